Background: an optimization exercise with open tools, aiming at small area, a short achievable clock period and few clock cycles per item. Do not read the settings as production practice. At most, simulation tests tie the RTL to the original design; equivalence was not proved. The runs stand in the order in which they began. Some may have run side by side, so a run need not build on the results above it, and the first need not be the original design. The series may have gaps, and a smaller design here may also do less where the tests do not look. The RTL of run 2 was laid out without a check of its function. Power and IR drop assume default switching activity.

## flow/run.sh

```bash
#!/bin/bash
# synth_recipe.tcl (not shown) runs the flow's synth.tcl, then flattens the netlist and writes it again
# the make line also repeats each setting of config.mk as NAME=value (left out here)
make -C /OpenROAD-flow-scripts/flow DESIGN_CONFIG=/design/flow/config.mk WORK_HOME=/design/flow/orfs CLKGATE_MAP_FILE= SYNTH_SCRIPT=/design/flow/synth_recipe.tcl finish
```

## flow/config.mk

```make
export PLATFORM = sky130hd
export DESIGN_NAME = seqpolar
export DESIGN_NICKNAME = seqpolar
export VERILOG_FILES = /design/flow/design.v
export SDC_FILE = /design/flow/constraint.sdc
export NUM_CORES = 4
export LEC_CHECK = 0
export CAP_MARGIN = 20
export CORE_MARGIN = 2
export CORE_UTILIZATION = 40
export SLEW_MARGIN = 20
```

## flow/constraint.sdc

```tcl
create_clock -name core_clock -period 7.0 [get_ports {i_clk}]
set_input_delay 1.4000 -clock core_clock [delete_from_list [all_inputs] [get_ports {i_clk}]]
set_output_delay 1.4000 -clock core_clock [all_outputs]
set_load 0.01 [all_outputs]
```

## flow/design.v

```verilog
`default_nettype	none
module	seqpolar(i_clk, i_reset, i_stb, i_xval, i_yval, i_aux, o_busy,
		o_done, o_mag, o_phase, o_aux);
	localparam	IW=29,	 
			OW=26, 
			NSTAGES=33,
			XTRA= 3, 
			WW=35,	 
			PW=36;	 
	input	wire	i_clk, i_reset, i_stb;
	input	wire	signed	[(IW-1):0]	i_xval, i_yval;
	output	wire				o_busy;
	output	reg				o_done;
	output	reg	signed	[(OW-1):0]	o_mag;
	output	reg		[(OW-1):0]	o_phase;
	input	wire				i_aux;
	output	reg				o_aux;
	wire	signed [(WW-1):0]	e_xval, e_yval;
	assign	e_xval = { {(2){i_xval[(IW-1)]}}, i_xval, {(WW-IW-2){1'b0}} };
	assign	e_yval = { {(2){i_yval[(IW-1)]}}, i_yval, {(WW-IW-2){1'b0}} };
	reg	signed	[(WW-1):0]	xv, yv, prex, prey;
	reg		[(PW-1):0]	ph, preph;
	reg		aux;
	always @(posedge i_clk)
	if (i_reset)
		aux <= 0;
	else if ((i_stb)&&(!o_busy))
		aux <= i_aux;
	always @(posedge i_clk)
		case({i_xval[IW-1], i_yval[IW-1]})
		2'b01: begin  
			prex <=  e_xval - e_yval;
			prey <=  e_xval + e_yval;
			preph <= 36'he00000000;
			end
		2'b10: begin  
			prex <= -e_xval + e_yval;
			prey <= -e_xval - e_yval;
			preph <= 36'h600000000;
			end
		2'b11: begin  
			prex <= -e_xval - e_yval;
			prey <=  e_xval - e_yval;
			preph <= 36'ha00000000;
			end
		default: begin  
			prex <=  e_xval + e_yval;
			prey <= -e_xval + e_yval;
			preph <= 36'h200000000;
			end
		endcase
	reg	[35:0]	cangle;
	always @(posedge i_clk)
		case(state)
		6'd0: cangle <= 36'h12e40_51da;  
		6'd1: cangle <= 36'h09fb3_85b5;  
		6'd2: cangle <= 36'h05111_1d41;  
		6'd3: cangle <= 36'h028b0_d430;  
		6'd4: cangle <= 36'h0145d_7e15;  
		6'd5: cangle <= 36'h00a2f_61e5;  
		6'd6: cangle <= 36'h00517_c551;  
		6'd7: cangle <= 36'h0028b_e534;  
		6'd8: cangle <= 36'h00145_f2eb;  
		6'd9: cangle <= 36'h000a2_f980;  
		6'd10: cangle <= 36'h00051_7cc1;  
		6'd11: cangle <= 36'h00028_be60;  
		6'd12: cangle <= 36'h00014_5f30;  
		6'd13: cangle <= 36'h0000a_2f98;  
		6'd14: cangle <= 36'h00005_17cc;  
		6'd15: cangle <= 36'h00002_8be6;  
		6'd16: cangle <= 36'h00001_45f3;  
		6'd17: cangle <= 36'h00000_a2f9;  
		6'd18: cangle <= 36'h00000_517c;  
		6'd19: cangle <= 36'h00000_28be;  
		6'd20: cangle <= 36'h00000_145f;  
		6'd21: cangle <= 36'h00000_0a2f;  
		6'd22: cangle <= 36'h00000_0517;  
		6'd23: cangle <= 36'h00000_028b;  
		6'd24: cangle <= 36'h00000_0145;  
		6'd25: cangle <= 36'h00000_00a2;  
		6'd26: cangle <= 36'h00000_0051;  
		6'd27: cangle <= 36'h00000_0028;  
		6'd28: cangle <= 36'h00000_0014;  
		6'd29: cangle <= 36'h00000_000a;  
		6'd30: cangle <= 36'h00000_0005;  
		6'd31: cangle <= 36'h00000_0002;  
		6'd32: cangle <= 36'h00000_0001;  
		6'd33: cangle <= 36'h00000_0000;  
		6'd34: cangle <= 36'h00000_0000;  
		6'd35: cangle <= 36'h00000_0000;  
		6'd36: cangle <= 36'h00000_0000;  
		default: cangle <= 36'h0;
		endcase
	reg		idle, pre_valid;
	reg	[5:0]	state;
	wire	last_state;
	assign	last_state = (state >= 34);
	always @(posedge i_clk)
	if (i_reset)
		idle <= 1'b1;
	else if (i_stb)
		idle <= 1'b0;
	else if (last_state)
		idle <= 1'b1;
	always @(posedge i_clk)
	if (i_reset)
		pre_valid <= 1'b0;
	else
		pre_valid <= (i_stb)&&(idle);
	always @(posedge i_clk)
	if (i_reset)
		state <= 0;
	else if (idle)
		state <= 0;
	else if (last_state)
		state <= 0;
	else
		state <= state + 1;
	always @(posedge i_clk)
	if (pre_valid)
	begin
		xv <= prex;
		yv <= prey;
		ph <= preph;
	end else if (yv[(WW-1)])  
	begin
		xv <= xv - (yv>>>state);
		yv <= yv + (xv>>>state);
		ph <= ph - cangle;
	end else begin
		xv <= xv + (yv>>>state);
		yv <= yv - (xv>>>state);
		ph <= ph + cangle;
	end
	always @(posedge i_clk)
	if (i_reset)
		o_done <= 1'b0;
	else
		o_done <= (last_state);
	wire	[(WW-1):0]	final_mag;
	assign	final_mag = xv + $signed({{(OW){1'b0}},
				xv[(WW-OW)],
				{(WW-OW-1){!xv[WW-OW]}}});
	always @(posedge i_clk)
	if (last_state)
	begin
		o_mag   <= final_mag[(WW-2):(WW-OW-1)];   
		o_phase <= ph[(PW-1):(PW-OW)];
		o_aux <= aux;
	end
	assign	o_busy = !idle;
	/*verilator lint_off UNUSED*/
	wire	[(WW-OW):0] unused_val;
	assign	unused_val = { final_mag[WW-1], final_mag[(WW-OW-1):0] };
	/*verilator lint_on UNUSED*/
endmodule
```

==> flow_summary.ini, run 1 <==
[yosys]
synth_area_per_cell_um2 = 7.953
synthTopCellsByArea = dfxtp_1, ha_1, xnor2_1, a21oi_1, edfxtp_1
ys_warn_count = 1
syn-num-nets = 3925
syn_area_mm2 = 0.02874
synthCells = 3614
synthArstFlopShare = 0
ys_types = 97
synth_edf_count = 53
synth_largest_area_cell = dfxtp_1
synth_flop_cell = dfxtp_1
synth_top_cell_area_share = 0.1477
synth_seq_area_share = 0.2030
ys_ff_latch = 265

[clock_network]
cts_tree = built
clk_pin_slew_ns = 0.07
cts_buffers = 31
clock-sinks = 265
cts-root-buf = clkbuf_16
h-tree-depth = 1
clock_path_buffers = 3
clock_latency_ns = 0.60
postCtsHoldBufs = 0

[final_layout]
syn2layout_area_growth_pct = 13.66
fill_cells = 7204
drive_gt1_frac = 0.1035
finish.utilization = 0.4578
final_cell_area_mm2 = 0.03267
nets = 4033

[drt]
wl_per_cell_um = 22.13
remaining_drc_errors = 0
dr.pass1.iters = 6
via_per_inst = 6.105
drt_iter0_drc = 3147
vias = 28680
drt_wl_total_mm = 104.0
antenna_left = 0

[critical_path]
crit_required_ns = 7.48
critPathMaxFanout = 75
crit_slowest_cell = or4_1
worstPathCellList = buf_16 -> mux2_2 -> mux4_2 -> mux2i_1 -> mux4_2 -> o21ai_0 -> nor3_2 -> buf_4 -> nor2_1 -> xnor2_1 -> ha_1 -> a2111o_1 -> a21oi_1 -> o21a_1 -> a21oi_1 -> a21o_1 -> or4_1 -> a2111oi_1 -> or3_1 -> o21ai_0 -> xnor2_1 -> mux2_2
cpPeakStageDelay_ns = 0.58
cp-end-kind = register
critical_path_arrival_ns = 7.15
startpoint_type = register
reg2reg_from = state[1]$_SDFF_PP0_
critPathKind = register to register
startpoint = state[1]$_SDFF_PP0_

[global_route]
grt_pass1_wl_mm = 158.3
antenna_found_initial = 1
grt_max_degree = 93
grtUsageTotal = 0.2701
grt_overflow_total = 0
grt_pass1_vias = 26660

[sta]
max-slew-margin-rel = 0.3031
worst_pin_slew_ns = 1.045
min_period_ns = 6.669
final-hold-violation-count = 0
setup_viol_count_final = 0
slew_viol_final = 0
fin_crit_sh = 0.9528
final.setup.tns_ns = 0
rsz0062_at_grt = false
setup_ws_ns = 0.3306
finClkSkew_ns = 0.01698
fmax_ghz = 0.1499

[place]
port_buffers = 116
place_area_mm2 = 0.03152
post-dp-hpwl_mm = 80.78
dp_slack_ns = 0.1340
gp_congestion = 1.081

[floorplan]
start_util = 0.4028
die_area_mm2 = 0.07402
ios = 117
num_rows = 98
core_mm2 = 0.07136
die-height_um = 272.1
die-width_um = 272.1

[pwr]
power_mw = 15.94
leakagePower_nw = 13.23
powerDensity_mw_per_mm2 = 487.8
ir_drop_v = 0.0002768

[hold_path]
hold_start = prex[12]$_DFF_P_
hold_class = register to register

[job]
max_cap_viol_count = 0

[status]
outcome = timing/DRC/antenna clean
## report_power, final
part           leakage [nW]  internal, mW  switching (mW)  total (mW)
Sequential             2.26          2.15           0.784        2.93
Clock                 0.543          1.02           0.685        1.71
Combinational          10.4          5.16            6.15        11.3
Total                  13.2          8.32            7.62        15.9
## through the flow
step | instances | hold slack [ns]
global route | 4697 | 0.4571
floorplan | 3614 | 0.4014
finish | 4698 | 0.4257
detailed placement | 4637 | 0.4162
CTS | 4695 | 0.4302
global placement | 4637 | 0.4103
## layout make-up
cell class | count | area (um2) | area share
diodes | 1 | 2.502 | 0.00007659
repair buffers | 290 | 2519 | 0.07709
well taps | 950 | 1189 | 0.03638
multi-input cells | 2975 | 21410 | 0.6552
flip-flops and latches | 265 | 5857 | 0.1793
clock buffers | 42 | 942.2 | 0.02884
inverters | 159 | 596.8 | 0.01827
clock inverters | 16 | 160.2 | 0.004902
## repair_timing
item	4_1_cts	5_1_grt
gates resized for setup	0	6
endpoints found under the setup margin	0	7
buffers inserted	0	2
## flip-flops by register name (all words and copies together) (netlist names)
signal,cells
aux,1
yv,35
idle,1
o_phase,26
o_done,1
xv,35
prex,31
o_aux,1
preph,2
pre_valid,1
ph,36
cangle,33
prey,30
state,6
o_mag,26
## final timing paths
kind	to	slack, ns	depth (start not counted)
max	yv[34]$_DFF_P_	0.33	22
min	xv[12]$_DFF_P_	0.43	2
max reg2reg	yv[34]$_DFF_P_	0.33	22
min reg2reg	xv[12]$_DFF_P_	0.43	2
## Yosys cell counts (55+ instances only)
master and instances:
o21ai_0 222, mux2i_1 55, inv_1 151, nand2_1 319, nor2_1 354, ha_1 242
nor3_1 77, xor2_1 98, mux4_2 69, a21oi_1 326, a21o_1 76, xnor2_1 208
clkbuf_1 152, dfxtp_1 212
## critical path: cells and delay by family (launching register included)
family                   cells  cell delay, ns
adder cells (fa/ha/maj)      1            0.27
XOR/XNOR                     2            0.31
flip-flops                   1            0.51
AND/OR/NAND/NOR              4            1.18
buffers and inverters        2            0.54
AO/OA/AOI/OAI                8            1.77
multiplexers                 5            1.88
## logic make-up after synthesis
group	count (synthesis)	share of synthesized area
buffers and inverters	374	0.05324
DFF	265	0.2030
and+or+nand+nor	1089	0.1779
adders and majority gates	249	0.1102
muxes	170	0.09659
AOI/OAI and AO/OA	1161	0.2658
xor gates and xnor gates	306	0.09324
## per-layer routing
metal / part of all wire / up-vias / wire (um) / GRT usage
li1: - / 13580 / - / -
met1: 0.43 / 13550 / 44910 / 0.3651
met2: 0.45 / 1310 / 46670 / 0.4377
met3: 0.079 / 233 / 8229 / 0.03782
met4: 0.040 / 2 / 4143 / 0.09933
met5: 0.00013 / - / 13 / 0
## layout by cell type, fill, tap and decap left out, types with 29 or more instances in the layout
master / count
a211oi_1: 39
a21o_1: 76
a21oi_1: 326
a221oi_1: 50
a31oi_1: 44
and3_1: 29
buf_4: 169
clkbuf_16: 35
clkdlybuf4s50_1: 116
dfxtp_1: 205
edfxtp_1: 53
ha_1: 239
inv_1: 151
mux2_2: 35
mux2i_1: 55
mux4_2: 69
nand2_1: 319
nand2b_1: 43
nand3_1: 50
nor2_1: 354
nor2b_1: 43
nor3_1: 76
o211ai_1: 32
o21a_1: 41
o21ai_0: 221
o21bai_1: 33
o22ai_1: 39
o31ai_1: 31
or3_1: 34
xnor2_1: 208
xor2_1: 98
Testbench counts, summed over its fixed seeds: cycles 18,432, items 512.
==> inputs of run 2 (changes only) <==
==> flow/design.v (replaced) <==
`default_nettype none
module seqpolar(i_clk, i_reset, i_stb, i_xval, i_yval, i_aux, o_busy,
		o_done, o_mag, o_phase, o_aux);
	input	wire		i_clk, i_reset, i_stb;
	input	wire	[28:0]	i_xval, i_yval;
	input	wire		i_aux;
	output	wire		o_busy;
	output	reg		o_done;
	output	wire	[25:0]	o_mag;
	output	wire	[25:0]	o_phase;
	output	reg		o_aux;
	reg		busy;
	reg	[5:0]	k;		 
	reg	[33:0]	xv;		 
	reg	[33:0]	yv;		 
	reg	[35:1]	ph;		 
	wire	sx = i_xval[28], sy = i_yval[28];
	wire	[33:0]	ex = { {1{sx}}, i_xval, 4'b0 };
	wire	[33:0]	ey = { {1{sy}}, i_yval, 4'b0 };
	wire	[33:0]	nsel = sy ? ey : ex;
	wire	[33:0]	neg  = -nsel;
	wire	[33:0]	ld_x = !sx ? ex : (sy ? neg : ey);
	wire	[33:0]	ld_y = !sx ? ey : (sy ? ex : neg);
	wire	[35:1]	ld_p = { !sx, !(sx^sy), 33'h1c7c6e34f };
	wire		d = yv[33];			 
	wire	[33:0]	ysh = $signed(yv) >>> k;
	wire	[33:0]	xsh = xv >> k;
	wire		last = (k == 6'd33);
	wire	[9:0]	x34 = xv[9:0] + {9'b0, d};
	wire		rnd = last && (x34[9] || (x34[7:0] != 8'd0));
	wire	[33:0]	xop = (ysh ^ {34{d}}) | {25'b0, rnd, 8'b0};
	wire	[33:0]	xn = xv + xop + {33'b0, d};
	wire	[33:0]	yn = yv + (xsh ^ {34{!d}}) + {33'b0, !d};
	reg	[34:0]	ang;
	always @(*)
		case (k)
		6'd1: ang = 35'h12e4051da;
		6'd2: ang = 35'h09fb385b5;
		6'd3: ang = 35'h051111d41;
		6'd4: ang = 35'h028b0d430;
		6'd5: ang = 35'h0145d7e15;
		6'd6: ang = 35'h00a2f61e5;
		6'd7: ang = 35'h00517c551;
		6'd8: ang = 35'h0028be534;
		6'd9: ang = 35'h00145f2eb;
		6'd10: ang = 35'h000a2f980;
		6'd11: ang = 35'h000517cc1;
		6'd12: ang = 35'h00028be60;
		6'd13: ang = 35'h000145f30;
		6'd14: ang = 35'h0000a2f98;
		6'd15: ang = 35'h0000517cc;
		6'd16: ang = 35'h000028be6;
		6'd17: ang = 35'h0000145f3;
		6'd18: ang = 35'h00000a2f9;
		6'd19: ang = 35'h00000517c;
		6'd20: ang = 35'h0000028be;
		6'd21: ang = 35'h00000145f;
		6'd22: ang = 35'h000000a2f;
		6'd23: ang = 35'h000000517;
		6'd24: ang = 35'h00000028b;
		6'd25: ang = 35'h000000145;
		6'd26: ang = 35'h0000000a2;
		6'd27: ang = 35'h000000051;
		6'd28: ang = 35'h000000028;
		6'd29: ang = 35'h000000014;
		6'd30: ang = 35'h00000000a;
		6'd31: ang = 35'h000000005;
		6'd32: ang = 35'h000000002;
		6'd33: ang = 35'h000000001;
		default: ang = 35'h0;
		endcase
	wire	[35:1]	pn = ph + (ang & {35{!d}});
	wire	load = i_stb && !busy;
	always @(posedge i_clk)
	begin
		if (load) begin
			xv <= ld_x;
			yv <= ld_y;
			ph <= ld_p;
			k  <= 6'd0;
		end else begin
			xv <= xn;
			yv <= yn;
			ph <= pn;
			k  <= k + 6'd1;
		end
	end
	always @(posedge i_clk)
	if (load)
		o_aux <= i_aux;
	always @(posedge i_clk)
	if (i_reset) begin
		busy   <= 1'b0;
		o_done <= 1'b0;
	end else begin
		o_done <= busy && last;
		if (load)
			busy <= 1'b1;
		else if (last)
			busy <= 1'b0;
	end
	assign	o_busy  = busy;
	assign	o_mag   = xv[33:8];
	assign	o_phase = ph[35:10];
endmodule
==> run 2 against run 1 <==
  * Still clean on timing, DRC and antenna
  * Design area down 44%
  * Global-route usage down 0.68 points
  * Non-clock buffer count down 151
  * Critical path type unchanged
  * Critical endpoint is now xv[18]$_DFF_P_
  * Largest cell class unchanged
==> flow_summary.ini, run 2 <==
[status]
outcome = timing/DRC/antenna clean

[floorplan]
die-height_um = 207.9
num_rows = 74
ios = 117
start_util = 0.4062
die_area_mm2 = 0.04320
core_mm2 = 0.04092
die-width_um = 207.9

[final_layout]
mostFrequentLayoutCell = nand2_1
finish.utilization = 0.4462
syn2layout_area_growth_pct = 9.846
num_antenna_cells = 0
largestRegisters = ph x35, xv x34, yv x34
largest_register = ph
drive_gt1_frac = 0.06399
largest_reg_flops = 35
final_cell_area_mm2 = 0.01826
nets = 2381
fill_cells = 4173
final_cell_mix = nand2_1, nor2_1, a21oi_1

[clock_network]
post_cts_buffers = 0
post_cts_resized = 0
clk_pin_slew_ns = 0.07
cts_tree = built
clock-sinks = 145
clock_path_buffers = 2
postCtsHoldBufs = 0
cts-root-buf = clkbuf_16
cts_buffers = 17
h-tree-depth = 4
clock_latency_ns = 0.47

[sta]
final-hold-violation-count = 0
fin_crit_sh = 0.8967
worst_pin_slew_ns = 1.156
max-slew-margin-rel = 0.2265
rsz0062_at_grt = false
final.setup.tns_ns = 0
setup_viol_count_final = 0
fmax_ghz = 0.1593
slew_viol_final = 0
finClkSkew_ns = 0.01073
min_period_ns = 6.277

[place]
post-dp-hpwl_mm = 45.36
port_buffers = 116
place_area_mm2 = 0.01771
gp_congestion = 0.9617

[yosys]
synth_largest_area_cell = dfxtp_1
synth_flop_cell = dfxtp_1
synthArstFlopShare = 0
synth_edf_count = 1
yosysMostFrequentCell = nand2_1
syn_area_mm2 = 0.01662
ys_warn_count = 1
synth_top_cell_area_share = 0.1734
syn-num-nets = 2418
synthCells = 2243
synth_seq_area_share = 0.1752
synthTopCellsByArea = dfxtp_1, ha_1, a21oi_1, nand2_1, mux4_2
synth_area_per_cell_um2 = 7.411
netlist_top_cells_count = nand2_1, nor2_1, a21oi_1
ys_types = 78
ys_ff_latch = 145

[global_route]
grt_max_degree = 89
grtUsageTotal = 0.2633
grt_pass1_wl_mm = 89.69
grt_overflow_total = 0
antenna_found_initial = 0
grt_pass1_vias = 15470

[critical_path]
r2r_cells = 17
r2r_slack_ns = 0.72
critical_path_arrival_ns = 6.60
cp-end-kind = register
startpoint_type = register
critPathMaxFanout = 27
critPathKind = register to register
crit_required_ns = 7.33

[drt]
drt_iter0_drc = 1413
drt_wl_total_mm = 58.19
antenna_left = 0
remaining_drc_errors = 0
vias = 16470
dr.pass1.iters = 7
via_per_inst = 5.987
wl_per_cell_um = 21.15

[job]
max_cap_viol_count = 0

[hold_path]
whs_path_depth = 1
hold_class = register to register
[run 2: cells by family after synthesis]
family	Yosys count	share of synthesized area
adder cells (fa/ha/maj)	113	0.08641
AND/OR/NAND/NOR	732	0.1995
XOR/XNOR	196	0.1033
buffers and inverters	242	0.06744
AO/OA/AOI/OAI	693	0.2630
flip-flops	145	0.1752
multiplexers	122	0.1051
[run 2: final timing paths]
path	start	to
worst max register to register	k[4]$_SDFF_PP0_	xv[18]$_DFF_P_
worst min-delay path	busy$_SDFFE_PP0P_	o_done$_SDFF_PP0_
worst max-delay path	k[4]$_SDFF_PP0_	xv[18]$_DFF_P_
worst min register to register	busy$_SDFFE_PP0P_	o_done$_SDFF_PP0_
[run 2: per-stage QoR]
stage          cells  hold WS (ns)  setup slack (ns)
2_1_floorplan   2243        0.5091             1.573
3_3_place_gp    2719        0.4935            0.8285
3_5_place_dp    2719        0.4958            0.8940
4_1_cts         2751        0.5056            0.8593
5_1_grt         2751        0.5249            0.3576
6_report        2751        0.5020            0.7231
[run 2: routing by layer]
layer,GRT usage,wire [um],part of all wire
met5,0,0,0
met4,0.09269,1904,0.033
met3,0.03797,3098,0.053
met2,0.4482,28040,0.48
met1,0.3389,25140,0.43
[run 2: area by class of cell]
class / count / area (um2) / area share
Timing Repair Buffer: 139 / 1351 / 0.07401
Sequential cell: 145 / 2925 / 0.1602
Clock buffer: 19 / 442.9 / 0.02426
Multi-Input combinational cell: 1856 / 12590 / 0.6896
Inverter: 47 / 178.9 / 0.009799
Clock inverter: 13 / 103.9 / 0.005688
Tap cell: 532 / 665.6 / 0.03646
[run 2: critical path, stage by stage, from the launching register on]
cell and delay (ns):
dfxtp_2 0.51, nor2_1 0.96, nand2_1 0.60, a211oi_1 0.71
or3_1 0.26, mux2_2 0.35, fa_1 0.41, a21o_1 0.21
a21oi_1 0.31, o21ai_0 0.19, a41o_1 0.34, a211oi_1 0.36
o21ai_0 0.19, a21oi_1 0.19, o21ai_0 0.12, a21oi_1 0.19
xor2_1 0.16, o21ai_0 0.08
Power of run 2 is not shown: the default activity estimate is doubtful for this run.
==> inputs of run 3 (changes only) <==
==> flow/design.v (replaced) <==
`default_nettype none
module seqpolar(i_clk, i_reset, i_stb, i_xval, i_yval, i_aux, o_busy,
		o_done, o_mag, o_phase, o_aux);
	input	wire		i_clk, i_reset, i_stb;
	input	wire	[28:0]	i_xval, i_yval;
	input	wire		i_aux;
	output	wire		o_busy;
	output	reg		o_done;
	output	wire	[25:0]	o_mag;
	output	wire	[25:0]	o_phase;
	output	reg		o_aux;
	reg		busy;
	reg		rot;		 
	reg	[5:0]	k;		 
	reg	[5:0]	kn;		 
	reg	[33:0]	xv;		 
	reg	[39:1]	yn;		 
	reg	[35:1]	ph;		 
	wire	sx = i_xval[28], sy = i_yval[28];
	wire	[33:0]	ex = { {1{sx}}, i_xval, 4'b0 };
	wire	[39:1]	ey = { {7{sy}}, i_yval, 3'b0 };
	wire	[33:0]	ld_x = sx ? { {2{sx}}, i_xval, 3'b0 } : ex;
	wire	[35:1]	ld_p = { !sx, !(sx^sy), 33'h1c7c6e34f };
	wire		d = yn[39];			 
	wire	[39:0]	y0 = { yn, 1'b0 };
	wire	[39:0]	ys0 = kn[0] ? y0  : { {2{y0[39]}},  y0[39:2] };
	wire	[39:0]	ys1 = kn[1] ? ys0 : { {4{ys0[39]}}, ys0[39:4] };
	wire	[39:0]	ys2 = kn[2] ? ys1 : { {8{ys1[39]}}, ys1[39:8] };
	wire	[39:0]	ys3 = kn[3] ? ys2 : { {16{ys2[39]}}, ys2[39:16] };
	wire	[39:0]	ys4 = kn[4] ? ys3 : { {32{ys3[39]}}, ys3[39:32] };
	wire	[33:0]	ysh = kn[5] ? ys4[33:0] : {34{ys4[39]}};
	wire	[33:0]	xmask = {34{1'b1}} << k;
	wire	[33:0]	xm = xv & xmask;
	wire		last = (k == 6'd33);
	wire	[9:0]	x34 = xv[9:0] + {9'b0, d};
	wire		rnd = last && (x34[9] || (x34[7:0] != 8'd0));
	wire	[33:0]	xop = (ysh ^ {34{d}}) | {25'b0, rnd, 8'b0};
	wire	[33:0]	xa = xv & {34{!rot}};
	wire	[33:0]	xn_s_a = xa;
	wire	[33:0]	xn_s_b = xop;
	wire	[33:0]	xn_s_p = xn_s_a ^ xn_s_b;
	wire	[33:0]	xn_s_g = xn_s_a & xn_s_b;
	wire	xn_s_ci = d;
	wire xn_s_g0c = xn_s_g[0] | (xn_s_p[0] & xn_s_ci);
	wire xn_s_g0 = xn_s_g[1] | (xn_s_p[1] & xn_s_g0c);
	wire xn_s_p0 = xn_s_p[1] & xn_s_p[0];
	wire xn_s_g1 = xn_s_g[3] | (xn_s_p[3] & xn_s_g[2]);
	wire xn_s_p1 = xn_s_p[3] & xn_s_p[2];
	wire xn_s_g2 = xn_s_g[5] | (xn_s_p[5] & xn_s_g[4]);
	wire xn_s_p2 = xn_s_p[5] & xn_s_p[4];
	wire xn_s_g3 = xn_s_g[7] | (xn_s_p[7] & xn_s_g[6]);
	wire xn_s_p3 = xn_s_p[7] & xn_s_p[6];
	wire xn_s_g4 = xn_s_g[9] | (xn_s_p[9] & xn_s_g[8]);
	wire xn_s_p4 = xn_s_p[9] & xn_s_p[8];
	wire xn_s_g5 = xn_s_g[11] | (xn_s_p[11] & xn_s_g[10]);
	wire xn_s_p5 = xn_s_p[11] & xn_s_p[10];
	wire xn_s_g6 = xn_s_g[13] | (xn_s_p[13] & xn_s_g[12]);
	wire xn_s_p6 = xn_s_p[13] & xn_s_p[12];
	wire xn_s_g7 = xn_s_g[15] | (xn_s_p[15] & xn_s_g[14]);
	wire xn_s_p7 = xn_s_p[15] & xn_s_p[14];
	wire xn_s_g8 = xn_s_g[17] | (xn_s_p[17] & xn_s_g[16]);
	wire xn_s_p8 = xn_s_p[17] & xn_s_p[16];
	wire xn_s_g9 = xn_s_g[19] | (xn_s_p[19] & xn_s_g[18]);
	wire xn_s_p9 = xn_s_p[19] & xn_s_p[18];
	wire xn_s_g10 = xn_s_g[21] | (xn_s_p[21] & xn_s_g[20]);
	wire xn_s_p10 = xn_s_p[21] & xn_s_p[20];
	wire xn_s_g11 = xn_s_g[23] | (xn_s_p[23] & xn_s_g[22]);
	wire xn_s_p11 = xn_s_p[23] & xn_s_p[22];
	wire xn_s_g12 = xn_s_g[25] | (xn_s_p[25] & xn_s_g[24]);
	wire xn_s_p12 = xn_s_p[25] & xn_s_p[24];
	wire xn_s_g13 = xn_s_g[27] | (xn_s_p[27] & xn_s_g[26]);
	wire xn_s_p13 = xn_s_p[27] & xn_s_p[26];
	wire xn_s_g14 = xn_s_g[29] | (xn_s_p[29] & xn_s_g[28]);
	wire xn_s_p14 = xn_s_p[29] & xn_s_p[28];
	wire xn_s_g15 = xn_s_g[31] | (xn_s_p[31] & xn_s_g[30]);
	wire xn_s_p15 = xn_s_p[31] & xn_s_p[30];
	wire xn_s_g16 = xn_s_g[2] | (xn_s_p[2] & xn_s_g0);
	wire xn_s_p16 = xn_s_p[2] & xn_s_p0;
	wire xn_s_g17 = xn_s_g1 | (xn_s_p1 & xn_s_g0);
	wire xn_s_p17 = xn_s_p1 & xn_s_p0;
	wire xn_s_g18 = xn_s_g[6] | (xn_s_p[6] & xn_s_g2);
	wire xn_s_p18 = xn_s_p[6] & xn_s_p2;
	wire xn_s_g19 = xn_s_g3 | (xn_s_p3 & xn_s_g2);
	wire xn_s_p19 = xn_s_p3 & xn_s_p2;
	wire xn_s_g20 = xn_s_g[10] | (xn_s_p[10] & xn_s_g4);
	wire xn_s_p20 = xn_s_p[10] & xn_s_p4;
	wire xn_s_g21 = xn_s_g5 | (xn_s_p5 & xn_s_g4);
	wire xn_s_p21 = xn_s_p5 & xn_s_p4;
	wire xn_s_g22 = xn_s_g[14] | (xn_s_p[14] & xn_s_g6);
	wire xn_s_p22 = xn_s_p[14] & xn_s_p6;
	wire xn_s_g23 = xn_s_g7 | (xn_s_p7 & xn_s_g6);
	wire xn_s_p23 = xn_s_p7 & xn_s_p6;
	wire xn_s_g24 = xn_s_g[18] | (xn_s_p[18] & xn_s_g8);
	wire xn_s_p24 = xn_s_p[18] & xn_s_p8;
	wire xn_s_g25 = xn_s_g9 | (xn_s_p9 & xn_s_g8);
	wire xn_s_p25 = xn_s_p9 & xn_s_p8;
	wire xn_s_g26 = xn_s_g[22] | (xn_s_p[22] & xn_s_g10);
	wire xn_s_p26 = xn_s_p[22] & xn_s_p10;
	wire xn_s_g27 = xn_s_g11 | (xn_s_p11 & xn_s_g10);
	wire xn_s_p27 = xn_s_p11 & xn_s_p10;
	wire xn_s_g28 = xn_s_g[26] | (xn_s_p[26] & xn_s_g12);
	wire xn_s_p28 = xn_s_p[26] & xn_s_p12;
	wire xn_s_g29 = xn_s_g13 | (xn_s_p13 & xn_s_g12);
	wire xn_s_p29 = xn_s_p13 & xn_s_p12;
	wire xn_s_g30 = xn_s_g[30] | (xn_s_p[30] & xn_s_g14);
	wire xn_s_p30 = xn_s_p[30] & xn_s_p14;
	wire xn_s_g31 = xn_s_g15 | (xn_s_p15 & xn_s_g14);
	wire xn_s_p31 = xn_s_p15 & xn_s_p14;
	wire xn_s_g32 = xn_s_g[4] | (xn_s_p[4] & xn_s_g17);
	wire xn_s_p32 = xn_s_p[4] & xn_s_p17;
	wire xn_s_g33 = xn_s_g2 | (xn_s_p2 & xn_s_g17);
	wire xn_s_p33 = xn_s_p2 & xn_s_p17;
	wire xn_s_g34 = xn_s_g18 | (xn_s_p18 & xn_s_g17);
	wire xn_s_p34 = xn_s_p18 & xn_s_p17;
	wire xn_s_g35 = xn_s_g19 | (xn_s_p19 & xn_s_g17);
	wire xn_s_p35 = xn_s_p19 & xn_s_p17;
	wire xn_s_g36 = xn_s_g[12] | (xn_s_p[12] & xn_s_g21);
	wire xn_s_p36 = xn_s_p[12] & xn_s_p21;
	wire xn_s_g37 = xn_s_g6 | (xn_s_p6 & xn_s_g21);
	wire xn_s_p37 = xn_s_p6 & xn_s_p21;
	wire xn_s_g38 = xn_s_g22 | (xn_s_p22 & xn_s_g21);
	wire xn_s_p38 = xn_s_p22 & xn_s_p21;
	wire xn_s_g39 = xn_s_g23 | (xn_s_p23 & xn_s_g21);
	wire xn_s_p39 = xn_s_p23 & xn_s_p21;
	wire xn_s_g40 = xn_s_g[20] | (xn_s_p[20] & xn_s_g25);
	wire xn_s_p40 = xn_s_p[20] & xn_s_p25;
	wire xn_s_g41 = xn_s_g10 | (xn_s_p10 & xn_s_g25);
	wire xn_s_p41 = xn_s_p10 & xn_s_p25;
	wire xn_s_g42 = xn_s_g26 | (xn_s_p26 & xn_s_g25);
	wire xn_s_p42 = xn_s_p26 & xn_s_p25;
	wire xn_s_g43 = xn_s_g27 | (xn_s_p27 & xn_s_g25);
	wire xn_s_p43 = xn_s_p27 & xn_s_p25;
	wire xn_s_g44 = xn_s_g[28] | (xn_s_p[28] & xn_s_g29);
	wire xn_s_p44 = xn_s_p[28] & xn_s_p29;
	wire xn_s_g45 = xn_s_g14 | (xn_s_p14 & xn_s_g29);
	wire xn_s_p45 = xn_s_p14 & xn_s_p29;
	wire xn_s_g46 = xn_s_g30 | (xn_s_p30 & xn_s_g29);
	wire xn_s_p46 = xn_s_p30 & xn_s_p29;
	wire xn_s_g47 = xn_s_g31 | (xn_s_p31 & xn_s_g29);
	wire xn_s_p47 = xn_s_p31 & xn_s_p29;
	wire xn_s_g48 = xn_s_g[8] | (xn_s_p[8] & xn_s_g35);
	wire xn_s_p48 = xn_s_p[8] & xn_s_p35;
	wire xn_s_g49 = xn_s_g4 | (xn_s_p4 & xn_s_g35);
	wire xn_s_p49 = xn_s_p4 & xn_s_p35;
	wire xn_s_g50 = xn_s_g20 | (xn_s_p20 & xn_s_g35);
	wire xn_s_p50 = xn_s_p20 & xn_s_p35;
	wire xn_s_g51 = xn_s_g21 | (xn_s_p21 & xn_s_g35);
	wire xn_s_p51 = xn_s_p21 & xn_s_p35;
	wire xn_s_g52 = xn_s_g36 | (xn_s_p36 & xn_s_g35);
	wire xn_s_p52 = xn_s_p36 & xn_s_p35;
	wire xn_s_g53 = xn_s_g37 | (xn_s_p37 & xn_s_g35);
	wire xn_s_p53 = xn_s_p37 & xn_s_p35;
	wire xn_s_g54 = xn_s_g38 | (xn_s_p38 & xn_s_g35);
	wire xn_s_p54 = xn_s_p38 & xn_s_p35;
	wire xn_s_g55 = xn_s_g39 | (xn_s_p39 & xn_s_g35);
	wire xn_s_p55 = xn_s_p39 & xn_s_p35;
	wire xn_s_g56 = xn_s_g[24] | (xn_s_p[24] & xn_s_g43);
	wire xn_s_p56 = xn_s_p[24] & xn_s_p43;
	wire xn_s_g57 = xn_s_g12 | (xn_s_p12 & xn_s_g43);
	wire xn_s_p57 = xn_s_p12 & xn_s_p43;
	wire xn_s_g58 = xn_s_g28 | (xn_s_p28 & xn_s_g43);
	wire xn_s_p58 = xn_s_p28 & xn_s_p43;
	wire xn_s_g59 = xn_s_g29 | (xn_s_p29 & xn_s_g43);
	wire xn_s_p59 = xn_s_p29 & xn_s_p43;
	wire xn_s_g60 = xn_s_g44 | (xn_s_p44 & xn_s_g43);
	wire xn_s_p60 = xn_s_p44 & xn_s_p43;
	wire xn_s_g61 = xn_s_g45 | (xn_s_p45 & xn_s_g43);
	wire xn_s_p61 = xn_s_p45 & xn_s_p43;
	wire xn_s_g62 = xn_s_g46 | (xn_s_p46 & xn_s_g43);
	wire xn_s_p62 = xn_s_p46 & xn_s_p43;
	wire xn_s_g63 = xn_s_g47 | (xn_s_p47 & xn_s_g43);
	wire xn_s_p63 = xn_s_p47 & xn_s_p43;
	wire xn_s_g64 = xn_s_g[16] | (xn_s_p[16] & xn_s_g55);
	wire xn_s_p64 = xn_s_p[16] & xn_s_p55;
	wire xn_s_g65 = xn_s_g8 | (xn_s_p8 & xn_s_g55);
	wire xn_s_p65 = xn_s_p8 & xn_s_p55;
	wire xn_s_g66 = xn_s_g24 | (xn_s_p24 & xn_s_g55);
	wire xn_s_p66 = xn_s_p24 & xn_s_p55;
	wire xn_s_g67 = xn_s_g25 | (xn_s_p25 & xn_s_g55);
	wire xn_s_p67 = xn_s_p25 & xn_s_p55;
	wire xn_s_g68 = xn_s_g40 | (xn_s_p40 & xn_s_g55);
	wire xn_s_p68 = xn_s_p40 & xn_s_p55;
	wire xn_s_g69 = xn_s_g41 | (xn_s_p41 & xn_s_g55);
	wire xn_s_p69 = xn_s_p41 & xn_s_p55;
	wire xn_s_g70 = xn_s_g42 | (xn_s_p42 & xn_s_g55);
	wire xn_s_p70 = xn_s_p42 & xn_s_p55;
	wire xn_s_g71 = xn_s_g43 | (xn_s_p43 & xn_s_g55);
	wire xn_s_p71 = xn_s_p43 & xn_s_p55;
	wire xn_s_g72 = xn_s_g56 | (xn_s_p56 & xn_s_g55);
	wire xn_s_p72 = xn_s_p56 & xn_s_p55;
	wire xn_s_g73 = xn_s_g57 | (xn_s_p57 & xn_s_g55);
	wire xn_s_p73 = xn_s_p57 & xn_s_p55;
	wire xn_s_g74 = xn_s_g58 | (xn_s_p58 & xn_s_g55);
	wire xn_s_p74 = xn_s_p58 & xn_s_p55;
	wire xn_s_g75 = xn_s_g59 | (xn_s_p59 & xn_s_g55);
	wire xn_s_p75 = xn_s_p59 & xn_s_p55;
	wire xn_s_g76 = xn_s_g60 | (xn_s_p60 & xn_s_g55);
	wire xn_s_p76 = xn_s_p60 & xn_s_p55;
	wire xn_s_g77 = xn_s_g61 | (xn_s_p61 & xn_s_g55);
	wire xn_s_p77 = xn_s_p61 & xn_s_p55;
	wire xn_s_g78 = xn_s_g62 | (xn_s_p62 & xn_s_g55);
	wire xn_s_p78 = xn_s_p62 & xn_s_p55;
	wire xn_s_g79 = xn_s_g63 | (xn_s_p63 & xn_s_g55);
	wire xn_s_p79 = xn_s_p63 & xn_s_p55;
	wire xn_s_g80 = xn_s_g[32] | (xn_s_p[32] & xn_s_g79);
	wire xn_s_p80 = xn_s_p[32] & xn_s_p79;
	wire	[33:0]	xn_s_c = {xn_s_g80, xn_s_g79, xn_s_g78, xn_s_g77, xn_s_g76, xn_s_g75, xn_s_g74, xn_s_g73, xn_s_g72, xn_s_g71, xn_s_g70, xn_s_g69, xn_s_g68, xn_s_g67, xn_s_g66, xn_s_g65, xn_s_g64, xn_s_g55, xn_s_g54, xn_s_g53, xn_s_g52, xn_s_g51, xn_s_g50, xn_s_g49, xn_s_g48, xn_s_g35, xn_s_g34, xn_s_g33, xn_s_g32, xn_s_g17, xn_s_g16, xn_s_g0, xn_s_g0c, xn_s_ci};
	wire	[33:0]	xn_s = xn_s_p ^ xn_s_c;
	wire	[33:0]	xn = xn_s;
	wire	[38:0]	ya = { yn[38:1], 1'b0 } & {39{!rot}};
	wire	[38:0]	yop = { {5{rot & xv[33]}}, xm } ^ {39{!d}};
	wire	[38:0]	ynn_s_a = ya;
	wire	[38:0]	ynn_s_b = yop;
	wire	[38:0]	ynn_s_p = ynn_s_a ^ ynn_s_b;
	wire	[38:0]	ynn_s_g = ynn_s_a & ynn_s_b;
	wire	ynn_s_ci = !d;
	wire ynn_s_g0c = ynn_s_g[0] | (ynn_s_p[0] & ynn_s_ci);
	wire ynn_s_g0 = ynn_s_g[1] | (ynn_s_p[1] & ynn_s_g0c);
	wire ynn_s_p0 = ynn_s_p[1] & ynn_s_p[0];
	wire ynn_s_g1 = ynn_s_g[3] | (ynn_s_p[3] & ynn_s_g[2]);
	wire ynn_s_p1 = ynn_s_p[3] & ynn_s_p[2];
	wire ynn_s_g2 = ynn_s_g[5] | (ynn_s_p[5] & ynn_s_g[4]);
	wire ynn_s_p2 = ynn_s_p[5] & ynn_s_p[4];
	wire ynn_s_g3 = ynn_s_g[7] | (ynn_s_p[7] & ynn_s_g[6]);
	wire ynn_s_p3 = ynn_s_p[7] & ynn_s_p[6];
	wire ynn_s_g4 = ynn_s_g[9] | (ynn_s_p[9] & ynn_s_g[8]);
	wire ynn_s_p4 = ynn_s_p[9] & ynn_s_p[8];
	wire ynn_s_g5 = ynn_s_g[11] | (ynn_s_p[11] & ynn_s_g[10]);
	wire ynn_s_p5 = ynn_s_p[11] & ynn_s_p[10];
	wire ynn_s_g6 = ynn_s_g[13] | (ynn_s_p[13] & ynn_s_g[12]);
	wire ynn_s_p6 = ynn_s_p[13] & ynn_s_p[12];
	wire ynn_s_g7 = ynn_s_g[15] | (ynn_s_p[15] & ynn_s_g[14]);
	wire ynn_s_p7 = ynn_s_p[15] & ynn_s_p[14];
	wire ynn_s_g8 = ynn_s_g[17] | (ynn_s_p[17] & ynn_s_g[16]);
	wire ynn_s_p8 = ynn_s_p[17] & ynn_s_p[16];
	wire ynn_s_g9 = ynn_s_g[19] | (ynn_s_p[19] & ynn_s_g[18]);
	wire ynn_s_p9 = ynn_s_p[19] & ynn_s_p[18];
	wire ynn_s_g10 = ynn_s_g[21] | (ynn_s_p[21] & ynn_s_g[20]);
	wire ynn_s_p10 = ynn_s_p[21] & ynn_s_p[20];
	wire ynn_s_g11 = ynn_s_g[23] | (ynn_s_p[23] & ynn_s_g[22]);
	wire ynn_s_p11 = ynn_s_p[23] & ynn_s_p[22];
	wire ynn_s_g12 = ynn_s_g[25] | (ynn_s_p[25] & ynn_s_g[24]);
	wire ynn_s_p12 = ynn_s_p[25] & ynn_s_p[24];
	wire ynn_s_g13 = ynn_s_g[27] | (ynn_s_p[27] & ynn_s_g[26]);
	wire ynn_s_p13 = ynn_s_p[27] & ynn_s_p[26];
	wire ynn_s_g14 = ynn_s_g[29] | (ynn_s_p[29] & ynn_s_g[28]);
	wire ynn_s_p14 = ynn_s_p[29] & ynn_s_p[28];
	wire ynn_s_g15 = ynn_s_g[31] | (ynn_s_p[31] & ynn_s_g[30]);
	wire ynn_s_p15 = ynn_s_p[31] & ynn_s_p[30];
	wire ynn_s_g16 = ynn_s_g[33] | (ynn_s_p[33] & ynn_s_g[32]);
	wire ynn_s_p16 = ynn_s_p[33] & ynn_s_p[32];
	wire ynn_s_g17 = ynn_s_g[35] | (ynn_s_p[35] & ynn_s_g[34]);
	wire ynn_s_p17 = ynn_s_p[35] & ynn_s_p[34];
	wire ynn_s_g18 = ynn_s_g[37] | (ynn_s_p[37] & ynn_s_g[36]);
	wire ynn_s_p18 = ynn_s_p[37] & ynn_s_p[36];
	wire ynn_s_g19 = ynn_s_g[2] | (ynn_s_p[2] & ynn_s_g0);
	wire ynn_s_p19 = ynn_s_p[2] & ynn_s_p0;
	wire ynn_s_g20 = ynn_s_g1 | (ynn_s_p1 & ynn_s_g0);
	wire ynn_s_p20 = ynn_s_p1 & ynn_s_p0;
	wire ynn_s_g21 = ynn_s_g[6] | (ynn_s_p[6] & ynn_s_g2);
	wire ynn_s_p21 = ynn_s_p[6] & ynn_s_p2;
	wire ynn_s_g22 = ynn_s_g3 | (ynn_s_p3 & ynn_s_g2);
	wire ynn_s_p22 = ynn_s_p3 & ynn_s_p2;
	wire ynn_s_g23 = ynn_s_g[10] | (ynn_s_p[10] & ynn_s_g4);
	wire ynn_s_p23 = ynn_s_p[10] & ynn_s_p4;
	wire ynn_s_g24 = ynn_s_g5 | (ynn_s_p5 & ynn_s_g4);
	wire ynn_s_p24 = ynn_s_p5 & ynn_s_p4;
	wire ynn_s_g25 = ynn_s_g[14] | (ynn_s_p[14] & ynn_s_g6);
	wire ynn_s_p25 = ynn_s_p[14] & ynn_s_p6;
	wire ynn_s_g26 = ynn_s_g7 | (ynn_s_p7 & ynn_s_g6);
	wire ynn_s_p26 = ynn_s_p7 & ynn_s_p6;
	wire ynn_s_g27 = ynn_s_g[18] | (ynn_s_p[18] & ynn_s_g8);
	wire ynn_s_p27 = ynn_s_p[18] & ynn_s_p8;
	wire ynn_s_g28 = ynn_s_g9 | (ynn_s_p9 & ynn_s_g8);
	wire ynn_s_p28 = ynn_s_p9 & ynn_s_p8;
	wire ynn_s_g29 = ynn_s_g[22] | (ynn_s_p[22] & ynn_s_g10);
	wire ynn_s_p29 = ynn_s_p[22] & ynn_s_p10;
	wire ynn_s_g30 = ynn_s_g11 | (ynn_s_p11 & ynn_s_g10);
	wire ynn_s_p30 = ynn_s_p11 & ynn_s_p10;
	wire ynn_s_g31 = ynn_s_g[26] | (ynn_s_p[26] & ynn_s_g12);
	wire ynn_s_p31 = ynn_s_p[26] & ynn_s_p12;
	wire ynn_s_g32 = ynn_s_g13 | (ynn_s_p13 & ynn_s_g12);
	wire ynn_s_p32 = ynn_s_p13 & ynn_s_p12;
	wire ynn_s_g33 = ynn_s_g[30] | (ynn_s_p[30] & ynn_s_g14);
	wire ynn_s_p33 = ynn_s_p[30] & ynn_s_p14;
	wire ynn_s_g34 = ynn_s_g15 | (ynn_s_p15 & ynn_s_g14);
	wire ynn_s_p34 = ynn_s_p15 & ynn_s_p14;
	wire ynn_s_g35 = ynn_s_g[34] | (ynn_s_p[34] & ynn_s_g16);
	wire ynn_s_p35 = ynn_s_p[34] & ynn_s_p16;
	wire ynn_s_g36 = ynn_s_g17 | (ynn_s_p17 & ynn_s_g16);
	wire ynn_s_p36 = ynn_s_p17 & ynn_s_p16;
	wire ynn_s_g37 = ynn_s_g[4] | (ynn_s_p[4] & ynn_s_g20);
	wire ynn_s_p37 = ynn_s_p[4] & ynn_s_p20;
	wire ynn_s_g38 = ynn_s_g2 | (ynn_s_p2 & ynn_s_g20);
	wire ynn_s_p38 = ynn_s_p2 & ynn_s_p20;
	wire ynn_s_g39 = ynn_s_g21 | (ynn_s_p21 & ynn_s_g20);
	wire ynn_s_p39 = ynn_s_p21 & ynn_s_p20;
	wire ynn_s_g40 = ynn_s_g22 | (ynn_s_p22 & ynn_s_g20);
	wire ynn_s_p40 = ynn_s_p22 & ynn_s_p20;
	wire ynn_s_g41 = ynn_s_g[12] | (ynn_s_p[12] & ynn_s_g24);
	wire ynn_s_p41 = ynn_s_p[12] & ynn_s_p24;
	wire ynn_s_g42 = ynn_s_g6 | (ynn_s_p6 & ynn_s_g24);
	wire ynn_s_p42 = ynn_s_p6 & ynn_s_p24;
	wire ynn_s_g43 = ynn_s_g25 | (ynn_s_p25 & ynn_s_g24);
	wire ynn_s_p43 = ynn_s_p25 & ynn_s_p24;
	wire ynn_s_g44 = ynn_s_g26 | (ynn_s_p26 & ynn_s_g24);
	wire ynn_s_p44 = ynn_s_p26 & ynn_s_p24;
	wire ynn_s_g45 = ynn_s_g[20] | (ynn_s_p[20] & ynn_s_g28);
	wire ynn_s_p45 = ynn_s_p[20] & ynn_s_p28;
	wire ynn_s_g46 = ynn_s_g10 | (ynn_s_p10 & ynn_s_g28);
	wire ynn_s_p46 = ynn_s_p10 & ynn_s_p28;
	wire ynn_s_g47 = ynn_s_g29 | (ynn_s_p29 & ynn_s_g28);
	wire ynn_s_p47 = ynn_s_p29 & ynn_s_p28;
	wire ynn_s_g48 = ynn_s_g30 | (ynn_s_p30 & ynn_s_g28);
	wire ynn_s_p48 = ynn_s_p30 & ynn_s_p28;
	wire ynn_s_g49 = ynn_s_g[28] | (ynn_s_p[28] & ynn_s_g32);
	wire ynn_s_p49 = ynn_s_p[28] & ynn_s_p32;
	wire ynn_s_g50 = ynn_s_g14 | (ynn_s_p14 & ynn_s_g32);
	wire ynn_s_p50 = ynn_s_p14 & ynn_s_p32;
	wire ynn_s_g51 = ynn_s_g33 | (ynn_s_p33 & ynn_s_g32);
	wire ynn_s_p51 = ynn_s_p33 & ynn_s_p32;
	wire ynn_s_g52 = ynn_s_g34 | (ynn_s_p34 & ynn_s_g32);
	wire ynn_s_p52 = ynn_s_p34 & ynn_s_p32;
	wire ynn_s_g53 = ynn_s_g[36] | (ynn_s_p[36] & ynn_s_g36);
	wire ynn_s_p53 = ynn_s_p[36] & ynn_s_p36;
	wire ynn_s_g54 = ynn_s_g18 | (ynn_s_p18 & ynn_s_g36);
	wire ynn_s_p54 = ynn_s_p18 & ynn_s_p36;
	wire ynn_s_g55 = ynn_s_g[8] | (ynn_s_p[8] & ynn_s_g40);
	wire ynn_s_p55 = ynn_s_p[8] & ynn_s_p40;
	wire ynn_s_g56 = ynn_s_g4 | (ynn_s_p4 & ynn_s_g40);
	wire ynn_s_p56 = ynn_s_p4 & ynn_s_p40;
	wire ynn_s_g57 = ynn_s_g23 | (ynn_s_p23 & ynn_s_g40);
	wire ynn_s_p57 = ynn_s_p23 & ynn_s_p40;
	wire ynn_s_g58 = ynn_s_g24 | (ynn_s_p24 & ynn_s_g40);
	wire ynn_s_p58 = ynn_s_p24 & ynn_s_p40;
	wire ynn_s_g59 = ynn_s_g41 | (ynn_s_p41 & ynn_s_g40);
	wire ynn_s_p59 = ynn_s_p41 & ynn_s_p40;
	wire ynn_s_g60 = ynn_s_g42 | (ynn_s_p42 & ynn_s_g40);
	wire ynn_s_p60 = ynn_s_p42 & ynn_s_p40;
	wire ynn_s_g61 = ynn_s_g43 | (ynn_s_p43 & ynn_s_g40);
	wire ynn_s_p61 = ynn_s_p43 & ynn_s_p40;
	wire ynn_s_g62 = ynn_s_g44 | (ynn_s_p44 & ynn_s_g40);
	wire ynn_s_p62 = ynn_s_p44 & ynn_s_p40;
	wire ynn_s_g63 = ynn_s_g[24] | (ynn_s_p[24] & ynn_s_g48);
	wire ynn_s_p63 = ynn_s_p[24] & ynn_s_p48;
	wire ynn_s_g64 = ynn_s_g12 | (ynn_s_p12 & ynn_s_g48);
	wire ynn_s_p64 = ynn_s_p12 & ynn_s_p48;
	wire ynn_s_g65 = ynn_s_g31 | (ynn_s_p31 & ynn_s_g48);
	wire ynn_s_p65 = ynn_s_p31 & ynn_s_p48;
	wire ynn_s_g66 = ynn_s_g32 | (ynn_s_p32 & ynn_s_g48);
	wire ynn_s_p66 = ynn_s_p32 & ynn_s_p48;
	wire ynn_s_g67 = ynn_s_g49 | (ynn_s_p49 & ynn_s_g48);
	wire ynn_s_p67 = ynn_s_p49 & ynn_s_p48;
	wire ynn_s_g68 = ynn_s_g50 | (ynn_s_p50 & ynn_s_g48);
	wire ynn_s_p68 = ynn_s_p50 & ynn_s_p48;
	wire ynn_s_g69 = ynn_s_g51 | (ynn_s_p51 & ynn_s_g48);
	wire ynn_s_p69 = ynn_s_p51 & ynn_s_p48;
	wire ynn_s_g70 = ynn_s_g52 | (ynn_s_p52 & ynn_s_g48);
	wire ynn_s_p70 = ynn_s_p52 & ynn_s_p48;
	wire ynn_s_g71 = ynn_s_g[16] | (ynn_s_p[16] & ynn_s_g62);
	wire ynn_s_p71 = ynn_s_p[16] & ynn_s_p62;
	wire ynn_s_g72 = ynn_s_g8 | (ynn_s_p8 & ynn_s_g62);
	wire ynn_s_p72 = ynn_s_p8 & ynn_s_p62;
	wire ynn_s_g73 = ynn_s_g27 | (ynn_s_p27 & ynn_s_g62);
	wire ynn_s_p73 = ynn_s_p27 & ynn_s_p62;
	wire ynn_s_g74 = ynn_s_g28 | (ynn_s_p28 & ynn_s_g62);
	wire ynn_s_p74 = ynn_s_p28 & ynn_s_p62;
	wire ynn_s_g75 = ynn_s_g45 | (ynn_s_p45 & ynn_s_g62);
	wire ynn_s_p75 = ynn_s_p45 & ynn_s_p62;
	wire ynn_s_g76 = ynn_s_g46 | (ynn_s_p46 & ynn_s_g62);
	wire ynn_s_p76 = ynn_s_p46 & ynn_s_p62;
	wire ynn_s_g77 = ynn_s_g47 | (ynn_s_p47 & ynn_s_g62);
	wire ynn_s_p77 = ynn_s_p47 & ynn_s_p62;
	wire ynn_s_g78 = ynn_s_g48 | (ynn_s_p48 & ynn_s_g62);
	wire ynn_s_p78 = ynn_s_p48 & ynn_s_p62;
	wire ynn_s_g79 = ynn_s_g63 | (ynn_s_p63 & ynn_s_g62);
	wire ynn_s_p79 = ynn_s_p63 & ynn_s_p62;
	wire ynn_s_g80 = ynn_s_g64 | (ynn_s_p64 & ynn_s_g62);
	wire ynn_s_p80 = ynn_s_p64 & ynn_s_p62;
	wire ynn_s_g81 = ynn_s_g65 | (ynn_s_p65 & ynn_s_g62);
	wire ynn_s_p81 = ynn_s_p65 & ynn_s_p62;
	wire ynn_s_g82 = ynn_s_g66 | (ynn_s_p66 & ynn_s_g62);
	wire ynn_s_p82 = ynn_s_p66 & ynn_s_p62;
	wire ynn_s_g83 = ynn_s_g67 | (ynn_s_p67 & ynn_s_g62);
	wire ynn_s_p83 = ynn_s_p67 & ynn_s_p62;
	wire ynn_s_g84 = ynn_s_g68 | (ynn_s_p68 & ynn_s_g62);
	wire ynn_s_p84 = ynn_s_p68 & ynn_s_p62;
	wire ynn_s_g85 = ynn_s_g69 | (ynn_s_p69 & ynn_s_g62);
	wire ynn_s_p85 = ynn_s_p69 & ynn_s_p62;
	wire ynn_s_g86 = ynn_s_g70 | (ynn_s_p70 & ynn_s_g62);
	wire ynn_s_p86 = ynn_s_p70 & ynn_s_p62;
	wire ynn_s_g87 = ynn_s_g[32] | (ynn_s_p[32] & ynn_s_g86);
	wire ynn_s_p87 = ynn_s_p[32] & ynn_s_p86;
	wire ynn_s_g88 = ynn_s_g16 | (ynn_s_p16 & ynn_s_g86);
	wire ynn_s_p88 = ynn_s_p16 & ynn_s_p86;
	wire ynn_s_g89 = ynn_s_g35 | (ynn_s_p35 & ynn_s_g86);
	wire ynn_s_p89 = ynn_s_p35 & ynn_s_p86;
	wire ynn_s_g90 = ynn_s_g36 | (ynn_s_p36 & ynn_s_g86);
	wire ynn_s_p90 = ynn_s_p36 & ynn_s_p86;
	wire ynn_s_g91 = ynn_s_g53 | (ynn_s_p53 & ynn_s_g86);
	wire ynn_s_p91 = ynn_s_p53 & ynn_s_p86;
	wire ynn_s_g92 = ynn_s_g54 | (ynn_s_p54 & ynn_s_g86);
	wire ynn_s_p92 = ynn_s_p54 & ynn_s_p86;
	wire	[38:0]	ynn_s_c = {ynn_s_g92, ynn_s_g91, ynn_s_g90, ynn_s_g89, ynn_s_g88, ynn_s_g87, ynn_s_g86, ynn_s_g85, ynn_s_g84, ynn_s_g83, ynn_s_g82, ynn_s_g81, ynn_s_g80, ynn_s_g79, ynn_s_g78, ynn_s_g77, ynn_s_g76, ynn_s_g75, ynn_s_g74, ynn_s_g73, ynn_s_g72, ynn_s_g71, ynn_s_g62, ynn_s_g61, ynn_s_g60, ynn_s_g59, ynn_s_g58, ynn_s_g57, ynn_s_g56, ynn_s_g55, ynn_s_g40, ynn_s_g39, ynn_s_g38, ynn_s_g37, ynn_s_g20, ynn_s_g19, ynn_s_g0, ynn_s_g0c, ynn_s_ci};
	wire	[38:0]	ynn_s = ynn_s_p ^ ynn_s_c;
	wire	[38:0]	ynn = ynn_s;
	wire	[34:0]	ang =
		({35{k == 6'd1}} & 35'h12e4051da) |
		({35{k == 6'd2}} & 35'h09fb385b5) |
		({35{k == 6'd3}} & 35'h051111d41) |
		({35{k == 6'd4}} & 35'h028b0d430) |
		({35{k == 6'd5}} & 35'h0145d7e15) |
		({35{k == 6'd6}} & 35'h00a2f61e5) |
		({35{k == 6'd7}} & 35'h00517c551) |
		({35{k == 6'd8}} & 35'h0028be534) |
		({35{k == 6'd9}} & 35'h00145f2eb) |
		({35{k == 6'd10}} & 35'h000a2f980) |
		({35{k == 6'd11}} & 35'h000517cc1) |
		({35{k == 6'd12}} & 35'h00028be60) |
		({35{k == 6'd13}} & 35'h000145f30) |
		({35{k == 6'd14}} & 35'h0000a2f98) |
		({35{k == 6'd15}} & 35'h0000517cc) |
		({35{k == 6'd16}} & 35'h000028be6) |
		({35{k == 6'd17}} & 35'h0000145f3) |
		({35{k == 6'd18}} & 35'h00000a2f9) |
		({35{k == 6'd19}} & 35'h00000517c) |
		({35{k == 6'd20}} & 35'h0000028be) |
		({35{k == 6'd21}} & 35'h00000145f) |
		({35{k == 6'd22}} & 35'h000000a2f) |
		({35{k == 6'd23}} & 35'h000000517) |
		({35{k == 6'd24}} & 35'h00000028b) |
		({35{k == 6'd25}} & 35'h000000145) |
		({35{k == 6'd26}} & 35'h0000000a2) |
		({35{k == 6'd27}} & 35'h000000051) |
		({35{k == 6'd28}} & 35'h000000028) |
		({35{k == 6'd29}} & 35'h000000014) |
		({35{k == 6'd30}} & 35'h00000000a) |
		({35{k == 6'd31}} & 35'h000000005) |
		({35{k == 6'd32}} & 35'h000000002) |
		({35{k == 6'd33}} & 35'h000000001);
	wire	[34:0]	pn_s_a = ph;
	wire	[34:0]	pn_s_b = (ang & {35{!d}});
	wire	[34:0]	pn_s_p = pn_s_a ^ pn_s_b;
	wire	[34:0]	pn_s_g = pn_s_a & pn_s_b;
	wire	pn_s_ci = 1'b0;
	wire pn_s_g0c = pn_s_g[0] | (pn_s_p[0] & pn_s_ci);
	wire pn_s_g0 = pn_s_g[1] | (pn_s_p[1] & pn_s_g0c);
	wire pn_s_p0 = pn_s_p[1] & pn_s_p[0];
	wire pn_s_g1 = pn_s_g[3] | (pn_s_p[3] & pn_s_g[2]);
	wire pn_s_p1 = pn_s_p[3] & pn_s_p[2];
	wire pn_s_g2 = pn_s_g[5] | (pn_s_p[5] & pn_s_g[4]);
	wire pn_s_p2 = pn_s_p[5] & pn_s_p[4];
	wire pn_s_g3 = pn_s_g[7] | (pn_s_p[7] & pn_s_g[6]);
	wire pn_s_p3 = pn_s_p[7] & pn_s_p[6];
	wire pn_s_g4 = pn_s_g[9] | (pn_s_p[9] & pn_s_g[8]);
	wire pn_s_p4 = pn_s_p[9] & pn_s_p[8];
	wire pn_s_g5 = pn_s_g[11] | (pn_s_p[11] & pn_s_g[10]);
	wire pn_s_p5 = pn_s_p[11] & pn_s_p[10];
	wire pn_s_g6 = pn_s_g[13] | (pn_s_p[13] & pn_s_g[12]);
	wire pn_s_p6 = pn_s_p[13] & pn_s_p[12];
	wire pn_s_g7 = pn_s_g[15] | (pn_s_p[15] & pn_s_g[14]);
	wire pn_s_p7 = pn_s_p[15] & pn_s_p[14];
	wire pn_s_g8 = pn_s_g[17] | (pn_s_p[17] & pn_s_g[16]);
	wire pn_s_p8 = pn_s_p[17] & pn_s_p[16];
	wire pn_s_g9 = pn_s_g[19] | (pn_s_p[19] & pn_s_g[18]);
	wire pn_s_p9 = pn_s_p[19] & pn_s_p[18];
	wire pn_s_g10 = pn_s_g[21] | (pn_s_p[21] & pn_s_g[20]);
	wire pn_s_p10 = pn_s_p[21] & pn_s_p[20];
	wire pn_s_g11 = pn_s_g[23] | (pn_s_p[23] & pn_s_g[22]);
	wire pn_s_p11 = pn_s_p[23] & pn_s_p[22];
	wire pn_s_g12 = pn_s_g[25] | (pn_s_p[25] & pn_s_g[24]);
	wire pn_s_p12 = pn_s_p[25] & pn_s_p[24];
	wire pn_s_g13 = pn_s_g[27] | (pn_s_p[27] & pn_s_g[26]);
	wire pn_s_p13 = pn_s_p[27] & pn_s_p[26];
	wire pn_s_g14 = pn_s_g[29] | (pn_s_p[29] & pn_s_g[28]);
	wire pn_s_p14 = pn_s_p[29] & pn_s_p[28];
	wire pn_s_g15 = pn_s_g[31] | (pn_s_p[31] & pn_s_g[30]);
	wire pn_s_p15 = pn_s_p[31] & pn_s_p[30];
	wire pn_s_g16 = pn_s_g[33] | (pn_s_p[33] & pn_s_g[32]);
	wire pn_s_p16 = pn_s_p[33] & pn_s_p[32];
	wire pn_s_g17 = pn_s_g1 | (pn_s_p1 & pn_s_g0);
	wire pn_s_p17 = pn_s_p1 & pn_s_p0;
	wire pn_s_g18 = pn_s_g3 | (pn_s_p3 & pn_s_g2);
	wire pn_s_p18 = pn_s_p3 & pn_s_p2;
	wire pn_s_g19 = pn_s_g5 | (pn_s_p5 & pn_s_g4);
	wire pn_s_p19 = pn_s_p5 & pn_s_p4;
	wire pn_s_g20 = pn_s_g7 | (pn_s_p7 & pn_s_g6);
	wire pn_s_p20 = pn_s_p7 & pn_s_p6;
	wire pn_s_g21 = pn_s_g9 | (pn_s_p9 & pn_s_g8);
	wire pn_s_p21 = pn_s_p9 & pn_s_p8;
	wire pn_s_g22 = pn_s_g11 | (pn_s_p11 & pn_s_g10);
	wire pn_s_p22 = pn_s_p11 & pn_s_p10;
	wire pn_s_g23 = pn_s_g13 | (pn_s_p13 & pn_s_g12);
	wire pn_s_p23 = pn_s_p13 & pn_s_p12;
	wire pn_s_g24 = pn_s_g15 | (pn_s_p15 & pn_s_g14);
	wire pn_s_p24 = pn_s_p15 & pn_s_p14;
	wire pn_s_g25 = pn_s_g18 | (pn_s_p18 & pn_s_g17);
	wire pn_s_p25 = pn_s_p18 & pn_s_p17;
	wire pn_s_g26 = pn_s_g20 | (pn_s_p20 & pn_s_g19);
	wire pn_s_p26 = pn_s_p20 & pn_s_p19;
	wire pn_s_g27 = pn_s_g22 | (pn_s_p22 & pn_s_g21);
	wire pn_s_p27 = pn_s_p22 & pn_s_p21;
	wire pn_s_g28 = pn_s_g24 | (pn_s_p24 & pn_s_g23);
	wire pn_s_p28 = pn_s_p24 & pn_s_p23;
	wire pn_s_g29 = pn_s_g26 | (pn_s_p26 & pn_s_g25);
	wire pn_s_p29 = pn_s_p26 & pn_s_p25;
	wire pn_s_g30 = pn_s_g28 | (pn_s_p28 & pn_s_g27);
	wire pn_s_p30 = pn_s_p28 & pn_s_p27;
	wire pn_s_g31 = pn_s_g30 | (pn_s_p30 & pn_s_g29);
	wire pn_s_p31 = pn_s_p30 & pn_s_p29;
	wire pn_s_g32 = pn_s_g27 | (pn_s_p27 & pn_s_g29);
	wire pn_s_p32 = pn_s_p27 & pn_s_p29;
	wire pn_s_g33 = pn_s_g19 | (pn_s_p19 & pn_s_g25);
	wire pn_s_p33 = pn_s_p19 & pn_s_p25;
	wire pn_s_g34 = pn_s_g21 | (pn_s_p21 & pn_s_g29);
	wire pn_s_p34 = pn_s_p21 & pn_s_p29;
	wire pn_s_g35 = pn_s_g23 | (pn_s_p23 & pn_s_g32);
	wire pn_s_p35 = pn_s_p23 & pn_s_p32;
	wire pn_s_g36 = pn_s_g2 | (pn_s_p2 & pn_s_g17);
	wire pn_s_p36 = pn_s_p2 & pn_s_p17;
	wire pn_s_g37 = pn_s_g4 | (pn_s_p4 & pn_s_g25);
	wire pn_s_p37 = pn_s_p4 & pn_s_p25;
	wire pn_s_g38 = pn_s_g6 | (pn_s_p6 & pn_s_g33);
	wire pn_s_p38 = pn_s_p6 & pn_s_p33;
	wire pn_s_g39 = pn_s_g8 | (pn_s_p8 & pn_s_g29);
	wire pn_s_p39 = pn_s_p8 & pn_s_p29;
	wire pn_s_g40 = pn_s_g10 | (pn_s_p10 & pn_s_g34);
	wire pn_s_p40 = pn_s_p10 & pn_s_p34;
	wire pn_s_g41 = pn_s_g12 | (pn_s_p12 & pn_s_g32);
	wire pn_s_p41 = pn_s_p12 & pn_s_p32;
	wire pn_s_g42 = pn_s_g14 | (pn_s_p14 & pn_s_g35);
	wire pn_s_p42 = pn_s_p14 & pn_s_p35;
	wire pn_s_g43 = pn_s_g16 | (pn_s_p16 & pn_s_g31);
	wire pn_s_p43 = pn_s_p16 & pn_s_p31;
	wire pn_s_g44 = pn_s_g[2] | (pn_s_p[2] & pn_s_g0);
	wire pn_s_p44 = pn_s_p[2] & pn_s_p0;
	wire pn_s_g45 = pn_s_g[4] | (pn_s_p[4] & pn_s_g17);
	wire pn_s_p45 = pn_s_p[4] & pn_s_p17;
	wire pn_s_g46 = pn_s_g[6] | (pn_s_p[6] & pn_s_g36);
	wire pn_s_p46 = pn_s_p[6] & pn_s_p36;
	wire pn_s_g47 = pn_s_g[8] | (pn_s_p[8] & pn_s_g25);
	wire pn_s_p47 = pn_s_p[8] & pn_s_p25;
	wire pn_s_g48 = pn_s_g[10] | (pn_s_p[10] & pn_s_g37);
	wire pn_s_p48 = pn_s_p[10] & pn_s_p37;
	wire pn_s_g49 = pn_s_g[12] | (pn_s_p[12] & pn_s_g33);
	wire pn_s_p49 = pn_s_p[12] & pn_s_p33;
	wire pn_s_g50 = pn_s_g[14] | (pn_s_p[14] & pn_s_g38);
	wire pn_s_p50 = pn_s_p[14] & pn_s_p38;
	wire pn_s_g51 = pn_s_g[16] | (pn_s_p[16] & pn_s_g29);
	wire pn_s_p51 = pn_s_p[16] & pn_s_p29;
	wire pn_s_g52 = pn_s_g[18] | (pn_s_p[18] & pn_s_g39);
	wire pn_s_p52 = pn_s_p[18] & pn_s_p39;
	wire pn_s_g53 = pn_s_g[20] | (pn_s_p[20] & pn_s_g34);
	wire pn_s_p53 = pn_s_p[20] & pn_s_p34;
	wire pn_s_g54 = pn_s_g[22] | (pn_s_p[22] & pn_s_g40);
	wire pn_s_p54 = pn_s_p[22] & pn_s_p40;
	wire pn_s_g55 = pn_s_g[24] | (pn_s_p[24] & pn_s_g32);
	wire pn_s_p55 = pn_s_p[24] & pn_s_p32;
	wire pn_s_g56 = pn_s_g[26] | (pn_s_p[26] & pn_s_g41);
	wire pn_s_p56 = pn_s_p[26] & pn_s_p41;
	wire pn_s_g57 = pn_s_g[28] | (pn_s_p[28] & pn_s_g35);
	wire pn_s_p57 = pn_s_p[28] & pn_s_p35;
	wire pn_s_g58 = pn_s_g[30] | (pn_s_p[30] & pn_s_g42);
	wire pn_s_p58 = pn_s_p[30] & pn_s_p42;
	wire pn_s_g59 = pn_s_g[32] | (pn_s_p[32] & pn_s_g31);
	wire pn_s_p59 = pn_s_p[32] & pn_s_p31;
	wire	[34:0]	pn_s_c = {pn_s_g43, pn_s_g59, pn_s_g31, pn_s_g58, pn_s_g42, pn_s_g57, pn_s_g35, pn_s_g56, pn_s_g41, pn_s_g55, pn_s_g32, pn_s_g54, pn_s_g40, pn_s_g53, pn_s_g34, pn_s_g52, pn_s_g39, pn_s_g51, pn_s_g29, pn_s_g50, pn_s_g38, pn_s_g49, pn_s_g33, pn_s_g48, pn_s_g37, pn_s_g47, pn_s_g25, pn_s_g46, pn_s_g36, pn_s_g45, pn_s_g17, pn_s_g44, pn_s_g0, pn_s_g0c, pn_s_ci};
	wire	[34:0]	pn_s = pn_s_p ^ pn_s_c;
	wire	[35:1]	pn = pn_s;
	wire	load = i_stb && !busy;
	always @(posedge i_clk)
	begin
		if (load) begin
			xv <= ld_x;
			yn <= ey;
			rot <= sx;
			ph <= ld_p;
			k  <= 6'd0;
			kn <= 6'h3f;
		end else begin
			xv <= xn;
			yn <= ynn;
			ph <= pn;
			k  <= k + {5'd0, !rot};
			kn <= ~(k + {5'd0, !rot});
			rot <= 1'b0;
		end
	end
	always @(posedge i_clk)
	if (load)
		o_aux <= i_aux;
	always @(posedge i_clk)
	if (i_reset) begin
		busy   <= 1'b0;
		o_done <= 1'b0;
	end else begin
		o_done <= busy && last;
		if (load)
			busy <= 1'b1;
		else if (last)
			busy <= 1'b0;
	end
	assign	o_busy  = busy;
	assign	o_mag   = xv[33:8];
	assign	o_phase = ph[35:10];
endmodule
--- a/flow/config.mk
+++ b/flow/config.mk
@@ -10,2 +10,3 @@
 export CORE_UTILIZATION = 40
+export SETUP_SLACK_MARGIN = 2
 export SLEW_MARGIN = 20
==> run 3 against run 2 <==
  * Die area fell by 24%
  * Utilization up 2.3 points
  * Critical path depth increased by 3
  * Sequential share of layout area is 1.4 points higher
  * Register-to-register slack gained 1.5 ns
  * Global-route usage is 1.1 points lower
  * Synthesized area fell by 24%
  * Fmax grew 31%
  * First-iteration DRC count decreased by 28%
  * Worst hold slack better by 0.024 ns
  * Flip-flop and latch count decreased by 21
  * Critical path type unchanged
  * Largest cell class unchanged
  * Highest routed layer unchanged
==> flow_summary.ini, run 3 <==
[drt]
drt_iter0_drc = 1012
wl_per_cell_um = 20.15
antenna_left = 0
remaining_drc_errors = 0
via_per_inst = 5.721
vias = 11770
dr.pass1.iters = 6
drt_wl_total_mm = 41.44

[yosys]
synthTopCellsByArea = dfxtp_1, ha_1, xnor2_1, a21oi_1, nand2_1
synth_seq_area_share = 0.1979
synth_flop_cell = dfxtp_1
yosysMostFrequentCell = nand2_1
netlist_top_cells_count = nand2_1, nor2_1, dfxtp_1
synth_edf_count = 1
synth_largest_area_cell = dfxtp_1
ys_warn_count = 1
synth_top_cell_area_share = 0.1955
synthArstFlopShare = 0
synthCells = 1631
syn_area_mm2 = 0.01259
synth_area_per_cell_um2 = 7.720
syn-num-nets = 1825
ys_ff_latch = 124
ys_types = 73

[sta]
max-slew-margin-rel = 0.4002
final.setup.tns_ns = 0
worst_pin_slew_ns = 0.8903
slew_viol_final = 0
fin_crit_sh = 0.6830
min_period_ns = 4.781
rsz0062_at_grt = true
finClkSkew_ns = 0.01436
whs_ns = 0.5258
final-hold-violation-count = 0
setup_ws_ns = 2.219
fmax_ghz = 0.2092
setup_viol_count_final = 0

[critical_path]
crit_slowest_cell = dfxtp_4
crit_required_ns = 7.29
critPathKind = register to register
startpoint = kn[1]$_SDFF_PP1_
worstPathCellList = buf_4 -> mux2_2 -> o21ai_0 -> mux2i_1 -> o21ai_0 -> o22ai_1 -> o211a_1 -> ha_1 -> o211ai_1 -> a21o_1 -> a211oi_4 -> o221a_4 -> nand3_2 -> nand3_2 -> a31oi_1 -> o21ba_2 -> fa_2 -> xnor2_2 -> xnor2_1 -> a21oi_1
cp-end-kind = register
cpPeakStageDelay_ns = 0.42
startpoint_type = register
critPathMaxFanout = 9
critical_path_arrival_ns = 5.07
reg2reg_from = kn[1]$_SDFF_PP1_

[global_route]
grtUsageTotal = 0.2524
antenna_found_initial = 0
grt_max_degree = 54
grt_pass1_wl_mm = 64.83
grt_pass1_vias = 11540
grt_overflow_total = 0

[place]
port_buffers = 116
dp_slack_ns = 1.399
post-dp-hpwl_mm = 31.74
gp_congestion = 0.9620

[clock_network]
clock_path_buffers = 2
cts_buffers = 17
h-tree-depth = 4
cts-root-buf = clkbuf_16
clk_pin_slew_ns = 0.07
cts_tree = built
clock-sinks = 124
clock_latency_ns = 0.44
postCtsHoldBufs = 0

[final_layout]
largest_register = yn
fill_cells = 3106
mostFrequentLayoutCell = nand2_1
drive_gt1_frac = 0.08128
nets = 1842
syn2layout_area_growth_pct = 14.79
largestRegisters = yn x39, ph x35, xv x34
final_cell_mix = nand2_1, nor2_1, a21oi_1
largest_reg_flops = 39
num_antenna_cells = 0

[floorplan]
die-width_um = 181.4
die-height_um = 181.4
ios = 117
die_area_mm2 = 0.03292
core_mm2 = 0.03083
num_rows = 64
start_util = 0.4084

[hold_path]
hold_start = busy$_SDFFE_PP0P_
hold_class = register to register

[job]
max_cap_viol_count = 0

[status]
outcome = timing/DRC/antenna clean
run 3: changes by cell type after synthesis, sizes merged, moves of 21 or more:
cell / delta
a21o: -29
nor3: -22
nand2: -85
a21oi: -78
xor2: -75
nor2: -75
o211ai: -31
clkbuf: -42
dfxtp: -21
fa: +26
mux4: -34
o21ai: -75
nor2b: +25
run 3: repair_timing:
item                                    4_1_cts  5_1_grt
resized for setup                            21       28
setup buffers                                 4       10
endpoints found under the setup margin       15       13
pin swaps                                     1        6
run 3: worst paths after layout:
| kind | end | slack (ns) | cells past startpoint |
|---|---|---|---|
| setup reg to reg | xv[33]$_DFF_P_ | 2.22 | 20 |
| setup / recovery | xv[33]$_DFF_P_ | 2.22 | 20 |
| hold / removal | o_done$_SDFF_PP0_ | 0.53 | 1 |
| hold reg to reg | o_done$_SDFF_PP0_ | 0.53 | 1 |
run 3: layout make-up:
type	instances	area [um2]	area share
clock buffer	20	456.7	0.03160
clock inverter	12	111.4	0.007704
inverter	51	202.7	0.01402
multi-input combinational	1306	9249	0.6399
sequential	124	2514	0.1739
tap	396	495.5	0.03428
timing repair buffer	148	1425	0.09860
run 3: worst max-delay path, delay by kind of cell (launching register included):
family / cells / cell delay, ns
buffers and inverters: 1 / 0.14
DFF: 1 / 0.42
AOI/OAI and AO/OA: 11 / 2.31
adders and majority gates: 2 / 0.74
and+or+nand+nor: 2 / 0.18
xor gates and xnor gates: 2 / 0.28
muxes: 2 / 0.55
run 3: metrics by stage:
step | util | instance area [um2] | std cells
after detailed placement | 0.4416 | 13610 | 2011
after floorplan | - | 12590 | 1631
after CTS | 0.4628 | 14270 | 2047
final | 0.4688 | 14450 | 2057
after global placement | 0.4416 | 13610 | 2011
after global routing | 0.4688 | 14450 | 2057
run 3: kinds of logic after synthesis:
group | after synthesis | share of synthesized area
XOR/XNOR | 125 | 0.08694
buffers and inverters | 201 | 0.07691
AO/OA/AOI/OAI | 430 | 0.2199
AND/OR/NAND/NOR | 551 | 0.2084
adder cells (fa/ha/maj) | 132 | 0.1485
multiplexers | 68 | 0.06151
flip-flops | 124 | 0.1979
run 3: metal layers:
metal,track usage,share of wire
met1,0.3317,0.45
met2,0.4107,0.46
met3,0.04593,0.053
met4,0.09854,0.037
met5,0,0
Testbench counts for the RTL of run 3, summed over its fixed seeds: cycles 18,182, items 512.
Power of run 3 is not shown: the default activity estimate is doubtful for this run.
==> inputs of run 4 (changes only) <==
--- a/flow/config.mk
+++ b/flow/config.mk
@@ -10,3 +10,3 @@
 export CORE_UTILIZATION = 40
-export SETUP_SLACK_MARGIN = 2
+export SETUP_SLACK_MARGIN = 2.5
 export SLEW_MARGIN = 20
==> run 4 against run 3 <==
  * Die area did not move
  * Synthesized cell count is the same
  * Flip-flop and latch count unchanged
  * Worst hold slack improved by 0.019 ns
  * Routed wire length up 3.5%
  * Critical path depth is the same
  * Utilization is 1.9 points higher
  * Count of clock-buffer cells in the layout decreased by 1
  * Non-clock buffer count is 31 higher
  * Global-route usage is 0.33 points higher
  * Design area up 4.0%
  * Register-to-register slack better by 0.34 ns
  * Critical path type unchanged
  * Highest routed layer unchanged
==> flow_summary.ini, run 4 <==
[clock_network]
cts_tree = built
clock-sinks = 124
h-tree-depth = 4
clk_pin_slew_ns = 0.08
cts_buffers = 17
cts-root-buf = clkbuf_16
postCtsHoldBufs = 0
clock_latency_ns = 0.44
clock_path_buffers = 2

[yosys]
synth_top_cell_area_share = 0.1955
ys_types = 73
synth_flop_cell = dfxtp_1
synth_largest_area_cell = dfxtp_1
syn_area_mm2 = 0.01259
yosysMostFrequentCell = nand2_1
synth_seq_area_share = 0.1979
netlist_top_cells_count = nand2_1, nor2_1, dfxtp_1
synthArstFlopShare = 0
syn-num-nets = 1825
synthTopCellsByArea = dfxtp_1, ha_1, xnor2_1, a21oi_1, nand2_1
synth_edf_count = 1
ys_warn_count = 1
ys_ff_latch = 124
synthCells = 1631
synth_area_per_cell_um2 = 7.720

[global_route]
grt_pass1_vias = 11520
antenna_found_initial = 0
grt_overflow_total = 0
grtUsageTotal = 0.2557
grt_max_degree = 58
grt_pass1_wl_mm = 66.10

[critical_path]
critPathKind = register to register
critical_path_arrival_ns = 4.73
cp-end-kind = register
critPathMaxFanout = 6
crit_slowest_cell = dfxtp_4
crit_required_ns = 7.29
worstPathCellList = buf_4 -> mux2_2 -> o21ai_1 -> mux2i_2 -> o21ai_1 -> o22ai_1 -> o211a_1 -> ha_4 -> o211ai_1 -> a21o_1 -> a211oi_2 -> o221a_2 -> nand3_2 -> nand3_2 -> a31oi_4 -> o21ba_4 -> fa_2 -> xnor2_2 -> xnor2_1 -> a21oi_1
startpoint_type = register
cpPeakStageDelay_ns = 0.40
reg2reg_from = kn[1]$_SDFF_PP1_
startpoint = kn[1]$_SDFF_PP1_

[drt]
drt_wl_total_mm = 42.88
remaining_drc_errors = 0
drt_iter0_drc = 1101
vias = 12090
via_per_inst = 5.793
antenna_left = 0
dr.pass1.iters = 6
wl_per_cell_um = 20.55

[floorplan]
die-width_um = 181.4
die-height_um = 181.4
num_rows = 64
die_area_mm2 = 0.03292
ios = 117
core_mm2 = 0.03083
start_util = 0.4084

[sta]
final.setup.tns_ns = 0
setup_viol_count_final = 0
min_period_ns = 4.441
finClkSkew_ns = 0.01917
max-slew-margin-rel = 0.4140
final-hold-violation-count = 0
slew_viol_final = 0
worst_pin_slew_ns = 0.8698
fin_crit_sh = 0.6344
rsz0062_at_grt = true
fmax_ghz = 0.2252

[final_layout]
num_antenna_cells = 0
nets = 1873
syn2layout_area_growth_pct = 19.37
largest_reg_flops = 39
mostFrequentLayoutCell = nand2_1
largest_register = yn
final_cell_mix = nand2_1, nor2_1, a21oi_1
largestRegisters = yn x39, ph x35, xv x34
drive_gt1_frac = 0.1266

[job]
max_cap_viol_count = 0

[hold_path]
hold_start = ph[1]$_SDFF_PP1_
hold_class = register to register

[place]
post-dp-hpwl_mm = 32.00
port_buffers = 116
gp_congestion = 0.9398

[status]
outcome = timing/DRC/antenna clean
[run 4: cell counts after synthesis]
Identical to the previous run, type by type.
[run 4: timing repair]
item / CTS / global route
gates resized for setup: 75 / 67
pin swaps: 16 / 16
gates cloned: 1 / 2
setup endpoints to repair: 43 / 21
setup buffers: 17 / 24
[run 4: cell type report]
cell class | count | area (um2)
tap | 396 | 495.5
fill | 3009 | 15800
multi-input combinational | 1306 | 9494
sequential | 124 | 2531
clock inverter | 12 | 90.09
clock buffer | 19 | 442.9
timing repair buffer | 179 | 1769
inverter | 51 | 207.7
[run 4: per-layer routing]
metal | vias up | GRT usage | wire length (um)
met4 | 0 | 0.09593 | 1629
met2 | 468 | 0.4124 | 19470
met5 | - | 0 | 0
li1 | 5795 | - | -
met1 | 5730 | 0.3457 | 19190
met3 | 98 | 0.03771 | 2584
[run 4: path summary, 6_finish.rpt]
check                                        end  cells past startpoint  slack [ns]
worst min-delay path            ph[1]$_SDFF_PP1_                      2        0.55
worst max-delay path              xv[33]$_DFF_P_                     20        2.56
worst min register to register  ph[1]$_SDFF_PP1_                      2        0.55
worst max register to register    xv[33]$_DFF_P_                     20        2.56
[run 4: kinds of logic (layout without fill, tap and decap cells)]
| group | Yosys count | count (layout) | share of synthesized area |
|---|---|---|---|
| AND/OR/NAND/NOR | 551 | 551 | 0.2084 |
| AO/OA/AOI/OAI | 430 | 430 | 0.2199 |
| buffers and inverters | 201 | 261 | 0.07691 |
| adder cells (fa/ha/maj) | 132 | 132 | 0.1485 |
| XOR/XNOR | 125 | 125 | 0.08694 |
| flip-flops | 124 | 124 | 0.1979 |
| multiplexers | 68 | 68 | 0.06151 |
[run 4: stage by stage]
stage          worst slack (ns)  cells  utilization  instance area, um2  hold WS (ns)
2_1_floorplan             2.441   1631            -               12610        0.5090
3_3_place_gp              1.617   2012       0.4421               13630        0.5156
3_5_place_dp              1.444   2012       0.4421               13630        0.5285
4_1_cts                   2.480   2061       0.4726               14570        0.5495
5_1_grt                   2.328   2087       0.4875               15030        0.5731
6_report                  2.559   2087       0.4875               15030        0.5451
[run 4: worst max-delay path: cells and delay by family (launching register included)]
kind	cells	cell delay, ns
simple gates	2	0.20
fa+ha+maj	2	0.64
flops	1	0.40
buf+inv	1	0.14
xor+xnor	2	0.29
mux	2	0.52
compound gates	11	2.09
Power of run 4 is not shown: the default activity estimate is doubtful for this run.
==> inputs of run 5 (changes only) <==
--- a/flow/config.mk
+++ b/flow/config.mk
@@ -9,3 +9,3 @@
 export CORE_MARGIN = 2
-export CORE_UTILIZATION = 40
+export CORE_UTILIZATION = 60
 export SETUP_SLACK_MARGIN = 2.5
==> run 5 against run 4 <==
  * Still clean
  * Design area is 1.0% lower
  * Worst setup slack worse by 0.092 ns
  * Register-to-register slack got worse by 0.09 ns
  * Cell count fell by 5.9%
  * Die area fell by 33%
  * First-iteration DRC count is 9.1% higher
  * Non-clock buffer count rose by 1
  * Clock skew is 0.0091 ns lower
  * Flip-flop and latch count stayed put
  * Fmax shrank 2.0%
  * Critical endpoint unchanged
  * Highest routed layer unchanged
==> flow_summary.ini, run 5 <==
[status]
outcome = timing/DRC/antenna clean

[global_route]
grt_overflow_total = 0
grt_pass1_wl_mm = 61.71
antenna_found_initial = 1
grt_max_degree = 63
grtUsageTotal = 0.3577
grt_pass1_vias = 11290

[final_layout]
num_antenna_cells = 0
final_cell_mix = nand2_1, nor2_1, a21oi_1
mostFrequentLayoutCell = nand2_1
fill_cells = 1670
final-seq-area_mm2 = 0.002532
drive_gt1_frac = 0.1223
multiInputGateArea_mm2 = 0.009418
largest_reg_flops = 39
nets = 1874
largestRegisters = yn x39, ph x35, xv x34
largest_register = yn
syn2layout_area_growth_pct = 18.14

[floorplan]
ios = 117
die_area_mm2 = 0.02216
core_mm2 = 0.02043
die-width_um = 148.9
num_rows = 52
start_util = 0.6164
die-height_um = 148.9

[yosys]
synth_flop_cell = dfxtp_1
synth_largest_area_cell = dfxtp_1
synth_area_per_cell_um2 = 7.720
synth_top_cell_area_share = 0.1955
synthArstFlopShare = 0
yosysMostFrequentCell = nand2_1
ys_warn_count = 1
synth_edf_count = 1
netlist_top_cells_count = nand2_1, nor2_1, dfxtp_1
ys_types = 73
syn-num-nets = 1825
ys_ff_latch = 124
synth_seq_area_share = 0.1979
synthCells = 1631
syn_area_mm2 = 0.01259
synthTopCellsByArea = dfxtp_1, ha_1, xnor2_1, a21oi_1, nand2_1

[critical_path]
cpPeakStageDelay_ns = 0.42
critPathBufInv = 3
startpoint_type = register
rr_endpoint = xv[33]$_DFF_P_
crit_required_ns = 7.30
r2r_slack_ns = 2.47
critical_path_arrival_ns = 4.84
critPathKind = register to register
worst-path-stages = 24
cp-end-kind = register
reg2reg_from = kn[1]$_SDFF_PP1_
critPathMaxFanout = 6
r2r_cells = 24
worstPathCellList = buf_6 -> buf_4 -> mux4_2 -> nand2_1 -> nand2_2 -> inv_2 -> nor2_1 -> a311o_1 -> o211a_1 -> nor2b_1 -> o22ai_1 -> fa_2 -> nand2b_4 -> a21o_1 -> a211oi_2 -> o221a_2 -> nand3_2 -> nand3_2 -> a31oi_4 -> o21ba_4 -> fa_2 -> xnor2_2 -> xnor2_1 -> a21oi_1
crit_slowest_cell = dfxtp_4
crit_family = compound AO/OA/AOI/OAI gates

[job]
max_cap_viol_count = 0

[drt]
remaining_drc_errors = 0
antenna_left = 0
dr.pass1.iters = 8
drt_iter0_drc = 1201
via_per_inst = 6.273
vias = 12310
wl_per_cell_um = 20.62
drt_wl_total_mm = 40.48

[sta]
fmax_ghz = 0.2206
final-hold-violation-count = 0
min_period_ns = 4.533
rsz0062_at_grt = true
max-slew-margin-rel = 0.4317
final.setup.tns_ns = 0
finClkSkew_ns = 0.01009
setup_viol_count_final = 0
slew_viol_final = 0
worst_pin_slew_ns = 0.8525
fin_crit_sh = 0.6476

[hold_path]
hold_start = busy$_SDFFE_PP0P_
hold_end = o_done$_SDFF_PP0_
whs_path_depth = 1
hold_class = register to register

[clock_network]
clock_latency_ns = 0.43
clock-sinks = 124
clock_path_buffers = 2
h-tree-depth = 4
cts-root-buf = clkbuf_16
cts_tree = built
cts_buffers = 17
clk_pin_slew_ns = 0.06

[place]
gp_congestion = 0.9656
port_buffers = 116
post-dp-hpwl_mm = 29.33
[run 5: metal layers]
layer | wire [um] | vias up | global-route usage
met5 | 0 | - | 0
met4 | 2041 | 0 | 0.1533
met3 | 3900 | 128 | 0.08807
met2 | 17440 | 644 | 0.5491
met1 | 17100 | 5738 | 0.4803
li1 | - | 5803 | -
[run 5: layout make-up]
type / count / area share
inverters: 51 / 0.01388
clock buffers: 19 / 0.03120
well taps: 270 / 0.02271
clock inverters: 13 / 0.008579
multi-input cells: 1306 / 0.6331
repair buffers: 180 / 0.1204
flip-flops and latches: 124 / 0.1702
[run 5: worst max-delay path by stage]
stage,start,endpoint,slack (ns)
after floorplan,kn[0]$_SDFF_PP1_,xv[33]$_DFF_P_,2.44
after global placement,k[3]$_SDFF_PP0_,ph[33]$_SDFF_PP1_,1.52
after detailed placement,kn[1]$_SDFF_PP1_,xv[33]$_DFF_P_,1.39
after CTS,kn[0]$_SDFF_PP1_,xv[33]$_DFF_P_,2.50
after global routing,kn[1]$_SDFF_PP1_,xv[33]$_DFF_P_,2.27
final,kn[1]$_SDFF_PP1_,xv[33]$_DFF_P_,2.47
[run 5: worst register-to-register path: stages (launching register included)]
cell	delay, ns
dfxtp_4	0.42
buf_6	0.14
buf_4	0.11
mux4_2	0.31
nand2_1	0.11
nand2_2	0.08
inv_2	0.05
nor2_1	0.03
a311o_1	0.27
o211a_1	0.15
nor2b_1	0.11
o22ai_1	0.09
fa_2	0.37
nand2b_4	0.16
a21o_1	0.18
a211oi_2	0.22
o221a_2	0.28
nand3_2	0.09
nand3_2	0.11
a31oi_4	0.11
o21ba_4	0.23
fa_2	0.35
xnor2_2	0.20
xnor2_1	0.13
a21oi_1	0.08
[run 5: logic make-up (layout without fill, tap and decap cells)]
family / Yosys count / after routing / synth area share
flops: 124 / 124 / 0.1979
simple gates: 551 / 551 / 0.2084
buf+inv: 201 / 263 / 0.07691
fa+ha+maj: 132 / 132 / 0.1485
mux: 68 / 68 / 0.06151
compound gates: 430 / 430 / 0.2199
xor+xnor: 125 / 125 / 0.08694
[run 5: what timing repair did]
action | in CTS | in global routing
pin swaps | 8 | 25
hold buffers | 0 | 0
endpoints found under the setup margin | 48 | 20
gates cloned | 0 | 1
gates resized for setup | 60 | 67
setup buffers | 22 | 26
[run 5: per-stage QoR]
stage,std cells,hold slack [ns],setup WS (ns),util,instance area [um2]
floorplan,1631,0.5090,2.441,-,12610
global placement,1882,0.4999,1.520,0.6580,13440
detailed placement,1882,0.5103,1.385,0.6580,13440
CTS,1936,0.5196,2.503,0.7046,14400
global route,1963,0.5355,2.267,0.7282,14880
finish,1963,0.5146,2.467,0.7282,14880
Power of run 5 is not shown: the default activity estimate is doubtful for this run.
==> inputs of run 6 (changes only) <==
--- a/flow/config.mk
+++ b/flow/config.mk
@@ -10,3 +10,3 @@
 export CORE_UTILIZATION = 60
-export SETUP_SLACK_MARGIN = 2.5
+export SETUP_SLACK_MARGIN = 2.8
 export SLEW_MARGIN = 20
==> run 6 against run 5 <==
  * Still clean on timing, DRC and antenna
  * First-iteration DRC count up 20%
  * Synthesized area unchanged
  * Routed wire length up 4.9%
  * Worst hold slack gained 0.014 ns
  * Cell count rose by 1.8%
  * Synthesized cell count stayed put
  * Via count is 3.5% higher
  * Count of clock-buffer cells in the layout fell by 1
  * Non-clock buffer count increased by 36
  * Design area grew 3.5%
  * Critical path depth is 6 lower
  * Worst setup slack improved by 0.0060 ns
==> flow_summary.ini, run 6 <==
[status]
outcome = timing/DRC/antenna clean

[drt]
vias = 12740
dr.pass1.iters = 8
wl_per_cell_um = 21.25
drt_iter0_drc = 1439
antenna_left = 0
via_per_inst = 6.373
drt_wl_total_mm = 42.49
remaining_drc_errors = 0

[place]
port_buffers = 116
post-dp-hpwl_mm = 29.91
gp_congestion = 0.9859

[yosys]
yosys.area_share.simple = 0.2084
synthMuxAreaShare = 0.06151
syn-num-nets = 1825
ys_types = 73
synthCells = 1631
synth_fa_ha_area_frac = 0.1484
netlist_top_cells_count = nand2_1, nor2_1, dfxtp_1
synth_compound_area_frac = 0.2199
synth_flop_cell = dfxtp_1
syn_area_mm2 = 0.01259
ys_ff_latch = 124
synth_top_family_by_area = compound AO/OA/AOI/OAI gates
synthTopCellsByArea = dfxtp_1, ha_1, xnor2_1, a21oi_1, nand2_1
synth_top_cell_area_share = 0.1955
synth_largest_area_cell = dfxtp_1
synth_seq_area_share = 0.1979
synth_area_per_cell_um2 = 7.720
ys_warn_count = 1
yosysMostFrequentCell = nand2_1
synthXorXnorAreaFrac = 0.08694
synth_edf_count = 1
synthArstFlopShare = 0

[sta]
rsz0062_at_grt = true
final-hold-violation-count = 0
worst_pin_slew_ns = 0.9313
slew_viol_final = 0
finClkSkew_ns = 0.01435
fmax_ghz = 0.2209
fin_crit_sh = 0.6467
final.setup.tns_ns = 0
max-slew-margin-rel = 0.3791
setup_viol_count_final = 0
min_period_ns = 4.527

[critical_path]
cp-end-kind = register
crit_required_ns = 7.29
critical_path_arrival_ns = 4.81
critPathKind = register to register
r2r_slack_ns = 2.47
r2r_cells = 18
startpoint_type = register
critPathMaxFanout = 12

[final_layout]
syn2layout_area_growth_pct = 22.30
largest_reg_flops = 39
nets = 1910
largest_register = yn
drive_gt1_frac = 0.1579
mostFrequentLayoutCell = nand2_1
final_cell_mix = nand2_1, nor2_1, a21oi_1
largestRegisters = yn x39, ph x35, xv x34
num_antenna_cells = 0

[hold_path]
hold_class = register to register
whs_path_depth = 1

[global_route]
grt_overflow_total = 0
grt_pass1_vias = 11680
grt_max_degree = 89
grt.met1_usage = 0.5011
grtUsageTotal = 0.3720
antenna_found_initial = 0
grt_busiest_layer = met2
use_met3 = 0.06942
grt_pass1_wl_mm = 64.30
use_met2 = 0.5822

[clock_network]
clock-sinks = 124
cts_tree = built
cts_buffers = 17
clock_path_buffers = 2
clk_pin_slew_ns = 0.07
cts-root-buf = clkbuf_16
clock_latency_ns = 0.43
h-tree-depth = 4

[floorplan]
num_rows = 52
die-width_um = 148.9
die_area_mm2 = 0.02216
start_util = 0.6164
core_mm2 = 0.02043
die-height_um = 148.9
ios = 117

[job]
max_cap_viol_count = 0
[run 6: cell count changes in the layout (fill, tap and decap cells not counted), sizes merged]
cell and change:
clkinv -2, buf +33, bufinv +2, inv +2
bufbuf +1, clkbuf +1, clkinvlp -1
[run 6: worst max-delay path, cell delays in order, from the launching register on]
cell and delay, ns:
dfxtp_1 0.72, inv_1 0.35, a311o_1 0.41, o211a_1 0.15, nor2b_1 0.14, o22ai_2 0.09
fa_2 0.35, nand2b_4 0.15, a21o_1 0.20, a211oi_2 0.28, o221a_4 0.28, nand3_2 0.09
nand3_2 0.10, a31oi_4 0.09, o21ba_4 0.23, fa_2 0.35, xnor2_2 0.15, xnor2_1 0.17
a21oi_1 0.08
[run 6: cell families after synthesis]
family / count (synthesis)
adders and majority gates: 132
and+or+nand+nor: 551
AOI/OAI and AO/OA: 430
DFF: 124
xor gates and xnor gates: 125
buffers and inverters: 201
muxes: 68
[run 6: area by class of cell]
cell class                      instances  area, um2
Tap cell                              270      337.8
Clock buffer                           18      439.2
Fill cell                            1543       5030
Clock inverter                         14      196.4
Inverter                               51      206.4
Multi-Input combinational cell       1306       9592
Sequential cell                       124       2526
Timing Repair Buffer                  216       2102
[run 6: repair_timing]
| action | CTS | global route |
|---|---|---|
| gates cloned | 1 | 2 |
| pin swaps | 17 | 50 |
| setup buffers | 43 | 39 |
| hold buffers | 0 | 0 |
| endpoints found under the setup margin | 66 | 36 |
| resized for setup | 55 | 103 |
[run 6: layer usage]
metal | vias up | wire length [um]
met5 | - | 0
met3 | 144 | 4026
met4 | 0 | 2032
met1 | 5998 | 17680
li1 | 5880 | -
met2 | 718 | 18750
[run 6: worst paths after layout]
path / endpoint / startpoint
max: xv[33]$_DFF_P_ / kn[4]$_SDFF_PP1_
max reg2reg: xv[33]$_DFF_P_ / kn[4]$_SDFF_PP1_
min: o_done$_SDFF_PP0_ / busy$_SDFFE_PP0P_
min reg2reg: o_done$_SDFF_PP0_ / busy$_SDFFE_PP0P_
[run 6: per-stage QoR]
step                area, um2  std cells  hold WS [ns]  setup WS, ns  utilization
floorplan               12680       1631        0.5090         2.714            -
global placement        13490       1882        0.5092         1.615       0.6604
detailed placement      13490       1882        0.5125         1.595       0.6604
CTS                     14740       1958        0.5330         2.489       0.7215
global route            15400       1999        0.5440         2.322       0.7538
finish                  15400       1999        0.5290         2.473       0.7538
Power of run 6 is not shown: the default activity estimate is doubtful for this run.
==> inputs of run 7 (changes only) <==
==> flow/flow/run.sh (new file) <==
#!/bin/bash
set -euo pipefail
export BUFFER_PORTS_ARGS="-buffer_cell sky130_fd_sc_hd__buf_1"
bash standard.sh > standard_flow.log 2>&1
==> flow/standard.sh (new file) <==
#!/bin/bash
# synth_recipe.tcl (not shown) runs the flow's synth.tcl, then flattens the netlist and writes it again
# the make line also repeats each setting of config.mk as NAME=value (left out here)
make -C /OpenROAD-flow-scripts/flow DESIGN_CONFIG=/design/flow/config.mk WORK_HOME=/design/flow/orfs CLKGATE_MAP_FILE= SYNTH_SCRIPT=/design/flow/synth_recipe.tcl "${@:-finish}"
--- a/flow/config.mk
+++ b/flow/config.mk
@@ -9,4 +9,4 @@
 export CORE_MARGIN = 2
-export CORE_UTILIZATION = 60
-export SETUP_SLACK_MARGIN = 2.8
+export CORE_UTILIZATION = 40
+export SETUP_SLACK_MARGIN = 2.5
 export SLEW_MARGIN = 20
removed: flow/run.sh
==> run 7 against run 6 <==
  * Still clean on timing, DRC and antenna
  * Worst hold slack worse by 0.023 ns
  * Synthesized area unchanged
  * Global-route usage down 12 points
  * Worst setup slack better by 0.012 ns
  * Sequential share of layout area up 1.1 points
  * Critical path depth up 4
  * Largest cell class unchanged
==> flow_summary.ini, run 7 <==
[critical_path]
critPathMaxFanout = 8
endpoint = xv[33]$_DFF_P_
crit_required_ns = 7.31
r2r_slack_ns = 2.49
reg2reg_from = kn[0]$_SDFF_PP1_
cp-end-kind = register
r2r_cells = 22
startpoint_type = register
cpPeakStageDelay_ns = 0.53
rr_endpoint = xv[33]$_DFF_P_
startpoint = kn[0]$_SDFF_PP1_
critPathKind = register to register
critical_path_arrival_ns = 4.82
worstPathCellList = mux4_2 -> nand2_2 -> nand2_2 -> inv_2 -> nor2_1 -> a311o_1 -> o211a_1 -> nor2b_1 -> o22ai_2 -> fa_2 -> nand2b_4 -> a21o_1 -> a211oi_2 -> o221a_2 -> nand3_2 -> nand3_2 -> a31oi_2 -> o21ba_2 -> fa_2 -> xnor2_2 -> xnor2_1 -> a21oi_1
crit_slowest_cell = mux4_2

[global_route]
grt_pass1_wl_mm = 64.78
grt_overflow_total = 0
grt_pass1_vias = 11520
grt_max_degree = 55
antenna_found_initial = 0
grtUsageTotal = 0.2524

[clock_network]
clock_latency_ns = 0.45
clk_pin_slew_ns = 0.08
cts_buffers = 17
h-tree-depth = 4
cts-root-buf = clkbuf_16
cts_tree = built
clock_path_buffers = 2
clock-sinks = 124

[yosys]
synth_top_cell_area_share = 0.1955
synthCells = 1631
synthArstFlopShare = 0
ys_types = 73
yosysMostFrequentCell = nand2_1
syn-num-nets = 1825
synth_area_per_cell_um2 = 7.720
ys_warn_count = 1
syn_area_mm2 = 0.01259
synthTopCellsByArea = dfxtp_1, ha_1, xnor2_1, a21oi_1, nand2_1
synth_seq_area_share = 0.1979
synth_edf_count = 1
synth_flop_cell = dfxtp_1
netlist_top_cells_count = nand2_1, nor2_1, dfxtp_1
ys_ff_latch = 124
synth_largest_area_cell = dfxtp_1

[floorplan]
die-height_um = 181.4
ios = 117
die_area_mm2 = 0.03292
core_mm2 = 0.03083
die-width_um = 181.4
num_rows = 64
start_util = 0.4084

[final_layout]
final_cell_area_mm2 = 0.01442
drive_gt1_frac = 0.1297
final_cell_mix = nand2_1, nor2_1, a21oi_1
mostFrequentLayoutCell = nand2_1
nets = 1877
largestRegisters = yn x39, ph x35, xv x34
fin_cells = 2092
largest_reg_flops = 39
largest_register = yn
syn2layout_area_growth_pct = 14.52
finish.utilization = 0.4677
num_antenna_cells = 0
fill_cells = 3081

[sta]
setup_viol_count_final = 0
final-hold-violation-count = 0
fmax_ghz = 0.2215
rsz0062_at_grt = true
worst_pin_slew_ns = 0.9536
finClkSkew_ns = 0.01464
fin_crit_sh = 0.6450
max-slew-margin-rel = 0.3643
min_period_ns = 4.515
final.setup.tns_ns = 0
slew_viol_final = 0

[job]
max_cap_viol_count = 0

[place]
place_area_mm2 = 0.01290
port_buffers = 116
post-place-cells = 2011
gp_congestion = 0.9628
post-dp-hpwl_mm = 30.90

[status]
outcome = timing/DRC/antenna clean

[drt]
via_per_inst = 5.787
remaining_drc_errors = 0
wl_per_cell_um = 20.08
antenna_left = 0
dr.pass1.iters = 5
drt_wl_total_mm = 42.00
vias = 12110
drt_iter0_drc = 1226

[hold_path]
hold_start = busy$_SDFFE_PP0P_
hold_class = register to register
==> run 7: cell counts after synthesis <==
Identical to the previous run, type by type.
==> run 7: cell type report <==
class                           instances  area [um2]  share of cell area
Clock inverter                         15       158.9             0.01102
Tap cell                              396       495.5             0.03436
Clock buffer                           17       425.4             0.02950
Inverter                               51       206.4             0.01432
Sequential cell                       124        2530              0.1754
Timing Repair Buffer                  183        1114             0.07722
Multi-Input combinational cell       1306        9490              0.6581
==> run 7: worst min-delay path by stage <==
stage / to / slack, ns / cells past startpoint
global route: o_done$_SDFF_PP0_ / 0.53 / 1
detailed placement: o_done$_SDFF_PP0_ / 0.50 / 1
global placement: o_done$_SDFF_PP0_ / 0.50 / 1
floorplan: ph[1]$_SDFF_PP1_ / 0.51 / 2
CTS: o_done$_SDFF_PP0_ / 0.51 / 1
finish: o_done$_SDFF_PP0_ / 0.51 / 1
==> run 7: through the flow <==
stage	hold slack [ns]	setup slack [ns]
5_1_grt	0.5345	2.276
6_report	0.5057	2.485
4_1_cts	0.5085	2.436
3_5_place_dp	0.5026	1.490
3_3_place_gp	0.4951	1.563
2_1_floorplan	0.5090	2.441
==> run 7: layer usage <==
layer  vias to the layer above  track usage  wire length, um
met5                         -            0                0
met4                         0       0.1164             1966
met3                        93      0.04372             2701
met2                       464       0.4040            19220
met1                      5732       0.3318            18120
li1                       5817            -                -
==> run 7: cell families (layout without fill, tap and decap cells) <==
| family | after synthesis | in the layout | share of synthesized area |
|---|---|---|---|
| AND/OR/NAND/NOR | 551 | 551 | 0.2084 |
| adder cells (fa/ha/maj) | 132 | 132 | 0.1485 |
| XOR/XNOR | 125 | 125 | 0.08694 |
| buffers and inverters | 201 | 266 | 0.07691 |
| flip-flops | 124 | 124 | 0.1979 |
| multiplexers | 68 | 68 | 0.06151 |
| AO/OA/AOI/OAI | 430 | 430 | 0.2199 |
==> run 7: timing repair <==
item | in CTS | in global routing
setup endpoints to repair | 42 | 19
pin swaps | 7 | 31
hold buffers | 0 | 0
setup buffers | 20 | 25
gates resized for setup | 72 | 60
cloned | 3 | 1
==> run 7: critical path: cells and delay by family (launching register included) <==
kind | cells | cell delay, ns
compound gates | 9 | 1.64
xor+xnor | 2 | 0.31
fa+ha+maj | 2 | 0.77
buf+inv | 1 | 0.05
flops | 1 | 0.41
mux | 1 | 0.53
simple gates | 7 | 0.66
Power of run 7 is not shown: the default activity estimate is doubtful for this run.
==> inputs of run 8 (changes only) <==
--- a/flow/design.v
+++ b/flow/design.v
@@ -13,4 +13,6 @@
 	reg		rot;		 
-	reg	[5:0]	k;		 
-	reg	[5:0]	kn;		 
+	reg		k5;
+	reg	[3:0]	sa;		 
+	reg	[7:0]	sc;		 
+	reg		kbig;		 
 	reg	[33:0]	xv;		 
@@ -24,12 +26,50 @@
 	wire		d = yn[39];			 
-	wire	[39:0]	y0 = { yn, 1'b0 };
-	wire	[39:0]	ys0 = kn[0] ? y0  : { {2{y0[39]}},  y0[39:2] };
-	wire	[39:0]	ys1 = kn[1] ? ys0 : { {4{ys0[39]}}, ys0[39:4] };
-	wire	[39:0]	ys2 = kn[2] ? ys1 : { {8{ys1[39]}}, ys1[39:8] };
-	wire	[39:0]	ys3 = kn[3] ? ys2 : { {16{ys2[39]}}, ys2[39:16] };
-	wire	[39:0]	ys4 = kn[4] ? ys3 : { {32{ys3[39]}}, ys3[39:32] };
-	wire	[33:0]	ysh = kn[5] ? ys4[33:0] : {34{ys4[39]}};
-	wire	[33:0]	xmask = {34{1'b1}} << k;
+	wire	[35:0]	y0 = { yn[35:1], 1'b0 };
+	wire	[35:0]	ya0 = ({36{sa[0]}} & y0) |
+			({36{sa[1]}} & { {2{y0[35]}}, y0[35:2] }) |
+			({36{sa[2]}} & { {4{y0[35]}}, y0[35:4] }) |
+			({36{sa[3]}} & { {6{y0[35]}}, y0[35:6] });
+	wire	[35:0]	yb0 = ({36{sc[0]}} & ya0) |
+			({36{sc[1]}} & { {8{ya0[35]}}, ya0[35:8] }) |
+			({36{sc[2]}} & { {16{ya0[35]}}, ya0[35:16] }) |
+			({36{sc[3]}} & { {24{ya0[35]}}, ya0[35:24] }) |
+			({36{sc[4]}} & { {32{ya0[35]}}, ya0[35:32] });
+	wire	[33:0]	ysh = kbig ? {34{d}} : yb0[33:0];
+	wire	[33:0]	xmask;
+	assign	xmask[0] = !k5 & ((sc[0] & sa[0]));
+	assign	xmask[1] = !k5 & ((sc[0] & |sa[1:0]));
+	assign	xmask[2] = !k5 & ((sc[0] & |sa[2:0]));
+	assign	xmask[3] = !k5 & ((sc[0] & |sa[3:0]));
+	assign	xmask[4] = !k5 & (sc[0] | (sc[1] & sa[0]));
+	assign	xmask[5] = !k5 & (sc[0] | (sc[1] & |sa[1:0]));
+	assign	xmask[6] = !k5 & (sc[0] | (sc[1] & |sa[2:0]));
+	assign	xmask[7] = !k5 & (sc[0] | (sc[1] & |sa[3:0]));
+	assign	xmask[8] = !k5 & (|sc[1:0] | (sc[2] & sa[0]));
+	assign	xmask[9] = !k5 & (|sc[1:0] | (sc[2] & |sa[1:0]));
+	assign	xmask[10] = !k5 & (|sc[1:0] | (sc[2] & |sa[2:0]));
+	assign	xmask[11] = !k5 & (|sc[1:0] | (sc[2] & |sa[3:0]));
+	assign	xmask[12] = !k5 & (|sc[2:0] | (sc[3] & sa[0]));
+	assign	xmask[13] = !k5 & (|sc[2:0] | (sc[3] & |sa[1:0]));
+	assign	xmask[14] = !k5 & (|sc[2:0] | (sc[3] & |sa[2:0]));
+	assign	xmask[15] = !k5 & (|sc[2:0] | (sc[3] & |sa[3:0]));
+	assign	xmask[16] = !k5 & (|sc[3:0] | (sc[4] & sa[0]));
+	assign	xmask[17] = !k5 & (|sc[3:0] | (sc[4] & |sa[1:0]));
+	assign	xmask[18] = !k5 & (|sc[3:0] | (sc[4] & |sa[2:0]));
+	assign	xmask[19] = !k5 & (|sc[3:0] | (sc[4] & |sa[3:0]));
+	assign	xmask[20] = !k5 & (|sc[4:0] | (sc[5] & sa[0]));
+	assign	xmask[21] = !k5 & (|sc[4:0] | (sc[5] & |sa[1:0]));
+	assign	xmask[22] = !k5 & (|sc[4:0] | (sc[5] & |sa[2:0]));
+	assign	xmask[23] = !k5 & (|sc[4:0] | (sc[5] & |sa[3:0]));
+	assign	xmask[24] = !k5 & (|sc[5:0] | (sc[6] & sa[0]));
+	assign	xmask[25] = !k5 & (|sc[5:0] | (sc[6] & |sa[1:0]));
+	assign	xmask[26] = !k5 & (|sc[5:0] | (sc[6] & |sa[2:0]));
+	assign	xmask[27] = !k5 & (|sc[5:0] | (sc[6] & |sa[3:0]));
+	assign	xmask[28] = !k5 & (|sc[6:0] | (sc[7] & sa[0]));
+	assign	xmask[29] = !k5 & (|sc[6:0] | (sc[7] & |sa[1:0]));
+	assign	xmask[30] = !k5 & (|sc[6:0] | (sc[7] & |sa[2:0]));
+	assign	xmask[31] = !k5 & (|sc[6:0] | (sc[7] & |sa[3:0]));
+	assign	xmask[32] = !k5 | sa[0];
+	assign	xmask[33] = !k5 | |sa[1:0];
 	wire	[33:0]	xm = xv & xmask;
-	wire		last = (k == 6'd33);
+	wire		last = k5 & sa[1];		 
 	wire	[9:0]	x34 = xv[9:0] + {9'b0, d};
@@ -407,35 +447,35 @@
 	wire	[34:0]	ang =
-		({35{k == 6'd1}} & 35'h12e4051da) |
-		({35{k == 6'd2}} & 35'h09fb385b5) |
-		({35{k == 6'd3}} & 35'h051111d41) |
-		({35{k == 6'd4}} & 35'h028b0d430) |
-		({35{k == 6'd5}} & 35'h0145d7e15) |
-		({35{k == 6'd6}} & 35'h00a2f61e5) |
-		({35{k == 6'd7}} & 35'h00517c551) |
-		({35{k == 6'd8}} & 35'h0028be534) |
-		({35{k == 6'd9}} & 35'h00145f2eb) |
-		({35{k == 6'd10}} & 35'h000a2f980) |
-		({35{k == 6'd11}} & 35'h000517cc1) |
-		({35{k == 6'd12}} & 35'h00028be60) |
-		({35{k == 6'd13}} & 35'h000145f30) |
-		({35{k == 6'd14}} & 35'h0000a2f98) |
-		({35{k == 6'd15}} & 35'h0000517cc) |
-		({35{k == 6'd16}} & 35'h000028be6) |
-		({35{k == 6'd17}} & 35'h0000145f3) |
-		({35{k == 6'd18}} & 35'h00000a2f9) |
-		({35{k == 6'd19}} & 35'h00000517c) |
-		({35{k == 6'd20}} & 35'h0000028be) |
-		({35{k == 6'd21}} & 35'h00000145f) |
-		({35{k == 6'd22}} & 35'h000000a2f) |
-		({35{k == 6'd23}} & 35'h000000517) |
-		({35{k == 6'd24}} & 35'h00000028b) |
-		({35{k == 6'd25}} & 35'h000000145) |
-		({35{k == 6'd26}} & 35'h0000000a2) |
-		({35{k == 6'd27}} & 35'h000000051) |
-		({35{k == 6'd28}} & 35'h000000028) |
-		({35{k == 6'd29}} & 35'h000000014) |
-		({35{k == 6'd30}} & 35'h00000000a) |
-		({35{k == 6'd31}} & 35'h000000005) |
-		({35{k == 6'd32}} & 35'h000000002) |
-		({35{k == 6'd33}} & 35'h000000001);
+		({35{!k5 & sc[0] & sa[1]}} & 35'h12e4051da) |
+		({35{!k5 & sc[0] & sa[2]}} & 35'h09fb385b5) |
+		({35{!k5 & sc[0] & sa[3]}} & 35'h051111d41) |
+		({35{!k5 & sc[1] & sa[0]}} & 35'h028b0d430) |
+		({35{!k5 & sc[1] & sa[1]}} & 35'h0145d7e15) |
+		({35{!k5 & sc[1] & sa[2]}} & 35'h00a2f61e5) |
+		({35{!k5 & sc[1] & sa[3]}} & 35'h00517c551) |
+		({35{!k5 & sc[2] & sa[0]}} & 35'h0028be534) |
+		({35{!k5 & sc[2] & sa[1]}} & 35'h00145f2eb) |
+		({35{!k5 & sc[2] & sa[2]}} & 35'h000a2f980) |
+		({35{!k5 & sc[2] & sa[3]}} & 35'h000517cc1) |
+		({35{!k5 & sc[3] & sa[0]}} & 35'h00028be60) |
+		({35{!k5 & sc[3] & sa[1]}} & 35'h000145f30) |
+		({35{!k5 & sc[3] & sa[2]}} & 35'h0000a2f98) |
+		({35{!k5 & sc[3] & sa[3]}} & 35'h0000517cc) |
+		({35{!k5 & sc[4] & sa[0]}} & 35'h000028be6) |
+		({35{!k5 & sc[4] & sa[1]}} & 35'h0000145f3) |
+		({35{!k5 & sc[4] & sa[2]}} & 35'h00000a2f9) |
+		({35{!k5 & sc[4] & sa[3]}} & 35'h00000517c) |
+		({35{!k5 & sc[5] & sa[0]}} & 35'h0000028be) |
+		({35{!k5 & sc[5] & sa[1]}} & 35'h00000145f) |
+		({35{!k5 & sc[5] & sa[2]}} & 35'h000000a2f) |
+		({35{!k5 & sc[5] & sa[3]}} & 35'h000000517) |
+		({35{!k5 & sc[6] & sa[0]}} & 35'h00000028b) |
+		({35{!k5 & sc[6] & sa[1]}} & 35'h000000145) |
+		({35{!k5 & sc[6] & sa[2]}} & 35'h0000000a2) |
+		({35{!k5 & sc[6] & sa[3]}} & 35'h000000051) |
+		({35{!k5 & sc[7] & sa[0]}} & 35'h000000028) |
+		({35{!k5 & sc[7] & sa[1]}} & 35'h000000014) |
+		({35{!k5 & sc[7] & sa[2]}} & 35'h00000000a) |
+		({35{!k5 & sc[7] & sa[3]}} & 35'h000000005) |
+		({35{k5 & sa[0]}} & 35'h000000002) |
+		({35{k5 & sa[1]}} & 35'h000000001);
 	wire	[34:0]	pn_s_a = ph;
@@ -570,2 +610,5 @@
 	wire	load = i_stb && !busy;
+	wire	[3:0]	san = rot ? sa : { sa[2:0], sa[3] };
+	wire	[7:0]	scn = (rot || !sa[3]) ? sc : { sc[6:0], sc[7] };
+	wire		k5n = k5 || (!rot && sa[3] && sc[7]);
 	always @(posedge i_clk)
@@ -577,4 +620,6 @@
 			ph <= ld_p;
-			k  <= 6'd0;
-			kn <= 6'h3f;
+			k5 <= 1'b0;
+			sa <= 4'b0001;
+			sc <= 8'b00000001;
+			kbig <= 1'b0;
 		end else begin
@@ -583,4 +628,6 @@
 			ph <= pn;
-			k  <= k + {5'd0, !rot};
-			kn <= ~(k + {5'd0, !rot});
+			k5 <= k5n;
+			sa <= san;
+			sc <= scn;
+			kbig <= k5n || (|scn[7:5]) || (scn[4] && (san[2] || san[3]));
 			rot <= 1'b0;
--- a/flow/config.mk
+++ b/flow/config.mk
@@ -10,2 +10,3 @@
 export CORE_UTILIZATION = 40
+export CTS_BUF_LIST = sky130_fd_sc_hd__clkbuf_8
 export SETUP_SLACK_MARGIN = 2.5
==> run 8 against run 7 <==
  * Still clean
  * Cell count decreased by 0.48%
  * Clock skew grew 0.010 ns
  * Global-route usage is 0.54 points lower
  * Sequential share of layout area increased by 0.48 points
  * Count of clock-buffer cells in the layout did not move
==> flow_summary.ini, run 8 <==
[drt]
top_layer = met4
drt_iter0_drc = 1450
antenna_left = 0
met1_length_mm = 18.82
via_per_inst = 5.943
vias = 12370
wl_met2_mm = 18.24
dr.pass1.iters = 6
remaining_drc_errors = 0
wl_met3_mm = 3.983
wl_per_cell_um = 20.23
drt_wl_total_mm = 42.11

[critical_path]
critical_path_arrival_ns = 4.77
crit_required_ns = 7.35
crit_slowest_cell = or3_4
critPathBufInv = 2
critPathMaxFanout = 13
cpPeakStageDelay_ns = 0.40
startpoint_type = register
cp-end-kind = register
worstPathCellList = buf_12 -> or3_4 -> a22o_4 -> a222oi_1 -> buf_4 -> and3_1 -> o21ai_1 -> fa_2 -> nor2b_2 -> o31a_1 -> o21ai_2 -> a211oi_2 -> o21ai_2 -> nand2_2 -> o221ai_4 -> a21oi_2 -> a21oi_2 -> fa_2 -> xnor2_2 -> xnor2_1 -> a21oi_1
crit_family = compound AO/OA/AOI/OAI gates
critPathKind = register to register

[yosys]
synth_largest_area_cell = dfxtp_1
ys_types = 83
synth_edf_count = 1
synthTopCellsByArea = dfxtp_1, ha_1, xnor2_1, a21oi_1, a22oi_1
synth_top_cell_area_share = 0.1992
ys_warn_count = 1
yosysMostFrequentCell = nand2_1
syn-num-nets = 1818
synth_flop_cell = dfxtp_1
synth_area_per_cell_um2 = 7.727
netlist_top_cells_count = nand2_1, a21oi_1, dfxtp_1
synth_seq_area_share = 0.2016
ys_ff_latch = 126
syn_area_mm2 = 0.01256
synthCells = 1626
synthArstFlopShare = 0

[global_route]
antenna_found_initial = 0
grtUsageTotal = 0.2470
grt_overflow_total = 0
grt_pass1_wl_mm = 64.47
grt_pass1_vias = 11690
grt_max_degree = 73

[place]
post-place-cells = 1994
port_buffers = 116
place_area_mm2 = 0.01283
post-dp-hpwl_mm = 28.89
gp_congestion = 0.9601

[sta]
setup_viol_count_final = 0
max-slew-margin-rel = 0.4566
min_period_ns = 4.424
fmax_ghz = 0.2261
rsz0062_at_grt = true
finClkSkew_ns = 0.02465
final.setup.tns_ns = 0
fin_crit_sh = 0.6320
worst_pin_slew_ns = 0.8151
slew_viol_final = 0
final-hold-violation-count = 0

[floorplan]
num_rows = 64
die-height_um = 181.2
die-width_um = 181.2
core_mm2 = 0.03075
start_util = 0.4086
ios = 117
die_area_mm2 = 0.03284

[final_layout]
finish.utilization = 0.4620
drive_gt1_frac = 0.1234
final-seq-area_mm2 = 0.002561
largest_register = yn
largest_reg_flops = 39
fin_cells = 2082
final_cell_area_mm2 = 0.01421
final_cell_mix = nand2_1, a21oi_1, nor2_1
syn2layout_area_growth_pct = 13.06
nets = 1864
mostFrequentLayoutCell = nand2_1
largestRegisters = yn x39, ph x35, xv x34
fill_cells = 3174
multiInputGateArea_mm2 = 0.009354

[clock_network]
cts-root-buf = clkbuf_8
clock-sinks = 126
clock_path_buffers = 2
clk_pin_slew_ns = 0.10
cts_buffers = 17
cts_tree = built
clock_latency_ns = 0.49
h-tree-depth = 4

[job]
max_cap_viol_count = 0

[status]
outcome = timing/DRC/antenna clean

[hold_path]
hold_class = register to register
## run 8: cells by family (layout without fill, tap and decap cells)
logic type / Yosys count / in the layout / share of synthesized area
AOI/OAI and AO/OA: 493 / 493 / 0.2643
xor gates and xnor gates: 122 / 122 / 0.08504
adders and majority gates: 130 / 130 / 0.1468
buffers and inverters: 204 / 263 / 0.07747
DFF: 126 / 126 / 0.2016
muxes: 25 / 25 / 0.02021
other: 0 / 1 / 0
and+or+nand+nor: 526 / 526 / 0.2046
## run 8: metrics by stage
stage	hold slack (ns)	setup WS, ns
after CTS	0.4729	2.486
after detailed placement	0.4489	1.687
after floorplan	0.4859	2.504
after global routing	0.5495	2.395
final	0.5276	2.576
after global placement	0.4438	1.741
## run 8: worst paths after layout
path,end,cells after the start,startpoint,slack [ns]
max,xv[33]$_DFF_P_,21,sa[3]$_SDFF_PP0_,2.58
max reg2reg,xv[33]$_DFF_P_,21,sa[3]$_SDFF_PP0_,2.58
min reg2reg,o_done$_SDFF_PP0_,1,busy$_SDFFE_PP0P_,0.53
min,o_done$_SDFF_PP0_,1,busy$_SDFFE_PP0P_,0.53
## run 8: area by class of cell
type	count	share of cell area
Clock buffer	17	0.01647
Antenna cell	1	0.0001761
Timing Repair Buffer	190	0.08763
Tap cell	396	0.03488
Inverter	41	0.01224
Sequential cell	126	0.1803
Multi-Input combinational cell	1296	0.6584
Clock inverter	15	0.009864
## run 8: routing by layer
layer | vias to the layer above | GRT usage
met1 | 5846 | 0.3449
met3 | 92 | 0.06350
met4 | 0 | 0.07252
li1 | 5861 | -
met5 | - | 0
met2 | 574 | 0.3732
## run 8: repair_timing
| item | in CTS | in global routing |
|---|---|---|
| buffers inserted | 6 | 42 |
| endpoints found under the setup margin | 42 | 29 |
| pin swaps | 14 | 33 |
| resized for setup | 59 | 59 |
| gates cloned | 3 | 4 |
| hold buffers | 0 | 0 |
Testbench counts for the RTL of run 8, summed over its fixed seeds: cycles 18,182, items 512.
Power of run 8 is not shown: the default activity estimate is doubtful for this run.
==> inputs of run 9 (changes only) <==
--- a/flow/design.v
+++ b/flow/design.v
@@ -13,3 +13,3 @@
 	reg		rot;		 
-	reg		k5;
+	reg	[5:0]	k;		 
 	reg	[3:0]	sa;		 
@@ -37,39 +37,5 @@
 	wire	[33:0]	ysh = kbig ? {34{d}} : yb0[33:0];
-	wire	[33:0]	xmask;
-	assign	xmask[0] = !k5 & ((sc[0] & sa[0]));
-	assign	xmask[1] = !k5 & ((sc[0] & |sa[1:0]));
-	assign	xmask[2] = !k5 & ((sc[0] & |sa[2:0]));
-	assign	xmask[3] = !k5 & ((sc[0] & |sa[3:0]));
-	assign	xmask[4] = !k5 & (sc[0] | (sc[1] & sa[0]));
-	assign	xmask[5] = !k5 & (sc[0] | (sc[1] & |sa[1:0]));
-	assign	xmask[6] = !k5 & (sc[0] | (sc[1] & |sa[2:0]));
-	assign	xmask[7] = !k5 & (sc[0] | (sc[1] & |sa[3:0]));
-	assign	xmask[8] = !k5 & (|sc[1:0] | (sc[2] & sa[0]));
-	assign	xmask[9] = !k5 & (|sc[1:0] | (sc[2] & |sa[1:0]));
-	assign	xmask[10] = !k5 & (|sc[1:0] | (sc[2] & |sa[2:0]));
-	assign	xmask[11] = !k5 & (|sc[1:0] | (sc[2] & |sa[3:0]));
-	assign	xmask[12] = !k5 & (|sc[2:0] | (sc[3] & sa[0]));
-	assign	xmask[13] = !k5 & (|sc[2:0] | (sc[3] & |sa[1:0]));
-	assign	xmask[14] = !k5 & (|sc[2:0] | (sc[3] & |sa[2:0]));
-	assign	xmask[15] = !k5 & (|sc[2:0] | (sc[3] & |sa[3:0]));
-	assign	xmask[16] = !k5 & (|sc[3:0] | (sc[4] & sa[0]));
-	assign	xmask[17] = !k5 & (|sc[3:0] | (sc[4] & |sa[1:0]));
-	assign	xmask[18] = !k5 & (|sc[3:0] | (sc[4] & |sa[2:0]));
-	assign	xmask[19] = !k5 & (|sc[3:0] | (sc[4] & |sa[3:0]));
-	assign	xmask[20] = !k5 & (|sc[4:0] | (sc[5] & sa[0]));
-	assign	xmask[21] = !k5 & (|sc[4:0] | (sc[5] & |sa[1:0]));
-	assign	xmask[22] = !k5 & (|sc[4:0] | (sc[5] & |sa[2:0]));
-	assign	xmask[23] = !k5 & (|sc[4:0] | (sc[5] & |sa[3:0]));
-	assign	xmask[24] = !k5 & (|sc[5:0] | (sc[6] & sa[0]));
-	assign	xmask[25] = !k5 & (|sc[5:0] | (sc[6] & |sa[1:0]));
-	assign	xmask[26] = !k5 & (|sc[5:0] | (sc[6] & |sa[2:0]));
-	assign	xmask[27] = !k5 & (|sc[5:0] | (sc[6] & |sa[3:0]));
-	assign	xmask[28] = !k5 & (|sc[6:0] | (sc[7] & sa[0]));
-	assign	xmask[29] = !k5 & (|sc[6:0] | (sc[7] & |sa[1:0]));
-	assign	xmask[30] = !k5 & (|sc[6:0] | (sc[7] & |sa[2:0]));
-	assign	xmask[31] = !k5 & (|sc[6:0] | (sc[7] & |sa[3:0]));
-	assign	xmask[32] = !k5 | sa[0];
-	assign	xmask[33] = !k5 | |sa[1:0];
+	wire	[33:0]	xmask = {34{1'b1}} << k;
 	wire	[33:0]	xm = xv & xmask;
-	wire		last = k5 & sa[1];		 
+	wire		last = (k == 6'd33);
 	wire	[9:0]	x34 = xv[9:0] + {9'b0, d};
@@ -447,35 +413,35 @@
 	wire	[34:0]	ang =
-		({35{!k5 & sc[0] & sa[1]}} & 35'h12e4051da) |
-		({35{!k5 & sc[0] & sa[2]}} & 35'h09fb385b5) |
-		({35{!k5 & sc[0] & sa[3]}} & 35'h051111d41) |
-		({35{!k5 & sc[1] & sa[0]}} & 35'h028b0d430) |
-		({35{!k5 & sc[1] & sa[1]}} & 35'h0145d7e15) |
-		({35{!k5 & sc[1] & sa[2]}} & 35'h00a2f61e5) |
-		({35{!k5 & sc[1] & sa[3]}} & 35'h00517c551) |
-		({35{!k5 & sc[2] & sa[0]}} & 35'h0028be534) |
-		({35{!k5 & sc[2] & sa[1]}} & 35'h00145f2eb) |
-		({35{!k5 & sc[2] & sa[2]}} & 35'h000a2f980) |
-		({35{!k5 & sc[2] & sa[3]}} & 35'h000517cc1) |
-		({35{!k5 & sc[3] & sa[0]}} & 35'h00028be60) |
-		({35{!k5 & sc[3] & sa[1]}} & 35'h000145f30) |
-		({35{!k5 & sc[3] & sa[2]}} & 35'h0000a2f98) |
-		({35{!k5 & sc[3] & sa[3]}} & 35'h0000517cc) |
-		({35{!k5 & sc[4] & sa[0]}} & 35'h000028be6) |
-		({35{!k5 & sc[4] & sa[1]}} & 35'h0000145f3) |
-		({35{!k5 & sc[4] & sa[2]}} & 35'h00000a2f9) |
-		({35{!k5 & sc[4] & sa[3]}} & 35'h00000517c) |
-		({35{!k5 & sc[5] & sa[0]}} & 35'h0000028be) |
-		({35{!k5 & sc[5] & sa[1]}} & 35'h00000145f) |
-		({35{!k5 & sc[5] & sa[2]}} & 35'h000000a2f) |
-		({35{!k5 & sc[5] & sa[3]}} & 35'h000000517) |
-		({35{!k5 & sc[6] & sa[0]}} & 35'h00000028b) |
-		({35{!k5 & sc[6] & sa[1]}} & 35'h000000145) |
-		({35{!k5 & sc[6] & sa[2]}} & 35'h0000000a2) |
-		({35{!k5 & sc[6] & sa[3]}} & 35'h000000051) |
-		({35{!k5 & sc[7] & sa[0]}} & 35'h000000028) |
-		({35{!k5 & sc[7] & sa[1]}} & 35'h000000014) |
-		({35{!k5 & sc[7] & sa[2]}} & 35'h00000000a) |
-		({35{!k5 & sc[7] & sa[3]}} & 35'h000000005) |
-		({35{k5 & sa[0]}} & 35'h000000002) |
-		({35{k5 & sa[1]}} & 35'h000000001);
+		({35{!k[5] & sc[0] & sa[1]}} & 35'h12e4051da) |
+		({35{!k[5] & sc[0] & sa[2]}} & 35'h09fb385b5) |
+		({35{!k[5] & sc[0] & sa[3]}} & 35'h051111d41) |
+		({35{!k[5] & sc[1] & sa[0]}} & 35'h028b0d430) |
+		({35{!k[5] & sc[1] & sa[1]}} & 35'h0145d7e15) |
+		({35{!k[5] & sc[1] & sa[2]}} & 35'h00a2f61e5) |
+		({35{!k[5] & sc[1] & sa[3]}} & 35'h00517c551) |
+		({35{!k[5] & sc[2] & sa[0]}} & 35'h0028be534) |
+		({35{!k[5] & sc[2] & sa[1]}} & 35'h00145f2eb) |
+		({35{!k[5] & sc[2] & sa[2]}} & 35'h000a2f980) |
+		({35{!k[5] & sc[2] & sa[3]}} & 35'h000517cc1) |
+		({35{!k[5] & sc[3] & sa[0]}} & 35'h00028be60) |
+		({35{!k[5] & sc[3] & sa[1]}} & 35'h000145f30) |
+		({35{!k[5] & sc[3] & sa[2]}} & 35'h0000a2f98) |
+		({35{!k[5] & sc[3] & sa[3]}} & 35'h0000517cc) |
+		({35{!k[5] & sc[4] & sa[0]}} & 35'h000028be6) |
+		({35{!k[5] & sc[4] & sa[1]}} & 35'h0000145f3) |
+		({35{!k[5] & sc[4] & sa[2]}} & 35'h00000a2f9) |
+		({35{!k[5] & sc[4] & sa[3]}} & 35'h00000517c) |
+		({35{!k[5] & sc[5] & sa[0]}} & 35'h0000028be) |
+		({35{!k[5] & sc[5] & sa[1]}} & 35'h00000145f) |
+		({35{!k[5] & sc[5] & sa[2]}} & 35'h000000a2f) |
+		({35{!k[5] & sc[5] & sa[3]}} & 35'h000000517) |
+		({35{!k[5] & sc[6] & sa[0]}} & 35'h00000028b) |
+		({35{!k[5] & sc[6] & sa[1]}} & 35'h000000145) |
+		({35{!k[5] & sc[6] & sa[2]}} & 35'h0000000a2) |
+		({35{!k[5] & sc[6] & sa[3]}} & 35'h000000051) |
+		({35{!k[5] & sc[7] & sa[0]}} & 35'h000000028) |
+		({35{!k[5] & sc[7] & sa[1]}} & 35'h000000014) |
+		({35{!k[5] & sc[7] & sa[2]}} & 35'h00000000a) |
+		({35{!k[5] & sc[7] & sa[3]}} & 35'h000000005) |
+		({35{k[5] & sa[0]}} & 35'h000000002) |
+		({35{k[5] & sa[1]}} & 35'h000000001);
 	wire	[34:0]	pn_s_a = ph;
@@ -610,5 +576,3 @@
 	wire	load = i_stb && !busy;
-	wire	[3:0]	san = rot ? sa : { sa[2:0], sa[3] };
-	wire	[7:0]	scn = (rot || !sa[3]) ? sc : { sc[6:0], sc[7] };
-	wire		k5n = k5 || (!rot && sa[3] && sc[7]);
+	wire	[5:0]	knext = k + {5'd0, !rot};
 	always @(posedge i_clk)
@@ -620,3 +584,3 @@
 			ph <= ld_p;
-			k5 <= 1'b0;
+			k  <= 6'd0;
 			sa <= 4'b0001;
@@ -628,6 +592,6 @@
 			ph <= pn;
-			k5 <= k5n;
-			sa <= san;
-			sc <= scn;
-			kbig <= k5n || (|scn[7:5]) || (scn[4] && (san[2] || san[3]));
+			k  <= knext;
+			sa <= 4'b0001 << knext[1:0];
+			sc <= 8'b00000001 << knext[4:2];
+			kbig <= knext >= 6'd18;
 			rot <= 1'b0;
==> run 9 against run 8 <==
  * Still clean on timing, DRC and antenna
  * Non-clock buffer count shrank 17
  * Worst hold slack worse by 0.0070 ns
  * Worst setup slack worse by 0.096 ns
  * Sequential share of layout area rose by 1.1 points
  * Via count down 3.7%
  * Critical path depth shrank 1
  * Synthesized cell count is 1.3% lower
  * Routed wire length shrank 4.5%
  * Synthesized area is 1.0% lower
  * Utilization shrank 0.56 points
==> flow_summary.ini, run 9 <==
[final_layout]
largest_reg_flops = 39
nets = 1837
final_cell_mix = nand2_1, nor2_1, dfxtp_1
num_antenna_cells = 0
mostFrequentLayoutCell = nand2_1
largest_register = yn
largestRegisters = yn x39, ph x35, xv x34
drive_gt1_frac = 0.1165
syn2layout_area_growth_pct = 12.30

[clock_network]
clk_pin_slew_ns = 0.10
cts_tree = built
clock_latency_ns = 0.48
h-tree-depth = 4
cts-root-buf = clkbuf_8
clock_path_buffers = 2
clock-sinks = 131
cts_buffers = 17

[drt]
antenna_left = 0
via_per_inst = 5.808
wl_per_cell_um = 19.59
drt_iter0_drc = 968
vias = 11920
remaining_drc_errors = 0
dr.pass1.iters = 6
drt_wl_total_mm = 40.20

[sta]
setup_viol_count_final = 0
min_period_ns = 4.520
fmax_ghz = 0.2212
max-slew-margin-rel = 0.4810
final-hold-violation-count = 0
slew_viol_final = 0
worst_pin_slew_ns = 0.7785
finClkSkew_ns = 0.02104
fin_crit_sh = 0.6457
rsz0062_at_grt = true
final.setup.tns_ns = 0

[yosys]
synth_largest_area_cell = dfxtp_1
synthXorXnorAreaFrac = 0.09017
syn-num-nets = 1799
syn_area_mm2 = 0.01243
synthMuxAreaShare = 0.01741
synthArstFlopShare = 0
ys_warn_count = 1
ys_ff_latch = 131
synth_flop_cell = dfxtp_1
yosysMostFrequentCell = nand2_1
synth_area_per_cell_um2 = 7.747
synth_fa_ha_area_frac = 0.1503
synthCells = 1605
ys_types = 72
synth_compound_area_frac = 0.2420
synth_top_cell_area_share = 0.2093
synth_top_family_by_area = compound AO/OA/AOI/OAI gates
synth_seq_area_share = 0.2117
netlist_top_cells_count = nand2_1, dfxtp_1, nor2_1
synthTopCellsByArea = dfxtp_1, ha_1, xnor2_1, a22oi_1, nand2_1
synth_edf_count = 1
yosys.area_share.simple = 0.2140

[critical_path]
crit_required_ns = 7.35
critical_path_arrival_ns = 4.87
critPathKind = register to register
critPathMaxFanout = 5
startpoint_type = register
cp-end-kind = register

[global_route]
grt_pass1_wl_mm = 62.46
grt_max_degree = 71
antenna_found_initial = 0
grt_pass1_vias = 11540
grt_overflow_total = 0
grtUsageTotal = 0.2412

[floorplan]
ios = 117
die-width_um = 180.3
start_util = 0.4065
die-height_um = 180.3
num_rows = 64
core_mm2 = 0.03059
die_area_mm2 = 0.03251

[place]
post-dp-hpwl_mm = 29.57
port_buffers = 116
gp_congestion = 0.9159

[job]
max_cap_viol_count = 0

[hold_path]
hold_class = register to register

[status]
outcome = timing/DRC/antenna clean
## run 9: changes by cell type after synthesis, moves of 4 or more
| cell | previous run | this run |
|---|---|---|
| a21o_1 | 45 | 30 |
| a21oi_1 | 131 | 116 |
| and2_1 | 13 | 17 |
| clkbuf_1 | 91 | 84 |
| dfxtp_1 | 125 | 130 |
| mux2i_1 | 22 | 16 |
| nand3_1 | 27 | 55 |
| nor2b_1 | 74 | 82 |
| nor3_1 | 27 | 32 |
| nor3b_1 | 17 | 4 |
| o21ai_0 | 85 | 76 |
| o21ai_1 | 10 | 4 |
| or3_1 | 15 | 6 |
| xor2_1 | 23 | 27 |
## run 9: layout make-up
type	instances	area [um2]
clock buffers	18	247.7
repair buffers	173	972.2
clock inverters	14	153.9
well taps	396	495.5
inverters	40	153.9
fillers	3140	16630
flip-flops and latches	131	2668
multi-input cells	1280	9271
## run 9: critical path, cell delays in order, from the launching register on
cell and delay (ns):
dfxtp_4 0.36, buf_12 0.12, or3_4 0.42, a22o_4 0.27, a222oi_1 0.36, a21oi_1 0.15
o21ai_2 0.21, fa_2 0.24, inv_1 0.04, a21o_1 0.19, a2111o_1 0.41, a41o_4 0.26
a31oi_4 0.18, o21ai_2 0.10, a41o_1 0.20, o21a_1 0.20, nor2_2 0.12, fa_2 0.23
xnor2_2 0.11, xnor2_1 0.13, a21oi_1 0.08
## run 9: cells by family (layout without fill, tap and decap cells)
logic type	count (synthesis)	after routing
compound gates	448	448
xor+xnor	128	128
fa+ha+maj	132	132
buf+inv	194	245
flops	131	131
mux	21	21
simple gates	551	551
## run 9: worst paths after layout
check / start / endpoint / slack (ns) / cells after the start
setup / recovery: sa[3]$_SDFF_PP0_ / xv[33]$_DFF_P_ / 2.48 / 20
hold / removal: busy$_SDFFE_PP0P_ / o_done$_SDFF_PP0_ / 0.52 / 1
setup reg to reg: sa[3]$_SDFF_PP0_ / xv[33]$_DFF_P_ / 2.48 / 20
hold reg to reg: busy$_SDFFE_PP0P_ / o_done$_SDFF_PP0_ / 0.52 / 1
## run 9: what timing repair did
item	4_1_cts	5_1_grt
hold buffers	0	0
gates cloned	2	1
setup buffers	15	21
pin swaps	29	39
setup endpoints to repair	52	21
resized for setup	66	52
## run 9: per-stage QoR
stage	instances	instance area, um2	utilization	hold WS (ns)	setup slack (ns)
CTS	2030	13580	0.4440	0.5199	2.448
floorplan	1605	12440	-	0.5091	2.518
global route	2052	13960	0.4564	0.5470	2.285
global placement	1981	12740	0.4166	0.5012	1.502
detailed placement	1981	12740	0.4166	0.5065	1.393
finish	2052	13960	0.4564	0.5205	2.480
## run 9: layer usage
layer  vias to the layer above  GRT usage  wire (um)
met5                         -          0          0
met3                        89    0.03678       1899
li1                       5774          -          -
met1                      5679     0.2958      17030
met4                         0     0.1048       1594
met2                       375     0.4185      19670
Testbench counts for the RTL of run 9, summed over its fixed seeds: cycles 18,182, items 512.
Power of run 9 is not shown: the default activity estimate is doubtful for this run.
==> inputs of run 10 (changes only) <==
--- a/flow/design.v
+++ b/flow/design.v
@@ -13,3 +13,3 @@
 	reg		rot;		 
-	reg	[5:0]	k;		 
+	reg		k5;
 	reg	[3:0]	sa;		 
@@ -18,3 +18,3 @@
 	reg	[33:0]	xv;		 
-	reg	[39:1]	yn;		 
+	reg	[39:4]	yn;		 
 	reg	[35:1]	ph;		 
@@ -22,3 +22,3 @@
 	wire	[33:0]	ex = { {1{sx}}, i_xval, 4'b0 };
-	wire	[39:1]	ey = { {7{sy}}, i_yval, 3'b0 };
+	wire	[39:4]	ey = { {7{sy}}, i_yval };
 	wire	[33:0]	ld_x = sx ? { {2{sx}}, i_xval, 3'b0 } : ex;
@@ -26,3 +26,3 @@
 	wire		d = yn[39];			 
-	wire	[35:0]	y0 = { yn[35:1], 1'b0 };
+	wire	[35:0]	y0 = { yn[35:4], 4'b0 };
 	wire	[35:0]	ya0 = ({36{sa[0]}} & y0) |
@@ -37,5 +37,39 @@
 	wire	[33:0]	ysh = kbig ? {34{d}} : yb0[33:0];
-	wire	[33:0]	xmask = {34{1'b1}} << k;
+	wire	[33:0]	xmask;
+	assign	xmask[0] = !k5 & ((sc[0] & sa[0]));
+	assign	xmask[1] = !k5 & ((sc[0] & |sa[1:0]));
+	assign	xmask[2] = !k5 & ((sc[0] & |sa[2:0]));
+	assign	xmask[3] = !k5 & ((sc[0] & |sa[3:0]));
+	assign	xmask[4] = !k5 & (sc[0] | (sc[1] & sa[0]));
+	assign	xmask[5] = !k5 & (sc[0] | (sc[1] & |sa[1:0]));
+	assign	xmask[6] = !k5 & (sc[0] | (sc[1] & |sa[2:0]));
+	assign	xmask[7] = !k5 & (sc[0] | (sc[1] & |sa[3:0]));
+	assign	xmask[8] = !k5 & (|sc[1:0] | (sc[2] & sa[0]));
+	assign	xmask[9] = !k5 & (|sc[1:0] | (sc[2] & |sa[1:0]));
+	assign	xmask[10] = !k5 & (|sc[1:0] | (sc[2] & |sa[2:0]));
+	assign	xmask[11] = !k5 & (|sc[1:0] | (sc[2] & |sa[3:0]));
+	assign	xmask[12] = !k5 & (|sc[2:0] | (sc[3] & sa[0]));
+	assign	xmask[13] = !k5 & (|sc[2:0] | (sc[3] & |sa[1:0]));
+	assign	xmask[14] = !k5 & (|sc[2:0] | (sc[3] & |sa[2:0]));
+	assign	xmask[15] = !k5 & (|sc[2:0] | (sc[3] & |sa[3:0]));
+	assign	xmask[16] = !k5 & (|sc[3:0] | (sc[4] & sa[0]));
+	assign	xmask[17] = !k5 & (|sc[3:0] | (sc[4] & |sa[1:0]));
+	assign	xmask[18] = !k5 & (|sc[3:0] | (sc[4] & |sa[2:0]));
+	assign	xmask[19] = !k5 & (|sc[3:0] | (sc[4] & |sa[3:0]));
+	assign	xmask[20] = !k5 & (|sc[4:0] | (sc[5] & sa[0]));
+	assign	xmask[21] = !k5 & (|sc[4:0] | (sc[5] & |sa[1:0]));
+	assign	xmask[22] = !k5 & (|sc[4:0] | (sc[5] & |sa[2:0]));
+	assign	xmask[23] = !k5 & (|sc[4:0] | (sc[5] & |sa[3:0]));
+	assign	xmask[24] = !k5 & (|sc[5:0] | (sc[6] & sa[0]));
+	assign	xmask[25] = !k5 & (|sc[5:0] | (sc[6] & |sa[1:0]));
+	assign	xmask[26] = !k5 & (|sc[5:0] | (sc[6] & |sa[2:0]));
+	assign	xmask[27] = !k5 & (|sc[5:0] | (sc[6] & |sa[3:0]));
+	assign	xmask[28] = !k5 & (|sc[6:0] | (sc[7] & sa[0]));
+	assign	xmask[29] = !k5 & (|sc[6:0] | (sc[7] & |sa[1:0]));
+	assign	xmask[30] = !k5 & (|sc[6:0] | (sc[7] & |sa[2:0]));
+	assign	xmask[31] = !k5 & (|sc[6:0] | (sc[7] & |sa[3:0]));
+	assign	xmask[32] = !k5 | sa[0];
+	assign	xmask[33] = !k5 | |sa[1:0];
 	wire	[33:0]	xm = xv & xmask;
-	wire		last = (k == 6'd33);
+	wire		last = k5 & sa[1];		 
 	wire	[9:0]	x34 = xv[9:0] + {9'b0, d};
@@ -215,8 +249,8 @@
 	wire	[33:0]	xn = xn_s;
-	wire	[38:0]	ya = { yn[38:1], 1'b0 } & {39{!rot}};
-	wire	[38:0]	yop = { {5{rot & xv[33]}}, xm } ^ {39{!d}};
-	wire	[38:0]	ynn_s_a = ya;
-	wire	[38:0]	ynn_s_b = yop;
-	wire	[38:0]	ynn_s_p = ynn_s_a ^ ynn_s_b;
-	wire	[38:0]	ynn_s_g = ynn_s_a & ynn_s_b;
+	wire	[38:3]	ya = { yn[38:4], 1'b0 } & {36{!rot}};
+	wire	[38:3]	yop = { {5{rot & xv[33]}}, xm[33:3] } ^ {36{!d}};
+	wire	[35:0]	ynn_s_a = ya;
+	wire	[35:0]	ynn_s_b = yop;
+	wire	[35:0]	ynn_s_p = ynn_s_a ^ ynn_s_b;
+	wire	[35:0]	ynn_s_g = ynn_s_a & ynn_s_b;
 	wire	ynn_s_ci = !d;
@@ -257,191 +291,175 @@
 	wire ynn_s_p16 = ynn_s_p[33] & ynn_s_p[32];
-	wire ynn_s_g17 = ynn_s_g[35] | (ynn_s_p[35] & ynn_s_g[34]);
-	wire ynn_s_p17 = ynn_s_p[35] & ynn_s_p[34];
-	wire ynn_s_g18 = ynn_s_g[37] | (ynn_s_p[37] & ynn_s_g[36]);
-	wire ynn_s_p18 = ynn_s_p[37] & ynn_s_p[36];
-	wire ynn_s_g19 = ynn_s_g[2] | (ynn_s_p[2] & ynn_s_g0);
-	wire ynn_s_p19 = ynn_s_p[2] & ynn_s_p0;
-	wire ynn_s_g20 = ynn_s_g1 | (ynn_s_p1 & ynn_s_g0);
-	wire ynn_s_p20 = ynn_s_p1 & ynn_s_p0;
-	wire ynn_s_g21 = ynn_s_g[6] | (ynn_s_p[6] & ynn_s_g2);
-	wire ynn_s_p21 = ynn_s_p[6] & ynn_s_p2;
-	wire ynn_s_g22 = ynn_s_g3 | (ynn_s_p3 & ynn_s_g2);
-	wire ynn_s_p22 = ynn_s_p3 & ynn_s_p2;
-	wire ynn_s_g23 = ynn_s_g[10] | (ynn_s_p[10] & ynn_s_g4);
-	wire ynn_s_p23 = ynn_s_p[10] & ynn_s_p4;
-	wire ynn_s_g24 = ynn_s_g5 | (ynn_s_p5 & ynn_s_g4);
-	wire ynn_s_p24 = ynn_s_p5 & ynn_s_p4;
-	wire ynn_s_g25 = ynn_s_g[14] | (ynn_s_p[14] & ynn_s_g6);
-	wire ynn_s_p25 = ynn_s_p[14] & ynn_s_p6;
-	wire ynn_s_g26 = ynn_s_g7 | (ynn_s_p7 & ynn_s_g6);
-	wire ynn_s_p26 = ynn_s_p7 & ynn_s_p6;
-	wire ynn_s_g27 = ynn_s_g[18] | (ynn_s_p[18] & ynn_s_g8);
-	wire ynn_s_p27 = ynn_s_p[18] & ynn_s_p8;
-	wire ynn_s_g28 = ynn_s_g9 | (ynn_s_p9 & ynn_s_g8);
-	wire ynn_s_p28 = ynn_s_p9 & ynn_s_p8;
-	wire ynn_s_g29 = ynn_s_g[22] | (ynn_s_p[22] & ynn_s_g10);
-	wire ynn_s_p29 = ynn_s_p[22] & ynn_s_p10;
-	wire ynn_s_g30 = ynn_s_g11 | (ynn_s_p11 & ynn_s_g10);
-	wire ynn_s_p30 = ynn_s_p11 & ynn_s_p10;
-	wire ynn_s_g31 = ynn_s_g[26] | (ynn_s_p[26] & ynn_s_g12);
-	wire ynn_s_p31 = ynn_s_p[26] & ynn_s_p12;
-	wire ynn_s_g32 = ynn_s_g13 | (ynn_s_p13 & ynn_s_g12);
-	wire ynn_s_p32 = ynn_s_p13 & ynn_s_p12;
-	wire ynn_s_g33 = ynn_s_g[30] | (ynn_s_p[30] & ynn_s_g14);
-	wire ynn_s_p33 = ynn_s_p[30] & ynn_s_p14;
-	wire ynn_s_g34 = ynn_s_g15 | (ynn_s_p15 & ynn_s_g14);
-	wire ynn_s_p34 = ynn_s_p15 & ynn_s_p14;
-	wire ynn_s_g35 = ynn_s_g[34] | (ynn_s_p[34] & ynn_s_g16);
-	wire ynn_s_p35 = ynn_s_p[34] & ynn_s_p16;
-	wire ynn_s_g36 = ynn_s_g17 | (ynn_s_p17 & ynn_s_g16);
-	wire ynn_s_p36 = ynn_s_p17 & ynn_s_p16;
-	wire ynn_s_g37 = ynn_s_g[4] | (ynn_s_p[4] & ynn_s_g20);
-	wire ynn_s_p37 = ynn_s_p[4] & ynn_s_p20;
-	wire ynn_s_g38 = ynn_s_g2 | (ynn_s_p2 & ynn_s_g20);
-	wire ynn_s_p38 = ynn_s_p2 & ynn_s_p20;
-	wire ynn_s_g39 = ynn_s_g21 | (ynn_s_p21 & ynn_s_g20);
-	wire ynn_s_p39 = ynn_s_p21 & ynn_s_p20;
-	wire ynn_s_g40 = ynn_s_g22 | (ynn_s_p22 & ynn_s_g20);
-	wire ynn_s_p40 = ynn_s_p22 & ynn_s_p20;
-	wire ynn_s_g41 = ynn_s_g[12] | (ynn_s_p[12] & ynn_s_g24);
-	wire ynn_s_p41 = ynn_s_p[12] & ynn_s_p24;
-	wire ynn_s_g42 = ynn_s_g6 | (ynn_s_p6 & ynn_s_g24);
-	wire ynn_s_p42 = ynn_s_p6 & ynn_s_p24;
-	wire ynn_s_g43 = ynn_s_g25 | (ynn_s_p25 & ynn_s_g24);
-	wire ynn_s_p43 = ynn_s_p25 & ynn_s_p24;
-	wire ynn_s_g44 = ynn_s_g26 | (ynn_s_p26 & ynn_s_g24);
-	wire ynn_s_p44 = ynn_s_p26 & ynn_s_p24;
-	wire ynn_s_g45 = ynn_s_g[20] | (ynn_s_p[20] & ynn_s_g28);
-	wire ynn_s_p45 = ynn_s_p[20] & ynn_s_p28;
-	wire ynn_s_g46 = ynn_s_g10 | (ynn_s_p10 & ynn_s_g28);
-	wire ynn_s_p46 = ynn_s_p10 & ynn_s_p28;
-	wire ynn_s_g47 = ynn_s_g29 | (ynn_s_p29 & ynn_s_g28);
-	wire ynn_s_p47 = ynn_s_p29 & ynn_s_p28;
-	wire ynn_s_g48 = ynn_s_g30 | (ynn_s_p30 & ynn_s_g28);
-	wire ynn_s_p48 = ynn_s_p30 & ynn_s_p28;
-	wire ynn_s_g49 = ynn_s_g[28] | (ynn_s_p[28] & ynn_s_g32);
-	wire ynn_s_p49 = ynn_s_p[28] & ynn_s_p32;
-	wire ynn_s_g50 = ynn_s_g14 | (ynn_s_p14 & ynn_s_g32);
-	wire ynn_s_p50 = ynn_s_p14 & ynn_s_p32;
-	wire ynn_s_g51 = ynn_s_g33 | (ynn_s_p33 & ynn_s_g32);
-	wire ynn_s_p51 = ynn_s_p33 & ynn_s_p32;
-	wire ynn_s_g52 = ynn_s_g34 | (ynn_s_p34 & ynn_s_g32);
-	wire ynn_s_p52 = ynn_s_p34 & ynn_s_p32;
-	wire ynn_s_g53 = ynn_s_g[36] | (ynn_s_p[36] & ynn_s_g36);
-	wire ynn_s_p53 = ynn_s_p[36] & ynn_s_p36;
-	wire ynn_s_g54 = ynn_s_g18 | (ynn_s_p18 & ynn_s_g36);
-	wire ynn_s_p54 = ynn_s_p18 & ynn_s_p36;
-	wire ynn_s_g55 = ynn_s_g[8] | (ynn_s_p[8] & ynn_s_g40);
-	wire ynn_s_p55 = ynn_s_p[8] & ynn_s_p40;
-	wire ynn_s_g56 = ynn_s_g4 | (ynn_s_p4 & ynn_s_g40);
-	wire ynn_s_p56 = ynn_s_p4 & ynn_s_p40;
-	wire ynn_s_g57 = ynn_s_g23 | (ynn_s_p23 & ynn_s_g40);
-	wire ynn_s_p57 = ynn_s_p23 & ynn_s_p40;
-	wire ynn_s_g58 = ynn_s_g24 | (ynn_s_p24 & ynn_s_g40);
-	wire ynn_s_p58 = ynn_s_p24 & ynn_s_p40;
-	wire ynn_s_g59 = ynn_s_g41 | (ynn_s_p41 & ynn_s_g40);
-	wire ynn_s_p59 = ynn_s_p41 & ynn_s_p40;
-	wire ynn_s_g60 = ynn_s_g42 | (ynn_s_p42 & ynn_s_g40);
-	wire ynn_s_p60 = ynn_s_p42 & ynn_s_p40;
-	wire ynn_s_g61 = ynn_s_g43 | (ynn_s_p43 & ynn_s_g40);
-	wire ynn_s_p61 = ynn_s_p43 & ynn_s_p40;
-	wire ynn_s_g62 = ynn_s_g44 | (ynn_s_p44 & ynn_s_g40);
-	wire ynn_s_p62 = ynn_s_p44 & ynn_s_p40;
-	wire ynn_s_g63 = ynn_s_g[24] | (ynn_s_p[24] & ynn_s_g48);
-	wire ynn_s_p63 = ynn_s_p[24] & ynn_s_p48;
-	wire ynn_s_g64 = ynn_s_g12 | (ynn_s_p12 & ynn_s_g48);
-	wire ynn_s_p64 = ynn_s_p12 & ynn_s_p48;
-	wire ynn_s_g65 = ynn_s_g31 | (ynn_s_p31 & ynn_s_g48);
-	wire ynn_s_p65 = ynn_s_p31 & ynn_s_p48;
-	wire ynn_s_g66 = ynn_s_g32 | (ynn_s_p32 & ynn_s_g48);
-	wire ynn_s_p66 = ynn_s_p32 & ynn_s_p48;
-	wire ynn_s_g67 = ynn_s_g49 | (ynn_s_p49 & ynn_s_g48);
-	wire ynn_s_p67 = ynn_s_p49 & ynn_s_p48;
-	wire ynn_s_g68 = ynn_s_g50 | (ynn_s_p50 & ynn_s_g48);
-	wire ynn_s_p68 = ynn_s_p50 & ynn_s_p48;
-	wire ynn_s_g69 = ynn_s_g51 | (ynn_s_p51 & ynn_s_g48);
-	wire ynn_s_p69 = ynn_s_p51 & ynn_s_p48;
-	wire ynn_s_g70 = ynn_s_g52 | (ynn_s_p52 & ynn_s_g48);
-	wire ynn_s_p70 = ynn_s_p52 & ynn_s_p48;
-	wire ynn_s_g71 = ynn_s_g[16] | (ynn_s_p[16] & ynn_s_g62);
-	wire ynn_s_p71 = ynn_s_p[16] & ynn_s_p62;
-	wire ynn_s_g72 = ynn_s_g8 | (ynn_s_p8 & ynn_s_g62);
-	wire ynn_s_p72 = ynn_s_p8 & ynn_s_p62;
-	wire ynn_s_g73 = ynn_s_g27 | (ynn_s_p27 & ynn_s_g62);
-	wire ynn_s_p73 = ynn_s_p27 & ynn_s_p62;
-	wire ynn_s_g74 = ynn_s_g28 | (ynn_s_p28 & ynn_s_g62);
-	wire ynn_s_p74 = ynn_s_p28 & ynn_s_p62;
-	wire ynn_s_g75 = ynn_s_g45 | (ynn_s_p45 & ynn_s_g62);
-	wire ynn_s_p75 = ynn_s_p45 & ynn_s_p62;
-	wire ynn_s_g76 = ynn_s_g46 | (ynn_s_p46 & ynn_s_g62);
-	wire ynn_s_p76 = ynn_s_p46 & ynn_s_p62;
-	wire ynn_s_g77 = ynn_s_g47 | (ynn_s_p47 & ynn_s_g62);
-	wire ynn_s_p77 = ynn_s_p47 & ynn_s_p62;
-	wire ynn_s_g78 = ynn_s_g48 | (ynn_s_p48 & ynn_s_g62);
-	wire ynn_s_p78 = ynn_s_p48 & ynn_s_p62;
-	wire ynn_s_g79 = ynn_s_g63 | (ynn_s_p63 & ynn_s_g62);
-	wire ynn_s_p79 = ynn_s_p63 & ynn_s_p62;
-	wire ynn_s_g80 = ynn_s_g64 | (ynn_s_p64 & ynn_s_g62);
-	wire ynn_s_p80 = ynn_s_p64 & ynn_s_p62;
-	wire ynn_s_g81 = ynn_s_g65 | (ynn_s_p65 & ynn_s_g62);
-	wire ynn_s_p81 = ynn_s_p65 & ynn_s_p62;
-	wire ynn_s_g82 = ynn_s_g66 | (ynn_s_p66 & ynn_s_g62);
-	wire ynn_s_p82 = ynn_s_p66 & ynn_s_p62;
-	wire ynn_s_g83 = ynn_s_g67 | (ynn_s_p67 & ynn_s_g62);
-	wire ynn_s_p83 = ynn_s_p67 & ynn_s_p62;
-	wire ynn_s_g84 = ynn_s_g68 | (ynn_s_p68 & ynn_s_g62);
-	wire ynn_s_p84 = ynn_s_p68 & ynn_s_p62;
-	wire ynn_s_g85 = ynn_s_g69 | (ynn_s_p69 & ynn_s_g62);
-	wire ynn_s_p85 = ynn_s_p69 & ynn_s_p62;
-	wire ynn_s_g86 = ynn_s_g70 | (ynn_s_p70 & ynn_s_g62);
-	wire ynn_s_p86 = ynn_s_p70 & ynn_s_p62;
-	wire ynn_s_g87 = ynn_s_g[32] | (ynn_s_p[32] & ynn_s_g86);
-	wire ynn_s_p87 = ynn_s_p[32] & ynn_s_p86;
-	wire ynn_s_g88 = ynn_s_g16 | (ynn_s_p16 & ynn_s_g86);
-	wire ynn_s_p88 = ynn_s_p16 & ynn_s_p86;
-	wire ynn_s_g89 = ynn_s_g35 | (ynn_s_p35 & ynn_s_g86);
-	wire ynn_s_p89 = ynn_s_p35 & ynn_s_p86;
-	wire ynn_s_g90 = ynn_s_g36 | (ynn_s_p36 & ynn_s_g86);
-	wire ynn_s_p90 = ynn_s_p36 & ynn_s_p86;
-	wire ynn_s_g91 = ynn_s_g53 | (ynn_s_p53 & ynn_s_g86);
-	wire ynn_s_p91 = ynn_s_p53 & ynn_s_p86;
-	wire ynn_s_g92 = ynn_s_g54 | (ynn_s_p54 & ynn_s_g86);
-	wire ynn_s_p92 = ynn_s_p54 & ynn_s_p86;
-	wire	[38:0]	ynn_s_c = {ynn_s_g92, ynn_s_g91, ynn_s_g90, ynn_s_g89, ynn_s_g88, ynn_s_g87, ynn_s_g86, ynn_s_g85, ynn_s_g84, ynn_s_g83, ynn_s_g82, ynn_s_g81, ynn_s_g80, ynn_s_g79, ynn_s_g78, ynn_s_g77, ynn_s_g76, ynn_s_g75, ynn_s_g74, ynn_s_g73, ynn_s_g72, ynn_s_g71, ynn_s_g62, ynn_s_g61, ynn_s_g60, ynn_s_g59, ynn_s_g58, ynn_s_g57, ynn_s_g56, ynn_s_g55, ynn_s_g40, ynn_s_g39, ynn_s_g38, ynn_s_g37, ynn_s_g20, ynn_s_g19, ynn_s_g0, ynn_s_g0c, ynn_s_ci};
-	wire	[38:0]	ynn_s = ynn_s_p ^ ynn_s_c;
-	wire	[38:0]	ynn = ynn_s;
+	wire ynn_s_g17 = ynn_s_g[2] | (ynn_s_p[2] & ynn_s_g0);
+	wire ynn_s_p17 = ynn_s_p[2] & ynn_s_p0;
+	wire ynn_s_g18 = ynn_s_g1 | (ynn_s_p1 & ynn_s_g0);
+	wire ynn_s_p18 = ynn_s_p1 & ynn_s_p0;
+	wire ynn_s_g19 = ynn_s_g[6] | (ynn_s_p[6] & ynn_s_g2);
+	wire ynn_s_p19 = ynn_s_p[6] & ynn_s_p2;
+	wire ynn_s_g20 = ynn_s_g3 | (ynn_s_p3 & ynn_s_g2);
+	wire ynn_s_p20 = ynn_s_p3 & ynn_s_p2;
+	wire ynn_s_g21 = ynn_s_g[10] | (ynn_s_p[10] & ynn_s_g4);
+	wire ynn_s_p21 = ynn_s_p[10] & ynn_s_p4;
+	wire ynn_s_g22 = ynn_s_g5 | (ynn_s_p5 & ynn_s_g4);
+	wire ynn_s_p22 = ynn_s_p5 & ynn_s_p4;
+	wire ynn_s_g23 = ynn_s_g[14] | (ynn_s_p[14] & ynn_s_g6);
+	wire ynn_s_p23 = ynn_s_p[14] & ynn_s_p6;
+	wire ynn_s_g24 = ynn_s_g7 | (ynn_s_p7 & ynn_s_g6);
+	wire ynn_s_p24 = ynn_s_p7 & ynn_s_p6;
+	wire ynn_s_g25 = ynn_s_g[18] | (ynn_s_p[18] & ynn_s_g8);
+	wire ynn_s_p25 = ynn_s_p[18] & ynn_s_p8;
+	wire ynn_s_g26 = ynn_s_g9 | (ynn_s_p9 & ynn_s_g8);
+	wire ynn_s_p26 = ynn_s_p9 & ynn_s_p8;
+	wire ynn_s_g27 = ynn_s_g[22] | (ynn_s_p[22] & ynn_s_g10);
+	wire ynn_s_p27 = ynn_s_p[22] & ynn_s_p10;
+	wire ynn_s_g28 = ynn_s_g11 | (ynn_s_p11 & ynn_s_g10);
+	wire ynn_s_p28 = ynn_s_p11 & ynn_s_p10;
+	wire ynn_s_g29 = ynn_s_g[26] | (ynn_s_p[26] & ynn_s_g12);
+	wire ynn_s_p29 = ynn_s_p[26] & ynn_s_p12;
+	wire ynn_s_g30 = ynn_s_g13 | (ynn_s_p13 & ynn_s_g12);
+	wire ynn_s_p30 = ynn_s_p13 & ynn_s_p12;
+	wire ynn_s_g31 = ynn_s_g[30] | (ynn_s_p[30] & ynn_s_g14);
+	wire ynn_s_p31 = ynn_s_p[30] & ynn_s_p14;
+	wire ynn_s_g32 = ynn_s_g15 | (ynn_s_p15 & ynn_s_g14);
+	wire ynn_s_p32 = ynn_s_p15 & ynn_s_p14;
+	wire ynn_s_g33 = ynn_s_g[34] | (ynn_s_p[34] & ynn_s_g16);
+	wire ynn_s_p33 = ynn_s_p[34] & ynn_s_p16;
+	wire ynn_s_g34 = ynn_s_g[4] | (ynn_s_p[4] & ynn_s_g18);
+	wire ynn_s_p34 = ynn_s_p[4] & ynn_s_p18;
+	wire ynn_s_g35 = ynn_s_g2 | (ynn_s_p2 & ynn_s_g18);
+	wire ynn_s_p35 = ynn_s_p2 & ynn_s_p18;
+	wire ynn_s_g36 = ynn_s_g19 | (ynn_s_p19 & ynn_s_g18);
+	wire ynn_s_p36 = ynn_s_p19 & ynn_s_p18;
+	wire ynn_s_g37 = ynn_s_g20 | (ynn_s_p20 & ynn_s_g18);
+	wire ynn_s_p37 = ynn_s_p20 & ynn_s_p18;
+	wire ynn_s_g38 = ynn_s_g[12] | (ynn_s_p[12] & ynn_s_g22);
+	wire ynn_s_p38 = ynn_s_p[12] & ynn_s_p22;
+	wire ynn_s_g39 = ynn_s_g6 | (ynn_s_p6 & ynn_s_g22);
+	wire ynn_s_p39 = ynn_s_p6 & ynn_s_p22;
+	wire ynn_s_g40 = ynn_s_g23 | (ynn_s_p23 & ynn_s_g22);
+	wire ynn_s_p40 = ynn_s_p23 & ynn_s_p22;
+	wire ynn_s_g41 = ynn_s_g24 | (ynn_s_p24 & ynn_s_g22);
+	wire ynn_s_p41 = ynn_s_p24 & ynn_s_p22;
+	wire ynn_s_g42 = ynn_s_g[20] | (ynn_s_p[20] & ynn_s_g26);
+	wire ynn_s_p42 = ynn_s_p[20] & ynn_s_p26;
+	wire ynn_s_g43 = ynn_s_g10 | (ynn_s_p10 & ynn_s_g26);
+	wire ynn_s_p43 = ynn_s_p10 & ynn_s_p26;
+	wire ynn_s_g44 = ynn_s_g27 | (ynn_s_p27 & ynn_s_g26);
+	wire ynn_s_p44 = ynn_s_p27 & ynn_s_p26;
+	wire ynn_s_g45 = ynn_s_g28 | (ynn_s_p28 & ynn_s_g26);
+	wire ynn_s_p45 = ynn_s_p28 & ynn_s_p26;
+	wire ynn_s_g46 = ynn_s_g[28] | (ynn_s_p[28] & ynn_s_g30);
+	wire ynn_s_p46 = ynn_s_p[28] & ynn_s_p30;
+	wire ynn_s_g47 = ynn_s_g14 | (ynn_s_p14 & ynn_s_g30);
+	wire ynn_s_p47 = ynn_s_p14 & ynn_s_p30;
+	wire ynn_s_g48 = ynn_s_g31 | (ynn_s_p31 & ynn_s_g30);
+	wire ynn_s_p48 = ynn_s_p31 & ynn_s_p30;
+	wire ynn_s_g49 = ynn_s_g32 | (ynn_s_p32 & ynn_s_g30);
+	wire ynn_s_p49 = ynn_s_p32 & ynn_s_p30;
+	wire ynn_s_g50 = ynn_s_g[8] | (ynn_s_p[8] & ynn_s_g37);
+	wire ynn_s_p50 = ynn_s_p[8] & ynn_s_p37;
+	wire ynn_s_g51 = ynn_s_g4 | (ynn_s_p4 & ynn_s_g37);
+	wire ynn_s_p51 = ynn_s_p4 & ynn_s_p37;
+	wire ynn_s_g52 = ynn_s_g21 | (ynn_s_p21 & ynn_s_g37);
+	wire ynn_s_p52 = ynn_s_p21 & ynn_s_p37;
+	wire ynn_s_g53 = ynn_s_g22 | (ynn_s_p22 & ynn_s_g37);
+	wire ynn_s_p53 = ynn_s_p22 & ynn_s_p37;
+	wire ynn_s_g54 = ynn_s_g38 | (ynn_s_p38 & ynn_s_g37);
+	wire ynn_s_p54 = ynn_s_p38 & ynn_s_p37;
+	wire ynn_s_g55 = ynn_s_g39 | (ynn_s_p39 & ynn_s_g37);
+	wire ynn_s_p55 = ynn_s_p39 & ynn_s_p37;
+	wire ynn_s_g56 = ynn_s_g40 | (ynn_s_p40 & ynn_s_g37);
+	wire ynn_s_p56 = ynn_s_p40 & ynn_s_p37;
+	wire ynn_s_g57 = ynn_s_g41 | (ynn_s_p41 & ynn_s_g37);
+	wire ynn_s_p57 = ynn_s_p41 & ynn_s_p37;
+	wire ynn_s_g58 = ynn_s_g[24] | (ynn_s_p[24] & ynn_s_g45);
+	wire ynn_s_p58 = ynn_s_p[24] & ynn_s_p45;
+	wire ynn_s_g59 = ynn_s_g12 | (ynn_s_p12 & ynn_s_g45);
+	wire ynn_s_p59 = ynn_s_p12 & ynn_s_p45;
+	wire ynn_s_g60 = ynn_s_g29 | (ynn_s_p29 & ynn_s_g45);
+	wire ynn_s_p60 = ynn_s_p29 & ynn_s_p45;
+	wire ynn_s_g61 = ynn_s_g30 | (ynn_s_p30 & ynn_s_g45);
+	wire ynn_s_p61 = ynn_s_p30 & ynn_s_p45;
+	wire ynn_s_g62 = ynn_s_g46 | (ynn_s_p46 & ynn_s_g45);
+	wire ynn_s_p62 = ynn_s_p46 & ynn_s_p45;
+	wire ynn_s_g63 = ynn_s_g47 | (ynn_s_p47 & ynn_s_g45);
+	wire ynn_s_p63 = ynn_s_p47 & ynn_s_p45;
+	wire ynn_s_g64 = ynn_s_g48 | (ynn_s_p48 & ynn_s_g45);
+	wire ynn_s_p64 = ynn_s_p48 & ynn_s_p45;
+	wire ynn_s_g65 = ynn_s_g49 | (ynn_s_p49 & ynn_s_g45);
+	wire ynn_s_p65 = ynn_s_p49 & ynn_s_p45;
+	wire ynn_s_g66 = ynn_s_g[16] | (ynn_s_p[16] & ynn_s_g57);
+	wire ynn_s_p66 = ynn_s_p[16] & ynn_s_p57;
+	wire ynn_s_g67 = ynn_s_g8 | (ynn_s_p8 & ynn_s_g57);
+	wire ynn_s_p67 = ynn_s_p8 & ynn_s_p57;
+	wire ynn_s_g68 = ynn_s_g25 | (ynn_s_p25 & ynn_s_g57);
+	wire ynn_s_p68 = ynn_s_p25 & ynn_s_p57;
+	wire ynn_s_g69 = ynn_s_g26 | (ynn_s_p26 & ynn_s_g57);
+	wire ynn_s_p69 = ynn_s_p26 & ynn_s_p57;
+	wire ynn_s_g70 = ynn_s_g42 | (ynn_s_p42 & ynn_s_g57);
+	wire ynn_s_p70 = ynn_s_p42 & ynn_s_p57;
+	wire ynn_s_g71 = ynn_s_g43 | (ynn_s_p43 & ynn_s_g57);
+	wire ynn_s_p71 = ynn_s_p43 & ynn_s_p57;
+	wire ynn_s_g72 = ynn_s_g44 | (ynn_s_p44 & ynn_s_g57);
+	wire ynn_s_p72 = ynn_s_p44 & ynn_s_p57;
+	wire ynn_s_g73 = ynn_s_g45 | (ynn_s_p45 & ynn_s_g57);
+	wire ynn_s_p73 = ynn_s_p45 & ynn_s_p57;
+	wire ynn_s_g74 = ynn_s_g58 | (ynn_s_p58 & ynn_s_g57);
+	wire ynn_s_p74 = ynn_s_p58 & ynn_s_p57;
+	wire ynn_s_g75 = ynn_s_g59 | (ynn_s_p59 & ynn_s_g57);
+	wire ynn_s_p75 = ynn_s_p59 & ynn_s_p57;
+	wire ynn_s_g76 = ynn_s_g60 | (ynn_s_p60 & ynn_s_g57);
+	wire ynn_s_p76 = ynn_s_p60 & ynn_s_p57;
+	wire ynn_s_g77 = ynn_s_g61 | (ynn_s_p61 & ynn_s_g57);
+	wire ynn_s_p77 = ynn_s_p61 & ynn_s_p57;
+	wire ynn_s_g78 = ynn_s_g62 | (ynn_s_p62 & ynn_s_g57);
+	wire ynn_s_p78 = ynn_s_p62 & ynn_s_p57;
+	wire ynn_s_g79 = ynn_s_g63 | (ynn_s_p63 & ynn_s_g57);
+	wire ynn_s_p79 = ynn_s_p63 & ynn_s_p57;
+	wire ynn_s_g80 = ynn_s_g64 | (ynn_s_p64 & ynn_s_g57);
+	wire ynn_s_p80 = ynn_s_p64 & ynn_s_p57;
+	wire ynn_s_g81 = ynn_s_g65 | (ynn_s_p65 & ynn_s_g57);
+	wire ynn_s_p81 = ynn_s_p65 & ynn_s_p57;
+	wire ynn_s_g82 = ynn_s_g[32] | (ynn_s_p[32] & ynn_s_g81);
+	wire ynn_s_p82 = ynn_s_p[32] & ynn_s_p81;
+	wire ynn_s_g83 = ynn_s_g16 | (ynn_s_p16 & ynn_s_g81);
+	wire ynn_s_p83 = ynn_s_p16 & ynn_s_p81;
+	wire ynn_s_g84 = ynn_s_g33 | (ynn_s_p33 & ynn_s_g81);
+	wire ynn_s_p84 = ynn_s_p33 & ynn_s_p81;
+	wire	[35:0]	ynn_s_c = {ynn_s_g84, ynn_s_g83, ynn_s_g82, ynn_s_g81, ynn_s_g80, ynn_s_g79, ynn_s_g78, ynn_s_g77, ynn_s_g76, ynn_s_g75, ynn_s_g74, ynn_s_g73, ynn_s_g72, ynn_s_g71, ynn_s_g70, ynn_s_g69, ynn_s_g68, ynn_s_g67, ynn_s_g66, ynn_s_g57, ynn_s_g56, ynn_s_g55, ynn_s_g54, ynn_s_g53, ynn_s_g52, ynn_s_g51, ynn_s_g50, ynn_s_g37, ynn_s_g36, ynn_s_g35, ynn_s_g34, ynn_s_g18, ynn_s_g17, ynn_s_g0, ynn_s_g0c, ynn_s_ci};
+	wire	[35:0]	ynn_s = ynn_s_p ^ ynn_s_c;
+	wire	[38:3]	ynn = ynn_s;
 	wire	[34:0]	ang =
-		({35{!k[5] & sc[0] & sa[1]}} & 35'h12e4051da) |
-		({35{!k[5] & sc[0] & sa[2]}} & 35'h09fb385b5) |
-		({35{!k[5] & sc[0] & sa[3]}} & 35'h051111d41) |
-		({35{!k[5] & sc[1] & sa[0]}} & 35'h028b0d430) |
-		({35{!k[5] & sc[1] & sa[1]}} & 35'h0145d7e15) |
-		({35{!k[5] & sc[1] & sa[2]}} & 35'h00a2f61e5) |
-		({35{!k[5] & sc[1] & sa[3]}} & 35'h00517c551) |
-		({35{!k[5] & sc[2] & sa[0]}} & 35'h0028be534) |
-		({35{!k[5] & sc[2] & sa[1]}} & 35'h00145f2eb) |
-		({35{!k[5] & sc[2] & sa[2]}} & 35'h000a2f980) |
-		({35{!k[5] & sc[2] & sa[3]}} & 35'h000517cc1) |
-		({35{!k[5] & sc[3] & sa[0]}} & 35'h00028be60) |
-		({35{!k[5] & sc[3] & sa[1]}} & 35'h000145f30) |
-		({35{!k[5] & sc[3] & sa[2]}} & 35'h0000a2f98) |
-		({35{!k[5] & sc[3] & sa[3]}} & 35'h0000517cc) |
-		({35{!k[5] & sc[4] & sa[0]}} & 35'h000028be6) |
-		({35{!k[5] & sc[4] & sa[1]}} & 35'h0000145f3) |
-		({35{!k[5] & sc[4] & sa[2]}} & 35'h00000a2f9) |
-		({35{!k[5] & sc[4] & sa[3]}} & 35'h00000517c) |
-		({35{!k[5] & sc[5] & sa[0]}} & 35'h0000028be) |
-		({35{!k[5] & sc[5] & sa[1]}} & 35'h00000145f) |
-		({35{!k[5] & sc[5] & sa[2]}} & 35'h000000a2f) |
-		({35{!k[5] & sc[5] & sa[3]}} & 35'h000000517) |
-		({35{!k[5] & sc[6] & sa[0]}} & 35'h00000028b) |
-		({35{!k[5] & sc[6] & sa[1]}} & 35'h000000145) |
-		({35{!k[5] & sc[6] & sa[2]}} & 35'h0000000a2) |
-		({35{!k[5] & sc[6] & sa[3]}} & 35'h000000051) |
-		({35{!k[5] & sc[7] & sa[0]}} & 35'h000000028) |
-		({35{!k[5] & sc[7] & sa[1]}} & 35'h000000014) |
-		({35{!k[5] & sc[7] & sa[2]}} & 35'h00000000a) |
-		({35{!k[5] & sc[7] & sa[3]}} & 35'h000000005) |
-		({35{k[5] & sa[0]}} & 35'h000000002) |
-		({35{k[5] & sa[1]}} & 35'h000000001);
+		({35{!k5 & sc[0] & sa[1]}} & 35'h12e4051da) |
+		({35{!k5 & sc[0] & sa[2]}} & 35'h09fb385b5) |
+		({35{!k5 & sc[0] & sa[3]}} & 35'h051111d41) |
+		({35{!k5 & sc[1] & sa[0]}} & 35'h028b0d430) |
+		({35{!k5 & sc[1] & sa[1]}} & 35'h0145d7e15) |
+		({35{!k5 & sc[1] & sa[2]}} & 35'h00a2f61e5) |
+		({35{!k5 & sc[1] & sa[3]}} & 35'h00517c551) |
+		({35{!k5 & sc[2] & sa[0]}} & 35'h0028be534) |
+		({35{!k5 & sc[2] & sa[1]}} & 35'h00145f2eb) |
+		({35{!k5 & sc[2] & sa[2]}} & 35'h000a2f980) |
+		({35{!k5 & sc[2] & sa[3]}} & 35'h000517cc1) |
+		({35{!k5 & sc[3] & sa[0]}} & 35'h00028be60) |
+		({35{!k5 & sc[3] & sa[1]}} & 35'h000145f30) |
+		({35{!k5 & sc[3] & sa[2]}} & 35'h0000a2f98) |
+		({35{!k5 & sc[3] & sa[3]}} & 35'h0000517cc) |
+		({35{!k5 & sc[4] & sa[0]}} & 35'h000028be6) |
+		({35{!k5 & sc[4] & sa[1]}} & 35'h0000145f3) |
+		({35{!k5 & sc[4] & sa[2]}} & 35'h00000a2f9) |
+		({35{!k5 & sc[4] & sa[3]}} & 35'h00000517c) |
+		({35{!k5 & sc[5] & sa[0]}} & 35'h0000028be) |
+		({35{!k5 & sc[5] & sa[1]}} & 35'h00000145f) |
+		({35{!k5 & sc[5] & sa[2]}} & 35'h000000a2f) |
+		({35{!k5 & sc[5] & sa[3]}} & 35'h000000517) |
+		({35{!k5 & sc[6] & sa[0]}} & 35'h00000028b) |
+		({35{!k5 & sc[6] & sa[1]}} & 35'h000000145) |
+		({35{!k5 & sc[6] & sa[2]}} & 35'h0000000a2) |
+		({35{!k5 & sc[6] & sa[3]}} & 35'h000000051) |
+		({35{!k5 & sc[7] & sa[0]}} & 35'h000000028) |
+		({35{!k5 & sc[7] & sa[1]}} & 35'h000000014) |
+		({35{!k5 & sc[7] & sa[2]}} & 35'h00000000a) |
+		({35{!k5 & sc[7] & sa[3]}} & 35'h000000005) |
+		({35{k5 & sa[0]}} & 35'h000000002) |
+		({35{k5 & sa[1]}} & 35'h000000001);
 	wire	[34:0]	pn_s_a = ph;
@@ -576,3 +594,5 @@
 	wire	load = i_stb && !busy;
-	wire	[5:0]	knext = k + {5'd0, !rot};
+	wire	[3:0]	san = rot ? sa : { sa[2:0], sa[3] };
+	wire	[7:0]	scn = (rot || !sa[3]) ? sc : { sc[6:0], sc[7] };
+	wire		k5n = k5 || (!rot && sa[3] && sc[7]);
 	always @(posedge i_clk)
@@ -584,3 +604,3 @@
 			ph <= ld_p;
-			k  <= 6'd0;
+			k5 <= 1'b0;
 			sa <= 4'b0001;
@@ -592,6 +612,6 @@
 			ph <= pn;
-			k  <= knext;
-			sa <= 4'b0001 << knext[1:0];
-			sc <= 8'b00000001 << knext[4:2];
-			kbig <= knext >= 6'd18;
+			k5 <= k5n;
+			sa <= san;
+			sc <= scn;
+			kbig <= k5n || (|scn[7:5]) || (scn[4] && (san[2] || san[3]));
 			rot <= 1'b0;
==> run 10 against run 9 <==
  * Non-clock buffer count increased by 43
  * Sequential share of layout area down 1.3 points
  * Routed wire length fell by 0.55%
  * Global-route usage is 0.35 points higher
  * Synthesized area is 3.8% lower
  * Count of clock-buffer cells in the layout decreased by 1
  * Die area fell by 3.7%
  * Synthesized cell count down 3.7%
  * Worst hold slack worse by 0.0020 ns
  * Critical endpoint unchanged
  * Highest routed layer unchanged
==> flow_summary.ini, run 10 <==
[status]
outcome = timing/DRC/antenna clean

[critical_path]
reg2reg_from = sa[3]$_SDFF_PP0_
crit_required_ns = 7.34
crit_slowest_cell = dfxtp_4
r2r_cells = 22
critPathKind = register to register
cp-end-kind = register
worstPathCellList = buf_12 -> buf_12 -> a22oi_1 -> nand2_1 -> a222oi_1 -> buf_4 -> and3_1 -> nor3_1 -> ha_1 -> nand4_1 -> nor2_2 -> buf_4 -> o2111ai_4 -> a2111oi_4 -> o21bai_1 -> a31oi_1 -> a21o_1 -> a21oi_2 -> fa_2 -> xnor2_2 -> xnor2_1 -> a21oi_1
rr_endpoint = xv[33]$_DFF_P_
startpoint_type = register
cpPeakStageDelay_ns = 0.39
r2r_slack_ns = 2.28
critical_path_arrival_ns = 5.05
startpoint = sa[3]$_SDFF_PP0_
critPathMaxFanout = 15

[final_layout]
final_cell_area_mm2 = 0.01415
fin_cells = 2034
fill_cells = 2909
syn2layout_area_growth_pct = 18.32
largest_register = yn
drive_gt1_frac = 0.1655
final_cell_mix = nand2_1, a21oi_1, nor2_1, buf_1, dfxtp_1
largest_reg_flops = 36
num_antenna_cells = 0
nets = 1820
largestRegisters = yn x36, ph x35, xv x34
mostFrequentLayoutCell = nand2_1

[drt]
remaining_drc_errors = 0
via_per_inst = 5.807
drt_iter0_drc = 1145
drt_wl_total_mm = 39.98
antenna_left = 0
vias = 11810
dr.pass1.iters = 9
wl_per_cell_um = 19.65

[yosys]
netlist_top_cells_count = nand2_1, a21oi_1, nor2_1
synthTopCellsByArea = dfxtp_1, ha_1, xnor2_1, a21oi_1, fa_1
synth_edf_count = 1
synthArstFlopShare = 0
ys_ff_latch = 123
ys_types = 71
ys_warn_count = 1
syn-num-nets = 1735
yosysMostFrequentCell = nand2_1
synthCells = 1546
synth_flop_cell = dfxtp_1
syn_area_mm2 = 0.01196
synth_area_per_cell_um2 = 7.735
synth_seq_area_share = 0.2068
synth_top_cell_area_share = 0.2042
synth_largest_area_cell = dfxtp_1

[sta]
final.setup.tns_ns = 0
min_period_ns = 4.717
slew_viol_final = 0
finClkSkew_ns = 0.02717
worst_pin_slew_ns = 0.6957
max-slew-margin-rel = 0.5362
fin_crit_sh = 0.6738
setup_viol_count_final = 0
rsz0062_at_grt = true
fmax_ghz = 0.2120
setup_ws_ns = 2.283
final-hold-violation-count = 0

[floorplan]
die_area_mm2 = 0.03129
start_util = 0.4045
core_mm2 = 0.02956
num_rows = 63
die-width_um = 176.9
die-height_um = 176.9
ios = 117

[global_route]
antenna_found_initial = 0
grt_overflow_total = 0
grt_pass1_vias = 10620
grt_max_degree = 56
grt_pass1_wl_mm = 60.03
grtUsageTotal = 0.2447

[clock_network]
h-tree-depth = 4
cts_tree = built
cts_buffers = 17
clock_latency_ns = 0.49
cts-root-buf = clkbuf_8
clock_path_buffers = 2
postCtsHoldBufs = 0
clk_pin_slew_ns = 0.10
clock-sinks = 123

[job]
max_cap_viol_count = 0

[hold_path]
whs_path_depth = 1
hold_class = register to register
hold_start = busy$_SDFFE_PP0P_
hold_end = o_done$_SDFF_PP0_

[place]
dp_slack_ns = 1.317
place_area_mm2 = 0.01229
gp_congestion = 1.011
post-dp-hpwl_mm = 28.02
post-place-cells = 1917
port_buffers = 116
-- run 10: cell types whose count changed after synthesis, sizes merged, moves of 10 or more --
cell    change
a211oi     -11
a21oi      +10
a21o       +14
nand3      -24
nor3       -13
a22oi      -15
o21ai      +17
-- run 10: worst max-delay path by stage --
stage / depth (start not counted) / slack [ns] / end
floorplan: 22 / 2.48 / ph[32]$_SDFF_PP1_
global placement: 18 / 1.35 / ph[32]$_SDFF_PP1_
detailed placement: 18 / 1.32 / ph[32]$_SDFF_PP1_
CTS: 19 / 2.40 / xv[33]$_DFF_P_
global route: 22 / 2.09 / xv[33]$_DFF_P_
finish: 22 / 2.28 / xv[33]$_DFF_P_
-- run 10: worst max-delay path, delay by kind of cell (launching register included) --
family	cells	cell delay (ns)
compound gates	9	1.85
simple gates	5	0.74
fa+ha+maj	2	0.67
buf+inv	4	0.62
flops	1	0.39
xor+xnor	2	0.29
-- run 10: per-layer routing --
layer / track usage / share of wire / routed length (um)
met1: 0.3575 / 0.47 / 18800
met2: 0.3579 / 0.42 / 16860
met3: 0.05155 / 0.080 / 3184
met4: 0.07404 / 0.028 / 1137
met5: 0 / 0 / 0
-- run 10: area by class of cell --
cell class                      count  area [um2]  share of cell area
Clock buffer                       17       234.0             0.01654
Inverter                           33       135.1            0.009551
Multi-Input combinational cell   1240        9178              0.6487
Clock inverter                     15       234.0             0.01654
Sequential cell                   123        2515              0.1777
Tap cell                          390       488.0             0.03449
Timing Repair Buffer              216        1365             0.09648
-- run 10: cells by family (layout without fill, tap and decap cells) --
| family | count (synthesis) | count (layout) | synth area share |
|---|---|---|---|
| buffers and inverters | 183 | 281 | 0.07398 |
| XOR/XNOR | 118 | 118 | 0.08643 |
| flip-flops | 123 | 123 | 0.2068 |
| AO/OA/AOI/OAI | 465 | 465 | 0.2570 |
| multiplexers | 25 | 25 | 0.02135 |
| AND/OR/NAND/NOR | 505 | 505 | 0.2034 |
| adder cells (fa/ha/maj) | 127 | 127 | 0.1511 |
-- run 10: per-stage QoR --
stage	util	hold slack, ns
global route	0.4786	0.5502
CTS	0.4532	0.5214
global placement	0.4158	0.4973
detailed placement	0.4158	0.5135
floorplan	-	0.4618
finish	0.4786	0.5185
-- run 10: repair_timing --
item,4_1_cts,5_1_grt
gates cloned,1,3
endpoints found under the setup margin,62,23
pin swaps,27,56
gates resized for setup,88,79
setup buffers,35,46
Testbench counts for the RTL of run 10, summed over its fixed seeds: cycles 18,182, items 512.
Power of run 10 is not shown: the default activity estimate is doubtful for this run.
==> inputs of run 11 (changes only) <==
--- a/flow/design.v
+++ b/flow/design.v
@@ -15,2 +15,3 @@
 	reg	[3:0]	sa;		 
+	reg	[3:0]	san;		 
 	reg	[7:0]	sc;		 
@@ -27,3 +28,3 @@
 	wire	[35:0]	y0 = { yn[35:4], 4'b0 };
-	wire	[35:0]	ya0 = ({36{sa[0]}} & y0) |
+	wire	[35:0]	ya0a = ({36{sa[0]}} & y0) |
 			({36{sa[1]}} & { {2{y0[35]}}, y0[35:2] }) |
@@ -31,2 +32,7 @@
 			({36{sa[3]}} & { {6{y0[35]}}, y0[35:6] });
+	wire	[35:0]	ya0b = ({36{!san[0]}} & y0) |
+			({36{!san[1]}} & { {2{y0[35]}}, y0[35:2] }) |
+			({36{!san[2]}} & { {4{y0[35]}}, y0[35:4] }) |
+			({36{!san[3]}} & { {6{y0[35]}}, y0[35:6] });
+	wire	[35:0]	ya0 = { ya0b[35:18], ya0a[17:0] };
 	wire	[35:0]	yb0 = ({36{sc[0]}} & ya0) |
@@ -594,3 +600,3 @@
 	wire	load = i_stb && !busy;
-	wire	[3:0]	san = rot ? sa : { sa[2:0], sa[3] };
+	wire	[3:0]	sa_nx = rot ? sa : { sa[2:0], sa[3] };
 	wire	[7:0]	scn = (rot || !sa[3]) ? sc : { sc[6:0], sc[7] };
@@ -606,2 +612,3 @@
 			sa <= 4'b0001;
+			san <= 4'b1110;
 			sc <= 8'b00000001;
@@ -613,5 +620,6 @@
 			k5 <= k5n;
-			sa <= san;
+			sa <= sa_nx;
+			san <= ~sa_nx;
 			sc <= scn;
-			kbig <= k5n || (|scn[7:5]) || (scn[4] && (san[2] || san[3]));
+			kbig <= k5n || (|scn[7:5]) || (scn[4] && (sa_nx[2] || sa_nx[3]));
 			rot <= 1'b0;
--- a/flow/config.mk
+++ b/flow/config.mk
@@ -11,3 +11,3 @@
 export CTS_BUF_LIST = sky130_fd_sc_hd__clkbuf_8
-export SETUP_SLACK_MARGIN = 2.5
+export SETUP_SLACK_MARGIN = 3.0
 export SLEW_MARGIN = 20
==> run 11 against run 10 <==
  * Still clean
  * Non-clock buffer count is 22 higher
  * Routed wire length rose by 4.1%
  * Synthesized cell count grew 2.7%
  * Via count grew 3.4%
  * Synthesized area rose by 2.0%
  * Cell count increased by 3.2%
  * Count of clock-buffer cells in the layout unchanged
  * Largest cell class unchanged
  * Highest routed layer unchanged
==> flow_summary.ini, run 11 <==
[status]
outcome = timing/DRC/antenna clean

[floorplan]
num_rows = 63
core_mm2 = 0.02980
ios = 117
die-width_um = 178.6
die_area_mm2 = 0.03191
start_util = 0.4094
die-height_um = 178.6

[critical_path]
crit_slowest_cell = dfxtp_4
critPathBufInv = 2
worstPathCellList = clkinvlp_4 -> buf_6 -> a2bb2oi_1 -> o211ai_1 -> a22oi_1 -> nand2_1 -> xnor2_1 -> nor2_2 -> ha_4 -> o21ai_0 -> a211oi_2 -> o21ai_4 -> o21ai_4 -> a21oi_4 -> o31ai_4 -> a21oi_4 -> nor2_2 -> a211oi_2 -> fa_2 -> xnor2_2 -> xnor2_1 -> a21oi_1
cpPeakStageDelay_ns = 0.38
r2r_cells = 22
critPathKind = register to register
startpoint_type = register
critical_path_arrival_ns = 4.77
crit_family = compound AO/OA/AOI/OAI gates
crit_required_ns = 7.35
r2r_slack_ns = 2.57
critPathMaxFanout = 6
reg2reg_from = san[1]$_SDFF_PP1_
rr_endpoint = xv[33]$_DFF_P_
cp-end-kind = register

[yosys]
synthArstFlopShare = 0
synth_top_cell_area_share = 0.2068
synth_edf_count = 1
ys_ff_latch = 127
synth_largest_area_cell = dfxtp_1
yosysMostFrequentCell = nand2_1
netlist_top_cells_count = nand2_1, nor2_1, a21oi_1
synth_seq_area_share = 0.2092
syn-num-nets = 1777
synth_flop_cell = dfxtp_1
synthTopCellsByArea = dfxtp_1, ha_1, xnor2_1, a21oi_1, fa_1
synth_area_per_cell_um2 = 7.682
ys_warn_count = 1
synthCells = 1588
ys_types = 75
syn_area_mm2 = 0.01220

[drt]
vias = 12210
antenna_left = 0
drt_iter0_drc = 1065
wl_per_cell_um = 19.82
dr.pass1.iters = 8
via_per_inst = 5.816
remaining_drc_errors = 0
drt_wl_total_mm = 41.63

[global_route]
grt_max_degree = 99
grt_pass1_vias = 11400
grtUsageTotal = 0.2535
grt_overflow_total = 0
grt_pass1_wl_mm = 63.07
antenna_found_initial = 0

[clock_network]
clock-sinks = 127
clk_pin_slew_ns = 0.10
clock_path_buffers = 2
clock_latency_ns = 0.50
cts_buffers = 17
cts-root-buf = clkbuf_8
cts_tree = built
h-tree-depth = 4

[final_layout]
largestRegisters = yn x36, ph x35, xv x34
largest_register = yn
syn2layout_area_growth_pct = 20.90
num_antenna_cells = 0
fill_cells = 2913
nets = 1886
mostFrequentLayoutCell = nand2_1
drive_gt1_frac = 0.1953
final_cell_area_mm2 = 0.01475
finish.utilization = 0.4950
final_cell_mix = nand2_1, nor2_1, a21oi_1
largest_reg_flops = 36

[hold_path]
hold_class = register to register
whs_path_depth = 2
hold_start = sc[6]$_SDFF_PP0_
hold_end = sc[7]$_SDFF_PP0_

[place]
port_buffers = 116
place_area_mm2 = 0.01252
post-dp-hpwl_mm = 28.82
gp_congestion = 0.9390

[job]
max_cap_viol_count = 0

[sta]
setup_viol_count_final = 0
final-hold-violation-count = 0
fin_crit_sh = 0.6323
final.setup.tns_ns = 0
worst_pin_slew_ns = 1.050
min_period_ns = 4.426
slew_viol_final = 0
fmax_ghz = 0.2259
finClkSkew_ns = 0.01964
rsz0062_at_grt = true
max-slew-margin-rel = 0.3003
==> run 11: cell types whose count changed in the layout (fill, tap and decap cells not counted), moves of 8 or more <==
cell | previous run | this run
inv_1 | 27 | 50
o21ai_1 | 10 | 23
o221ai_2 | 0 | 10
and3_1 | 18 | 8
a22oi_1 | 59 | 46
nand2b_1 | 22 | 32
nor2b_1 | 70 | 59
nand2_1 | 134 | 146
nand2_2 | 12 | 3
nor2_1 | 115 | 123
a222oi_1 | 14 | 6
buf_4 | 83 | 97
o21ai_0 | 81 | 73
==> run 11: cell families (layout without fill, tap and decap cells) <==
logic type / Yosys count / count (layout) / share of synthesized area
fa+ha+maj: 127 / 127 / 0.1481
simple gates: 494 / 495 / 0.1925
flops: 127 / 127 / 0.2092
compound gates: 482 / 482 / 0.2591
buf+inv: 207 / 328 / 0.07969
xor+xnor: 129 / 129 / 0.09262
mux: 22 / 22 / 0.01877
==> run 11: how the worst max path moves through the flow <==
stage | start | endpoint | slack (ns) | depth (start not counted)
floorplan | san[0]$_SDFF_PP0_ | xv[33]$_DFF_P_ | 2.92 | 22
global route | san[1]$_SDFF_PP1_ | xv[33]$_DFF_P_ | 2.30 | 22
global placement | sc[2]$_SDFFE_PP0P_ | yn[37]$_DFF_P_ | 1.83 | 15
CTS | san[1]$_SDFF_PP1_ | xv[33]$_DFF_P_ | 2.62 | 21
detailed placement | sc[2]$_SDFFE_PP0P_ | yn[37]$_DFF_P_ | 1.74 | 15
finish | san[1]$_SDFF_PP1_ | xv[33]$_DFF_P_ | 2.57 | 22
==> run 11: stage by stage <==
step | setup WS (ns) | hold WS [ns] | cells
global route | 2.305 | 0.5359 | 2100
floorplan | 2.925 | 0.4626 | 1588
CTS | 2.621 | 0.5053 | 2055
global placement | 1.833 | 0.4824 | 1959
detailed placement | 1.740 | 0.4922 | 1959
finish | 2.574 | 0.5066 | 2100
==> run 11: final cells by class <==
cell class	count	area, um2	area share
multi-input combinational	1255	9438	0.6399
timing repair buffer	238	1559	0.1057
clock inverter	15	186.4	0.01264
sequential	127	2608	0.1768
inverter	58	236.5	0.01603
clock buffer	17	234.0	0.01586
tap	390	488.0	0.03308
==> run 11: tightest hold or removal path: stages (launching register included) <==
cell,delay [ns]
dfxtp_1,0.35
nand2_1,0.07
a21oi_1,0.05
==> run 11: metal layers <==
layer	vias to the layer above	wire, um	GRT usage
met4	0	1190	0.08198
met3	90	2858	0.04689
met5	-	0	0
met2	548	18620	0.3932
met1	5777	18960	0.3535
li1	5799	-	-
==> run 11: repair_timing <==
action                     4_1_cts  5_1_grt
setup endpoints to repair       78       45
hold buffers                     0        0
pin swaps                       50       46
gates cloned                     0        5
resized for setup              144       93
buffers inserted                64       40
Testbench counts for the RTL of run 11, summed over its fixed seeds: cycles 18,182, items 512.
Power of run 11 is not shown: the default activity estimate is doubtful for this run.
==> inputs of run 12 (changes only) <==
--- a/flow/design.v
+++ b/flow/design.v
@@ -15,3 +15,2 @@
 	reg	[3:0]	sa;		 
-	reg	[3:0]	san;		 
 	reg	[7:0]	sc;		 
@@ -28,3 +27,3 @@
 	wire	[35:0]	y0 = { yn[35:4], 4'b0 };
-	wire	[35:0]	ya0a = ({36{sa[0]}} & y0) |
+	wire	[35:0]	ya0 = ({36{sa[0]}} & y0) |
 			({36{sa[1]}} & { {2{y0[35]}}, y0[35:2] }) |
@@ -32,13 +31,39 @@
 			({36{sa[3]}} & { {6{y0[35]}}, y0[35:6] });
-	wire	[35:0]	ya0b = ({36{!san[0]}} & y0) |
-			({36{!san[1]}} & { {2{y0[35]}}, y0[35:2] }) |
-			({36{!san[2]}} & { {4{y0[35]}}, y0[35:4] }) |
-			({36{!san[3]}} & { {6{y0[35]}}, y0[35:6] });
-	wire	[35:0]	ya0 = { ya0b[35:18], ya0a[17:0] };
-	wire	[35:0]	yb0 = ({36{sc[0]}} & ya0) |
-			({36{sc[1]}} & { {8{ya0[35]}}, ya0[35:8] }) |
-			({36{sc[2]}} & { {16{ya0[35]}}, ya0[35:16] }) |
-			({36{sc[3]}} & { {24{ya0[35]}}, ya0[35:24] }) |
-			({36{sc[4]}} & { {32{ya0[35]}}, ya0[35:32] });
-	wire	[33:0]	ysh = kbig ? {34{d}} : yb0[33:0];
+	wire		ysg = y0[35];
+	wire	[33:0]	yb0;
+	assign	yb0[0] = (sc[0] & ya0[0]) | (sc[1] & ya0[8]) | (sc[2] & ya0[16]) | (sc[3] & ya0[24]) | (sc[4] & ya0[32]);
+	assign	yb0[1] = (sc[0] & ya0[1]) | (sc[1] & ya0[9]) | (sc[2] & ya0[17]) | (sc[3] & ya0[25]) | (sc[4] & ya0[33]);
+	assign	yb0[2] = (sc[0] & ya0[2]) | (sc[1] & ya0[10]) | (sc[2] & ya0[18]) | (sc[3] & ya0[26]) | (sc[4] & ya0[34]);
+	assign	yb0[3] = (sc[0] & ya0[3]) | (sc[1] & ya0[11]) | (sc[2] & ya0[19]) | (sc[3] & ya0[27]) | (sc[4] & ya0[35]);
+	assign	yb0[4] = (sc[0] & ya0[4]) | (sc[1] & ya0[12]) | (sc[2] & ya0[20]) | (sc[3] & ya0[28]) | (ysg & (sc[4]));
+	assign	yb0[5] = (sc[0] & ya0[5]) | (sc[1] & ya0[13]) | (sc[2] & ya0[21]) | (sc[3] & ya0[29]) | (ysg & (sc[4]));
+	assign	yb0[6] = (sc[0] & ya0[6]) | (sc[1] & ya0[14]) | (sc[2] & ya0[22]) | (sc[3] & ya0[30]) | (ysg & (sc[4]));
+	assign	yb0[7] = (sc[0] & ya0[7]) | (sc[1] & ya0[15]) | (sc[2] & ya0[23]) | (sc[3] & ya0[31]) | (ysg & (sc[4]));
+	assign	yb0[8] = (sc[0] & ya0[8]) | (sc[1] & ya0[16]) | (sc[2] & ya0[24]) | (sc[3] & ya0[32]) | (ysg & (sc[4]));
+	assign	yb0[9] = (sc[0] & ya0[9]) | (sc[1] & ya0[17]) | (sc[2] & ya0[25]) | (sc[3] & ya0[33]) | (ysg & (sc[4]));
+	assign	yb0[10] = (sc[0] & ya0[10]) | (sc[1] & ya0[18]) | (sc[2] & ya0[26]) | (sc[3] & ya0[34]) | (ysg & (sc[4]));
+	assign	yb0[11] = (sc[0] & ya0[11]) | (sc[1] & ya0[19]) | (sc[2] & ya0[27]) | (sc[3] & ya0[35]) | (ysg & (sc[4]));
+	assign	yb0[12] = (sc[0] & ya0[12]) | (sc[1] & ya0[20]) | (sc[2] & ya0[28]) | (ysg & (sc[3] | sc[4]));
+	assign	yb0[13] = (sc[0] & ya0[13]) | (sc[1] & ya0[21]) | (sc[2] & ya0[29]) | (ysg & (sc[3] | sc[4]));
+	assign	yb0[14] = (sc[0] & ya0[14]) | (sc[1] & ya0[22]) | (sc[2] & ya0[30]) | (ysg & (sc[3] | sc[4]));
+	assign	yb0[15] = (sc[0] & ya0[15]) | (sc[1] & ya0[23]) | (sc[2] & ya0[31]) | (ysg & (sc[3] | sc[4]));
+	assign	yb0[16] = (sc[0] & ya0[16]) | (sc[1] & ya0[24]) | (sc[2] & ya0[32]) | (ysg & (sc[3] | sc[4]));
+	assign	yb0[17] = (sc[0] & ya0[17]) | (sc[1] & ya0[25]) | (sc[2] & ya0[33]) | (ysg & (sc[3] | sc[4]));
+	assign	yb0[18] = (sc[0] & ya0[18]) | (sc[1] & ya0[26]) | (sc[2] & ya0[34]) | (ysg & (sc[3] | sc[4]));
+	assign	yb0[19] = (sc[0] & ya0[19]) | (sc[1] & ya0[27]) | (sc[2] & ya0[35]) | (ysg & (sc[3] | sc[4]));
+	assign	yb0[20] = (sc[0] & ya0[20]) | (sc[1] & ya0[28]) | (ysg & (sc[2] | sc[3] | sc[4]));
+	assign	yb0[21] = (sc[0] & ya0[21]) | (sc[1] & ya0[29]) | (ysg & (sc[2] | sc[3] | sc[4]));
+	assign	yb0[22] = (sc[0] & ya0[22]) | (sc[1] & ya0[30]) | (ysg & (sc[2] | sc[3] | sc[4]));
+	assign	yb0[23] = (sc[0] & ya0[23]) | (sc[1] & ya0[31]) | (ysg & (sc[2] | sc[3] | sc[4]));
+	assign	yb0[24] = (sc[0] & ya0[24]) | (sc[1] & ya0[32]) | (ysg & (sc[2] | sc[3] | sc[4]));
+	assign	yb0[25] = (sc[0] & ya0[25]) | (sc[1] & ya0[33]) | (ysg & (sc[2] | sc[3] | sc[4]));
+	assign	yb0[26] = (sc[0] & ya0[26]) | (sc[1] & ya0[34]) | (ysg & (sc[2] | sc[3] | sc[4]));
+	assign	yb0[27] = (sc[0] & ya0[27]) | (sc[1] & ya0[35]) | (ysg & (sc[2] | sc[3] | sc[4]));
+	assign	yb0[28] = (sc[0] & ya0[28]) | (ysg & (sc[1] | sc[2] | sc[3] | sc[4]));
+	assign	yb0[29] = (sc[0] & ya0[29]) | (ysg & (sc[1] | sc[2] | sc[3] | sc[4]));
+	assign	yb0[30] = (sc[0] & ya0[30]) | (ysg & (sc[1] | sc[2] | sc[3] | sc[4]));
+	assign	yb0[31] = (sc[0] & ya0[31]) | (ysg & (sc[1] | sc[2] | sc[3] | sc[4]));
+	assign	yb0[32] = (sc[0] & ya0[32]) | (ysg & (sc[1] | sc[2] | sc[3] | sc[4]));
+	assign	yb0[33] = (sc[0] & ya0[33]) | (ysg & (sc[1] | sc[2] | sc[3] | sc[4]));
+	wire	[33:0]	ysh = kbig ? {34{d}} : yb0;
 	wire	[33:0]	xmask;
@@ -600,3 +625,3 @@
 	wire	load = i_stb && !busy;
-	wire	[3:0]	sa_nx = rot ? sa : { sa[2:0], sa[3] };
+	wire	[3:0]	san = rot ? sa : { sa[2:0], sa[3] };
 	wire	[7:0]	scn = (rot || !sa[3]) ? sc : { sc[6:0], sc[7] };
@@ -612,3 +637,2 @@
 			sa <= 4'b0001;
-			san <= 4'b1110;
 			sc <= 8'b00000001;
@@ -620,6 +644,5 @@
 			k5 <= k5n;
-			sa <= sa_nx;
-			san <= ~sa_nx;
+			sa <= san;
 			sc <= scn;
-			kbig <= k5n || (|scn[7:5]) || (scn[4] && (sa_nx[2] || sa_nx[3]));
+			kbig <= k5n || (|scn[7:5]) || (scn[4] && (san[2] || san[3]));
 			rot <= 1'b0;
--- a/flow/config.mk
+++ b/flow/config.mk
@@ -11,3 +11,3 @@
 export CTS_BUF_LIST = sky130_fd_sc_hd__clkbuf_8
-export SETUP_SLACK_MARGIN = 3.0
+export SETUP_SLACK_MARGIN = 2.6
 export SLEW_MARGIN = 20
==> run 12 against run 11 <==
  * Clock skew increased by 0.013 ns
  * Utilization decreased by 1.9 points
  * Synthesized cell count decreased by 1.4%
  * Sequential share of layout area increased by 0.079 points
  * Routed wire length decreased by 1.8%
  * Worst setup slack got worse by 0.034 ns
  * Non-clock buffer count decreased by 36
  * Worst hold slack improved by 0.0018 ns
  * Fmax decreased by 0.76%
  * Via count decreased by 1.6%
  * Global-route usage decreased by 0.32 points
  * Flip-flop and latch count decreased by 4
  * Critical path type unchanged
==> flow_summary.ini, run 12 <==
[status]
outcome = timing/DRC/antenna clean

[drt]
via_per_inst = 5.886
remaining_drc_errors = 0
antenna_left = 0
drt_iter0_drc = 1310
wl_per_cell_um = 20.03
drt_wl_total_mm = 40.87
vias = 12010
dr.pass1.iters = 8

[clock_network]
clock_latency_ns = 0.51
postCtsHoldBufs = 0
clock-sinks = 123
cts_buffers = 17
clock_path_buffers = 2
h-tree-depth = 4
cts_tree = built
clk_pin_slew_ns = 0.09
cts-root-buf = clkbuf_8

[critical_path]
startpoint_type = register
cpPeakStageDelay_ns = 0.37
r2r_cells = 22
crit_slowest_cell = dfxtp_4
worstPathCellList = buf_12 -> bufbuf_16 -> a22oi_1 -> nand2_1 -> a22oi_1 -> nand3_1 -> xnor2_1 -> nor2_1 -> ha_1 -> a21oi_1 -> nor2b_1 -> o21ai_0 -> nand2_1 -> o311ai_4 -> a31oi_4 -> o41ai_4 -> inv_1 -> a21oi_2 -> fa_2 -> xnor2_2 -> xnor2_1 -> o21ai_1
reg2reg_from = sa[3]$_SDFF_PP0_
critical_path_arrival_ns = 4.81
critPathKind = register to register
r2r_slack_ns = 2.54
critPathBufInv = 3
crit_family = compound AO/OA/AOI/OAI gates
critPathMaxFanout = 25
crit_required_ns = 7.35
rr_endpoint = xv[33]$_DFF_P_
cp-end-kind = register

[yosys]
yosysMostFrequentCell = nand2_1
syn_area_mm2 = 0.01201
synthTopCellsByArea = dfxtp_1, ha_1, xnor2_1, a21oi_1, nand2_1
ys_warn_count = 1
netlist_top_cells_count = nand2_1, a21oi_1, nor2_1
synthArstFlopShare = 0
synth_largest_area_cell = dfxtp_1
ys_types = 71
synth_top_cell_area_share = 0.2034
synth_area_per_cell_um2 = 7.668
synth_edf_count = 1
syn-num-nets = 1755
synthCells = 1566
synth_seq_area_share = 0.2059
synth_flop_cell = dfxtp_1
ys_ff_latch = 123

[final_layout]
largest_reg_flops = 36
finish.utilization = 0.4759
fill_cells = 3007
largestRegisters = yn x36, ph x35, xv x34
nets = 1828
drive_gt1_frac = 0.1538
largest_register = yn
syn2layout_area_growth_pct = 17.47
num_antenna_cells = 0
mostFrequentLayoutCell = nand2_1
final_cell_mix = nand2_1, a21oi_1, nor2_1

[floorplan]
die-height_um = 177.3
ios = 117
die_area_mm2 = 0.03142
die-width_um = 177.3
core_mm2 = 0.02964
num_rows = 63
start_util = 0.4051

[sta]
final-hold-violation-count = 0
slew_viol_final = 0
rsz0062_at_grt = true
max-slew-margin-rel = 0.5029
fin_crit_sh = 0.6372
worst_pin_slew_ns = 0.7363
setup_viol_count_final = 0
finClkSkew_ns = 0.03248
fmax_ghz = 0.2242
min_period_ns = 4.460
final.setup.tns_ns = 0

[hold_path]
hold_start = busy$_SDFFE_PP0P_
hold_class = register to register
hold_end = o_done$_SDFF_PP0_
whs_path_depth = 1

[place]
port_buffers = 116
gp_congestion = 0.9773
post-dp-hpwl_mm = 28.66

[global_route]
grt_pass1_vias = 11240
grtUsageTotal = 0.2503
grt_max_degree = 57
grt_overflow_total = 0
grt_pass1_wl_mm = 61.02
antenna_found_initial = 0

[job]
max_cap_viol_count = 0
## run 12: cell types whose count changed after synthesis, moves of 6 or more
cell / before / now
a21o_1: 41 / 22
inv_1: 55 / 36
nand2_1: 151 / 170
a22oi_1: 55 / 73
nor2_1: 138 / 123
o221ai_1: 15 / 1
o31ai_1: 7 / 18
and2_1: 24 / 14
nor2b_1: 66 / 76
nor3b_1: 2 / 11
o21ai_0: 95 / 87
nand3_1: 25 / 32
o21ai_1: 8 / 1
mux2i_1: 15 / 21
## run 12: area by class of cell
class,instances,area (um2),area share
clock inverter,14,173.9,0.01233
clock buffer,17,234.0,0.01659
sequential,123,2505,0.1776
tap,390,488.0,0.03459
timing repair buffer,202,1329,0.09420
inverter,38,155.1,0.01100
multi-input combinational,1257,9221,0.6537
## run 12: per-layer routing
metal	part of all wire	track usage	vias up
li1	-	-	5675
met5	0	0	-
met1	0.42	0.3102	5667
met4	0.048	0.1226	0
met3	0.067	0.04424	124
met2	0.47	0.4181	548
## run 12: cells by family (layout without fill, tap and decap cells)
group                      after synthesis  after routing  synth area share
and+or+nand+nor                        529            529            0.2121
AOI/OAI and AO/OA                      457            457            0.2495
buffers and inverters                  186            271           0.07440
adders and majority gates              127            127            0.1505
DFF                                    123            123            0.2059
xor gates and xnor gates               121            121           0.08826
muxes                                   23             23           0.01938
## run 12: per-stage QoR
step | instances | hold WS, ns | area, um2 | worst slack, ns
after detailed placement | 1941 | 0.5027 | 12360 | 1.274
final | 2041 | 0.5084 | 14110 | 2.540
after CTS | 2007 | 0.5080 | 13440 | 2.467
after global placement | 1941 | 0.4954 | 12360 | 1.409
after global routing | 2041 | 0.5451 | 14110 | 2.303
after floorplan | 1566 | 0.5091 | 12040 | 2.633
## run 12: timing repair
item                       in CTS  in global routing
buffers inserted               32                 32
cloned                          3                  2
gates resized for setup        81                 95
pin swaps                      31                 44
setup endpoints to repair      61                 32
## run 12: how the worst max path moves through the flow
stage / start / to / cells past startpoint
floorplan: sa[0]$_SDFFE_PP1N_ / ph[32]$_SDFF_PP1_ / 19
global placement: k5$_SDFF_PP0_ / ph[32]$_SDFF_PP1_ / 17
detailed placement: k5$_SDFF_PP0_ / ph[32]$_SDFF_PP1_ / 17
CTS: sa[3]$_SDFF_PP0_ / xv[33]$_DFF_P_ / 21
global route: sa[3]$_SDFF_PP0_ / xv[33]$_DFF_P_ / 22
finish: sa[3]$_SDFF_PP0_ / xv[33]$_DFF_P_ / 22
## run 12: worst register-to-register path, delay by kind of cell (launching register included)
kind | cells | cell delay (ns)
fa+ha+maj | 2 | 0.58
buf+inv | 3 | 0.51
compound gates | 9 | 1.83
xor+xnor | 3 | 0.43
flops | 1 | 0.37
simple gates | 5 | 0.61
Testbench counts for the RTL of run 12, summed over its fixed seeds: cycles 18,182, items 512.
Power of run 12 is not shown: the default activity estimate is doubtful for this run.
==> inputs of run 13 (changes only) <==
==> flow/design.v: back to that of run 8 <==
--- a/flow/config.mk
+++ b/flow/config.mk
@@ -11,3 +11,3 @@
 export CTS_BUF_LIST = sky130_fd_sc_hd__clkbuf_8
-export SETUP_SLACK_MARGIN = 2.6
+export SETUP_SLACK_MARGIN = 2.7
 export SLEW_MARGIN = 20
==> run 13 against run 12 <==
  * Utilization rose by 0.43 points
  * Non-clock buffer count rose by 36
  * Via count rose by 4.0%
  * Routed wire length rose by 5.9%
  * Count of clock-buffer cells in the layout did not move
  * Critical path type unchanged
  * Global-route usage rose by 0.37 points
  * Synthesized area rose by 4.6%
  * Clock skew fell by 0.013 ns
==> flow_summary.ini, run 13 <==
[final_layout]
final_cell_mix = nand2_1, a21oi_1, nor2_1, buf_1, dfxtp_1
fill_cells = 3125
mostFrequentLayoutCell = nand2_1
fin_cells = 2129
final-seq-area_mm2 = 0.002561
nets = 1912
syn2layout_area_growth_pct = 17.53
num_antenna_cells = 0
largest_register = yn
multiInputGateArea_mm2 = 0.009548
largestRegisters = yn x39, ph x35, xv x34
drive_gt1_frac = 0.1691
largest_reg_flops = 39

[yosys]
synth_area_per_cell_um2 = 7.727
synthCells = 1626
synth_flop_cell = dfxtp_1
synthArstFlopShare = 0
synth_edf_count = 1
netlist_top_cells_count = nand2_1, a21oi_1, dfxtp_1
ys_warn_count = 1
yosysMostFrequentCell = nand2_1
syn-num-nets = 1818
ys_types = 83
synthTopCellsByArea = dfxtp_1, ha_1, xnor2_1, a21oi_1, a22oi_1
ys_ff_latch = 126
synth_top_cell_area_share = 0.1992
syn_area_mm2 = 0.01256
synth_largest_area_cell = dfxtp_1
synth_seq_area_share = 0.2016

[critical_path]
reg2reg_from = sa[3]$_SDFF_PP0_
critPathBufInv = 3
crit_required_ns = 7.38
cp-end-kind = register
critPathMaxFanout = 6
critPathKind = register to register
r2r_slack_ns = 2.70
worst-path-stages = 19
critical_path_arrival_ns = 4.68
crit_family = compound AO/OA/AOI/OAI gates
cpPeakStageDelay_ns = 0.41
startpoint = sa[3]$_SDFF_PP0_
startpoint_type = register
crit_slowest_cell = or3_4
r2r_cells = 19
worstPathCellList = buf_12 -> or3_4 -> buf_6 -> a22o_4 -> nand2_1 -> nand3_2 -> xnor2_1 -> and2_1 -> ha_1 -> nor2b_2 -> o31a_1 -> o21ai_4 -> buf_4 -> a211oi_1 -> o21ai_1 -> a21boi_2 -> o21a_1 -> or3_1 -> a31o_2
rr_endpoint = xv[15]$_DFF_P_
endpoint = xv[15]$_DFF_P_

[drt]
vias = 12490
drt_iter0_drc = 1196
via_per_inst = 5.868
remaining_drc_errors = 0
drt_wl_total_mm = 43.30
antenna_left = 0
dr.pass1.iters = 8
wl_per_cell_um = 20.34

[place]
port_buffers = 116
gp_congestion = 0.9765
post-dp-hpwl_mm = 30.06
post-place-cells = 1995

[clock_network]
clock-sinks = 126
cts_tree = built
cts-root-buf = clkbuf_8
cts_buffers = 17
clock_path_buffers = 2
h-tree-depth = 4
postCtsHoldBufs = 0
clk_pin_slew_ns = 0.10
clock_latency_ns = 0.48

[floorplan]
core_mm2 = 0.03075
ios = 117
die-height_um = 181.2
die_area_mm2 = 0.03284
num_rows = 64
start_util = 0.4086
die-width_um = 181.2

[hold_path]
hold_class = register to register
hold_start = sc[1]$_SDFFE_PP0P_

[sta]
max-slew-margin-rel = 0.3900
setup_viol_count_final = 0
fin_crit_sh = 0.6144
final.setup.tns_ns = 0
final-hold-violation-count = 0
worst_pin_slew_ns = 0.9150
min_period_ns = 4.301
slew_viol_final = 0
fmax_ghz = 0.2325
finClkSkew_ns = 0.01922
rsz0062_at_grt = true

[status]
outcome = timing/DRC/antenna clean

[global_route]
grt_pass1_wl_mm = 65.66
grtUsageTotal = 0.2540
antenna_found_initial = 0
grt_max_degree = 78
grt_overflow_total = 0
grt_pass1_vias = 11530

[job]
max_cap_viol_count = 0
[run 13: cell types whose count changed after synthesis, sizes merged, moves of 7 or more]
cell / before / now
a21o: 22 / 47
a22oi: 73 / 82
and3: 10 / 20
clkbuf: 82 / 92
nand2: 170 / 160
nand2b: 31 / 20
nor3: 19 / 27
o21ai: 88 / 96
o31ai: 19 / 11
or3: 8 / 15
[run 13: layout make-up]
cell class | count | share of cell area
Clock buffer | 17 | 0.01584
Clock inverter | 15 | 0.01008
Inverter | 41 | 0.01169
Multi-Input combinational cell | 1296 | 0.6466
Sequential cell | 126 | 0.1734
Tap cell | 396 | 0.03355
Timing Repair Buffer | 238 | 0.1088
[run 13: logic make-up after synthesis]
| family | Yosys count | share of synthesized area |
|---|---|---|
| and+or+nand+nor | 526 | 0.2046 |
| AOI/OAI and AO/OA | 493 | 0.2643 |
| buffers and inverters | 204 | 0.07747 |
| adders and majority gates | 130 | 0.1468 |
| DFF | 126 | 0.2016 |
| xor gates and xnor gates | 122 | 0.08504 |
| muxes | 25 | 0.02021 |
[run 13: per-stage QoR]
step | hold WS (ns) | cell area (um2) | worst slack (ns) | util
finish | 0.5138 | 14770 | 2.699 | 0.4802
floorplan | 0.4859 | 12620 | 2.696 | -
CTS | 0.5008 | 13940 | 2.583 | 0.4533
global route | 0.5418 | 14770 | 2.495 | 0.4802
global placement | 0.4436 | 12880 | 1.703 | 0.4189
detailed placement | 0.4608 | 12880 | 1.664 | 0.4189
[run 13: routing by layer]
metal | global-route usage | part of all wire | vias to the layer above
li1 | - | - | 5951
met1 | 0.3711 | 0.46 | 5926
met2 | 0.3822 | 0.43 | 526
met3 | 0.03628 | 0.077 | 91
met4 | 0.08228 | 0.027 | 0
met5 | 0 | 0 | -
[run 13: how the worst min path moves through the flow]
stage                          to  cells after the start
2_1_floorplan      ph[35]$_DFF_P_                      1
3_3_place_gp   sc[1]$_SDFFE_PP0P_                      2
3_5_place_dp   sc[1]$_SDFFE_PP0P_                      2
4_1_cts        sc[1]$_SDFFE_PP0P_                      2
5_1_grt         o_done$_SDFF_PP0_                      1
6_report       sc[1]$_SDFFE_PP0P_                      2
[run 13: what timing repair did]
item	CTS	global route
endpoints found under the setup margin	71	40
gates cloned	2	4
gates resized for setup	85	73
pin swaps	40	81
buffers inserted	36	60
[run 13: worst min-delay path: stages (launching register included)]
cell and delay (ns):
dfxtp_4 0.37, nand2_1 0.05, a21oi_1 0.06
Testbench counts for the RTL of run 13, summed over its fixed seeds: cycles 18,182, items 512.
Power of run 13 is not shown: the default activity estimate is doubtful for this run.
==> inputs of run 14 (changes only) <==
--- a/flow/config.mk
+++ b/flow/config.mk
@@ -9,5 +9,5 @@
 export CORE_MARGIN = 2
-export CORE_UTILIZATION = 40
+export CORE_UTILIZATION = 65
 export CTS_BUF_LIST = sky130_fd_sc_hd__clkbuf_8
-export SETUP_SLACK_MARGIN = 2.7
+export SETUP_SLACK_MARGIN = 2.5
 export SLEW_MARGIN = 20
==> run 14 against run 13 <==
  * Still clean
  * Routed wire length decreased by 8.2%
  * First-iteration DRC count is 44% higher
  * Utilization rose by 26 points
  * Register-to-register slack worse by 0.08 ns
  * Sequential share of layout area is 1.1 points higher
  * Worst hold slack worse by 0.0015 ns
  * Synthesized area did not move
  * Global-route usage up 13 points
  * Cell count fell by 9.3%
  * Count of clock-buffer cells in the layout is the same
  * Worst setup slack lost 0.084 ns
  * Critical endpoint is now xv[33]$_DFF_P_
==> flow_summary.ini, run 14 <==
[status]
outcome = timing/DRC/antenna clean

[drt]
vias = 12530
drt_iter0_drc = 1721
wl_per_cell_um = 20.60
antenna_left = 0
via_per_inst = 6.494
remaining_drc_errors = 0
drt_wl_total_mm = 39.76
dr.pass1.iters = 9

[yosys]
synth_seq_area_share = 0.2016
ys_types = 83
synth_flop_cell = dfxtp_1
ys_ff_latch = 126
synth_edf_count = 1
synth_area_per_cell_um2 = 7.727
ys_warn_count = 1
syn_area_mm2 = 0.01256
synth_top_cell_area_share = 0.1992
syn-num-nets = 1818
netlist_top_cells_count = nand2_1, a21oi_1, dfxtp_1
synthTopCellsByArea = dfxtp_1, ha_1, xnor2_1, a21oi_1, a22oi_1
synthArstFlopShare = 0
synth_largest_area_cell = dfxtp_1
synthCells = 1626
yosysMostFrequentCell = nand2_1

[sta]
max-slew-margin-rel = 0.3433
finClkSkew_ns = 0.02129
final-hold-violation-count = 0
fmax_ghz = 0.2280
final.setup.tns_ns = 0
fin_crit_sh = 0.6264
setup_viol_count_final = 0
worst_pin_slew_ns = 0.9807
min_period_ns = 4.385
rsz0062_at_grt = true
slew_viol_final = 0
setup_ws_ns = 2.615

[final_layout]
final_cell_mix = nand2_1, a21oi_1, nor2_1
largest_reg_flops = 39
largest_register = yn
nets = 1849
fill_cells = 1542
multiInputGateArea_mm2 = 0.009389
finish.utilization = 0.7387
final-seq-area_mm2 = 0.002561
mostFrequentLayoutCell = nand2_1
final_cell_area_mm2 = 0.01391
num_antenna_cells = 0
drive_gt1_frac = 0.1186
syn2layout_area_growth_pct = 10.71
largestRegisters = yn x39, ph x35, xv x34

[global_route]
grt_overflow_total = 0
grtUsageTotal = 0.3803
grt_max_degree = 69
grt_pass1_wl_mm = 60.82
antenna_found_initial = 1
grt_pass1_vias = 11470

[hold_path]
hold_class = register to register

[clock_network]
clock_path_buffers = 2
h-tree-depth = 4
cts_tree = built
clock_latency_ns = 0.48
clk_pin_slew_ns = 0.10
clock-sinks = 126
cts_buffers = 17
postCtsHoldBufs = 0
cts-root-buf = clkbuf_8

[floorplan]
die-width_um = 143.0
ios = 117
core_mm2 = 0.01883
die_area_mm2 = 0.02046
die-height_um = 143.0
num_rows = 50
start_util = 0.6672

[critical_path]
r2r_cells = 21
r2r_slack_ns = 2.61
critPathMaxFanout = 18
critical_path_arrival_ns = 4.74
startpoint_type = register
crit_required_ns = 7.35
critPathKind = register to register
reg2reg_from = sa[1]$_SDFFE_PP0N_
cp-end-kind = register
rr_endpoint = xv[33]$_DFF_P_
startpoint = sa[1]$_SDFFE_PP0N_
endpoint = xv[33]$_DFF_P_

[place]
post-dp-hpwl_mm = 27.89
gp_congestion = 1.008
place_area_mm2 = 0.01267
port_buffers = 116
dp_slack_ns = 1.747

[job]
max_cap_viol_count = 0
[run 14: how the worst min path moves through the flow]
stage,start,cells past startpoint,endpoint,slack [ns]
after floorplan,ph[35]$_DFF_P_,1,ph[35]$_DFF_P_,0.49
after global placement,sc[1]$_SDFFE_PP0P_,2,sc[2]$_SDFFE_PP0P_,0.46
after detailed placement,sc[1]$_SDFFE_PP0P_,2,sc[2]$_SDFFE_PP0P_,0.46
after CTS,sc[1]$_SDFFE_PP0P_,2,sc[2]$_SDFFE_PP0P_,0.49
after global routing,busy$_SDFFE_PP0P_,1,o_done$_SDFF_PP0_,0.52
final,busy$_SDFFE_PP0P_,1,o_done$_SDFF_PP0_,0.51
[run 14: kinds of logic (layout without fill, tap and decap cells)]
| kind of cell | count (synthesis) | count (layout) | share of synthesized area |
|---|---|---|---|
| multiplexers | 25 | 25 | 0.02021 |
| adder cells (fa/ha/maj) | 130 | 130 | 0.1468 |
| buffers and inverters | 204 | 248 | 0.07747 |
| AND/OR/NAND/NOR | 526 | 526 | 0.2046 |
| XOR/XNOR | 122 | 122 | 0.08504 |
| AO/OA/AOI/OAI | 493 | 493 | 0.2643 |
| flip-flops | 126 | 126 | 0.2016 |
[run 14: critical path, cell delays in order, from the launching register on]
cell	delay, ns
dfxtp_4	0.37
buf_4	0.20
buf_6	0.18
a22oi_1	0.17
nand2_1	0.19
a22oi_1	0.34
nand3_1	0.17
xnor2_1	0.26
nor2_1	0.08
ha_1	0.34
o21a_1	0.14
o211ai_1	0.13
a211oi_2	0.35
o21ai_2	0.11
nand2_2	0.10
o221ai_4	0.12
a21oi_2	0.15
a21oi_2	0.07
fa_2	0.33
xnor2_1	0.14
xnor2_1	0.20
a21oi_1	0.09
[run 14: final cells by class]
cell class | count | share of cell area
Clock inverter | 15 | 0.01178
Inverter | 41 | 0.01196
Timing Repair Buffer | 175 | 0.07691
Tap cell | 260 | 0.02339
Clock buffer | 17 | 0.01682
Sequential cell | 126 | 0.1841
Multi-Input combinational cell | 1296 | 0.6750
[run 14: routing by layer]
metal,vias up,wire length (um),GRT usage
met5,-,10,0
li1,5838,-,-
met4,2,1025,0.1089
met1,5887,17300,0.5514
met2,705,17280,0.5706
met3,102,4136,0.07713
[run 14: per-stage QoR]
step | std cells | hold WS, ns
final | 1930 | 0.5123
after global routing | 1930 | 0.5214
after CTS | 1900 | 0.4894
after detailed placement | 1859 | 0.4648
after global placement | 1859 | 0.4569
after floorplan | 1626 | 0.4859
[run 14: what timing repair did]
item | 4_1_cts | 5_1_grt
resized for setup | 61 | 55
setup endpoints to repair | 40 | 29
endpoints found under the hold margin | 0 | 0
pin swaps | 10 | 28
cloned | 2 | 2
buffers inserted | 7 | 28
Power of run 14 is not shown: the default activity estimate is doubtful for this run.
==> inputs of run 15 (changes only) <==
--- a/flow/design.v
+++ b/flow/design.v
@@ -16,5 +16,7 @@
 	reg	[7:0]	sc;		 
+	reg		sa1x, sa2x;	 
+	reg		sc1x, sc2x, sc3x;	 
 	reg		kbig;		 
 	reg	[33:0]	xv;		 
-	reg	[39:1]	yn;		 
+	reg	[39:4]	yn;		 
 	reg	[35:1]	ph;		 
@@ -22,3 +24,3 @@
 	wire	[33:0]	ex = { {1{sx}}, i_xval, 4'b0 };
-	wire	[39:1]	ey = { {7{sy}}, i_yval, 3'b0 };
+	wire	[39:4]	ey = { {7{sy}}, i_yval };
 	wire	[33:0]	ld_x = sx ? { {2{sx}}, i_xval, 3'b0 } : ex;
@@ -26,13 +28,77 @@
 	wire		d = yn[39];			 
-	wire	[35:0]	y0 = { yn[35:1], 1'b0 };
-	wire	[35:0]	ya0 = ({36{sa[0]}} & y0) |
-			({36{sa[1]}} & { {2{y0[35]}}, y0[35:2] }) |
-			({36{sa[2]}} & { {4{y0[35]}}, y0[35:4] }) |
-			({36{sa[3]}} & { {6{y0[35]}}, y0[35:6] });
-	wire	[35:0]	yb0 = ({36{sc[0]}} & ya0) |
-			({36{sc[1]}} & { {8{ya0[35]}}, ya0[35:8] }) |
-			({36{sc[2]}} & { {16{ya0[35]}}, ya0[35:16] }) |
-			({36{sc[3]}} & { {24{ya0[35]}}, ya0[35:24] }) |
-			({36{sc[4]}} & { {32{ya0[35]}}, ya0[35:32] });
-	wire	[33:0]	ysh = kbig ? {34{d}} : yb0[33:0];
+	wire	[35:0]	y0 = { yn[35:4], 4'b0 };
+	wire	[35:0]	ya0;
+	assign	ya0[0] = (sa[0] & y0[0]) | (sa[1] & y0[2]) | (sa[2] & y0[4]) | (sa[3] & y0[6]);
+	assign	ya0[1] = (sa[0] & y0[1]) | (sa[1] & y0[3]) | (sa[2] & y0[5]) | (sa[3] & y0[7]);
+	assign	ya0[2] = (sa[0] & y0[2]) | (sa[1] & y0[4]) | (sa[2] & y0[6]) | (sa[3] & y0[8]);
+	assign	ya0[3] = (sa[0] & y0[3]) | (sa[1] & y0[5]) | (sa[2] & y0[7]) | (sa[3] & y0[9]);
+	assign	ya0[4] = (sa[0] & y0[4]) | (sa[1] & y0[6]) | (sa[2] & y0[8]) | (sa[3] & y0[10]);
+	assign	ya0[5] = (sa[0] & y0[5]) | (sa[1] & y0[7]) | (sa[2] & y0[9]) | (sa[3] & y0[11]);
+	assign	ya0[6] = (sa[0] & y0[6]) | (sa[1] & y0[8]) | (sa[2] & y0[10]) | (sa[3] & y0[12]);
+	assign	ya0[7] = (sa[0] & y0[7]) | (sa[1] & y0[9]) | (sa[2] & y0[11]) | (sa[3] & y0[13]);
+	assign	ya0[8] = (sa[0] & y0[8]) | (sa[1] & y0[10]) | (sa[2] & y0[12]) | (sa[3] & y0[14]);
+	assign	ya0[9] = (sa[0] & y0[9]) | (sa[1] & y0[11]) | (sa[2] & y0[13]) | (sa[3] & y0[15]);
+	assign	ya0[10] = (sa[0] & y0[10]) | (sa[1] & y0[12]) | (sa[2] & y0[14]) | (sa[3] & y0[16]);
+	assign	ya0[11] = (sa[0] & y0[11]) | (sa[1] & y0[13]) | (sa[2] & y0[15]) | (sa[3] & y0[17]);
+	assign	ya0[12] = (sa[0] & y0[12]) | (sa[1] & y0[14]) | (sa[2] & y0[16]) | (sa[3] & y0[18]);
+	assign	ya0[13] = (sa[0] & y0[13]) | (sa[1] & y0[15]) | (sa[2] & y0[17]) | (sa[3] & y0[19]);
+	assign	ya0[14] = (sa[0] & y0[14]) | (sa[1] & y0[16]) | (sa[2] & y0[18]) | (sa[3] & y0[20]);
+	assign	ya0[15] = (sa[0] & y0[15]) | (sa[1] & y0[17]) | (sa[2] & y0[19]) | (sa[3] & y0[21]);
+	assign	ya0[16] = (sa[0] & y0[16]) | (sa[1] & y0[18]) | (sa[2] & y0[20]) | (sa[3] & y0[22]);
+	assign	ya0[17] = (sa[0] & y0[17]) | (sa[1] & y0[19]) | (sa[2] & y0[21]) | (sa[3] & y0[23]);
+	assign	ya0[18] = (sa[0] & y0[18]) | (sa[1] & y0[20]) | (sa[2] & y0[22]) | (sa[3] & y0[24]);
+	assign	ya0[19] = (sa[0] & y0[19]) | (sa[1] & y0[21]) | (sa[2] & y0[23]) | (sa[3] & y0[25]);
+	assign	ya0[20] = (sa[0] & y0[20]) | (sa[1] & y0[22]) | (sa[2] & y0[24]) | (sa[3] & y0[26]);
+	assign	ya0[21] = (sa[0] & y0[21]) | (sa[1] & y0[23]) | (sa[2] & y0[25]) | (sa[3] & y0[27]);
+	assign	ya0[22] = (sa[0] & y0[22]) | (sa[1] & y0[24]) | (sa[2] & y0[26]) | (sa[3] & y0[28]);
+	assign	ya0[23] = (sa[0] & y0[23]) | (sa[1] & y0[25]) | (sa[2] & y0[27]) | (sa[3] & y0[29]);
+	assign	ya0[24] = (sa[0] & y0[24]) | (sa[1] & y0[26]) | (sa[2] & y0[28]) | (sa[3] & y0[30]);
+	assign	ya0[25] = (sa[0] & y0[25]) | (sa[1] & y0[27]) | (sa[2] & y0[29]) | (sa[3] & y0[31]);
+	assign	ya0[26] = (sa[0] & y0[26]) | (sa[1] & y0[28]) | (sa[2] & y0[30]) | (sa[3] & y0[32]);
+	assign	ya0[27] = (sa[0] & y0[27]) | (sa[1] & y0[29]) | (sa[2] & y0[31]) | (sa[3] & y0[33]);
+	assign	ya0[28] = (sa[0] & y0[28]) | (sa[1] & y0[30]) | (sa[2] & y0[32]) | (sa[3] & y0[34]);
+	assign	ya0[29] = (sa[0] & y0[29]) | (sa[1] & y0[31]) | (sa[2] & y0[33]) | (sa[3] & y0[35]);
+	assign	ya0[30] = (sa[0] & y0[30]) | (sa[1] & y0[32]) | (sa[2] & y0[34]) | (y0[35] & sa[3]);
+	assign	ya0[31] = (sa[0] & y0[31]) | (sa[1] & y0[33]) | (sa[2] & y0[35]) | (y0[35] & sa[3]);
+	assign	ya0[32] = (sa[0] & y0[32]) | (sa[1] & y0[34]) | (y0[35] & sa2x);
+	assign	ya0[33] = (sa[0] & y0[33]) | (sa[1] & y0[35]) | (y0[35] & sa2x);
+	assign	ya0[34] = (sa[0] & y0[34]) | (y0[35] & sa1x);
+	assign	ya0[35] = (sa[0] & y0[35]) | (y0[35] & sa1x);
+	wire		ysg = y0[35];
+	wire	[33:0]	yb0;
+	assign	yb0[0] = (sc[0] & ya0[0]) | (sc[1] & ya0[8]) | (sc[2] & ya0[16]) | (sc[3] & ya0[24]) | (sc[4] & ya0[32]);
+	assign	yb0[1] = (sc[0] & ya0[1]) | (sc[1] & ya0[9]) | (sc[2] & ya0[17]) | (sc[3] & ya0[25]) | (sc[4] & ya0[33]);
+	assign	yb0[2] = (sc[0] & ya0[2]) | (sc[1] & ya0[10]) | (sc[2] & ya0[18]) | (sc[3] & ya0[26]) | (sc[4] & ya0[34]);
+	assign	yb0[3] = (sc[0] & ya0[3]) | (sc[1] & ya0[11]) | (sc[2] & ya0[19]) | (sc[3] & ya0[27]) | (sc[4] & ya0[35]);
+	assign	yb0[4] = (sc[0] & ya0[4]) | (sc[1] & ya0[12]) | (sc[2] & ya0[20]) | (sc[3] & ya0[28]) | (ysg & sc[4]);
+	assign	yb0[5] = (sc[0] & ya0[5]) | (sc[1] & ya0[13]) | (sc[2] & ya0[21]) | (sc[3] & ya0[29]) | (ysg & sc[4]);
+	assign	yb0[6] = (sc[0] & ya0[6]) | (sc[1] & ya0[14]) | (sc[2] & ya0[22]) | (sc[3] & ya0[30]) | (ysg & sc[4]);
+	assign	yb0[7] = (sc[0] & ya0[7]) | (sc[1] & ya0[15]) | (sc[2] & ya0[23]) | (sc[3] & ya0[31]) | (ysg & sc[4]);
+	assign	yb0[8] = (sc[0] & ya0[8]) | (sc[1] & ya0[16]) | (sc[2] & ya0[24]) | (sc[3] & ya0[32]) | (ysg & sc[4]);
+	assign	yb0[9] = (sc[0] & ya0[9]) | (sc[1] & ya0[17]) | (sc[2] & ya0[25]) | (sc[3] & ya0[33]) | (ysg & sc[4]);
+	assign	yb0[10] = (sc[0] & ya0[10]) | (sc[1] & ya0[18]) | (sc[2] & ya0[26]) | (sc[3] & ya0[34]) | (ysg & sc[4]);
+	assign	yb0[11] = (sc[0] & ya0[11]) | (sc[1] & ya0[19]) | (sc[2] & ya0[27]) | (sc[3] & ya0[35]) | (ysg & sc[4]);
+	assign	yb0[12] = (sc[0] & ya0[12]) | (sc[1] & ya0[20]) | (sc[2] & ya0[28]) | (ysg & sc3x);
+	assign	yb0[13] = (sc[0] & ya0[13]) | (sc[1] & ya0[21]) | (sc[2] & ya0[29]) | (ysg & sc3x);
+	assign	yb0[14] = (sc[0] & ya0[14]) | (sc[1] & ya0[22]) | (sc[2] & ya0[30]) | (ysg & sc3x);
+	assign	yb0[15] = (sc[0] & ya0[15]) | (sc[1] & ya0[23]) | (sc[2] & ya0[31]) | (ysg & sc3x);
+	assign	yb0[16] = (sc[0] & ya0[16]) | (sc[1] & ya0[24]) | (sc[2] & ya0[32]) | (ysg & sc3x);
+	assign	yb0[17] = (sc[0] & ya0[17]) | (sc[1] & ya0[25]) | (sc[2] & ya0[33]) | (ysg & sc3x);
+	assign	yb0[18] = (sc[0] & ya0[18]) | (sc[1] & ya0[26]) | (sc[2] & ya0[34]) | (ysg & sc3x);
+	assign	yb0[19] = (sc[0] & ya0[19]) | (sc[1] & ya0[27]) | (sc[2] & ya0[35]) | (ysg & sc3x);
+	assign	yb0[20] = (sc[0] & ya0[20]) | (sc[1] & ya0[28]) | (ysg & sc2x);
+	assign	yb0[21] = (sc[0] & ya0[21]) | (sc[1] & ya0[29]) | (ysg & sc2x);
+	assign	yb0[22] = (sc[0] & ya0[22]) | (sc[1] & ya0[30]) | (ysg & sc2x);
+	assign	yb0[23] = (sc[0] & ya0[23]) | (sc[1] & ya0[31]) | (ysg & sc2x);
+	assign	yb0[24] = (sc[0] & ya0[24]) | (sc[1] & ya0[32]) | (ysg & sc2x);
+	assign	yb0[25] = (sc[0] & ya0[25]) | (sc[1] & ya0[33]) | (ysg & sc2x);
+	assign	yb0[26] = (sc[0] & ya0[26]) | (sc[1] & ya0[34]) | (ysg & sc2x);
+	assign	yb0[27] = (sc[0] & ya0[27]) | (sc[1] & ya0[35]) | (ysg & sc2x);
+	assign	yb0[28] = (sc[0] & ya0[28]) | (ysg & sc1x);
+	assign	yb0[29] = (sc[0] & ya0[29]) | (ysg & sc1x);
+	assign	yb0[30] = (sc[0] & ya0[30]) | (ysg & sc1x);
+	assign	yb0[31] = (sc[0] & ya0[31]) | (ysg & sc1x);
+	assign	yb0[32] = (sc[0] & ya0[32]) | (ysg & sc1x);
+	assign	yb0[33] = (sc[0] & ya0[33]) | (ysg & sc1x);
+	wire	[33:0]	ysh = kbig ? {34{d}} : yb0;
 	wire	[33:0]	xmask;
@@ -249,8 +315,8 @@
 	wire	[33:0]	xn = xn_s;
-	wire	[38:0]	ya = { yn[38:1], 1'b0 } & {39{!rot}};
-	wire	[38:0]	yop = { {5{rot & xv[33]}}, xm } ^ {39{!d}};
-	wire	[38:0]	ynn_s_a = ya;
-	wire	[38:0]	ynn_s_b = yop;
-	wire	[38:0]	ynn_s_p = ynn_s_a ^ ynn_s_b;
-	wire	[38:0]	ynn_s_g = ynn_s_a & ynn_s_b;
+	wire	[38:3]	ya = { yn[38:4], 1'b0 } & {36{!rot}};
+	wire	[38:3]	yop = { {5{rot & xv[33]}}, xm[33:3] } ^ {36{!d}};
+	wire	[35:0]	ynn_s_a = ya;
+	wire	[35:0]	ynn_s_b = yop;
+	wire	[35:0]	ynn_s_p = ynn_s_a ^ ynn_s_b;
+	wire	[35:0]	ynn_s_g = ynn_s_a & ynn_s_b;
 	wire	ynn_s_ci = !d;
@@ -291,157 +357,141 @@
 	wire ynn_s_p16 = ynn_s_p[33] & ynn_s_p[32];
-	wire ynn_s_g17 = ynn_s_g[35] | (ynn_s_p[35] & ynn_s_g[34]);
-	wire ynn_s_p17 = ynn_s_p[35] & ynn_s_p[34];
-	wire ynn_s_g18 = ynn_s_g[37] | (ynn_s_p[37] & ynn_s_g[36]);
-	wire ynn_s_p18 = ynn_s_p[37] & ynn_s_p[36];
-	wire ynn_s_g19 = ynn_s_g[2] | (ynn_s_p[2] & ynn_s_g0);
-	wire ynn_s_p19 = ynn_s_p[2] & ynn_s_p0;
-	wire ynn_s_g20 = ynn_s_g1 | (ynn_s_p1 & ynn_s_g0);
-	wire ynn_s_p20 = ynn_s_p1 & ynn_s_p0;
-	wire ynn_s_g21 = ynn_s_g[6] | (ynn_s_p[6] & ynn_s_g2);
-	wire ynn_s_p21 = ynn_s_p[6] & ynn_s_p2;
-	wire ynn_s_g22 = ynn_s_g3 | (ynn_s_p3 & ynn_s_g2);
-	wire ynn_s_p22 = ynn_s_p3 & ynn_s_p2;
-	wire ynn_s_g23 = ynn_s_g[10] | (ynn_s_p[10] & ynn_s_g4);
-	wire ynn_s_p23 = ynn_s_p[10] & ynn_s_p4;
-	wire ynn_s_g24 = ynn_s_g5 | (ynn_s_p5 & ynn_s_g4);
-	wire ynn_s_p24 = ynn_s_p5 & ynn_s_p4;
-	wire ynn_s_g25 = ynn_s_g[14] | (ynn_s_p[14] & ynn_s_g6);
-	wire ynn_s_p25 = ynn_s_p[14] & ynn_s_p6;
-	wire ynn_s_g26 = ynn_s_g7 | (ynn_s_p7 & ynn_s_g6);
-	wire ynn_s_p26 = ynn_s_p7 & ynn_s_p6;
-	wire ynn_s_g27 = ynn_s_g[18] | (ynn_s_p[18] & ynn_s_g8);
-	wire ynn_s_p27 = ynn_s_p[18] & ynn_s_p8;
-	wire ynn_s_g28 = ynn_s_g9 | (ynn_s_p9 & ynn_s_g8);
-	wire ynn_s_p28 = ynn_s_p9 & ynn_s_p8;
-	wire ynn_s_g29 = ynn_s_g[22] | (ynn_s_p[22] & ynn_s_g10);
-	wire ynn_s_p29 = ynn_s_p[22] & ynn_s_p10;
-	wire ynn_s_g30 = ynn_s_g11 | (ynn_s_p11 & ynn_s_g10);
-	wire ynn_s_p30 = ynn_s_p11 & ynn_s_p10;
-	wire ynn_s_g31 = ynn_s_g[26] | (ynn_s_p[26] & ynn_s_g12);
-	wire ynn_s_p31 = ynn_s_p[26] & ynn_s_p12;
-	wire ynn_s_g32 = ynn_s_g13 | (ynn_s_p13 & ynn_s_g12);
-	wire ynn_s_p32 = ynn_s_p13 & ynn_s_p12;
-	wire ynn_s_g33 = ynn_s_g[30] | (ynn_s_p[30] & ynn_s_g14);
-	wire ynn_s_p33 = ynn_s_p[30] & ynn_s_p14;
-	wire ynn_s_g34 = ynn_s_g15 | (ynn_s_p15 & ynn_s_g14);
-	wire ynn_s_p34 = ynn_s_p15 & ynn_s_p14;
-	wire ynn_s_g35 = ynn_s_g[34] | (ynn_s_p[34] & ynn_s_g16);
-	wire ynn_s_p35 = ynn_s_p[34] & ynn_s_p16;
-	wire ynn_s_g36 = ynn_s_g17 | (ynn_s_p17 & ynn_s_g16);
-	wire ynn_s_p36 = ynn_s_p17 & ynn_s_p16;
-	wire ynn_s_g37 = ynn_s_g[4] | (ynn_s_p[4] & ynn_s_g20);
-	wire ynn_s_p37 = ynn_s_p[4] & ynn_s_p20;
-	wire ynn_s_g38 = ynn_s_g2 | (ynn_s_p2 & ynn_s_g20);
-	wire ynn_s_p38 = ynn_s_p2 & ynn_s_p20;
-	wire ynn_s_g39 = ynn_s_g21 | (ynn_s_p21 & ynn_s_g20);
-	wire ynn_s_p39 = ynn_s_p21 & ynn_s_p20;
-	wire ynn_s_g40 = ynn_s_g22 | (ynn_s_p22 & ynn_s_g20);
-	wire ynn_s_p40 = ynn_s_p22 & ynn_s_p20;
-	wire ynn_s_g41 = ynn_s_g[12] | (ynn_s_p[12] & ynn_s_g24);
-	wire ynn_s_p41 = ynn_s_p[12] & ynn_s_p24;
-	wire ynn_s_g42 = ynn_s_g6 | (ynn_s_p6 & ynn_s_g24);
-	wire ynn_s_p42 = ynn_s_p6 & ynn_s_p24;
-	wire ynn_s_g43 = ynn_s_g25 | (ynn_s_p25 & ynn_s_g24);
-	wire ynn_s_p43 = ynn_s_p25 & ynn_s_p24;
-	wire ynn_s_g44 = ynn_s_g26 | (ynn_s_p26 & ynn_s_g24);
-	wire ynn_s_p44 = ynn_s_p26 & ynn_s_p24;
-	wire ynn_s_g45 = ynn_s_g[20] | (ynn_s_p[20] & ynn_s_g28);
-	wire ynn_s_p45 = ynn_s_p[20] & ynn_s_p28;
-	wire ynn_s_g46 = ynn_s_g10 | (ynn_s_p10 & ynn_s_g28);
-	wire ynn_s_p46 = ynn_s_p10 & ynn_s_p28;
-	wire ynn_s_g47 = ynn_s_g29 | (ynn_s_p29 & ynn_s_g28);
-	wire ynn_s_p47 = ynn_s_p29 & ynn_s_p28;
-	wire ynn_s_g48 = ynn_s_g30 | (ynn_s_p30 & ynn_s_g28);
-	wire ynn_s_p48 = ynn_s_p30 & ynn_s_p28;
-	wire ynn_s_g49 = ynn_s_g[28] | (ynn_s_p[28] & ynn_s_g32);
-	wire ynn_s_p49 = ynn_s_p[28] & ynn_s_p32;
-	wire ynn_s_g50 = ynn_s_g14 | (ynn_s_p14 & ynn_s_g32);
-	wire ynn_s_p50 = ynn_s_p14 & ynn_s_p32;
-	wire ynn_s_g51 = ynn_s_g33 | (ynn_s_p33 & ynn_s_g32);
-	wire ynn_s_p51 = ynn_s_p33 & ynn_s_p32;
-	wire ynn_s_g52 = ynn_s_g34 | (ynn_s_p34 & ynn_s_g32);
-	wire ynn_s_p52 = ynn_s_p34 & ynn_s_p32;
-	wire ynn_s_g53 = ynn_s_g[36] | (ynn_s_p[36] & ynn_s_g36);
-	wire ynn_s_p53 = ynn_s_p[36] & ynn_s_p36;
-	wire ynn_s_g54 = ynn_s_g18 | (ynn_s_p18 & ynn_s_g36);
-	wire ynn_s_p54 = ynn_s_p18 & ynn_s_p36;
-	wire ynn_s_g55 = ynn_s_g[8] | (ynn_s_p[8] & ynn_s_g40);
-	wire ynn_s_p55 = ynn_s_p[8] & ynn_s_p40;
-	wire ynn_s_g56 = ynn_s_g4 | (ynn_s_p4 & ynn_s_g40);
-	wire ynn_s_p56 = ynn_s_p4 & ynn_s_p40;
-	wire ynn_s_g57 = ynn_s_g23 | (ynn_s_p23 & ynn_s_g40);
-	wire ynn_s_p57 = ynn_s_p23 & ynn_s_p40;
-	wire ynn_s_g58 = ynn_s_g24 | (ynn_s_p24 & ynn_s_g40);
-	wire ynn_s_p58 = ynn_s_p24 & ynn_s_p40;
-	wire ynn_s_g59 = ynn_s_g41 | (ynn_s_p41 & ynn_s_g40);
-	wire ynn_s_p59 = ynn_s_p41 & ynn_s_p40;
-	wire ynn_s_g60 = ynn_s_g42 | (ynn_s_p42 & ynn_s_g40);
-	wire ynn_s_p60 = ynn_s_p42 & ynn_s_p40;
-	wire ynn_s_g61 = ynn_s_g43 | (ynn_s_p43 & ynn_s_g40);
-	wire ynn_s_p61 = ynn_s_p43 & ynn_s_p40;
-	wire ynn_s_g62 = ynn_s_g44 | (ynn_s_p44 & ynn_s_g40);
-	wire ynn_s_p62 = ynn_s_p44 & ynn_s_p40;
-	wire ynn_s_g63 = ynn_s_g[24] | (ynn_s_p[24] & ynn_s_g48);
-	wire ynn_s_p63 = ynn_s_p[24] & ynn_s_p48;
-	wire ynn_s_g64 = ynn_s_g12 | (ynn_s_p12 & ynn_s_g48);
-	wire ynn_s_p64 = ynn_s_p12 & ynn_s_p48;
-	wire ynn_s_g65 = ynn_s_g31 | (ynn_s_p31 & ynn_s_g48);
-	wire ynn_s_p65 = ynn_s_p31 & ynn_s_p48;
-	wire ynn_s_g66 = ynn_s_g32 | (ynn_s_p32 & ynn_s_g48);
-	wire ynn_s_p66 = ynn_s_p32 & ynn_s_p48;
-	wire ynn_s_g67 = ynn_s_g49 | (ynn_s_p49 & ynn_s_g48);
-	wire ynn_s_p67 = ynn_s_p49 & ynn_s_p48;
-	wire ynn_s_g68 = ynn_s_g50 | (ynn_s_p50 & ynn_s_g48);
-	wire ynn_s_p68 = ynn_s_p50 & ynn_s_p48;
-	wire ynn_s_g69 = ynn_s_g51 | (ynn_s_p51 & ynn_s_g48);
-	wire ynn_s_p69 = ynn_s_p51 & ynn_s_p48;
-	wire ynn_s_g70 = ynn_s_g52 | (ynn_s_p52 & ynn_s_g48);
-	wire ynn_s_p70 = ynn_s_p52 & ynn_s_p48;
-	wire ynn_s_g71 = ynn_s_g[16] | (ynn_s_p[16] & ynn_s_g62);
-	wire ynn_s_p71 = ynn_s_p[16] & ynn_s_p62;
-	wire ynn_s_g72 = ynn_s_g8 | (ynn_s_p8 & ynn_s_g62);
-	wire ynn_s_p72 = ynn_s_p8 & ynn_s_p62;
-	wire ynn_s_g73 = ynn_s_g27 | (ynn_s_p27 & ynn_s_g62);
-	wire ynn_s_p73 = ynn_s_p27 & ynn_s_p62;
-	wire ynn_s_g74 = ynn_s_g28 | (ynn_s_p28 & ynn_s_g62);
-	wire ynn_s_p74 = ynn_s_p28 & ynn_s_p62;
-	wire ynn_s_g75 = ynn_s_g45 | (ynn_s_p45 & ynn_s_g62);
-	wire ynn_s_p75 = ynn_s_p45 & ynn_s_p62;
-	wire ynn_s_g76 = ynn_s_g46 | (ynn_s_p46 & ynn_s_g62);
-	wire ynn_s_p76 = ynn_s_p46 & ynn_s_p62;
-	wire ynn_s_g77 = ynn_s_g47 | (ynn_s_p47 & ynn_s_g62);
-	wire ynn_s_p77 = ynn_s_p47 & ynn_s_p62;
-	wire ynn_s_g78 = ynn_s_g48 | (ynn_s_p48 & ynn_s_g62);
-	wire ynn_s_p78 = ynn_s_p48 & ynn_s_p62;
-	wire ynn_s_g79 = ynn_s_g63 | (ynn_s_p63 & ynn_s_g62);
-	wire ynn_s_p79 = ynn_s_p63 & ynn_s_p62;
-	wire ynn_s_g80 = ynn_s_g64 | (ynn_s_p64 & ynn_s_g62);
-	wire ynn_s_p80 = ynn_s_p64 & ynn_s_p62;
-	wire ynn_s_g81 = ynn_s_g65 | (ynn_s_p65 & ynn_s_g62);
-	wire ynn_s_p81 = ynn_s_p65 & ynn_s_p62;
-	wire ynn_s_g82 = ynn_s_g66 | (ynn_s_p66 & ynn_s_g62);
-	wire ynn_s_p82 = ynn_s_p66 & ynn_s_p62;
-	wire ynn_s_g83 = ynn_s_g67 | (ynn_s_p67 & ynn_s_g62);
-	wire ynn_s_p83 = ynn_s_p67 & ynn_s_p62;
-	wire ynn_s_g84 = ynn_s_g68 | (ynn_s_p68 & ynn_s_g62);
-	wire ynn_s_p84 = ynn_s_p68 & ynn_s_p62;
-	wire ynn_s_g85 = ynn_s_g69 | (ynn_s_p69 & ynn_s_g62);
-	wire ynn_s_p85 = ynn_s_p69 & ynn_s_p62;
-	wire ynn_s_g86 = ynn_s_g70 | (ynn_s_p70 & ynn_s_g62);
-	wire ynn_s_p86 = ynn_s_p70 & ynn_s_p62;
-	wire ynn_s_g87 = ynn_s_g[32] | (ynn_s_p[32] & ynn_s_g86);
-	wire ynn_s_p87 = ynn_s_p[32] & ynn_s_p86;
-	wire ynn_s_g88 = ynn_s_g16 | (ynn_s_p16 & ynn_s_g86);
-	wire ynn_s_p88 = ynn_s_p16 & ynn_s_p86;
-	wire ynn_s_g89 = ynn_s_g35 | (ynn_s_p35 & ynn_s_g86);
-	wire ynn_s_p89 = ynn_s_p35 & ynn_s_p86;
-	wire ynn_s_g90 = ynn_s_g36 | (ynn_s_p36 & ynn_s_g86);
-	wire ynn_s_p90 = ynn_s_p36 & ynn_s_p86;
-	wire ynn_s_g91 = ynn_s_g53 | (ynn_s_p53 & ynn_s_g86);
-	wire ynn_s_p91 = ynn_s_p53 & ynn_s_p86;
-	wire ynn_s_g92 = ynn_s_g54 | (ynn_s_p54 & ynn_s_g86);
-	wire ynn_s_p92 = ynn_s_p54 & ynn_s_p86;
-	wire	[38:0]	ynn_s_c = {ynn_s_g92, ynn_s_g91, ynn_s_g90, ynn_s_g89, ynn_s_g88, ynn_s_g87, ynn_s_g86, ynn_s_g85, ynn_s_g84, ynn_s_g83, ynn_s_g82, ynn_s_g81, ynn_s_g80, ynn_s_g79, ynn_s_g78, ynn_s_g77, ynn_s_g76, ynn_s_g75, ynn_s_g74, ynn_s_g73, ynn_s_g72, ynn_s_g71, ynn_s_g62, ynn_s_g61, ynn_s_g60, ynn_s_g59, ynn_s_g58, ynn_s_g57, ynn_s_g56, ynn_s_g55, ynn_s_g40, ynn_s_g39, ynn_s_g38, ynn_s_g37, ynn_s_g20, ynn_s_g19, ynn_s_g0, ynn_s_g0c, ynn_s_ci};
-	wire	[38:0]	ynn_s = ynn_s_p ^ ynn_s_c;
-	wire	[38:0]	ynn = ynn_s;
+	wire ynn_s_g17 = ynn_s_g[2] | (ynn_s_p[2] & ynn_s_g0);
+	wire ynn_s_p17 = ynn_s_p[2] & ynn_s_p0;
+	wire ynn_s_g18 = ynn_s_g1 | (ynn_s_p1 & ynn_s_g0);
+	wire ynn_s_p18 = ynn_s_p1 & ynn_s_p0;
+	wire ynn_s_g19 = ynn_s_g[6] | (ynn_s_p[6] & ynn_s_g2);
+	wire ynn_s_p19 = ynn_s_p[6] & ynn_s_p2;
+	wire ynn_s_g20 = ynn_s_g3 | (ynn_s_p3 & ynn_s_g2);
+	wire ynn_s_p20 = ynn_s_p3 & ynn_s_p2;
+	wire ynn_s_g21 = ynn_s_g[10] | (ynn_s_p[10] & ynn_s_g4);
+	wire ynn_s_p21 = ynn_s_p[10] & ynn_s_p4;
+	wire ynn_s_g22 = ynn_s_g5 | (ynn_s_p5 & ynn_s_g4);
+	wire ynn_s_p22 = ynn_s_p5 & ynn_s_p4;
+	wire ynn_s_g23 = ynn_s_g[14] | (ynn_s_p[14] & ynn_s_g6);
+	wire ynn_s_p23 = ynn_s_p[14] & ynn_s_p6;
+	wire ynn_s_g24 = ynn_s_g7 | (ynn_s_p7 & ynn_s_g6);
+	wire ynn_s_p24 = ynn_s_p7 & ynn_s_p6;
+	wire ynn_s_g25 = ynn_s_g[18] | (ynn_s_p[18] & ynn_s_g8);
+	wire ynn_s_p25 = ynn_s_p[18] & ynn_s_p8;
+	wire ynn_s_g26 = ynn_s_g9 | (ynn_s_p9 & ynn_s_g8);
+	wire ynn_s_p26 = ynn_s_p9 & ynn_s_p8;
+	wire ynn_s_g27 = ynn_s_g[22] | (ynn_s_p[22] & ynn_s_g10);
+	wire ynn_s_p27 = ynn_s_p[22] & ynn_s_p10;
+	wire ynn_s_g28 = ynn_s_g11 | (ynn_s_p11 & ynn_s_g10);
+	wire ynn_s_p28 = ynn_s_p11 & ynn_s_p10;
+	wire ynn_s_g29 = ynn_s_g[26] | (ynn_s_p[26] & ynn_s_g12);
+	wire ynn_s_p29 = ynn_s_p[26] & ynn_s_p12;
+	wire ynn_s_g30 = ynn_s_g13 | (ynn_s_p13 & ynn_s_g12);
+	wire ynn_s_p30 = ynn_s_p13 & ynn_s_p12;
+	wire ynn_s_g31 = ynn_s_g[30] | (ynn_s_p[30] & ynn_s_g14);
+	wire ynn_s_p31 = ynn_s_p[30] & ynn_s_p14;
+	wire ynn_s_g32 = ynn_s_g15 | (ynn_s_p15 & ynn_s_g14);
+	wire ynn_s_p32 = ynn_s_p15 & ynn_s_p14;
+	wire ynn_s_g33 = ynn_s_g[34] | (ynn_s_p[34] & ynn_s_g16);
+	wire ynn_s_p33 = ynn_s_p[34] & ynn_s_p16;
+	wire ynn_s_g34 = ynn_s_g[4] | (ynn_s_p[4] & ynn_s_g18);
+	wire ynn_s_p34 = ynn_s_p[4] & ynn_s_p18;
+	wire ynn_s_g35 = ynn_s_g2 | (ynn_s_p2 & ynn_s_g18);
+	wire ynn_s_p35 = ynn_s_p2 & ynn_s_p18;
+	wire ynn_s_g36 = ynn_s_g19 | (ynn_s_p19 & ynn_s_g18);
+	wire ynn_s_p36 = ynn_s_p19 & ynn_s_p18;
+	wire ynn_s_g37 = ynn_s_g20 | (ynn_s_p20 & ynn_s_g18);
+	wire ynn_s_p37 = ynn_s_p20 & ynn_s_p18;
+	wire ynn_s_g38 = ynn_s_g[12] | (ynn_s_p[12] & ynn_s_g22);
+	wire ynn_s_p38 = ynn_s_p[12] & ynn_s_p22;
+	wire ynn_s_g39 = ynn_s_g6 | (ynn_s_p6 & ynn_s_g22);
+	wire ynn_s_p39 = ynn_s_p6 & ynn_s_p22;
+	wire ynn_s_g40 = ynn_s_g23 | (ynn_s_p23 & ynn_s_g22);
+	wire ynn_s_p40 = ynn_s_p23 & ynn_s_p22;
+	wire ynn_s_g41 = ynn_s_g24 | (ynn_s_p24 & ynn_s_g22);
+	wire ynn_s_p41 = ynn_s_p24 & ynn_s_p22;
+	wire ynn_s_g42 = ynn_s_g[20] | (ynn_s_p[20] & ynn_s_g26);
+	wire ynn_s_p42 = ynn_s_p[20] & ynn_s_p26;
+	wire ynn_s_g43 = ynn_s_g10 | (ynn_s_p10 & ynn_s_g26);
+	wire ynn_s_p43 = ynn_s_p10 & ynn_s_p26;
+	wire ynn_s_g44 = ynn_s_g27 | (ynn_s_p27 & ynn_s_g26);
+	wire ynn_s_p44 = ynn_s_p27 & ynn_s_p26;
+	wire ynn_s_g45 = ynn_s_g28 | (ynn_s_p28 & ynn_s_g26);
+	wire ynn_s_p45 = ynn_s_p28 & ynn_s_p26;
+	wire ynn_s_g46 = ynn_s_g[28] | (ynn_s_p[28] & ynn_s_g30);
+	wire ynn_s_p46 = ynn_s_p[28] & ynn_s_p30;
+	wire ynn_s_g47 = ynn_s_g14 | (ynn_s_p14 & ynn_s_g30);
+	wire ynn_s_p47 = ynn_s_p14 & ynn_s_p30;
+	wire ynn_s_g48 = ynn_s_g31 | (ynn_s_p31 & ynn_s_g30);
+	wire ynn_s_p48 = ynn_s_p31 & ynn_s_p30;
+	wire ynn_s_g49 = ynn_s_g32 | (ynn_s_p32 & ynn_s_g30);
+	wire ynn_s_p49 = ynn_s_p32 & ynn_s_p30;
+	wire ynn_s_g50 = ynn_s_g[8] | (ynn_s_p[8] & ynn_s_g37);
+	wire ynn_s_p50 = ynn_s_p[8] & ynn_s_p37;
+	wire ynn_s_g51 = ynn_s_g4 | (ynn_s_p4 & ynn_s_g37);
+	wire ynn_s_p51 = ynn_s_p4 & ynn_s_p37;
+	wire ynn_s_g52 = ynn_s_g21 | (ynn_s_p21 & ynn_s_g37);
+	wire ynn_s_p52 = ynn_s_p21 & ynn_s_p37;
+	wire ynn_s_g53 = ynn_s_g22 | (ynn_s_p22 & ynn_s_g37);
+	wire ynn_s_p53 = ynn_s_p22 & ynn_s_p37;
+	wire ynn_s_g54 = ynn_s_g38 | (ynn_s_p38 & ynn_s_g37);
+	wire ynn_s_p54 = ynn_s_p38 & ynn_s_p37;
+	wire ynn_s_g55 = ynn_s_g39 | (ynn_s_p39 & ynn_s_g37);
+	wire ynn_s_p55 = ynn_s_p39 & ynn_s_p37;
+	wire ynn_s_g56 = ynn_s_g40 | (ynn_s_p40 & ynn_s_g37);
+	wire ynn_s_p56 = ynn_s_p40 & ynn_s_p37;
+	wire ynn_s_g57 = ynn_s_g41 | (ynn_s_p41 & ynn_s_g37);
+	wire ynn_s_p57 = ynn_s_p41 & ynn_s_p37;
+	wire ynn_s_g58 = ynn_s_g[24] | (ynn_s_p[24] & ynn_s_g45);
+	wire ynn_s_p58 = ynn_s_p[24] & ynn_s_p45;
+	wire ynn_s_g59 = ynn_s_g12 | (ynn_s_p12 & ynn_s_g45);
+	wire ynn_s_p59 = ynn_s_p12 & ynn_s_p45;
+	wire ynn_s_g60 = ynn_s_g29 | (ynn_s_p29 & ynn_s_g45);
+	wire ynn_s_p60 = ynn_s_p29 & ynn_s_p45;
+	wire ynn_s_g61 = ynn_s_g30 | (ynn_s_p30 & ynn_s_g45);
+	wire ynn_s_p61 = ynn_s_p30 & ynn_s_p45;
+	wire ynn_s_g62 = ynn_s_g46 | (ynn_s_p46 & ynn_s_g45);
+	wire ynn_s_p62 = ynn_s_p46 & ynn_s_p45;
+	wire ynn_s_g63 = ynn_s_g47 | (ynn_s_p47 & ynn_s_g45);
+	wire ynn_s_p63 = ynn_s_p47 & ynn_s_p45;
+	wire ynn_s_g64 = ynn_s_g48 | (ynn_s_p48 & ynn_s_g45);
+	wire ynn_s_p64 = ynn_s_p48 & ynn_s_p45;
+	wire ynn_s_g65 = ynn_s_g49 | (ynn_s_p49 & ynn_s_g45);
+	wire ynn_s_p65 = ynn_s_p49 & ynn_s_p45;
+	wire ynn_s_g66 = ynn_s_g[16] | (ynn_s_p[16] & ynn_s_g57);
+	wire ynn_s_p66 = ynn_s_p[16] & ynn_s_p57;
+	wire ynn_s_g67 = ynn_s_g8 | (ynn_s_p8 & ynn_s_g57);
+	wire ynn_s_p67 = ynn_s_p8 & ynn_s_p57;
+	wire ynn_s_g68 = ynn_s_g25 | (ynn_s_p25 & ynn_s_g57);
+	wire ynn_s_p68 = ynn_s_p25 & ynn_s_p57;
+	wire ynn_s_g69 = ynn_s_g26 | (ynn_s_p26 & ynn_s_g57);
+	wire ynn_s_p69 = ynn_s_p26 & ynn_s_p57;
+	wire ynn_s_g70 = ynn_s_g42 | (ynn_s_p42 & ynn_s_g57);
+	wire ynn_s_p70 = ynn_s_p42 & ynn_s_p57;
+	wire ynn_s_g71 = ynn_s_g43 | (ynn_s_p43 & ynn_s_g57);
+	wire ynn_s_p71 = ynn_s_p43 & ynn_s_p57;
+	wire ynn_s_g72 = ynn_s_g44 | (ynn_s_p44 & ynn_s_g57);
+	wire ynn_s_p72 = ynn_s_p44 & ynn_s_p57;
+	wire ynn_s_g73 = ynn_s_g45 | (ynn_s_p45 & ynn_s_g57);
+	wire ynn_s_p73 = ynn_s_p45 & ynn_s_p57;
+	wire ynn_s_g74 = ynn_s_g58 | (ynn_s_p58 & ynn_s_g57);
+	wire ynn_s_p74 = ynn_s_p58 & ynn_s_p57;
+	wire ynn_s_g75 = ynn_s_g59 | (ynn_s_p59 & ynn_s_g57);
+	wire ynn_s_p75 = ynn_s_p59 & ynn_s_p57;
+	wire ynn_s_g76 = ynn_s_g60 | (ynn_s_p60 & ynn_s_g57);
+	wire ynn_s_p76 = ynn_s_p60 & ynn_s_p57;
+	wire ynn_s_g77 = ynn_s_g61 | (ynn_s_p61 & ynn_s_g57);
+	wire ynn_s_p77 = ynn_s_p61 & ynn_s_p57;
+	wire ynn_s_g78 = ynn_s_g62 | (ynn_s_p62 & ynn_s_g57);
+	wire ynn_s_p78 = ynn_s_p62 & ynn_s_p57;
+	wire ynn_s_g79 = ynn_s_g63 | (ynn_s_p63 & ynn_s_g57);
+	wire ynn_s_p79 = ynn_s_p63 & ynn_s_p57;
+	wire ynn_s_g80 = ynn_s_g64 | (ynn_s_p64 & ynn_s_g57);
+	wire ynn_s_p80 = ynn_s_p64 & ynn_s_p57;
+	wire ynn_s_g81 = ynn_s_g65 | (ynn_s_p65 & ynn_s_g57);
+	wire ynn_s_p81 = ynn_s_p65 & ynn_s_p57;
+	wire ynn_s_g82 = ynn_s_g[32] | (ynn_s_p[32] & ynn_s_g81);
+	wire ynn_s_p82 = ynn_s_p[32] & ynn_s_p81;
+	wire ynn_s_g83 = ynn_s_g16 | (ynn_s_p16 & ynn_s_g81);
+	wire ynn_s_p83 = ynn_s_p16 & ynn_s_p81;
+	wire ynn_s_g84 = ynn_s_g33 | (ynn_s_p33 & ynn_s_g81);
+	wire ynn_s_p84 = ynn_s_p33 & ynn_s_p81;
+	wire	[35:0]	ynn_s_c = {ynn_s_g84, ynn_s_g83, ynn_s_g82, ynn_s_g81, ynn_s_g80, ynn_s_g79, ynn_s_g78, ynn_s_g77, ynn_s_g76, ynn_s_g75, ynn_s_g74, ynn_s_g73, ynn_s_g72, ynn_s_g71, ynn_s_g70, ynn_s_g69, ynn_s_g68, ynn_s_g67, ynn_s_g66, ynn_s_g57, ynn_s_g56, ynn_s_g55, ynn_s_g54, ynn_s_g53, ynn_s_g52, ynn_s_g51, ynn_s_g50, ynn_s_g37, ynn_s_g36, ynn_s_g35, ynn_s_g34, ynn_s_g18, ynn_s_g17, ynn_s_g0, ynn_s_g0c, ynn_s_ci};
+	wire	[35:0]	ynn_s = ynn_s_p ^ ynn_s_c;
+	wire	[38:3]	ynn = ynn_s;
 	wire	[34:0]	ang =
@@ -623,2 +673,7 @@
 			sc <= 8'b00000001;
+			sa1x <= 1'b0;
+			sa2x <= 1'b0;
+			sc1x <= 1'b0;
+			sc2x <= 1'b0;
+			sc3x <= 1'b0;
 			kbig <= 1'b0;
@@ -631,2 +686,7 @@
 			sc <= scn;
+			sa1x <= |san[3:1];
+			sa2x <= |san[3:2];
+			sc1x <= |scn[4:1];
+			sc2x <= |scn[4:2];
+			sc3x <= |scn[4:3];
 			kbig <= k5n || (|scn[7:5]) || (scn[4] && (san[2] || san[3]));
--- a/flow/config.mk
+++ b/flow/config.mk
@@ -9,5 +9,5 @@
 export CORE_MARGIN = 2
-export CORE_UTILIZATION = 65
+export CORE_UTILIZATION = 40
 export CTS_BUF_LIST = sky130_fd_sc_hd__clkbuf_8
-export SETUP_SLACK_MARGIN = 2.5
+export SETUP_SLACK_MARGIN = 2.6
 export SLEW_MARGIN = 20
==> run 15 against run 14 <==
  * Flip-flop and latch count up 2
  * Cell count grew 5.9%
  * Worst hold slack improved by 0.0047 ns
  * Critical path depth unchanged
  * Worst setup slack got worse by 0.078 ns
  * Global-route usage fell by 14 points
  * Via count fell by 5.4%
  * Fmax fell by 1.8%
  * Count of clock-buffer cells in the layout unchanged
  * Non-clock buffer count is 11 higher
  * Synthesized area is 1.9% lower
  * Critical path type unchanged
  * Highest routed layer is now met4
==> flow_summary.ini, run 15 <==
[final_layout]
syn2layout_area_growth_pct = 11.60
nets = 1824
largestRegisters = yn x36, ph x35, xv x34
fill_cells = 3073
num_antenna_cells = 0
largest_register = yn
mostFrequentLayoutCell = nand2_1
largest_reg_flops = 36
fin_cells = 2044
final_cell_mix = nand2_1, a21oi_1, dfxtp_1
drive_gt1_frac = 0.1238

[critical_path]
cpPeakStageDelay_ns = 0.45
critical_path_arrival_ns = 4.83
critPathMaxFanout = 22
worstPathCellList = a22oi_1 -> nand2_1 -> a222oi_1 -> o2111ai_1 -> o21ai_1 -> mux2i_1 -> fa_2 -> nor2b_4 -> o2111a_2 -> o31ai_4 -> a21oi_4 -> o211a_4 -> nor3_4 -> o31ai_4 -> a21oi_4 -> nor2_2 -> a211oi_2 -> fa_2 -> xnor2_2 -> xnor2_1 -> a21oi_1
crit_family = compound AO/OA/AOI/OAI gates
critPathBufInv = 0
cp-end-kind = register
crit_slowest_cell = dfxtp_4
crit_required_ns = 7.37
startpoint_type = register
critPathKind = register to register

[sta]
rsz0062_at_grt = true
min_period_ns = 4.463
slew_viol_final = 0
fmax_ghz = 0.2240
max-slew-margin-rel = 0.4937
whs_ns = 0.5170
worst_pin_slew_ns = 0.7579
fin_crit_sh = 0.6376
final-hold-violation-count = 0
setup_viol_count_final = 0
finClkSkew_ns = 0.02014
final.setup.tns_ns = 0

[yosys]
synthTopCellsByArea = dfxtp_1, ha_1, xnor2_1, nand2_1, a21oi_1
syn-num-nets = 1783
ys_types = 80
yosysMostFrequentCell = nand2_1
ys_ff_latch = 128
synth_top_family_by_area = compound AO/OA/AOI/OAI gates
yosys.area_share.simple = 0.2085
synthXorXnorAreaFrac = 0.08949
synthMuxAreaShare = 0.01907
syn_area_mm2 = 0.01233
synthArstFlopShare = 0
synthCells = 1594
netlist_top_cells_count = nand2_1, dfxtp_1, a21oi_1
synth_top_cell_area_share = 0.2062
synth_compound_area_frac = 0.2510
synth_area_per_cell_um2 = 7.736
synth_largest_area_cell = dfxtp_1
synth_fa_ha_area_frac = 0.1465
synth_seq_area_share = 0.2086
synth_edf_count = 1
synth_flop_cell = dfxtp_1
ys_warn_count = 1

[drt]
via_per_inst = 5.799
vias = 11850
wl_per_cell_um = 19.17
antenna_left = 0
remaining_drc_errors = 0
drt_wl_total_mm = 39.19
dr.pass1.iters = 7
drt_iter0_drc = 1300

[floorplan]
die-width_um = 179.6
die-height_um = 179.6
num_rows = 64
die_area_mm2 = 0.03225
start_util = 0.4042
core_mm2 = 0.03051
ios = 117

[job]
max_cap_viol_count = 0

[clock_network]
clock-sinks = 128
h-tree-depth = 4
cts_buffers = 17
cts-root-buf = clkbuf_8
clock_path_buffers = 2
clk_pin_slew_ns = 0.11
cts_tree = built
clock_latency_ns = 0.49

[global_route]
antenna_found_initial = 0
grt_pass1_vias = 11310
grt_max_degree = 63
grt_overflow_total = 0
grtUsageTotal = 0.2391
grt_pass1_wl_mm = 62.96

[place]
post-dp-hpwl_mm = 27.70
gp_congestion = 0.9052
post-place-cells = 1960
port_buffers = 116

[hold_path]
hold_class = register to register

[status]
outcome = timing/DRC/antenna clean
## run 15: worst reg2reg max path, stage by stage (launching register included)
cell       delay, ns
dfxtp_4         0.45
a22oi_1         0.19
nand2_1         0.18
a222oi_1        0.32
o2111ai_1       0.15
o21ai_1         0.16
mux2i_1         0.26
fa_2            0.27
nor2b_4         0.05
o2111a_2        0.27
o31ai_4         0.29
a21oi_4         0.13
o211a_4         0.28
nor3_4          0.27
o31ai_4         0.10
a21oi_4         0.17
nor2_2          0.06
a211oi_2        0.17
fa_2            0.25
xnor2_2         0.12
xnor2_1         0.13
a21oi_1         0.07
## run 15: cell type report
type	count	area, um2	share of cell area
sequential	128	2604	0.1892
multi-input combinational	1266	9076	0.6595
clock inverter	15	146.4	0.01064
timing repair buffer	186	1061	0.07710
clock buffer	17	234.0	0.01700
inverter	36	145.1	0.01055
tap	396	495.5	0.03600
## run 15: worst paths after layout
check	startpoint	end	slack, ns	depth (start not counted)
worst min-delay path	busy$_SDFFE_PP0P_	o_done$_SDFF_PP0_	0.52	1
worst max register to register	yn[35]$_DFF_P_	xv[33]$_DFF_P_	2.54	21
worst min register to register	busy$_SDFFE_PP0P_	o_done$_SDFF_PP0_	0.52	1
worst max-delay path	yn[35]$_DFF_P_	xv[33]$_DFF_P_	2.54	21
## run 15: repair_timing
item	in CTS	in global routing
endpoints found under the hold margin	0	0
pin swaps	23	27
cloned	0	0
gates resized for setup	57	46
buffers inserted	28	24
hold buffers	0	0
setup endpoints to repair	61	22
## run 15: per-layer routing
layer	track usage	part of all wire	up-vias
met5	0	0	-
met4	0.07772	0.026	0
met3	0.03626	0.074	68
met2	0.3600	0.44	515
met1	0.3482	0.46	5581
li1	-	-	5690
## run 15: cells by family (layout without fill, tap and decap cells)
family	count (synthesis)	after routing
compound gates	462	462
xor+xnor	126	126
mux	23	23
simple gates	528	528
buf+inv	200	254
fa+ha+maj	127	127
flops	128	128
## run 15: through the flow
step | util | setup slack [ns] | area [um2]
detailed placement | 0.4131 | 1.502 | 12600
finish | 0.4511 | 2.537 | 13760
global route | 0.4511 | 2.315 | 13760
CTS | 0.4398 | 2.574 | 13420
floorplan | - | 2.611 | 12330
global placement | 0.4131 | 1.549 | 12600
Testbench counts for the RTL of run 15, summed over its fixed seeds: cycles 18,182, items 512.
Power of run 15 is not shown: the default activity estimate is doubtful for this run.
==> inputs of run 16 (changes only) <==
--- a/flow/config.mk
+++ b/flow/config.mk
@@ -9,3 +9,3 @@
 export CORE_MARGIN = 2
-export CORE_UTILIZATION = 40
+export CORE_UTILIZATION = 65
 export CTS_BUF_LIST = sky130_fd_sc_hd__clkbuf_8
==> run 16 against run 15 <==
  * Synthesized cell count is the same
  * Utilization grew 30 points
  * Routed wire length shrank 1.0%
  * Global-route usage grew 13 points
  * Fmax shrank 3.4%
  * Non-clock buffer count grew 23
  * Critical path depth grew 1
  * Highest routed layer unchanged
  * Worst hold slack gained 0.0029 ns
  * First-iteration DRC count grew 58%
  * Register-to-register slack lost 0.16 ns
  * Flip-flop and latch count is the same
==> flow_summary.ini, run 16 <==
[critical_path]
worstPathCellList = buf_12 -> buf_12 -> a222oi_1 -> o21ai_0 -> a21oi_1 -> nand2_1 -> xnor2_1 -> nor2_1 -> ha_1 -> o2111a_2 -> o31ai_4 -> a21oi_4 -> o211a_4 -> nor3_4 -> o31ai_4 -> a21oi_4 -> nor2_2 -> a211oi_2 -> fa_2 -> xnor2_2 -> xnor2_1 -> a21oi_1
crit_required_ns = 7.34
cpPeakStageDelay_ns = 0.46
critical_path_arrival_ns = 4.97
critPathMaxFanout = 20
startpoint_type = register
rr_endpoint = xv[33]$_DFF_P_
endpoint = xv[33]$_DFF_P_
r2r_cells = 22
r2r_slack_ns = 2.38
reg2reg_from = sa[3]$_SDFF_PP0_
critPathKind = register to register
startpoint = sa[3]$_SDFF_PP0_
cp-end-kind = register
crit_slowest_cell = a222oi_1

[yosys]
yosysMostFrequentCell = nand2_1
ys_ff_latch = 128
synth_edf_count = 1
netlist_top_cells_count = nand2_1, dfxtp_1, a21oi_1
synth_largest_area_cell = dfxtp_1
synth_area_per_cell_um2 = 7.736
synthArstFlopShare = 0
synth_flop_cell = dfxtp_1
synthCells = 1594
synthTopCellsByArea = dfxtp_1, ha_1, xnor2_1, nand2_1, a21oi_1
syn-num-nets = 1783
ys_warn_count = 1
ys_types = 80
synth_seq_area_share = 0.2086
syn_area_mm2 = 0.01233
synth_top_cell_area_share = 0.2062

[final_layout]
drive_gt1_frac = 0.1579
final_cell_mix = nand2_1, a21oi_1, buf_1
multiInputGateArea_mm2 = 0.009223
num_antenna_cells = 0
fill_cells = 1475
final-seq-area_mm2 = 0.002609
largest_reg_flops = 36
nets = 1848
finish.utilization = 0.7538
syn2layout_area_growth_pct = 13.95
mostFrequentLayoutCell = nand2_1
largestRegisters = yn x36, ph x35, xv x34
largest_register = yn

[job]
max_cap_viol_count = 0

[clock_network]
cts_buffers = 17
cts_tree = built
clk_pin_slew_ns = 0.10
clock_path_buffers = 2
h-tree-depth = 4
clock_latency_ns = 0.49
cts-root-buf = clkbuf_8
postCtsHoldBufs = 0
clock-sinks = 128

[floorplan]
start_util = 0.6615
core_mm2 = 0.01864
die-width_um = 141.7
die_area_mm2 = 0.02009
die-height_um = 141.7
num_rows = 50
ios = 117

[global_route]
grt_overflow_total = 0
grtUsageTotal = 0.3716
antenna_found_initial = 0
grt_pass1_vias = 11040
grt_pass1_wl_mm = 58.95
grt_max_degree = 64

[drt]
met1_length_mm = 16.42
wl_per_cell_um = 20.35
wl_met2_mm = 16.50
vias = 12390
wl_met3_mm = 4.175
drt_wl_total_mm = 38.79
drt_iter0_drc = 2051
via_per_inst = 6.501
dr.pass1.iters = 15
antenna_left = 0
top_layer = met4
remaining_drc_errors = 0

[hold_path]
hold_start = busy$_SDFFE_PP0P_
hold_class = register to register

[sta]
slew_viol_final = 0
finClkSkew_ns = 0.02078
final-hold-violation-count = 0
whs_ns = 0.5199
fmax_ghz = 0.2164
setup_viol_count_final = 0
worst_pin_slew_ns = 0.7422
final.setup.tns_ns = 0
fin_crit_sh = 0.6601
max-slew-margin-rel = 0.5052
setup_ws_ns = 2.379
rsz0062_at_grt = true
min_period_ns = 4.621

[status]
outcome = timing/DRC/antenna clean

[place]
gp_congestion = 0.9841
port_buffers = 116
post-dp-hpwl_mm = 25.39
dp_slack_ns = 1.591
[run 16: routing by layer]
layer | GRT usage | up-vias
li1 | - | 5748
met1 | 0.5287 | 5719
met2 | 0.5529 | 753
met3 | 0.07999 | 171
met4 | 0.1405 | 0
met5 | 0 | -
[run 16: area by class of cell]
type                       count  area share
timing repair buffer         209     0.09892
clock buffer                  17     0.01665
clock inverter                15     0.01140
inverter                      36     0.01024
sequential                   128      0.1856
multi-input combinational   1267      0.6563
tap                          234     0.02084
[run 16: worst max-delay path: cells and delay by family, from the launching register on]
family | cells | cell delay (ns)
DFF | 1 | 0.41
xor gates and xnor gates | 3 | 0.41
adders and majority gates | 2 | 0.62
buffers and inverters | 2 | 0.32
AOI/OAI and AO/OA | 11 | 2.22
and+or+nand+nor | 4 | 0.49
[run 16: per-stage QoR]
stage,instances,area (um2)
after floorplan,1594,12330
after global placement,1798,12400
after detailed placement,1798,12400
after CTS,1882,13630
after global routing,1906,14050
final,1906,14050
[run 16: cell families (layout without fill, tap and decap cells)]
kind of cell,count (synthesis),after routing,synth area share
simple gates,528,529,0.2085
compound gates,462,462,0.2510
buf+inv,200,277,0.07681
flops,128,128,0.2086
fa+ha+maj,127,127,0.1465
xor+xnor,126,126,0.08949
mux,23,23,0.01907
[run 16: worst min-delay path by stage]
| stage | cells after the start | end |
|---|---|---|
| finish | 1 | o_done$_SDFF_PP0_ |
| global route | 1 | o_done$_SDFF_PP0_ |
| CTS | 1 | o_done$_SDFF_PP0_ |
| detailed placement | 1 | o_done$_SDFF_PP0_ |
| global placement | 1 | o_done$_SDFF_PP0_ |
| floorplan | 2 | ph[1]$_SDFF_PP1_ |
[run 16: repair_timing]
| item | in CTS | in global routing |
|---|---|---|
| setup buffers | 48 | 23 |
| resized for setup | 98 | 60 |
| gates cloned | 4 | 1 |
| endpoints found under the setup margin | 61 | 21 |
| pin swaps | 65 | 36 |
Power of run 16 is not shown: the default activity estimate is doubtful for this run.
==> inputs of run 17 (changes only) <==
--- a/flow/config.mk
+++ b/flow/config.mk
@@ -9,3 +9,3 @@
 export CORE_MARGIN = 2
-export CORE_UTILIZATION = 65
+export CORE_UTILIZATION = 50
 export CTS_BUF_LIST = sky130_fd_sc_hd__clkbuf_8
==> run 17 against run 16 <==
  * Flip-flop and latch count did not move
  * Die area rose by 29%
  * Still clean on timing, DRC and antenna
  * Utilization fell by 17 points
  * Critical endpoint unchanged
  * Largest cell class unchanged
  * Worst setup slack improved by 0.063 ns
  * Critical path type unchanged
  * Sequential share of layout area fell by 0.26 points
==> flow_summary.ini, run 17 <==
[sta]
rsz0062_at_grt = true
min_period_ns = 4.558
whs_ns = 0.5181
final-hold-violation-count = 0
final.setup.tns_ns = 0
worst_pin_slew_ns = 1.007
max-slew-margin-rel = 0.3290
slew_viol_final = 0
fin_crit_sh = 0.6512
finClkSkew_ns = 0.01458
fmax_ghz = 0.2194
setup_viol_count_final = 0

[yosys]
synth_edf_count = 1
synth_seq_area_share = 0.2086
ys_ff_latch = 128
netlist_top_cells_count = nand2_1, dfxtp_1, a21oi_1
ys_types = 80
synth_top_cell_area_share = 0.2062
synthTopCellsByArea = dfxtp_1, ha_1, xnor2_1, nand2_1, a21oi_1
ys_warn_count = 1
yosysMostFrequentCell = nand2_1
synth_flop_cell = dfxtp_1
synthCells = 1594
synth_area_per_cell_um2 = 7.736
syn-num-nets = 1783
syn_area_mm2 = 0.01233
synth_largest_area_cell = dfxtp_1
synthArstFlopShare = 0

[critical_path]
critical_path_arrival_ns = 4.90
startpoint_type = register
cp-end-kind = register
reg2reg_from = sa[3]$_SDFF_PP0_
critPathMaxFanout = 6
startpoint = sa[3]$_SDFF_PP0_
critPathKind = register to register
r2r_cells = 21
crit_required_ns = 7.34

[clock_network]
cts-root-buf = clkbuf_8
clk_pin_slew_ns = 0.10
cts_buffers = 17
clock-sinks = 128
clock_latency_ns = 0.48
h-tree-depth = 4
cts_tree = built
clock_path_buffers = 2

[global_route]
grt_pass1_vias = 11530
grt_max_degree = 92
antenna_found_initial = 0
grt_busiest_layer = met2
use_met3 = 0.06112
grt.met1_usage = 0.4355
grt_pass1_wl_mm = 63.40
grtUsageTotal = 0.3079
use_met2 = 0.4641
grt_overflow_total = 0

[drt]
drt_wl_total_mm = 40.79
vias = 12080
antenna_left = 0
drt_iter0_drc = 1298
remaining_drc_errors = 0
wl_per_cell_um = 20.35
via_per_inst = 6.026
dr.pass1.iters = 7

[place]
port_buffers = 116
post-place-cells = 1889
gp_congestion = 0.9044
post-dp-hpwl_mm = 27.15

[hold_path]
whs_path_depth = 1
hold_class = register to register
hold_start = busy$_SDFFE_PP0P_

[final_layout]
syn2layout_area_growth_pct = 15.76
largest_reg_flops = 36
fill_cells = 2328
largestRegisters = yn x36, ph x35, xv x34
final_cell_mix = nand2_1, a21oi_1, buf_1
fin_cells = 2004
num_antenna_cells = 0
nets = 1856
largest_register = yn
mostFrequentLayoutCell = nand2_1
drive_gt1_frac = 0.1649

[status]
outcome = timing/DRC/antenna clean

[job]
max_cap_viol_count = 0

[floorplan]
core_mm2 = 0.02425
ios = 117
num_rows = 57
die-height_um = 161.0
die-width_um = 161.0
die_area_mm2 = 0.02594
start_util = 0.5086
-- run 17: cell counts after synthesis --
Identical to the previous run, type by type.
-- run 17: worst max-delay path, cell delays in order, from the launching register on --
cell and delay, ns:
dfxtp_4 0.42, a22oi_2 0.17, nand2_2 0.12, a222oi_1 0.37, o2111ai_1 0.20, o21ai_2 0.13, mux2i_2 0.30, fa_2 0.28
nor2b_4 0.05, o2111a_2 0.29, o31ai_4 0.29, a21oi_4 0.13, o211a_4 0.26, nor3_4 0.27, o31ai_4 0.10, a21oi_4 0.19
nor2_2 0.05, a211oi_2 0.19, fa_2 0.26, xnor2_2 0.11, xnor2_1 0.14, a21oi_1 0.08
-- run 17: final cells by class --
class,count,area [um2],area share
multi-input combinational,1266,9251,0.6481
sequential,128,2613,0.1830
timing repair buffer,218,1458,0.1021
tap,324,405.4,0.02840
clock buffer,17,234.0,0.01639
clock inverter,15,168.9,0.01183
inverter,36,145.1,0.01017
-- run 17: worst paths after layout --
path                            slack, ns                 to
worst min register to register       0.52  o_done$_SDFF_PP0_
worst max-delay path                 2.44     xv[33]$_DFF_P_
worst max register to register       2.44     xv[33]$_DFF_P_
worst min-delay path                 0.52  o_done$_SDFF_PP0_
-- run 17: cell families after synthesis --
logic type                 count (synthesis)  share of synthesized area
muxes                                     23                    0.01907
and+or+nand+nor                          528                     0.2085
xor gates and xnor gates                 126                    0.08949
DFF                                      128                     0.2086
buffers and inverters                    200                    0.07681
AOI/OAI and AO/OA                        462                     0.2510
adders and majority gates                127                     0.1465
-- run 17: layer usage --
metal,share of wire,vias to the layer above
li1,-,5774
met1,0.45,5668
met2,0.43,537
met3,0.082,97
met4,0.030,0
met5,0,-
-- run 17: metrics by stage --
stage / instance area, um2 / setup slack [ns] / util
after floorplan: 12330 / 2.611 / -
after global placement: 12520 / 1.634 / 0.5164
after detailed placement: 12520 / 1.620 / 0.5164
after CTS: 13760 / 2.502 / 0.5673
after global routing: 14270 / 2.176 / 0.5887
final: 14270 / 2.442 / 0.5887
-- run 17: what timing repair did --
item / CTS / global route
pin swaps: 64 / 44
hold endpoints to repair: 0 / 0
hold buffers: 0 / 0
endpoints found under the setup margin: 57 / 31
gates resized for setup: 93 / 69
buffers inserted: 54 / 24
gates cloned: 2 / 3
Power of run 17 is not shown: the default activity estimate is doubtful for this run.
==> inputs of run 18 (changes only) <==
--- a/flow/config.mk
+++ b/flow/config.mk
@@ -9,5 +9,5 @@
 export CORE_MARGIN = 2
-export CORE_UTILIZATION = 50
+export CORE_UTILIZATION = 40
 export CTS_BUF_LIST = sky130_fd_sc_hd__clkbuf_8
-export SETUP_SLACK_MARGIN = 2.6
+export SETUP_SLACK_MARGIN = 2.8
 export SLEW_MARGIN = 20
==> run 18 against run 17 <==
  * Global-route usage shrank 6.0 points
  * Cell count grew 3.6%
  * Largest cell class unchanged
  * Sequential share of layout area shrank 0.15 points
  * Highest routed layer unchanged
  * Critical path type unchanged
  * Synthesized area is the same
  * Worst setup slack gained 0.021 ns
  * Non-clock buffer count is the same
==> flow_summary.ini, run 18 <==
[global_route]
grt_pass1_vias = 11540
grt_overflow_total = 0
grt_pass1_wl_mm = 64.28
grtUsageTotal = 0.2478
antenna_found_initial = 0
grt_max_degree = 92

[final_layout]
drive_gt1_frac = 0.1708
fill_cells = 3006
multiInputGateArea_mm2 = 0.009379
nets = 1856
largest_register = yn
num_antenna_cells = 0
largest_reg_flops = 36
mostFrequentLayoutCell = nand2_1
largestRegisters = yn x36, ph x35, xv x34
final_cell_mix = nand2_1, a21oi_1, buf_1
syn2layout_area_growth_pct = 16.55
final-seq-area_mm2 = 0.002609

[job]
max_cap_viol_count = 0

[drt]
dr.pass1.iters = 9
antenna_left = 0
remaining_drc_errors = 0
vias = 12110
drt_iter0_drc = 1241
via_per_inst = 5.832
drt_wl_total_mm = 40.82
wl_per_cell_um = 19.66

[yosys]
synth_largest_area_cell = dfxtp_1
synth_edf_count = 1
synthArstFlopShare = 0
synth_area_per_cell_um2 = 7.736
ys_warn_count = 1
synth_seq_area_share = 0.2086
synthCells = 1594
ys_types = 80
yosysMostFrequentCell = nand2_1
synth_flop_cell = dfxtp_1
synthTopCellsByArea = dfxtp_1, ha_1, xnor2_1, nand2_1, a21oi_1
syn_area_mm2 = 0.01233
ys_ff_latch = 128
syn-num-nets = 1783
netlist_top_cells_count = nand2_1, dfxtp_1, a21oi_1
synth_top_cell_area_share = 0.2062

[sta]
final.setup.tns_ns = 0
fin_crit_sh = 0.6482
slew_viol_final = 0
fmax_ghz = 0.2204
final-hold-violation-count = 0
min_period_ns = 4.537
rsz0062_at_grt = true
worst_pin_slew_ns = 1.045
max-slew-margin-rel = 0.3035
finClkSkew_ns = 0.02881
setup_viol_count_final = 0

[place]
port_buffers = 116
post-dp-hpwl_mm = 28.40
gp_congestion = 0.9379

[critical_path]
critPathKind = register to register
critPathMaxFanout = 5
cp-end-kind = register
critical_path_arrival_ns = 4.89
crit_required_ns = 7.35
startpoint_type = register

[floorplan]
die-height_um = 179.6
core_mm2 = 0.03051
start_util = 0.4042
ios = 117
die-width_um = 179.6
die_area_mm2 = 0.03225
num_rows = 64

[clock_network]
clock_path_buffers = 2
cts-root-buf = clkbuf_8
clock-sinks = 128
clk_pin_slew_ns = 0.10
h-tree-depth = 4
clock_latency_ns = 0.51
postCtsHoldBufs = 0
cts_buffers = 17
cts_tree = built

[status]
outcome = timing/DRC/antenna clean

[hold_path]
hold_class = register to register
run 18: changes by cell type in the layout (fill, tap and decap cells not counted), moves of 4 or more:
cell and delta:
buf_4 +8, a21oi_2 +5, clkinvlp_4 -4, a22oi_2 +4, nand2_2 -6, buf_8 -4, nand2_1 +4, a21oi_1 -5
a22oi_1 -4
run 18: worst max-delay path, cell delays in order, from the launching register on:
cell and delay [ns]:
dfxtp_1 0.43, a22oi_2 0.24, nand2_1 0.14, a22oi_1 0.16, o21ai_1 0.11, a221oi_2 0.23
xnor2_1 0.16, and2_1 0.18, ha_1 0.24, nor2b_4 0.13, o2111a_2 0.27, o31ai_4 0.31
a21oi_4 0.12, o211a_4 0.27, nor3_4 0.25, o31ai_4 0.10, a21oi_4 0.19, nor2_4 0.05
a211oi_4 0.21, fa_2 0.27, xnor2_2 0.11, xnor2_1 0.14, a21oi_1 0.08
run 18: timing repair:
item	CTS	global route
endpoints found under the setup margin	62	40
gates cloned	2	0
pin swaps	65	67
setup buffers	55	26
resized for setup	97	73
run 18: path summary, 6_finish.rpt:
path,cells after the start,slack (ns),to,start
max,22,2.46,xv[33]$_DFF_P_,yn[26]$_DFF_P_
min reg2reg,1,0.53,o_done$_SDFF_PP0_,busy$_SDFFE_PP0P_
max reg2reg,22,2.46,xv[33]$_DFF_P_,yn[26]$_DFF_P_
min,1,0.53,o_done$_SDFF_PP0_,busy$_SDFFE_PP0P_
run 18: final cells by class:
class / count / share of cell area
multi-input cells: 1266 / 0.6526
inverters: 36 / 0.01019
well taps: 396 / 0.03447
clock buffers: 17 / 0.01628
repair buffers: 218 / 0.09428
flip-flops and latches: 128 / 0.1815
clock inverters: 15 / 0.01071
run 18: cell families after synthesis:
group | count (synthesis) | share of synthesized area
DFF | 128 | 0.2086
and+or+nand+nor | 528 | 0.2085
muxes | 23 | 0.01907
AOI/OAI and AO/OA | 462 | 0.2510
buffers and inverters | 200 | 0.07681
adders and majority gates | 127 | 0.1465
xor gates and xnor gates | 126 | 0.08949
run 18: routing by layer:
layer	share of wire	track usage	up-vias
met3	0.080	0.05207	98
met2	0.44	0.3818	552
met1	0.45	0.3418	5704
met4	0.033	0.08911	0
met5	0	0	-
li1	-	-	5754
run 18: per-stage QoR:
stage | setup slack, ns | util | cells | hold slack, ns | instance area (um2)
6_report | 2.463 | 0.4711 | 2076 | 0.5323 | 14370
3_3_place_gp | 1.838 | 0.4142 | 1961 | 0.5036 | 12640
5_1_grt | 2.195 | 0.4711 | 2076 | 0.5675 | 14370
4_1_cts | 2.472 | 0.4543 | 2050 | 0.5380 | 13860
3_5_place_dp | 1.771 | 0.4142 | 1961 | 0.5193 | 12640
2_1_floorplan | 2.778 | - | 1594 | 0.5091 | 12370
Power of run 18 is not shown: the default activity estimate is doubtful for this run.
==> inputs of run 19 (changes only) <==
==> flow/run.sh (new file) <==
#!/bin/bash
# synth_recipe.tcl (not shown) runs the flow's synth.tcl, then flattens the netlist and writes it again
# the make line also repeats each setting of config.mk as NAME=value (left out here)
make -C /OpenROAD-flow-scripts/flow DESIGN_CONFIG=/design/flow/config.mk WORK_HOME=/design/flow/orfs CLKGATE_MAP_FILE= SYNTH_SCRIPT=/design/flow/synth_recipe.tcl finish
--- a/flow/config.mk
+++ b/flow/config.mk
@@ -11,3 +11,3 @@
 export CTS_BUF_LIST = sky130_fd_sc_hd__clkbuf_8
-export SETUP_SLACK_MARGIN = 2.8
+export SETUP_SLACK_MARGIN = 2.6
 export SLEW_MARGIN = 20
removed: flow/flow/run.sh
removed: flow/standard.sh
==> run 19 against run 18 <==
  * Design area up 1.4%
  * Critical path depth down 3
  * Sequential share of layout area down 0.25 points
  * Still clean
  * Highest routed layer unchanged
==> flow_summary.ini, run 19 <==
[global_route]
grt_max_degree = 93
grt_pass1_vias = 11210
grt_overflow_total = 0
grtUsageTotal = 0.2403
grt_pass1_wl_mm = 62.65
antenna_found_initial = 0

[clock_network]
clock_path_buffers = 2
h-tree-depth = 4
clock-sinks = 128
cts_tree = built
cts_buffers = 17
clk_pin_slew_ns = 0.09
cts-root-buf = clkbuf_8
clock_latency_ns = 0.49

[floorplan]
start_util = 0.4042
die-width_um = 179.6
die-height_um = 179.6
core_mm2 = 0.03051
die_area_mm2 = 0.03225
ios = 117
num_rows = 64

[sta]
finClkSkew_ns = 0.02063
worst_pin_slew_ns = 0.9034
min_period_ns = 4.534
max-slew-margin-rel = 0.3977
final-hold-violation-count = 0
final.setup.tns_ns = 0
fmax_ghz = 0.2206
setup_viol_count_final = 0
slew_viol_final = 0
fin_crit_sh = 0.6477
rsz0062_at_grt = true

[status]
outcome = timing/DRC/antenna clean

[final_layout]
nets = 1820
largest_register = yn
num_antenna_cells = 0
final_cell_mix = nand2_1, a21oi_1, clkdlybuf4s50_1
finish.utilization = 0.4777
largest_reg_flops = 36
drive_gt1_frac = 0.1241
mostFrequentLayoutCell = nand2_1
syn2layout_area_growth_pct = 18.19
fin_cells = 2040
largestRegisters = yn x36, ph x35, xv x34

[place]
port_buffers = 116
post-place-cells = 1958
gp_congestion = 0.9115
post-dp-hpwl_mm = 27.62

[yosys]
syn-num-nets = 1783
ys_types = 80
synth_seq_area_share = 0.2086
ys_ff_latch = 128
ys_warn_count = 1
synth_top_cell_area_share = 0.2062
synth_edf_count = 1
synth_largest_area_cell = dfxtp_1
synthArstFlopShare = 0
netlist_top_cells_count = nand2_1, dfxtp_1, a21oi_1
synthCells = 1594
syn_area_mm2 = 0.01233
synth_flop_cell = dfxtp_1
synthTopCellsByArea = dfxtp_1, ha_1, xnor2_1, nand2_1, a21oi_1
synth_area_per_cell_um2 = 7.736
yosysMostFrequentCell = nand2_1

[critical_path]
crit_required_ns = 7.35
startpoint_type = register
r2r_cells = 19
rr_endpoint = ph[34]$_DFF_P_
reg2reg_from = sa[0]$_SDFFE_PP1N_
r2r_slack_ns = 2.47
cp-end-kind = register
critPathKind = register to register
critPathMaxFanout = 25
critical_path_arrival_ns = 4.89

[hold_path]
whs_path_depth = 1
hold_class = register to register
hold_end = o_done$_SDFF_PP0_
hold_start = busy$_SDFFE_PP0P_

[drt]
drt_iter0_drc = 1278
antenna_left = 0
via_per_inst = 5.789
dr.pass1.iters = 8
remaining_drc_errors = 0
drt_wl_total_mm = 39.50
vias = 11810
wl_per_cell_um = 19.36

[job]
max_cap_viol_count = 0
-- run 19: cell counts after synthesis --
No cell type changed its count.
-- run 19: worst max-delay path: stages (launching register included) --
cell and delay (ns):
dfxtp_4 0.44, buf_6 0.24, nand2_1 0.22, inv_1 0.17
nor2_2 0.07, nand2_1 0.09, nor3_1 0.06, a31oi_1 0.33
ha_1 0.33, a211oi_2 0.22, o21bai_1 0.14, o211ai_1 0.27
o21a_1 0.23, buf_4 0.14, o21ai_4 0.07, a31o_2 0.26
a221o_2 0.44, fa_1 0.42, xnor2_1 0.16, o21ai_0 0.08
-- run 19: worst max-delay path by stage --
stage                       startpoint              to  cells after the start
finish              sa[0]$_SDFFE_PP1N_  ph[34]$_DFF_P_                     19
global route          sa[3]$_SDFF_PP0_  xv[33]$_DFF_P_                     22
CTS                   sa[1]$_SDFF_PP0_  xv[33]$_DFF_P_                     22
detailed placement       k5$_SDFF_PP0_  ph[34]$_DFF_P_                     18
global placement         k5$_SDFF_PP0_  ph[34]$_DFF_P_                     18
floorplan             sa[2]$_SDFF_PP0_  xv[33]$_DFF_P_                     22
-- run 19: area by class of cell --
cell class                 count  area [um2]
tap                          396       495.5
fill                        3005       15930
timing repair buffer         181        1739
clock inverter                13       186.4
multi-input combinational   1267        9143
sequential                   128        2609
inverter                      36       141.4
clock buffer                  19       261.5
-- run 19: repair_timing --
item	4_1_cts	5_1_grt
setup buffers	27	21
hold buffers	0	0
endpoints found under the setup margin	56	25
endpoints found under the hold margin	0	0
resized for setup	66	39
cloned	1	0
pin swaps	22	19
-- run 19: logic make-up after synthesis --
group           Yosys count  share of synthesized area
buf+inv                 200                    0.07681
flops                   128                     0.2086
compound gates          462                     0.2510
fa+ha+maj               127                     0.1465
simple gates            528                     0.2085
mux                      23                    0.01907
xor+xnor                126                    0.08949
-- run 19: metrics by stage --
stage	instance area, um2	hold slack (ns)	setup WS, ns
final	14580	0.5136	2.466
after global placement	13310	0.5033	1.511
after CTS	14250	0.5169	2.490
after detailed placement	13310	0.5073	1.410
after floorplan	12330	0.5091	2.611
after global routing	14580	0.5379	2.208
-- run 19: per-layer routing --
layer	vias to the layer above	track usage	part of all wire
met4	0	0.08293	0.030
met3	75	0.05450	0.083
met1	5545	0.3446	0.46
met5	-	0	0
li1	5687	-	-
met2	503	0.3525	0.43
Power of run 19 is not shown: the default activity estimate is doubtful for this run.
==> inputs of run 20 (changes only) <==
==> flow/flow/run.sh (new file) <==
#!/bin/bash
set -euo pipefail
export BUFFER_PORTS_ARGS="-buffer_cell sky130_fd_sc_hd__buf_1"
bash standard.sh > standard_flow.log 2>&1
==> flow/standard.sh (new file) <==
#!/bin/bash
# synth_recipe.tcl (not shown) runs the flow's synth.tcl, then flattens the netlist and writes it again
# the make line also repeats each setting of config.mk as NAME=value (left out here)
make -C /OpenROAD-flow-scripts/flow DESIGN_CONFIG=/design/flow/config.mk WORK_HOME=/design/flow/orfs CLKGATE_MAP_FILE= SYNTH_SCRIPT=/design/flow/synth_recipe.tcl "${@:-finish}"
--- a/flow/config.mk
+++ b/flow/config.mk
@@ -11,2 +11,3 @@
 export CTS_BUF_LIST = sky130_fd_sc_hd__clkbuf_8
+export PLACE_DENSITY = 0.7
 export SETUP_SLACK_MARGIN = 2.6
removed: flow/run.sh
==> run 20 against run 19 <==
  * Synthesized area is the same
  * Highest routed layer unchanged
  * Count of clock-buffer cells in the layout shrank 2
  * Clock skew shrank 0.0037 ns
==> flow_summary.ini, run 20 <==
[clock_network]
clock_path_buffers = 2
h-tree-depth = 4
cts_buffers = 17
cts_tree = built
cts-root-buf = clkbuf_8
clock_latency_ns = 0.48
clk_pin_slew_ns = 0.09
clock-sinks = 128

[final_layout]
num_antenna_cells = 0
mostFrequentLayoutCell = nand2_1
fill_cells = 2990
largestRegisters = yn x36, ph x35, xv x34
final_cell_mix = nand2_1, a21oi_1, buf_1
drive_gt1_frac = 0.1532
largest_reg_flops = 36
syn2layout_area_growth_pct = 15.25
largest_register = yn
nets = 1853

[job]
max_cap_viol_count = 0

[critical_path]
cpPeakStageDelay_ns = 0.40
critical_path_arrival_ns = 4.92
crit_required_ns = 7.36
crit_family = compound AO/OA/AOI/OAI gates
startpoint_type = register
worstPathCellList = buf_4 -> a22oi_1 -> nand2_1 -> a222oi_1 -> nand3_1 -> xnor2_2 -> o22ai_2 -> ha_4 -> a21o_1 -> a21o_2 -> a21oi_4 -> a21oi_4 -> o211a_4 -> nor3_4 -> o31ai_4 -> a21oi_4 -> nor2_2 -> a211oi_2 -> fa_2 -> xnor2_2 -> xnor2_1 -> a21oi_1
critPathMostFrequentCell = a21oi_4
cp-end-kind = register
critPathBufInv = 1
critPathKind = register to register
critPathMaxFanout = 8
crit_slowest_cell = dfxtp_4

[drt]
drt_iter0_drc = 1530
remaining_drc_errors = 0
antenna_left = 0
dr.pass1.iters = 8
wl_per_cell_um = 19.08
vias = 12170
via_per_inst = 5.873
drt_wl_total_mm = 39.55

[yosys]
ys_ff_latch = 128
synth_largest_area_cell = dfxtp_1
ys_types = 80
synthCells = 1594
syn-num-nets = 1783
syn_area_mm2 = 0.01233
synthTopCellsByArea = dfxtp_1, ha_1, xnor2_1, nand2_1, a21oi_1
synth_flop_cell = dfxtp_1
yosysMostFrequentCell = nand2_1
synth_fa_ha_area_frac = 0.1465
synthMuxAreaShare = 0.01907
synth_seq_area_share = 0.2086
synth_area_per_cell_um2 = 7.736
yosys.area_share.simple = 0.2085
synth_top_cell_area_share = 0.2062
ys_warn_count = 1
synth_top_family_by_area = compound AO/OA/AOI/OAI gates
synthXorXnorAreaFrac = 0.08949
netlist_top_cells_count = nand2_1, dfxtp_1, a21oi_1
synth_compound_area_frac = 0.2510
synthArstFlopShare = 0
synth_edf_count = 1

[global_route]
grt_max_degree = 93
grtUsageTotal = 0.2330
use_met3 = 0.04396
grt_busiest_layer = met2
grt.met1_usage = 0.3192
grt_overflow_total = 0
grt_pass1_wl_mm = 61.50
use_met2 = 0.3612
antenna_found_initial = 0
grt_pass1_vias = 11410

[floorplan]
die-width_um = 179.6
core_mm2 = 0.03051
start_util = 0.4042
num_rows = 64
ios = 117
die_area_mm2 = 0.03225
die-height_um = 179.6

[sta]
whs_ns = 0.5212
slew_viol_final = 0
final-hold-violation-count = 0
fin_crit_sh = 0.6515
rsz0062_at_grt = true
final.setup.tns_ns = 0
fmax_ghz = 0.2193
worst_pin_slew_ns = 0.7700
max-slew-margin-rel = 0.4867
min_period_ns = 4.560
finClkSkew_ns = 0.01692
setup_viol_count_final = 0

[place]
gp_congestion = 0.9685
port_buffers = 116
post-dp-hpwl_mm = 27.01

[status]
outcome = timing/DRC/antenna clean

[hold_path]
hold_class = register to register
[run 20: cell counts after synthesis]
No cell type changed its count.
[run 20: path summary, 6_finish.rpt]
path	startpoint	endpoint	slack (ns)	cells past startpoint
setup / recovery	sa[0]$_SDFFE_PP1N_	xv[33]$_DFF_P_	2.44	22
setup reg to reg	sa[0]$_SDFFE_PP1N_	xv[33]$_DFF_P_	2.44	22
hold / removal	busy$_SDFFE_PP0P_	o_done$_SDFF_PP0_	0.52	1
hold reg to reg	busy$_SDFFE_PP0P_	o_done$_SDFF_PP0_	0.52	1
[run 20: repair_timing]
item / 4_1_cts / 5_1_grt
pin swaps: 20 / 43
gates cloned: 0 / 1
endpoints found under the setup margin: 60 / 20
hold buffers: 0 / 0
gates resized for setup: 67 / 80
setup buffers: 33 / 48
[run 20: through the flow]
stage	worst slack [ns]	area (um2)	util	std cells
floorplan	2.611	12330	-	1594
global placement	1.601	12590	0.4126	1958
detailed placement	1.484	12590	0.4126	1958
CTS	2.553	13500	0.4426	2023
global route	2.233	14210	0.4658	2073
finish	2.440	14210	0.4658	2073
[run 20: final cells by class]
| cell class | instances | area (um2) | share of cell area |
|---|---|---|---|
| well taps | 396 | 495.5 | 0.03486 |
| clock buffers | 17 | 234.0 | 0.01646 |
| multi-input cells | 1266 | 9219 | 0.6486 |
| repair buffers | 215 | 1321 | 0.09297 |
| flip-flops and latches | 128 | 2611 | 0.1837 |
| clock inverters | 15 | 186.4 | 0.01312 |
| inverters | 36 | 145.1 | 0.01021 |
[run 20: layer usage]
layer | vias to the layer above | share of wire
met5 | - | 0
met1 | 5713 | 0.44
li1 | 5762 | -
met2 | 600 | 0.45
met3 | 99 | 0.082
met4 | 0 | 0.033
[run 20: kinds of logic after synthesis]
family,Yosys count
adder cells (fa/ha/maj),127
XOR/XNOR,126
multiplexers,23
flip-flops,128
AO/OA/AOI/OAI,462
AND/OR/NAND/NOR,528
buffers and inverters,200
Power of run 20 is not shown: the default activity estimate is doubtful for this run.
==> inputs of run 21 (changes only) <==
--- a/flow/design.v
+++ b/flow/design.v
@@ -21,2 +21,3 @@
 	reg	[39:4]	yn;		 
+	reg		pc;		 
 	reg	[35:1]	ph;		 
@@ -530,131 +531,136 @@
 		({35{k5 & sa[1]}} & 35'h000000001);
-	wire	[34:0]	pn_s_a = ph;
-	wire	[34:0]	pn_s_b = (ang & {35{!d}});
-	wire	[34:0]	pn_s_p = pn_s_a ^ pn_s_b;
-	wire	[34:0]	pn_s_g = pn_s_a & pn_s_b;
-	wire	pn_s_ci = 1'b0;
-	wire pn_s_g0c = pn_s_g[0] | (pn_s_p[0] & pn_s_ci);
-	wire pn_s_g0 = pn_s_g[1] | (pn_s_p[1] & pn_s_g0c);
-	wire pn_s_p0 = pn_s_p[1] & pn_s_p[0];
-	wire pn_s_g1 = pn_s_g[3] | (pn_s_p[3] & pn_s_g[2]);
-	wire pn_s_p1 = pn_s_p[3] & pn_s_p[2];
-	wire pn_s_g2 = pn_s_g[5] | (pn_s_p[5] & pn_s_g[4]);
-	wire pn_s_p2 = pn_s_p[5] & pn_s_p[4];
-	wire pn_s_g3 = pn_s_g[7] | (pn_s_p[7] & pn_s_g[6]);
-	wire pn_s_p3 = pn_s_p[7] & pn_s_p[6];
-	wire pn_s_g4 = pn_s_g[9] | (pn_s_p[9] & pn_s_g[8]);
-	wire pn_s_p4 = pn_s_p[9] & pn_s_p[8];
-	wire pn_s_g5 = pn_s_g[11] | (pn_s_p[11] & pn_s_g[10]);
-	wire pn_s_p5 = pn_s_p[11] & pn_s_p[10];
-	wire pn_s_g6 = pn_s_g[13] | (pn_s_p[13] & pn_s_g[12]);
-	wire pn_s_p6 = pn_s_p[13] & pn_s_p[12];
-	wire pn_s_g7 = pn_s_g[15] | (pn_s_p[15] & pn_s_g[14]);
-	wire pn_s_p7 = pn_s_p[15] & pn_s_p[14];
-	wire pn_s_g8 = pn_s_g[17] | (pn_s_p[17] & pn_s_g[16]);
-	wire pn_s_p8 = pn_s_p[17] & pn_s_p[16];
-	wire pn_s_g9 = pn_s_g[19] | (pn_s_p[19] & pn_s_g[18]);
-	wire pn_s_p9 = pn_s_p[19] & pn_s_p[18];
-	wire pn_s_g10 = pn_s_g[21] | (pn_s_p[21] & pn_s_g[20]);
-	wire pn_s_p10 = pn_s_p[21] & pn_s_p[20];
-	wire pn_s_g11 = pn_s_g[23] | (pn_s_p[23] & pn_s_g[22]);
-	wire pn_s_p11 = pn_s_p[23] & pn_s_p[22];
-	wire pn_s_g12 = pn_s_g[25] | (pn_s_p[25] & pn_s_g[24]);
-	wire pn_s_p12 = pn_s_p[25] & pn_s_p[24];
-	wire pn_s_g13 = pn_s_g[27] | (pn_s_p[27] & pn_s_g[26]);
-	wire pn_s_p13 = pn_s_p[27] & pn_s_p[26];
-	wire pn_s_g14 = pn_s_g[29] | (pn_s_p[29] & pn_s_g[28]);
-	wire pn_s_p14 = pn_s_p[29] & pn_s_p[28];
-	wire pn_s_g15 = pn_s_g[31] | (pn_s_p[31] & pn_s_g[30]);
-	wire pn_s_p15 = pn_s_p[31] & pn_s_p[30];
-	wire pn_s_g16 = pn_s_g[33] | (pn_s_p[33] & pn_s_g[32]);
-	wire pn_s_p16 = pn_s_p[33] & pn_s_p[32];
-	wire pn_s_g17 = pn_s_g1 | (pn_s_p1 & pn_s_g0);
-	wire pn_s_p17 = pn_s_p1 & pn_s_p0;
-	wire pn_s_g18 = pn_s_g3 | (pn_s_p3 & pn_s_g2);
-	wire pn_s_p18 = pn_s_p3 & pn_s_p2;
-	wire pn_s_g19 = pn_s_g5 | (pn_s_p5 & pn_s_g4);
-	wire pn_s_p19 = pn_s_p5 & pn_s_p4;
-	wire pn_s_g20 = pn_s_g7 | (pn_s_p7 & pn_s_g6);
-	wire pn_s_p20 = pn_s_p7 & pn_s_p6;
-	wire pn_s_g21 = pn_s_g9 | (pn_s_p9 & pn_s_g8);
-	wire pn_s_p21 = pn_s_p9 & pn_s_p8;
-	wire pn_s_g22 = pn_s_g11 | (pn_s_p11 & pn_s_g10);
-	wire pn_s_p22 = pn_s_p11 & pn_s_p10;
-	wire pn_s_g23 = pn_s_g13 | (pn_s_p13 & pn_s_g12);
-	wire pn_s_p23 = pn_s_p13 & pn_s_p12;
-	wire pn_s_g24 = pn_s_g15 | (pn_s_p15 & pn_s_g14);
-	wire pn_s_p24 = pn_s_p15 & pn_s_p14;
-	wire pn_s_g25 = pn_s_g18 | (pn_s_p18 & pn_s_g17);
-	wire pn_s_p25 = pn_s_p18 & pn_s_p17;
-	wire pn_s_g26 = pn_s_g20 | (pn_s_p20 & pn_s_g19);
-	wire pn_s_p26 = pn_s_p20 & pn_s_p19;
-	wire pn_s_g27 = pn_s_g22 | (pn_s_p22 & pn_s_g21);
-	wire pn_s_p27 = pn_s_p22 & pn_s_p21;
-	wire pn_s_g28 = pn_s_g24 | (pn_s_p24 & pn_s_g23);
-	wire pn_s_p28 = pn_s_p24 & pn_s_p23;
-	wire pn_s_g29 = pn_s_g26 | (pn_s_p26 & pn_s_g25);
-	wire pn_s_p29 = pn_s_p26 & pn_s_p25;
-	wire pn_s_g30 = pn_s_g28 | (pn_s_p28 & pn_s_g27);
-	wire pn_s_p30 = pn_s_p28 & pn_s_p27;
-	wire pn_s_g31 = pn_s_g30 | (pn_s_p30 & pn_s_g29);
-	wire pn_s_p31 = pn_s_p30 & pn_s_p29;
-	wire pn_s_g32 = pn_s_g27 | (pn_s_p27 & pn_s_g29);
-	wire pn_s_p32 = pn_s_p27 & pn_s_p29;
-	wire pn_s_g33 = pn_s_g19 | (pn_s_p19 & pn_s_g25);
-	wire pn_s_p33 = pn_s_p19 & pn_s_p25;
-	wire pn_s_g34 = pn_s_g21 | (pn_s_p21 & pn_s_g29);
-	wire pn_s_p34 = pn_s_p21 & pn_s_p29;
-	wire pn_s_g35 = pn_s_g23 | (pn_s_p23 & pn_s_g32);
-	wire pn_s_p35 = pn_s_p23 & pn_s_p32;
-	wire pn_s_g36 = pn_s_g2 | (pn_s_p2 & pn_s_g17);
-	wire pn_s_p36 = pn_s_p2 & pn_s_p17;
-	wire pn_s_g37 = pn_s_g4 | (pn_s_p4 & pn_s_g25);
-	wire pn_s_p37 = pn_s_p4 & pn_s_p25;
-	wire pn_s_g38 = pn_s_g6 | (pn_s_p6 & pn_s_g33);
-	wire pn_s_p38 = pn_s_p6 & pn_s_p33;
-	wire pn_s_g39 = pn_s_g8 | (pn_s_p8 & pn_s_g29);
-	wire pn_s_p39 = pn_s_p8 & pn_s_p29;
-	wire pn_s_g40 = pn_s_g10 | (pn_s_p10 & pn_s_g34);
-	wire pn_s_p40 = pn_s_p10 & pn_s_p34;
-	wire pn_s_g41 = pn_s_g12 | (pn_s_p12 & pn_s_g32);
-	wire pn_s_p41 = pn_s_p12 & pn_s_p32;
-	wire pn_s_g42 = pn_s_g14 | (pn_s_p14 & pn_s_g35);
-	wire pn_s_p42 = pn_s_p14 & pn_s_p35;
-	wire pn_s_g43 = pn_s_g16 | (pn_s_p16 & pn_s_g31);
-	wire pn_s_p43 = pn_s_p16 & pn_s_p31;
-	wire pn_s_g44 = pn_s_g[2] | (pn_s_p[2] & pn_s_g0);
-	wire pn_s_p44 = pn_s_p[2] & pn_s_p0;
-	wire pn_s_g45 = pn_s_g[4] | (pn_s_p[4] & pn_s_g17);
-	wire pn_s_p45 = pn_s_p[4] & pn_s_p17;
-	wire pn_s_g46 = pn_s_g[6] | (pn_s_p[6] & pn_s_g36);
-	wire pn_s_p46 = pn_s_p[6] & pn_s_p36;
-	wire pn_s_g47 = pn_s_g[8] | (pn_s_p[8] & pn_s_g25);
-	wire pn_s_p47 = pn_s_p[8] & pn_s_p25;
-	wire pn_s_g48 = pn_s_g[10] | (pn_s_p[10] & pn_s_g37);
-	wire pn_s_p48 = pn_s_p[10] & pn_s_p37;
-	wire pn_s_g49 = pn_s_g[12] | (pn_s_p[12] & pn_s_g33);
-	wire pn_s_p49 = pn_s_p[12] & pn_s_p33;
-	wire pn_s_g50 = pn_s_g[14] | (pn_s_p[14] & pn_s_g38);
-	wire pn_s_p50 = pn_s_p[14] & pn_s_p38;
-	wire pn_s_g51 = pn_s_g[16] | (pn_s_p[16] & pn_s_g29);
-	wire pn_s_p51 = pn_s_p[16] & pn_s_p29;
-	wire pn_s_g52 = pn_s_g[18] | (pn_s_p[18] & pn_s_g39);
-	wire pn_s_p52 = pn_s_p[18] & pn_s_p39;
-	wire pn_s_g53 = pn_s_g[20] | (pn_s_p[20] & pn_s_g34);
-	wire pn_s_p53 = pn_s_p[20] & pn_s_p34;
-	wire pn_s_g54 = pn_s_g[22] | (pn_s_p[22] & pn_s_g40);
-	wire pn_s_p54 = pn_s_p[22] & pn_s_p40;
-	wire pn_s_g55 = pn_s_g[24] | (pn_s_p[24] & pn_s_g32);
-	wire pn_s_p55 = pn_s_p[24] & pn_s_p32;
-	wire pn_s_g56 = pn_s_g[26] | (pn_s_p[26] & pn_s_g41);
-	wire pn_s_p56 = pn_s_p[26] & pn_s_p41;
-	wire pn_s_g57 = pn_s_g[28] | (pn_s_p[28] & pn_s_g35);
-	wire pn_s_p57 = pn_s_p[28] & pn_s_p35;
-	wire pn_s_g58 = pn_s_g[30] | (pn_s_p[30] & pn_s_g42);
-	wire pn_s_p58 = pn_s_p[30] & pn_s_p42;
-	wire pn_s_g59 = pn_s_g[32] | (pn_s_p[32] & pn_s_g31);
-	wire pn_s_p59 = pn_s_p[32] & pn_s_p31;
-	wire	[34:0]	pn_s_c = {pn_s_g43, pn_s_g59, pn_s_g31, pn_s_g58, pn_s_g42, pn_s_g57, pn_s_g35, pn_s_g56, pn_s_g41, pn_s_g55, pn_s_g32, pn_s_g54, pn_s_g40, pn_s_g53, pn_s_g34, pn_s_g52, pn_s_g39, pn_s_g51, pn_s_g29, pn_s_g50, pn_s_g38, pn_s_g49, pn_s_g33, pn_s_g48, pn_s_g37, pn_s_g47, pn_s_g25, pn_s_g46, pn_s_g36, pn_s_g45, pn_s_g17, pn_s_g44, pn_s_g0, pn_s_g0c, pn_s_ci};
-	wire	[34:0]	pn_s = pn_s_p ^ pn_s_c;
-	wire	[35:1]	pn = pn_s;
+	wire	[34:0]	pa = ang & {35{!d}};
+	wire	[18:0]	phl = { 1'b0, ph[18:1] };
+	wire	[18:0]	pal = { 1'b0, pa[17:0] };
+	wire	[18:0]	pl_s_a = phl;
+	wire	[18:0]	pl_s_b = pal;
+	wire	[18:0]	pl_s_p = pl_s_a ^ pl_s_b;
+	wire	[18:0]	pl_s_g = pl_s_a & pl_s_b;
+	wire	pl_s_ci = 1'b0;
+	wire pl_s_g0c = pl_s_g[0] | (pl_s_p[0] & pl_s_ci);
+	wire pl_s_g0 = pl_s_g[1] | (pl_s_p[1] & pl_s_g0c);
+	wire pl_s_p0 = pl_s_p[1] & pl_s_p[0];
+	wire pl_s_g1 = pl_s_g[3] | (pl_s_p[3] & pl_s_g[2]);
+	wire pl_s_p1 = pl_s_p[3] & pl_s_p[2];
+	wire pl_s_g2 = pl_s_g[5] | (pl_s_p[5] & pl_s_g[4]);
+	wire pl_s_p2 = pl_s_p[5] & pl_s_p[4];
+	wire pl_s_g3 = pl_s_g[7] | (pl_s_p[7] & pl_s_g[6]);
+	wire pl_s_p3 = pl_s_p[7] & pl_s_p[6];
+	wire pl_s_g4 = pl_s_g[9] | (pl_s_p[9] & pl_s_g[8]);
+	wire pl_s_p4 = pl_s_p[9] & pl_s_p[8];
+	wire pl_s_g5 = pl_s_g[11] | (pl_s_p[11] & pl_s_g[10]);
+	wire pl_s_p5 = pl_s_p[11] & pl_s_p[10];
+	wire pl_s_g6 = pl_s_g[13] | (pl_s_p[13] & pl_s_g[12]);
+	wire pl_s_p6 = pl_s_p[13] & pl_s_p[12];
+	wire pl_s_g7 = pl_s_g[15] | (pl_s_p[15] & pl_s_g[14]);
+	wire pl_s_p7 = pl_s_p[15] & pl_s_p[14];
+	wire pl_s_g8 = pl_s_g[17] | (pl_s_p[17] & pl_s_g[16]);
+	wire pl_s_p8 = pl_s_p[17] & pl_s_p[16];
+	wire pl_s_g9 = pl_s_g1 | (pl_s_p1 & pl_s_g0);
+	wire pl_s_p9 = pl_s_p1 & pl_s_p0;
+	wire pl_s_g10 = pl_s_g3 | (pl_s_p3 & pl_s_g2);
+	wire pl_s_p10 = pl_s_p3 & pl_s_p2;
+	wire pl_s_g11 = pl_s_g5 | (pl_s_p5 & pl_s_g4);
+	wire pl_s_p11 = pl_s_p5 & pl_s_p4;
+	wire pl_s_g12 = pl_s_g7 | (pl_s_p7 & pl_s_g6);
+	wire pl_s_p12 = pl_s_p7 & pl_s_p6;
+	wire pl_s_g13 = pl_s_g10 | (pl_s_p10 & pl_s_g9);
+	wire pl_s_p13 = pl_s_p10 & pl_s_p9;
+	wire pl_s_g14 = pl_s_g12 | (pl_s_p12 & pl_s_g11);
+	wire pl_s_p14 = pl_s_p12 & pl_s_p11;
+	wire pl_s_g15 = pl_s_g14 | (pl_s_p14 & pl_s_g13);
+	wire pl_s_p15 = pl_s_p14 & pl_s_p13;
+	wire pl_s_g16 = pl_s_g11 | (pl_s_p11 & pl_s_g13);
+	wire pl_s_p16 = pl_s_p11 & pl_s_p13;
+	wire pl_s_g17 = pl_s_g2 | (pl_s_p2 & pl_s_g9);
+	wire pl_s_p17 = pl_s_p2 & pl_s_p9;
+	wire pl_s_g18 = pl_s_g4 | (pl_s_p4 & pl_s_g13);
+	wire pl_s_p18 = pl_s_p4 & pl_s_p13;
+	wire pl_s_g19 = pl_s_g6 | (pl_s_p6 & pl_s_g16);
+	wire pl_s_p19 = pl_s_p6 & pl_s_p16;
+	wire pl_s_g20 = pl_s_g8 | (pl_s_p8 & pl_s_g15);
+	wire pl_s_p20 = pl_s_p8 & pl_s_p15;
+	wire pl_s_g21 = pl_s_g[2] | (pl_s_p[2] & pl_s_g0);
+	wire pl_s_p21 = pl_s_p[2] & pl_s_p0;
+	wire pl_s_g22 = pl_s_g[4] | (pl_s_p[4] & pl_s_g9);
+	wire pl_s_p22 = pl_s_p[4] & pl_s_p9;
+	wire pl_s_g23 = pl_s_g[6] | (pl_s_p[6] & pl_s_g17);
+	wire pl_s_p23 = pl_s_p[6] & pl_s_p17;
+	wire pl_s_g24 = pl_s_g[8] | (pl_s_p[8] & pl_s_g13);
+	wire pl_s_p24 = pl_s_p[8] & pl_s_p13;
+	wire pl_s_g25 = pl_s_g[10] | (pl_s_p[10] & pl_s_g18);
+	wire pl_s_p25 = pl_s_p[10] & pl_s_p18;
+	wire pl_s_g26 = pl_s_g[12] | (pl_s_p[12] & pl_s_g16);
+	wire pl_s_p26 = pl_s_p[12] & pl_s_p16;
+	wire pl_s_g27 = pl_s_g[14] | (pl_s_p[14] & pl_s_g19);
+	wire pl_s_p27 = pl_s_p[14] & pl_s_p19;
+	wire pl_s_g28 = pl_s_g[16] | (pl_s_p[16] & pl_s_g15);
+	wire pl_s_p28 = pl_s_p[16] & pl_s_p15;
+	wire	[18:0]	pl_s_c = {pl_s_g20, pl_s_g28, pl_s_g15, pl_s_g27, pl_s_g19, pl_s_g26, pl_s_g16, pl_s_g25, pl_s_g18, pl_s_g24, pl_s_g13, pl_s_g23, pl_s_g17, pl_s_g22, pl_s_g9, pl_s_g21, pl_s_g0, pl_s_g0c, pl_s_ci};
+	wire	[18:0]	pl_s = pl_s_p ^ pl_s_c;
+	wire	[18:0]	pl = pl_s;
+	wire		pcl = last && !d && (&ph[18:1]);
+	wire	[35:19]	phh = ph[35:19];
+	wire	[35:19]	pah = pa[34:18] | {16'b0, pcl};
+	wire	[16:0]	ph_hi_s_a = phh;
+	wire	[16:0]	ph_hi_s_b = pah;
+	wire	[16:0]	ph_hi_s_p = ph_hi_s_a ^ ph_hi_s_b;
+	wire	[16:0]	ph_hi_s_g = ph_hi_s_a & ph_hi_s_b;
+	wire	ph_hi_s_ci = pc;
+	wire ph_hi_s_g0c = ph_hi_s_g[0] | (ph_hi_s_p[0] & ph_hi_s_ci);
+	wire ph_hi_s_g0 = ph_hi_s_g[1] | (ph_hi_s_p[1] & ph_hi_s_g0c);
+	wire ph_hi_s_p0 = ph_hi_s_p[1] & ph_hi_s_p[0];
+	wire ph_hi_s_g1 = ph_hi_s_g[3] | (ph_hi_s_p[3] & ph_hi_s_g[2]);
+	wire ph_hi_s_p1 = ph_hi_s_p[3] & ph_hi_s_p[2];
+	wire ph_hi_s_g2 = ph_hi_s_g[5] | (ph_hi_s_p[5] & ph_hi_s_g[4]);
+	wire ph_hi_s_p2 = ph_hi_s_p[5] & ph_hi_s_p[4];
+	wire ph_hi_s_g3 = ph_hi_s_g[7] | (ph_hi_s_p[7] & ph_hi_s_g[6]);
+	wire ph_hi_s_p3 = ph_hi_s_p[7] & ph_hi_s_p[6];
+	wire ph_hi_s_g4 = ph_hi_s_g[9] | (ph_hi_s_p[9] & ph_hi_s_g[8]);
+	wire ph_hi_s_p4 = ph_hi_s_p[9] & ph_hi_s_p[8];
+	wire ph_hi_s_g5 = ph_hi_s_g[11] | (ph_hi_s_p[11] & ph_hi_s_g[10]);
+	wire ph_hi_s_p5 = ph_hi_s_p[11] & ph_hi_s_p[10];
+	wire ph_hi_s_g6 = ph_hi_s_g[13] | (ph_hi_s_p[13] & ph_hi_s_g[12]);
+	wire ph_hi_s_p6 = ph_hi_s_p[13] & ph_hi_s_p[12];
+	wire ph_hi_s_g7 = ph_hi_s_g[15] | (ph_hi_s_p[15] & ph_hi_s_g[14]);
+	wire ph_hi_s_p7 = ph_hi_s_p[15] & ph_hi_s_p[14];
+	wire ph_hi_s_g8 = ph_hi_s_g1 | (ph_hi_s_p1 & ph_hi_s_g0);
+	wire ph_hi_s_p8 = ph_hi_s_p1 & ph_hi_s_p0;
+	wire ph_hi_s_g9 = ph_hi_s_g3 | (ph_hi_s_p3 & ph_hi_s_g2);
+	wire ph_hi_s_p9 = ph_hi_s_p3 & ph_hi_s_p2;
+	wire ph_hi_s_g10 = ph_hi_s_g5 | (ph_hi_s_p5 & ph_hi_s_g4);
+	wire ph_hi_s_p10 = ph_hi_s_p5 & ph_hi_s_p4;
+	wire ph_hi_s_g11 = ph_hi_s_g7 | (ph_hi_s_p7 & ph_hi_s_g6);
+	wire ph_hi_s_p11 = ph_hi_s_p7 & ph_hi_s_p6;
+	wire ph_hi_s_g12 = ph_hi_s_g9 | (ph_hi_s_p9 & ph_hi_s_g8);
+	wire ph_hi_s_p12 = ph_hi_s_p9 & ph_hi_s_p8;
+	wire ph_hi_s_g13 = ph_hi_s_g11 | (ph_hi_s_p11 & ph_hi_s_g10);
+	wire ph_hi_s_p13 = ph_hi_s_p11 & ph_hi_s_p10;
+	wire ph_hi_s_g14 = ph_hi_s_g13 | (ph_hi_s_p13 & ph_hi_s_g12);
+	wire ph_hi_s_p14 = ph_hi_s_p13 & ph_hi_s_p12;
+	wire ph_hi_s_g15 = ph_hi_s_g10 | (ph_hi_s_p10 & ph_hi_s_g12);
+	wire ph_hi_s_p15 = ph_hi_s_p10 & ph_hi_s_p12;
+	wire ph_hi_s_g16 = ph_hi_s_g2 | (ph_hi_s_p2 & ph_hi_s_g8);
+	wire ph_hi_s_p16 = ph_hi_s_p2 & ph_hi_s_p8;
+	wire ph_hi_s_g17 = ph_hi_s_g4 | (ph_hi_s_p4 & ph_hi_s_g12);
+	wire ph_hi_s_p17 = ph_hi_s_p4 & ph_hi_s_p12;
+	wire ph_hi_s_g18 = ph_hi_s_g6 | (ph_hi_s_p6 & ph_hi_s_g15);
+	wire ph_hi_s_p18 = ph_hi_s_p6 & ph_hi_s_p15;
+	wire ph_hi_s_g19 = ph_hi_s_g[2] | (ph_hi_s_p[2] & ph_hi_s_g0);
+	wire ph_hi_s_p19 = ph_hi_s_p[2] & ph_hi_s_p0;
+	wire ph_hi_s_g20 = ph_hi_s_g[4] | (ph_hi_s_p[4] & ph_hi_s_g8);
+	wire ph_hi_s_p20 = ph_hi_s_p[4] & ph_hi_s_p8;
+	wire ph_hi_s_g21 = ph_hi_s_g[6] | (ph_hi_s_p[6] & ph_hi_s_g16);
+	wire ph_hi_s_p21 = ph_hi_s_p[6] & ph_hi_s_p16;
+	wire ph_hi_s_g22 = ph_hi_s_g[8] | (ph_hi_s_p[8] & ph_hi_s_g12);
+	wire ph_hi_s_p22 = ph_hi_s_p[8] & ph_hi_s_p12;
+	wire ph_hi_s_g23 = ph_hi_s_g[10] | (ph_hi_s_p[10] & ph_hi_s_g17);
+	wire ph_hi_s_p23 = ph_hi_s_p[10] & ph_hi_s_p17;
+	wire ph_hi_s_g24 = ph_hi_s_g[12] | (ph_hi_s_p[12] & ph_hi_s_g15);
+	wire ph_hi_s_p24 = ph_hi_s_p[12] & ph_hi_s_p15;
+	wire ph_hi_s_g25 = ph_hi_s_g[14] | (ph_hi_s_p[14] & ph_hi_s_g18);
+	wire ph_hi_s_p25 = ph_hi_s_p[14] & ph_hi_s_p18;
+	wire	[16:0]	ph_hi_s_c = {ph_hi_s_g14, ph_hi_s_g25, ph_hi_s_g18, ph_hi_s_g24, ph_hi_s_g15, ph_hi_s_g23, ph_hi_s_g17, ph_hi_s_g22, ph_hi_s_g12, ph_hi_s_g21, ph_hi_s_g16, ph_hi_s_g20, ph_hi_s_g8, ph_hi_s_g19, ph_hi_s_g0, ph_hi_s_g0c, ph_hi_s_ci};
+	wire	[16:0]	ph_hi_s = ph_hi_s_p ^ ph_hi_s_c;
+	wire	[35:19]	ph_hi = ph_hi_s;
 	wire	load = i_stb && !busy;
@@ -670,2 +676,3 @@
 			ph <= ld_p;
+			pc <= 1'b0;
 			k5 <= 1'b0;
@@ -682,3 +689,4 @@
 			yn <= ynn;
-			ph <= pn;
+			ph <= { ph_hi, pl[17:0] };
+			pc <= pl[18];
 			k5 <= k5n;
--- a/flow/config.mk
+++ b/flow/config.mk
@@ -11,3 +11,2 @@
 export CTS_BUF_LIST = sky130_fd_sc_hd__clkbuf_8
-export PLACE_DENSITY = 0.7
 export SETUP_SLACK_MARGIN = 2.6
==> run 21 against run 20 <==
  * Sequential share of layout area is 0.30 points higher
  * Count of clock-buffer cells in the layout stayed put
  * Flip-flop and latch count is 1 higher
  * Synthesized area is 0.16% lower
  * Routed wire length is 8.1% higher
  * Die area is 0.16% lower
  * Worst setup slack better by 0.12 ns
  * Non-clock buffer count is 14 lower
  * Utilization is 0.34 points lower
  * Worst hold slack worse by 0.0067 ns
  * Global-route usage is 2.6 points higher
  * Fmax is 2.6% higher
  * Critical path type unchanged
  * Critical endpoint unchanged
==> flow_summary.ini, run 21 <==
[yosys]
ys_warn_count = 1
synth_edf_count = 1
syn_area_mm2 = 0.01231
synthArstFlopShare = 0
synth_largest_area_cell = dfxtp_1
syn-num-nets = 1773
netlist_top_cells_count = nand2_1, dfxtp_1, a21oi_1
ys_ff_latch = 129
synthTopCellsByArea = dfxtp_1, ha_1, xnor2_1, nand2_1, fa_1
synth_top_cell_area_share = 0.2081
synth_flop_cell = dfxtp_1
yosysMostFrequentCell = nand2_1
synthCells = 1585
synth_area_per_cell_um2 = 7.768
synth_seq_area_share = 0.2106
ys_types = 73

[final_layout]
nets = 1832
syn2layout_area_growth_pct = 14.30
finish.utilization = 0.4625
fill_cells = 3118
fin_cells = 2053
final_cell_mix = nand2_1, dfxtp_1, buf_1
final_cell_area_mm2 = 0.01407
largest_reg_flops = 36
largest_register = yn
final-seq-area_mm2 = 0.002628
drive_gt1_frac = 0.1424
multiInputGateArea_mm2 = 0.009170
largestRegisters = yn x36, ph x35, xv x34
mostFrequentLayoutCell = nand2_1
num_antenna_cells = 0

[critical_path]
rr_endpoint = xv[33]$_DFF_P_
critPathKind = register to register
critPathMaxFanout = 21
reg2reg_from = sa[1]$_SDFF_PP0_
crit_slowest_cell = dfxtp_4
cpPeakStageDelay_ns = 0.40
startpoint_type = register
r2r_cells = 23
critical_path_arrival_ns = 4.82
r2r_slack_ns = 2.56
endpoint = xv[33]$_DFF_P_
cp-end-kind = register
startpoint = sa[1]$_SDFF_PP0_
crit_required_ns = 7.37
worstPathCellList = buf_4 -> buf_8 -> a22oi_1 -> nand2_2 -> a222oi_1 -> nand3_1 -> xnor2_1 -> nor2_1 -> ha_1 -> o21ai_0 -> nor2_1 -> o211ai_1 -> buf_4 -> a21boi_4 -> a211oi_4 -> o31ai_2 -> o21ai_2 -> a21boi_2 -> nor2_2 -> fa_2 -> xnor2_2 -> xnor2_1 -> a21oi_1

[sta]
slew_viol_final = 0
max-slew-margin-rel = 0.4249
worst_pin_slew_ns = 0.8627
min_period_ns = 4.443
setup_viol_count_final = 0
fin_crit_sh = 0.6347
final-hold-violation-count = 0
fmax_ghz = 0.2251
final.setup.tns_ns = 0
rsz0062_at_grt = true
finClkSkew_ns = 0.01843

[floorplan]
start_util = 0.4046
die-width_um = 179.4
ios = 117
die-height_um = 179.4
die_area_mm2 = 0.03220
core_mm2 = 0.03043
num_rows = 64

[global_route]
grt_pass1_vias = 11740
antenna_found_initial = 0
grt_overflow_total = 0
grtUsageTotal = 0.2589
grt_max_degree = 62
grt_pass1_wl_mm = 66.39

[drt]
antenna_left = 0
remaining_drc_errors = 0
dr.pass1.iters = 8
vias = 12090
via_per_inst = 5.891
wl_per_cell_um = 20.83
drt_iter0_drc = 1280
drt_wl_total_mm = 42.77

[status]
outcome = timing/DRC/antenna clean

[place]
place_area_mm2 = 0.01259
gp_congestion = 0.9725
port_buffers = 116
post-place-cells = 1951
post-dp-hpwl_mm = 30.20

[hold_path]
hold_class = register to register
whs_path_depth = 1
hold_start = busy$_SDFFE_PP0P_

[job]
max_cap_viol_count = 0

[clock_network]
clock_latency_ns = 0.50
clock_path_buffers = 2
cts-root-buf = clkbuf_8
cts_tree = built
clk_pin_slew_ns = 0.10
clock-sinks = 129
cts_buffers = 17
h-tree-depth = 4
## run 21: cell types whose count changed after synthesis, moves of 8 or more
cell      before  now
clkbuf_1      92   84
nor3b_1       11   19
nor2_1       117  103
a21o_1        39   31
a21oi_1      124  113
## run 21: how the worst min path moves through the flow
stage                              endpoint  slack (ns)
after floorplan           o_done$_SDFF_PP0_        0.52
after global placement    o_done$_SDFF_PP0_        0.50
after detailed placement  o_done$_SDFF_PP0_        0.50
after CTS                 o_done$_SDFF_PP0_        0.51
after global routing      o_done$_SDFF_PP0_        0.53
final                     o_done$_SDFF_PP0_        0.51
## run 21: metrics by stage
stage / worst slack, ns / hold slack, ns
final: 2.557 / 0.5145
after global routing: 2.288 / 0.5350
after global placement: 1.709 / 0.5034
after floorplan: 2.602 / 0.5181
after CTS: 2.551 / 0.5149
after detailed placement: 1.554 / 0.5032
## run 21: what timing repair did
| item | 4_1_cts | 5_1_grt |
|---|---|---|
| gates cloned | 0 | 2 |
| buffers inserted | 44 | 24 |
| hold buffers | 0 | 0 |
| pin swaps | 40 | 63 |
| gates resized for setup | 75 | 58 |
| setup endpoints to repair | 58 | 24 |
## run 21: logic make-up after synthesis
family          count (synthesis)  share of synthesized area
flops                         129                     0.2106
buf+inv                       198                    0.07622
compound gates                453                     0.2482
mux                            23                    0.01900
simple gates                  533                     0.2122
fa+ha+maj                     126                     0.1463
xor+xnor                      123                    0.08750
## run 21: cell type report
cell class	count	share of cell area
flip-flops and latches	129	0.1867
inverters	36	0.01014
well taps	396	0.03521
multi-input cells	1258	0.6516
repair inverters	1	0.0003557
repair buffers	201	0.08545
clock buffers	17	0.01663
clock inverters	15	0.01387
## run 21: per-layer routing
layer,track usage,up-vias,part of all wire
li1,-,5738,-
met1,0.3336,5703,0.42
met2,0.4215,536,0.46
met3,0.04072,117,0.068
met4,0.1281,0,0.050
met5,0,-,0
## run 21: worst max-delay path: cells and delay by family (launching register included)
family,cells,cell delay [ns]
AND/OR/NAND/NOR,5,0.61
AO/OA/AOI/OAI,10,1.68
XOR/XNOR,3,0.45
buffers and inverters,3,0.48
flip-flops,1,0.40
adder cells (fa/ha/maj),2,0.68
Testbench counts for the RTL of run 21, summed over its fixed seeds: cycles 18,182, items 512.
Power of run 21 is not shown: the default activity estimate is doubtful for this run.

==> re-timing with driven ports <==
In the flow no input, the clock included, has a driving cell. The finished layouts below were timed again as built, in two steps.
Step 1, drivers: a clkbuf_16 drives i_clk and a buf_2 each remaining input, both assumed.
Step 2 times the ports against the registers' clock, not the clock port: input delays grow and output delays shrink by t, the midpoint of the rising clock arrivals with the driver on.
Slacks: ideal ports / drivers / drivers and shift; pairs: ideal ports / drivers.
run | t, ns | setup WS [ns] | hold WS [ns] | clock arrival spread, ns | worst slew at a driven data input, ns
run 1 | 0.661 | 0.331 / 0.331 / 0.217 | 0.426 / 0.426 / 0.426 | 0.017 / 0.018 | 0.03
run 2 | 0.520 | 0.723 / 0.723 / 0.723 | 0.502 / 0.502 / 0.502 | 0.011 / 0.011 | 0.05
run 3 | 0.486 | 2.219 / 2.219 / 2.219 | 0.526 / 0.526 / 0.526 | 0.014 / 0.014 | 0.06
run 4 | 0.485 | 2.559 / 2.559 / 2.559 | 0.545 / 0.545 / 0.545 | 0.019 / 0.019 | 0.07
run 5 | 0.477 | 2.467 / 2.467 / 2.467 | 0.515 / 0.515 / 0.515 | 0.010 / 0.010 | 0.05
run 6 | 0.478 | 2.473 / 2.473 / 2.473 | 0.529 / 0.529 / 0.529 | 0.014 / 0.015 | 0.07
run 7 | 0.491 | 2.485 / 2.485 / 2.485 | 0.506 / 0.506 / 0.506 | 0.015 / 0.015 | 0.06
run 8 | 0.530 | 2.576 / 2.576 / 2.576 | 0.528 / 0.528 / 0.528 | 0.025 / 0.025 | 0.04
run 9 | 0.522 | 2.480 / 2.480 / 2.480 | 0.521 / 0.521 / 0.521 | 0.021 / 0.021 | 0.03
run 10 | 0.526 | 2.283 / 2.283 / 2.283 | 0.519 / 0.519 / 0.519 | 0.027 / 0.027 | 0.04
run 11 | 0.537 | 2.574 / 2.574 / 2.574 | 0.507 / 0.507 / 0.507 | 0.019 / 0.020 | 0.05
run 12 | 0.536 | 2.540 / 2.540 / 2.540 | 0.508 / 0.508 / 0.508 | 0.032 / 0.033 | 0.03
run 13 | 0.524 | 2.699 / 2.699 / 2.699 | 0.514 / 0.514 / 0.514 | 0.020 / 0.019 | 0.04
run 14 | 0.518 | 2.615 / 2.615 / 2.615 | 0.512 / 0.512 / 0.512 | 0.021 / 0.021 | 0.04
run 15 | 0.528 | 2.537 / 2.537 / 2.537 | 0.517 / 0.517 / 0.517 | 0.020 / 0.021 | 0.03
run 16 | 0.523 | 2.379 / 2.379 / 2.379 | 0.520 / 0.520 / 0.520 | 0.021 / 0.020 | 0.03
run 17 | 0.518 | 2.442 / 2.442 / 2.442 | 0.518 / 0.518 / 0.518 | 0.016 / 0.015 | 0.03
run 18 | 0.546 | 2.463 / 2.463 / 2.463 | 0.532 / 0.532 / 0.532 | 0.031 / 0.032 | 0.04
run 19 | 0.526 | 2.466 / 2.466 / 2.466 | 0.514 / 0.514 / 0.514 | 0.020 / 0.021 | 0.04
run 20 | 0.521 | 2.440 / 2.440 / 2.440 | 0.521 / 0.521 / 0.521 | 0.020 / 0.020 | 0.04
run 21 | 0.537 | 2.557 / 2.557 / 2.557 | 0.514 / 0.514 / 0.514 | 0.019 / 0.018 | 0.04
After both steps setup and hold are still met in every run listed. For run 1, which loses most, drivers alone change the setup slack by 0.000 ns; drivers and shift together by -0.114 ns.
